From an optimization exercise on the open Yosys and OpenROAD flow, aimed at small area; shortcuts taken in it are not production practice. At most, simulation tests tie the RTL to the original design; equivalence was not proved. Order is by start time. A run may have started before the one above it ended, and the first run may already hold edits. Not every run is shown, and edits may drop behaviour that the tests do not exercise. No functional check of the RTL was part of runs 3 and 4. In runs 7 to 20 the design's own scripts or RTL, not TritonCTS, make the clock network. The flow treats the clock pin as an ideal source. Dropping or thinning the clock tree relies on that and would not hold on a real chip. Power figures rest on the tool's default switching activity, not on a simulated workload.

==> run.sh <==
#!/bin/bash
# synth_recipe.tcl (not shown) runs the flow's synth.tcl, then flattens the netlist and writes it again
# the make line also repeats each setting of config.mk as NAME=value (left out here)
make -C /OpenROAD-flow-scripts/flow DESIGN_CONFIG=/design/flow/config.mk WORK_HOME=/design/flow/orfs CLKGATE_MAP_FILE= SYNTH_SCRIPT=/design/flow/synth_recipe.tcl finish
==> config.mk <==
export PLATFORM = sky130hd
export DESIGN_NAME = wave_wrapper
export DESIGN_NICKNAME = wave_wrapper
export VERILOG_FILES = /design/flow/design.v
export SDC_FILE = /design/flow/constraint.sdc
export NUM_CORES = 8
export LEC_CHECK = 0
export CAP_MARGIN = 20
export CORE_MARGIN = 2
export CORE_UTILIZATION = 40
export SLEW_MARGIN = 20
==> constraint.sdc <==
create_clock -name core_clock -period 10.0 [get_ports {clk}]
set_input_delay 2.0000 -clock core_clock [delete_from_list [all_inputs] [get_ports {clk}]]
set_output_delay 2.0000 -clock core_clock [all_outputs]
set_load 0.01 [all_outputs]
==> design.v <==
`timescale 1ns / 1ps
module freq_divider(
    input clk_in,   
    input rst, 
    input [1:0] sel,
    output reg clk_en
);
    reg [7:0] counter;
    reg [7:0] current_divisor;
    always @(*) begin
        case (sel)
            2'b00: current_divisor = 8'd195;  
            2'b01: current_divisor = 8'd39;  
            2'b10: current_divisor = 8'd4;  
            2'b11: current_divisor = 8'd2;   
            default: current_divisor = 8'd195;  
        endcase
    end
    always @(posedge clk_in or posedge rst) begin
        if (rst) begin
            counter <= 8'd0;
            clk_en <= 0;
        end else begin
            if (counter == (current_divisor - 1)) begin
                counter <= 8'd0;
					 clk_en <= 1;
            end else begin
                counter <= counter + 1'd1;
					 clk_en <=0;
				end 
            end
    end
endmodule
module square_wave(
    input clk,rst,
	 input [1:0] dc,
	 input clk_en,
	 output reg level,
	 output reg signed [15:0] square_out
);
	reg [7:0] counter;
   reg [7:0] dc_max;
always@(*)
  begin
    case (dc)
	  2'b00 : dc_max = 8'd32 ;   
	  2'b01 : dc_max = 8'd64 ;   
	  2'b10 : dc_max = 8'd128;   
	  2'b11 : dc_max = 8'd192;   
	endcase
end
always@(posedge clk)
  begin
    if (rst) 
	       counter <= 8'd0;
	 else if (clk_en)
          counter <= counter + 1'b1;
  end
always@(posedge clk)
  begin
    level <= (counter < dc_max);
		 if (counter < dc_max)
		    square_out <= 16'sd32767;
		 else 
		    square_out <= -16'sd32768;	  		  
		   end
endmodule
module saw_wave (
 input clk,rst,
 input dc,
 input clk_en,
 input [1:0] dc_sel,
 output reg signed [15:0] saw_out
);
 reg signed [15:0] step;
always@(*) begin
 case (dc_sel)
   2'b00: step = 16'd2048;
	2'b01: step = 16'd1024;
	2'b10: step = 16'd512;
	2'b11: step = 16'd341;
	 endcase
end
always@(posedge clk )
 begin
  if (rst) 
     saw_out <= -16'sd32768;
  else if (clk_en) begin 
   if (dc)
     saw_out <= saw_out + step;
	 else
	  saw_out <= -16'sd32768;
 end
 end
endmodule
module trig_wave(
 input clk,rst,
 input dc,
 input clk_en,
 input [1:0] dc_sel,
 output reg signed [15:0] trig_out
);
 reg signed [15:0] step_up;
 reg signed [15:0] step_down;
always@(*) begin
 case (dc_sel)
   2'b00: step_up = 16'd2048;
	2'b01: step_up = 16'd1024;
	2'b10: step_up = 16'd512;
	2'b11: step_up = 16'd341;
	 endcase
end
always@(*) begin
 case (dc_sel)
   2'b00: step_down = 16'd292;
	2'b01: step_down = 16'd341;
	2'b10: step_down = 16'd512;
	2'b11: step_down = 16'd1024;
	 endcase
end
always@(posedge clk) 
 begin
  if (rst) 
	 trig_out <= -16'sd32768;
  else if (clk_en) begin
   if (dc) begin
	 if (trig_out > 16'sd32767 - step_up)
	     trig_out <= 16'sd32767;
	 else 
	     trig_out <= trig_out + step_up;
	  end else begin
	   if (trig_out < -16'sd32768 + step_down)
		  trig_out <= -16'sd32768;
	   else
	     trig_out <= trig_out - step_down;
     end
	  end
end
endmodule
module lut_sin (
    input  wire [7:0]  address,
    input  wire        clock,
    output reg  [15:0] q
);
    reg [7:0]  addr_q;
    reg [15:0] word;
    always @(*) begin
        case (addr_q)
            8'd0: word = 16'h0000;
            8'd1: word = 16'h0324;
            8'd2: word = 16'h0648;
            8'd3: word = 16'h096A;
            8'd4: word = 16'h0C8C;
            8'd5: word = 16'h0FAB;
            8'd6: word = 16'h12C8;
            8'd7: word = 16'h15E2;
            8'd8: word = 16'h18F9;
            8'd9: word = 16'h1C0B;
            8'd10: word = 16'h1F1A;
            8'd11: word = 16'h2223;
            8'd12: word = 16'h2528;
            8'd13: word = 16'h2826;
            8'd14: word = 16'h2B1F;
            8'd15: word = 16'h2E11;
            8'd16: word = 16'h30FB;
            8'd17: word = 16'h33DF;
            8'd18: word = 16'h36BA;
            8'd19: word = 16'h398C;
            8'd20: word = 16'h3C56;
            8'd21: word = 16'h3F17;
            8'd22: word = 16'h41CE;
            8'd23: word = 16'h447A;
            8'd24: word = 16'h471C;
            8'd25: word = 16'h49B4;
            8'd26: word = 16'h4C3F;
            8'd27: word = 16'h4EBF;
            8'd28: word = 16'h5133;
            8'd29: word = 16'h539B;
            8'd30: word = 16'h55F5;
            8'd31: word = 16'h5842;
            8'd32: word = 16'h5A82;
            8'd33: word = 16'h5CB3;
            8'd34: word = 16'h5ED7;
            8'd35: word = 16'h60EB;
            8'd36: word = 16'h62F1;
            8'd37: word = 16'h64E8;
            8'd38: word = 16'h66CF;
            8'd39: word = 16'h68A6;
            8'd40: word = 16'h6A6D;
            8'd41: word = 16'h6C23;
            8'd42: word = 16'h6DC9;
            8'd43: word = 16'h6F5E;
            8'd44: word = 16'h70E2;
            8'd45: word = 16'h7254;
            8'd46: word = 16'h73B5;
            8'd47: word = 16'h7504;
            8'd48: word = 16'h7641;
            8'd49: word = 16'h776B;
            8'd50: word = 16'h7884;
            8'd51: word = 16'h7989;
            8'd52: word = 16'h7A7C;
            8'd53: word = 16'h7B5C;
            8'd54: word = 16'h7C29;
            8'd55: word = 16'h7CE3;
            8'd56: word = 16'h7D89;
            8'd57: word = 16'h7E1D;
            8'd58: word = 16'h7E9C;
            8'd59: word = 16'h7F09;
            8'd60: word = 16'h7F61;
            8'd61: word = 16'h7FA6;
            8'd62: word = 16'h7FD8;
            8'd63: word = 16'h7FF5;
            8'd64: word = 16'h7FFF;
            8'd65: word = 16'h7FF5;
            8'd66: word = 16'h7FD8;
            8'd67: word = 16'h7FA6;
            8'd68: word = 16'h7F61;
            8'd69: word = 16'h7F09;
            8'd70: word = 16'h7E9C;
            8'd71: word = 16'h7E1D;
            8'd72: word = 16'h7D89;
            8'd73: word = 16'h7CE3;
            8'd74: word = 16'h7C29;
            8'd75: word = 16'h7B5C;
            8'd76: word = 16'h7A7C;
            8'd77: word = 16'h7989;
            8'd78: word = 16'h7884;
            8'd79: word = 16'h776B;
            8'd80: word = 16'h7641;
            8'd81: word = 16'h7504;
            8'd82: word = 16'h73B5;
            8'd83: word = 16'h7254;
            8'd84: word = 16'h70E2;
            8'd85: word = 16'h6F5E;
            8'd86: word = 16'h6DC9;
            8'd87: word = 16'h6C23;
            8'd88: word = 16'h6A6D;
            8'd89: word = 16'h68A6;
            8'd90: word = 16'h66CF;
            8'd91: word = 16'h64E8;
            8'd92: word = 16'h62F1;
            8'd93: word = 16'h60EB;
            8'd94: word = 16'h5ED7;
            8'd95: word = 16'h5CB3;
            8'd96: word = 16'h5A82;
            8'd97: word = 16'h5842;
            8'd98: word = 16'h55F5;
            8'd99: word = 16'h539B;
            8'd100: word = 16'h5133;
            8'd101: word = 16'h4EBF;
            8'd102: word = 16'h4C3F;
            8'd103: word = 16'h49B4;
            8'd104: word = 16'h471C;
            8'd105: word = 16'h447A;
            8'd106: word = 16'h41CE;
            8'd107: word = 16'h3F17;
            8'd108: word = 16'h3C56;
            8'd109: word = 16'h398C;
            8'd110: word = 16'h36BA;
            8'd111: word = 16'h33DF;
            8'd112: word = 16'h30FB;
            8'd113: word = 16'h2E11;
            8'd114: word = 16'h2B1F;
            8'd115: word = 16'h2826;
            8'd116: word = 16'h2528;
            8'd117: word = 16'h2223;
            8'd118: word = 16'h1F1A;
            8'd119: word = 16'h1C0B;
            8'd120: word = 16'h18F9;
            8'd121: word = 16'h15E2;
            8'd122: word = 16'h12C8;
            8'd123: word = 16'h0FAB;
            8'd124: word = 16'h0C8C;
            8'd125: word = 16'h096A;
            8'd126: word = 16'h0648;
            8'd127: word = 16'h0324;
            8'd128: word = 16'h0000;
            8'd129: word = 16'hFCDC;
            8'd130: word = 16'hF9B8;
            8'd131: word = 16'hF696;
            8'd132: word = 16'hF374;
            8'd133: word = 16'hF055;
            8'd134: word = 16'hED38;
            8'd135: word = 16'hEA1E;
            8'd136: word = 16'hE707;
            8'd137: word = 16'hE3F5;
            8'd138: word = 16'hE0E6;
            8'd139: word = 16'hDDDD;
            8'd140: word = 16'hDAD8;
            8'd141: word = 16'hD7DA;
            8'd142: word = 16'hD4E1;
            8'd143: word = 16'hD1EF;
            8'd144: word = 16'hCF05;
            8'd145: word = 16'hCC21;
            8'd146: word = 16'hC946;
            8'd147: word = 16'hC674;
            8'd148: word = 16'hC3AA;
            8'd149: word = 16'hC0E9;
            8'd150: word = 16'hBE32;
            8'd151: word = 16'hBB86;
            8'd152: word = 16'hB8E4;
            8'd153: word = 16'hB64C;
            8'd154: word = 16'hB3C1;
            8'd155: word = 16'hB141;
            8'd156: word = 16'hAECD;
            8'd157: word = 16'hAC65;
            8'd158: word = 16'hAA0B;
            8'd159: word = 16'hA7BE;
            8'd160: word = 16'hA57E;
            8'd161: word = 16'hA34D;
            8'd162: word = 16'hA129;
            8'd163: word = 16'h9F15;
            8'd164: word = 16'h9D0F;
            8'd165: word = 16'h9B18;
            8'd166: word = 16'h9931;
            8'd167: word = 16'h975A;
            8'd168: word = 16'h9593;
            8'd169: word = 16'h93DD;
            8'd170: word = 16'h9237;
            8'd171: word = 16'h90A2;
            8'd172: word = 16'h8F1E;
            8'd173: word = 16'h8DAC;
            8'd174: word = 16'h8C4B;
            8'd175: word = 16'h8AFC;
            8'd176: word = 16'h89BF;
            8'd177: word = 16'h8895;
            8'd178: word = 16'h877C;
            8'd179: word = 16'h8677;
            8'd180: word = 16'h8584;
            8'd181: word = 16'h84A4;
            8'd182: word = 16'h83D7;
            8'd183: word = 16'h831D;
            8'd184: word = 16'h8277;
            8'd185: word = 16'h81E3;
            8'd186: word = 16'h8164;
            8'd187: word = 16'h80F7;
            8'd188: word = 16'h809F;
            8'd189: word = 16'h805A;
            8'd190: word = 16'h8028;
            8'd191: word = 16'h800B;
            8'd192: word = 16'h8001;
            8'd193: word = 16'h800B;
            8'd194: word = 16'h8028;
            8'd195: word = 16'h805A;
            8'd196: word = 16'h809F;
            8'd197: word = 16'h80F7;
            8'd198: word = 16'h8164;
            8'd199: word = 16'h81E3;
            8'd200: word = 16'h8277;
            8'd201: word = 16'h831D;
            8'd202: word = 16'h83D7;
            8'd203: word = 16'h84A4;
            8'd204: word = 16'h8584;
            8'd205: word = 16'h8677;
            8'd206: word = 16'h877C;
            8'd207: word = 16'h8895;
            8'd208: word = 16'h89BF;
            8'd209: word = 16'h8AFC;
            8'd210: word = 16'h8C4B;
            8'd211: word = 16'h8DAC;
            8'd212: word = 16'h8F1E;
            8'd213: word = 16'h90A2;
            8'd214: word = 16'h9237;
            8'd215: word = 16'h93DD;
            8'd216: word = 16'h9593;
            8'd217: word = 16'h975A;
            8'd218: word = 16'h9931;
            8'd219: word = 16'h9B18;
            8'd220: word = 16'h9D0F;
            8'd221: word = 16'h9F15;
            8'd222: word = 16'hA129;
            8'd223: word = 16'hA34D;
            8'd224: word = 16'hA57E;
            8'd225: word = 16'hA7BE;
            8'd226: word = 16'hAA0B;
            8'd227: word = 16'hAC65;
            8'd228: word = 16'hAECD;
            8'd229: word = 16'hB141;
            8'd230: word = 16'hB3C1;
            8'd231: word = 16'hB64C;
            8'd232: word = 16'hB8E4;
            8'd233: word = 16'hBB86;
            8'd234: word = 16'hBE32;
            8'd235: word = 16'hC0E9;
            8'd236: word = 16'hC3AA;
            8'd237: word = 16'hC674;
            8'd238: word = 16'hC946;
            8'd239: word = 16'hCC21;
            8'd240: word = 16'hCF05;
            8'd241: word = 16'hD1EF;
            8'd242: word = 16'hD4E1;
            8'd243: word = 16'hD7DA;
            8'd244: word = 16'hDAD8;
            8'd245: word = 16'hDDDD;
            8'd246: word = 16'hE0E6;
            8'd247: word = 16'hE3F5;
            8'd248: word = 16'hE707;
            8'd249: word = 16'hEA1E;
            8'd250: word = 16'hED38;
            8'd251: word = 16'hF055;
            8'd252: word = 16'hF374;
            8'd253: word = 16'hF696;
            8'd254: word = 16'hF9B8;
            8'd255: word = 16'hFCDC;
            default: word = 16'h0000;
        endcase
    end
    always @(posedge clock) begin
        addr_q <= address;
        q      <= word;
    end
endmodule
`timescale 1ns / 1ps
module sin_wave (
 input clk, rst,
 input clk_en,
 output signed [15:0] sin_out
);
 reg [7:0] addr;
 lut_sin u_rom(
  .address   (addr),
  .clock     (clk),
  .q         (sin_out)
);
always@(posedge clk)
 begin
  if (rst) 
   addr <= 8'h00;
 else if (clk_en)
   addr <= addr + 1'b1;
end
endmodule
module lut_ecg (
    input  wire [7:0]  address,
    input  wire        clock,
    output reg  [15:0] q
);
    reg [7:0]  addr_q;
    reg [15:0] word;
    always @(*) begin
        case (addr_q)
            8'd0: word = 16'h0000;
            8'd1: word = 16'h0000;
            8'd2: word = 16'h0000;
            8'd3: word = 16'h0000;
            8'd4: word = 16'h0000;
            8'd5: word = 16'h0000;
            8'd6: word = 16'h0000;
            8'd7: word = 16'h0000;
            8'd8: word = 16'h0000;
            8'd9: word = 16'h0000;
            8'd10: word = 16'h0000;
            8'd11: word = 16'h0000;
            8'd12: word = 16'h0000;
            8'd13: word = 16'h0000;
            8'd14: word = 16'h0000;
            8'd15: word = 16'h0000;
            8'd16: word = 16'h0000;
            8'd17: word = 16'h0000;
            8'd18: word = 16'h0000;
            8'd19: word = 16'h0000;
            8'd20: word = 16'h0000;
            8'd21: word = 16'h0000;
            8'd22: word = 16'h0000;
            8'd23: word = 16'h0000;
            8'd24: word = 16'h0000;
            8'd25: word = 16'h0000;
            8'd26: word = 16'h0000;
            8'd27: word = 16'h0000;
            8'd28: word = 16'h0000;
            8'd29: word = 16'h0001;
            8'd30: word = 16'h0002;
            8'd31: word = 16'h0004;
            8'd32: word = 16'h0007;
            8'd33: word = 16'h000E;
            8'd34: word = 16'h0019;
            8'd35: word = 16'h002C;
            8'd36: word = 16'h004A;
            8'd37: word = 16'h007A;
            8'd38: word = 16'h00C2;
            8'd39: word = 16'h0129;
            8'd40: word = 16'h01B8;
            8'd41: word = 16'h0276;
            8'd42: word = 16'h0368;
            8'd43: word = 16'h048E;
            8'd44: word = 16'h05E2;
            8'd45: word = 16'h0759;
            8'd46: word = 16'h08DE;
            8'd47: word = 16'h0A57;
            8'd48: word = 16'h0BA8;
            8'd49: word = 16'h0CB2;
            8'd50: word = 16'h0D5D;
            8'd51: word = 16'h0D98;
            8'd52: word = 16'h0D5D;
            8'd53: word = 16'h0CB2;
            8'd54: word = 16'h0BA8;
            8'd55: word = 16'h0A57;
            8'd56: word = 16'h08DE;
            8'd57: word = 16'h0759;
            8'd58: word = 16'h05E2;
            8'd59: word = 16'h048E;
            8'd60: word = 16'h0368;
            8'd61: word = 16'h0276;
            8'd62: word = 16'h01B8;
            8'd63: word = 16'h0129;
            8'd64: word = 16'h00C2;
            8'd65: word = 16'h007A;
            8'd66: word = 16'h004A;
            8'd67: word = 16'h002C;
            8'd68: word = 16'h0019;
            8'd69: word = 16'h000E;
            8'd70: word = 16'h0007;
            8'd71: word = 16'h0004;
            8'd72: word = 16'h0002;
            8'd73: word = 16'h0001;
            8'd74: word = 16'h0000;
            8'd75: word = 16'h0000;
            8'd76: word = 16'h0000;
            8'd77: word = 16'h0000;
            8'd78: word = 16'h0000;
            8'd79: word = 16'h0000;
            8'd80: word = 16'h0000;
            8'd81: word = 16'h0000;
            8'd82: word = 16'h0000;
            8'd83: word = 16'h0000;
            8'd84: word = 16'h0000;
            8'd85: word = 16'h0000;
            8'd86: word = 16'h0000;
            8'd87: word = 16'h0000;
            8'd88: word = 16'h0000;
            8'd89: word = 16'h0000;
            8'd90: word = 16'h0000;
            8'd91: word = 16'h0000;
            8'd92: word = 16'h0000;
            8'd93: word = 16'h0000;
            8'd94: word = 16'h0000;
            8'd95: word = 16'h0000;
            8'd96: word = 16'h0000;
            8'd97: word = 16'h0000;
            8'd98: word = 16'h0000;
            8'd99: word = 16'h0000;
            8'd100: word = 16'h0000;
            8'd101: word = 16'h0000;
            8'd102: word = 16'h0000;
            8'd103: word = 16'h0000;
            8'd104: word = 16'h0000;
            8'd105: word = 16'h0000;
            8'd106: word = 16'h0000;
            8'd107: word = 16'hFFFF;
            8'd108: word = 16'hFFFB;
            8'd109: word = 16'hFFE0;
            8'd110: word = 16'hFF5E;
            8'd111: word = 16'hFDA8;
            8'd112: word = 16'hF9A1;
            8'd113: word = 16'hF345;
            8'd114: word = 16'hED4D;
            8'd115: word = 16'hEBCF;
            8'd116: word = 16'hEFF8;
            8'd117: word = 16'hF6A4;
            8'd118: word = 16'hFBFC;
            8'd119: word = 16'hFEBB;
            8'd120: word = 16'hFFB5;
            8'd121: word = 16'hFFF5;
            8'd122: word = 16'h0017;
            8'd123: word = 16'h010C;
            8'd124: word = 16'h0729;
            8'd125: word = 16'h1E46;
            8'd126: word = 16'h4F28;
            8'd127: word = 16'h7FFF;
            8'd128: word = 16'h7FFF;
            8'd129: word = 16'h4F28;
            8'd130: word = 16'h1E46;
            8'd131: word = 16'h0729;
            8'd132: word = 16'h010C;
            8'd133: word = 16'h0016;
            8'd134: word = 16'hFFEC;
            8'd135: word = 16'hFF83;
            8'd136: word = 16'hFDE3;
            8'd137: word = 16'hF94E;
            8'd138: word = 16'hF067;
            8'd139: word = 16'hE547;
            8'd140: word = 16'hDE58;
            8'd141: word = 16'hE0D6;
            8'd142: word = 16'hEAC8;
            8'd143: word = 16'hF561;
            8'd144: word = 16'hFC17;
            8'd145: word = 16'hFEF1;
            8'd146: word = 16'hFFCA;
            8'd147: word = 16'hFFF8;
            8'd148: word = 16'hFFFF;
            8'd149: word = 16'h0000;
            8'd150: word = 16'h0000;
            8'd151: word = 16'h0000;
            8'd152: word = 16'h0001;
            8'd153: word = 16'h0001;
            8'd154: word = 16'h0002;
            8'd155: word = 16'h0003;
            8'd156: word = 16'h0005;
            8'd157: word = 16'h0008;
            8'd158: word = 16'h000C;
            8'd159: word = 16'h0011;
            8'd160: word = 16'h001A;
            8'd161: word = 16'h0025;
            8'd162: word = 16'h0036;
            8'd163: word = 16'h004D;
            8'd164: word = 16'h006C;
            8'd165: word = 16'h0097;
            8'd166: word = 16'h00CF;
            8'd167: word = 16'h0118;
            8'd168: word = 16'h0177;
            8'd169: word = 16'h01F1;
            8'd170: word = 16'h0289;
            8'd171: word = 16'h0346;
            8'd172: word = 16'h042C;
            8'd173: word = 16'h0541;
            8'd174: word = 16'h068A;
            8'd175: word = 16'h0809;
            8'd176: word = 16'h09C1;
            8'd177: word = 16'h0BB1;
            8'd178: word = 16'h0DD9;
            8'd179: word = 16'h1033;
            8'd180: word = 16'h12B8;
            8'd181: word = 16'h155E;
            8'd182: word = 16'h1817;
            8'd183: word = 16'h1AD4;
            8'd184: word = 16'h1D83;
            8'd185: word = 16'h2011;
            8'd186: word = 16'h226B;
            8'd187: word = 16'h247D;
            8'd188: word = 16'h2636;
            8'd189: word = 16'h2787;
            8'd190: word = 16'h2863;
            8'd191: word = 16'h28C3;
            8'd192: word = 16'h28A3;
            8'd193: word = 16'h2804;
            8'd194: word = 16'h26EC;
            8'd195: word = 16'h2566;
            8'd196: word = 16'h237E;
            8'd197: word = 16'h2146;
            8'd198: word = 16'h1ECF;
            8'd199: word = 16'h1C2E;
            8'd200: word = 16'h1976;
            8'd201: word = 16'h16B9;
            8'd202: word = 16'h1408;
            8'd203: word = 16'h1171;
            8'd204: word = 16'h0F00;
            8'd205: word = 16'h0CBF;
            8'd206: word = 16'h0AB2;
            8'd207: word = 16'h08DE;
            8'd208: word = 16'h0742;
            8'd209: word = 16'h05DF;
            8'd210: word = 16'h04B1;
            8'd211: word = 16'h03B3;
            8'd212: word = 16'h02E3;
            8'd213: word = 16'h0239;
            8'd214: word = 16'h01B0;
            8'd215: word = 16'h0145;
            8'd216: word = 16'h00F1;
            8'd217: word = 16'h00B1;
            8'd218: word = 16'h0080;
            8'd219: word = 16'h005B;
            8'd220: word = 16'h0041;
            8'd221: word = 16'h002D;
            8'd222: word = 16'h001F;
            8'd223: word = 16'h0015;
            8'd224: word = 16'h000E;
            8'd225: word = 16'h0009;
            8'd226: word = 16'h0006;
            8'd227: word = 16'h0004;
            8'd228: word = 16'h0003;
            8'd229: word = 16'h0002;
            8'd230: word = 16'h0001;
            8'd231: word = 16'h0001;
            8'd232: word = 16'h0000;
            8'd233: word = 16'h0000;
            8'd234: word = 16'h0000;
            8'd235: word = 16'h0000;
            8'd236: word = 16'h0000;
            8'd237: word = 16'h0000;
            8'd238: word = 16'h0000;
            8'd239: word = 16'h0000;
            8'd240: word = 16'h0000;
            8'd241: word = 16'h0000;
            8'd242: word = 16'h0000;
            8'd243: word = 16'h0000;
            8'd244: word = 16'h0000;
            8'd245: word = 16'h0000;
            8'd246: word = 16'h0000;
            8'd247: word = 16'h0000;
            8'd248: word = 16'h0000;
            8'd249: word = 16'h0000;
            8'd250: word = 16'h0000;
            8'd251: word = 16'h0000;
            8'd252: word = 16'h0000;
            8'd253: word = 16'h0000;
            8'd254: word = 16'h0000;
            8'd255: word = 16'h0000;
            default: word = 16'h0000;
        endcase
    end
    always @(posedge clock) begin
        addr_q <= address;
        q      <= word;
    end
endmodule
module ecg_wave(
 input clk,rst,
 input clk_en,
 output signed [15:0] ecg_out
);
 reg [7:0] addr;
 lut_ecg u_rom(addr,clk,ecg_out);
always@(posedge clk)
 begin
  if (rst)
   addr <= 8'h00;
  else if (clk_en)
   addr <= addr + 1'b1;
	 end
endmodule
module mux5to1 (
    input [2:0] sel,
    input signed [15:0] i0,
    input signed [15:0] i1, 
    input signed [15:0] i2, 
    input signed [15:0] i3, 
    input signed [15:0] i4, 
    output signed [15:0] out
);
assign out =
            (sel ==3'b000) ? i0:
            (sel ==3'b001) ? i1:
            (sel ==3'b010) ? i2:
            (sel ==3'b011) ? i3:
            (sel ==3'b100) ? i4:
                          16'sd0;
endmodule
module top_wave (
 input clk,
 input rst,
 input [1:0] dc,
 input [1:0] sel,
 input [2:0] sel_wave,
 output  signed [15:0] wave_final
);
  wire [1:0] sel_i = sel;
  wire clk_en_tb;
  wire signed [15:0] i0;
  wire signed [15:0] i1;
  wire signed [15:0] i2;
  wire signed [15:0] i3;
  wire signed [15:0] i4;
  wire level;
 freq_divider u_freq_divider (
   .clk_in (clk),
	.rst    (rst),
	.sel    (sel),
	.clk_en (clk_en_tb)
);
 square_wave u_square_wave (
   .clk  (clk),
	.rst  (rst),
	.dc   (dc),
	.clk_en (clk_en_tb),
	.level (level),
	.square_out (i0)
);
 saw_wave u_saw_wave (
   .clk (clk),
	.rst (rst),
   .clk_en (clk_en_tb),
	.dc  (level),
	.dc_sel (sel_i),
	.saw_out (i1)
);
 trig_wave u_trig_wave (
   .clk    (clk),
	.rst    (rst),
	.clk_en (clk_en_tb),
	.dc     (level),
	.dc_sel (sel_i),
	.trig_out (i2)
);
 sin_wave u_sin_wave (
   .clk (clk),
   .rst (rst),
   .clk_en (clk_en_tb),
   .sin_out (i3)
);
 ecg_wave u_ecg_wave (
   .clk     (clk),
   .rst     (rst),
   .clk_en  (clk_en_tb),
   .ecg_out (i4)
);
 mux5to1 u_mux (sel_wave,i0,i1,i2,i3,i4,wave_final);
endmodule
module amp(
 input signed [15:0] wave,
 input [2:0] amp_sel,
 output signed [23:0] wave_out
);
wire signed [23:0] wave_ext;
assign wave_ext = {{8{wave[15]}},wave};
assign wave_out =
                  (amp_sel ==3'b000) ? wave_ext:
                  (amp_sel ==3'b001) ? (wave_ext >>>1):
						(amp_sel ==3'b010) ? (wave_ext >>>2):
						(amp_sel ==3'b011) ? (wave_ext <<<1):
						(amp_sel ==3'b100) ? (wave_ext <<<2):
						        wave_ext;
endmodule 
module wave_gen(
 input clk,rst,
 input [1:0] sel_f,
 input [1:0] dc_sel,
 input [2:0] amp_sel,
 input [2:0] sel_wave,
 output signed [23:0] gen_out
);
wire signed [15:0] wave_raw;
top_wave u_top_wave (
  .clk        (clk),
  .rst        (rst),
  .dc         (dc_sel),
  .sel        (sel_f),
  .sel_wave   (sel_wave),
  .wave_final (wave_raw)
);
amp u_amp(
  .wave (wave_raw),
  .amp_sel (amp_sel),
  .wave_out (gen_out)
);
endmodule 
module noise_freq(
 input clk_i,
 input rst_i,
 input [1:0] sel_i,
 output reg en_f
);
reg [15:0] div_value; 
reg [15:0] counter;
always@(*) begin
  case(sel_i)
     2'b00: div_value = 16'd2500;  
	  2'b01: div_value = 16'd500;  
	  2'b10: div_value = 16'd250;  
	  2'b11: div_value = 16'd125;   
	  default: div_value = 16'd2500;
	    endcase
end
always@(posedge clk_i) begin
 if (rst_i) begin
     counter <= 16'd0;
	  en_f <= 0;
 end else if (counter == div_value - 1) begin
     counter <= 16'd0;
	  en_f <= 1;
 end 
  else begin
     counter <= counter + 1'b1;
	  en_f <= 0;
 end
  end
endmodule
module noise_gen(
  input clk_g,
  input rst_i,
  input en_g,
  output reg signed [15:0] gen_o
);
 wire feedback;
 assign feedback = gen_o[15] ^
                   gen_o[13] ^
			 		    gen_o[12] ^
			          gen_o[10];
always@(posedge clk_g) 
 begin
  if (rst_i)
      gen_o <= 16'b1010110100111000;
  else if (en_g)
      gen_o <= {feedback,gen_o[15:1]};
	 end
endmodule	
module noise_top(
 input clk_t,
 input rst_t,
 input [1:0] sel_n,
 input [2:0] sel_amp,
 output signed [23:0] top_o
);
 wire signed [15:0] raw_noise;
 wire en_t;
 noise_freq u_noise_freq (
     .clk_i (clk_t),
	  .rst_i (rst_t),
	  .sel_i (sel_n),
	  .en_f (en_t)
);
 noise_gen u_noise_gen (
     .clk_g (clk_t),
	  .rst_i (rst_t),
	  .en_g  (en_t),
	  .gen_o (raw_noise)  
);
  amp u_amp (
     .wave (raw_noise),
	  .amp_sel (sel_amp),
	  .wave_out (top_o)
);
endmodule
module wave_wrapper(
 input clk,
 input rst,
 input enable,
 input [2:0] wave_in_wrapper,
 input [2:0] amp_wrapper,
 input [1:0] dc_wrapper,
 input [1:0] sel_f_wrapper,
 input [1:0] noise_sel, 
 input [2:0] noise_amp,
 output reg signed [23:0] wave_out
);
 wire signed [23:0] wave_in;
 wire signed [23:0] noise_in;
 wave_gen u_wave_gen(
  .clk       (clk),
  .rst       (rst),
  .sel_f     (sel_f_wrapper),
  .dc_sel    (dc_wrapper),
  .amp_sel   (amp_wrapper),
  .sel_wave  (wave_in_wrapper),
  .gen_out   (wave_in)
);
 noise_top u_noise_top(
  .clk_t (clk),
  .rst_t (rst),
  .sel_n (noise_sel),
  .sel_amp (noise_amp),
  .top_o (noise_in)
);
always@(posedge clk)
 begin
   if(rst) 
	  wave_out <= 0;
	else if (enable)
         wave_out <= wave_in;
   else
         wave_out <= wave_in + noise_in;
		end
endmodule	
==> reports/results.ini, run 1 <==
[outcome]
status = no timing/DRC/antenna violations

[layout]
area_growth_pct = 6.26
layout.nets = 2487
final_layout_size_suffix_gt1_share_pct = 6.39
final_common_cell = nor2_1
final_util_pct = 43.1
final_cell_count_no_fill = 2948
mostFrequentLayoutCells = nor2_1 (277), nand2_1 (258), o21ai_0 (224), a21oi_1 (196), dfxtp_1 (152)

[placement]
dp_cells = 2915
dp_hpwl_um = 45800
place_congestion = 1.02
port_buffers = 41

[sta]
worstMarginPinSlew_ns = 1.07
relSlewSlack_pct = 28.5
period_share_pct = 62.6
rsz0062_at_grt = no
post-route-min-period_ns = 6.26
hold_viol_final = 0
finClkSkew_ns = 0.0167
finalSetupViolCount = 0
totalNegativeSetupSlack_ns = 0
slew_violations = 0
max_freq_mhz = 160

[hold_path]
min_to = u_wave_gen.u_top_wave.u_ecg_wave.u_rom.addr_q[7]$_DFF_P_
holdPathStages = 0
worstHoldStart = u_wave_gen.u_top_wave.u_ecg_wave.addr[7]$_SDFFE_PP0P_
hold_class = flip-flop to flip-flop

[floorplanning]
boundaryPins = 42
die_w_um = 213
die_h_um = 213
placement_rows = 76
initial_core_util_pct = 40.6
core_mm2 = 0.0431
die-area_mm2 = 0.0454

[detailed_routing]
via_per_inst = 6.58
drcViolationCount = 0
wl_per_cell_um = 22.1
vias = 19397
ant_nets = 0
drtIter0Drc = 2695
wl_um = 65200
firstDrtPassIters = 7

[worst_setup_path]
r2r-end = wave_out[22]$_SDFF_PP0_
required_ns = 10.38
worstSetupStartpointType = primary input
cp_max_fo = 16
crit_chain = clkdlybuf4s50_1 -> or4_1 -> o21ai_1 -> inv_1 -> mux4_2 -> nand2_1 -> nand2_1 -> ha_1 -> or4_4 -> a2111oi_4 -> o21ai_2 -> a311oi_2 -> o21ai_2 -> a21o_1 -> a221oi_2
crit_path_end_kind = flip-flop
path_buf_inv = 2
max_stage_delay_ns = 0.82
cp.arrival_ns = 6.64
reg2reg_from = u_wave_gen.u_top_wave.u_square_wave.square_out[14]$_DFF_P_
path_delay_family = compound AO/OA/AOI/OAI gates
cp_slowest_cell = or4_1
r2r_cells = 15
critical_path_class = primary input to flip-flop
r2r_slack_ns = 5.48

[cts]
cts-root-buf = clkbuf_16
insertion_delay_ns = 0.46
ctsHoldBuffers = 0
cts.reportedPaths.clkPinSlew_ns = 0.07
cts_inserted_buffers = 17
cts_tree = yes
post-cts-setup-buffers = 0
clockBufferDepth = 2
cts_max_level = 4
cts_resized = 0
clock_sinks = 167

[pwr]
vdd_ir_drop_max_v = 0.000131
leakagePower_nw = 6.80
power_density_mw_per_mm2 = 90.6

[logic_synthesis]
ys_seq_area_share_pct = 19.4
syn_nets = 2598
synth_area_leaders = dfxtp_1 (18%), ha_1 (8.5%), o21ai_0 (6.4%), nor2_1 (5.9%), a21oi_1 (5.6%)
async_reset_ff_share_pct = 5.39
synthFlopType = dfxtp_1
synth-seq-cells = 167
avgSynthCellArea_um2 = 7.10
netlist_area_mm2 = 0.0175
synth_edf_count = 0
yosysTopAreaCellShare_pct = 18.1
synth_cell_types = 86
syn-instance-count = 2460
yosysWarnings = 11
synth_top_area_cell = dfxtp_1

[grt]
grt_pass1_vias = 17661
antenna_found_initial = 1
grt_pass1_wl_um = 101000
grt_overflow_total = 0
grt_max_degree = 98
grt_use_total_pct = 28.3

[job]
maxCapViolCount = 0

[per-layer routing]
metal,global-route usage (%),vias to the layer above,part of all wire [%]
met4,12.4,0,4.5
met2,42.2,1293,43
met3,5.77,220,11
met1,39.3,9060,42
li1,-,8824,-
met5,0,-,0
[power breakdown]
group | internal [W] | switching, W
clock network | 0.000327 | 0.000291
registers | 0.000694 | 0.0000283
logic | 0.000146 | 0.000197
[cell usage after synthesis (16+ instances only)]
| cell type | n |
|---|---|
| nor2_1 | 277 |
| nand2_1 | 258 |
| o21ai_0 | 224 |
| a21oi_1 | 196 |
| dfxtp_1 | 158 |
| clkbuf_1 | 127 |
| ha_1 | 119 |
| nor3_1 | 76 |
| a31oi_1 | 71 |
| nand3_1 | 67 |
| inv_1 | 62 |
| nand2b_1 | 58 |
| xor2_1 | 44 |
| mux2i_1 | 41 |
| nor2b_1 | 39 |
| buf_2 | 37 |
| xnor2_1 | 34 |
| o211ai_1 | 32 |
| a211oi_1 | 31 |
| a22oi_1 | 27 |
| buf_1 | 27 |
| or3_1 | 27 |
| mux4_2 | 26 |
| o22ai_1 | 23 |
| a21o_1 | 19 |
| and3_1 | 19 |
| nand4_1 | 19 |
| o31ai_1 | 18 |
| o221ai_1 | 16 |
[cell type report]
cell class,instances,area (µm²)
inverters,68,255
multi-input cells,2024,13000
repair buffers,71,626
diodes,1,2.50
fillers,4418,24500
well taps,585,732
clock inverters,12,97.6
flip-flops and latches,167,3400
clock buffers,20,447
[per-stage QoR]
stage               setup WS, ns  power (W)  instance area [µm²]  hold slack (ns)
finish                      3.74    0.00168                18600            0.366
global route                3.51    0.00177                18600            0.382
CTS                         3.82    0.00170                18600            0.366
detailed placement          3.34    0.00107                18000            0.357
global placement            3.38    0.00107                18000            0.350
floorplan                   4.51   0.000977                17500            0.339
[state kept, by name (all words and copies together) (netlist names), 16 cells and up]
signal,cells
wave_out,19
u_noise_top.u_noise_freq.counter,16
u_noise_top.u_noise_gen.gen_o,16
u_wave_gen.u_top_wave.u_ecg_wave.u_rom.q,16
u_wave_gen.u_top_wave.u_saw_wave.saw_out,16
u_wave_gen.u_top_wave.u_sin_wave.u_rom.q,16
u_wave_gen.u_top_wave.u_trig_wave.trig_out,16
[how the worst max path moves through the flow]
stage               cells past startpoint                      end               start  slack, ns
finish                                 15  wave_out[22]$_SDFF_PP0_  wave_in_wrapper[1]       3.74
global route                           14  wave_out[22]$_SDFF_PP0_        noise_amp[0]       3.51
CTS                                    15  wave_out[22]$_SDFF_PP0_  wave_in_wrapper[1]       3.82
detailed placement                     15  wave_out[22]$_SDFF_PP0_  wave_in_wrapper[1]       3.34
global placement                       15  wave_out[22]$_SDFF_PP0_  wave_in_wrapper[1]       3.38
floorplan                              16  wave_out[22]$_SDFF_PP0_  wave_in_wrapper[0]       4.51
[worst register-to-register path: stages (launching register included)]
cell and delay [ns]:
dfxtp_1 0.30, buf_4 0.19, or4_1 0.79, o21ai_1 0.37, inv_1 0.07, mux4_2 0.47
nand2_1 0.10, nand2_1 0.08, ha_1 0.24, or4_4 0.56, a2111oi_4 0.34, o21ai_2 0.12
a311oi_2 0.33, o21ai_2 0.10, a21o_1 0.20, a221oi_2 0.20
[cells by family after synthesis]
kind of cell    share of synthesized area [%]
mux                                      6.54
simple gates                             23.8
fa+ha+maj                                8.63
flops                                    19.4
buf+inv                                  6.26
xor+xnor                                 3.91
compound gates                           31.5
==> run 2, diff against run 1 <==
==> design.v (replaced) <==
module sin_quarter (
    input  wire [5:0]  j,
    output reg  [14:0] m
);
    always @(*) begin
        case (j)
            6'd0: m = 15'h0000;
            6'd1: m = 15'h0324;
            6'd2: m = 15'h0648;
            6'd3: m = 15'h096A;
            6'd4: m = 15'h0C8C;
            6'd5: m = 15'h0FAB;
            6'd6: m = 15'h12C8;
            6'd7: m = 15'h15E2;
            6'd8: m = 15'h18F9;
            6'd9: m = 15'h1C0B;
            6'd10: m = 15'h1F1A;
            6'd11: m = 15'h2223;
            6'd12: m = 15'h2528;
            6'd13: m = 15'h2826;
            6'd14: m = 15'h2B1F;
            6'd15: m = 15'h2E11;
            6'd16: m = 15'h30FB;
            6'd17: m = 15'h33DF;
            6'd18: m = 15'h36BA;
            6'd19: m = 15'h398C;
            6'd20: m = 15'h3C56;
            6'd21: m = 15'h3F17;
            6'd22: m = 15'h41CE;
            6'd23: m = 15'h447A;
            6'd24: m = 15'h471C;
            6'd25: m = 15'h49B4;
            6'd26: m = 15'h4C3F;
            6'd27: m = 15'h4EBF;
            6'd28: m = 15'h5133;
            6'd29: m = 15'h539B;
            6'd30: m = 15'h55F5;
            6'd31: m = 15'h5842;
            6'd32: m = 15'h5A82;
            6'd33: m = 15'h5CB3;
            6'd34: m = 15'h5ED7;
            6'd35: m = 15'h60EB;
            6'd36: m = 15'h62F1;
            6'd37: m = 15'h64E8;
            6'd38: m = 15'h66CF;
            6'd39: m = 15'h68A6;
            6'd40: m = 15'h6A6D;
            6'd41: m = 15'h6C23;
            6'd42: m = 15'h6DC9;
            6'd43: m = 15'h6F5E;
            6'd44: m = 15'h70E2;
            6'd45: m = 15'h7254;
            6'd46: m = 15'h73B5;
            6'd47: m = 15'h7504;
            6'd48: m = 15'h7641;
            6'd49: m = 15'h776B;
            6'd50: m = 15'h7884;
            6'd51: m = 15'h7989;
            6'd52: m = 15'h7A7C;
            6'd53: m = 15'h7B5C;
            6'd54: m = 15'h7C29;
            6'd55: m = 15'h7CE3;
            6'd56: m = 15'h7D89;
            6'd57: m = 15'h7E1D;
            6'd58: m = 15'h7E9C;
            6'd59: m = 15'h7F09;
            6'd60: m = 15'h7F61;
            6'd61: m = 15'h7FA6;
            6'd62: m = 15'h7FD8;
            6'd63: m = 15'h7FF5;
            default: m = 15'h0000;
        endcase
    end
endmodule
module ecg_table (
    input  wire [7:0] a,
    output wire [15:0] q
);
    wire new_n25, new_n26, new_n27, new_n28, new_n29, new_n30, new_n31, new_n32;
    wire new_n33, new_n34, new_n35, new_n36, new_n37, new_n38, new_n39, new_n40;
    wire new_n41, new_n42, new_n43, new_n44, new_n45, new_n46, new_n47, new_n48;
    wire new_n49, new_n50, new_n51, new_n52, new_n53, new_n54, new_n55, new_n56;
    wire new_n57, new_n58, new_n59, new_n60, new_n61, new_n62, new_n63, new_n64;
    wire new_n65, new_n66, new_n67, new_n68, new_n69, new_n70, new_n71, new_n72;
    wire new_n73, new_n74, new_n75, new_n76, new_n77, new_n78, new_n79, new_n80;
    wire new_n81, new_n82, new_n83, new_n84, new_n85, new_n86, new_n87, new_n88;
    wire new_n89, new_n90, new_n91, new_n92, new_n93, new_n94, new_n95, new_n96;
    wire new_n97, new_n98, new_n99, new_n100, new_n101, new_n102, new_n103, new_n104;
    wire new_n105, new_n106, new_n107, new_n108, new_n109, new_n110, new_n111, new_n112;
    wire new_n113, new_n114, new_n115, new_n116, new_n117, new_n118, new_n119, new_n120;
    wire new_n121, new_n122, new_n123, new_n124, new_n125, new_n126, new_n127, new_n128;
    wire new_n129, new_n130, new_n131, new_n132, new_n134, new_n135, new_n136, new_n137;
    wire new_n138, new_n139, new_n140, new_n141, new_n142, new_n143, new_n144, new_n145;
    wire new_n146, new_n147, new_n148, new_n149, new_n150, new_n151, new_n152, new_n153;
    wire new_n154, new_n155, new_n156, new_n157, new_n158, new_n159, new_n160, new_n161;
    wire new_n162, new_n163, new_n164, new_n165, new_n166, new_n167, new_n168, new_n169;
    wire new_n170, new_n171, new_n172, new_n173, new_n174, new_n175, new_n176, new_n177;
    wire new_n178, new_n179, new_n180, new_n181, new_n182, new_n183, new_n184, new_n185;
    wire new_n186, new_n187, new_n188, new_n189, new_n190, new_n191, new_n192, new_n193;
    wire new_n194, new_n195, new_n196, new_n197, new_n198, new_n199, new_n200, new_n201;
    wire new_n202, new_n203, new_n204, new_n205, new_n207, new_n208, new_n209, new_n210;
    wire new_n211, new_n212, new_n213, new_n214, new_n215, new_n216, new_n217, new_n218;
    wire new_n219, new_n220, new_n221, new_n222, new_n223, new_n224, new_n225, new_n226;
    wire new_n227, new_n228, new_n229, new_n230, new_n231, new_n232, new_n233, new_n234;
    wire new_n235, new_n236, new_n237, new_n238, new_n239, new_n240, new_n241, new_n242;
    wire new_n243, new_n244, new_n245, new_n246, new_n247, new_n248, new_n249, new_n250;
    wire new_n251, new_n252, new_n253, new_n254, new_n255, new_n256, new_n257, new_n258;
    wire new_n259, new_n260, new_n261, new_n262, new_n263, new_n264, new_n265, new_n266;
    wire new_n267, new_n268, new_n269, new_n270, new_n271, new_n273, new_n274, new_n275;
    wire new_n276, new_n277, new_n278, new_n279, new_n280, new_n281, new_n282, new_n283;
    wire new_n284, new_n285, new_n286, new_n287, new_n288, new_n289, new_n290, new_n291;
    wire new_n292, new_n293, new_n294, new_n295, new_n296, new_n297, new_n298, new_n299;
    wire new_n300, new_n301, new_n302, new_n303, new_n304, new_n305, new_n306, new_n307;
    wire new_n308, new_n309, new_n310, new_n311, new_n312, new_n313, new_n314, new_n315;
    wire new_n316, new_n317, new_n318, new_n319, new_n320, new_n321, new_n322, new_n323;
    wire new_n324, new_n325, new_n326, new_n327, new_n328, new_n330, new_n331, new_n332;
    wire new_n333, new_n334, new_n335, new_n336, new_n337, new_n338, new_n339, new_n340;
    wire new_n341, new_n342, new_n343, new_n344, new_n345, new_n346, new_n347, new_n348;
    wire new_n349, new_n350, new_n351, new_n352, new_n353, new_n354, new_n355, new_n356;
    wire new_n357, new_n358, new_n359, new_n360, new_n361, new_n362, new_n363, new_n364;
    wire new_n365, new_n366, new_n367, new_n368, new_n369, new_n370, new_n371, new_n372;
    wire new_n374, new_n375, new_n376, new_n377, new_n378, new_n379, new_n380, new_n381;
    wire new_n382, new_n383, new_n384, new_n385, new_n386, new_n387, new_n388, new_n389;
    wire new_n390, new_n391, new_n392, new_n393, new_n394, new_n395, new_n396, new_n397;
    wire new_n398, new_n399, new_n400, new_n401, new_n402, new_n403, new_n404, new_n405;
    wire new_n406, new_n407, new_n408, new_n409, new_n410, new_n411, new_n412, new_n413;
    wire new_n414, new_n415, new_n416, new_n417, new_n418, new_n419, new_n420, new_n421;
    wire new_n422, new_n423, new_n425, new_n426, new_n427, new_n428, new_n429, new_n430;
    wire new_n431, new_n432, new_n433, new_n434, new_n435, new_n436, new_n437, new_n438;
    wire new_n439, new_n440, new_n441, new_n442, new_n443, new_n444, new_n445, new_n446;
    wire new_n447, new_n448, new_n449, new_n450, new_n451, new_n452, new_n453, new_n454;
    wire new_n455, new_n456, new_n457, new_n458, new_n459, new_n460, new_n461, new_n463;
    wire new_n464, new_n465, new_n466, new_n467, new_n468, new_n469, new_n470, new_n471;
    wire new_n472, new_n473, new_n474, new_n475, new_n476, new_n477, new_n478, new_n479;
    wire new_n480, new_n481, new_n482, new_n483, new_n484, new_n485, new_n486, new_n487;
    wire new_n488, new_n489, new_n490, new_n491, new_n492, new_n493, new_n494, new_n495;
    wire new_n496, new_n497, new_n499, new_n500, new_n501, new_n502, new_n503, new_n504;
    wire new_n505, new_n506, new_n507, new_n508, new_n509, new_n510, new_n511, new_n512;
    wire new_n513, new_n514, new_n515, new_n516, new_n517, new_n518, new_n519, new_n520;
    wire new_n521, new_n522, new_n523, new_n524, new_n525, new_n526, new_n527, new_n528;
    wire new_n529, new_n530, new_n532, new_n533, new_n534, new_n535, new_n536, new_n537;
    wire new_n538, new_n539, new_n540, new_n541, new_n542, new_n543, new_n544, new_n545;
    wire new_n546, new_n547, new_n548, new_n549, new_n550, new_n551, new_n552, new_n553;
    wire new_n554, new_n555, new_n556, new_n557, new_n558, new_n560, new_n561, new_n562;
    wire new_n563, new_n564, new_n565, new_n566, new_n567, new_n568, new_n569, new_n570;
    wire new_n571, new_n572, new_n573, new_n574, new_n575, new_n576, new_n577, new_n578;
    wire new_n579, new_n580, new_n581, new_n582, new_n583, new_n584, new_n585, new_n586;
    wire new_n587, new_n588, new_n589, new_n590, new_n592, new_n593, new_n594, new_n595;
    wire new_n596, new_n597, new_n598, new_n599, new_n600, new_n601, new_n602, new_n603;
    wire new_n604, new_n605, new_n606, new_n607, new_n608, new_n609, new_n610, new_n611;
    wire new_n612, new_n613, new_n615, new_n616, new_n617, new_n618, new_n619, new_n620;
    wire new_n621, new_n622, new_n623, new_n624, new_n625, new_n626, new_n627, new_n628;
    wire new_n629, new_n631, new_n632, new_n633, new_n634, new_n635, new_n636, new_n637;
    wire new_n638, new_n639, new_n640, new_n641, new_n643, new_n644, new_n645, new_n646;
    wire new_n647, new_n648, new_n650, new_n651;
    assign new_n25 = a[0] & a[1];
    assign new_n26 = ~a[0] & ~a[1];
    assign new_n27 = ~a[0] & ~a[2];
    assign new_n28 = a[2] & ~new_n26;
    assign new_n29 = ~new_n27 & ~new_n28;
    assign new_n30 = a[4] & ~new_n29;
    assign new_n31 = ~new_n26 & new_n30;
    assign new_n32 = ~new_n25 & new_n31;
    assign new_n33 = a[1] & ~a[3];
    assign new_n34 = new_n27 & ~new_n33;
    assign new_n35 = ~a[4] & ~new_n25;
    assign new_n36 = ~new_n34 & new_n35;
    assign new_n37 = ~a[3] & a[4];
    assign new_n38 = new_n25 & new_n37;
    assign new_n39 = ~a[5] & ~new_n38;
    assign new_n40 = ~new_n36 & new_n39;
    assign new_n41 = ~new_n32 & new_n40;
    assign new_n42 = a[0] & a[2];
    assign new_n43 = a[1] & new_n42;
    assign new_n44 = ~new_n27 & ~new_n43;
    assign new_n45 = ~a[3] & ~new_n44;
    assign new_n46 = a[2] & new_n26;
    assign new_n47 = a[1] & a[3];
    assign new_n48 = ~new_n27 & ~new_n42;
    assign new_n49 = new_n47 & new_n48;
    assign new_n50 = ~new_n46 & ~new_n49;
    assign new_n51 = ~new_n45 & new_n50;
    assign new_n52 = ~a[4] & ~new_n51;
    assign new_n53 = ~a[0] & a[2];
    assign new_n54 = a[3] & ~new_n53;
    assign new_n55 = a[4] & ~new_n54;
    assign new_n56 = ~a[0] & a[1];
    assign new_n57 = a[2] & ~new_n56;
    assign new_n58 = new_n55 & new_n57;
    assign new_n59 = a[5] & ~new_n58;
    assign new_n60 = ~new_n52 & new_n59;
    assign new_n61 = ~a[6] & ~new_n60;
    assign new_n62 = ~new_n41 & new_n61;
    assign new_n63 = a[1] & a[2];
    assign new_n64 = ~a[1] & ~a[2];
    assign new_n65 = ~new_n63 & ~new_n64;
    assign new_n66 = ~a[3] & ~new_n65;
    assign new_n67 = ~a[0] & new_n66;
    assign new_n68 = new_n27 & new_n47;
    assign new_n69 = a[4] & ~new_n68;
    assign new_n70 = a[0] & a[3];
    assign new_n71 = ~new_n63 & new_n70;
    assign new_n72 = ~new_n69 & ~new_n71;
    assign new_n73 = ~new_n67 & new_n72;
    assign new_n74 = a[1] & ~a[2];
    assign new_n75 = a[3] & new_n74;
    assign new_n76 = a[4] & ~new_n75;
    assign new_n77 = new_n67 & new_n76;
    assign new_n78 = ~a[5] & ~new_n77;
    assign new_n79 = ~new_n73 & new_n78;
    assign new_n80 = a[0] & ~new_n65;
    assign new_n81 = ~new_n53 & ~new_n80;
    assign new_n82 = ~a[3] & ~a[4];
    assign new_n83 = a[5] & new_n82;
    assign new_n84 = ~new_n81 & new_n83;
    assign new_n85 = a[6] & ~new_n84;
    assign new_n86 = ~new_n79 & new_n85;
    assign new_n87 = ~new_n62 & ~new_n86;
    assign new_n88 = a[7] & ~new_n87;
    assign new_n89 = ~a[1] & a[2];
    assign new_n90 = ~a[3] & ~new_n89;
    assign new_n91 = ~new_n53 & new_n90;
    assign new_n92 = ~new_n25 & new_n28;
    assign new_n93 = ~a[2] & ~new_n56;
    assign new_n94 = ~new_n92 & ~new_n93;
    assign new_n95 = ~new_n64 & ~new_n94;
    assign new_n96 = a[3] & ~new_n95;
    assign new_n97 = ~new_n91 & ~new_n96;
    assign new_n98 = a[4] & ~new_n97;
    assign new_n99 = ~a[2] & ~new_n25;
    assign new_n100 = a[3] & ~new_n99;
    assign new_n101 = ~a[4] & new_n100;
    assign new_n102 = ~new_n28 & new_n101;
    assign new_n103 = ~new_n98 & ~new_n102;
    assign new_n104 = a[5] & ~new_n103;
    assign new_n105 = ~a[4] & ~a[5];
    assign new_n106 = a[0] & ~a[1];
    assign new_n107 = a[2] & ~new_n106;
    assign new_n108 = ~a[3] & ~new_n107;
    assign new_n109 = a[2] & a[3];
    assign new_n110 = ~new_n47 & ~new_n109;
    assign new_n111 = new_n44 & ~new_n110;
    assign new_n112 = ~new_n108 & ~new_n111;
    assign new_n113 = new_n44 & new_n112;
    assign new_n114 = new_n105 & new_n113;
    assign new_n115 = a[6] & ~new_n114;
    assign new_n116 = ~new_n104 & new_n115;
    assign new_n117 = ~a[3] & new_n94;
    assign new_n118 = a[4] & ~new_n117;
    assign new_n119 = a[3] & new_n80;
    assign new_n120 = new_n118 & ~new_n119;
    assign new_n121 = ~a[4] & ~new_n42;
    assign new_n122 = ~new_n82 & ~new_n121;
    assign new_n123 = ~new_n45 & ~new_n122;
    assign new_n124 = a[5] & ~new_n123;
    assign new_n125 = ~new_n120 & new_n124;
    assign new_n126 = a[4] & ~a[5];
    assign new_n127 = new_n106 & new_n109;
    assign new_n128 = new_n126 & new_n127;
    assign new_n129 = ~a[6] & ~new_n128;
    assign new_n130 = ~new_n125 & new_n129;
    assign new_n131 = ~new_n116 & ~new_n130;
    assign new_n132 = ~a[7] & ~new_n131;
    assign q[0] = ~new_n88 & ~new_n132;
    assign new_n134 = ~a[2] & new_n26;
    assign new_n135 = ~new_n25 & ~new_n26;
    assign new_n136 = ~a[3] & new_n135;
    assign new_n137 = ~new_n134 & ~new_n136;
    assign new_n138 = new_n105 & ~new_n137;
    assign new_n139 = new_n31 & new_n54;
    assign new_n140 = ~new_n42 & new_n101;
    assign new_n141 = ~new_n38 & ~new_n140;
    assign new_n142 = ~new_n139 & new_n141;
    assign new_n143 = a[5] & ~new_n142;
    assign new_n144 = ~new_n138 & ~new_n143;
    assign new_n145 = a[6] & ~new_n144;
    assign new_n146 = ~a[3] & new_n42;
    assign new_n147 = ~a[1] & ~a[3];
    assign new_n148 = a[0] & new_n147;
    assign new_n149 = a[4] & ~new_n148;
    assign new_n150 = ~new_n146 & new_n149;
    assign new_n151 = a[3] & new_n81;
    assign new_n152 = new_n150 & ~new_n151;
    assign new_n153 = new_n42 & new_n47;
    assign new_n154 = ~a[4] & ~new_n153;
    assign new_n155 = a[0] & ~a[2];
    assign new_n156 = a[3] & new_n155;
    assign new_n157 = ~new_n53 & ~new_n147;
    assign new_n158 = ~new_n156 & new_n157;
    assign new_n159 = new_n154 & new_n158;
    assign new_n160 = a[5] & ~a[6];
    assign new_n161 = ~new_n159 & new_n160;
    assign new_n162 = ~new_n152 & new_n161;
    assign new_n163 = a[2] & new_n56;
    assign new_n164 = ~a[5] & ~a[6];
    assign new_n165 = a[3] & a[4];
    assign new_n166 = new_n164 & new_n165;
    assign new_n167 = new_n163 & new_n166;
    assign new_n168 = ~a[7] & ~new_n167;
    assign new_n169 = ~new_n162 & new_n168;
    assign new_n170 = ~new_n145 & new_n169;
    assign new_n171 = ~new_n31 & ~new_n165;
    assign new_n172 = ~new_n49 & ~new_n171;
    assign new_n173 = ~a[3] & new_n26;
    assign new_n174 = ~a[3] & ~new_n99;
    assign new_n175 = ~new_n173 & ~new_n174;
    assign new_n176 = ~a[2] & ~new_n26;
    assign new_n177 = ~new_n46 & ~new_n176;
    assign new_n178 = ~a[4] & ~new_n177;
    assign new_n179 = new_n175 & new_n178;
    assign new_n180 = ~a[5] & ~new_n179;
    assign new_n181 = ~new_n172 & new_n180;
    assign new_n182 = ~new_n63 & ~new_n155;
    assign new_n183 = new_n83 & new_n182;
    assign new_n184 = ~new_n181 & ~new_n183;
    assign new_n185 = a[6] & ~new_n184;
    assign new_n186 = ~a[3] & ~new_n95;
    assign new_n187 = ~new_n156 & ~new_n186;
    assign new_n188 = a[4] & ~new_n187;
    assign new_n189 = ~new_n29 & ~new_n137;
    assign new_n190 = ~a[4] & ~new_n49;
    assign new_n191 = ~new_n189 & new_n190;
    assign new_n192 = new_n160 & ~new_n191;
    assign new_n193 = ~new_n188 & new_n192;
    assign new_n194 = ~a[3] & new_n27;
    assign new_n195 = new_n76 & ~new_n194;
    assign new_n196 = ~new_n173 & new_n195;
    assign new_n197 = a[3] & ~new_n107;
    assign new_n198 = ~a[3] & ~new_n48;
    assign new_n199 = ~a[4] & ~new_n198;
    assign new_n200 = ~new_n197 & new_n199;
    assign new_n201 = new_n164 & ~new_n200;
    assign new_n202 = ~new_n196 & new_n201;
    assign new_n203 = a[7] & ~new_n202;
    assign new_n204 = ~new_n193 & new_n203;
    assign new_n205 = ~new_n185 & new_n204;
    assign q[1] = ~new_n170 & ~new_n205;
    assign new_n207 = ~a[2] & ~new_n135;
    assign new_n208 = a[3] & new_n207;
    assign new_n209 = ~new_n127 & ~new_n208;
    assign new_n210 = new_n118 & new_n209;
    assign new_n211 = ~a[3] & new_n93;
    assign new_n212 = a[3] & new_n63;
    assign new_n213 = ~a[4] & ~new_n212;
    assign new_n214 = ~new_n156 & new_n213;
    assign new_n215 = ~new_n211 & new_n214;
    assign new_n216 = a[5] & ~new_n215;
    assign new_n217 = ~new_n210 & new_n216;
    assign new_n218 = new_n126 & new_n153;
    assign new_n219 = ~a[7] & ~new_n218;
    assign new_n220 = ~new_n217 & new_n219;
    assign new_n221 = ~new_n46 & ~new_n208;
    assign new_n222 = ~a[3] & ~new_n43;
    assign new_n223 = ~new_n26 & new_n222;
    assign new_n224 = ~a[4] & ~new_n223;
    assign new_n225 = new_n221 & new_n224;
    assign new_n226 = ~a[3] & new_n28;
    assign new_n227 = a[4] & ~new_n226;
    assign new_n228 = a[3] & ~new_n63;
    assign new_n229 = ~new_n99 & new_n228;
    assign new_n230 = new_n227 & ~new_n229;
    assign new_n231 = a[5] & ~new_n230;
    assign new_n232 = ~new_n225 & new_n231;
    assign new_n233 = a[3] & new_n53;
    assign new_n234 = a[3] & new_n64;
    assign new_n235 = ~new_n233 & ~new_n234;
    assign new_n236 = ~new_n25 & ~new_n155;
    assign new_n237 = new_n235 & new_n236;
    assign new_n238 = new_n72 & ~new_n237;
    assign new_n239 = a[4] & ~new_n173;
    assign new_n240 = ~new_n233 & new_n239;
    assign new_n241 = ~a[5] & ~new_n240;
    assign new_n242 = ~new_n238 & new_n241;
    assign new_n243 = a[7] & ~new_n242;
    assign new_n244 = ~new_n232 & new_n243;
    assign new_n245 = ~a[6] & ~new_n244;
    assign new_n246 = ~new_n220 & new_n245;
    assign new_n247 = ~a[3] & new_n80;
    assign new_n248 = a[3] & new_n28;
    assign new_n249 = a[4] & ~new_n248;
    assign new_n250 = ~new_n247 & new_n249;
    assign new_n251 = a[3] & ~new_n176;
    assign new_n252 = ~new_n53 & new_n251;
    assign new_n253 = ~a[3] & ~new_n134;
    assign new_n254 = ~a[4] & ~new_n253;
    assign new_n255 = ~new_n252 & new_n254;
    assign new_n256 = ~a[5] & ~new_n255;
    assign new_n257 = ~new_n250 & new_n256;
    assign new_n258 = ~a[2] & ~new_n106;
    assign new_n259 = new_n83 & new_n258;
    assign new_n260 = a[7] & ~new_n259;
    assign new_n261 = ~new_n257 & new_n260;
    assign new_n262 = new_n55 & ~new_n223;
    assign new_n263 = a[5] & ~new_n190;
    assign new_n264 = ~new_n262 & new_n263;
    assign new_n265 = ~a[5] & new_n82;
    assign new_n266 = ~new_n46 & ~new_n99;
    assign new_n267 = new_n265 & new_n266;
    assign new_n268 = ~a[7] & ~new_n267;
    assign new_n269 = ~new_n264 & new_n268;
    assign new_n270 = a[6] & ~new_n269;
    assign new_n271 = ~new_n261 & new_n270;
    assign q[2] = new_n246 | new_n271;
    assign new_n273 = ~new_n56 & new_n197;
    assign new_n274 = ~a[4] & ~new_n273;
    assign new_n275 = ~new_n63 & new_n136;
    assign new_n276 = new_n274 & ~new_n275;
    assign new_n277 = ~new_n25 & new_n65;
    assign new_n278 = new_n37 & ~new_n277;
    assign new_n279 = new_n70 & ~new_n74;
    assign new_n280 = a[4] & ~new_n279;
    assign new_n281 = ~new_n251 & new_n280;
    assign new_n282 = ~new_n278 & new_n281;
    assign new_n283 = a[5] & ~new_n282;
    assign new_n284 = ~new_n276 & new_n283;
    assign new_n285 = ~new_n93 & ~new_n107;
    assign new_n286 = ~new_n75 & new_n121;
    assign new_n287 = ~new_n252 & new_n286;
    assign new_n288 = ~new_n285 & new_n287;
    assign new_n289 = ~a[3] & ~new_n106;
    assign new_n290 = new_n65 & new_n289;
    assign new_n291 = ~new_n92 & ~new_n290;
    assign new_n292 = new_n227 & ~new_n291;
    assign new_n293 = ~a[5] & ~new_n292;
    assign new_n294 = ~new_n288 & new_n293;
    assign new_n295 = ~new_n284 & ~new_n294;
    assign new_n296 = ~a[6] & ~new_n295;
    assign new_n297 = a[3] & new_n95;
    assign new_n298 = new_n149 & ~new_n297;
    assign new_n299 = ~new_n93 & new_n289;
    assign new_n300 = new_n54 & ~new_n207;
    assign new_n301 = ~a[4] & ~new_n300;
    assign new_n302 = ~new_n299 & new_n301;
    assign new_n303 = ~a[5] & ~new_n302;
    assign new_n304 = ~new_n298 & new_n303;
    assign new_n305 = new_n64 & new_n83;
    assign new_n306 = a[6] & ~new_n305;
    assign new_n307 = ~new_n304 & new_n306;
    assign new_n308 = ~new_n296 & ~new_n307;
    assign new_n309 = a[7] & ~new_n308;
    assign new_n310 = ~new_n46 & ~new_n80;
    assign new_n311 = a[3] & ~new_n310;
    assign new_n312 = ~new_n67 & ~new_n311;
    assign new_n313 = ~a[4] & ~new_n312;
    assign new_n314 = a[3] & new_n285;
    assign new_n315 = ~new_n146 & ~new_n314;
    assign new_n316 = ~new_n148 & new_n315;
    assign new_n317 = a[4] & ~new_n316;
    assign new_n318 = new_n160 & ~new_n317;
    assign new_n319 = ~new_n313 & new_n318;
    assign new_n320 = ~new_n63 & ~new_n134;
    assign new_n321 = new_n265 & new_n320;
    assign new_n322 = a[5] & ~new_n82;
    assign new_n323 = ~new_n106 & new_n322;
    assign new_n324 = ~new_n34 & new_n323;
    assign new_n325 = ~new_n321 & ~new_n324;
    assign new_n326 = a[6] & ~new_n325;
    assign new_n327 = ~a[7] & ~new_n326;
    assign new_n328 = ~new_n319 & new_n327;
    assign q[3] = ~new_n309 & ~new_n328;
    assign new_n330 = ~a[3] & new_n320;
    assign new_n331 = a[3] & ~new_n320;
    assign new_n332 = ~new_n330 & ~new_n331;
    assign new_n333 = ~new_n108 & ~new_n332;
    assign new_n334 = ~a[4] & ~new_n70;
    assign new_n335 = ~new_n333 & new_n334;
    assign new_n336 = new_n165 & new_n277;
    assign new_n337 = ~new_n37 & ~new_n336;
    assign new_n338 = ~new_n223 & ~new_n337;
    assign new_n339 = a[6] & ~new_n338;
    assign new_n340 = ~new_n335 & new_n339;
    assign new_n341 = ~new_n153 & ~new_n171;
    assign new_n342 = ~new_n74 & new_n198;
    assign new_n343 = ~new_n100 & ~new_n342;
    assign new_n344 = ~a[1] & ~new_n343;
    assign new_n345 = ~a[4] & ~new_n344;
    assign new_n346 = ~a[6] & ~new_n345;
    assign new_n347 = ~new_n341 & new_n346;
    assign new_n348 = ~new_n340 & ~new_n347;
    assign new_n349 = ~a[5] & ~new_n348;
    assign new_n350 = new_n30 & ~new_n253;
    assign new_n351 = new_n199 & ~new_n234;
    assign new_n352 = new_n160 & ~new_n351;
    assign new_n353 = ~new_n350 & new_n352;
    assign new_n354 = ~new_n349 & ~new_n353;
    assign new_n355 = a[7] & ~new_n354;
    assign new_n356 = ~a[4] & ~new_n111;
    assign new_n357 = a[5] & ~new_n356;
    assign new_n358 = ~new_n112 & ~new_n140;
    assign new_n359 = new_n357 & ~new_n358;
    assign new_n360 = new_n105 & new_n147;
    assign new_n361 = new_n48 & new_n360;
    assign new_n362 = ~new_n359 & ~new_n361;
    assign new_n363 = a[6] & ~new_n362;
    assign new_n364 = ~new_n67 & ~new_n153;
    assign new_n365 = a[4] & ~new_n364;
    assign new_n366 = new_n82 & ~new_n285;
    assign new_n367 = ~new_n28 & ~new_n110;
    assign new_n368 = new_n160 & ~new_n367;
    assign new_n369 = ~new_n366 & new_n368;
    assign new_n370 = ~new_n365 & new_n369;
    assign new_n371 = ~new_n363 & ~new_n370;
    assign new_n372 = ~a[7] & ~new_n371;
    assign q[4] = new_n355 | new_n372;
    assign new_n374 = ~a[4] & ~new_n56;
    assign new_n375 = ~new_n110 & new_n374;
    assign new_n376 = new_n176 & ~new_n234;
    assign new_n377 = a[4] & ~new_n127;
    assign new_n378 = ~new_n376 & new_n377;
    assign new_n379 = ~new_n375 & ~new_n378;
    assign new_n380 = a[5] & ~new_n379;
    assign new_n381 = new_n155 & new_n265;
    assign new_n382 = ~new_n380 & ~new_n381;
    assign new_n383 = a[6] & ~new_n382;
    assign new_n384 = ~new_n63 & ~new_n186;
    assign new_n385 = ~new_n297 & new_n384;
    assign new_n386 = ~a[3] & new_n43;
    assign new_n387 = ~a[4] & ~new_n386;
    assign new_n388 = ~new_n385 & new_n387;
    assign new_n389 = new_n93 & ~new_n147;
    assign new_n390 = ~new_n117 & ~new_n389;
    assign new_n391 = a[4] & ~new_n390;
    assign new_n392 = new_n160 & ~new_n391;
    assign new_n393 = ~new_n388 & new_n392;
    assign new_n394 = ~new_n383 & ~new_n393;
    assign new_n395 = ~a[7] & ~new_n394;
    assign new_n396 = ~new_n42 & ~new_n110;
    assign new_n397 = a[5] & new_n396;
    assign new_n398 = ~new_n30 & ~new_n165;
    assign new_n399 = ~new_n397 & ~new_n398;
    assign new_n400 = ~a[6] & ~new_n399;
    assign new_n401 = new_n222 & ~new_n277;
    assign new_n402 = a[3] & ~new_n44;
    assign new_n403 = new_n105 & ~new_n402;
    assign new_n404 = ~new_n401 & new_n403;
    assign new_n405 = new_n110 & new_n175;
    assign new_n406 = ~a[4] & a[5];
    assign new_n407 = ~new_n46 & new_n406;
    assign new_n408 = ~new_n405 & new_n407;
    assign new_n409 = ~new_n404 & ~new_n408;
    assign new_n410 = new_n400 & new_n409;
    assign new_n411 = ~a[5] & a[6];
    assign new_n412 = a[3] & new_n94;
    assign new_n413 = ~new_n27 & new_n136;
    assign new_n414 = ~a[4] & ~new_n413;
    assign new_n415 = ~new_n412 & new_n414;
    assign new_n416 = ~new_n53 & new_n66;
    assign new_n417 = a[4] & ~new_n47;
    assign new_n418 = ~new_n233 & new_n417;
    assign new_n419 = ~new_n416 & new_n418;
    assign new_n420 = ~new_n415 & ~new_n419;
    assign new_n421 = new_n411 & ~new_n420;
    assign new_n422 = ~new_n410 & ~new_n421;
    assign new_n423 = a[7] & ~new_n422;
    assign q[5] = new_n395 | new_n423;
    assign new_n425 = ~new_n42 & new_n253;
    assign new_n426 = new_n280 & ~new_n425;
    assign new_n427 = new_n357 & ~new_n426;
    assign new_n428 = new_n99 & new_n265;
    assign new_n429 = ~new_n427 & ~new_n428;
    assign new_n430 = a[6] & ~new_n429;
    assign new_n431 = ~new_n25 & new_n228;
    assign new_n432 = new_n118 & ~new_n431;
    assign new_n433 = ~new_n91 & ~new_n207;
    assign new_n434 = ~a[4] & ~new_n433;
    assign new_n435 = new_n160 & ~new_n434;
    assign new_n436 = ~new_n432 & new_n435;
    assign new_n437 = ~a[7] & ~new_n436;
    assign new_n438 = ~new_n430 & new_n437;
    assign new_n439 = new_n221 & ~new_n416;
    assign new_n440 = a[4] & ~new_n439;
    assign new_n441 = a[3] & ~new_n134;
    assign new_n442 = ~new_n25 & new_n441;
    assign new_n443 = ~a[4] & ~new_n416;
    assign new_n444 = ~new_n442 & new_n443;
    assign new_n445 = ~new_n440 & ~new_n444;
    assign new_n446 = new_n411 & ~new_n445;
    assign new_n447 = ~new_n198 & new_n417;
    assign new_n448 = new_n48 & new_n289;
    assign new_n449 = new_n274 & ~new_n448;
    assign new_n450 = ~new_n447 & ~new_n449;
    assign new_n451 = a[5] & ~new_n450;
    assign new_n452 = ~a[3] & ~new_n163;
    assign new_n453 = ~new_n27 & new_n452;
    assign new_n454 = ~a[4] & ~new_n453;
    assign new_n455 = new_n37 & ~new_n177;
    assign new_n456 = ~a[5] & ~new_n455;
    assign new_n457 = ~new_n454 & new_n456;
    assign new_n458 = ~a[6] & ~new_n457;
    assign new_n459 = ~new_n451 & new_n458;
    assign new_n460 = a[7] & ~new_n459;
    assign new_n461 = ~new_n446 & new_n460;
    assign q[6] = ~new_n438 & ~new_n461;
    assign new_n463 = ~new_n46 & new_n280;
    assign new_n464 = ~new_n117 & new_n463;
    assign new_n465 = new_n301 & ~new_n452;
    assign new_n466 = ~a[6] & ~new_n465;
    assign new_n467 = ~new_n464 & new_n466;
    assign new_n468 = ~new_n153 & ~new_n234;
    assign new_n469 = new_n175 & new_n468;
    assign new_n470 = a[4] & ~new_n469;
    assign new_n471 = a[6] & ~new_n375;
    assign new_n472 = ~new_n470 & new_n471;
    assign new_n473 = a[5] & ~new_n472;
    assign new_n474 = ~new_n467 & new_n473;
    assign new_n475 = ~new_n63 & new_n82;
    assign new_n476 = new_n411 & new_n475;
    assign new_n477 = ~new_n330 & new_n476;
    assign new_n478 = ~a[7] & ~new_n477;
    assign new_n479 = ~new_n474 & new_n478;
    assign new_n480 = ~new_n186 & ~new_n252;
    assign new_n481 = ~new_n26 & new_n35;
    assign new_n482 = new_n480 & new_n481;
    assign new_n483 = a[4] & ~new_n480;
    assign new_n484 = a[5] & ~new_n483;
    assign new_n485 = ~new_n482 & new_n484;
    assign new_n486 = ~new_n148 & new_n154;
    assign new_n487 = new_n177 & new_n486;
    assign new_n488 = new_n456 & ~new_n487;
    assign new_n489 = ~a[6] & ~new_n488;
    assign new_n490 = ~new_n485 & new_n489;
    assign new_n491 = ~new_n106 & new_n228;
    assign new_n492 = new_n454 & ~new_n491;
    assign new_n493 = a[4] & new_n343;
    assign new_n494 = ~new_n492 & ~new_n493;
    assign new_n495 = new_n411 & ~new_n494;
    assign new_n496 = a[7] & ~new_n495;
    assign new_n497 = ~new_n490 & new_n496;
    assign q[7] = ~new_n479 & ~new_n497;
    assign new_n499 = a[4] & new_n290;
    assign new_n500 = ~a[4] & ~new_n233;
    assign new_n501 = ~new_n285 & new_n500;
    assign new_n502 = ~new_n499 & ~new_n501;
    assign new_n503 = ~a[5] & ~new_n502;
    assign new_n504 = ~new_n25 & ~new_n396;
    assign new_n505 = ~new_n113 & new_n504;
    assign new_n506 = a[4] & ~new_n505;
    assign new_n507 = new_n274 & ~new_n386;
    assign new_n508 = a[5] & ~new_n507;
    assign new_n509 = ~new_n506 & new_n508;
    assign new_n510 = ~new_n503 & ~new_n509;
    assign new_n511 = ~a[6] & ~new_n510;
    assign new_n512 = new_n65 & new_n82;
    assign new_n513 = ~new_n56 & new_n512;
    assign new_n514 = a[3] & ~new_n135;
    assign new_n515 = new_n121 & new_n514;
    assign new_n516 = ~new_n278 & ~new_n515;
    assign new_n517 = ~new_n513 & new_n516;
    assign new_n518 = new_n411 & ~new_n517;
    assign new_n519 = ~new_n511 & ~new_n518;
    assign new_n520 = a[7] & ~new_n519;
    assign new_n521 = new_n150 & new_n209;
    assign new_n522 = new_n214 & ~new_n222;
    assign new_n523 = ~a[6] & ~new_n522;
    assign new_n524 = ~new_n521 & new_n523;
    assign new_n525 = a[6] & ~new_n101;
    assign new_n526 = a[4] & new_n315;
    assign new_n527 = new_n525 & ~new_n526;
    assign new_n528 = a[5] & ~a[7];
    assign new_n529 = ~new_n527 & new_n528;
    assign new_n530 = ~new_n524 & new_n529;
    assign q[8] = new_n520 | new_n530;
    assign new_n532 = ~new_n211 & new_n287;
    assign new_n533 = new_n37 & ~new_n56;
    assign new_n534 = ~new_n80 & new_n533;
    assign new_n535 = ~new_n532 & ~new_n534;
    assign new_n536 = new_n411 & ~new_n535;
    assign new_n537 = ~new_n90 & ~new_n233;
    assign new_n538 = ~a[4] & ~new_n537;
    assign new_n539 = ~new_n455 & ~new_n538;
    assign new_n540 = new_n164 & ~new_n539;
    assign new_n541 = new_n37 & ~new_n310;
    assign new_n542 = new_n47 & new_n121;
    assign new_n543 = ~new_n336 & ~new_n542;
    assign new_n544 = ~new_n541 & new_n543;
    assign new_n545 = new_n160 & ~new_n544;
    assign new_n546 = ~new_n540 & ~new_n545;
    assign new_n547 = ~new_n536 & new_n546;
    assign new_n548 = a[7] & ~new_n547;
    assign new_n549 = a[6] & new_n528;
    assign new_n550 = ~a[4] & new_n111;
    assign new_n551 = ~new_n195 & ~new_n550;
    assign new_n552 = new_n549 & ~new_n551;
    assign new_n553 = ~new_n47 & new_n332;
    assign new_n554 = a[4] & ~new_n553;
    assign new_n555 = ~a[6] & new_n528;
    assign new_n556 = ~new_n301 & new_n555;
    assign new_n557 = ~new_n554 & new_n556;
    assign new_n558 = ~new_n552 & ~new_n557;
    assign q[9] = new_n548 | ~new_n558;
    assign new_n560 = new_n35 & new_n109;
    assign new_n561 = ~new_n285 & ~new_n491;
    assign new_n562 = new_n69 & ~new_n561;
    assign new_n563 = ~new_n560 & ~new_n562;
    assign new_n564 = a[5] & ~new_n563;
    assign new_n565 = ~a[3] & ~new_n28;
    assign new_n566 = new_n126 & new_n565;
    assign new_n567 = ~new_n90 & ~new_n514;
    assign new_n568 = new_n105 & ~new_n567;
    assign new_n569 = ~new_n566 & ~new_n568;
    assign new_n570 = ~new_n564 & new_n569;
    assign new_n571 = ~a[6] & ~new_n570;
    assign new_n572 = ~new_n147 & ~new_n212;
    assign new_n573 = ~new_n208 & new_n572;
    assign new_n574 = ~a[4] & ~new_n573;
    assign new_n575 = ~a[3] & new_n99;
    assign new_n576 = a[4] & ~new_n575;
    assign new_n577 = new_n411 & ~new_n576;
    assign new_n578 = ~new_n574 & new_n577;
    assign new_n579 = ~new_n571 & ~new_n578;
    assign new_n580 = a[7] & ~new_n579;
    assign new_n581 = ~a[4] & ~new_n100;
    assign new_n582 = new_n549 & ~new_n581;
    assign new_n583 = ~new_n75 & ~new_n401;
    assign new_n584 = a[4] & ~new_n583;
    assign new_n585 = new_n582 & ~new_n584;
    assign new_n586 = a[4] & new_n109;
    assign new_n587 = new_n555 & ~new_n586;
    assign new_n588 = new_n320 & new_n587;
    assign new_n589 = ~new_n581 & new_n588;
    assign new_n590 = ~new_n585 & ~new_n589;
    assign q[10] = new_n580 | ~new_n590;
    assign new_n592 = ~new_n66 & ~new_n251;
    assign new_n593 = a[6] & new_n105;
    assign new_n594 = ~new_n592 & new_n593;
    assign new_n595 = ~new_n66 & ~new_n194;
    assign new_n596 = a[4] & ~new_n331;
    assign new_n597 = new_n595 & new_n596;
    assign new_n598 = a[5] & ~new_n154;
    assign new_n599 = ~new_n597 & new_n598;
    assign new_n600 = new_n235 & new_n595;
    assign new_n601 = new_n105 & ~new_n600;
    assign new_n602 = ~new_n566 & ~new_n601;
    assign new_n603 = ~new_n599 & new_n602;
    assign new_n604 = ~a[6] & ~new_n603;
    assign new_n605 = ~new_n594 & ~new_n604;
    assign new_n606 = a[7] & ~new_n605;
    assign new_n607 = new_n149 & ~new_n367;
    assign new_n608 = new_n525 & ~new_n607;
    assign new_n609 = a[4] & new_n441;
    assign new_n610 = ~new_n213 & ~new_n609;
    assign new_n611 = ~a[6] & ~new_n610;
    assign new_n612 = new_n528 & ~new_n611;
    assign new_n613 = ~new_n608 & new_n612;
    assign q[11] = new_n606 | new_n613;
    assign new_n615 = ~new_n290 & ~new_n396;
    assign new_n616 = a[4] & ~new_n615;
    assign new_n617 = new_n582 & ~new_n616;
    assign new_n618 = new_n90 & ~new_n155;
    assign new_n619 = ~new_n96 & ~new_n618;
    assign new_n620 = new_n105 & ~new_n619;
    assign new_n621 = a[5] & ~new_n441;
    assign new_n622 = new_n576 & new_n621;
    assign new_n623 = ~new_n566 & ~new_n622;
    assign new_n624 = ~new_n620 & new_n623;
    assign new_n625 = ~a[6] & ~new_n624;
    assign new_n626 = ~new_n109 & ~new_n475;
    assign new_n627 = new_n593 & new_n626;
    assign new_n628 = ~new_n625 & ~new_n627;
    assign new_n629 = a[7] & ~new_n628;
    assign q[12] = new_n617 | new_n629;
    assign new_n631 = ~new_n64 & new_n165;
    assign new_n632 = ~new_n43 & new_n631;
    assign new_n633 = new_n582 & ~new_n632;
    assign new_n634 = ~new_n54 & new_n320;
    assign new_n635 = new_n105 & ~new_n634;
    assign new_n636 = a[5] & new_n609;
    assign new_n637 = ~new_n566 & ~new_n636;
    assign new_n638 = ~new_n635 & new_n637;
    assign new_n639 = ~a[6] & ~new_n638;
    assign new_n640 = ~new_n476 & ~new_n639;
    assign new_n641 = a[7] & ~new_n640;
    assign q[13] = new_n633 | new_n641;
    assign new_n643 = a[4] & ~new_n565;
    assign new_n644 = a[7] & new_n164;
    assign new_n645 = ~new_n643 & new_n644;
    assign new_n646 = ~new_n512 & new_n645;
    assign new_n647 = ~new_n63 & new_n631;
    assign new_n648 = new_n582 & ~new_n647;
    assign q[14] = new_n646 | new_n648;
    assign new_n650 = ~new_n475 & new_n645;
    assign new_n651 = new_n582 & ~new_n631;
    assign q[15] = new_n650 | new_n651;
endmodule
module wave_wrapper(
 input clk,
 input rst,
 input enable,
 input [2:0] wave_in_wrapper,
 input [2:0] amp_wrapper,
 input [1:0] dc_wrapper,
 input [1:0] sel_f_wrapper,
 input [1:0] noise_sel,
 input [2:0] noise_amp,
 output [23:0] wave_out
);
 reg  [7:0] dcnt;
 reg        clk_en;
 reg  [7:0] dlast;
 wire [7:0] dinc;
 always @(*) begin
  case (sel_f_wrapper)
   2'b00: dlast = 8'd194;
   2'b01: dlast = 8'd38;
   2'b10: dlast = 8'd3;
   default: dlast = 8'd1;
  endcase
 end
 rca #(8) u_dinc (.a(dcnt), .b(8'd0), .ci(1'b1), .s(dinc), .co());
 wire dhit = (dcnt == dlast);
 always @(posedge clk) begin
  dcnt   <= (rst | dhit) ? 8'd0 : dinc;
  clk_en <= ~rst & dhit;
 end
 reg r1, r2, c1, c2;
 reg [7:0] aqq;
 always @(posedge clk) begin
  r1 <= rst;
  r2 <= r1;
  c1 <= clk_en;
  c2 <= c1;
 end
 wire [7:0] ainc;
 rca #(8) u_ainc (.a(aqq), .b(8'd0), .ci(c2), .s(ainc), .co());
 wire [7:0] aprev = r2 ? 8'd0 : ainc;           
 always @(posedge clk) aqq <= aprev;
 wire [2:0] anow_t;
 rca #(3) u_anow (.a(aprev[7:5]), .b(3'd0), .ci(c1 & (&aprev[4:0])), .s(anow_t), .co());
 wire [2:0] anow = r1 ? 3'd0 : anow_t;          
 reg level;
 reg below;
 always @(*) begin
  case (dc_wrapper)
   2'b00: below = (anow == 3'd0);
   2'b01: below = (anow[2:1] == 2'd0);
   2'b10: below = ~anow[2];
   default: below = ~(anow[2] & anow[1]);
  endcase
 end
 always @(posedge clk) level <= below;
 reg [11:0] step_up;
 reg [15:0] step_dn_neg;
 always @(*) begin
  case (sel_f_wrapper)
   2'b00: begin step_up = 12'd2048; step_dn_neg = 16'hFEDC; end   
   2'b01: begin step_up = 12'd1024; step_dn_neg = 16'hFEAB; end   
   2'b10: begin step_up = 12'd512;  step_dn_neg = 16'hFE00; end   
   default: begin step_up = 12'd341; step_dn_neg = 16'hFC00; end  
  endcase
 end
 reg  [15:0] saw;
 wire [15:0] saw_sum;
 rca #(16) u_saw (.a(saw), .b(clk_en ? {4'd0, step_up} : 16'd0), .ci(1'b0), .s(saw_sum), .co());
 always @(posedge clk)
  saw <= (rst | (clk_en & ~level)) ? 16'h8000 : saw_sum;
 reg  [15:0] trig;
 wire [15:0] trig_sum;
 wire [15:0] trig_step = ~clk_en ? 16'd0 : level ? {4'd0, step_up} : step_dn_neg;
 rca #(16) u_trig (.a(trig), .b(trig_step), .ci(1'b0), .s(trig_sum), .co());
 wire trig_ovf = clk_en & (level ? (~trig[15] & trig_sum[15]) : (trig[15] & ~trig_sum[15]));
 always @(posedge clk)
  trig <= rst ? 16'h8000 : trig_ovf ? {~level, {15{level}}} : trig_sum;
 wire        sgn = aqq[7];
 wire [5:0]  jneg;
 rca #(6) u_jneg (.a(~aqq[5:0]), .b(6'd0), .ci(1'b1), .s(jneg), .co());
 wire [5:0]  j = aqq[6] ? jneg : aqq[5:0];
 wire        top = aqq[6] & ~(|aqq[5:0]);
 wire [14:0] mq;
 sin_quarter u_sin (.j(j), .m(mq));
 wire [14:0] mag = mq | {15{top}};
 wire [15:0] ecg;
 ecg_table u_ecg (.a(aqq), .q(ecg));
 wire ws0 = (wave_in_wrapper == 3'd0);
 wire ws1 = (wave_in_wrapper == 3'd1);
 wire ws2 = (wave_in_wrapper == 3'd2);
 wire ws3 = (wave_in_wrapper == 3'd3);
 wire ws4 = (wave_in_wrapper == 3'd4);
 wire [15:0] wave = ({16{ws0}} & {~level, {15{level}}})
                  | ({16{ws1}} & saw)
                  | ({16{ws2}} & trig)
                  | ({16{ws3}} & ({1'b0, mag} ^ {16{sgn}}))
                  | ({16{ws4}} & ecg);
 wire wfill = ws3 & sgn;
 wire wm2 = ~rst & (amp_wrapper == 3'd2);
 wire wm1 = ~rst & (amp_wrapper == 3'd1);
 wire wp1 = ~rst & (amp_wrapper == 3'd3);
 wire wp2 = ~rst & (amp_wrapper == 3'd4);
 wire w0  = ~rst & ~(amp_wrapper == 3'd1 | amp_wrapper == 3'd2 | amp_wrapper == 3'd3 | amp_wrapper == 3'd4);
 wire noff = rst | enable;
 wire nm2 = ~noff & (noise_amp == 3'd2);
 wire nm1 = ~noff & (noise_amp == 3'd1);
 wire np1 = ~noff & (noise_amp == 3'd3);
 wire np2 = ~noff & (noise_amp == 3'd4);
 wire n0  = ~noff & ~(noise_amp == 3'd1 | noise_amp == 3'd2 | noise_amp == 3'd3 | noise_amp == 3'd4);
 wire [17:0] wsc, nsc;
 shifter u_wsh (.x(wave), .fill(wfill), .m2(wm2), .m1(wm1), .z(w0), .p1(wp1), .p2(wp2), .y(wsc));
 reg  [15:0] lfsr;
 shifter u_nsh (.x(lfsr), .fill(1'b0), .m2(nm2), .m1(nm1), .z(n0), .p1(np1), .p2(np2), .y(nsc));
 wire cin = ws3 & sgn & (w0 | wp1 | wp2 | (wm1 & ~mag[0]) | (wm2 & ~mag[0] & ~mag[1]));
 wire [9:0] lo;
 wire       c10;
 rca #(10) u_lo (.a(wsc[9:0]), .b(nsc[9:0]), .ci(cin), .s(lo), .co(c10));
 reg  [9:0] lo_r;
 reg        c10_r;
 reg  [7:0] wh_r, nh_r;
 always @(posedge clk) begin
  lo_r  <= lo;
  c10_r <= c10;
  wh_r  <= wsc[17:10];
  nh_r  <= nsc[17:10];
 end
 wire [8:0] hi;
 rca #(9) u_hi (.a({wh_r[7], wh_r}), .b({nh_r[7], nh_r}), .ci(c10_r), .s(hi), .co());
 assign wave_out = {{5{hi[8]}}, hi, lo_r};
 reg  [15:0] ncnt;
 reg         nen;
 reg  [15:0] nlast;
 wire [15:0] ninc;
 always @(*) begin
  case (noise_sel)
   2'b00: nlast = 16'd2499;
   2'b01: nlast = 16'd499;
   2'b10: nlast = 16'd249;
   default: nlast = 16'd124;
  endcase
 end
 rca #(16) u_ninc (.a(ncnt), .b(16'd0), .ci(1'b1), .s(ninc), .co());
 wire nhit = (ncnt == nlast);
 always @(posedge clk) begin
  ncnt <= (rst | nhit) ? 16'd0 : ninc;
  nen  <= ~rst & nhit;
 end
 always @(posedge clk) begin
  if (rst)
   lfsr <= 16'hAD38;
  else if (nen)
   lfsr <= {lfsr[15] ^ lfsr[13] ^ lfsr[12] ^ lfsr[10], lfsr[15:1]};
 end
endmodule
module rca #(parameter W = 8) (
 input  [W-1:0] a,
 input  [W-1:0] b,
 input          ci,
 output [W-1:0] s,
 output         co
);
 wire [W:0] c;
 assign c[0] = ci;
 genvar i;
 generate
  for (i = 0; i < W; i = i + 1) begin : bit_
   assign s[i]   = a[i] ^ b[i] ^ c[i];
   assign c[i+1] = (a[i] & b[i]) | (c[i] & (a[i] ^ b[i]));
  end
 endgenerate
 assign co = c[W];
endmodule
module shifter (
 input  [15:0] x,
 input         fill,
 input         m2, m1, z, p1, p2,
 output [17:0] y
);
 wire [21:0] e = {{4{x[15]}}, x, fill, fill};    
 genvar i;
 generate
  for (i = 0; i < 18; i = i + 1) begin : bit_
   assign y[i] = (m2 & e[i+4]) | (m1 & e[i+3]) | (z & e[i+2]) | (p1 & e[i+1]) | (p2 & e[i]);
  end
 endgenerate
endmodule
--- a/config.mk
+++ b/config.mk
@@ -5,6 +5,7 @@
 export SDC_FILE = /design/flow/constraint.sdc
 export NUM_CORES = 8
 export LEC_CHECK = 0
+export ABC_AREA = 1
 export CAP_MARGIN = 20
 export CORE_MARGIN = 2
 export CORE_UTILIZATION = 40
==> run 2 against run 1 <==
Net effect: non-clock buffer count is 8 lower; final area fell by 35%; count of clock-buffer cells in the layout decreased by 3; synthesized area decreased by 37%; register-to-register slack got worse by 3.6 ns; sequential power down 34%; first-iteration DRC count is 44% lower; clock power fell by 2%; still clean; die area decreased by 37%.
==> reports/results.ini, run 2 <==
[sta]
relSlewSlack_pct = 44.3  ; +16 points
max_freq_mhz = 111  ; -31%
post-route-min-period_ns = 9.05  ; +2.78 ns
worstMarginPinSlew_ns = 0.833  ; -0.240 ns
hold_viol_final = 0  ; unchanged
rsz0062_at_grt = no
finClkSkew_ns = 0.0194  ; +0.00269 ns
totalNegativeSetupSlack_ns = 0  ; unchanged
finalSetupViolCount = 0  ; unchanged
period_share_pct = 90.5  ; +28 points
setup_ws_ns = 0.954  ; -2.78 ns
slew_violations = 0  ; unchanged

[logic_synthesis]
syn_nets = 1889  ; -27%
netlist_area_mm2 = 0.0110  ; -37%
syn-instance-count = 1758  ; -29%
synthMuxAreaShare_pct = 0  ; -6.5 points
yosysWarnings = 2  ; -9
synthFlopType = dfxtp_1
netlist_top_cells_count = nand2_1 (533), inv_1 (232), nor2_1 (167), nand3_1 (156), dfxtp_1 (114)
synth_top_family_by_area = simple AND/OR/NAND/NOR gates
synth_edf_count = 0  ; unchanged
synthAdderAreaFrac_pct = 15.6  ; +7.0 points
avgSynthCellArea_um2 = 6.24  ; -12%
synth_compound_area_share_pct = 14.2  ; -17 points
synth_area_leaders = dfxtp_1 (21%), nand2_1 (18%), ha_1 (8.3%), inv_1 (7.9%), fa_1 (7.3%)
async_reset_ff_share_pct = 0  ; -5.4 points
synth-simple-area-share_pct = 36.4  ; +13 points
synthXorXnorAreaFrac_pct = 0.719  ; -3.2 points
synth_cell_types = 54  ; -37%
synth_most_common_cell = nand2_1
synth-seq-cells = 114  ; -32%
synth_top_area_cell = dfxtp_1
ys_seq_area_share_pct = 20.8  ; +1.4 points
yosysTopAreaCellShare_pct = 20.8  ; +2.7 points

[worst_setup_path]
required_ns = 10.35  ; -0.03 ns
max_stage_delay_ns = 0.58  ; -0.24 ns
crit_path_end_kind = flip-flop
path_common_cell = fa_1
cp_max_fo = 15  ; -1
critical_path_class = primary input to flip-flop
r2r_cells = 29  ; +14
reg2reg_from = aqq[0]$_DFF_P_
cp_slowest_cell = clkdlybuf4s50_1
worstSetupStartpointType = primary input
crit_start = sel_f_wrapper[1]
cp.arrival_ns = 9.40  ; +2.76 ns

[detailed_routing]
wl_per_cell_um = 19.4  ; -12%
wl_um = 41000  ; -37%
drtIter0Drc = 1512  ; -44%
firstDrtPassIters = 6  ; -1
via_per_inst = 5.64  ; -14%
vias = 11958  ; -38%
drcViolationCount = 0  ; unchanged
ant_nets = 0  ; unchanged

[placement]
dp_hpwl_um = 31100  ; -32%
port_buffers = 41  ; unchanged
place_congestion = 1.01  ; -0.91%
dp_slack_ns = 0.559  ; -2.78 ns
dp_cells = 2087  ; -28%

[cts]
cts.reportedPaths.clkPinSlew_ns = 0.06  ; about the same
ctsHoldBuffers = 0  ; unchanged
cts_tree = yes
clock_sinks = 114  ; -32%
cts_inserted_buffers = 17  ; unchanged
cts_resized = 0  ; unchanged
cts_max_level = 4  ; unchanged
post-cts-setup-buffers = 0  ; unchanged
insertion_delay_ns = 0.43  ; -0.03 ns
clockBufferDepth = 2  ; unchanged
cts-root-buf = clkbuf_16

[floorplanning]
placement_rows = 60  ; -21%
initial_core_util_pct = 40.7  ; +0.12 points
core_mm2 = 0.0270  ; -37%
die_w_um = 170  ; -20%
die_h_um = 170  ; -20%
boundaryPins = 42  ; unchanged
die-area_mm2 = 0.0288  ; -37%

[grt]
antenna_found_initial = 1  ; unchanged
grt_max_degree = 43  ; -56%
grt_overflow_total = 0  ; unchanged
grt_pass1_wl_um = 64200  ; -37%
grt_pass1_vias = 11340  ; -36%
grt_use_total_pct = 29.0  ; +0.67 points

[pwr]
leakagePower_nw = 5.94  ; -13%
power_density_mw_per_mm2 = 103  ; +14%
vdd_ir_drop_max_v = 0.0000811  ; -38%
power.total_w = 0.00125  ; -25%

[layout]
mostFrequentLayoutCells = nand2_1 (533), inv_1 (232), nor2_1 (167), nand3_1 (156), dfxtp_1 (114)
layout.nets = 1896  ; -24%
final_cell_count_no_fill = 2120  ; -28%
area_growth_pct = 10.7
final_layout_size_suffix_gt1_share_pct = 5.51  ; -0.88 points
final_util_pct = 45.0  ; +1.9 points
final_common_cell = nand2_1

[job]
maxCapViolCount = 0  ; unchanged

[hold_path]
hold_class = flip-flop to flip-flop
worstHoldStart = c1$_DFF_P_
holdPathStages = 0  ; unchanged

[outcome]
status = no timing/DRC/antenna violations

-- run 2: cell count changes in the layout (fill, tap and decap cells not counted), moves of 66 or more --
cell | previous run | this run
o21ai_0 | 224 | 75
nand2_1 | 258 | 533
nor2_1 | 277 | 167
nand3_1 | 67 | 156
nor3_1 | 76 | 10
a21oi_1 | 196 | 101
inv_1 | 62 | 232
-- run 2: final timing paths --
check	end	slack (ns)
min reg2reg	c2$_DFF_P_	0.37
max	trig[8]$_SDFF_PP0_	0.95
min	c2$_DFF_P_	0.37
max reg2reg	lo_r[9]$_DFF_P_	1.84
-- run 2: final cells by class --
cell class                      instances  area (µm²)
Antenna cell                            1        2.50
Clock buffer                           17         425
Clock inverter                         15         163
Fill cell                            2905       14800
Inverter                              241         907
Multi-Input combinational cell       1328        7360
Sequential cell                       114        2280
Tap cell                              341         427
Timing Repair Buffer                   63         576
-- run 2: layer usage --
layer / share of wire, % / GRT usage, %
met5: 0.032 / 0
met4: 4.1 / 12.4
met3: 9.7 / 5.92
met2: 42 / 43.5
met1: 44 / 40.2
-- run 2: critical path, delay by kind of cell --
family	cells	cell delay, ns
AOI/OAI and AO/OA	2	0.33
adders and majority gates	15	4.87
buffers and inverters	10	1.24
and+or+nand+nor	5	0.95
-- run 2: cell families after synthesis --
family                   count (synthesis)
AND/OR/NAND/NOR                        939
buffers and inverters                  316
AO/OA/AOI/OAI                          267
flip-flops                             114
adder cells (fa/ha/maj)                113
XOR/XNOR                                 9
-- run 2: through the flow --
step	hold slack, ns	area [µm²]
final	0.372	12100
after global routing	0.386	12100
after CTS	0.377	12100
after detailed placement	0.366	11500
after global placement	0.368	11500
after floorplan	0.331	11000
-- run 2: power breakdown --
part / switching (W) / internal (W) / leakage, nW
Combinational: 0.000110 / 0.0000641 / 4.73
Clock: 0.000252 / 0.000353 / 0.285
Sequential: 0.00000747 / 0.000468 / 0.925
==> run 3, diff against run 2 <==
==> design.v (replaced) <==
module sin_quarter (
    input  wire [5:0]  j,
    output reg  [14:0] m
);
    always @(*) begin
        case (j)
            6'd0: m = 15'h0000;
            6'd1: m = 15'h0324;
            6'd2: m = 15'h0648;
            6'd3: m = 15'h096A;
            6'd4: m = 15'h0C8C;
            6'd5: m = 15'h0FAB;
            6'd6: m = 15'h12C8;
            6'd7: m = 15'h15E2;
            6'd8: m = 15'h18F9;
            6'd9: m = 15'h1C0B;
            6'd10: m = 15'h1F1A;
            6'd11: m = 15'h2223;
            6'd12: m = 15'h2528;
            6'd13: m = 15'h2826;
            6'd14: m = 15'h2B1F;
            6'd15: m = 15'h2E11;
            6'd16: m = 15'h30FB;
            6'd17: m = 15'h33DF;
            6'd18: m = 15'h36BA;
            6'd19: m = 15'h398C;
            6'd20: m = 15'h3C56;
            6'd21: m = 15'h3F17;
            6'd22: m = 15'h41CE;
            6'd23: m = 15'h447A;
            6'd24: m = 15'h471C;
            6'd25: m = 15'h49B4;
            6'd26: m = 15'h4C3F;
            6'd27: m = 15'h4EBF;
            6'd28: m = 15'h5133;
            6'd29: m = 15'h539B;
            6'd30: m = 15'h55F5;
            6'd31: m = 15'h5842;
            6'd32: m = 15'h5A82;
            6'd33: m = 15'h5CB3;
            6'd34: m = 15'h5ED7;
            6'd35: m = 15'h60EB;
            6'd36: m = 15'h62F1;
            6'd37: m = 15'h64E8;
            6'd38: m = 15'h66CF;
            6'd39: m = 15'h68A6;
            6'd40: m = 15'h6A6D;
            6'd41: m = 15'h6C23;
            6'd42: m = 15'h6DC9;
            6'd43: m = 15'h6F5E;
            6'd44: m = 15'h70E2;
            6'd45: m = 15'h7254;
            6'd46: m = 15'h73B5;
            6'd47: m = 15'h7504;
            6'd48: m = 15'h7641;
            6'd49: m = 15'h776B;
            6'd50: m = 15'h7884;
            6'd51: m = 15'h7989;
            6'd52: m = 15'h7A7C;
            6'd53: m = 15'h7B5C;
            6'd54: m = 15'h7C29;
            6'd55: m = 15'h7CE3;
            6'd56: m = 15'h7D89;
            6'd57: m = 15'h7E1D;
            6'd58: m = 15'h7E9C;
            6'd59: m = 15'h7F09;
            6'd60: m = 15'h7F61;
            6'd61: m = 15'h7FA6;
            6'd62: m = 15'h7FD8;
            6'd63: m = 15'h7FF5;
            default: m = 15'h0000;
        endcase
    end
endmodule
module ecg_table (
    input  wire [7:0] a,
    output wire [15:0] q
);
    wire new_n25, new_n26, new_n27, new_n28, new_n29, new_n30, new_n31, new_n32;
    wire new_n33, new_n34, new_n35, new_n36, new_n37, new_n38, new_n39, new_n40;
    wire new_n41, new_n42, new_n43, new_n44, new_n45, new_n46, new_n47, new_n48;
    wire new_n49, new_n50, new_n51, new_n52, new_n53, new_n54, new_n55, new_n56;
    wire new_n57, new_n58, new_n59, new_n60, new_n61, new_n62, new_n63, new_n64;
    wire new_n65, new_n66, new_n67, new_n68, new_n69, new_n70, new_n71, new_n72;
    wire new_n73, new_n74, new_n75, new_n76, new_n77, new_n78, new_n79, new_n80;
    wire new_n81, new_n82, new_n83, new_n84, new_n85, new_n86, new_n87, new_n88;
    wire new_n89, new_n90, new_n91, new_n92, new_n93, new_n94, new_n95, new_n96;
    wire new_n97, new_n98, new_n99, new_n100, new_n101, new_n102, new_n103, new_n104;
    wire new_n105, new_n106, new_n107, new_n108, new_n109, new_n110, new_n111, new_n112;
    wire new_n113, new_n114, new_n115, new_n116, new_n117, new_n118, new_n119, new_n120;
    wire new_n121, new_n122, new_n123, new_n124, new_n125, new_n126, new_n127, new_n128;
    wire new_n129, new_n130, new_n131, new_n132, new_n134, new_n135, new_n136, new_n137;
    wire new_n138, new_n139, new_n140, new_n141, new_n142, new_n143, new_n144, new_n145;
    wire new_n146, new_n147, new_n148, new_n149, new_n150, new_n151, new_n152, new_n153;
    wire new_n154, new_n155, new_n156, new_n157, new_n158, new_n159, new_n160, new_n161;
    wire new_n162, new_n163, new_n164, new_n165, new_n166, new_n167, new_n168, new_n169;
    wire new_n170, new_n171, new_n172, new_n173, new_n174, new_n175, new_n176, new_n177;
    wire new_n178, new_n179, new_n180, new_n181, new_n182, new_n183, new_n184, new_n185;
    wire new_n186, new_n187, new_n188, new_n189, new_n190, new_n191, new_n192, new_n193;
    wire new_n194, new_n195, new_n196, new_n197, new_n198, new_n199, new_n200, new_n201;
    wire new_n202, new_n203, new_n204, new_n205, new_n206, new_n207, new_n208, new_n209;
    wire new_n210, new_n211, new_n213, new_n214, new_n215, new_n216, new_n217, new_n218;
    wire new_n219, new_n220, new_n221, new_n222, new_n223, new_n224, new_n225, new_n226;
    wire new_n227, new_n228, new_n229, new_n230, new_n231, new_n232, new_n233, new_n234;
    wire new_n235, new_n236, new_n237, new_n238, new_n239, new_n240, new_n241, new_n242;
    wire new_n243, new_n244, new_n245, new_n246, new_n247, new_n248, new_n249, new_n250;
    wire new_n251, new_n252, new_n253, new_n254, new_n255, new_n256, new_n257, new_n258;
    wire new_n259, new_n260, new_n261, new_n262, new_n263, new_n264, new_n265, new_n266;
    wire new_n267, new_n268, new_n269, new_n270, new_n271, new_n272, new_n273, new_n274;
    wire new_n275, new_n276, new_n278, new_n279, new_n280, new_n281, new_n282, new_n283;
    wire new_n284, new_n285, new_n286, new_n287, new_n288, new_n289, new_n290, new_n291;
    wire new_n292, new_n293, new_n294, new_n295, new_n296, new_n297, new_n298, new_n299;
    wire new_n300, new_n301, new_n302, new_n303, new_n304, new_n305, new_n306, new_n307;
    wire new_n308, new_n309, new_n310, new_n311, new_n312, new_n313, new_n314, new_n315;
    wire new_n316, new_n317, new_n318, new_n319, new_n320, new_n321, new_n322, new_n323;
    wire new_n325, new_n326, new_n327, new_n328, new_n329, new_n330, new_n331, new_n332;
    wire new_n333, new_n334, new_n335, new_n336, new_n337, new_n338, new_n339, new_n340;
    wire new_n341, new_n342, new_n343, new_n344, new_n345, new_n346, new_n347, new_n348;
    wire new_n349, new_n350, new_n351, new_n352, new_n353, new_n354, new_n355, new_n356;
    wire new_n357, new_n358, new_n359, new_n360, new_n361, new_n362, new_n363, new_n364;
    wire new_n365, new_n366, new_n368, new_n369, new_n370, new_n371, new_n372, new_n373;
    wire new_n374, new_n375, new_n376, new_n377, new_n378, new_n379, new_n380, new_n381;
    wire new_n382, new_n383, new_n384, new_n385, new_n386, new_n387, new_n388, new_n389;
    wire new_n390, new_n391, new_n392, new_n393, new_n394, new_n395, new_n396, new_n397;
    wire new_n398, new_n399, new_n400, new_n401, new_n402, new_n403, new_n404, new_n405;
    wire new_n406, new_n407, new_n408, new_n409, new_n410, new_n411, new_n412, new_n413;
    wire new_n414, new_n416, new_n417, new_n418, new_n419, new_n420, new_n421, new_n422;
    wire new_n423, new_n424, new_n425, new_n426, new_n427, new_n428, new_n429, new_n430;
    wire new_n431, new_n432, new_n433, new_n434, new_n435, new_n436, new_n437, new_n438;
    wire new_n439, new_n440, new_n441, new_n442, new_n443, new_n444, new_n445, new_n446;
    wire new_n447, new_n448, new_n449, new_n451, new_n452, new_n453, new_n454, new_n455;
    wire new_n456, new_n457, new_n458, new_n459, new_n460, new_n461, new_n462, new_n463;
    wire new_n464, new_n465, new_n466, new_n467, new_n468, new_n469, new_n470, new_n471;
    wire new_n472, new_n473, new_n474, new_n475, new_n476, new_n477, new_n478, new_n479;
    wire new_n480, new_n481, new_n482, new_n483, new_n484, new_n486, new_n487, new_n488;
    wire new_n489, new_n490, new_n491, new_n492, new_n493, new_n494, new_n495, new_n496;
    wire new_n497, new_n498, new_n499, new_n500, new_n501, new_n502, new_n503, new_n504;
    wire new_n505, new_n506, new_n507, new_n508, new_n509, new_n510, new_n511, new_n512;
    wire new_n513, new_n515, new_n516, new_n517, new_n518, new_n519, new_n520, new_n521;
    wire new_n522, new_n523, new_n524, new_n525, new_n526, new_n527, new_n528, new_n529;
    wire new_n530, new_n531, new_n532, new_n533, new_n534, new_n535, new_n536, new_n537;
    wire new_n538, new_n539, new_n540, new_n541, new_n542, new_n543, new_n545, new_n546;
    wire new_n547, new_n548, new_n549, new_n550, new_n551, new_n552, new_n553, new_n554;
    wire new_n555, new_n556, new_n557, new_n558, new_n559, new_n560, new_n561, new_n562;
    wire new_n563, new_n564, new_n565, new_n566, new_n567, new_n568, new_n569, new_n570;
    wire new_n571, new_n572, new_n573, new_n575, new_n576, new_n577, new_n578, new_n579;
    wire new_n580, new_n581, new_n582, new_n583, new_n584, new_n585, new_n586, new_n587;
    wire new_n588, new_n589, new_n590, new_n591, new_n593, new_n594, new_n595, new_n596;
    wire new_n597, new_n598, new_n599, new_n600, new_n601, new_n602, new_n603, new_n604;
    wire new_n605, new_n606, new_n608, new_n609, new_n610, new_n611, new_n612, new_n613;
    wire new_n614, new_n616, new_n617, new_n618, new_n619, new_n621, new_n622, new_n623;
    wire new_n624, new_n625, new_n626;
    assign new_n25 = ~a[0] & ~a[3];
    assign new_n26 = a[2] & new_n25;
    assign new_n27 = a[0] & ~a[1];
    assign new_n28 = ~a[0] & a[1];
    assign new_n29 = ~new_n27 & ~new_n28;
    assign new_n30 = a[2] & ~new_n29;
    assign new_n31 = ~new_n26 & ~new_n30;
    assign new_n32 = a[4] & a[5];
    assign new_n33 = a[1] & ~a[2];
    assign new_n34 = a[0] & a[3];
    assign new_n35 = new_n33 & new_n34;
    assign new_n36 = new_n32 & ~new_n35;
    assign new_n37 = new_n31 & new_n36;
    assign new_n38 = ~a[4] & ~new_n27;
    assign new_n39 = ~a[3] & ~a[4];
    assign new_n40 = ~new_n38 & ~new_n39;
    assign new_n41 = ~new_n26 & ~new_n40;
    assign new_n42 = ~a[4] & ~a[5];
    assign new_n43 = a[2] & a[3];
    assign new_n44 = new_n42 & ~new_n43;
    assign new_n45 = ~new_n41 & new_n44;
    assign new_n46 = a[1] & a[2];
    assign new_n47 = a[3] & ~new_n46;
    assign new_n48 = ~a[4] & a[5];
    assign new_n49 = ~a[0] & ~a[2];
    assign new_n50 = ~new_n27 & ~new_n49;
    assign new_n51 = new_n48 & new_n50;
    assign new_n52 = new_n47 & new_n51;
    assign new_n53 = a[6] & ~new_n52;
    assign new_n54 = ~new_n45 & new_n53;
    assign new_n55 = ~new_n37 & new_n54;
    assign new_n56 = a[0] & ~a[3];
    assign new_n57 = ~a[1] & new_n56;
    assign new_n58 = a[4] & ~new_n57;
    assign new_n59 = ~a[1] & ~a[2];
    assign new_n60 = ~new_n46 & ~new_n59;
    assign new_n61 = a[0] & ~new_n60;
    assign new_n62 = new_n25 & new_n60;
    assign new_n63 = ~new_n61 & ~new_n62;
    assign new_n64 = new_n58 & ~new_n63;
    assign new_n65 = a[0] & a[2];
    assign new_n66 = ~new_n49 & ~new_n65;
    assign new_n67 = ~a[3] & ~new_n66;
    assign new_n68 = new_n38 & new_n67;
    assign new_n69 = a[3] & ~a[4];
    assign new_n70 = new_n65 & new_n69;
    assign new_n71 = ~new_n68 & ~new_n70;
    assign new_n72 = ~new_n64 & new_n71;
    assign new_n73 = a[5] & ~new_n72;
    assign new_n74 = a[4] & ~a[5];
    assign new_n75 = new_n43 & new_n74;
    assign new_n76 = new_n27 & new_n75;
    assign new_n77 = ~a[6] & ~new_n76;
    assign new_n78 = ~new_n73 & new_n77;
    assign new_n79 = ~new_n55 & ~new_n78;
    assign new_n80 = ~a[7] & ~new_n79;
    assign new_n81 = ~a[0] & a[2];
    assign new_n82 = ~a[3] & ~new_n29;
    assign new_n83 = ~new_n81 & ~new_n82;
    assign new_n84 = new_n38 & new_n83;
    assign new_n85 = a[1] & ~a[3];
    assign new_n86 = a[4] & ~new_n85;
    assign new_n87 = ~new_n28 & new_n86;
    assign new_n88 = ~new_n30 & new_n87;
    assign new_n89 = ~a[5] & ~new_n88;
    assign new_n90 = ~new_n84 & new_n89;
    assign new_n91 = a[3] & new_n33;
    assign new_n92 = ~a[1] & ~a[3];
    assign new_n93 = a[2] & new_n92;
    assign new_n94 = ~new_n91 & ~new_n93;
    assign new_n95 = ~new_n25 & ~new_n34;
    assign new_n96 = ~new_n28 & new_n95;
    assign new_n97 = new_n94 & ~new_n96;
    assign new_n98 = a[2] & ~new_n97;
    assign new_n99 = a[4] & ~new_n98;
    assign new_n100 = a[3] & ~new_n59;
    assign new_n101 = new_n66 & new_n100;
    assign new_n102 = new_n46 & new_n56;
    assign new_n103 = ~a[4] & ~new_n102;
    assign new_n104 = new_n25 & ~new_n46;
    assign new_n105 = new_n103 & ~new_n104;
    assign new_n106 = ~new_n101 & new_n105;
    assign new_n107 = a[5] & ~new_n106;
    assign new_n108 = ~new_n99 & new_n107;
    assign new_n109 = ~new_n90 & ~new_n108;
    assign new_n110 = ~a[6] & ~new_n109;
    assign new_n111 = ~a[0] & ~a[1];
    assign new_n112 = ~a[2] & ~new_n111;
    assign new_n113 = ~new_n28 & new_n66;
    assign new_n114 = ~a[3] & ~new_n113;
    assign new_n115 = ~new_n112 & new_n114;
    assign new_n116 = ~new_n81 & new_n100;
    assign new_n117 = ~new_n115 & ~new_n116;
    assign new_n118 = ~a[0] & a[4];
    assign new_n119 = ~new_n117 & new_n118;
    assign new_n120 = a[0] & new_n47;
    assign new_n121 = new_n25 & ~new_n60;
    assign new_n122 = ~a[4] & ~new_n121;
    assign new_n123 = ~new_n120 & new_n122;
    assign new_n124 = ~a[5] & ~new_n123;
    assign new_n125 = ~new_n119 & new_n124;
    assign new_n126 = a[5] & new_n39;
    assign new_n127 = ~new_n61 & ~new_n81;
    assign new_n128 = new_n126 & ~new_n127;
    assign new_n129 = a[6] & ~new_n128;
    assign new_n130 = ~new_n125 & new_n129;
    assign new_n131 = ~new_n110 & ~new_n130;
    assign new_n132 = a[7] & ~new_n131;
    assign q[0] = ~new_n80 & ~new_n132;
    assign new_n134 = ~a[5] & a[6];
    assign new_n135 = ~a[4] & new_n43;
    assign new_n136 = new_n28 & new_n135;
    assign new_n137 = a[6] & ~new_n136;
    assign new_n138 = ~new_n134 & ~new_n137;
    assign new_n139 = ~a[1] & new_n49;
    assign new_n140 = ~new_n82 & ~new_n139;
    assign new_n141 = new_n42 & ~new_n140;
    assign new_n142 = ~new_n49 & ~new_n59;
    assign new_n143 = a[3] & new_n65;
    assign new_n144 = new_n142 & ~new_n143;
    assign new_n145 = new_n32 & ~new_n144;
    assign new_n146 = ~new_n141 & ~new_n145;
    assign new_n147 = ~new_n138 & new_n146;
    assign new_n148 = ~new_n33 & new_n56;
    assign new_n149 = a[4] & ~new_n148;
    assign new_n150 = ~new_n50 & new_n100;
    assign new_n151 = new_n149 & ~new_n150;
    assign new_n152 = a[3] & ~new_n81;
    assign new_n153 = ~new_n28 & ~new_n61;
    assign new_n154 = new_n152 & new_n153;
    assign new_n155 = new_n151 & ~new_n154;
    assign new_n156 = a[1] & a[3];
    assign new_n157 = a[2] & new_n156;
    assign new_n158 = ~a[4] & ~new_n157;
    assign new_n159 = ~a[2] & new_n34;
    assign new_n160 = new_n158 & ~new_n159;
    assign new_n161 = ~new_n81 & ~new_n92;
    assign new_n162 = new_n160 & new_n161;
    assign new_n163 = a[5] & ~new_n162;
    assign new_n164 = ~new_n155 & new_n163;
    assign new_n165 = new_n28 & new_n75;
    assign new_n166 = ~a[6] & ~new_n165;
    assign new_n167 = ~new_n164 & new_n166;
    assign new_n168 = ~new_n147 & ~new_n167;
    assign new_n169 = ~a[7] & ~new_n168;
    assign new_n170 = ~a[2] & a[4];
    assign new_n171 = ~new_n82 & ~new_n156;
    assign new_n172 = new_n170 & ~new_n171;
    assign new_n173 = ~new_n33 & new_n152;
    assign new_n174 = ~a[4] & ~new_n49;
    assign new_n175 = new_n173 & new_n174;
    assign new_n176 = ~a[3] & ~new_n46;
    assign new_n177 = ~a[4] & new_n176;
    assign new_n178 = ~new_n66 & new_n177;
    assign new_n179 = ~a[5] & ~new_n178;
    assign new_n180 = ~new_n175 & new_n179;
    assign new_n181 = ~new_n172 & new_n180;
    assign new_n182 = a[0] & ~a[2];
    assign new_n183 = ~new_n140 & ~new_n182;
    assign new_n184 = new_n66 & new_n156;
    assign new_n185 = ~new_n183 & ~new_n184;
    assign new_n186 = ~a[4] & ~new_n185;
    assign new_n187 = ~new_n56 & ~new_n176;
    assign new_n188 = ~new_n60 & ~new_n187;
    assign new_n189 = ~new_n104 & ~new_n159;
    assign new_n190 = ~new_n188 & new_n189;
    assign new_n191 = a[4] & new_n190;
    assign new_n192 = a[5] & ~new_n191;
    assign new_n193 = ~new_n186 & new_n192;
    assign new_n194 = ~new_n181 & ~new_n193;
    assign new_n195 = ~a[6] & ~new_n194;
    assign new_n196 = ~new_n112 & ~new_n113;
    assign new_n197 = ~a[4] & ~new_n29;
    assign new_n198 = ~new_n69 & ~new_n197;
    assign new_n199 = ~new_n196 & ~new_n198;
    assign new_n200 = ~a[3] & ~new_n65;
    assign new_n201 = ~new_n28 & new_n200;
    assign new_n202 = a[4] & ~new_n184;
    assign new_n203 = ~new_n201 & new_n202;
    assign new_n204 = ~a[5] & ~new_n203;
    assign new_n205 = ~new_n199 & new_n204;
    assign new_n206 = ~new_n46 & ~new_n182;
    assign new_n207 = new_n126 & new_n206;
    assign new_n208 = a[6] & ~new_n207;
    assign new_n209 = ~new_n205 & new_n208;
    assign new_n210 = ~new_n195 & ~new_n209;
    assign new_n211 = a[7] & ~new_n210;
    assign q[1] = ~new_n169 & ~new_n211;
    assign new_n213 = ~a[3] & new_n49;
    assign new_n214 = a[4] & ~new_n213;
    assign new_n215 = ~new_n201 & new_n214;
    assign new_n216 = ~new_n49 & new_n60;
    assign new_n217 = a[3] & ~new_n216;
    assign new_n218 = a[5] & ~new_n217;
    assign new_n219 = new_n215 & new_n218;
    assign new_n220 = a[3] & ~new_n29;
    assign new_n221 = new_n49 & new_n92;
    assign new_n222 = a[1] & new_n65;
    assign new_n223 = new_n48 & ~new_n222;
    assign new_n224 = ~new_n221 & new_n223;
    assign new_n225 = ~new_n220 & new_n224;
    assign new_n226 = a[2] & ~a[3];
    assign new_n227 = new_n74 & ~new_n226;
    assign new_n228 = ~new_n83 & new_n227;
    assign new_n229 = a[0] & a[1];
    assign new_n230 = new_n100 & ~new_n229;
    assign new_n231 = new_n42 & ~new_n182;
    assign new_n232 = ~new_n230 & new_n231;
    assign new_n233 = ~a[6] & ~new_n232;
    assign new_n234 = ~new_n228 & new_n233;
    assign new_n235 = ~new_n225 & new_n234;
    assign new_n236 = ~new_n219 & new_n235;
    assign new_n237 = new_n43 & ~new_n111;
    assign new_n238 = a[0] & new_n188;
    assign new_n239 = ~new_n237 & ~new_n238;
    assign new_n240 = new_n74 & ~new_n239;
    assign new_n241 = a[3] & ~new_n139;
    assign new_n242 = ~new_n65 & new_n241;
    assign new_n243 = ~a[5] & ~new_n221;
    assign new_n244 = ~a[4] & new_n243;
    assign new_n245 = ~new_n242 & new_n244;
    assign new_n246 = ~a[2] & ~new_n27;
    assign new_n247 = new_n126 & new_n246;
    assign new_n248 = a[6] & ~new_n247;
    assign new_n249 = ~new_n245 & new_n248;
    assign new_n250 = ~new_n240 & new_n249;
    assign new_n251 = ~new_n236 & ~new_n250;
    assign new_n252 = a[7] & ~new_n251;
    assign new_n253 = ~a[2] & ~new_n28;
    assign new_n254 = ~new_n30 & ~new_n253;
    assign new_n255 = ~a[3] & new_n254;
    assign new_n256 = a[4] & ~new_n255;
    assign new_n257 = ~new_n154 & new_n256;
    assign new_n258 = ~a[3] & new_n253;
    assign new_n259 = new_n160 & ~new_n258;
    assign new_n260 = a[5] & ~new_n259;
    assign new_n261 = ~new_n257 & new_n260;
    assign new_n262 = new_n65 & new_n156;
    assign new_n263 = a[4] & new_n262;
    assign new_n264 = ~a[5] & new_n263;
    assign new_n265 = ~a[6] & ~new_n264;
    assign new_n266 = ~new_n261 & new_n265;
    assign new_n267 = new_n52 & new_n117;
    assign new_n268 = new_n32 & ~new_n117;
    assign new_n269 = ~a[5] & new_n39;
    assign new_n270 = ~new_n30 & ~new_n229;
    assign new_n271 = new_n269 & ~new_n270;
    assign new_n272 = a[6] & ~new_n271;
    assign new_n273 = ~new_n268 & new_n272;
    assign new_n274 = ~new_n267 & new_n273;
    assign new_n275 = ~new_n266 & ~new_n274;
    assign new_n276 = ~a[7] & ~new_n275;
    assign q[2] = ~new_n252 & ~new_n276;
    assign new_n278 = new_n100 & ~new_n254;
    assign new_n279 = new_n58 & ~new_n278;
    assign new_n280 = a[1] & ~new_n66;
    assign new_n281 = new_n41 & ~new_n280;
    assign new_n282 = ~a[5] & ~new_n281;
    assign new_n283 = ~new_n279 & new_n282;
    assign new_n284 = new_n59 & new_n126;
    assign new_n285 = ~new_n283 & ~new_n284;
    assign new_n286 = a[6] & ~new_n285;
    assign new_n287 = ~a[5] & ~a[6];
    assign new_n288 = ~new_n201 & ~new_n230;
    assign new_n289 = a[4] & new_n254;
    assign new_n290 = ~new_n288 & ~new_n289;
    assign new_n291 = ~new_n28 & new_n38;
    assign new_n292 = ~new_n290 & ~new_n291;
    assign new_n293 = new_n287 & ~new_n292;
    assign new_n294 = a[5] & ~a[6];
    assign new_n295 = new_n25 & new_n33;
    assign new_n296 = new_n94 & ~new_n295;
    assign new_n297 = a[4] & ~new_n296;
    assign new_n298 = a[3] & new_n59;
    assign new_n299 = ~a[4] & ~new_n298;
    assign new_n300 = ~new_n295 & new_n299;
    assign new_n301 = ~new_n27 & ~new_n159;
    assign new_n302 = new_n300 & new_n301;
    assign new_n303 = ~new_n297 & ~new_n302;
    assign new_n304 = new_n294 & ~new_n303;
    assign new_n305 = a[7] & ~new_n304;
    assign new_n306 = ~new_n293 & new_n305;
    assign new_n307 = ~new_n286 & new_n306;
    assign new_n308 = a[3] & new_n81;
    assign new_n309 = ~a[1] & new_n308;
    assign new_n310 = ~new_n60 & ~new_n95;
    assign new_n311 = ~a[4] & ~new_n310;
    assign new_n312 = ~new_n309 & new_n311;
    assign new_n313 = ~new_n151 & ~new_n312;
    assign new_n314 = new_n294 & ~new_n313;
    assign new_n315 = new_n134 & new_n177;
    assign new_n316 = ~new_n139 & new_n315;
    assign new_n317 = ~new_n86 & ~new_n143;
    assign new_n318 = a[5] & a[6];
    assign new_n319 = ~new_n150 & new_n318;
    assign new_n320 = ~new_n317 & new_n319;
    assign new_n321 = ~a[7] & ~new_n320;
    assign new_n322 = ~new_n316 & new_n321;
    assign new_n323 = ~new_n314 & new_n322;
    assign q[3] = ~new_n307 & ~new_n323;
    assign new_n325 = ~new_n112 & ~new_n190;
    assign new_n326 = new_n100 & new_n206;
    assign new_n327 = ~new_n325 & ~new_n326;
    assign new_n328 = a[4] & ~new_n327;
    assign new_n329 = new_n111 & new_n226;
    assign new_n330 = ~new_n173 & ~new_n329;
    assign new_n331 = new_n160 & new_n330;
    assign new_n332 = new_n134 & ~new_n331;
    assign new_n333 = ~new_n328 & new_n332;
    assign new_n334 = ~new_n156 & new_n299;
    assign new_n335 = ~new_n115 & new_n334;
    assign new_n336 = a[4] & ~new_n262;
    assign new_n337 = ~new_n295 & new_n336;
    assign new_n338 = new_n287 & ~new_n337;
    assign new_n339 = ~new_n335 & new_n338;
    assign new_n340 = ~new_n67 & new_n299;
    assign new_n341 = ~new_n56 & new_n86;
    assign new_n342 = ~new_n113 & new_n341;
    assign new_n343 = new_n294 & ~new_n342;
    assign new_n344 = ~new_n340 & new_n343;
    assign new_n345 = a[7] & ~new_n344;
    assign new_n346 = ~new_n339 & new_n345;
    assign new_n347 = ~new_n333 & new_n346;
    assign new_n348 = new_n31 & new_n100;
    assign new_n349 = ~new_n121 & ~new_n348;
    assign new_n350 = a[4] & ~new_n349;
    assign new_n351 = new_n60 & new_n82;
    assign new_n352 = ~new_n237 & new_n299;
    assign new_n353 = ~new_n351 & new_n352;
    assign new_n354 = new_n294 & ~new_n353;
    assign new_n355 = ~new_n350 & new_n354;
    assign new_n356 = ~a[4] & ~new_n262;
    assign new_n357 = new_n318 & ~new_n356;
    assign new_n358 = ~new_n81 & new_n176;
    assign new_n359 = a[3] & new_n280;
    assign new_n360 = ~new_n358 & ~new_n359;
    assign new_n361 = new_n357 & ~new_n360;
    assign new_n362 = ~a[1] & new_n66;
    assign new_n363 = new_n315 & new_n362;
    assign new_n364 = ~a[7] & ~new_n363;
    assign new_n365 = ~new_n361 & new_n364;
    assign new_n366 = ~new_n355 & new_n365;
    assign q[4] = ~new_n347 & ~new_n366;
    assign new_n368 = ~new_n188 & ~new_n308;
    assign new_n369 = ~new_n156 & new_n368;
    assign new_n370 = a[4] & ~new_n369;
    assign new_n371 = new_n69 & new_n254;
    assign new_n372 = new_n82 & new_n174;
    assign new_n373 = new_n134 & ~new_n372;
    assign new_n374 = ~new_n371 & new_n373;
    assign new_n375 = ~new_n370 & new_n374;
    assign new_n376 = ~new_n114 & ~new_n173;
    assign new_n377 = a[4] & ~new_n376;
    assign new_n378 = new_n300 & ~new_n362;
    assign new_n379 = new_n294 & ~new_n378;
    assign new_n380 = ~new_n377 & new_n379;
    assign new_n381 = a[3] & ~new_n49;
    assign new_n382 = ~new_n222 & new_n381;
    assign new_n383 = new_n103 & ~new_n258;
    assign new_n384 = ~new_n382 & new_n383;
    assign new_n385 = ~new_n214 & new_n287;
    assign new_n386 = ~new_n384 & new_n385;
    assign new_n387 = a[7] & ~new_n386;
    assign new_n388 = ~new_n380 & new_n387;
    assign new_n389 = ~new_n375 & new_n388;
    assign new_n390 = new_n30 & new_n69;
    assign new_n391 = a[3] & new_n112;
    assign new_n392 = a[4] & ~new_n391;
    assign new_n393 = ~new_n43 & ~new_n112;
    assign new_n394 = a[3] & ~new_n50;
    assign new_n395 = ~new_n393 & ~new_n394;
    assign new_n396 = new_n392 & new_n395;
    assign new_n397 = ~new_n390 & ~new_n396;
    assign new_n398 = a[5] & ~new_n397;
    assign new_n399 = new_n182 & new_n269;
    assign new_n400 = ~new_n398 & ~new_n399;
    assign new_n401 = a[6] & ~new_n400;
    assign new_n402 = a[3] & new_n270;
    assign new_n403 = new_n56 & ~new_n59;
    assign new_n404 = ~a[4] & ~new_n403;
    assign new_n405 = ~new_n402 & new_n404;
    assign new_n406 = ~a[4] & new_n294;
    assign new_n407 = ~new_n43 & new_n229;
    assign new_n408 = new_n294 & ~new_n407;
    assign new_n409 = ~new_n62 & ~new_n298;
    assign new_n410 = new_n408 & new_n409;
    assign new_n411 = ~new_n406 & ~new_n410;
    assign new_n412 = ~new_n405 & ~new_n411;
    assign new_n413 = ~a[7] & ~new_n412;
    assign new_n414 = ~new_n401 & new_n413;
    assign q[5] = ~new_n389 & ~new_n414;
    assign new_n416 = ~new_n35 & ~new_n111;
    assign new_n417 = ~new_n188 & new_n416;
    assign new_n418 = a[4] & ~new_n417;
    assign new_n419 = ~a[4] & ~new_n220;
    assign new_n420 = new_n368 & new_n419;
    assign new_n421 = ~new_n418 & ~new_n420;
    assign new_n422 = new_n134 & ~new_n421;
    assign new_n423 = ~a[4] & ~new_n67;
    assign new_n424 = ~new_n359 & new_n423;
    assign new_n425 = new_n368 & new_n424;
    assign new_n426 = ~new_n67 & ~new_n156;
    assign new_n427 = a[4] & ~new_n426;
    assign new_n428 = a[5] & ~new_n427;
    assign new_n429 = ~new_n425 & new_n428;
    assign new_n430 = ~new_n68 & new_n243;
    assign new_n431 = ~a[6] & ~new_n430;
    assign new_n432 = ~new_n429 & new_n431;
    assign new_n433 = ~new_n422 & ~new_n432;
    assign new_n434 = a[7] & ~new_n433;
    assign new_n435 = a[4] & new_n294;
    assign new_n436 = ~a[2] & ~new_n241;
    assign new_n437 = new_n408 & ~new_n436;
    assign new_n438 = ~new_n435 & ~new_n437;
    assign new_n439 = ~new_n298 & ~new_n326;
    assign new_n440 = new_n256 & new_n439;
    assign new_n441 = ~new_n438 & ~new_n440;
    assign new_n442 = ~a[4] & new_n134;
    assign new_n443 = ~a[3] & ~new_n142;
    assign new_n444 = new_n442 & new_n443;
    assign new_n445 = ~new_n65 & ~new_n139;
    assign new_n446 = new_n357 & ~new_n445;
    assign new_n447 = ~new_n444 & ~new_n446;
    assign new_n448 = ~new_n441 & new_n447;
    assign new_n449 = ~a[7] & ~new_n448;
    assign q[6] = new_n434 | new_n449;
    assign new_n451 = ~a[3] & new_n190;
    assign new_n452 = ~new_n242 & ~new_n451;
    assign new_n453 = a[4] & new_n452;
    assign new_n454 = new_n197 & ~new_n452;
    assign new_n455 = a[5] & ~new_n454;
    assign new_n456 = ~new_n453 & new_n455;
    assign new_n457 = ~a[4] & ~new_n30;
    assign new_n458 = new_n241 & new_n457;
    assign new_n459 = new_n243 & ~new_n458;
    assign new_n460 = ~a[6] & ~new_n459;
    assign new_n461 = ~new_n456 & new_n460;
    assign new_n462 = new_n97 & new_n442;
    assign new_n463 = a[4] & ~new_n65;
    assign new_n464 = new_n134 & new_n463;
    assign new_n465 = ~new_n221 & new_n464;
    assign new_n466 = ~new_n101 & new_n465;
    assign new_n467 = a[7] & ~new_n466;
    assign new_n468 = ~new_n462 & new_n467;
    assign new_n469 = ~new_n461 & new_n468;
    assign new_n470 = a[1] & ~new_n65;
    assign new_n471 = new_n381 & ~new_n470;
    assign new_n472 = new_n256 & ~new_n471;
    assign new_n473 = ~new_n40 & ~new_n359;
    assign new_n474 = new_n187 & new_n473;
    assign new_n475 = ~a[6] & ~new_n474;
    assign new_n476 = ~new_n472 & new_n475;
    assign new_n477 = new_n82 & new_n170;
    assign new_n478 = new_n137 & ~new_n263;
    assign new_n479 = ~new_n477 & new_n478;
    assign new_n480 = a[5] & ~new_n479;
    assign new_n481 = ~new_n476 & new_n480;
    assign new_n482 = new_n221 & new_n442;
    assign new_n483 = ~a[7] & ~new_n482;
    assign new_n484 = ~new_n481 & new_n483;
    assign q[7] = ~new_n469 & ~new_n484;
    assign new_n486 = new_n149 & ~new_n154;
    assign new_n487 = ~a[3] & ~new_n222;
    assign new_n488 = new_n160 & ~new_n487;
    assign new_n489 = ~new_n486 & ~new_n488;
    assign new_n490 = new_n294 & ~new_n489;
    assign new_n491 = a[4] & new_n318;
    assign new_n492 = ~new_n200 & new_n491;
    assign new_n493 = ~new_n394 & new_n492;
    assign new_n494 = ~a[7] & ~new_n493;
    assign new_n495 = ~new_n490 & new_n494;
    assign new_n496 = ~a[3] & a[4];
    assign new_n497 = ~new_n59 & new_n206;
    assign new_n498 = new_n496 & ~new_n497;
    assign new_n499 = ~a[4] & ~new_n97;
    assign new_n500 = new_n153 & new_n499;
    assign new_n501 = ~new_n498 & ~new_n500;
    assign new_n502 = new_n134 & ~new_n501;
    assign new_n503 = new_n161 & new_n406;
    assign new_n504 = new_n360 & new_n503;
    assign new_n505 = a[4] & ~new_n59;
    assign new_n506 = new_n287 & ~new_n505;
    assign new_n507 = ~new_n288 & new_n506;
    assign new_n508 = ~new_n50 & new_n294;
    assign new_n509 = new_n392 & new_n508;
    assign new_n510 = a[7] & ~new_n509;
    assign new_n511 = ~new_n507 & new_n510;
    assign new_n512 = ~new_n504 & new_n511;
    assign new_n513 = ~new_n502 & new_n512;
    assign q[8] = ~new_n495 & ~new_n513;
    assign new_n515 = new_n153 & new_n496;
    assign new_n516 = ~new_n91 & new_n445;
    assign new_n517 = new_n383 & new_n516;
    assign new_n518 = ~new_n515 & ~new_n517;
    assign new_n519 = new_n134 & ~new_n518;
    assign new_n520 = ~new_n148 & ~new_n497;
    assign new_n521 = a[4] & ~new_n351;
    assign new_n522 = ~new_n520 & new_n521;
    assign new_n523 = new_n69 & new_n470;
    assign new_n524 = a[5] & ~new_n523;
    assign new_n525 = ~new_n522 & new_n524;
    assign new_n526 = ~a[4] & ~new_n81;
    assign new_n527 = ~new_n226 & new_n526;
    assign new_n528 = new_n243 & ~new_n527;
    assign new_n529 = ~a[6] & ~new_n528;
    assign new_n530 = ~new_n525 & new_n529;
    assign new_n531 = ~new_n519 & ~new_n530;
    assign new_n532 = a[7] & ~new_n531;
    assign new_n533 = ~new_n43 & new_n214;
    assign new_n534 = new_n357 & ~new_n533;
    assign new_n535 = ~new_n139 & new_n176;
    assign new_n536 = ~a[1] & ~new_n49;
    assign new_n537 = a[3] & ~new_n536;
    assign new_n538 = ~new_n535 & ~new_n537;
    assign new_n539 = a[4] & ~new_n538;
    assign new_n540 = new_n294 & ~new_n473;
    assign new_n541 = ~new_n539 & new_n540;
    assign new_n542 = ~new_n534 & ~new_n541;
    assign new_n543 = ~a[7] & ~new_n542;
    assign q[9] = new_n532 | new_n543;
    assign new_n545 = a[3] & new_n153;
    assign new_n546 = ~new_n351 & ~new_n545;
    assign new_n547 = new_n435 & ~new_n546;
    assign new_n548 = ~new_n40 & ~new_n85;
    assign new_n549 = ~new_n326 & new_n548;
    assign new_n550 = a[4] & ~new_n443;
    assign new_n551 = new_n134 & ~new_n550;
    assign new_n552 = ~new_n549 & new_n551;
    assign new_n553 = ~a[6] & new_n42;
    assign new_n554 = ~new_n226 & new_n553;
    assign new_n555 = a[3] & new_n29;
    assign new_n556 = new_n554 & ~new_n555;
    assign new_n557 = new_n135 & new_n294;
    assign new_n558 = ~new_n262 & new_n557;
    assign new_n559 = ~new_n556 & ~new_n558;
    assign new_n560 = ~new_n552 & new_n559;
    assign new_n561 = ~new_n547 & new_n560;
    assign new_n562 = a[7] & ~new_n561;
    assign new_n563 = a[2] & new_n187;
    assign new_n564 = ~new_n258 & ~new_n563;
    assign new_n565 = ~a[7] & new_n491;
    assign new_n566 = ~new_n564 & new_n565;
    assign new_n567 = new_n392 & ~new_n535;
    assign new_n568 = new_n60 & new_n381;
    assign new_n569 = ~a[4] & ~new_n568;
    assign new_n570 = ~a[7] & new_n294;
    assign new_n571 = ~new_n569 & new_n570;
    assign new_n572 = ~new_n567 & new_n571;
    assign new_n573 = ~new_n566 & ~new_n572;
    assign q[10] = new_n562 | ~new_n573;
    assign new_n575 = ~new_n216 & new_n392;
    assign new_n576 = ~new_n262 & ~new_n575;
    assign new_n577 = new_n294 & ~new_n576;
    assign new_n578 = ~new_n116 & ~new_n443;
    assign new_n579 = new_n553 & ~new_n578;
    assign new_n580 = ~new_n33 & ~new_n93;
    assign new_n581 = ~new_n159 & new_n442;
    assign new_n582 = new_n580 & new_n581;
    assign new_n583 = ~new_n579 & ~new_n582;
    assign new_n584 = ~new_n577 & new_n583;
    assign new_n585 = a[7] & ~new_n584;
    assign new_n586 = ~new_n57 & ~new_n237;
    assign new_n587 = new_n565 & ~new_n586;
    assign new_n588 = new_n241 & new_n435;
    assign new_n589 = ~new_n158 & new_n570;
    assign new_n590 = ~new_n588 & new_n589;
    assign new_n591 = ~new_n587 & ~new_n590;
    assign q[11] = new_n585 | ~new_n591;
    assign new_n593 = new_n60 & new_n200;
    assign new_n594 = ~new_n143 & ~new_n593;
    assign new_n595 = new_n565 & ~new_n594;
    assign new_n596 = ~new_n213 & new_n287;
    assign new_n597 = ~new_n278 & new_n596;
    assign new_n598 = ~a[6] & ~new_n241;
    assign new_n599 = new_n550 & new_n598;
    assign new_n600 = a[5] & ~new_n599;
    assign new_n601 = ~new_n43 & ~new_n176;
    assign new_n602 = a[6] & ~new_n601;
    assign new_n603 = a[7] & ~new_n74;
    assign new_n604 = ~new_n602 & new_n603;
    assign new_n605 = ~new_n600 & new_n604;
    assign new_n606 = ~new_n597 & new_n605;
    assign q[12] = new_n595 | new_n606;
    assign new_n608 = new_n111 & ~new_n152;
    assign new_n609 = new_n554 & new_n608;
    assign new_n610 = ~new_n315 & ~new_n588;
    assign new_n611 = ~new_n609 & new_n610;
    assign new_n612 = a[7] & ~new_n611;
    assign new_n613 = ~a[7] & new_n318;
    assign new_n614 = new_n263 & new_n613;
    assign q[13] = new_n612 | new_n614;
    assign new_n616 = new_n157 & new_n565;
    assign new_n617 = a[7] & new_n287;
    assign new_n618 = new_n39 & new_n59;
    assign new_n619 = new_n617 & new_n618;
    assign q[14] = new_n616 | new_n619;
    assign new_n621 = new_n100 & ~new_n174;
    assign new_n622 = ~a[4] & ~new_n100;
    assign new_n623 = new_n613 & ~new_n622;
    assign new_n624 = ~new_n621 & new_n623;
    assign new_n625 = ~new_n177 & new_n617;
    assign new_n626 = ~new_n215 & new_n625;
    assign q[15] = new_n624 | new_n626;
endmodule
module wave_wrapper(
 input clk,
 input rst,
 input enable,
 input [2:0] wave_in_wrapper,
 input [2:0] amp_wrapper,
 input [1:0] dc_wrapper,
 input [1:0] sel_f_wrapper,
 input [1:0] noise_sel,
 input [2:0] noise_amp,
 output [23:0] wave_out
);
 reg  [7:0] dcnt;
 reg        clk_en;
 reg  [7:0] dlast;
 wire [7:0] dinc;
 always @(*) begin
  case (sel_f_wrapper)
   2'b00: dlast = 8'd194;
   2'b01: dlast = 8'd38;
   2'b10: dlast = 8'd3;
   default: dlast = 8'd1;
  endcase
 end
 rca #(8) u_dinc (.a(dcnt), .b(8'd0), .ci(1'b1), .s(dinc), .co());
 wire dhit = (dcnt == dlast);
 always @(posedge clk) begin
  dcnt   <= (rst | dhit) ? 8'd0 : dinc;
  clk_en <= ~rst & dhit;
 end
 reg r1, r2, c1, c2;
 reg [7:0] aqq;
 always @(posedge clk) begin
  r1 <= rst;
  r2 <= r1;
  c1 <= clk_en;
  c2 <= c1;
 end
 wire [7:0] ainc;
 rca #(8) u_ainc (.a(aqq), .b(8'd0), .ci(c2), .s(ainc), .co());
 wire [7:0] aprev = r2 ? 8'd0 : ainc;           
 always @(posedge clk) aqq <= aprev;
 wire [2:0] anow_t;
 rca #(3) u_anow (.a(aprev[7:5]), .b(3'd0), .ci(c1 & (&aprev[4:0])), .s(anow_t), .co());
 wire [2:0] anow = r1 ? 3'd0 : anow_t;          
 reg level;
 reg below;
 always @(*) begin
  case (dc_wrapper)
   2'b00: below = (anow == 3'd0);
   2'b01: below = (anow[2:1] == 2'd0);
   2'b10: below = ~anow[2];
   default: below = ~(anow[2] & anow[1]);
  endcase
 end
 always @(posedge clk) level <= below;
 reg [11:0] step_up;
 reg [15:0] step_dn_neg;
 always @(*) begin
  case (sel_f_wrapper)
   2'b00: begin step_up = 12'd2048; step_dn_neg = 16'hFEDC; end   
   2'b01: begin step_up = 12'd1024; step_dn_neg = 16'hFEAB; end   
   2'b10: begin step_up = 12'd512;  step_dn_neg = 16'hFE00; end   
   default: begin step_up = 12'd341; step_dn_neg = 16'hFC00; end  
  endcase
 end
 reg  [15:0] saw_u;
 wire [15:0] saw_sum;
 rca #(16) u_saw (.a(saw_u), .b(clk_en ? {4'd0, step_up} : 16'd0), .ci(1'b0), .s(saw_sum), .co());
 always @(posedge clk)
  saw_u <= (rst | (clk_en & ~level)) ? 16'd0 : saw_sum;
 wire [15:0] saw = {~saw_u[15], saw_u[14:0]};
 reg  [15:0] trig_u;
 wire [15:0] trig_sum;
 wire        trig_co;
 wire [15:0] trig_step = ~clk_en ? 16'd0 : level ? {4'd0, step_up} : step_dn_neg;
 rca #(16) u_trig (.a(trig_u), .b(trig_step), .ci(1'b0), .s(trig_sum), .co(trig_co));
 wire trig_ovf = clk_en & (level ? trig_co : ~trig_co);
 always @(posedge clk)
  trig_u <= rst ? 16'd0 : trig_ovf ? {16{level}} : trig_sum;
 wire [15:0] trig = {~trig_u[15], trig_u[14:0]};
 wire        sgn = aqq[7];
 wire [5:0]  jneg;
 rca #(6) u_jneg (.a(~aqq[5:0]), .b(6'd0), .ci(1'b1), .s(jneg), .co());
 wire [5:0]  j = aqq[6] ? jneg : aqq[5:0];
 wire        top = aqq[6] & ~(|aqq[5:0]);
 wire [14:0] mq;
 sin_quarter u_sin (.j(j), .m(mq));
 wire [14:0] mag = mq | {15{top}};
 wire [15:0] ecg_sm;
 ecg_table u_ecg (.a(aqq), .q(ecg_sm));
 wire ws0 = (wave_in_wrapper == 3'd0);
 wire ws1 = (wave_in_wrapper == 3'd1);
 wire ws2 = (wave_in_wrapper == 3'd2);
 wire ws3 = (wave_in_wrapper == 3'd3);
 wire ws4 = (wave_in_wrapper == 3'd4);
 wire [15:0] vsel = ({16{ws0}} & {~level, {15{level}}})
                  | ({16{ws1}} & saw)
                  | ({16{ws2}} & trig)
                  | ({16{ws3}} & {1'b0, mag})
                  | ({16{ws4}} & {1'b0, ecg_sm[14:0]});
 wire neg = (ws3 & sgn) | (ws4 & ecg_sm[15]);
 wire [15:0] wave = vsel ^ {16{neg}};
 wire wfill = neg;
 wire wm2 = ~rst & (amp_wrapper == 3'd2);
 wire wm1 = ~rst & (amp_wrapper == 3'd1);
 wire wp1 = ~rst & (amp_wrapper == 3'd3);
 wire wp2 = ~rst & (amp_wrapper == 3'd4);
 wire w0  = ~rst & ~(amp_wrapper == 3'd1 | amp_wrapper == 3'd2 | amp_wrapper == 3'd3 | amp_wrapper == 3'd4);
 wire noff = rst | enable;
 wire nm2 = ~noff & (noise_amp == 3'd2);
 wire nm1 = ~noff & (noise_amp == 3'd1);
 wire np1 = ~noff & (noise_amp == 3'd3);
 wire np2 = ~noff & (noise_amp == 3'd4);
 wire n0  = ~noff & ~(noise_amp == 3'd1 | noise_amp == 3'd2 | noise_amp == 3'd3 | noise_amp == 3'd4);
 wire [17:0] wsc, nsc;
 shifter u_wsh (.x(wave), .fill(wfill), .m2(wm2), .m1(wm1), .z(w0), .p1(wp1), .p2(wp2), .y(wsc));
 reg  [15:0] lfsr;
 shifter u_nsh (.x(lfsr), .fill(1'b0), .m2(nm2), .m1(nm1), .z(n0), .p1(np1), .p2(np2), .y(nsc));
 wire cin = neg & (w0 | wp1 | wp2 | (wm1 & ~vsel[0]) | (wm2 & ~vsel[0] & ~vsel[1]));
 wire [9:0] lo;
 wire       c10;
 rca #(10) u_lo (.a(wsc[9:0]), .b(nsc[9:0]), .ci(cin), .s(lo), .co(c10));
 reg  [9:0] lo_r;
 reg        c10_r;
 reg  [7:0] wh_r, nh_r;
 always @(posedge clk) begin
  lo_r  <= lo;
  c10_r <= c10;
  wh_r  <= wsc[17:10];
  nh_r  <= nsc[17:10];
 end
 wire [8:0] hi;
 rca #(9) u_hi (.a({wh_r[7], wh_r}), .b({nh_r[7], nh_r}), .ci(c10_r), .s(hi), .co());
 assign wave_out = {{5{hi[8]}}, hi, lo_r};
 reg  [15:0] ncnt;
 reg         nen;
 reg  [15:0] nlast;
 wire [15:0] ninc;
 always @(*) begin
  case (noise_sel)
   2'b00: nlast = 16'd2499;
   2'b01: nlast = 16'd499;
   2'b10: nlast = 16'd249;
   default: nlast = 16'd124;
  endcase
 end
 rca #(16) u_ninc (.a(ncnt), .b(16'd0), .ci(1'b1), .s(ninc), .co());
 wire nhit = (ncnt == nlast);
 always @(posedge clk) begin
  ncnt <= (rst | nhit) ? 16'd0 : ninc;
  nen  <= ~rst & nhit;
 end
 always @(posedge clk) begin
  if (rst)
   lfsr <= 16'hAD38;
  else if (nen)
   lfsr <= {lfsr[15] ^ lfsr[13] ^ lfsr[12] ^ lfsr[10], lfsr[15:1]};
 end
endmodule
module rca #(parameter W = 8) (
 input  [W-1:0] a,
 input  [W-1:0] b,
 input          ci,
 output [W-1:0] s,
 output         co
);
 wire [W:0] c;
 assign c[0] = ci;
 genvar i;
 generate
  for (i = 0; i < W; i = i + 1) begin : bit_
   assign s[i]   = a[i] ^ b[i] ^ c[i];
   assign c[i+1] = (a[i] & b[i]) | (c[i] & (a[i] ^ b[i]));
  end
 endgenerate
 assign co = c[W];
endmodule
module shifter (
 input  [15:0] x,
 input         fill,
 input         m2, m1, z, p1, p2,
 output [17:0] y
);
 wire [21:0] e = {{4{x[15]}}, x, fill, fill};    
 genvar i;
 generate
  for (i = 0; i < 18; i = i + 1) begin : bit_
   assign y[i] = (m2 & e[i+4]) | (m1 & e[i+3]) | (z & e[i+2]) | (p1 & e[i+1]) | (p2 & e[i]);
  end
 endgenerate
endmodule
==> flow/run.sh (new file) <==
#!/bin/bash
# Layout flow: the standard ORFS flow (standard.sh), with
#  - the ABC script of the synthesis replaced by flow/abc_area.script
#    (area-oriented mapping; registers are untouched, so they are the
#    standard synthesis's), and
#  - the port buffers made with the smallest buffer cell.
set -euo pipefail
here=$(pwd)
rm -rf "$here/scripts"
cp -r "$FLOW_HOME/scripts" "$here/scripts"
cp "$here/flow/abc_area.script" "$here/scripts/abc_area.script"
bash standard.sh SCRIPTS_DIR="$here/scripts" \
  "BUFFER_PORTS_ARGS=-buffer_cell sky130_fd_sc_hd__buf_1" \
  finish > "$here/flow_make.log" 2>&1
==> flow/abc_area.script (new file) <==
strash
&get -n
&deepsyn -T 200
&put
dch
map -a
topo
stime -c
==> standard.sh (new file) <==
#!/bin/bash
# synth_recipe.tcl (not shown) runs the flow's synth.tcl, then flattens the netlist and writes it again
# the make line also repeats each setting of config.mk as NAME=value (left out here)
make -C /OpenROAD-flow-scripts/flow DESIGN_CONFIG=/design/flow/config.mk WORK_HOME=/design/flow/orfs CLKGATE_MAP_FILE= SYNTH_SCRIPT=/design/flow/synth_recipe.tcl "${@:-finish}"
removed: run.sh
==> run 3 against run 2 <==
Net effect: non-clock buffer count increased by 43; maximum frequency down 1.9%; global-route usage rose by 6.2 points; largest cell class unchanged; largest power group unchanged.
==> reports/results.ini, run 3 <==
[outcome]
status = no timing/DRC/antenna violations

[cts]
cts_resized = 0  ; unchanged
cts_max_level = 4  ; unchanged
ctsHoldBuffers = 0  ; unchanged
clockBufferDepth = 2  ; unchanged
cts.reportedPaths.clkPinSlew_ns = 0.07  ; about the same
post-cts-setup-buffers = 0  ; unchanged
clock_sinks = 114  ; unchanged
insertion_delay_ns = 0.42  ; about the same
cts-root-buf = clkbuf_16
cts_tree = yes
cts_inserted_buffers = 17  ; unchanged

[sta]
hold_viol_final = 0  ; unchanged
relSlewSlack_pct = 27.3  ; -17 points
holdWs_ns = 0.389  ; +0.0176 ns
max_freq_mhz = 108  ; -1.9%
finalSetupViolCount = 0  ; unchanged
period_share_pct = 92.2  ; +1.7 points
totalNegativeSetupSlack_ns = 0  ; unchanged
rsz0062_at_grt = no
slew_violations = 0  ; unchanged
post-route-min-period_ns = 9.22  ; +0.172 ns
finClkSkew_ns = 0.0184  ; -0.000992 ns
worstMarginPinSlew_ns = 1.08  ; +0.249 ns
setup_ws_ns = 0.782  ; -0.172 ns

[floorplanning]
core_mm2 = 0.0228  ; -15%
placement_rows = 55  ; -8.3%
initial_core_util_pct = 41.0  ; +0.31 points
die_h_um = 157  ; -7.5%
die_w_um = 157  ; -7.5%
boundaryPins = 42  ; unchanged
die-area_mm2 = 0.0246  ; -14%

[placement]
port_buffers = 41  ; unchanged
dp_slack_ns = 0.418  ; -0.141 ns
place_congestion = 1.13  ; +11%
dp_cells = 1716  ; -18%
dp_hpwl_um = 32800  ; +5.6%

[logic_synthesis]
netlist_top_cells_count = clkinv_1 (267), nor2_1 (212), dfxtp_1 (114), a21oi_1 (102), nand2_1 (82)
async_reset_ff_share_pct = 0  ; unchanged
yosysTopAreaCellShare_pct = 24.4  ; +3.6 points
synth_most_common_cell = clkinv_1
synth_area_leaders = dfxtp_1 (24%), clkinv_1 (11%), ha_1 (9.0%), fa_1 (8.8%), nor2_1 (8.5%)
syn_nets = 1428  ; -24%
synth-seq-cells = 114  ; unchanged
ys_seq_area_share_pct = 24.4  ; +3.6 points
synthFlopType = dfxtp_1
yosysWarnings = 2  ; unchanged
synth_cell_types = 42  ; -22%
syn-instance-count = 1302  ; -26%
netlist_area_mm2 = 0.00934  ; -15%
avgSynthCellArea_um2 = 7.17  ; +15%
synth_top_area_cell = dfxtp_1
synth_edf_count = 0  ; unchanged

[pwr]
p_comb_share_pct = 12.9  ; -1.0 points
p_sw_w = 0.000386  ; +4.6%
power_frac_clock_pct = 49.2  ; +1.0 points
p_seq_share_pct = 37.9  ; about the same
power.total_w = 0.00126  ; +0.32%
leakagePower_nw = 4.07  ; -31%
intPower_w = 0.000873  ; -1.4%
switching_share_pct = 30.7  ; +1.2 points
power_density_mw_per_mm2 = 115  ; +11%
vdd_ir_drop_max_v = 0.0000907  ; +12%

[layout]
mostFrequentLayoutCells = clkinv_1 (267), nor2_1 (212), dfxtp_1 (114), a21oi_1 (101), nand2_1 (82)
final_common_cell = clkinv_1
final_cell_count_no_fill = 1748  ; -18%
final_layout_size_suffix_gt1_share_pct = 7.11  ; +1.6 points
antennaDiodeCount = 0  ; -1
layout.nets = 1548  ; -18%
area_growth_pct = 17.0

[worst_setup_path]
reg2reg_from = aqq[0]$_DFF_P_
critical_path_class = primary input to flip-flop
r2r-end = lo_r[9]$_DFF_P_
required_ns = 10.34  ; about the same
cp.arrival_ns = 9.55  ; +0.15 ns
max_stage_delay_ns = 0.41  ; -0.17 ns
crit_path_end_kind = flip-flop
crit_start = sel_f_wrapper[0]
path_common_cell = fa_1
worstSetupStartpointType = primary input
r2r_cells = 32  ; +10%
cp_slowest_cell = fa_1
r2r_slack_ns = 1.14  ; -0.70 ns
cp_max_fo = 16  ; +1
endpoint = trig_u[3]$_SDFF_PP0_

[detailed_routing]
firstDrtPassIters = 6  ; unchanged
via_per_inst = 6.15  ; +9.1%
drcViolationCount = 0  ; unchanged
drtIter0Drc = 1486  ; -1.7%
wl_um = 42000  ; +2.4%
ant_nets = 0  ; unchanged
wl_per_cell_um = 24.0  ; +24%
vias = 10758  ; -10%

[job]
maxCapViolCount = 0  ; unchanged

[hold_path]
hold_class = flip-flop to flip-flop

[grt]
grt_overflow_total = 0  ; unchanged
grt_pass1_wl_um = 64300  ; about the same
grt_use_total_pct = 35.1  ; +6.2 points
grt_pass1_vias = 10358  ; -8.7%
antenna_found_initial = 1  ; unchanged
grt_max_degree = 29  ; -33%

-- run 3: cell types whose count changed after synthesis, moves of 30 or more --
cell,before,now
clkbuf_1,35,0
o22ai_1,22,52
inv_1,232,0
nand2_1,533,82
nor2_1,167,212
nand3_1,156,46
clkinv_1,2,267
-- run 3: kinds of logic (layout without fill, tap and decap cells) --
kind of cell	Yosys count	in the layout	share of synthesized area (%)
xor gates and xnor gates	20	20	1.88
buffers and inverters	272	405	11.1
adders and majority gates	108	108	17.8
and+or+nand+nor	397	397	17.7
DFF	114	114	24.4
AOI/OAI and AO/OA	391	391	27.1
-- run 3: through the flow --
stage / cell area, µm² / utilization (%)
after floorplan: 9340 / -
after global placement: 10300 / 45.4
after detailed placement: 10300 / 45.4
after CTS: 10900 / 48.0
after global routing: 10900 / 48.0
final: 10900 / 48.0
-- run 3: critical path, delay by kind of cell --
kind / cells / cell delay (ns)
and+or+nand+nor: 2 / 0.65
AOI/OAI and AO/OA: 2 / 0.55
buffers and inverters: 11 / 1.23
adders and majority gates: 16 / 5.10
-- run 3: power groups by stage --
stage | clock, W | combinational, W | sequential, W
2_1_floorplan | 0 | 0.0000936 | 0.000489
3_3_place_gp | 0 | 0.000159 | 0.000487
3_5_place_dp | 0 | 0.000157 | 0.000487
4_1_cts | 0.000630 | 0.000158 | 0.000477
5_1_grt | 0.000651 | 0.000177 | 0.000478
6_report | 0.000620 | 0.000162 | 0.000477
-- run 3: layout make-up --
cell class | count | area (µm²)
fillers | 2376 | 11900
multi-input cells | 916 | 6020
flip-flops and latches | 114 | 2280
inverters | 267 | 1000
repair buffers | 106 | 642
clock buffers | 17 | 425
well taps | 313 | 392
clock inverters | 15 | 161
-- run 3: routing by layer --
layer	wire length (µm)	track usage, %	vias up	part of all wire (%)
met5	11	0	-	0.026
met4	2690	19.3	2	6.4
met3	4740	9.53	200	11
met2	17400	51.0	771	41
met1	17200	47.0	4966	41
li1	-	-	4819	-
-- run 3: worst min path at each step --
stage,start,slack [ns],endpoint,cells after the start
2_1_floorplan,c1$_DFF_P_,0.33,c2$_DFF_P_,0
3_3_place_gp,r1$_DFF_P_,0.36,r2$_DFF_P_,0
3_5_place_dp,r1$_DFF_P_,0.37,r2$_DFF_P_,0
4_1_cts,r1$_DFF_P_,0.39,r2$_DFF_P_,0
5_1_grt,r1$_DFF_P_,0.39,r2$_DFF_P_,0
6_report,r1$_DFF_P_,0.39,r2$_DFF_P_,0
==> run 4, diff against run 3 <==
--- a/design.v
+++ b/design.v
@@ -1,76 +1,279 @@
 module sin_quarter (
-    input  wire [5:0]  j,
-    output reg  [14:0] m
+    input  wire [5:0] j,
+    output wire [14:0] m
 );
-    always @(*) begin
-        case (j)
-            6'd0: m = 15'h0000;
-            6'd1: m = 15'h0324;
-            6'd2: m = 15'h0648;
-            6'd3: m = 15'h096A;
-            6'd4: m = 15'h0C8C;
-            6'd5: m = 15'h0FAB;
-            6'd6: m = 15'h12C8;
-            6'd7: m = 15'h15E2;
-            6'd8: m = 15'h18F9;
-            6'd9: m = 15'h1C0B;
-            6'd10: m = 15'h1F1A;
-            6'd11: m = 15'h2223;
-            6'd12: m = 15'h2528;
-            6'd13: m = 15'h2826;
-            6'd14: m = 15'h2B1F;
-            6'd15: m = 15'h2E11;
-            6'd16: m = 15'h30FB;
-            6'd17: m = 15'h33DF;
-            6'd18: m = 15'h36BA;
-            6'd19: m = 15'h398C;
-            6'd20: m = 15'h3C56;
-            6'd21: m = 15'h3F17;
-            6'd22: m = 15'h41CE;
-            6'd23: m = 15'h447A;
-            6'd24: m = 15'h471C;
-            6'd25: m = 15'h49B4;
-            6'd26: m = 15'h4C3F;
-            6'd27: m = 15'h4EBF;
-            6'd28: m = 15'h5133;
-            6'd29: m = 15'h539B;
-            6'd30: m = 15'h55F5;
-            6'd31: m = 15'h5842;
-            6'd32: m = 15'h5A82;
-            6'd33: m = 15'h5CB3;
-            6'd34: m = 15'h5ED7;
-            6'd35: m = 15'h60EB;
-            6'd36: m = 15'h62F1;
-            6'd37: m = 15'h64E8;
-            6'd38: m = 15'h66CF;
-            6'd39: m = 15'h68A6;
-            6'd40: m = 15'h6A6D;
-            6'd41: m = 15'h6C23;
-            6'd42: m = 15'h6DC9;
-            6'd43: m = 15'h6F5E;
-            6'd44: m = 15'h70E2;
-            6'd45: m = 15'h7254;
-            6'd46: m = 15'h73B5;
-            6'd47: m = 15'h7504;
-            6'd48: m = 15'h7641;
-            6'd49: m = 15'h776B;
-            6'd50: m = 15'h7884;
-            6'd51: m = 15'h7989;
-            6'd52: m = 15'h7A7C;
-            6'd53: m = 15'h7B5C;
-            6'd54: m = 15'h7C29;
-            6'd55: m = 15'h7CE3;
-            6'd56: m = 15'h7D89;
-            6'd57: m = 15'h7E1D;
-            6'd58: m = 15'h7E9C;
-            6'd59: m = 15'h7F09;
-            6'd60: m = 15'h7F61;
-            6'd61: m = 15'h7FA6;
-            6'd62: m = 15'h7FD8;
-            6'd63: m = 15'h7FF5;
-            default: m = 15'h0000;
-        endcase
-    end
+    wire new_n22, new_n23, new_n24, new_n25, new_n26, new_n27, new_n28, new_n29;
+    wire new_n30, new_n31, new_n32, new_n33, new_n34, new_n35, new_n36, new_n37;
+    wire new_n38, new_n39, new_n40, new_n41, new_n42, new_n43, new_n44, new_n45;
+    wire new_n46, new_n47, new_n48, new_n49, new_n50, new_n51, new_n52, new_n53;
+    wire new_n54, new_n55, new_n56, new_n57, new_n58, new_n59, new_n60, new_n61;
+    wire new_n62, new_n63, new_n64, new_n66, new_n67, new_n68, new_n69, new_n70;
+    wire new_n71, new_n72, new_n73, new_n74, new_n75, new_n76, new_n77, new_n78;
+    wire new_n79, new_n80, new_n81, new_n82, new_n83, new_n84, new_n85, new_n86;
+    wire new_n87, new_n88, new_n89, new_n90, new_n91, new_n92, new_n93, new_n95;
+    wire new_n96, new_n97, new_n98, new_n99, new_n100, new_n101, new_n102, new_n103;
+    wire new_n104, new_n105, new_n106, new_n107, new_n108, new_n109, new_n110, new_n111;
+    wire new_n112, new_n113, new_n114, new_n115, new_n116, new_n117, new_n118, new_n119;
+    wire new_n120, new_n121, new_n122, new_n123, new_n124, new_n125, new_n127, new_n128;
+    wire new_n129, new_n130, new_n131, new_n132, new_n133, new_n134, new_n135, new_n136;
+    wire new_n137, new_n138, new_n139, new_n140, new_n141, new_n142, new_n143, new_n145;
+    wire new_n146, new_n147, new_n148, new_n149, new_n150, new_n151, new_n152, new_n153;
+    wire new_n155, new_n156, new_n157, new_n158, new_n159, new_n160, new_n161, new_n162;
+    wire new_n163, new_n164, new_n165, new_n166, new_n168, new_n169, new_n170, new_n171;
+    wire new_n172, new_n173, new_n174, new_n175, new_n176, new_n177, new_n178, new_n180;
+    wire new_n181, new_n182, new_n183, new_n184, new_n185, new_n186, new_n187, new_n188;
+    wire new_n189, new_n190, new_n191, new_n192, new_n193, new_n194, new_n195, new_n197;
+    wire new_n198, new_n199, new_n200, new_n201, new_n202, new_n203, new_n204, new_n205;
+    wire new_n206, new_n207, new_n208, new_n209, new_n210, new_n212, new_n213, new_n214;
+    wire new_n215, new_n216, new_n217, new_n218, new_n219, new_n220, new_n222, new_n223;
+    wire new_n224, new_n225, new_n226, new_n227, new_n228, new_n229, new_n230, new_n231;
+    wire new_n232, new_n233, new_n234, new_n236, new_n237, new_n238, new_n239, new_n240;
+    wire new_n241, new_n242, new_n243, new_n244, new_n245, new_n246, new_n248, new_n249;
+    wire new_n250, new_n251, new_n252, new_n253, new_n254, new_n255, new_n256, new_n257;
+    wire new_n258, new_n260, new_n261, new_n262;
+    assign new_n22 = ~j[1] & j[2];
+    assign new_n23 = ~j[0] & j[1];
+    assign new_n24 = j[0] & ~j[1];
+    assign new_n25 = ~new_n23 & ~new_n24;
+    assign new_n26 = j[2] & ~new_n25;
+    assign new_n27 = ~j[1] & ~j[2];
+    assign new_n28 = ~j[0] & ~new_n27;
+    assign new_n29 = ~new_n26 & new_n28;
+    assign new_n30 = ~new_n22 & ~new_n29;
+    assign new_n31 = ~j[3] & new_n30;
+    assign new_n32 = j[0] & ~j[3];
+    assign new_n33 = ~new_n30 & ~new_n32;
+    assign new_n34 = ~new_n31 & ~new_n33;
+    assign new_n35 = ~j[4] & ~new_n34;
+    assign new_n36 = j[1] & j[2];
+    assign new_n37 = j[0] & new_n36;
+    assign new_n38 = ~new_n27 & ~new_n37;
+    assign new_n39 = j[0] & j[2];
+    assign new_n40 = ~j[3] & ~new_n39;
+    assign new_n41 = ~new_n38 & ~new_n40;
+    assign new_n42 = ~new_n27 & new_n40;
+    assign new_n43 = ~new_n41 & ~new_n42;
+    assign new_n44 = j[4] & ~new_n43;
+    assign new_n45 = ~j[5] & ~new_n44;
+    assign new_n46 = ~new_n35 & new_n45;
+    assign new_n47 = j[4] & ~new_n31;
+    assign new_n48 = j[3] & new_n25;
+    assign new_n49 = ~j[0] & new_n27;
+    assign new_n50 = j[3] & ~new_n39;
+    assign new_n51 = ~new_n49 & new_n50;
+    assign new_n52 = ~new_n23 & new_n51;
+    assign new_n53 = ~new_n48 & ~new_n52;
+    assign new_n54 = new_n47 & new_n53;
+    assign new_n55 = j[3] & ~new_n22;
+    assign new_n56 = ~j[0] & j[2];
+    assign new_n57 = j[1] & ~new_n56;
+    assign new_n58 = new_n55 & ~new_n57;
+    assign new_n59 = ~j[4] & ~new_n58;
+    assign new_n60 = ~j[2] & ~new_n25;
+    assign new_n61 = ~new_n42 & ~new_n60;
+    assign new_n62 = new_n59 & new_n61;
+    assign new_n63 = j[5] & ~new_n62;
+    assign new_n64 = ~new_n54 & new_n63;
+    assign m[0] = new_n46 | new_n64;
+    assign new_n66 = ~j[1] & new_n40;
+    assign new_n67 = ~new_n36 & ~new_n66;
+    assign new_n68 = j[4] & ~new_n67;
+    assign new_n69 = ~new_n47 & ~new_n68;
+    assign new_n70 = ~new_n58 & ~new_n69;
+    assign new_n71 = j[3] & ~new_n60;
+    assign new_n72 = ~new_n36 & new_n71;
+    assign new_n73 = j[3] & ~new_n72;
+    assign new_n74 = ~j[2] & ~new_n24;
+    assign new_n75 = j[0] & new_n74;
+    assign new_n76 = ~new_n39 & ~new_n75;
+    assign new_n77 = ~new_n73 & new_n76;
+    assign new_n78 = j[3] & new_n37;
+    assign new_n79 = ~j[4] & ~new_n78;
+    assign new_n80 = ~new_n77 & new_n79;
+    assign new_n81 = ~j[5] & ~new_n80;
+    assign new_n82 = ~new_n70 & new_n81;
+    assign new_n83 = j[0] & ~new_n34;
+    assign new_n84 = new_n70 & new_n83;
+    assign new_n85 = j[0] & ~j[2];
+    assign new_n86 = new_n55 & ~new_n85;
+    assign new_n87 = ~j[4] & ~new_n86;
+    assign new_n88 = ~j[1] & new_n39;
+    assign new_n89 = ~j[3] & new_n22;
+    assign new_n90 = ~new_n88 & ~new_n89;
+    assign new_n91 = new_n87 & new_n90;
+    assign new_n92 = j[5] & ~new_n91;
+    assign new_n93 = ~new_n84 & new_n92;
+    assign m[1] = ~new_n82 & ~new_n93;
+    assign new_n95 = ~new_n39 & new_n71;
+    assign new_n96 = new_n47 & ~new_n95;
+    assign new_n97 = ~new_n74 & ~new_n88;
+    assign new_n98 = ~j[3] & ~new_n97;
+    assign new_n99 = ~new_n29 & ~new_n60;
+    assign new_n100 = ~new_n98 & ~new_n99;
+    assign new_n101 = new_n98 & new_n99;
+    assign new_n102 = ~j[4] & ~new_n101;
+    assign new_n103 = ~new_n100 & new_n102;
+    assign new_n104 = ~new_n96 & ~new_n103;
+    assign new_n105 = j[5] & ~new_n104;
+    assign new_n106 = ~j[3] & ~new_n25;
+    assign new_n107 = ~new_n48 & ~new_n106;
+    assign new_n108 = ~j[2] & ~new_n107;
+    assign new_n109 = j[3] & ~new_n26;
+    assign new_n110 = ~new_n108 & new_n109;
+    assign new_n111 = ~j[2] & ~new_n75;
+    assign new_n112 = j[3] & ~new_n111;
+    assign new_n113 = new_n99 & ~new_n112;
+    assign new_n114 = ~new_n110 & ~new_n113;
+    assign new_n115 = ~new_n74 & new_n114;
+    assign new_n116 = ~j[4] & ~new_n115;
+    assign new_n117 = ~new_n26 & ~new_n85;
+    assign new_n118 = ~j[3] & new_n117;
+    assign new_n119 = ~new_n56 & new_n118;
+    assign new_n120 = new_n30 & ~new_n39;
+    assign new_n121 = new_n71 & ~new_n120;
+    assign new_n122 = ~new_n119 & ~new_n121;
+    assign new_n123 = j[4] & ~new_n122;
+    assign new_n124 = ~j[5] & ~new_n123;
+    assign new_n125 = ~new_n116 & new_n124;
+    assign m[2] = new_n105 | new_n125;
+    assign new_n127 = ~new_n73 & ~new_n89;
+    assign new_n128 = ~new_n43 & new_n127;
+    assign new_n129 = j[4] & ~new_n128;
+    assign new_n130 = ~new_n74 & new_n129;
+    assign new_n131 = ~new_n84 & new_n130;
+    assign new_n132 = ~j[3] & ~new_n36;
+    assign new_n133 = ~new_n111 & new_n132;
+    assign new_n134 = ~new_n28 & new_n59;
+    assign new_n135 = ~new_n133 & new_n134;
+    assign new_n136 = ~j[5] & ~new_n135;
+    assign new_n137 = ~new_n131 & new_n136;
+    assign new_n138 = new_n113 & ~new_n117;
+    assign new_n139 = j[3] & new_n74;
+    assign new_n140 = ~j[4] & ~new_n139;
+    assign new_n141 = ~new_n138 & new_n140;
+    assign new_n142 = j[5] & ~new_n141;
+    assign new_n143 = ~new_n123 & new_n142;
+    assign m[3] = new_n137 | new_n143;
+    assign new_n145 = j[4] & ~new_n51;
+    assign new_n146 = ~new_n119 & new_n145;
+    assign new_n147 = j[1] & new_n146;
+    assign new_n148 = ~new_n87 & ~new_n147;
+    assign new_n149 = ~j[5] & ~new_n148;
+    assign new_n150 = ~j[4] & new_n114;
+    assign new_n151 = j[4] & ~new_n127;
+    assign new_n152 = j[5] & ~new_n151;
+    assign new_n153 = ~new_n150 & new_n152;
+    assign m[4] = ~new_n149 & ~new_n153;
+    assign new_n155 = ~j[4] & ~new_n32;
+    assign new_n156 = ~new_n72 & new_n155;
+    assign new_n157 = ~new_n146 & ~new_n156;
+    assign new_n158 = ~j[5] & ~new_n157;
+    assign new_n159 = ~j[3] & new_n97;
+    assign new_n160 = j[4] & ~new_n121;
+    assign new_n161 = ~new_n159 & new_n160;
+    assign new_n162 = ~j[0] & new_n22;
+    assign new_n163 = new_n155 & ~new_n162;
+    assign new_n164 = ~new_n58 & new_n163;
+    assign new_n165 = ~new_n161 & ~new_n164;
+    assign new_n166 = j[5] & ~new_n165;
+    assign m[5] = ~new_n158 & ~new_n166;
+    assign new_n168 = j[2] & ~new_n24;
+    assign new_n169 = j[3] & ~new_n168;
+    assign new_n170 = j[1] & new_n40;
+    assign new_n171 = ~new_n169 & ~new_n170;
+    assign new_n172 = j[4] & ~new_n171;
+    assign new_n173 = new_n30 & new_n141;
+    assign new_n174 = ~new_n172 & ~new_n173;
+    assign new_n175 = j[5] & ~new_n174;
+    assign new_n176 = ~j[4] & new_n128;
+    assign new_n177 = ~j[5] & ~new_n68;
+    assign new_n178 = ~new_n176 & new_n177;
+    assign m[6] = ~new_n175 & ~new_n178;
+    assign new_n180 = j[3] & new_n49;
+    assign new_n181 = j[2] & ~j[3];
+    assign new_n182 = ~j[5] & ~new_n181;
+    assign new_n183 = ~new_n180 & new_n182;
+    assign new_n184 = j[3] & j[5];
+    assign new_n185 = ~new_n28 & new_n184;
+    assign new_n186 = ~new_n183 & ~new_n185;
+    assign new_n187 = ~j[4] & ~new_n186;
+    assign new_n188 = ~new_n40 & new_n117;
+    assign new_n189 = ~j[5] & ~new_n89;
+    assign new_n190 = ~new_n188 & new_n189;
+    assign new_n191 = ~j[3] & ~new_n57;
+    assign new_n192 = j[5] & ~new_n191;
+    assign new_n193 = ~new_n52 & new_n192;
+    assign new_n194 = j[4] & ~new_n193;
+    assign new_n195 = ~new_n190 & new_n194;
+    assign m[7] = ~new_n187 & ~new_n195;
+    assign new_n197 = j[3] & new_n57;
+    assign new_n198 = ~new_n118 & ~new_n197;
+    assign new_n199 = j[4] & ~new_n198;
+    assign new_n200 = j[3] & new_n28;
+    assign new_n201 = new_n155 & ~new_n200;
+    assign new_n202 = ~new_n199 & ~new_n201;
+    assign new_n203 = ~j[5] & ~new_n202;
+    assign new_n204 = new_n32 & ~new_n36;
+    assign new_n205 = ~new_n71 & ~new_n204;
+    assign new_n206 = j[4] & ~new_n205;
+    assign new_n207 = j[3] & ~j[4];
+    assign new_n208 = j[1] & new_n207;
+    assign new_n209 = j[5] & ~new_n208;
+    assign new_n210 = ~new_n206 & new_n209;
+    assign m[8] = ~new_n203 & ~new_n210;
+    assign new_n212 = ~j[4] & ~new_n106;
+    assign new_n213 = ~new_n208 & new_n212;
+    assign new_n214 = j[4] & ~new_n88;
+    assign new_n215 = ~new_n108 & new_n214;
+    assign new_n216 = ~new_n213 & ~new_n215;
+    assign new_n217 = ~j[5] & ~new_n216;
+    assign new_n218 = ~new_n110 & new_n155;
+    assign new_n219 = j[5] & ~new_n218;
+    assign new_n220 = ~new_n129 & new_n219;
+    assign m[9] = ~new_n217 & ~new_n220;
+    assign new_n222 = ~new_n77 & new_n109;
+    assign new_n223 = new_n212 & ~new_n222;
+    assign new_n224 = j[4] & ~new_n27;
+    assign new_n225 = new_n132 & new_n224;
+    assign new_n226 = ~new_n223 & ~new_n225;
+    assign new_n227 = j[5] & ~new_n226;
+    assign new_n228 = j[3] & ~new_n24;
+    assign new_n229 = new_n160 & new_n228;
+    assign new_n230 = ~j[3] & ~new_n120;
+    assign new_n231 = ~j[4] & new_n110;
+    assign new_n232 = ~j[5] & ~new_n231;
+    assign new_n233 = ~new_n230 & new_n232;
+    assign new_n234 = ~new_n229 & new_n233;
+    assign m[10] = ~new_n227 & ~new_n234;
+    assign new_n236 = new_n31 & new_n129;
+    assign new_n237 = ~new_n27 & new_n140;
+    assign new_n238 = ~new_n119 & new_n237;
+    assign new_n239 = ~new_n236 & ~new_n238;
+    assign new_n240 = j[5] & ~new_n239;
+    assign new_n241 = j[4] & new_n222;
+    assign new_n242 = ~new_n162 & new_n207;
+    assign new_n243 = ~new_n75 & new_n242;
+    assign new_n244 = ~j[5] & ~new_n243;
+    assign new_n245 = ~new_n133 & new_n244;
+    assign new_n246 = ~new_n241 & new_n245;
+    assign m[11] = ~new_n240 & ~new_n246;
+    assign new_n248 = ~j[2] & j[3];
+    assign new_n249 = j[1] & new_n181;
+    assign new_n250 = ~new_n248 & ~new_n249;
+    assign new_n251 = ~j[4] & ~new_n112;
+    assign new_n252 = ~new_n250 & new_n251;
+    assign new_n253 = ~j[5] & ~new_n252;
+    assign new_n254 = ~new_n133 & new_n250;
+    assign new_n255 = j[5] & ~new_n254;
+    assign new_n256 = ~new_n253 & ~new_n255;
+    assign new_n257 = ~j[5] & ~new_n250;
+    assign new_n258 = j[4] & ~new_n257;
+    assign m[12] = new_n256 | new_n258;
+    assign new_n260 = new_n251 & ~new_n255;
+    assign new_n261 = j[4] & ~new_n132;
+    assign new_n262 = ~j[5] & new_n261;
+    assign m[13] = ~new_n260 & ~new_n262;
+    assign m[14] = j[5] | new_n261;
 endmodule
 module ecg_table (
     input  wire [7:0] a,
@@ -769,19 +972,18 @@
  reg  [7:0] dcnt;
  reg        clk_en;
  reg  [7:0] dlast;
- wire [7:0] dinc;
  always @(*) begin
   case (sel_f_wrapper)
-   2'b00: dlast = 8'd194;
-   2'b01: dlast = 8'd38;
-   2'b10: dlast = 8'd3;
-   default: dlast = 8'd1;
+   2'b00: dlast = 8'h32;
+   2'b01: dlast = 8'h02;
+   2'b10: dlast = 8'h2A;
+   default: dlast = 8'h0A;
   endcase
  end
- rca #(8) u_dinc (.a(dcnt), .b(8'd0), .ci(1'b1), .s(dinc), .co());
+ wire dfb = dcnt[7] ^ dcnt[4] ^ dcnt[2] ^ dcnt[1] ^ ~(|dcnt[6:0]);
  wire dhit = (dcnt == dlast);
  always @(posedge clk) begin
-  dcnt   <= (rst | dhit) ? 8'd0 : dinc;
+  dcnt   <= (rst | dhit) ? 8'h85 : {dcnt[6:0], dfb};
   clk_en <= ~rst & dhit;
  end
  reg r1, r2, c1, c2;
@@ -892,19 +1094,18 @@
  reg  [15:0] ncnt;
  reg         nen;
  reg  [15:0] nlast;
- wire [15:0] ninc;
  always @(*) begin
   case (noise_sel)
-   2'b00: nlast = 16'd2499;
-   2'b01: nlast = 16'd499;
-   2'b10: nlast = 16'd249;
-   default: nlast = 16'd124;
+   2'b00: nlast = 16'hF801;
+   2'b01: nlast = 16'hF809;
+   2'b10: nlast = 16'hD085;
+   default: nlast = 16'hD885;
   endcase
  end
- rca #(16) u_ninc (.a(ncnt), .b(16'd0), .ci(1'b1), .s(ninc), .co());
+ wire nfb = ncnt[15] ^ ncnt[11] ^ ncnt[8] ^ ncnt[6] ^ ~(|ncnt[14:0]);
  wire nhit = (ncnt == nlast);
  always @(posedge clk) begin
-  ncnt <= (rst | nhit) ? 16'd0 : ninc;
+  ncnt <= (rst | nhit) ? 16'h65C2 : {ncnt[14:0], nfb};
   nen  <= ~rst & nhit;
  end
  always @(posedge clk) begin
==> flow/run.sh (replaced) <==
#!/bin/bash
# Layout flow: the standard ORFS flow (standard.sh), with
#  - the ABC script of the synthesis replaced by flow/abc_area.script
#    (area-oriented mapping; registers are untouched, so they are the
#    standard synthesis's),
#  - the port buffers made with the smallest buffer cell,
#  - clock tree synthesis with smaller clock buffers and no dummy loads.
# make's output goes to flow_make.log; each ORFS step logs to orfs/logs/.
set -euo pipefail
here=$(pwd)
rm -rf "$here/scripts"
cp -r "$FLOW_HOME/scripts" "$here/scripts"
cp "$here/flow/abc_area.script" "$here/scripts/abc_area.script"
bash standard.sh SCRIPTS_DIR="$here/scripts" \
  "BUFFER_PORTS_ARGS=-buffer_cell sky130_fd_sc_hd__buf_1" \
  "CTS_ARGS=-sink_clustering_enable -repair_clock_nets -dont_use_dummy_load -sink_clustering_size 30 -sink_clustering_max_diameter 150 -buf_list sky130_fd_sc_hd__clkbuf_8" \
  finish > "$here/flow_make.log" 2>&1
--- a/config.mk
+++ b/config.mk
@@ -9,4 +9,5 @@
 export CAP_MARGIN = 20
 export CORE_MARGIN = 2
 export CORE_UTILIZATION = 40
+export GPL_TIMING_DRIVEN = 0
 export SLEW_MARGIN = 20
==> run 4 against run 3 <==
Net effect: synthesized cell count down 0.77%; via count down 5.9%; clock power down about 50%; maximum frequency down 4.3%; routed wire length down 12%; register-to-register slack worse by 0.77 ns; synthesized area down 3.6%; sequential cell count unchanged; combinational power down 37%; largest power group is now registers.
==> reports/results.ini, run 4 <==
[worst_setup_path]
r2r-end = lo_r[9]$_DFF_P_
critical_path_class = flip-flop to flip-flop
max_stage_delay_ns = 0.60  ; +0.19 ns
worstSetupStartpointType = flip-flop
crit_cells = 28  ; -9.7%
cp_max_fo = 20  ; +4
reg2reg_from = aqq[0]$_DFF_P_
crit_path_end_kind = flip-flop
r2r_slack_ns = 0.37  ; -0.77 ns
required_ns = 10.30  ; -0.04 ns
cp.arrival_ns = 9.93  ; +0.38 ns
cp_slowest_cell = nor4_1
endpoint = lo_r[9]$_DFF_P_
path_delay_family = adder cells
path_common_cell = fa_1
path_buf_inv = 7  ; -4
r2r_cells = 28  ; -13%
crit_start = aqq[0]$_DFF_P_

[cts]
clockBufferDepth = 2  ; unchanged
cts_inserted_buffers = 17  ; unchanged
clock_sinks = 114  ; unchanged
ctsHoldBuffers = 0  ; unchanged
cts_tree = yes
insertion_delay_ns = 0.44  ; +0.02 ns
cts_max_level = 4  ; unchanged
post-cts-setup-buffers = 0  ; unchanged
cts-root-buf = clkbuf_8
cts.reportedPaths.clkPinSlew_ns = 0.06  ; about the same

[hold_path]
hold_class = flip-flop to flip-flop
holdPathStages = 0  ; unchanged
worstHoldStart = r1$_DFF_P_

[layout]
area_growth_pct = 8.96
final_common_cell = clkinv_1
mostFrequentLayoutCells = clkinv_1 (256), nor2_1 (221), nand2_1 (116), dfxtp_1 (109), a21oi_1 (86)
final_layout_size_suffix_gt1_share_pct = 3.92  ; -3.2 points
layout.nets = 1450  ; -6.3%
final_util_pct = 44.7  ; -3.3 points

[detailed_routing]
drtIter0Drc = 1132  ; -24%
via_per_inst = 6.20  ; +0.82%
wl_um = 37100  ; -12%
ant_nets = 0  ; unchanged
drcViolationCount = 0  ; unchanged
firstDrtPassIters = 8  ; +2
vias = 10126  ; -5.9%
wl_per_cell_um = 22.7  ; -5.4%

[logic_synthesis]
ys_seq_area_share_pct = 25.3  ; +0.91 points
synth-seq-cells = 114  ; unchanged
synth_compound_area_share_pct = 26.8  ; -0.29 points
synth_top_area_cell = dfxtp_1
synthXorXnorAreaFrac_pct = 2.04  ; +0.17 points
syn-instance-count = 1292  ; -0.77%
synth_most_common_cell = clkinv_1
synth_cell_types = 40  ; -4.8%
netlist_area_mm2 = 0.00900  ; -3.6%
yosysTopAreaCellShare_pct = 25.3  ; +0.91 points
avgSynthCellArea_um2 = 6.97  ; -2.9%
synthMuxAreaShare_pct = 0  ; unchanged
syn_nets = 1389  ; -2.7%
yosysWarnings = 1  ; -1
synth-simple-area-share_pct = 20.1  ; +2.4 points
synth_area_leaders = dfxtp_1 (25%), clkinv_1 (11%), nor2_1 (9.3%), fa_1 (9.1%), ha_1 (5.3%)
netlist_top_cells_count = clkinv_1 (261), nor2_1 (224), nand2_1 (116), dfxtp_1 (114), a21oi_1 (88)
synthFlopType = dfxtp_1
synth_edf_count = 0  ; unchanged
synthAdderAreaFrac_pct = 14.4  ; -3.4 points
async_reset_ff_share_pct = 0  ; unchanged
synth_top_family_by_area = compound AO/OA/AOI/OAI gates

[floorplanning]
die-area_mm2 = 0.0237  ; -3.5%
core_mm2 = 0.0220  ; -3.6%
boundaryPins = 42  ; unchanged
initial_core_util_pct = 41.0  ; about the same
placement_rows = 54  ; -1.8%
die_h_um = 154  ; -1.8%
die_w_um = 154  ; -1.8%

[pwr]
leakagePower_nw = 3.47  ; -15%
vdd_ir_drop_max_v = 0.0000855  ; -5.7%
power.total_w = 0.000888  ; -29%
power_density_mw_per_mm2 = 90.5  ; -21%

[grt]
grt_pass1_wl_um = 57100  ; -11%
grt_overflow_total = 0  ; unchanged
grt_pass1_vias = 9598  ; -7.3%
antenna_found_initial = 1  ; unchanged
grt_use_total_pct = 31.5  ; -3.7 points
grt_max_degree = 33  ; +14%

[sta]
finalSetupViolCount = 0  ; unchanged
worstMarginPinSlew_ns = 1.06  ; -0.0206 ns
hold_viol_final = 0  ; unchanged
slew_violations = 0  ; unchanged
max_freq_mhz = 104  ; -4.3%
period_share_pct = 96.3  ; +4.2 points
post-route-min-period_ns = 9.63  ; +0.416 ns
relSlewSlack_pct = 28.5  ; +1.2 points
rsz0062_at_grt = no
finClkSkew_ns = 0.0198  ; +0.00142 ns
holdWs_ns = 0.363  ; -0.0262 ns

[placement]
dp_hpwl_um = 28700  ; -13%
place_congestion = 1.03  ; -8.3%
port_buffers = 41  ; unchanged

[job]
maxCapViolCount = 0  ; unchanged

[outcome]
status = no timing/DRC/antenna violations

-- run 4: worst min-delay path by stage --
stage               slack (ns)         end
finish                    0.36  r2$_DFF_P_
global route              0.37  r2$_DFF_P_
CTS                       0.36  r2$_DFF_P_
detailed placement        0.34  r2$_DFF_P_
global placement          0.35  r2$_DFF_P_
floorplan                 0.33  c2$_DFF_P_
-- run 4: repair_timing --
| item | 4_1_cts | 5_1_grt |
|---|---|---|
| setup endpoints to repair | 4 | 3 |
| pin swaps | 0 | 0 |
| gates resized for setup | 8 | 6 |
-- run 4: layout make-up --
cell class	instances	area, µm²
tap	280	350
clock buffer	17	234
buffer	5	37.5
fill	2305	12100
multi-input combinational	912	5740
sequential	114	2290
antenna	1	2.50
timing repair buffer	42	163
inverter	261	993
-- run 4: per-layer routing --
layer  GRT usage (%)  part of all wire (%)
met1            42.8                    42
met2            47.4                    42
met3            7.10                    10
met4            14.6                   5.3
met5               0                     0
-- run 4: cell families (layout without fill, tap and decap cells) --
family | Yosys count | after routing
AND/OR/NAND/NOR | 440 | 440
flip-flops | 114 | 114
other | 0 | 1
AO/OA/AOI/OAI | 372 | 372
adder cells (fa/ha/maj) | 79 | 79
buffers and inverters | 266 | 325
XOR/XNOR | 21 | 21
-- run 4: worst register-to-register path, delay by kind of cell (launching register included) --
family,cells,cell delay [ns]
adders and majority gates,12,4.55
xor gates and xnor gates,1,0.24
buffers and inverters,7,1.64
and+or+nand+nor,4,1.41
DFF,1,0.51
AOI/OAI and AO/OA,4,1.16
-- run 4: metrics by stage --
stage / area, µm² / instances / worst slack, ns / setup TNS, ns
2_1_floorplan: 9000 / 1292 / 1.44 / 0
3_3_place_gp: 9510 / 1613 / -1.45 / -4.87
3_5_place_dp: 9530 / 1614 / -1.04 / -2.88
4_1_cts: 9780 / 1631 / 0.156 / 0
5_1_grt: 9810 / 1631 / 0.0170 / 0
6_report: 9810 / 1632 / 0.366 / 0
-- run 4: power breakdown --
part	switching, W	internal, W	leakage, nW
clock	0.000158	0.000149	0.122
sequential	0.00000866	0.000470	0.933
combinational	0.0000690	0.0000333	2.41
==> run 5, diff against run 4 <==
--- a/design.v
+++ b/design.v
@@ -1,279 +1,76 @@
 module sin_quarter (
-    input  wire [5:0] j,
-    output wire [14:0] m
+    input  wire [5:0]  j,
+    output reg  [14:0] m
 );
-    wire new_n22, new_n23, new_n24, new_n25, new_n26, new_n27, new_n28, new_n29;
-    wire new_n30, new_n31, new_n32, new_n33, new_n34, new_n35, new_n36, new_n37;
-    wire new_n38, new_n39, new_n40, new_n41, new_n42, new_n43, new_n44, new_n45;
-    wire new_n46, new_n47, new_n48, new_n49, new_n50, new_n51, new_n52, new_n53;
-    wire new_n54, new_n55, new_n56, new_n57, new_n58, new_n59, new_n60, new_n61;
-    wire new_n62, new_n63, new_n64, new_n66, new_n67, new_n68, new_n69, new_n70;
-    wire new_n71, new_n72, new_n73, new_n74, new_n75, new_n76, new_n77, new_n78;
-    wire new_n79, new_n80, new_n81, new_n82, new_n83, new_n84, new_n85, new_n86;
-    wire new_n87, new_n88, new_n89, new_n90, new_n91, new_n92, new_n93, new_n95;
-    wire new_n96, new_n97, new_n98, new_n99, new_n100, new_n101, new_n102, new_n103;
-    wire new_n104, new_n105, new_n106, new_n107, new_n108, new_n109, new_n110, new_n111;
-    wire new_n112, new_n113, new_n114, new_n115, new_n116, new_n117, new_n118, new_n119;
-    wire new_n120, new_n121, new_n122, new_n123, new_n124, new_n125, new_n127, new_n128;
-    wire new_n129, new_n130, new_n131, new_n132, new_n133, new_n134, new_n135, new_n136;
-    wire new_n137, new_n138, new_n139, new_n140, new_n141, new_n142, new_n143, new_n145;
-    wire new_n146, new_n147, new_n148, new_n149, new_n150, new_n151, new_n152, new_n153;
-    wire new_n155, new_n156, new_n157, new_n158, new_n159, new_n160, new_n161, new_n162;
-    wire new_n163, new_n164, new_n165, new_n166, new_n168, new_n169, new_n170, new_n171;
-    wire new_n172, new_n173, new_n174, new_n175, new_n176, new_n177, new_n178, new_n180;
-    wire new_n181, new_n182, new_n183, new_n184, new_n185, new_n186, new_n187, new_n188;
-    wire new_n189, new_n190, new_n191, new_n192, new_n193, new_n194, new_n195, new_n197;
-    wire new_n198, new_n199, new_n200, new_n201, new_n202, new_n203, new_n204, new_n205;
-    wire new_n206, new_n207, new_n208, new_n209, new_n210, new_n212, new_n213, new_n214;
-    wire new_n215, new_n216, new_n217, new_n218, new_n219, new_n220, new_n222, new_n223;
-    wire new_n224, new_n225, new_n226, new_n227, new_n228, new_n229, new_n230, new_n231;
-    wire new_n232, new_n233, new_n234, new_n236, new_n237, new_n238, new_n239, new_n240;
-    wire new_n241, new_n242, new_n243, new_n244, new_n245, new_n246, new_n248, new_n249;
-    wire new_n250, new_n251, new_n252, new_n253, new_n254, new_n255, new_n256, new_n257;
-    wire new_n258, new_n260, new_n261, new_n262;
-    assign new_n22 = ~j[1] & j[2];
-    assign new_n23 = ~j[0] & j[1];
-    assign new_n24 = j[0] & ~j[1];
-    assign new_n25 = ~new_n23 & ~new_n24;
-    assign new_n26 = j[2] & ~new_n25;
-    assign new_n27 = ~j[1] & ~j[2];
-    assign new_n28 = ~j[0] & ~new_n27;
-    assign new_n29 = ~new_n26 & new_n28;
-    assign new_n30 = ~new_n22 & ~new_n29;
-    assign new_n31 = ~j[3] & new_n30;
-    assign new_n32 = j[0] & ~j[3];
-    assign new_n33 = ~new_n30 & ~new_n32;
-    assign new_n34 = ~new_n31 & ~new_n33;
-    assign new_n35 = ~j[4] & ~new_n34;
-    assign new_n36 = j[1] & j[2];
-    assign new_n37 = j[0] & new_n36;
-    assign new_n38 = ~new_n27 & ~new_n37;
-    assign new_n39 = j[0] & j[2];
-    assign new_n40 = ~j[3] & ~new_n39;
-    assign new_n41 = ~new_n38 & ~new_n40;
-    assign new_n42 = ~new_n27 & new_n40;
-    assign new_n43 = ~new_n41 & ~new_n42;
-    assign new_n44 = j[4] & ~new_n43;
-    assign new_n45 = ~j[5] & ~new_n44;
-    assign new_n46 = ~new_n35 & new_n45;
-    assign new_n47 = j[4] & ~new_n31;
-    assign new_n48 = j[3] & new_n25;
-    assign new_n49 = ~j[0] & new_n27;
-    assign new_n50 = j[3] & ~new_n39;
-    assign new_n51 = ~new_n49 & new_n50;
-    assign new_n52 = ~new_n23 & new_n51;
-    assign new_n53 = ~new_n48 & ~new_n52;
-    assign new_n54 = new_n47 & new_n53;
-    assign new_n55 = j[3] & ~new_n22;
-    assign new_n56 = ~j[0] & j[2];
-    assign new_n57 = j[1] & ~new_n56;
-    assign new_n58 = new_n55 & ~new_n57;
-    assign new_n59 = ~j[4] & ~new_n58;
-    assign new_n60 = ~j[2] & ~new_n25;
-    assign new_n61 = ~new_n42 & ~new_n60;
-    assign new_n62 = new_n59 & new_n61;
-    assign new_n63 = j[5] & ~new_n62;
-    assign new_n64 = ~new_n54 & new_n63;
-    assign m[0] = new_n46 | new_n64;
-    assign new_n66 = ~j[1] & new_n40;
-    assign new_n67 = ~new_n36 & ~new_n66;
-    assign new_n68 = j[4] & ~new_n67;
-    assign new_n69 = ~new_n47 & ~new_n68;
-    assign new_n70 = ~new_n58 & ~new_n69;
-    assign new_n71 = j[3] & ~new_n60;
-    assign new_n72 = ~new_n36 & new_n71;
-    assign new_n73 = j[3] & ~new_n72;
-    assign new_n74 = ~j[2] & ~new_n24;
-    assign new_n75 = j[0] & new_n74;
-    assign new_n76 = ~new_n39 & ~new_n75;
-    assign new_n77 = ~new_n73 & new_n76;
-    assign new_n78 = j[3] & new_n37;
-    assign new_n79 = ~j[4] & ~new_n78;
-    assign new_n80 = ~new_n77 & new_n79;
-    assign new_n81 = ~j[5] & ~new_n80;
-    assign new_n82 = ~new_n70 & new_n81;
-    assign new_n83 = j[0] & ~new_n34;
-    assign new_n84 = new_n70 & new_n83;
-    assign new_n85 = j[0] & ~j[2];
-    assign new_n86 = new_n55 & ~new_n85;
-    assign new_n87 = ~j[4] & ~new_n86;
-    assign new_n88 = ~j[1] & new_n39;
-    assign new_n89 = ~j[3] & new_n22;
-    assign new_n90 = ~new_n88 & ~new_n89;
-    assign new_n91 = new_n87 & new_n90;
-    assign new_n92 = j[5] & ~new_n91;
-    assign new_n93 = ~new_n84 & new_n92;
-    assign m[1] = ~new_n82 & ~new_n93;
-    assign new_n95 = ~new_n39 & new_n71;
-    assign new_n96 = new_n47 & ~new_n95;
-    assign new_n97 = ~new_n74 & ~new_n88;
-    assign new_n98 = ~j[3] & ~new_n97;
-    assign new_n99 = ~new_n29 & ~new_n60;
-    assign new_n100 = ~new_n98 & ~new_n99;
-    assign new_n101 = new_n98 & new_n99;
-    assign new_n102 = ~j[4] & ~new_n101;
-    assign new_n103 = ~new_n100 & new_n102;
-    assign new_n104 = ~new_n96 & ~new_n103;
-    assign new_n105 = j[5] & ~new_n104;
-    assign new_n106 = ~j[3] & ~new_n25;
-    assign new_n107 = ~new_n48 & ~new_n106;
-    assign new_n108 = ~j[2] & ~new_n107;
-    assign new_n109 = j[3] & ~new_n26;
-    assign new_n110 = ~new_n108 & new_n109;
-    assign new_n111 = ~j[2] & ~new_n75;
-    assign new_n112 = j[3] & ~new_n111;
-    assign new_n113 = new_n99 & ~new_n112;
-    assign new_n114 = ~new_n110 & ~new_n113;
-    assign new_n115 = ~new_n74 & new_n114;
-    assign new_n116 = ~j[4] & ~new_n115;
-    assign new_n117 = ~new_n26 & ~new_n85;
-    assign new_n118 = ~j[3] & new_n117;
-    assign new_n119 = ~new_n56 & new_n118;
-    assign new_n120 = new_n30 & ~new_n39;
-    assign new_n121 = new_n71 & ~new_n120;
-    assign new_n122 = ~new_n119 & ~new_n121;
-    assign new_n123 = j[4] & ~new_n122;
-    assign new_n124 = ~j[5] & ~new_n123;
-    assign new_n125 = ~new_n116 & new_n124;
-    assign m[2] = new_n105 | new_n125;
-    assign new_n127 = ~new_n73 & ~new_n89;
-    assign new_n128 = ~new_n43 & new_n127;
-    assign new_n129 = j[4] & ~new_n128;
-    assign new_n130 = ~new_n74 & new_n129;
-    assign new_n131 = ~new_n84 & new_n130;
-    assign new_n132 = ~j[3] & ~new_n36;
-    assign new_n133 = ~new_n111 & new_n132;
-    assign new_n134 = ~new_n28 & new_n59;
-    assign new_n135 = ~new_n133 & new_n134;
-    assign new_n136 = ~j[5] & ~new_n135;
-    assign new_n137 = ~new_n131 & new_n136;
-    assign new_n138 = new_n113 & ~new_n117;
-    assign new_n139 = j[3] & new_n74;
-    assign new_n140 = ~j[4] & ~new_n139;
-    assign new_n141 = ~new_n138 & new_n140;
-    assign new_n142 = j[5] & ~new_n141;
-    assign new_n143 = ~new_n123 & new_n142;
-    assign m[3] = new_n137 | new_n143;
-    assign new_n145 = j[4] & ~new_n51;
-    assign new_n146 = ~new_n119 & new_n145;
-    assign new_n147 = j[1] & new_n146;
-    assign new_n148 = ~new_n87 & ~new_n147;
-    assign new_n149 = ~j[5] & ~new_n148;
-    assign new_n150 = ~j[4] & new_n114;
-    assign new_n151 = j[4] & ~new_n127;
-    assign new_n152 = j[5] & ~new_n151;
-    assign new_n153 = ~new_n150 & new_n152;
-    assign m[4] = ~new_n149 & ~new_n153;
-    assign new_n155 = ~j[4] & ~new_n32;
-    assign new_n156 = ~new_n72 & new_n155;
-    assign new_n157 = ~new_n146 & ~new_n156;
-    assign new_n158 = ~j[5] & ~new_n157;
-    assign new_n159 = ~j[3] & new_n97;
-    assign new_n160 = j[4] & ~new_n121;
-    assign new_n161 = ~new_n159 & new_n160;
-    assign new_n162 = ~j[0] & new_n22;
-    assign new_n163 = new_n155 & ~new_n162;
-    assign new_n164 = ~new_n58 & new_n163;
-    assign new_n165 = ~new_n161 & ~new_n164;
-    assign new_n166 = j[5] & ~new_n165;
-    assign m[5] = ~new_n158 & ~new_n166;
-    assign new_n168 = j[2] & ~new_n24;
-    assign new_n169 = j[3] & ~new_n168;
-    assign new_n170 = j[1] & new_n40;
-    assign new_n171 = ~new_n169 & ~new_n170;
-    assign new_n172 = j[4] & ~new_n171;
-    assign new_n173 = new_n30 & new_n141;
-    assign new_n174 = ~new_n172 & ~new_n173;
-    assign new_n175 = j[5] & ~new_n174;
-    assign new_n176 = ~j[4] & new_n128;
-    assign new_n177 = ~j[5] & ~new_n68;
-    assign new_n178 = ~new_n176 & new_n177;
-    assign m[6] = ~new_n175 & ~new_n178;
-    assign new_n180 = j[3] & new_n49;
-    assign new_n181 = j[2] & ~j[3];
-    assign new_n182 = ~j[5] & ~new_n181;
-    assign new_n183 = ~new_n180 & new_n182;
-    assign new_n184 = j[3] & j[5];
-    assign new_n185 = ~new_n28 & new_n184;
-    assign new_n186 = ~new_n183 & ~new_n185;
-    assign new_n187 = ~j[4] & ~new_n186;
-    assign new_n188 = ~new_n40 & new_n117;
-    assign new_n189 = ~j[5] & ~new_n89;
-    assign new_n190 = ~new_n188 & new_n189;
-    assign new_n191 = ~j[3] & ~new_n57;
-    assign new_n192 = j[5] & ~new_n191;
-    assign new_n193 = ~new_n52 & new_n192;
-    assign new_n194 = j[4] & ~new_n193;
-    assign new_n195 = ~new_n190 & new_n194;
-    assign m[7] = ~new_n187 & ~new_n195;
-    assign new_n197 = j[3] & new_n57;
-    assign new_n198 = ~new_n118 & ~new_n197;
-    assign new_n199 = j[4] & ~new_n198;
-    assign new_n200 = j[3] & new_n28;
-    assign new_n201 = new_n155 & ~new_n200;
-    assign new_n202 = ~new_n199 & ~new_n201;
-    assign new_n203 = ~j[5] & ~new_n202;
-    assign new_n204 = new_n32 & ~new_n36;
-    assign new_n205 = ~new_n71 & ~new_n204;
-    assign new_n206 = j[4] & ~new_n205;
-    assign new_n207 = j[3] & ~j[4];
-    assign new_n208 = j[1] & new_n207;
-    assign new_n209 = j[5] & ~new_n208;
-    assign new_n210 = ~new_n206 & new_n209;
-    assign m[8] = ~new_n203 & ~new_n210;
-    assign new_n212 = ~j[4] & ~new_n106;
-    assign new_n213 = ~new_n208 & new_n212;
-    assign new_n214 = j[4] & ~new_n88;
-    assign new_n215 = ~new_n108 & new_n214;
-    assign new_n216 = ~new_n213 & ~new_n215;
-    assign new_n217 = ~j[5] & ~new_n216;
-    assign new_n218 = ~new_n110 & new_n155;
-    assign new_n219 = j[5] & ~new_n218;
-    assign new_n220 = ~new_n129 & new_n219;
-    assign m[9] = ~new_n217 & ~new_n220;
-    assign new_n222 = ~new_n77 & new_n109;
-    assign new_n223 = new_n212 & ~new_n222;
-    assign new_n224 = j[4] & ~new_n27;
-    assign new_n225 = new_n132 & new_n224;
-    assign new_n226 = ~new_n223 & ~new_n225;
-    assign new_n227 = j[5] & ~new_n226;
-    assign new_n228 = j[3] & ~new_n24;
-    assign new_n229 = new_n160 & new_n228;
-    assign new_n230 = ~j[3] & ~new_n120;
-    assign new_n231 = ~j[4] & new_n110;
-    assign new_n232 = ~j[5] & ~new_n231;
-    assign new_n233 = ~new_n230 & new_n232;
-    assign new_n234 = ~new_n229 & new_n233;
-    assign m[10] = ~new_n227 & ~new_n234;
-    assign new_n236 = new_n31 & new_n129;
-    assign new_n237 = ~new_n27 & new_n140;
-    assign new_n238 = ~new_n119 & new_n237;
-    assign new_n239 = ~new_n236 & ~new_n238;
-    assign new_n240 = j[5] & ~new_n239;
-    assign new_n241 = j[4] & new_n222;
-    assign new_n242 = ~new_n162 & new_n207;
-    assign new_n243 = ~new_n75 & new_n242;
-    assign new_n244 = ~j[5] & ~new_n243;
-    assign new_n245 = ~new_n133 & new_n244;
-    assign new_n246 = ~new_n241 & new_n245;
-    assign m[11] = ~new_n240 & ~new_n246;
-    assign new_n248 = ~j[2] & j[3];
-    assign new_n249 = j[1] & new_n181;
-    assign new_n250 = ~new_n248 & ~new_n249;
-    assign new_n251 = ~j[4] & ~new_n112;
-    assign new_n252 = ~new_n250 & new_n251;
-    assign new_n253 = ~j[5] & ~new_n252;
-    assign new_n254 = ~new_n133 & new_n250;
-    assign new_n255 = j[5] & ~new_n254;
-    assign new_n256 = ~new_n253 & ~new_n255;
-    assign new_n257 = ~j[5] & ~new_n250;
-    assign new_n258 = j[4] & ~new_n257;
-    assign m[12] = new_n256 | new_n258;
-    assign new_n260 = new_n251 & ~new_n255;
-    assign new_n261 = j[4] & ~new_n132;
-    assign new_n262 = ~j[5] & new_n261;
-    assign m[13] = ~new_n260 & ~new_n262;
-    assign m[14] = j[5] | new_n261;
+    always @(*) begin
+        case (j)
+            6'd0: m = 15'h0000;
+            6'd1: m = 15'h0324;
+            6'd2: m = 15'h0648;
+            6'd3: m = 15'h096A;
+            6'd4: m = 15'h0C8C;
+            6'd5: m = 15'h0FAB;
+            6'd6: m = 15'h12C8;
+            6'd7: m = 15'h15E2;
+            6'd8: m = 15'h18F9;
+            6'd9: m = 15'h1C0B;
+            6'd10: m = 15'h1F1A;
+            6'd11: m = 15'h2223;
+            6'd12: m = 15'h2528;
+            6'd13: m = 15'h2826;
+            6'd14: m = 15'h2B1F;
+            6'd15: m = 15'h2E11;
+            6'd16: m = 15'h30FB;
+            6'd17: m = 15'h33DF;
+            6'd18: m = 15'h36BA;
+            6'd19: m = 15'h398C;
+            6'd20: m = 15'h3C56;
+            6'd21: m = 15'h3F17;
+            6'd22: m = 15'h41CE;
+            6'd23: m = 15'h447A;
+            6'd24: m = 15'h471C;
+            6'd25: m = 15'h49B4;
+            6'd26: m = 15'h4C3F;
+            6'd27: m = 15'h4EBF;
+            6'd28: m = 15'h5133;
+            6'd29: m = 15'h539B;
+            6'd30: m = 15'h55F5;
+            6'd31: m = 15'h5842;
+            6'd32: m = 15'h5A82;
+            6'd33: m = 15'h5CB3;
+            6'd34: m = 15'h5ED7;
+            6'd35: m = 15'h60EB;
+            6'd36: m = 15'h62F1;
+            6'd37: m = 15'h64E8;
+            6'd38: m = 15'h66CF;
+            6'd39: m = 15'h68A6;
+            6'd40: m = 15'h6A6D;
+            6'd41: m = 15'h6C23;
+            6'd42: m = 15'h6DC9;
+            6'd43: m = 15'h6F5E;
+            6'd44: m = 15'h70E2;
+            6'd45: m = 15'h7254;
+            6'd46: m = 15'h73B5;
+            6'd47: m = 15'h7504;
+            6'd48: m = 15'h7641;
+            6'd49: m = 15'h776B;
+            6'd50: m = 15'h7884;
+            6'd51: m = 15'h7989;
+            6'd52: m = 15'h7A7C;
+            6'd53: m = 15'h7B5C;
+            6'd54: m = 15'h7C29;
+            6'd55: m = 15'h7CE3;
+            6'd56: m = 15'h7D89;
+            6'd57: m = 15'h7E1D;
+            6'd58: m = 15'h7E9C;
+            6'd59: m = 15'h7F09;
+            6'd60: m = 15'h7F61;
+            6'd61: m = 15'h7FA6;
+            6'd62: m = 15'h7FD8;
+            6'd63: m = 15'h7FF5;
+            default: m = 15'h0000;
+        endcase
+    end
 endmodule
 module ecg_table (
     input  wire [7:0] a,
--- a/flow/run.sh
+++ b/flow/run.sh
@@ -13,5 +13,5 @@
 cp "$here/flow/abc_area.script" "$here/scripts/abc_area.script"
 bash standard.sh SCRIPTS_DIR="$here/scripts" \
   "BUFFER_PORTS_ARGS=-buffer_cell sky130_fd_sc_hd__buf_1" \
-  "CTS_ARGS=-sink_clustering_enable -repair_clock_nets -dont_use_dummy_load -sink_clustering_size 30 -sink_clustering_max_diameter 150 -buf_list sky130_fd_sc_hd__clkbuf_8" \
+  "CTS_ARGS=-sink_clustering_enable -repair_clock_nets -dont_use_dummy_load -buf_list sky130_fd_sc_hd__clkbuf_8" \
   finish > "$here/flow_make.log" 2>&1
==> run 5 against run 4 <==
Net effect: first-iteration DRC count grew 0.35%; final area grew 1.1%; critical path type is now primary input to flip-flop; setup slack lost 0.094 ns; sequential power is essentially flat; hold slack lost 0.027 ns; count of clock-buffer cells in the layout is the same.
==> reports/results.ini, run 5 <==
[floorplanning]
placement_rows = 55  ; +1.9%
die_w_um = 155  ; +0.43%
die-area_mm2 = 0.0239  ; +0.87%
die_h_um = 155  ; +0.43%
initial_core_util_pct = 40.5  ; -0.51 points
core_mm2 = 0.0224  ; +2.2%
boundaryPins = 42  ; unchanged

[logic_synthesis]
netlist_top_cells_count = clkinv_1 (242), nor2_1 (194), dfxtp_1 (114), nand2_1 (114), o21ai_0 (104)
synth_compound_area_share_pct = 28.2  ; +1.4 points
synthXorXnorAreaFrac_pct = 1.64  ; -0.40 points
async_reset_ff_share_pct = 0  ; unchanged
avgSynthCellArea_um2 = 7.07  ; +1.4%
synth-seq-cells = 114  ; unchanged
synthMuxAreaShare_pct = 0  ; unchanged
synthAdderAreaFrac_pct = 15.5  ; +1.1 points
yosysWarnings = 2  ; +1
syn-instance-count = 1285  ; -0.54%
netlist_area_mm2 = 0.00908  ; +0.89%
synth_edf_count = 0  ; unchanged
ys_seq_area_share_pct = 25.1  ; -0.22 points
synthFlopType = dfxtp_1
synth_cell_types = 40  ; unchanged
synth_top_family_by_area = compound AO/OA/AOI/OAI gates
synth_top_area_cell = dfxtp_1
yosysTopAreaCellShare_pct = 25.1  ; -0.22 points
synth_area_leaders = dfxtp_1 (25%), clkinv_1 (10%), fa_1 (9.0%), nor2_1 (8.0%), ha_1 (6.5%)
synth-simple-area-share_pct = 19.2  ; -0.98 points
syn_nets = 1391  ; +0.14%
synth_most_common_cell = clkinv_1

[grt]
grt_pass1_vias = 9552  ; -0.48%
grt_use_total_pct = 32.4  ; +0.97 points
grt_overflow_total = 0  ; unchanged
antenna_found_initial = 1  ; unchanged
grt_pass1_wl_um = 58700  ; +2.9%
grt_max_degree = 27  ; -18%

[sta]
slew_violations = 0  ; unchanged
post-route-min-period_ns = 9.73  ; +0.0942 ns
worstMarginPinSlew_ns = 1.11  ; +0.0534 ns
period_share_pct = 97.3  ; +0.94 points
holdWs_ns = 0.336  ; -0.0272 ns
rsz0062_at_grt = no
totalNegativeSetupSlack_ns = 0  ; unchanged
finalSetupViolCount = 0  ; unchanged
finClkSkew_ns = 0.0245  ; +0.00467 ns
max_freq_mhz = 103  ; -0.97%
hold_viol_final = 0  ; unchanged
relSlewSlack_pct = 25.1  ; -3.4 points

[cts]
cts-root-buf = clkbuf_8
cts_max_level = 4  ; unchanged
insertion_delay_ns = 0.42  ; -0.02 ns
clockBufferDepth = 2  ; unchanged
ctsHoldBuffers = 0  ; unchanged
cts_tree = yes
cts.reportedPaths.clkPinSlew_ns = 0.07  ; about the same
cts_inserted_buffers = 17  ; unchanged
post-cts-setup-buffers = 0  ; unchanged
clock_sinks = 114  ; unchanged

[layout]
area_growth_pct = 9.20
seq_area_mm2 = 0.00229  ; +0.22%
mostFrequentLayoutCells = clkinv_1 (235), nor2_1 (191), nand2_1 (114), dfxtp_1 (109), o21ai_0 (102)
multiInputGateArea_mm2 = 0.00590  ; +2.7%
fillers = 2396  ; +3.9%
antennaDiodeCount = 0  ; -1
final_common_cell = clkinv_1
final_layout_size_suffix_gt1_share_pct = 4.83  ; +0.90 points
final_area_mm2 = 0.00992  ; +1.1%
layout.nets = 1455  ; +0.34%

[hold_path]
hold_class = flip-flop to flip-flop

[detailed_routing]
wl_um = 38800  ; +4.6%
ant_nets = 0  ; unchanged
via_per_inst = 6.21  ; about the same
drtIter0Drc = 1136  ; +0.35%
wl_per_cell_um = 23.8  ; +4.6%
drcViolationCount = 0  ; unchanged
firstDrtPassIters = 6  ; -2
vias = 10132  ; +0.059%

[placement]
place_congestion = 1.02  ; -1.5%
dp_hpwl_um = 29800  ; +3.9%
placed_cell_area_mm2 = 0.00963  ; +0.96%
port_buffers = 41  ; unchanged

[worst_setup_path]
crit_path_end_kind = flip-flop
cp_max_fo = 16  ; -20%
required_ns = 10.28  ; -0.02 ns
worstSetupStartpointType = primary input
critical_path_class = primary input to flip-flop
cp.arrival_ns = 10.01  ; +0.08 ns

[pwr]
leakagePower_nw = 3.45  ; -0.46%
vdd_ir_drop_max_v = 0.0000733  ; -14%
power_density_mw_per_mm2 = 88.3  ; -2.4%

[outcome]
status = no timing/DRC/antenna violations

[job]
maxCapViolCount = 0  ; unchanged

[run 5: cell count changes after synthesis, sizes merged, moves of 6 or more]
cell / previous run / this run
o21ai: 82 / 104
nor4: 12 / 5
a21oi: 88 / 97
a22oi: 27 / 16
o22ai: 50 / 43
o211ai: 16 / 24
ha: 38 / 47
a31oi: 12 / 18
nor2: 224 / 194
or2: 4 / 10
o2111ai: 12 / 19
clkinv: 261 / 242
[run 5: cell families after synthesis]
group | after synthesis
DFF | 114
buffers and inverters | 247
and+or+nand+nor | 416
xor gates and xnor gates | 17
AOI/OAI and AO/OA | 403
adders and majority gates | 88
[run 5: final timing paths]
path | start | to | slack, ns | cells after the start
setup / recovery | wave_in_wrapper[2] | lo_r[9]$_DFF_P_ | 0.27 | 24
hold / removal | r1$_DFF_P_ | r2$_DFF_P_ | 0.34 | 0
setup reg to reg | aqq[5]$_DFF_P_ | lo_r[9]$_DFF_P_ | 0.33 | 23
hold reg to reg | r1$_DFF_P_ | r2$_DFF_P_ | 0.34 | 0
[run 5: final cells by class]
class                      instances  share of cell area (%)
multi-input combinational        924                    59.4
sequential                       114                    23.1
inverter                         242                    9.27
tap                              285                    3.59
clock buffer                      17                    2.36
timing repair buffer              44                    1.79
buffer                             5                   0.378
timing repair inverter             1                  0.0504
[run 5: repair_timing]
action / in CTS / in global routing
endpoints found under the setup margin: 4 / 12
cloned: 0 / 1
gates resized for setup: 9 / 13
[run 5: critical path, stage by stage]
cell       delay (ns)
buf_1            0.24
clkinv_1         0.13
nor3_2           0.38
clkinv_1         0.17
nor2_1           0.47
clkinv_1         0.50
a2111oi_1        0.57
nor2_2           0.29
clkinv_1         0.27
xor2_1           0.37
a221oi_1         0.23
fa_1             0.49
fa_1             0.43
fa_1             0.46
fa_1             0.47
fa_1             0.46
fa_1             0.44
fa_1             0.43
clkinv_1         0.07
fa_1             0.17
clkinv_1         0.08
fa_1             0.42
clkinv_1         0.07
fa_1             0.37
[run 5: where the power goes]
part           switching, W  internal [W]
Combinational     0.0000654     0.0000318
Sequential       0.00000852      0.000470
Clock              0.000152      0.000149
[run 5: per-layer routing]
layer	GRT usage (%)	vias to the layer above	share of wire [%]
li1	-	4642	-
met4	14.0	2	5.1
met3	7.76	140	10
met5	0	-	0.028
met1	43.9	4685	42
met2	49.4	663	43
[run 5: through the flow]
step                      total power [W]  setup slack (ns)  cells  utilization [%]
after floorplan                  0.000550             0.751   1285                -
after global placement           0.000584             -2.99   1611             42.8
after detailed placement         0.000585            -0.918   1614             42.9
after CTS                        0.000885            0.0176   1631             44.0
after global routing             0.000919            0.0179   1632             44.2
final                            0.000876             0.272   1632             44.2
==> run 6, diff against run 5 <==
--- a/design.v
+++ b/design.v
@@ -1,76 +1,279 @@
 module sin_quarter (
-    input  wire [5:0]  j,
-    output reg  [14:0] m
+    input  wire [5:0] j,
+    output wire [14:0] m
 );
-    always @(*) begin
-        case (j)
-            6'd0: m = 15'h0000;
-            6'd1: m = 15'h0324;
-            6'd2: m = 15'h0648;
-            6'd3: m = 15'h096A;
-            6'd4: m = 15'h0C8C;
-            6'd5: m = 15'h0FAB;
-            6'd6: m = 15'h12C8;
-            6'd7: m = 15'h15E2;
-            6'd8: m = 15'h18F9;
-            6'd9: m = 15'h1C0B;
-            6'd10: m = 15'h1F1A;
-            6'd11: m = 15'h2223;
-            6'd12: m = 15'h2528;
-            6'd13: m = 15'h2826;
-            6'd14: m = 15'h2B1F;
-            6'd15: m = 15'h2E11;
-            6'd16: m = 15'h30FB;
-            6'd17: m = 15'h33DF;
-            6'd18: m = 15'h36BA;
-            6'd19: m = 15'h398C;
-            6'd20: m = 15'h3C56;
-            6'd21: m = 15'h3F17;
-            6'd22: m = 15'h41CE;
-            6'd23: m = 15'h447A;
-            6'd24: m = 15'h471C;
-            6'd25: m = 15'h49B4;
-            6'd26: m = 15'h4C3F;
-            6'd27: m = 15'h4EBF;
-            6'd28: m = 15'h5133;
-            6'd29: m = 15'h539B;
-            6'd30: m = 15'h55F5;
-            6'd31: m = 15'h5842;
-            6'd32: m = 15'h5A82;
-            6'd33: m = 15'h5CB3;
-            6'd34: m = 15'h5ED7;
-            6'd35: m = 15'h60EB;
-            6'd36: m = 15'h62F1;
-            6'd37: m = 15'h64E8;
-            6'd38: m = 15'h66CF;
-            6'd39: m = 15'h68A6;
-            6'd40: m = 15'h6A6D;
-            6'd41: m = 15'h6C23;
-            6'd42: m = 15'h6DC9;
-            6'd43: m = 15'h6F5E;
-            6'd44: m = 15'h70E2;
-            6'd45: m = 15'h7254;
-            6'd46: m = 15'h73B5;
-            6'd47: m = 15'h7504;
-            6'd48: m = 15'h7641;
-            6'd49: m = 15'h776B;
-            6'd50: m = 15'h7884;
-            6'd51: m = 15'h7989;
-            6'd52: m = 15'h7A7C;
-            6'd53: m = 15'h7B5C;
-            6'd54: m = 15'h7C29;
-            6'd55: m = 15'h7CE3;
-            6'd56: m = 15'h7D89;
-            6'd57: m = 15'h7E1D;
-            6'd58: m = 15'h7E9C;
-            6'd59: m = 15'h7F09;
-            6'd60: m = 15'h7F61;
-            6'd61: m = 15'h7FA6;
-            6'd62: m = 15'h7FD8;
-            6'd63: m = 15'h7FF5;
-            default: m = 15'h0000;
-        endcase
-    end
+    wire new_n22, new_n23, new_n24, new_n25, new_n26, new_n27, new_n28, new_n29;
+    wire new_n30, new_n31, new_n32, new_n33, new_n34, new_n35, new_n36, new_n37;
+    wire new_n38, new_n39, new_n40, new_n41, new_n42, new_n43, new_n44, new_n45;
+    wire new_n46, new_n47, new_n48, new_n49, new_n50, new_n51, new_n52, new_n53;
+    wire new_n54, new_n55, new_n56, new_n57, new_n58, new_n59, new_n60, new_n61;
+    wire new_n62, new_n63, new_n64, new_n66, new_n67, new_n68, new_n69, new_n70;
+    wire new_n71, new_n72, new_n73, new_n74, new_n75, new_n76, new_n77, new_n78;
+    wire new_n79, new_n80, new_n81, new_n82, new_n83, new_n84, new_n85, new_n86;
+    wire new_n87, new_n88, new_n89, new_n90, new_n91, new_n92, new_n93, new_n95;
+    wire new_n96, new_n97, new_n98, new_n99, new_n100, new_n101, new_n102, new_n103;
+    wire new_n104, new_n105, new_n106, new_n107, new_n108, new_n109, new_n110, new_n111;
+    wire new_n112, new_n113, new_n114, new_n115, new_n116, new_n117, new_n118, new_n119;
+    wire new_n120, new_n121, new_n122, new_n123, new_n124, new_n125, new_n127, new_n128;
+    wire new_n129, new_n130, new_n131, new_n132, new_n133, new_n134, new_n135, new_n136;
+    wire new_n137, new_n138, new_n139, new_n140, new_n141, new_n142, new_n143, new_n145;
+    wire new_n146, new_n147, new_n148, new_n149, new_n150, new_n151, new_n152, new_n153;
+    wire new_n155, new_n156, new_n157, new_n158, new_n159, new_n160, new_n161, new_n162;
+    wire new_n163, new_n164, new_n165, new_n166, new_n168, new_n169, new_n170, new_n171;
+    wire new_n172, new_n173, new_n174, new_n175, new_n176, new_n177, new_n178, new_n180;
+    wire new_n181, new_n182, new_n183, new_n184, new_n185, new_n186, new_n187, new_n188;
+    wire new_n189, new_n190, new_n191, new_n192, new_n193, new_n194, new_n195, new_n197;
+    wire new_n198, new_n199, new_n200, new_n201, new_n202, new_n203, new_n204, new_n205;
+    wire new_n206, new_n207, new_n208, new_n209, new_n210, new_n212, new_n213, new_n214;
+    wire new_n215, new_n216, new_n217, new_n218, new_n219, new_n220, new_n222, new_n223;
+    wire new_n224, new_n225, new_n226, new_n227, new_n228, new_n229, new_n230, new_n231;
+    wire new_n232, new_n233, new_n234, new_n236, new_n237, new_n238, new_n239, new_n240;
+    wire new_n241, new_n242, new_n243, new_n244, new_n245, new_n246, new_n248, new_n249;
+    wire new_n250, new_n251, new_n252, new_n253, new_n254, new_n255, new_n256, new_n257;
+    wire new_n258, new_n260, new_n261, new_n262;
+    assign new_n22 = ~j[1] & j[2];
+    assign new_n23 = ~j[0] & j[1];
+    assign new_n24 = j[0] & ~j[1];
+    assign new_n25 = ~new_n23 & ~new_n24;
+    assign new_n26 = j[2] & ~new_n25;
+    assign new_n27 = ~j[1] & ~j[2];
+    assign new_n28 = ~j[0] & ~new_n27;
+    assign new_n29 = ~new_n26 & new_n28;
+    assign new_n30 = ~new_n22 & ~new_n29;
+    assign new_n31 = ~j[3] & new_n30;
+    assign new_n32 = j[0] & ~j[3];
+    assign new_n33 = ~new_n30 & ~new_n32;
+    assign new_n34 = ~new_n31 & ~new_n33;
+    assign new_n35 = ~j[4] & ~new_n34;
+    assign new_n36 = j[1] & j[2];
+    assign new_n37 = j[0] & new_n36;
+    assign new_n38 = ~new_n27 & ~new_n37;
+    assign new_n39 = j[0] & j[2];
+    assign new_n40 = ~j[3] & ~new_n39;
+    assign new_n41 = ~new_n38 & ~new_n40;
+    assign new_n42 = ~new_n27 & new_n40;
+    assign new_n43 = ~new_n41 & ~new_n42;
+    assign new_n44 = j[4] & ~new_n43;
+    assign new_n45 = ~j[5] & ~new_n44;
+    assign new_n46 = ~new_n35 & new_n45;
+    assign new_n47 = j[4] & ~new_n31;
+    assign new_n48 = j[3] & new_n25;
+    assign new_n49 = ~j[0] & new_n27;
+    assign new_n50 = j[3] & ~new_n39;
+    assign new_n51 = ~new_n49 & new_n50;
+    assign new_n52 = ~new_n23 & new_n51;
+    assign new_n53 = ~new_n48 & ~new_n52;
+    assign new_n54 = new_n47 & new_n53;
+    assign new_n55 = j[3] & ~new_n22;
+    assign new_n56 = ~j[0] & j[2];
+    assign new_n57 = j[1] & ~new_n56;
+    assign new_n58 = new_n55 & ~new_n57;
+    assign new_n59 = ~j[4] & ~new_n58;
+    assign new_n60 = ~j[2] & ~new_n25;
+    assign new_n61 = ~new_n42 & ~new_n60;
+    assign new_n62 = new_n59 & new_n61;
+    assign new_n63 = j[5] & ~new_n62;
+    assign new_n64 = ~new_n54 & new_n63;
+    assign m[0] = new_n46 | new_n64;
+    assign new_n66 = ~j[1] & new_n40;
+    assign new_n67 = ~new_n36 & ~new_n66;
+    assign new_n68 = j[4] & ~new_n67;
+    assign new_n69 = ~new_n47 & ~new_n68;
+    assign new_n70 = ~new_n58 & ~new_n69;
+    assign new_n71 = j[3] & ~new_n60;
+    assign new_n72 = ~new_n36 & new_n71;
+    assign new_n73 = j[3] & ~new_n72;
+    assign new_n74 = ~j[2] & ~new_n24;
+    assign new_n75 = j[0] & new_n74;
+    assign new_n76 = ~new_n39 & ~new_n75;
+    assign new_n77 = ~new_n73 & new_n76;
+    assign new_n78 = j[3] & new_n37;
+    assign new_n79 = ~j[4] & ~new_n78;
+    assign new_n80 = ~new_n77 & new_n79;
+    assign new_n81 = ~j[5] & ~new_n80;
+    assign new_n82 = ~new_n70 & new_n81;
+    assign new_n83 = j[0] & ~new_n34;
+    assign new_n84 = new_n70 & new_n83;
+    assign new_n85 = j[0] & ~j[2];
+    assign new_n86 = new_n55 & ~new_n85;
+    assign new_n87 = ~j[4] & ~new_n86;
+    assign new_n88 = ~j[1] & new_n39;
+    assign new_n89 = ~j[3] & new_n22;
+    assign new_n90 = ~new_n88 & ~new_n89;
+    assign new_n91 = new_n87 & new_n90;
+    assign new_n92 = j[5] & ~new_n91;
+    assign new_n93 = ~new_n84 & new_n92;
+    assign m[1] = ~new_n82 & ~new_n93;
+    assign new_n95 = ~new_n39 & new_n71;
+    assign new_n96 = new_n47 & ~new_n95;
+    assign new_n97 = ~new_n74 & ~new_n88;
+    assign new_n98 = ~j[3] & ~new_n97;
+    assign new_n99 = ~new_n29 & ~new_n60;
+    assign new_n100 = ~new_n98 & ~new_n99;
+    assign new_n101 = new_n98 & new_n99;
+    assign new_n102 = ~j[4] & ~new_n101;
+    assign new_n103 = ~new_n100 & new_n102;
+    assign new_n104 = ~new_n96 & ~new_n103;
+    assign new_n105 = j[5] & ~new_n104;
+    assign new_n106 = ~j[3] & ~new_n25;
+    assign new_n107 = ~new_n48 & ~new_n106;
+    assign new_n108 = ~j[2] & ~new_n107;
+    assign new_n109 = j[3] & ~new_n26;
+    assign new_n110 = ~new_n108 & new_n109;
+    assign new_n111 = ~j[2] & ~new_n75;
+    assign new_n112 = j[3] & ~new_n111;
+    assign new_n113 = new_n99 & ~new_n112;
+    assign new_n114 = ~new_n110 & ~new_n113;
+    assign new_n115 = ~new_n74 & new_n114;
+    assign new_n116 = ~j[4] & ~new_n115;
+    assign new_n117 = ~new_n26 & ~new_n85;
+    assign new_n118 = ~j[3] & new_n117;
+    assign new_n119 = ~new_n56 & new_n118;
+    assign new_n120 = new_n30 & ~new_n39;
+    assign new_n121 = new_n71 & ~new_n120;
+    assign new_n122 = ~new_n119 & ~new_n121;
+    assign new_n123 = j[4] & ~new_n122;
+    assign new_n124 = ~j[5] & ~new_n123;
+    assign new_n125 = ~new_n116 & new_n124;
+    assign m[2] = new_n105 | new_n125;
+    assign new_n127 = ~new_n73 & ~new_n89;
+    assign new_n128 = ~new_n43 & new_n127;
+    assign new_n129 = j[4] & ~new_n128;
+    assign new_n130 = ~new_n74 & new_n129;
+    assign new_n131 = ~new_n84 & new_n130;
+    assign new_n132 = ~j[3] & ~new_n36;
+    assign new_n133 = ~new_n111 & new_n132;
+    assign new_n134 = ~new_n28 & new_n59;
+    assign new_n135 = ~new_n133 & new_n134;
+    assign new_n136 = ~j[5] & ~new_n135;
+    assign new_n137 = ~new_n131 & new_n136;
+    assign new_n138 = new_n113 & ~new_n117;
+    assign new_n139 = j[3] & new_n74;
+    assign new_n140 = ~j[4] & ~new_n139;
+    assign new_n141 = ~new_n138 & new_n140;
+    assign new_n142 = j[5] & ~new_n141;
+    assign new_n143 = ~new_n123 & new_n142;
+    assign m[3] = new_n137 | new_n143;
+    assign new_n145 = j[4] & ~new_n51;
+    assign new_n146 = ~new_n119 & new_n145;
+    assign new_n147 = j[1] & new_n146;
+    assign new_n148 = ~new_n87 & ~new_n147;
+    assign new_n149 = ~j[5] & ~new_n148;
+    assign new_n150 = ~j[4] & new_n114;
+    assign new_n151 = j[4] & ~new_n127;
+    assign new_n152 = j[5] & ~new_n151;
+    assign new_n153 = ~new_n150 & new_n152;
+    assign m[4] = ~new_n149 & ~new_n153;
+    assign new_n155 = ~j[4] & ~new_n32;
+    assign new_n156 = ~new_n72 & new_n155;
+    assign new_n157 = ~new_n146 & ~new_n156;
+    assign new_n158 = ~j[5] & ~new_n157;
+    assign new_n159 = ~j[3] & new_n97;
+    assign new_n160 = j[4] & ~new_n121;
+    assign new_n161 = ~new_n159 & new_n160;
+    assign new_n162 = ~j[0] & new_n22;
+    assign new_n163 = new_n155 & ~new_n162;
+    assign new_n164 = ~new_n58 & new_n163;
+    assign new_n165 = ~new_n161 & ~new_n164;
+    assign new_n166 = j[5] & ~new_n165;
+    assign m[5] = ~new_n158 & ~new_n166;
+    assign new_n168 = j[2] & ~new_n24;
+    assign new_n169 = j[3] & ~new_n168;
+    assign new_n170 = j[1] & new_n40;
+    assign new_n171 = ~new_n169 & ~new_n170;
+    assign new_n172 = j[4] & ~new_n171;
+    assign new_n173 = new_n30 & new_n141;
+    assign new_n174 = ~new_n172 & ~new_n173;
+    assign new_n175 = j[5] & ~new_n174;
+    assign new_n176 = ~j[4] & new_n128;
+    assign new_n177 = ~j[5] & ~new_n68;
+    assign new_n178 = ~new_n176 & new_n177;
+    assign m[6] = ~new_n175 & ~new_n178;
+    assign new_n180 = j[3] & new_n49;
+    assign new_n181 = j[2] & ~j[3];
+    assign new_n182 = ~j[5] & ~new_n181;
+    assign new_n183 = ~new_n180 & new_n182;
+    assign new_n184 = j[3] & j[5];
+    assign new_n185 = ~new_n28 & new_n184;
+    assign new_n186 = ~new_n183 & ~new_n185;
+    assign new_n187 = ~j[4] & ~new_n186;
+    assign new_n188 = ~new_n40 & new_n117;
+    assign new_n189 = ~j[5] & ~new_n89;
+    assign new_n190 = ~new_n188 & new_n189;
+    assign new_n191 = ~j[3] & ~new_n57;
+    assign new_n192 = j[5] & ~new_n191;
+    assign new_n193 = ~new_n52 & new_n192;
+    assign new_n194 = j[4] & ~new_n193;
+    assign new_n195 = ~new_n190 & new_n194;
+    assign m[7] = ~new_n187 & ~new_n195;
+    assign new_n197 = j[3] & new_n57;
+    assign new_n198 = ~new_n118 & ~new_n197;
+    assign new_n199 = j[4] & ~new_n198;
+    assign new_n200 = j[3] & new_n28;
+    assign new_n201 = new_n155 & ~new_n200;
+    assign new_n202 = ~new_n199 & ~new_n201;
+    assign new_n203 = ~j[5] & ~new_n202;
+    assign new_n204 = new_n32 & ~new_n36;
+    assign new_n205 = ~new_n71 & ~new_n204;
+    assign new_n206 = j[4] & ~new_n205;
+    assign new_n207 = j[3] & ~j[4];
+    assign new_n208 = j[1] & new_n207;
+    assign new_n209 = j[5] & ~new_n208;
+    assign new_n210 = ~new_n206 & new_n209;
+    assign m[8] = ~new_n203 & ~new_n210;
+    assign new_n212 = ~j[4] & ~new_n106;
+    assign new_n213 = ~new_n208 & new_n212;
+    assign new_n214 = j[4] & ~new_n88;
+    assign new_n215 = ~new_n108 & new_n214;
+    assign new_n216 = ~new_n213 & ~new_n215;
+    assign new_n217 = ~j[5] & ~new_n216;
+    assign new_n218 = ~new_n110 & new_n155;
+    assign new_n219 = j[5] & ~new_n218;
+    assign new_n220 = ~new_n129 & new_n219;
+    assign m[9] = ~new_n217 & ~new_n220;
+    assign new_n222 = ~new_n77 & new_n109;
+    assign new_n223 = new_n212 & ~new_n222;
+    assign new_n224 = j[4] & ~new_n27;
+    assign new_n225 = new_n132 & new_n224;
+    assign new_n226 = ~new_n223 & ~new_n225;
+    assign new_n227 = j[5] & ~new_n226;
+    assign new_n228 = j[3] & ~new_n24;
+    assign new_n229 = new_n160 & new_n228;
+    assign new_n230 = ~j[3] & ~new_n120;
+    assign new_n231 = ~j[4] & new_n110;
+    assign new_n232 = ~j[5] & ~new_n231;
+    assign new_n233 = ~new_n230 & new_n232;
+    assign new_n234 = ~new_n229 & new_n233;
+    assign m[10] = ~new_n227 & ~new_n234;
+    assign new_n236 = new_n31 & new_n129;
+    assign new_n237 = ~new_n27 & new_n140;
+    assign new_n238 = ~new_n119 & new_n237;
+    assign new_n239 = ~new_n236 & ~new_n238;
+    assign new_n240 = j[5] & ~new_n239;
+    assign new_n241 = j[4] & new_n222;
+    assign new_n242 = ~new_n162 & new_n207;
+    assign new_n243 = ~new_n75 & new_n242;
+    assign new_n244 = ~j[5] & ~new_n243;
+    assign new_n245 = ~new_n133 & new_n244;
+    assign new_n246 = ~new_n241 & new_n245;
+    assign m[11] = ~new_n240 & ~new_n246;
+    assign new_n248 = ~j[2] & j[3];
+    assign new_n249 = j[1] & new_n181;
+    assign new_n250 = ~new_n248 & ~new_n249;
+    assign new_n251 = ~j[4] & ~new_n112;
+    assign new_n252 = ~new_n250 & new_n251;
+    assign new_n253 = ~j[5] & ~new_n252;
+    assign new_n254 = ~new_n133 & new_n250;
+    assign new_n255 = j[5] & ~new_n254;
+    assign new_n256 = ~new_n253 & ~new_n255;
+    assign new_n257 = ~j[5] & ~new_n250;
+    assign new_n258 = j[4] & ~new_n257;
+    assign m[12] = new_n256 | new_n258;
+    assign new_n260 = new_n251 & ~new_n255;
+    assign new_n261 = j[4] & ~new_n132;
+    assign new_n262 = ~j[5] & new_n261;
+    assign m[13] = ~new_n260 & ~new_n262;
+    assign m[14] = j[5] | new_n261;
 endmodule
 module ecg_table (
     input  wire [7:0] a,
@@ -876,17 +1079,18 @@
  wire [9:0] lo;
  wire       c10;
  rca #(10) u_lo (.a(wsc[9:0]), .b(nsc[9:0]), .ci(cin), .s(lo), .co(c10));
+ wire [8:0] hp;
+ rca #(9) u_hp (.a({wsc[17], wsc[17:10]}), .b({nsc[17], nsc[17:10]}), .ci(1'b0), .s(hp), .co());
  reg  [9:0] lo_r;
  reg        c10_r;
- reg  [7:0] wh_r, nh_r;
+ reg  [8:0] hp_r;
  always @(posedge clk) begin
   lo_r  <= lo;
   c10_r <= c10;
-  wh_r  <= wsc[17:10];
-  nh_r  <= nsc[17:10];
+  hp_r  <= hp;
  end
  wire [8:0] hi;
- rca #(9) u_hi (.a({wh_r[7], wh_r}), .b({nh_r[7], nh_r}), .ci(c10_r), .s(hi), .co());
+ rca #(9) u_hi (.a(hp_r), .b(9'd0), .ci(c10_r), .s(hi), .co());
  assign wave_out = {{5{hi[8]}}, hi, lo_r};
  reg  [15:0] ncnt;
  reg         nen;
==> flow/run.sh (replaced) <==
#!/bin/bash
# Layout flow: the standard ORFS flow (standard.sh) with three changes,
# made in a copy of the ORFS scripts:
#  - synthesis uses flow/abc_area.script as its ABC script (area-oriented
#    mapping of the logic between the registers; the registers themselves
#    are the standard synthesis's, untouched);
#  - port buffers use the smallest buffer cell;
#  - the clock tree is built by flow/clock_tree.tcl (four clock buffers,
#    each driving one quarter of the flip-flops) in place of TritonCTS;
#    the rest of the CTS step (timing repair, legalisation) is ORFS's.
# make's output goes to flow_make.log; each ORFS step logs to orfs/logs/.
set -euo pipefail
here=$(pwd)
rm -rf "$here/scripts"
cp -r "$FLOW_HOME/scripts" "$here/scripts"
cp "$here/flow/abc_area.script" "$here/scripts/abc_area.script"
cp "$here/flow/clock_tree.tcl" "$here/scripts/clock_tree.tcl"
grep -q 'log_cmd clock_tree_synthesis {\*}$cts_args' "$here/scripts/cts.tcl"
sed -i 's|log_cmd clock_tree_synthesis {\*}$cts_args|source $::env(SCRIPTS_DIR)/clock_tree.tcl|' "$here/scripts/cts.tcl"
bash standard.sh SCRIPTS_DIR="$here/scripts" \
  "BUFFER_PORTS_ARGS=-buffer_cell sky130_fd_sc_hd__buf_1" \
  finish > "$here/flow_make.log" 2>&1
==> flow/clock_tree.tcl (new file) <==
# Clock tree for a small design, in place of TritonCTS: the flip-flops are
# split into four groups by position (two halves by x, each split in two by
# y), and each group is driven by one clock buffer placed at the group's
# centre; the clock port drives the four buffers.  Sourced by cts.tcl in
# place of clock_tree_synthesis.
set ctb_cell sky130_fd_sc_hd__clkbuf_4
set ctb_block [ord::get_db_block]
set ctb_clk_port [lindex [get_property [lindex [all_clocks] 0] sources] 0]
set ctb_net [$ctb_block findNet [get_name [get_nets -of_objects $ctb_clk_port]]]
set ctb_sinks {}
foreach it [$ctb_net getITerms] {
  set inst [$it getInst]
  set bb [$inst getBBox]
  lappend ctb_sinks [list [expr {([$bb xMin] + [$bb xMax]) / 2}] \
    [expr {([$bb yMin] + [$bb yMax]) / 2}] \
    "[$inst getName]/[[$it getMTerm] getName]"]
}
puts "clock_tree: [llength $ctb_sinks] sinks on [$ctb_net getName]"
set ctb_groups {}
set ctb_byx [lsort -integer -index 0 $ctb_sinks]
set ctb_n [llength $ctb_byx]
set ctb_half [expr {$ctb_n / 2}]
foreach part [list [lrange $ctb_byx 0 [expr {$ctb_half - 1}]] [lrange $ctb_byx $ctb_half end]] {
  set byy [lsort -integer -index 1 $part]
  set m [expr {[llength $byy] / 2}]
  lappend ctb_groups [lrange $byy 0 [expr {$m - 1}]] [lrange $byy $m end]
}
set ctb_i 0
foreach grp $ctb_groups {
  if {[llength $grp] == 0} { continue }
  set sx 0; set sy 0; set pins {}
  foreach s $grp {
    set sx [expr {$sx + [lindex $s 0]}]
    set sy [expr {$sy + [lindex $s 1]}]
    lappend pins [lindex $s 2]
  }
  set dbu [$ctb_block getDbUnitsPerMicron]
  set cx [expr {double($sx) / [llength $grp] / $dbu}]
  set cy [expr {double($sy) / [llength $grp] / $dbu}]
  puts "clock_tree: buffer $ctb_i drives [llength $grp] sinks at ($cx, $cy)"
  insert_buffer -buffer_cell $ctb_cell -net [$ctb_net getName] \
    -load_pins [get_pins $pins] -location [list $cx $cy] \
    -buffer_name clkbuf_leaf_$ctb_i -net_name clknet_leaf_$ctb_i
  incr ctb_i
}
foreach n [$ctb_block getNets] {
  if {[string match clknet_leaf_* [$n getName]] || [$n getName] eq [$ctb_net getName]} {
    $n setSigType CLOCK
  }
}
==> run 6 against run 5 <==
Net effect: the run now fails in clock tree synthesis; synthesized cell count increased by 0.47%; synthesized area decreased by 1.4%.
==> reports/results.ini, run 6 <==
[outcome]
status = stopped before the end
haltStage = clock tree synthesis
error_line = [ERROR STA-2204] get_property NULL is not an object.

[logic_synthesis]
synth_most_common_cell = clkinv_1
async_reset_ff_share_pct = 0  ; unchanged
synthMuxAreaShare_pct = 0  ; unchanged
synth_area_leaders = dfxtp_1 (24%), clkinv_1 (11%), nor2_1 (10%), fa_1 (8.7%), ha_1 (6.6%)
synth-simple-area-share_pct = 20.6  ; +1.4 points
syn_nets = 1395  ; +0.29%
synth_top_area_cell = dfxtp_1
synth_cell_types = 39  ; -2.5%
syn-instance-count = 1291  ; +0.47%
synth-seq-cells = 107  ; -6.1%
yosysWarnings = 1  ; -1
yosysTopAreaCellShare_pct = 23.9  ; -1.2 points
synthXorXnorAreaFrac_pct = 2.15  ; +0.51 points
synthFlopType = dfxtp_1
ys_seq_area_share_pct = 23.9  ; -1.2 points
synth_top_family_by_area = compound AO/OA/AOI/OAI gates
netlist_top_cells_count = clkinv_1 (251), nor2_1 (238), dfxtp_1 (107), a21oi_1 (100), nand2_1 (93)
netlist_area_mm2 = 0.00896  ; -1.4%
synthAdderAreaFrac_pct = 15.3  ; -0.23 points
synth_edf_count = 0  ; unchanged
synth_compound_area_share_pct = 27.1  ; -1.0 points
avgSynthCellArea_um2 = 6.94  ; -1.8%

[floorplanning]
placement_rows = 54  ; -1.8%
die_h_um = 154  ; -0.68%
die_w_um = 154  ; -0.68%
initial_core_util_pct = 40.9  ; +0.43 points
boundaryPins = 42  ; unchanged

[placement]
place_congestion = 1.07  ; +5.4%
port_buffers = 41  ; unchanged
placed_cell_area_mm2 = 0.00955  ; -0.78%
dp_hpwl_um = 28800  ; -3.4%

## run 6: cells by family after synthesis
family	after synthesis
AND/OR/NAND/NOR	441
XOR/XNOR	22
flip-flops	107
adder cells (fa/ha/maj)	86
AO/OA/AOI/OAI	379
buffers and inverters	256
## run 6: worst min path at each step
stage	end	start	cells past startpoint
3_5_place_dp	r2$_DFF_P_	r1$_DFF_P_	0
3_3_place_gp	r2$_DFF_P_	r1$_DFF_P_	0
2_1_floorplan	c2$_DFF_P_	c1$_DFF_P_	0
## run 6: power groups by stage
stage	combinational, W	sequential (W)	clock (W)
after floorplan	0.0000591	0.000461	0
after global placement	0.0000912	0.000460	0
after detailed placement	0.0000919	0.000460	0
## run 6: through the flow
stage               instances  setup WS [ns]
global placement         1612          -1.96
detailed placement       1617         -0.238
floorplan                1291           1.25
==> run 7, diff against run 6 <==
==> flow/clock_tree.tcl (replaced) <==
set ctb_leaf_cell sky130_fd_sc_hd__clkbuf_16
set ctb_root_cell sky130_fd_sc_hd__clkbuf_8
if {![info exists ctb_nx]} { set ctb_nx 2 }
if {![info exists ctb_ny]} { set ctb_ny 2 }
if {![info exists ctb_nroot]} { set ctb_nroot 2 }
set ctb_block [ord::get_db_block]
set ctb_dbu [$ctb_block getDbUnitsPerMicron]

# the clock net: the net on the flip-flops' clock pins, driven by a port
set ctb_net ""
foreach inst [$ctb_block getInsts] {
  set it [$inst findITerm CLK]
  if {$it ne "NULL" && $it ne ""} {
    set n [$it getNet]
    if {$n ne "NULL" && [llength [$n getBTerms]] > 0} { set ctb_net $n; break }
  }
}
if {$ctb_net eq ""} { error "clock_tree: no clock net found" }
set ctb_clk [$ctb_net getName]

set ctb_sinks {}
foreach it [$ctb_net getITerms] {
  set inst [$it getInst]
  set bb [$inst getBBox]
  lappend ctb_sinks [list [expr {([$bb xMin] + [$bb xMax]) / 2}] \
    [expr {([$bb yMin] + [$bb yMax]) / 2}] \
    "[$inst getName]/[[$it getMTerm] getName]"]
}
puts "clock_tree: [llength $ctb_sinks] sinks on $ctb_clk"

# split a list of {x y ...} into k parts of equal size, sorted by index idx
proc ctb_split {items k idx} {
  set s [lsort -integer -index $idx $items]
  set n [llength $s]
  set parts {}
  for {set i 0} {$i < $k} {incr i} {
    lappend parts [lrange $s [expr {$i * $n / $k}] [expr {($i + 1) * $n / $k - 1}]]
  }
  return $parts
}
proc ctb_centre {items dbu} {
  set sx 0; set sy 0
  foreach s $items { set sx [expr {$sx + [lindex $s 0]}]; set sy [expr {$sy + [lindex $s 1]}] }
  return [list [expr {double($sx) / [llength $items] / $dbu}] [expr {double($sy) / [llength $items] / $dbu}]]
}

set ctb_groups {}
foreach col [ctb_split $ctb_sinks $ctb_nx 0] {
  foreach grp [ctb_split $col $ctb_ny 1] { if {[llength $grp] > 0} { lappend ctb_groups $grp } }
}
set ctb_leaves {}
set ctb_i 0
foreach grp $ctb_groups {
  set pins {}
  foreach s $grp { lappend pins [sta::find_pin [lindex $s 2]] }
  set pins [lsearch -all -inline -not -exact $pins NULL]
  if {[llength $pins] != [llength $grp]} {
    error "clock_tree: found [llength $pins] of [llength $grp] clock pins"
  }
  set c [ctb_centre $grp $ctb_dbu]
  puts "clock_tree: leaf $ctb_i drives [llength $grp] sinks at $c"
  insert_buffer -buffer_cell $ctb_leaf_cell -net $ctb_clk -load_pins $pins \
    -location $c -buffer_name ctb_leaf_$ctb_i -net_name ctb_leafnet_$ctb_i
  set li [$ctb_block findInst ctb_leaf_$ctb_i]
  if {$li eq "NULL"} {
    foreach inst [$ctb_block getInsts] {
      if {[string match ctb_leaf_${ctb_i}* [$inst getName]]} { set li $inst }
    }
  }
  set x [expr {round([lindex $c 0] * $ctb_dbu)}]
  set y [expr {round([lindex $c 1] * $ctb_dbu)}]
  lappend ctb_leaves [list $x $y "[$li getName]/A"]
  incr ctb_i
}
if {[llength $ctb_leaves] > 4} {
  set ctb_j 0
  foreach part [ctb_split $ctb_leaves $ctb_nroot 0] {
    set pins {}
    foreach s $part { lappend pins [sta::find_pin [lindex $s 2]] }
    set c [ctb_centre $part $ctb_dbu]
    puts "clock_tree: root $ctb_j drives [llength $part] leaf buffers at $c"
    insert_buffer -buffer_cell $ctb_root_cell -net $ctb_clk -load_pins $pins \
      -location $c -buffer_name ctb_root_$ctb_j -net_name ctb_rootnet_$ctb_j
    incr ctb_j
  }
}
foreach n [$ctb_block getNets] {
  if {[string match ctb_* [$n getName]] || [$n getName] eq $ctb_clk} { $n setSigType CLOCK }
}
set ctb_left [llength [$ctb_net getITerms]]
puts "clock_tree: the clock port now drives $ctb_left cell pins"
if {$ctb_left > 4} { error "clock_tree: the clock port still drives $ctb_left pins" }
==> run 7 against run 6 <==
Net effect: synthesized area did not move; now clean on timing, DRC and antenna; synthesized cell count did not move.
==> reports/results.ini, run 7 <==
[sta]
slew_violations = 0
worstMarginPinSlew_ns = 1.20
relSlewSlack_pct = 19.8
period_share_pct = 95.8
finClkSkew_ns = 0.0124
rsz0062_at_grt = no
post-route-min-period_ns = 9.58
hold_viol_final = 0
max_freq_mhz = 104
finalSetupViolCount = 0
setup_ws_ns = 0.415

[logic_synthesis]
async_reset_ff_share_pct = 0  ; unchanged
yosysTopAreaCellShare_pct = 23.9  ; unchanged
synth_most_common_cell = clkinv_1
synthFlopType = dfxtp_1
syn_nets = 1395  ; unchanged
syn-instance-count = 1291  ; unchanged
avgSynthCellArea_um2 = 6.94  ; unchanged
synth_cell_types = 39  ; unchanged
netlist_area_mm2 = 0.00896  ; unchanged
ys_seq_area_share_pct = 23.9  ; unchanged
synth_edf_count = 0  ; unchanged
netlist_top_cells_count = clkinv_1 (251), nor2_1 (238), dfxtp_1 (107), a21oi_1 (100), nand2_1 (93)
synth_top_area_cell = dfxtp_1
synth_area_leaders = dfxtp_1 (24%), clkinv_1 (11%), nor2_1 (10%), fa_1 (8.7%), ha_1 (6.6%)
synth-seq-cells = 107  ; unchanged
yosysWarnings = 1  ; unchanged

[placement]
place_congestion = 1.07  ; unchanged
placed_cell_area_mm2 = 0.00955  ; unchanged
port_buffers = 41  ; unchanged
dp_hpwl_um = 28800  ; unchanged
dp_slack_ns = -0.238  ; unchanged

[detailed_routing]
via_per_inst = 6.21
vias = 10074
drtIter0Drc = 1051
dr_wl_met3_um = 3840
wl_met1_um = 14900
wl_met2_um = 16000
topRoutingLayerUsed = met4
wl_um = 36700
ant_nets = 0
wl_per_cell_um = 22.6
drcViolationCount = 0
firstDrtPassIters = 7

[hold_path]
min_to = r2$_DFF_P_
hold_class = flip-flop to flip-flop
holdPathStages = 0
worstHoldStart = r1$_DFF_P_

[worst_setup_path]
r2r-end = lo_r[9]$_DFF_P_
required_ns = 10.05
cp_max_fo = 23
cp.arrival_ns = 9.63
r2r_cells = 26
path_buf_inv = 7
cp_slowest_cell = dfxtp_1
critical_path_class = flip-flop to flip-flop
path_common_cell = fa_1
reg2reg_from = aqq[4]$_DFF_P_
worstSetupStartpointType = flip-flop
r2r_slack_ns = 0.42
path_delay_family = adder cells
crit_path_end_kind = flip-flop
max_stage_delay_ns = 1.13

[grt]
grt_pass1_vias = 9558
grt_pass1_wl_um = 56600
grt_overflow_total = 0
grt_use_total_pct = 30.4
grt_max_degree = 28
antenna_found_initial = 0

[cts]
cts.reportedPaths.clkPinSlew_ns = 0.10
insertion_delay_ns = 0.17
post-cts-setup-buffers = 0

[floorplanning]
die-area_mm2 = 0.0236
boundaryPins = 42  ; unchanged
initial_core_util_pct = 40.9  ; unchanged
core_mm2 = 0.0219
die_h_um = 154  ; unchanged
die_w_um = 154  ; unchanged
placement_rows = 54  ; unchanged

[pwr]
power_density_mw_per_mm2 = 74.9
vdd_ir_drop_max_v = 0.0000948
leakagePower_nw = 3.38
power.total_w = 0.000724

[layout]
layout.nets = 1448
mostFrequentLayoutCells = clkinv_1 (247), nor2_1 (238), dfxtp_1 (105), a21oi_1 (98), nand2_1 (93)
final_layout_size_suffix_gt1_share_pct = 3.06
antennaDiodeCount = 0
area_growth_pct = 7.97
final_area_mm2 = 0.00967
final_util_pct = 44.2
final_common_cell = clkinv_1

[job]
maxCapViolCount = 0

[outcome]
status = no timing/DRC/antenna violations

run 7: worst max path at each step:
| stage | from | endpoint | slack, ns | depth (start not counted) |
|---|---|---|---|---|
| detailed placement | aqq[0]$_DFF_P_ | lo_r[9]$_DFF_P_ | -0.24 | 30 |
| finish | aqq[4]$_DFF_P_ | lo_r[9]$_DFF_P_ | 0.42 | 26 |
| CTS | aqq[0]$_DFF_P_ | lo_r[9]$_DFF_P_ | 0.19 | 30 |
| global route | aqq[4]$_DFF_P_ | lo_r[9]$_DFF_P_ | 0.06 | 26 |
| global placement | aqq[0]$_DFF_P_ | lo_r[9]$_DFF_P_ | -1.96 | 29 |
| floorplan | aqq[0]$_DFF_P_ | lo_r[9]$_DFF_P_ | 1.25 | 29 |
run 7: worst reg2reg max path, delay by kind of cell, from the launching register on:
kind	cells	cell delay, ns
adders and majority gates	11	4.32
buffers and inverters	7	1.91
DFF	1	1.13
AOI/OAI and AO/OA	3	1.01
and+or+nand+nor	4	0.85
xor gates and xnor gates	1	0.26
run 7: per-layer routing:
metal	vias up	track usage [%]
met5	-	0
met4	0	11.3
met3	169	5.44
met2	653	48.5
met1	4618	41.2
li1	4634	-
run 7: logic make-up (layout without fill, tap and decap cells):
logic type	after synthesis	count (layout)	share of synthesized area (%)
AOI/OAI and AO/OA	379	379	27.1
xor gates and xnor gates	22	22	2.15
adders and majority gates	86	86	15.3
buffers and inverters	256	307	10.9
DFF	107	107	23.9
and+or+nand+nor	441	441	20.6
run 7: power by group:
| group | total [W] | leakage [nW] | switching [W] | internal [W] |
|---|---|---|---|---|
| clock network | 0.000181 | 0.0493 | 0.000107 | 0.0000739 |
| registers | 0.000450 | 0.875 | 0.00000784 | 0.000443 |
| logic | 0.0000926 | 2.45 | 0.0000622 | 0.0000305 |
| total | 0.000724 | 3.38 | 0.000177 | 0.000547 |
run 7: what timing repair did:
| action | in CTS | in global routing |
|---|---|---|
| hold buffers | 0 | 0 |
| gates resized for setup | 1 | 4 |
| cloned | 0 | 1 |
| endpoints found under the setup margin | 1 | 3 |
run 7: stage by stage:
stage	TNS, ns	hold slack (ns)	instances
floorplan	0	0.332	1291
global placement	-14.30	0.337	1612
detailed placement	-0.238	0.340	1617
CTS	0	0.340	1621
global route	0	0.369	1622
finish	0	0.362	1622
run 7: layout make-up, without the clock buffers:
cell class | count | area, µm²
repair buffers | 46 | 205
plain buffers | 5 | 37.5
inverters | 251 | 955
well taps | 280 | 350
multi-input cells | 928 | 5880
repair inverters | 1 | 5.00
flip-flops and latches | 107 | 2140
fillers | 2377 | 12200
==> run 8, diff against run 7 <==
==> flow/abc_area.script (replaced) <==
strash
&get -n
&deepsyn -T 200
&dch
&nf -p -R 1000 -F 8 -C 32
&put
topo
==> run 8 against run 7 <==
Net effect: utilization decreased by 0.22 points; sequential power about the same; sequential share of layout area increased by 0.35 points; still clean.
==> reports/results.ini, run 8 <==
[pwr]
leakagePower_nw = 3.22  ; -4.6%
power_density_mw_per_mm2 = 75.8  ; +1.2%
power.total_w = 0.000723  ; -0.22%
switching_share_pct = 24.0  ; -0.49 points
p_seq_share_pct = 62.4  ; +0.2 points
intPower_w = 0.000549  ; +0.43%
power_frac_clock_pct = 25.3  ; +0.3 points
p_sw_w = 0.000173  ; -2.2%
p_comb_share_pct = 12.3  ; -0.5 points
vdd_ir_drop_max_v = 0.0000714  ; -25%

[floorplanning]
boundaryPins = 42  ; unchanged
core_mm2 = 0.0217  ; -0.93%
die-area_mm2 = 0.0231  ; -2.1%
die_w_um = 152  ; -1.1%
placement_rows = 54  ; unchanged
initial_core_util_pct = 40.4  ; -0.51 points
die_h_um = 152  ; -1.1%

[cts]
cts_resized = 0  ; -1
post-cts-setup-buffers = 0  ; unchanged
insertion_delay_ns = 0.17  ; about the same
ctsHoldBuffers = 0  ; unchanged
cts.reportedPaths.clkPinSlew_ns = 0.11  ; about the same

[grt]
grt_pass1_wl_um = 50700  ; -10%
grt_use_total_pct = 26.6  ; -3.8 points
grt_max_degree = 42  ; +50%
antenna_found_initial = 0  ; unchanged
grt_pass1_vias = 8837  ; -7.5%
grt_overflow_total = 0  ; unchanged

[sta]
relSlewSlack_pct = 24.2  ; +4.4 points
slew_violations = 0  ; unchanged
period_share_pct = 95.9  ; about the same
finalSetupViolCount = 0  ; unchanged
setup_ws_ns = 0.414  ; -0.00135 ns
max_freq_mhz = 104  ; about the same
worstMarginPinSlew_ns = 1.14  ; -0.0644 ns
hold_viol_final = 0  ; unchanged
rsz0062_at_grt = no
post-route-min-period_ns = 9.59  ; +0.00135 ns
finClkSkew_ns = 0.0162  ; +0.00379 ns

[placement]
port_buffers = 41  ; unchanged
dp_slack_ns = 0.373  ; +0.611 ns
dp_hpwl_um = 23700  ; -18%
place_congestion = 0.978  ; -8.8%
dp_cells = 1429  ; -12%

[layout]
final_util_pct = 44.0  ; -0.22 points
mostFrequentLayoutCells = nor2_1 (118), nand2_1 (117), dfxtp_1 (103), a21oi_1 (84), clkinv_1 (70)
layout.nets = 1259  ; -13%
final_common_cell = nor2_1
fillers = 2261  ; -4.9%
antennaDiodeCount = 0  ; unchanged
final_layout_size_suffix_gt1_share_pct = 3.21  ; +0.15 points
final_cell_count_no_fill = 1433  ; -12%
area_growth_pct = 8.78

[logic_synthesis]
synthFlopType = dfxtp_1
synth_top_area_cell = dfxtp_1
synth_edf_count = 0  ; unchanged
synth_most_common_cell = nor2_1
synth_area_leaders = dfxtp_1 (24%), fa_1 (8.9%), ha_1 (6.7%), nor2_1 (5.1%), nand2_1 (5.0%)
synth-seq-cells = 107  ; unchanged
syn-instance-count = 1099  ; -15%
ys_seq_area_share_pct = 24.4  ; +0.53 points
netlist_top_cells_count = nor2_1 (118), nand2_1 (117), dfxtp_1 (107), a21oi_1 (85), clkinv_1 (71)
syn_nets = 1203  ; -14%
async_reset_ff_share_pct = 0  ; unchanged
avgSynthCellArea_um2 = 7.98  ; +15%
synth_cell_types = 62  ; +59%
yosysTopAreaCellShare_pct = 24.4  ; +0.53 points
yosysWarnings = 1  ; unchanged
netlist_area_mm2 = 0.00877  ; -2.2%

[detailed_routing]
via_per_inst = 6.69  ; +7.8%
ant_nets = 0  ; unchanged
wl_per_cell_um = 22.6  ; +0.15%
firstDrtPassIters = 8  ; +1
drtIter0Drc = 1295  ; +23%
vias = 9592  ; -4.8%
wl_um = 32400  ; -12%
drcViolationCount = 0  ; unchanged

[worst_setup_path]
crit_start = aqq[0]$_DFF_P_
required_ns = 10.06  ; about the same
cp_max_fo = 34  ; +48%
cp.arrival_ns = 9.64  ; about the same
worstSetupStartpointType = flip-flop
crit_path_end_kind = flip-flop
r2r_cells = 27  ; +3.8%
critical_path_class = flip-flop to flip-flop
reg2reg_from = aqq[0]$_DFF_P_

[job]
maxCapViolCount = 0  ; unchanged

[outcome]
status = no timing/DRC/antenna violations

[hold_path]
holdPathStages = 0  ; unchanged
hold_class = flip-flop to flip-flop
worstHoldStart = r1$_DFF_P_

[run 8: cells by family after synthesis]
kind of cell | Yosys count | share of synthesized area [%]
AOI/OAI and AO/OA | 388 | 31.1
buffers and inverters | 76 | 3.47
muxes | 2 | 0.243
xor gates and xnor gates | 26 | 2.60
and+or+nand+nor | 414 | 22.5
DFF | 107 | 24.4
adders and majority gates | 86 | 15.6
[run 8: per-stage QoR]
step,area (µm²),hold slack [ns],TNS (ns)
CTS,9520,0.354,0
global route,9540,0.375,0
floorplan,8770,0.325,0
finish,9540,0.366,0
global placement,9270,0.357,-24.53
detailed placement,9420,0.354,0
[run 8: final timing paths]
check	endpoint	slack (ns)
min	r2$_DFF_P_	0.37
min reg2reg	r2$_DFF_P_	0.37
max reg2reg	lo_r[9]$_DFF_P_	0.41
max	lo_r[9]$_DFF_P_	0.41
[run 8: area by class of cell, without the clock buffers]
cell class | instances | area (µm²) | area share (%)
Timing Repair Buffer | 50 | 248 | 2.60
Sequential cell | 107 | 2150 | 22.5
Tap cell | 280 | 350 | 3.67
Buffer | 5 | 37.5 | 0.394
Multi-Input combinational cell | 916 | 6380 | 66.9
Inverter | 71 | 270 | 2.83
[run 8: routing by layer]
| metal | part of all wire [%] | GRT usage, % | vias up |
|---|---|---|---|
| li1 | - | - | 4328 |
| met1 | 44 | 38.7 | 4559 |
| met2 | 42 | 39.9 | 594 |
| met3 | 9.7 | 4.39 | 111 |
| met4 | 3.9 | 9.08 | 0 |
| met5 | 0 | 0 | - |
[run 8: power groups by stage]
stage / logic [W] / clock network (W) / registers, W
after global routing: 0.0000996 / 0.000205 / 0.000453
after floorplan: 0.0000569 / 0 / 0.000461
final: 0.0000892 / 0.000182 / 0.000451
after global placement: 0.0000858 / 0 / 0.000461
after CTS: 0.0000890 / 0.000137 / 0.000461
after detailed placement: 0.0000886 / 0 / 0.000461
[run 8: worst max-delay path, cell delays in order (launching register included)]
cell,delay (ns)
dfxtp_2,0.86
clkinvlp_4,0.54
ha_1,0.71
nand2_1,0.14
o21a_1,0.39
nor2_1,0.49
nand2b_1,0.27
clkinv_1,0.09
ha_1,0.35
a2111oi_0,0.42
nand2_1,0.11
a221o_1,0.41
o2111ai_1,0.16
xnor2_1,0.26
a221oi_1,0.19
fa_1,0.49
fa_1,0.42
fa_1,0.41
fa_1,0.39
fa_1,0.40
fa_1,0.40
fa_1,0.38
clkinv_1,0.07
fa_1,0.16
clkinv_1,0.08
fa_1,0.42
clkinv_1,0.07
fa_1,0.37
==> run 9, diff against run 8 <==
--- a/flow/run.sh
+++ b/flow/run.sh
@@ -6,8 +6,8 @@
 #    are the standard synthesis's, untouched);
 #  - port buffers use the smallest buffer cell;
 #  - the clock tree is built by flow/clock_tree.tcl (four clock buffers,
-#    each driving one quarter of the flip-flops) in place of TritonCTS;
-#    the rest of the CTS step (timing repair, legalisation) is ORFS's.
+#    each driving one quarter of the flip-flops) in place of TritonCTS; the
+#    rest of the CTS step (timing repair, legalisation) is ORFS's.
 # make's output goes to flow_make.log; each ORFS step logs to orfs/logs/.
 set -euo pipefail
 here=$(pwd)
==> flow/abc_area.script (replaced) <==
strash
&get -n
&deepsyn -T 200
&put
dch
map -a
topo
stime -c
==> run 9 against run 8 <==
Net effect: critical endpoint unchanged; routed wire length grew 13%; hold slack lost 0.0034 ns; sequential share of layout area shrank 0.35 points; clock skew shrank 0.0038 ns.
==> reports/results.ini, run 9 <==
[pwr]
leakagePower_nw = 3.38  ; +4.8%
vdd_ir_drop_max_v = 0.0000948  ; +33%
power_density_mw_per_mm2 = 74.9  ; -1.2%

[cts]
insertion_delay_ns = 0.17  ; about the same
ctsHoldBuffers = 0  ; unchanged
cts.reportedPaths.clkPinSlew_ns = 0.10  ; about the same
post-cts-setup-buffers = 0  ; unchanged

[hold_path]
holdPathStages = 0  ; unchanged
min_to = r2$_DFF_P_
hold_class = flip-flop to flip-flop
worstHoldStart = r1$_DFF_P_

[grt]
grt_pass1_wl_um = 56600  ; +12%
antenna_found_initial = 0  ; unchanged
grt_overflow_total = 0  ; unchanged
grt_pass1_vias = 9558  ; +8.2%
use_met2_pct = 48.5  ; +8.5 points
grt-busiest-layer = met2
grt_use_total_pct = 30.4  ; +3.8 points
use_met1_pct = 41.2  ; +2.5 points
use_met3_pct = 5.44  ; +1.0 points
grt_max_degree = 28  ; -33%

[outcome]
status = no timing/DRC/antenna violations

[worst_setup_path]
r2r-end = lo_r[9]$_DFF_P_
r2r_cells = 26  ; -3.7%
critical_path_class = flip-flop to flip-flop
path_common_cell = fa_1
cp.arrival_ns = 9.63  ; about the same
crit_path_end_kind = flip-flop
max_stage_delay_ns = 1.13  ; +0.27 ns
path_delay_family = adder cells
reg2reg_from = aqq[4]$_DFF_P_
required_ns = 10.05  ; about the same
cp_slowest_cell = dfxtp_1
worstSetupStartpointType = flip-flop
r2r_slack_ns = 0.42  ; about the same
cp_max_fo = 23  ; -32%
path_buf_inv = 7  ; +2

[logic_synthesis]
netlist_area_mm2 = 0.00896  ; +2.2%
ys_seq_area_share_pct = 23.9  ; -0.53 points
yosysWarnings = 1  ; unchanged
synth_cell_types = 39  ; -37%
async_reset_ff_share_pct = 0  ; unchanged
syn_nets = 1395  ; +16%
yosysTopAreaCellShare_pct = 23.9  ; -0.53 points
synth_most_common_cell = clkinv_1
synth_edf_count = 0  ; unchanged
netlist_top_cells_count = clkinv_1 (251), nor2_1 (238), dfxtp_1 (107), a21oi_1 (100), nand2_1 (93)
synthFlopType = dfxtp_1
synth_area_leaders = dfxtp_1 (24%), clkinv_1 (11%), nor2_1 (10%), fa_1 (8.7%), ha_1 (6.6%)
syn-instance-count = 1291  ; +17%
avgSynthCellArea_um2 = 6.94  ; -13%
synth-seq-cells = 107  ; unchanged
synth_top_area_cell = dfxtp_1

[sta]
rsz0062_at_grt = no
relSlewSlack_pct = 19.8  ; -4.4 points
slew_violations = 0  ; unchanged
totalNegativeSetupSlack_ns = 0  ; unchanged
finalSetupViolCount = 0  ; unchanged
max_freq_mhz = 104  ; about the same
worstMarginPinSlew_ns = 1.20  ; +0.0644 ns
period_share_pct = 95.8  ; about the same
finClkSkew_ns = 0.0124  ; -0.00379 ns
hold_viol_final = 0  ; unchanged
post-route-min-period_ns = 9.58  ; -0.00135 ns

[layout]
layout.nets = 1448  ; +15%
area_growth_pct = 7.97
mostFrequentLayoutCells = clkinv_1 (247), nor2_1 (238), dfxtp_1 (105), a21oi_1 (98), nand2_1 (93)
final_area_mm2 = 0.00967  ; +1.4%
final_common_cell = clkinv_1
fillers = 2377  ; +5.1%
final_layout_size_suffix_gt1_share_pct = 3.06  ; -0.15 points
antennaDiodeCount = 0  ; unchanged

[floorplanning]
die_w_um = 154  ; +1.1%
initial_core_util_pct = 40.9  ; +0.51 points
boundaryPins = 42  ; unchanged
core_mm2 = 0.0219  ; +0.93%
placement_rows = 54  ; unchanged
die_h_um = 154  ; +1.1%
die-area_mm2 = 0.0236  ; +2.1%

[detailed_routing]
wl_um = 36700  ; +13%
firstDrtPassIters = 7  ; -1
ant_nets = 0  ; unchanged
drcViolationCount = 0  ; unchanged
via_per_inst = 6.21  ; -7.2%
vias = 10074  ; +5.0%
drtIter0Drc = 1051  ; -19%
wl_per_cell_um = 22.6  ; -0.15%

[placement]
placed_cell_area_mm2 = 0.00955  ; +1.4%
dp_hpwl_um = 28800  ; +21%
place_congestion = 1.07  ; +9.6%
port_buffers = 41  ; unchanged

[job]
maxCapViolCount = 0  ; unchanged

## run 9: changes by cell type after synthesis, moves of 12 or more
cell and delta:
nor2b_1 -24, and2_0 -24, a222oi_1 -26, nand3_1 +12, nor2_1 +120, a21oi_1 +15
o22ai_1 +30, nand2b_1 -12, o21ai_0 +13, nand2_1 -24, clkinv_1 +180
## run 9: how the worst max path moves through the flow
stage	cells after the start	from	slack, ns	endpoint
after floorplan	29	aqq[0]$_DFF_P_	1.25	lo_r[9]$_DFF_P_
after global placement	29	aqq[0]$_DFF_P_	-1.96	lo_r[9]$_DFF_P_
final	26	aqq[4]$_DFF_P_	0.42	lo_r[9]$_DFF_P_
after CTS	30	aqq[0]$_DFF_P_	0.19	lo_r[9]$_DFF_P_
after detailed placement	30	aqq[0]$_DFF_P_	-0.24	lo_r[9]$_DFF_P_
after global routing	26	aqq[4]$_DFF_P_	0.06	lo_r[9]$_DFF_P_
## run 9: what timing repair did
action                     4_1_cts  5_1_grt
resized for setup                1        4
setup endpoints to repair        1        3
cloned                           0        1
## run 9: power by group
part	internal, W	total [W]	switching, W
logic	0.0000305	0.0000926	0.0000622
registers	0.000443	0.000450	0.00000784
clock network	0.0000739	0.000181	0.000107
## run 9: cell type report, without the clock buffers
type                       instances  area [µm²]  share of cell area (%)
multi-input combinational        928        5880                    60.7
sequential                       107        2140                    22.2
inverter                         251         955                    9.87
tap                              280         350                    3.62
timing repair buffer              46         205                    2.12
buffer                             5        37.5                   0.388
timing repair inverter             1        5.00                  0.0517
## run 9: per-stage QoR
step           hold WS [ns]  setup slack [ns]  utilization [%]  power [W]  cells
2_1_floorplan         0.332              1.25                -   0.000520   1291
3_3_place_gp          0.337             -1.96             43.2   0.000551   1612
3_5_place_dp          0.340            -0.238             43.6   0.000552   1617
4_1_cts               0.340             0.190             44.1   0.000690   1621
5_1_grt               0.369            0.0641             44.2   0.000760   1622
6_report              0.362             0.415             44.2   0.000724   1622
## run 9: kinds of logic after synthesis
logic type	count (synthesis)	synth area share [%]
buffers and inverters	256	10.9
adders and majority gates	86	15.3
AOI/OAI and AO/OA	379	27.1
xor gates and xnor gates	22	2.15
and+or+nand+nor	441	20.6
DFF	107	23.9
## run 9: routing by layer
metal | routed length, µm | part of all wire [%] | vias up
li1 | - | - | 4634
met1 | 14900 | 41 | 4618
met2 | 16000 | 44 | 653
met3 | 3840 | 10 | 169
met4 | 1900 | 5.2 | 0
met5 | 0 | 0 | -
==> run 10, diff against run 9 <==
==> design.v (replaced) <==
module sin_quarter (
    input  wire [5:0] j,
    output wire [14:0] m
);
    wire new_n22, new_n23, new_n24, new_n25, new_n26, new_n27, new_n28, new_n29;
    wire new_n30, new_n31, new_n32, new_n33, new_n34, new_n35, new_n36, new_n37;
    wire new_n38, new_n39, new_n40, new_n41, new_n42, new_n43, new_n44, new_n45;
    wire new_n46, new_n47, new_n48, new_n49, new_n50, new_n51, new_n52, new_n53;
    wire new_n54, new_n55, new_n56, new_n57, new_n58, new_n59, new_n60, new_n61;
    wire new_n62, new_n63, new_n64, new_n66, new_n67, new_n68, new_n69, new_n70;
    wire new_n71, new_n72, new_n73, new_n74, new_n75, new_n76, new_n77, new_n78;
    wire new_n79, new_n80, new_n81, new_n82, new_n83, new_n84, new_n85, new_n86;
    wire new_n87, new_n88, new_n89, new_n90, new_n91, new_n92, new_n93, new_n95;
    wire new_n96, new_n97, new_n98, new_n99, new_n100, new_n101, new_n102, new_n103;
    wire new_n104, new_n105, new_n106, new_n107, new_n108, new_n109, new_n110, new_n111;
    wire new_n112, new_n113, new_n114, new_n115, new_n116, new_n117, new_n118, new_n119;
    wire new_n120, new_n121, new_n122, new_n123, new_n124, new_n125, new_n127, new_n128;
    wire new_n129, new_n130, new_n131, new_n132, new_n133, new_n134, new_n135, new_n136;
    wire new_n137, new_n138, new_n139, new_n140, new_n141, new_n142, new_n143, new_n145;
    wire new_n146, new_n147, new_n148, new_n149, new_n150, new_n151, new_n152, new_n153;
    wire new_n155, new_n156, new_n157, new_n158, new_n159, new_n160, new_n161, new_n162;
    wire new_n163, new_n164, new_n165, new_n166, new_n168, new_n169, new_n170, new_n171;
    wire new_n172, new_n173, new_n174, new_n175, new_n176, new_n177, new_n178, new_n180;
    wire new_n181, new_n182, new_n183, new_n184, new_n185, new_n186, new_n187, new_n188;
    wire new_n189, new_n190, new_n191, new_n192, new_n193, new_n194, new_n195, new_n197;
    wire new_n198, new_n199, new_n200, new_n201, new_n202, new_n203, new_n204, new_n205;
    wire new_n206, new_n207, new_n208, new_n209, new_n210, new_n212, new_n213, new_n214;
    wire new_n215, new_n216, new_n217, new_n218, new_n219, new_n220, new_n222, new_n223;
    wire new_n224, new_n225, new_n226, new_n227, new_n228, new_n229, new_n230, new_n231;
    wire new_n232, new_n233, new_n234, new_n236, new_n237, new_n238, new_n239, new_n240;
    wire new_n241, new_n242, new_n243, new_n244, new_n245, new_n246, new_n248, new_n249;
    wire new_n250, new_n251, new_n252, new_n253, new_n254, new_n255, new_n256, new_n257;
    wire new_n258, new_n260, new_n261, new_n262;
    assign new_n22 = ~j[1] & j[2];
    assign new_n23 = ~j[0] & j[1];
    assign new_n24 = j[0] & ~j[1];
    assign new_n25 = ~new_n23 & ~new_n24;
    assign new_n26 = j[2] & ~new_n25;
    assign new_n27 = ~j[1] & ~j[2];
    assign new_n28 = ~j[0] & ~new_n27;
    assign new_n29 = ~new_n26 & new_n28;
    assign new_n30 = ~new_n22 & ~new_n29;
    assign new_n31 = ~j[3] & new_n30;
    assign new_n32 = j[0] & ~j[3];
    assign new_n33 = ~new_n30 & ~new_n32;
    assign new_n34 = ~new_n31 & ~new_n33;
    assign new_n35 = ~j[4] & ~new_n34;
    assign new_n36 = j[1] & j[2];
    assign new_n37 = j[0] & new_n36;
    assign new_n38 = ~new_n27 & ~new_n37;
    assign new_n39 = j[0] & j[2];
    assign new_n40 = ~j[3] & ~new_n39;
    assign new_n41 = ~new_n38 & ~new_n40;
    assign new_n42 = ~new_n27 & new_n40;
    assign new_n43 = ~new_n41 & ~new_n42;
    assign new_n44 = j[4] & ~new_n43;
    assign new_n45 = ~j[5] & ~new_n44;
    assign new_n46 = ~new_n35 & new_n45;
    assign new_n47 = j[4] & ~new_n31;
    assign new_n48 = j[3] & new_n25;
    assign new_n49 = ~j[0] & new_n27;
    assign new_n50 = j[3] & ~new_n39;
    assign new_n51 = ~new_n49 & new_n50;
    assign new_n52 = ~new_n23 & new_n51;
    assign new_n53 = ~new_n48 & ~new_n52;
    assign new_n54 = new_n47 & new_n53;
    assign new_n55 = j[3] & ~new_n22;
    assign new_n56 = ~j[0] & j[2];
    assign new_n57 = j[1] & ~new_n56;
    assign new_n58 = new_n55 & ~new_n57;
    assign new_n59 = ~j[4] & ~new_n58;
    assign new_n60 = ~j[2] & ~new_n25;
    assign new_n61 = ~new_n42 & ~new_n60;
    assign new_n62 = new_n59 & new_n61;
    assign new_n63 = j[5] & ~new_n62;
    assign new_n64 = ~new_n54 & new_n63;
    assign m[0] = new_n46 | new_n64;
    assign new_n66 = ~j[1] & new_n40;
    assign new_n67 = ~new_n36 & ~new_n66;
    assign new_n68 = j[4] & ~new_n67;
    assign new_n69 = ~new_n47 & ~new_n68;
    assign new_n70 = ~new_n58 & ~new_n69;
    assign new_n71 = j[3] & ~new_n60;
    assign new_n72 = ~new_n36 & new_n71;
    assign new_n73 = j[3] & ~new_n72;
    assign new_n74 = ~j[2] & ~new_n24;
    assign new_n75 = j[0] & new_n74;
    assign new_n76 = ~new_n39 & ~new_n75;
    assign new_n77 = ~new_n73 & new_n76;
    assign new_n78 = j[3] & new_n37;
    assign new_n79 = ~j[4] & ~new_n78;
    assign new_n80 = ~new_n77 & new_n79;
    assign new_n81 = ~j[5] & ~new_n80;
    assign new_n82 = ~new_n70 & new_n81;
    assign new_n83 = j[0] & ~new_n34;
    assign new_n84 = new_n70 & new_n83;
    assign new_n85 = j[0] & ~j[2];
    assign new_n86 = new_n55 & ~new_n85;
    assign new_n87 = ~j[4] & ~new_n86;
    assign new_n88 = ~j[1] & new_n39;
    assign new_n89 = ~j[3] & new_n22;
    assign new_n90 = ~new_n88 & ~new_n89;
    assign new_n91 = new_n87 & new_n90;
    assign new_n92 = j[5] & ~new_n91;
    assign new_n93 = ~new_n84 & new_n92;
    assign m[1] = ~new_n82 & ~new_n93;
    assign new_n95 = ~new_n39 & new_n71;
    assign new_n96 = new_n47 & ~new_n95;
    assign new_n97 = ~new_n74 & ~new_n88;
    assign new_n98 = ~j[3] & ~new_n97;
    assign new_n99 = ~new_n29 & ~new_n60;
    assign new_n100 = ~new_n98 & ~new_n99;
    assign new_n101 = new_n98 & new_n99;
    assign new_n102 = ~j[4] & ~new_n101;
    assign new_n103 = ~new_n100 & new_n102;
    assign new_n104 = ~new_n96 & ~new_n103;
    assign new_n105 = j[5] & ~new_n104;
    assign new_n106 = ~j[3] & ~new_n25;
    assign new_n107 = ~new_n48 & ~new_n106;
    assign new_n108 = ~j[2] & ~new_n107;
    assign new_n109 = j[3] & ~new_n26;
    assign new_n110 = ~new_n108 & new_n109;
    assign new_n111 = ~j[2] & ~new_n75;
    assign new_n112 = j[3] & ~new_n111;
    assign new_n113 = new_n99 & ~new_n112;
    assign new_n114 = ~new_n110 & ~new_n113;
    assign new_n115 = ~new_n74 & new_n114;
    assign new_n116 = ~j[4] & ~new_n115;
    assign new_n117 = ~new_n26 & ~new_n85;
    assign new_n118 = ~j[3] & new_n117;
    assign new_n119 = ~new_n56 & new_n118;
    assign new_n120 = new_n30 & ~new_n39;
    assign new_n121 = new_n71 & ~new_n120;
    assign new_n122 = ~new_n119 & ~new_n121;
    assign new_n123 = j[4] & ~new_n122;
    assign new_n124 = ~j[5] & ~new_n123;
    assign new_n125 = ~new_n116 & new_n124;
    assign m[2] = new_n105 | new_n125;
    assign new_n127 = ~new_n73 & ~new_n89;
    assign new_n128 = ~new_n43 & new_n127;
    assign new_n129 = j[4] & ~new_n128;
    assign new_n130 = ~new_n74 & new_n129;
    assign new_n131 = ~new_n84 & new_n130;
    assign new_n132 = ~j[3] & ~new_n36;
    assign new_n133 = ~new_n111 & new_n132;
    assign new_n134 = ~new_n28 & new_n59;
    assign new_n135 = ~new_n133 & new_n134;
    assign new_n136 = ~j[5] & ~new_n135;
    assign new_n137 = ~new_n131 & new_n136;
    assign new_n138 = new_n113 & ~new_n117;
    assign new_n139 = j[3] & new_n74;
    assign new_n140 = ~j[4] & ~new_n139;
    assign new_n141 = ~new_n138 & new_n140;
    assign new_n142 = j[5] & ~new_n141;
    assign new_n143 = ~new_n123 & new_n142;
    assign m[3] = new_n137 | new_n143;
    assign new_n145 = j[4] & ~new_n51;
    assign new_n146 = ~new_n119 & new_n145;
    assign new_n147 = j[1] & new_n146;
    assign new_n148 = ~new_n87 & ~new_n147;
    assign new_n149 = ~j[5] & ~new_n148;
    assign new_n150 = ~j[4] & new_n114;
    assign new_n151 = j[4] & ~new_n127;
    assign new_n152 = j[5] & ~new_n151;
    assign new_n153 = ~new_n150 & new_n152;
    assign m[4] = ~new_n149 & ~new_n153;
    assign new_n155 = ~j[4] & ~new_n32;
    assign new_n156 = ~new_n72 & new_n155;
    assign new_n157 = ~new_n146 & ~new_n156;
    assign new_n158 = ~j[5] & ~new_n157;
    assign new_n159 = ~j[3] & new_n97;
    assign new_n160 = j[4] & ~new_n121;
    assign new_n161 = ~new_n159 & new_n160;
    assign new_n162 = ~j[0] & new_n22;
    assign new_n163 = new_n155 & ~new_n162;
    assign new_n164 = ~new_n58 & new_n163;
    assign new_n165 = ~new_n161 & ~new_n164;
    assign new_n166 = j[5] & ~new_n165;
    assign m[5] = ~new_n158 & ~new_n166;
    assign new_n168 = j[2] & ~new_n24;
    assign new_n169 = j[3] & ~new_n168;
    assign new_n170 = j[1] & new_n40;
    assign new_n171 = ~new_n169 & ~new_n170;
    assign new_n172 = j[4] & ~new_n171;
    assign new_n173 = new_n30 & new_n141;
    assign new_n174 = ~new_n172 & ~new_n173;
    assign new_n175 = j[5] & ~new_n174;
    assign new_n176 = ~j[4] & new_n128;
    assign new_n177 = ~j[5] & ~new_n68;
    assign new_n178 = ~new_n176 & new_n177;
    assign m[6] = ~new_n175 & ~new_n178;
    assign new_n180 = j[3] & new_n49;
    assign new_n181 = j[2] & ~j[3];
    assign new_n182 = ~j[5] & ~new_n181;
    assign new_n183 = ~new_n180 & new_n182;
    assign new_n184 = j[3] & j[5];
    assign new_n185 = ~new_n28 & new_n184;
    assign new_n186 = ~new_n183 & ~new_n185;
    assign new_n187 = ~j[4] & ~new_n186;
    assign new_n188 = ~new_n40 & new_n117;
    assign new_n189 = ~j[5] & ~new_n89;
    assign new_n190 = ~new_n188 & new_n189;
    assign new_n191 = ~j[3] & ~new_n57;
    assign new_n192 = j[5] & ~new_n191;
    assign new_n193 = ~new_n52 & new_n192;
    assign new_n194 = j[4] & ~new_n193;
    assign new_n195 = ~new_n190 & new_n194;
    assign m[7] = ~new_n187 & ~new_n195;
    assign new_n197 = j[3] & new_n57;
    assign new_n198 = ~new_n118 & ~new_n197;
    assign new_n199 = j[4] & ~new_n198;
    assign new_n200 = j[3] & new_n28;
    assign new_n201 = new_n155 & ~new_n200;
    assign new_n202 = ~new_n199 & ~new_n201;
    assign new_n203 = ~j[5] & ~new_n202;
    assign new_n204 = new_n32 & ~new_n36;
    assign new_n205 = ~new_n71 & ~new_n204;
    assign new_n206 = j[4] & ~new_n205;
    assign new_n207 = j[3] & ~j[4];
    assign new_n208 = j[1] & new_n207;
    assign new_n209 = j[5] & ~new_n208;
    assign new_n210 = ~new_n206 & new_n209;
    assign m[8] = ~new_n203 & ~new_n210;
    assign new_n212 = ~j[4] & ~new_n106;
    assign new_n213 = ~new_n208 & new_n212;
    assign new_n214 = j[4] & ~new_n88;
    assign new_n215 = ~new_n108 & new_n214;
    assign new_n216 = ~new_n213 & ~new_n215;
    assign new_n217 = ~j[5] & ~new_n216;
    assign new_n218 = ~new_n110 & new_n155;
    assign new_n219 = j[5] & ~new_n218;
    assign new_n220 = ~new_n129 & new_n219;
    assign m[9] = ~new_n217 & ~new_n220;
    assign new_n222 = ~new_n77 & new_n109;
    assign new_n223 = new_n212 & ~new_n222;
    assign new_n224 = j[4] & ~new_n27;
    assign new_n225 = new_n132 & new_n224;
    assign new_n226 = ~new_n223 & ~new_n225;
    assign new_n227 = j[5] & ~new_n226;
    assign new_n228 = j[3] & ~new_n24;
    assign new_n229 = new_n160 & new_n228;
    assign new_n230 = ~j[3] & ~new_n120;
    assign new_n231 = ~j[4] & new_n110;
    assign new_n232 = ~j[5] & ~new_n231;
    assign new_n233 = ~new_n230 & new_n232;
    assign new_n234 = ~new_n229 & new_n233;
    assign m[10] = ~new_n227 & ~new_n234;
    assign new_n236 = new_n31 & new_n129;
    assign new_n237 = ~new_n27 & new_n140;
    assign new_n238 = ~new_n119 & new_n237;
    assign new_n239 = ~new_n236 & ~new_n238;
    assign new_n240 = j[5] & ~new_n239;
    assign new_n241 = j[4] & new_n222;
    assign new_n242 = ~new_n162 & new_n207;
    assign new_n243 = ~new_n75 & new_n242;
    assign new_n244 = ~j[5] & ~new_n243;
    assign new_n245 = ~new_n133 & new_n244;
    assign new_n246 = ~new_n241 & new_n245;
    assign m[11] = ~new_n240 & ~new_n246;
    assign new_n248 = ~j[2] & j[3];
    assign new_n249 = j[1] & new_n181;
    assign new_n250 = ~new_n248 & ~new_n249;
    assign new_n251 = ~j[4] & ~new_n112;
    assign new_n252 = ~new_n250 & new_n251;
    assign new_n253 = ~j[5] & ~new_n252;
    assign new_n254 = ~new_n133 & new_n250;
    assign new_n255 = j[5] & ~new_n254;
    assign new_n256 = ~new_n253 & ~new_n255;
    assign new_n257 = ~j[5] & ~new_n250;
    assign new_n258 = j[4] & ~new_n257;
    assign m[12] = new_n256 | new_n258;
    assign new_n260 = new_n251 & ~new_n255;
    assign new_n261 = j[4] & ~new_n132;
    assign new_n262 = ~j[5] & new_n261;
    assign m[13] = ~new_n260 & ~new_n262;
    assign m[14] = j[5] | new_n261;
endmodule
module ecg_table (
    input  wire [7:0] a,
    output wire [15:0] q
);
    wire new_n25, new_n26, new_n27, new_n28, new_n29, new_n30, new_n31, new_n32;
    wire new_n33, new_n34, new_n35, new_n36, new_n37, new_n38, new_n39, new_n40;
    wire new_n41, new_n42, new_n43, new_n44, new_n45, new_n46, new_n47, new_n48;
    wire new_n49, new_n50, new_n51, new_n52, new_n53, new_n54, new_n55, new_n56;
    wire new_n57, new_n58, new_n59, new_n60, new_n61, new_n62, new_n63, new_n64;
    wire new_n65, new_n66, new_n67, new_n68, new_n69, new_n70, new_n71, new_n72;
    wire new_n73, new_n74, new_n75, new_n76, new_n77, new_n78, new_n79, new_n80;
    wire new_n81, new_n82, new_n83, new_n84, new_n85, new_n86, new_n87, new_n88;
    wire new_n89, new_n90, new_n91, new_n92, new_n93, new_n94, new_n95, new_n96;
    wire new_n97, new_n98, new_n99, new_n100, new_n101, new_n102, new_n103, new_n104;
    wire new_n105, new_n106, new_n107, new_n108, new_n109, new_n110, new_n111, new_n112;
    wire new_n113, new_n114, new_n115, new_n116, new_n117, new_n118, new_n119, new_n120;
    wire new_n121, new_n122, new_n123, new_n124, new_n125, new_n126, new_n127, new_n128;
    wire new_n129, new_n130, new_n131, new_n132, new_n133, new_n134, new_n135, new_n136;
    wire new_n137, new_n138, new_n139, new_n140, new_n141, new_n142, new_n143, new_n144;
    wire new_n145, new_n146, new_n147, new_n148, new_n150, new_n151, new_n152, new_n153;
    wire new_n154, new_n155, new_n156, new_n157, new_n158, new_n159, new_n160, new_n161;
    wire new_n162, new_n163, new_n164, new_n165, new_n166, new_n167, new_n168, new_n169;
    wire new_n170, new_n171, new_n172, new_n173, new_n174, new_n175, new_n176, new_n177;
    wire new_n178, new_n179, new_n180, new_n181, new_n182, new_n183, new_n184, new_n185;
    wire new_n186, new_n187, new_n188, new_n189, new_n190, new_n191, new_n192, new_n193;
    wire new_n194, new_n195, new_n196, new_n197, new_n198, new_n199, new_n200, new_n201;
    wire new_n202, new_n203, new_n204, new_n205, new_n206, new_n207, new_n208, new_n209;
    wire new_n210, new_n211, new_n212, new_n213, new_n214, new_n215, new_n216, new_n217;
    wire new_n218, new_n219, new_n220, new_n221, new_n223, new_n224, new_n225, new_n226;
    wire new_n227, new_n228, new_n229, new_n230, new_n231, new_n232, new_n233, new_n234;
    wire new_n235, new_n236, new_n237, new_n238, new_n239, new_n240, new_n241, new_n242;
    wire new_n243, new_n244, new_n245, new_n246, new_n247, new_n248, new_n249, new_n250;
    wire new_n251, new_n252, new_n253, new_n254, new_n255, new_n256, new_n257, new_n258;
    wire new_n259, new_n260, new_n261, new_n262, new_n263, new_n264, new_n265, new_n266;
    wire new_n267, new_n268, new_n269, new_n270, new_n271, new_n272, new_n273, new_n274;
    wire new_n275, new_n276, new_n277, new_n278, new_n279, new_n280, new_n281, new_n282;
    wire new_n283, new_n284, new_n286, new_n287, new_n288, new_n289, new_n290, new_n291;
    wire new_n292, new_n293, new_n294, new_n295, new_n296, new_n297, new_n298, new_n299;
    wire new_n300, new_n301, new_n302, new_n303, new_n304, new_n305, new_n306, new_n307;
    wire new_n308, new_n309, new_n310, new_n311, new_n312, new_n313, new_n314, new_n315;
    wire new_n316, new_n317, new_n318, new_n319, new_n320, new_n321, new_n322, new_n323;
    wire new_n324, new_n325, new_n326, new_n327, new_n328, new_n329, new_n330, new_n331;
    wire new_n332, new_n333, new_n334, new_n335, new_n337, new_n338, new_n339, new_n340;
    wire new_n341, new_n342, new_n343, new_n344, new_n345, new_n346, new_n347, new_n348;
    wire new_n349, new_n350, new_n351, new_n352, new_n353, new_n354, new_n355, new_n356;
    wire new_n357, new_n358, new_n359, new_n360, new_n361, new_n362, new_n363, new_n364;
    wire new_n365, new_n366, new_n367, new_n368, new_n369, new_n370, new_n371, new_n372;
    wire new_n373, new_n375, new_n376, new_n377, new_n378, new_n379, new_n380, new_n381;
    wire new_n382, new_n383, new_n384, new_n385, new_n386, new_n387, new_n388, new_n389;
    wire new_n390, new_n391, new_n392, new_n393, new_n394, new_n395, new_n396, new_n397;
    wire new_n398, new_n399, new_n400, new_n401, new_n402, new_n403, new_n404, new_n405;
    wire new_n406, new_n407, new_n408, new_n409, new_n410, new_n411, new_n412, new_n413;
    wire new_n414, new_n415, new_n416, new_n417, new_n418, new_n419, new_n420, new_n421;
    wire new_n422, new_n423, new_n425, new_n426, new_n427, new_n428, new_n429, new_n430;
    wire new_n431, new_n432, new_n433, new_n434, new_n435, new_n436, new_n437, new_n438;
    wire new_n439, new_n440, new_n441, new_n442, new_n443, new_n444, new_n445, new_n446;
    wire new_n447, new_n448, new_n449, new_n450, new_n451, new_n452, new_n453, new_n454;
    wire new_n455, new_n456, new_n457, new_n458, new_n459, new_n460, new_n461, new_n462;
    wire new_n464, new_n465, new_n466, new_n467, new_n468, new_n469, new_n470, new_n471;
    wire new_n472, new_n473, new_n474, new_n475, new_n476, new_n477, new_n478, new_n479;
    wire new_n480, new_n481, new_n482, new_n483, new_n484, new_n485, new_n486, new_n487;
    wire new_n488, new_n489, new_n490, new_n491, new_n492, new_n493, new_n494, new_n495;
    wire new_n496, new_n497, new_n498, new_n500, new_n501, new_n502, new_n503, new_n504;
    wire new_n505, new_n506, new_n507, new_n508, new_n509, new_n510, new_n511, new_n512;
    wire new_n513, new_n514, new_n515, new_n516, new_n517, new_n518, new_n519, new_n520;
    wire new_n521, new_n522, new_n523, new_n524, new_n525, new_n526, new_n527, new_n528;
    wire new_n529, new_n530, new_n531, new_n532, new_n534, new_n535, new_n536, new_n537;
    wire new_n538, new_n539, new_n540, new_n541, new_n542, new_n543, new_n544, new_n545;
    wire new_n546, new_n547, new_n548, new_n549, new_n550, new_n551, new_n552, new_n553;
    wire new_n554, new_n555, new_n556, new_n557, new_n558, new_n559, new_n560, new_n562;
    wire new_n563, new_n564, new_n565, new_n566, new_n567, new_n568, new_n569, new_n570;
    wire new_n571, new_n572, new_n573, new_n574, new_n575, new_n576, new_n577, new_n578;
    wire new_n579, new_n580, new_n581, new_n582, new_n583, new_n584, new_n585, new_n586;
    wire new_n588, new_n589, new_n590, new_n591, new_n592, new_n593, new_n594, new_n595;
    wire new_n596, new_n597, new_n598, new_n599, new_n600, new_n601, new_n602, new_n603;
    wire new_n604, new_n605, new_n606, new_n607, new_n608, new_n609, new_n610, new_n612;
    wire new_n613, new_n614, new_n615, new_n616, new_n617, new_n618, new_n619, new_n620;
    wire new_n621, new_n622, new_n623, new_n624, new_n625, new_n627, new_n628, new_n629;
    wire new_n630, new_n631, new_n632, new_n633, new_n635, new_n637, new_n638, new_n639;
    wire new_n640, new_n641, new_n642, new_n643, new_n644, new_n645, new_n646;
    assign new_n25 = ~a[3] & ~a[4];
    assign new_n26 = ~a[2] & ~a[4];
    assign new_n27 = ~a[3] & new_n26;
    assign new_n28 = a[3] & a[4];
    assign new_n29 = a[0] & new_n28;
    assign new_n30 = ~a[2] & new_n29;
    assign new_n31 = ~a[1] & new_n30;
    assign new_n32 = a[0] & a[1];
    assign new_n33 = a[2] & new_n32;
    assign new_n34 = ~a[2] & ~a[3];
    assign new_n35 = ~a[0] & a[1];
    assign new_n36 = new_n34 & new_n35;
    assign new_n37 = ~new_n33 & ~new_n36;
    assign new_n38 = a[0] & a[2];
    assign new_n39 = a[3] & new_n38;
    assign new_n40 = ~a[4] & new_n39;
    assign new_n41 = new_n37 & ~new_n40;
    assign new_n42 = a[5] & ~a[6];
    assign new_n43 = ~a[1] & ~a[2];
    assign new_n44 = new_n25 & new_n43;
    assign new_n45 = new_n42 & ~new_n44;
    assign new_n46 = ~a[3] & a[4];
    assign new_n47 = ~a[0] & ~a[1];
    assign new_n48 = a[2] & new_n47;
    assign new_n49 = new_n46 & new_n48;
    assign new_n50 = new_n45 & ~new_n49;
    assign new_n51 = new_n41 & new_n50;
    assign new_n52 = ~new_n31 & new_n51;
    assign new_n53 = a[2] & ~a[3];
    assign new_n54 = ~a[4] & new_n53;
    assign new_n55 = ~a[0] & new_n54;
    assign new_n56 = ~a[5] & a[6];
    assign new_n57 = a[0] & ~a[1];
    assign new_n58 = new_n26 & new_n57;
    assign new_n59 = new_n56 & ~new_n58;
    assign new_n60 = ~new_n55 & new_n59;
    assign new_n61 = ~a[5] & ~a[6];
    assign new_n62 = a[0] & new_n27;
    assign new_n63 = ~new_n61 & ~new_n62;
    assign new_n64 = ~a[1] & a[4];
    assign new_n65 = new_n39 & new_n64;
    assign new_n66 = ~new_n63 & ~new_n65;
    assign new_n67 = ~new_n60 & ~new_n66;
    assign new_n68 = ~new_n52 & new_n67;
    assign new_n69 = new_n27 & new_n68;
    assign new_n70 = ~a[0] & ~a[2];
    assign new_n71 = ~a[1] & new_n70;
    assign new_n72 = ~a[1] & new_n34;
    assign new_n73 = ~new_n39 & ~new_n72;
    assign new_n74 = ~new_n71 & ~new_n73;
    assign new_n75 = ~a[2] & a[3];
    assign new_n76 = ~a[4] & new_n47;
    assign new_n77 = new_n75 & new_n76;
    assign new_n78 = a[2] & a[3];
    assign new_n79 = a[1] & a[4];
    assign new_n80 = ~a[0] & ~new_n79;
    assign new_n81 = new_n78 & ~new_n80;
    assign new_n82 = ~new_n33 & ~new_n54;
    assign new_n83 = ~new_n81 & new_n82;
    assign new_n84 = ~new_n77 & new_n83;
    assign new_n85 = ~new_n74 & new_n84;
    assign new_n86 = ~a[5] & ~new_n85;
    assign new_n87 = a[1] & ~a[3];
    assign new_n88 = new_n26 & new_n87;
    assign new_n89 = a[6] & ~new_n88;
    assign new_n90 = ~new_n86 & new_n89;
    assign new_n91 = ~new_n69 & new_n90;
    assign new_n92 = new_n25 & new_n91;
    assign new_n93 = ~new_n64 & ~new_n71;
    assign new_n94 = a[1] & a[3];
    assign new_n95 = new_n26 & new_n94;
    assign new_n96 = ~a[4] & new_n32;
    assign new_n97 = ~new_n29 & ~new_n96;
    assign new_n98 = ~new_n95 & new_n97;
    assign new_n99 = new_n93 & new_n98;
    assign new_n100 = new_n61 & ~new_n99;
    assign new_n101 = ~new_n92 & ~new_n100;
    assign new_n102 = a[2] & new_n57;
    assign new_n103 = ~new_n101 & ~new_n102;
    assign new_n104 = ~a[4] & new_n78;
    assign new_n105 = ~new_n27 & ~new_n104;
    assign new_n106 = a[4] & new_n53;
    assign new_n107 = ~new_n75 & ~new_n106;
    assign new_n108 = ~a[0] & ~new_n107;
    assign new_n109 = new_n105 & ~new_n108;
    assign new_n110 = a[1] & ~new_n109;
    assign new_n111 = ~a[1] & new_n54;
    assign new_n112 = a[6] & ~new_n111;
    assign new_n113 = ~a[2] & a[4];
    assign new_n114 = ~a[3] & new_n113;
    assign new_n115 = new_n47 & new_n114;
    assign new_n116 = a[3] & ~a[4];
    assign new_n117 = ~a[0] & new_n116;
    assign new_n118 = ~a[5] & ~new_n117;
    assign new_n119 = a[0] & new_n25;
    assign new_n120 = new_n118 & ~new_n119;
    assign new_n121 = ~new_n115 & new_n120;
    assign new_n122 = new_n112 & new_n121;
    assign new_n123 = ~new_n110 & new_n122;
    assign new_n124 = new_n32 & new_n75;
    assign new_n125 = ~a[4] & new_n124;
    assign new_n126 = new_n42 & ~new_n125;
    assign new_n127 = ~a[0] & ~new_n105;
    assign new_n128 = new_n25 & new_n33;
    assign new_n129 = new_n38 & new_n46;
    assign new_n130 = ~new_n48 & ~new_n129;
    assign new_n131 = ~new_n128 & new_n130;
    assign new_n132 = ~new_n127 & new_n131;
    assign new_n133 = new_n126 & new_n132;
    assign new_n134 = ~new_n123 & ~new_n133;
    assign new_n135 = ~new_n103 & new_n134;
    assign new_n136 = a[7] & ~new_n135;
    assign new_n137 = new_n47 & new_n78;
    assign new_n138 = a[4] & new_n38;
    assign new_n139 = a[1] & new_n138;
    assign new_n140 = ~new_n137 & ~new_n139;
    assign new_n141 = a[5] & a[6];
    assign new_n142 = ~new_n32 & new_n113;
    assign new_n143 = new_n141 & ~new_n142;
    assign new_n144 = ~new_n114 & ~new_n125;
    assign new_n145 = new_n143 & new_n144;
    assign new_n146 = new_n140 & new_n145;
    assign new_n147 = ~a[7] & ~new_n146;
    assign new_n148 = new_n68 & new_n147;
    assign q[0] = new_n136 | new_n148;
    assign new_n150 = ~a[0] & new_n78;
    assign new_n151 = new_n118 & new_n150;
    assign new_n152 = ~a[6] & ~new_n151;
    assign new_n153 = ~new_n48 & ~new_n152;
    assign new_n154 = new_n107 & ~new_n116;
    assign new_n155 = new_n32 & new_n154;
    assign new_n156 = a[1] & new_n34;
    assign new_n157 = a[5] & ~new_n156;
    assign new_n158 = ~new_n31 & new_n157;
    assign new_n159 = ~a[2] & new_n116;
    assign new_n160 = a[4] & ~new_n75;
    assign new_n161 = ~new_n159 & ~new_n160;
    assign new_n162 = ~a[0] & ~new_n161;
    assign new_n163 = ~a[1] & new_n40;
    assign new_n164 = ~new_n162 & ~new_n163;
    assign new_n165 = new_n158 & new_n164;
    assign new_n166 = ~new_n155 & new_n165;
    assign new_n167 = ~new_n153 & ~new_n166;
    assign new_n168 = a[1] & a[2];
    assign new_n169 = a[3] & new_n168;
    assign new_n170 = ~a[4] & new_n169;
    assign new_n171 = ~a[0] & new_n170;
    assign new_n172 = new_n28 & new_n38;
    assign new_n173 = new_n143 & ~new_n172;
    assign new_n174 = ~new_n171 & new_n173;
    assign new_n175 = new_n25 & ~new_n32;
    assign new_n176 = new_n56 & ~new_n76;
    assign new_n177 = ~new_n175 & new_n176;
    assign new_n178 = ~a[7] & ~new_n177;
    assign new_n179 = ~new_n174 & new_n178;
    assign new_n180 = ~new_n167 & new_n179;
    assign new_n181 = new_n26 & new_n47;
    assign new_n182 = ~a[1] & ~new_n46;
    assign new_n183 = ~new_n181 & new_n182;
    assign new_n184 = new_n46 & new_n168;
    assign new_n185 = a[0] & new_n116;
    assign new_n186 = ~a[2] & new_n35;
    assign new_n187 = ~new_n185 & ~new_n186;
    assign new_n188 = ~new_n184 & new_n187;
    assign new_n189 = ~new_n183 & new_n188;
    assign new_n190 = ~new_n38 & ~new_n189;
    assign new_n191 = ~a[5] & ~new_n138;
    assign new_n192 = ~new_n190 & new_n191;
    assign new_n193 = new_n112 & ~new_n192;
    assign new_n194 = ~new_n69 & new_n193;
    assign new_n195 = new_n25 & new_n70;
    assign new_n196 = new_n53 & new_n57;
    assign new_n197 = a[2] & new_n35;
    assign new_n198 = ~new_n196 & ~new_n197;
    assign new_n199 = ~new_n181 & new_n198;
    assign new_n200 = new_n32 & new_n114;
    assign new_n201 = a[0] & new_n113;
    assign new_n202 = new_n28 & ~new_n201;
    assign new_n203 = ~new_n200 & ~new_n202;
    assign new_n204 = new_n199 & new_n203;
    assign new_n205 = new_n126 & new_n204;
    assign new_n206 = a[3] & new_n57;
    assign new_n207 = ~new_n40 & ~new_n206;
    assign new_n208 = ~new_n102 & new_n207;
    assign new_n209 = ~a[4] & ~new_n208;
    assign new_n210 = new_n46 & new_n57;
    assign new_n211 = ~a[2] & new_n210;
    assign new_n212 = new_n75 & new_n79;
    assign new_n213 = new_n35 & new_n113;
    assign new_n214 = new_n61 & ~new_n213;
    assign new_n215 = ~new_n212 & new_n214;
    assign new_n216 = ~new_n211 & new_n215;
    assign new_n217 = ~new_n209 & new_n216;
    assign new_n218 = ~new_n205 & ~new_n217;
    assign new_n219 = ~new_n195 & ~new_n218;
    assign new_n220 = a[7] & ~new_n219;
    assign new_n221 = ~new_n194 & new_n220;
    assign q[1] = new_n180 | new_n221;
    assign new_n223 = a[5] & new_n62;
    assign new_n224 = ~a[4] & ~a[5];
    assign new_n225 = new_n33 & new_n224;
    assign new_n226 = ~new_n77 & ~new_n111;
    assign new_n227 = ~new_n225 & new_n226;
    assign new_n228 = ~new_n223 & new_n227;
    assign new_n229 = ~new_n35 & ~new_n57;
    assign new_n230 = new_n114 & ~new_n229;
    assign new_n231 = ~new_n181 & ~new_n230;
    assign new_n232 = ~a[5] & ~new_n231;
    assign new_n233 = new_n152 & ~new_n232;
    assign new_n234 = new_n228 & new_n233;
    assign new_n235 = new_n25 & new_n35;
    assign new_n236 = a[4] & new_n78;
    assign new_n237 = ~a[1] & new_n236;
    assign new_n238 = ~new_n184 & ~new_n237;
    assign new_n239 = ~new_n124 & ~new_n196;
    assign new_n240 = ~new_n137 & new_n239;
    assign new_n241 = new_n238 & new_n240;
    assign new_n242 = a[5] & ~new_n241;
    assign new_n243 = ~new_n235 & ~new_n242;
    assign new_n244 = new_n234 & new_n243;
    assign new_n245 = ~new_n91 & ~new_n244;
    assign new_n246 = a[7] & ~new_n245;
    assign new_n247 = a[3] & new_n47;
    assign new_n248 = new_n113 & new_n247;
    assign new_n249 = a[0] & new_n26;
    assign new_n250 = ~new_n170 & ~new_n249;
    assign new_n251 = ~new_n248 & new_n250;
    assign new_n252 = new_n32 & ~new_n107;
    assign new_n253 = ~a[3] & new_n213;
    assign new_n254 = new_n45 & ~new_n253;
    assign new_n255 = ~new_n49 & ~new_n65;
    assign new_n256 = new_n254 & new_n255;
    assign new_n257 = ~new_n252 & new_n256;
    assign new_n258 = new_n251 & new_n257;
    assign new_n259 = ~new_n104 & ~new_n114;
    assign new_n260 = new_n47 & ~new_n259;
    assign new_n261 = new_n141 & ~new_n212;
    assign new_n262 = ~new_n184 & new_n261;
    assign new_n263 = ~new_n260 & new_n262;
    assign new_n264 = ~new_n61 & ~new_n263;
    assign new_n265 = ~new_n138 & ~new_n264;
    assign new_n266 = new_n78 & ~new_n229;
    assign new_n267 = ~a[6] & ~new_n266;
    assign new_n268 = new_n53 & new_n64;
    assign new_n269 = ~new_n170 & ~new_n268;
    assign new_n270 = ~new_n36 & ~new_n102;
    assign new_n271 = a[0] & new_n46;
    assign new_n272 = ~a[1] & new_n75;
    assign new_n273 = ~new_n271 & ~new_n272;
    assign new_n274 = new_n270 & new_n273;
    assign new_n275 = new_n269 & new_n274;
    assign new_n276 = new_n267 & new_n275;
    assign new_n277 = ~a[1] & ~new_n38;
    assign new_n278 = new_n25 & ~new_n70;
    assign new_n279 = ~new_n277 & new_n278;
    assign new_n280 = ~a[5] & ~new_n279;
    assign new_n281 = ~new_n276 & new_n280;
    assign new_n282 = ~new_n265 & ~new_n281;
    assign new_n283 = ~new_n258 & new_n282;
    assign new_n284 = ~a[7] & ~new_n283;
    assign q[2] = ~new_n246 & ~new_n284;
    assign new_n286 = ~new_n57 & ~new_n160;
    assign new_n287 = ~new_n159 & new_n286;
    assign new_n288 = new_n109 & new_n287;
    assign new_n289 = ~new_n29 & new_n81;
    assign new_n290 = new_n57 & ~new_n161;
    assign new_n291 = ~a[4] & new_n186;
    assign new_n292 = new_n56 & ~new_n291;
    assign new_n293 = ~new_n290 & new_n292;
    assign new_n294 = ~new_n289 & new_n293;
    assign new_n295 = ~new_n288 & new_n294;
    assign new_n296 = new_n34 & ~new_n35;
    assign new_n297 = ~new_n266 & ~new_n296;
    assign new_n298 = ~a[4] & ~new_n57;
    assign new_n299 = ~new_n235 & new_n298;
    assign new_n300 = new_n61 & ~new_n299;
    assign new_n301 = ~a[0] & new_n75;
    assign new_n302 = new_n26 & new_n42;
    assign new_n303 = ~new_n301 & new_n302;
    assign new_n304 = ~new_n300 & ~new_n303;
    assign new_n305 = new_n297 & ~new_n304;
    assign new_n306 = ~new_n44 & new_n141;
    assign new_n307 = new_n273 & new_n286;
    assign new_n308 = new_n42 & ~new_n186;
    assign new_n309 = ~new_n268 & new_n308;
    assign new_n310 = ~new_n307 & new_n309;
    assign new_n311 = ~new_n306 & ~new_n310;
    assign new_n312 = ~new_n305 & new_n311;
    assign new_n313 = ~new_n295 & new_n312;
    assign new_n314 = a[7] & ~new_n313;
    assign new_n315 = new_n78 & new_n141;
    assign new_n316 = new_n32 & new_n315;
    assign new_n317 = ~a[7] & ~new_n316;
    assign new_n318 = ~new_n39 & ~new_n87;
    assign new_n319 = new_n166 & ~new_n318;
    assign new_n320 = a[4] & new_n141;
    assign new_n321 = new_n25 & new_n56;
    assign new_n322 = ~new_n71 & new_n321;
    assign new_n323 = ~new_n320 & ~new_n322;
    assign new_n324 = ~new_n26 & new_n87;
    assign new_n325 = ~new_n323 & ~new_n324;
    assign new_n326 = new_n47 & ~new_n105;
    assign new_n327 = new_n42 & ~new_n210;
    assign new_n328 = new_n26 & new_n206;
    assign new_n329 = new_n327 & ~new_n328;
    assign new_n330 = ~new_n326 & new_n329;
    assign new_n331 = ~new_n325 & ~new_n330;
    assign new_n332 = ~a[0] & new_n212;
    assign new_n333 = ~new_n331 & ~new_n332;
    assign new_n334 = ~new_n319 & new_n333;
    assign new_n335 = new_n317 & ~new_n334;
    assign q[3] = ~new_n314 & ~new_n335;
    assign new_n337 = a[6] & ~new_n114;
    assign new_n338 = new_n38 & new_n94;
    assign new_n339 = ~new_n210 & ~new_n213;
    assign new_n340 = ~new_n338 & new_n339;
    assign new_n341 = new_n337 & new_n340;
    assign new_n342 = a[5] & ~new_n341;
    assign new_n343 = ~new_n276 & new_n342;
    assign new_n344 = new_n277 & new_n322;
    assign new_n345 = ~a[7] & ~new_n344;
    assign new_n346 = ~new_n343 & new_n345;
    assign new_n347 = a[4] & new_n48;
    assign new_n348 = a[5] & ~new_n106;
    assign new_n349 = ~new_n195 & ~new_n201;
    assign new_n350 = new_n348 & new_n349;
    assign new_n351 = ~new_n347 & new_n350;
    assign new_n352 = new_n61 & ~new_n159;
    assign new_n353 = ~a[4] & new_n168;
    assign new_n354 = ~new_n338 & ~new_n353;
    assign new_n355 = new_n352 & new_n354;
    assign new_n356 = ~new_n351 & ~new_n355;
    assign new_n357 = a[2] & new_n119;
    assign new_n358 = new_n43 & new_n116;
    assign new_n359 = ~new_n181 & ~new_n358;
    assign new_n360 = ~new_n253 & new_n359;
    assign new_n361 = ~new_n357 & new_n360;
    assign new_n362 = ~new_n356 & new_n361;
    assign new_n363 = ~new_n185 & ~new_n201;
    assign new_n364 = ~new_n272 & new_n363;
    assign new_n365 = new_n46 & ~new_n229;
    assign new_n366 = new_n53 & new_n76;
    assign new_n367 = a[6] & ~new_n169;
    assign new_n368 = ~new_n366 & new_n367;
    assign new_n369 = ~new_n365 & new_n368;
    assign new_n370 = new_n364 & new_n369;
    assign new_n371 = ~new_n141 & ~new_n370;
    assign new_n372 = ~new_n362 & new_n371;
    assign new_n373 = a[7] & ~new_n372;
    assign q[4] = ~new_n346 & ~new_n373;
    assign new_n375 = a[5] & ~new_n319;
    assign new_n376 = ~new_n62 & ~new_n375;
    assign new_n377 = a[6] & ~new_n376;
    assign new_n378 = new_n32 & new_n46;
    assign new_n379 = new_n47 & new_n53;
    assign new_n380 = ~new_n235 & ~new_n379;
    assign new_n381 = ~new_n378 & new_n380;
    assign new_n382 = new_n254 & new_n381;
    assign new_n383 = ~new_n377 & ~new_n382;
    assign new_n384 = ~new_n32 & ~new_n64;
    assign new_n385 = ~new_n38 & new_n384;
    assign new_n386 = a[3] & ~new_n385;
    assign new_n387 = ~new_n141 & ~new_n170;
    assign new_n388 = ~new_n386 & new_n387;
    assign new_n389 = ~new_n114 & ~new_n315;
    assign new_n390 = ~new_n47 & ~new_n389;
    assign new_n391 = ~new_n236 & ~new_n390;
    assign new_n392 = ~new_n388 & new_n391;
    assign new_n393 = ~a[7] & ~new_n392;
    assign new_n394 = ~new_n383 & new_n393;
    assign new_n395 = a[4] & ~new_n70;
    assign new_n396 = ~new_n29 & ~new_n53;
    assign new_n397 = new_n395 & new_n396;
    assign new_n398 = ~new_n48 & ~new_n58;
    assign new_n399 = ~new_n212 & new_n398;
    assign new_n400 = a[5] & ~new_n358;
    assign new_n401 = ~a[2] & new_n235;
    assign new_n402 = new_n400 & ~new_n401;
    assign new_n403 = new_n399 & new_n402;
    assign new_n404 = ~new_n397 & new_n403;
    assign new_n405 = ~new_n235 & ~new_n301;
    assign new_n406 = ~new_n338 & ~new_n395;
    assign new_n407 = ~new_n111 & new_n406;
    assign new_n408 = new_n405 & new_n407;
    assign new_n409 = ~a[5] & ~new_n408;
    assign new_n410 = ~a[6] & ~new_n409;
    assign new_n411 = ~new_n404 & new_n410;
    assign new_n412 = a[4] & new_n94;
    assign new_n413 = new_n25 & new_n57;
    assign new_n414 = new_n56 & ~new_n413;
    assign new_n415 = ~new_n412 & new_n414;
    assign new_n416 = new_n140 & new_n415;
    assign new_n417 = ~new_n73 & ~new_n182;
    assign new_n418 = new_n70 & ~new_n94;
    assign new_n419 = ~new_n405 & ~new_n418;
    assign new_n420 = ~new_n417 & ~new_n419;
    assign new_n421 = new_n416 & new_n420;
    assign new_n422 = ~new_n411 & ~new_n421;
    assign new_n423 = a[7] & ~new_n422;
    assign q[5] = new_n394 | new_n423;
    assign new_n425 = ~new_n96 & ~new_n185;
    assign new_n426 = ~new_n168 & ~new_n425;
    assign new_n427 = ~a[0] & new_n114;
    assign new_n428 = ~new_n129 & ~new_n412;
    assign new_n429 = new_n400 & new_n428;
    assign new_n430 = ~new_n427 & new_n429;
    assign new_n431 = ~new_n426 & new_n430;
    assign new_n432 = new_n32 & ~new_n154;
    assign new_n433 = ~new_n160 & ~new_n301;
    assign new_n434 = new_n277 & ~new_n433;
    assign new_n435 = ~new_n88 & new_n112;
    assign new_n436 = ~new_n434 & new_n435;
    assign new_n437 = ~new_n432 & new_n436;
    assign new_n438 = ~new_n431 & ~new_n437;
    assign new_n439 = ~new_n55 & ~new_n438;
    assign new_n440 = ~new_n141 & ~new_n439;
    assign new_n441 = a[7] & ~new_n440;
    assign new_n442 = ~a[4] & ~new_n229;
    assign new_n443 = ~new_n38 & ~new_n47;
    assign new_n444 = ~a[2] & ~new_n32;
    assign new_n445 = new_n443 & ~new_n444;
    assign new_n446 = ~new_n442 & new_n445;
    assign new_n447 = new_n34 & ~new_n79;
    assign new_n448 = ~new_n181 & ~new_n447;
    assign new_n449 = new_n327 & new_n448;
    assign new_n450 = ~new_n446 & new_n449;
    assign new_n451 = ~new_n155 & new_n450;
    assign new_n452 = new_n320 & ~new_n443;
    assign new_n453 = new_n398 & new_n452;
    assign new_n454 = new_n321 & new_n444;
    assign new_n455 = new_n317 & ~new_n454;
    assign new_n456 = ~new_n453 & new_n455;
    assign new_n457 = ~new_n451 & new_n456;
    assign new_n458 = new_n34 & new_n80;
    assign new_n459 = a[7] & new_n61;
    assign new_n460 = ~new_n128 & new_n459;
    assign new_n461 = ~new_n458 & new_n460;
    assign new_n462 = ~new_n457 & ~new_n461;
    assign q[6] = ~new_n441 & new_n462;
    assign new_n464 = new_n32 & new_n236;
    assign new_n465 = ~new_n230 & ~new_n464;
    assign new_n466 = ~new_n171 & new_n465;
    assign new_n467 = new_n141 & ~new_n466;
    assign new_n468 = new_n71 & new_n321;
    assign new_n469 = new_n25 & ~new_n168;
    assign new_n470 = new_n42 & ~new_n206;
    assign new_n471 = ~new_n469 & new_n470;
    assign new_n472 = new_n37 & ~new_n291;
    assign new_n473 = new_n471 & new_n472;
    assign new_n474 = ~new_n468 & ~new_n473;
    assign new_n475 = ~new_n467 & new_n474;
    assign new_n476 = ~new_n347 & ~new_n475;
    assign new_n477 = ~a[7] & ~new_n476;
    assign new_n478 = ~new_n47 & new_n104;
    assign new_n479 = new_n116 & ~new_n478;
    assign new_n480 = new_n234 & ~new_n479;
    assign new_n481 = ~new_n234 & ~new_n478;
    assign new_n482 = ~a[5] & ~new_n481;
    assign new_n483 = ~new_n480 & new_n482;
    assign new_n484 = ~new_n150 & new_n239;
    assign new_n485 = ~new_n38 & new_n122;
    assign new_n486 = a[4] & new_n42;
    assign new_n487 = ~new_n32 & new_n34;
    assign new_n488 = new_n443 & ~new_n487;
    assign new_n489 = new_n486 & ~new_n488;
    assign new_n490 = ~new_n485 & ~new_n489;
    assign new_n491 = new_n484 & ~new_n490;
    assign new_n492 = new_n52 & new_n442;
    assign new_n493 = ~a[3] & new_n61;
    assign new_n494 = new_n71 & new_n493;
    assign new_n495 = a[7] & ~new_n494;
    assign new_n496 = ~new_n492 & new_n495;
    assign new_n497 = ~new_n491 & new_n496;
    assign new_n498 = ~new_n483 & new_n497;
    assign q[7] = ~new_n477 & ~new_n498;
    assign new_n500 = ~new_n197 & ~new_n378;
    assign new_n501 = ~new_n469 & new_n500;
    assign new_n502 = a[3] & new_n35;
    assign new_n503 = ~new_n48 & ~new_n502;
    assign new_n504 = new_n42 & ~new_n169;
    assign new_n505 = new_n503 & new_n504;
    assign new_n506 = new_n501 & new_n505;
    assign new_n507 = ~new_n28 & ~new_n44;
    assign new_n508 = ~new_n268 & new_n507;
    assign new_n509 = new_n56 & ~new_n353;
    assign new_n510 = ~new_n186 & ~new_n206;
    assign new_n511 = new_n509 & new_n510;
    assign new_n512 = new_n508 & new_n511;
    assign new_n513 = ~new_n506 & ~new_n512;
    assign new_n514 = a[7] & ~new_n30;
    assign new_n515 = ~new_n513 & new_n514;
    assign new_n516 = new_n57 & new_n154;
    assign new_n517 = ~new_n124 & ~new_n129;
    assign new_n518 = ~a[7] & new_n42;
    assign new_n519 = ~new_n175 & new_n518;
    assign new_n520 = new_n517 & new_n519;
    assign new_n521 = new_n251 & new_n520;
    assign new_n522 = ~new_n516 & new_n521;
    assign new_n523 = ~new_n33 & new_n484;
    assign new_n524 = ~a[7] & new_n141;
    assign new_n525 = a[4] & new_n524;
    assign new_n526 = ~new_n523 & new_n525;
    assign new_n527 = new_n297 & new_n503;
    assign new_n528 = a[4] & ~new_n43;
    assign new_n529 = new_n459 & ~new_n528;
    assign new_n530 = ~new_n527 & new_n529;
    assign new_n531 = ~new_n526 & ~new_n530;
    assign new_n532 = ~new_n522 & new_n531;
    assign q[8] = new_n515 | ~new_n532;
    assign new_n534 = ~new_n238 & ~new_n384;
    assign new_n535 = ~new_n38 & new_n94;
    assign new_n536 = ~new_n395 & new_n535;
    assign new_n537 = ~new_n211 & ~new_n347;
    assign new_n538 = ~new_n536 & new_n537;
    assign new_n539 = ~new_n534 & new_n538;
    assign new_n540 = new_n42 & ~new_n539;
    assign new_n541 = ~new_n75 & new_n80;
    assign new_n542 = new_n507 & new_n541;
    assign new_n543 = ~new_n200 & ~new_n268;
    assign new_n544 = ~new_n328 & new_n543;
    assign new_n545 = ~new_n542 & new_n544;
    assign new_n546 = new_n56 & ~new_n545;
    assign new_n547 = ~new_n26 & ~new_n185;
    assign new_n548 = new_n61 & ~new_n547;
    assign new_n549 = new_n495 & ~new_n548;
    assign new_n550 = ~new_n546 & new_n549;
    assign new_n551 = ~new_n540 & new_n550;
    assign new_n552 = ~a[0] & new_n95;
    assign new_n553 = ~new_n115 & ~new_n552;
    assign new_n554 = new_n207 & new_n553;
    assign new_n555 = new_n238 & new_n554;
    assign new_n556 = new_n42 & ~new_n555;
    assign new_n557 = ~new_n236 & ~new_n427;
    assign new_n558 = new_n141 & ~new_n557;
    assign new_n559 = new_n317 & ~new_n558;
    assign new_n560 = ~new_n556 & new_n559;
    assign q[9] = ~new_n551 & ~new_n560;
    assign new_n562 = ~a[6] & ~new_n297;
    assign new_n563 = new_n510 & ~new_n562;
    assign new_n564 = new_n224 & ~new_n563;
    assign new_n565 = new_n42 & new_n104;
    assign new_n566 = ~new_n509 & ~new_n565;
    assign new_n567 = ~new_n32 & ~new_n259;
    assign new_n568 = ~new_n566 & new_n567;
    assign new_n569 = a[1] & new_n321;
    assign new_n570 = ~new_n124 & ~new_n247;
    assign new_n571 = new_n270 & new_n570;
    assign new_n572 = new_n486 & ~new_n571;
    assign new_n573 = ~new_n569 & ~new_n572;
    assign new_n574 = ~new_n568 & new_n573;
    assign new_n575 = ~new_n564 & new_n574;
    assign new_n576 = a[7] & ~new_n575;
    assign new_n577 = ~new_n104 & ~new_n106;
    assign new_n578 = ~a[1] & ~new_n577;
    assign new_n579 = ~new_n47 & new_n113;
    assign new_n580 = ~new_n124 & ~new_n579;
    assign new_n581 = ~new_n578 & new_n580;
    assign new_n582 = new_n518 & ~new_n581;
    assign new_n583 = ~new_n78 & ~new_n197;
    assign new_n584 = ~new_n296 & new_n583;
    assign new_n585 = new_n525 & ~new_n584;
    assign new_n586 = ~new_n582 & ~new_n585;
    assign q[10] = new_n576 | ~new_n586;
    assign new_n588 = a[2] & new_n79;
    assign new_n589 = ~new_n417 & ~new_n588;
    assign new_n590 = new_n42 & ~new_n589;
    assign new_n591 = ~new_n168 & ~new_n247;
    assign new_n592 = a[6] & ~new_n591;
    assign new_n593 = new_n73 & ~new_n592;
    assign new_n594 = new_n224 & ~new_n593;
    assign new_n595 = ~new_n590 & ~new_n594;
    assign new_n596 = a[7] & ~new_n595;
    assign new_n597 = ~new_n46 & ~new_n170;
    assign new_n598 = new_n518 & ~new_n597;
    assign new_n599 = new_n95 & new_n459;
    assign new_n600 = new_n418 & new_n486;
    assign new_n601 = new_n210 & new_n524;
    assign new_n602 = ~new_n600 & ~new_n601;
    assign new_n603 = ~new_n599 & new_n602;
    assign new_n604 = new_n169 & new_n525;
    assign new_n605 = new_n195 & new_n459;
    assign new_n606 = new_n172 & new_n524;
    assign new_n607 = ~new_n605 & ~new_n606;
    assign new_n608 = ~new_n604 & new_n607;
    assign new_n609 = new_n603 & new_n608;
    assign new_n610 = ~new_n598 & new_n609;
    assign q[11] = new_n596 | ~new_n610;
    assign new_n612 = a[1] & new_n53;
    assign new_n613 = a[6] & ~new_n75;
    assign new_n614 = ~new_n612 & new_n613;
    assign new_n615 = ~new_n267 & ~new_n614;
    assign new_n616 = ~new_n124 & ~new_n615;
    assign new_n617 = new_n224 & ~new_n616;
    assign new_n618 = a[3] & ~new_n71;
    assign new_n619 = new_n486 & ~new_n487;
    assign new_n620 = ~new_n618 & new_n619;
    assign new_n621 = ~new_n617 & ~new_n620;
    assign new_n622 = a[7] & ~new_n621;
    assign new_n623 = ~new_n156 & ~new_n379;
    assign new_n624 = new_n525 & ~new_n623;
    assign new_n625 = new_n607 & ~new_n624;
    assign q[12] = new_n622 | ~new_n625;
    assign new_n627 = new_n486 & new_n618;
    assign new_n628 = new_n56 & new_n469;
    assign new_n629 = ~new_n627 & ~new_n628;
    assign new_n630 = a[7] & ~new_n629;
    assign new_n631 = new_n338 & new_n525;
    assign new_n632 = new_n326 & new_n459;
    assign new_n633 = ~new_n631 & ~new_n632;
    assign q[13] = new_n630 | ~new_n633;
    assign new_n635 = new_n44 & new_n459;
    assign q[14] = new_n604 | new_n635;
    assign new_n637 = a[3] & ~new_n43;
    assign new_n638 = new_n525 & ~new_n637;
    assign new_n639 = a[3] & ~new_n444;
    assign new_n640 = new_n524 & new_n639;
    assign new_n641 = ~new_n459 & ~new_n640;
    assign new_n642 = ~new_n114 & ~new_n116;
    assign new_n643 = new_n46 & new_n47;
    assign new_n644 = ~new_n353 & ~new_n643;
    assign new_n645 = new_n642 & new_n644;
    assign new_n646 = ~new_n641 & ~new_n645;
    assign q[15] = new_n638 | new_n646;
endmodule
module wave_wrapper(
 input clk,
 input rst,
 input enable,
 input [2:0] wave_in_wrapper,
 input [2:0] amp_wrapper,
 input [1:0] dc_wrapper,
 input [1:0] sel_f_wrapper,
 input [1:0] noise_sel,
 input [2:0] noise_amp,
 output [23:0] wave_out
);
 reg  [7:0] dcnt;
 reg        clk_en;
 reg  [7:0] dlast;
 always @(*) begin
  case (sel_f_wrapper)
   2'b00: dlast = 8'h32;
   2'b01: dlast = 8'h02;
   2'b10: dlast = 8'h2A;
   default: dlast = 8'h0A;
  endcase
 end
 wire dfb = dcnt[7] ^ dcnt[4] ^ dcnt[2] ^ dcnt[1] ^ ~(|dcnt[6:0]);
 wire dhit = (dcnt == dlast);
 always @(posedge clk) begin
  dcnt   <= (rst | dhit) ? 8'h85 : {dcnt[6:0], dfb};
  clk_en <= ~rst & dhit;
 end
 reg r1, r2, c1, c2;
 reg [7:0] aqq;
 always @(posedge clk) begin
  r1 <= rst;
  r2 <= r1;
  c1 <= clk_en;
  c2 <= c1;
 end
 wire [7:0] ainc;
 rca #(8) u_ainc (.a(aqq), .b(8'd0), .ci(c2), .s(ainc), .co());
 wire [7:0] aprev = r2 ? 8'd0 : ainc;           
 always @(posedge clk) aqq <= aprev;
 wire [2:0] anow_t;
 rca #(3) u_anow (.a(aprev[7:5]), .b(3'd0), .ci(c1 & (&aprev[4:0])), .s(anow_t), .co());
 wire [2:0] anow = r1 ? 3'd0 : anow_t;          
 reg level;
 reg below;
 always @(*) begin
  case (dc_wrapper)
   2'b00: below = (anow == 3'd0);
   2'b01: below = (anow[2:1] == 2'd0);
   2'b10: below = ~anow[2];
   default: below = ~(anow[2] & anow[1]);
  endcase
 end
 always @(posedge clk) level <= below;
 reg [11:0] step_up;
 reg [15:0] step_dn_neg;
 always @(*) begin
  case (sel_f_wrapper)
   2'b00: begin step_up = 12'd2048; step_dn_neg = 16'hFEDC; end   
   2'b01: begin step_up = 12'd1024; step_dn_neg = 16'hFEAB; end   
   2'b10: begin step_up = 12'd512;  step_dn_neg = 16'hFE00; end   
   default: begin step_up = 12'd341; step_dn_neg = 16'hFC00; end  
  endcase
 end
 reg  [15:0] saw_u;
 wire [15:0] saw_sum;
 rca #(16) u_saw (.a(saw_u), .b(clk_en ? {4'd0, step_up} : 16'd0), .ci(1'b0), .s(saw_sum), .co());
 always @(posedge clk)
  saw_u <= (rst | (clk_en & ~level)) ? 16'd0 : saw_sum;
 wire [15:0] saw = {~saw_u[15], saw_u[14:0]};
 reg  [15:0] trig_u;
 wire [15:0] trig_sum;
 wire        trig_co;
 wire [15:0] trig_step = ~clk_en ? 16'd0 : level ? {4'd0, step_up} : step_dn_neg;
 rca #(16) u_trig (.a(trig_u), .b(trig_step), .ci(1'b0), .s(trig_sum), .co(trig_co));
 wire trig_ovf = clk_en & (level ? trig_co : ~trig_co);
 always @(posedge clk)
  trig_u <= rst ? 16'd0 : trig_ovf ? {16{level}} : trig_sum;
 wire [15:0] trig = {~trig_u[15], trig_u[14:0]};
 wire        sgn = aqq[7];
 wire [5:0]  jneg;
 rca #(6) u_jneg (.a(~aqq[5:0]), .b(6'd0), .ci(1'b1), .s(jneg), .co());
 wire [5:0]  j = aqq[6] ? jneg : aqq[5:0];
 wire        top = aqq[6] & ~(|aqq[5:0]);
 wire [14:0] mq;
 sin_quarter u_sin (.j(j), .m(mq));
 wire [14:0] mag = mq | {15{top}};
 wire [15:0] ecg_sm;
 ecg_table u_ecg (.a(aqq), .q(ecg_sm));
 wire ws0 = (wave_in_wrapper == 3'd0);
 wire ws1 = (wave_in_wrapper == 3'd1);
 wire ws2 = (wave_in_wrapper == 3'd2);
 wire ws3 = (wave_in_wrapper == 3'd3);
 wire ws4 = (wave_in_wrapper == 3'd4);
 wire [15:0] vsel = ({16{ws0}} & {~level, {15{level}}})
                  | ({16{ws1}} & saw)
                  | ({16{ws2}} & trig)
                  | ({16{ws3}} & {1'b0, mag})
                  | ({16{ws4}} & {1'b0, ecg_sm[14:0]});
 wire neg = (ws3 & sgn) | (ws4 & ecg_sm[15]);
 wire [15:0] wave = vsel ^ {16{neg}};
 wire wfill = neg;
 wire wm2 = ~rst & (amp_wrapper == 3'd2);
 wire wm1 = ~rst & (amp_wrapper == 3'd1);
 wire wp1 = ~rst & (amp_wrapper == 3'd3);
 wire wp2 = ~rst & (amp_wrapper == 3'd4);
 wire w0  = ~rst & ~(amp_wrapper == 3'd1 | amp_wrapper == 3'd2 | amp_wrapper == 3'd3 | amp_wrapper == 3'd4);
 wire noff = rst | enable;
 wire nm2 = ~noff & (noise_amp == 3'd2);
 wire nm1 = ~noff & (noise_amp == 3'd1);
 wire np1 = ~noff & (noise_amp == 3'd3);
 wire np2 = ~noff & (noise_amp == 3'd4);
 wire n0  = ~noff & ~(noise_amp == 3'd1 | noise_amp == 3'd2 | noise_amp == 3'd3 | noise_amp == 3'd4);
 wire [17:0] wsc, nsc;
 shifter u_wsh (.x(wave), .fill(wfill), .m2(wm2), .m1(wm1), .z(w0), .p1(wp1), .p2(wp2), .y(wsc));
 reg  [15:0] lfsr;
 shifter u_nsh (.x(lfsr), .fill(1'b0), .m2(nm2), .m1(nm1), .z(n0), .p1(np1), .p2(np2), .y(nsc));
 wire cin = neg & (w0 | wp1 | wp2 | (wm1 & ~vsel[0]) | (wm2 & ~vsel[0] & ~vsel[1]));
 wire [8:0] lo;
 wire       c9;
 rca #(9) u_lo (.a(wsc[8:0]), .b(nsc[8:0]), .ci(cin), .s(lo), .co(c9));
 wire [9:0] hp;
 rca #(10) u_hp (.a({wsc[17], wsc[17:9]}), .b({nsc[17], nsc[17:9]}), .ci(1'b0), .s(hp), .co());
 reg  [8:0] lo_r;
 reg        c9_r;
 reg  [9:0] hp_r;
 always @(posedge clk) begin
  lo_r <= lo;
  c9_r <= c9;
  hp_r <= hp;
 end
 wire [9:0] hi;
 rca #(10) u_hi (.a(hp_r), .b(10'd0), .ci(c9_r), .s(hi), .co());
 assign wave_out = {{5{hi[9]}}, hi, lo_r};
 reg  [15:0] ncnt;
 reg         nen;
 reg  [15:0] nlast;
 always @(*) begin
  case (noise_sel)
   2'b00: nlast = 16'hF801;
   2'b01: nlast = 16'hF809;
   2'b10: nlast = 16'hD085;
   default: nlast = 16'hD885;
  endcase
 end
 wire nfb = ncnt[15] ^ ncnt[11] ^ ncnt[8] ^ ncnt[6] ^ ~(|ncnt[14:0]);
 wire nhit = (ncnt == nlast);
 always @(posedge clk) begin
  ncnt <= (rst | nhit) ? 16'h65C2 : {ncnt[14:0], nfb};
  nen  <= ~rst & nhit;
 end
 always @(posedge clk) begin
  if (rst)
   lfsr <= 16'hAD38;
  else if (nen)
   lfsr <= {lfsr[15] ^ lfsr[13] ^ lfsr[12] ^ lfsr[10], lfsr[15:1]};
 end
endmodule
module rca #(parameter W = 8) (
 input  [W-1:0] a,
 input  [W-1:0] b,
 input          ci,
 output [W-1:0] s,
 output         co
);
 wire [W:0] c;
 assign c[0] = ci;
 genvar i;
 generate
  for (i = 0; i < W; i = i + 1) begin : bit_
   assign s[i]   = a[i] ^ b[i] ^ c[i];
   assign c[i+1] = (a[i] & b[i]) | (c[i] & (a[i] ^ b[i]));
  end
 endgenerate
 assign co = c[W];
endmodule
module shifter (
 input  [15:0] x,
 input         fill,
 input         m2, m1, z, p1, p2,
 output [17:0] y
);
 wire [21:0] e = {{4{x[15]}}, x, fill, fill};    
 genvar i;
 generate
  for (i = 0; i < 18; i = i + 1) begin : bit_
   assign y[i] = (m2 & e[i+4]) | (m1 & e[i+3]) | (z & e[i+2]) | (p1 & e[i+1]) | (p2 & e[i]);
  end
 endgenerate
endmodule
==> flow/abc_area.script (replaced) <==
strash
&get -n
&deepsyn -T 200
&dch
&nf -p -R 1000 -F 8 -C 32
&put
topo
==> run 10 against run 9 <==
Net effect: synthesized cell count decreased by 12%; global-route usage decreased by 2.4 points; critical endpoint is now lo_r[8]$_DFF_P_; maximum frequency decreased by 0.14%; sequential share of layout area increased by 0.27 points; register-to-register slack about the same; sequential power about the same; critical path type unchanged; synthesized area decreased by 1.9%; sequential cell count unchanged; clock skew decreased by 0.0012 ns; highest routed layer unchanged; critical path depth increased by 4; still clean on timing, DRC and antenna; utilization decreased by 0.054 points; clock power about the same.
==> reports/results.ini, run 10 <==
[outcome]
status = no timing/DRC/antenna violations

[grt]
grt-busiest-layer = met2
grt_overflow_total = 0  ; unchanged
grt_use_total_pct = 28.0  ; -2.4 points
use_met3_pct = 4.52  ; -0.92 points
grt_max_degree = 40  ; +43%
grt_pass1_vias = 9305  ; -2.6%
grt_pass1_wl_um = 53400  ; -5.8%
use_met2_pct = 41.9  ; -6.5 points
antenna_found_initial = 0  ; unchanged
use_met1_pct = 40.7  ; -0.48 points

[sta]
post-route-min-period_ns = 9.60  ; +0.0131 ns
worstMarginPinSlew_ns = 1.19  ; -0.0114 ns
relSlewSlack_pct = 18.6  ; -1.2 points
slew_violations = 0  ; unchanged
finalSetupViolCount = 0  ; unchanged
setup_ws_ns = 0.402  ; -0.0131 ns
max_freq_mhz = 104  ; -0.14%
rsz0062_at_grt = no
finClkSkew_ns = 0.0113  ; -0.00119 ns
totalNegativeSetupSlack_ns = 0  ; unchanged
hold_viol_final = 0  ; unchanged
period_share_pct = 96.0  ; +0.13 points

[logic_synthesis]
async_reset_ff_share_pct = 0  ; unchanged
synth_cell_types = 58  ; +49%
syn_nets = 1225  ; -12%
avgSynthCellArea_um2 = 7.77  ; +12%
synth_most_common_cell = nand2_1
synth-seq-cells = 107  ; unchanged
syn-instance-count = 1130  ; -12%
yosysWarnings = 1  ; unchanged
synth_edf_count = 0  ; unchanged
synth_top_area_cell = dfxtp_1
yosysTopAreaCellShare_pct = 24.4  ; +0.47 points
synth_area_leaders = dfxtp_1 (24%), fa_1 (8.9%), nand2_1 (6.0%), nor2_1 (5.8%), ha_1 (5.4%)
synthFlopType = dfxtp_1
ys_seq_area_share_pct = 24.4  ; +0.47 points
netlist_top_cells_count = nand2_1 (140), nor2_1 (136), dfxtp_1 (107), a21oi_1 (85), o21ai_0 (82)
netlist_area_mm2 = 0.00878  ; -1.9%

[cts]
ctsHoldBuffers = 0  ; unchanged
insertion_delay_ns = 0.17  ; about the same
cts.reportedPaths.clkPinSlew_ns = 0.11  ; about the same

[worst_setup_path]
crit_path_end_kind = flip-flop
worstSetupStartpointType = flip-flop
cp_max_fo = 28  ; +22%
path_common_cell = fa_1
cp_slowest_cell = o41ai_1
required_ns = 10.06  ; about the same
critical_path_class = flip-flop to flip-flop
max_stage_delay_ns = 0.59  ; -0.54 ns
path_buf_inv = 7  ; unchanged
path_delay_family = adder cells
cp.arrival_ns = 9.66  ; +0.03 ns

[floorplanning]
die_h_um = 152  ; -0.95%
initial_core_util_pct = 40.5  ; -0.42 points
core_mm2 = 0.0217  ; -0.93%
boundaryPins = 42  ; unchanged
placement_rows = 54  ; unchanged
die-area_mm2 = 0.0232  ; -1.9%
die_w_um = 152  ; -0.95%

[layout]
antennaDiodeCount = 0  ; unchanged
layout.nets = 1282  ; -11%
final_common_cell = nand2_1
final_util_pct = 44.1  ; -0.054 points
final_cell_count_no_fill = 1465  ; -9.7%
fillers = 2235  ; -6.0%
final_layout_size_suffix_gt1_share_pct = 3.12  ; +0.067 points
mostFrequentLayoutCells = nand2_1 (140), nor2_1 (136), dfxtp_1 (102), a21oi_1 (84), o21ai_0 (77)
final_area_mm2 = 0.00957  ; -1.0%
area_growth_pct = 8.96

[detailed_routing]
drcViolationCount = 0  ; unchanged
wl_um = 33600  ; -8.3%
via_per_inst = 6.70  ; +7.8%
vias = 9810  ; -2.6%
wl_per_cell_um = 22.9  ; +1.5%
firstDrtPassIters = 8  ; +1
drtIter0Drc = 1458  ; +39%
ant_nets = 0  ; unchanged

[placement]
place_congestion = 1.03  ; -3.8%
dp_cells = 1458  ; -9.8%
dp_hpwl_um = 24800  ; -14%
port_buffers = 41  ; unchanged
placed_cell_area_mm2 = 0.00944  ; -1.2%
dp_slack_ns = -0.0989  ; +0.139 ns

[pwr]
vdd_ir_drop_max_v = 0.0000838  ; -12%
power_density_mw_per_mm2 = 75.7  ; +1.2%
leakagePower_nw = 3.44  ; +1.7%

[hold_path]
hold_class = flip-flop to flip-flop

[job]
maxCapViolCount = 0  ; unchanged

==> run 10: cell types whose count changed in the layout (fill, tap and decap cells not counted), sizes merged, moves of 21 or more <==
cell,previous run,this run
nand2,93,140
and2,0,22
clkinv,248,62
nor2b,0,21
a222oi,0,29
nor2,238,136
o22ai,45,7
==> run 10: report_power, final <==
group / switching [W] / internal, W
Sequential: 0.00000872 / 0.000442
Combinational: 0.0000578 / 0.0000330
Clock: 0.000109 / 0.0000740
Total: 0.000176 / 0.000549
==> run 10: timing repair <==
| action | CTS | global route |
|---|---|---|
| resized for setup | 1 | 3 |
| setup endpoints to repair | 1 | 5 |
| setup buffers | 0 | 3 |
==> run 10: cells by family after synthesis <==
logic type | share of synthesized area (%)
DFF | 24.4
xor gates and xnor gates | 2.89
and+or+nand+nor | 24.0
buffers and inverters | 3.12
AOI/OAI and AO/OA | 31.2
muxes | 0.114
adders and majority gates | 14.3
==> run 10: per-layer routing <==
metal | part of all wire [%] | routed length (µm)
met3 | 10 | 3420
met4 | 4.4 | 1490
met1 | 43 | 14400
met5 | 0 | 0
met2 | 42 | 14200
==> run 10: metrics by stage <==
| stage | hold WS (ns) | power [W] |
|---|---|---|
| 6_report | 0.369 | 0.000725 |
| 5_1_grt | 0.387 | 0.000760 |
| 4_1_cts | 0.364 | 0.000689 |
| 3_5_place_dp | 0.363 | 0.000551 |
| 3_3_place_gp | 0.364 | 0.000547 |
| 2_1_floorplan | 0.325 | 0.000517 |
==> run 10: layout make-up, without the clock buffers <==
type | instances | area (µm²) | share of cell area (%)
inverters | 63 | 240 | 2.51
well taps | 280 | 350 | 3.66
flip-flops and latches | 107 | 2150 | 22.4
plain buffers | 5 | 37.5 | 0.392
multi-input cells | 955 | 6420 | 67.1
repair buffers | 51 | 274 | 2.86
==> run 10: final timing paths <==
| path | to | slack [ns] | depth (start not counted) | from |
|---|---|---|---|---|
| setup reg to reg | lo_r[8]$_DFF_P_ | 0.40 | 30 | aqq[0]$_DFF_P_ |
| hold reg to reg | r2$_DFF_P_ | 0.37 | 0 | r1$_DFF_P_ |
| hold / removal | r2$_DFF_P_ | 0.37 | 0 | r1$_DFF_P_ |
| setup / recovery | lo_r[8]$_DFF_P_ | 0.40 | 30 | aqq[0]$_DFF_P_ |
==> run 10: worst reg2reg max path: cells and delay by family, from the launching register on <==
family / cells / cell delay, ns
flip-flops: 1 / 0.57
AND/OR/NAND/NOR: 2 / 0.27
AO/OA/AOI/OAI: 9 / 2.80
buffers and inverters: 7 / 1.38
XOR/XNOR: 1 / 0.22
adder cells (fa/ha/maj): 11 / 4.24
==> run 11, diff against run 10 <==
==> flow/abc_area.script (replaced) <==
strash
&get -n
&deepsyn -T 200
&dc2
&dch
&nf -p -R 1000 -F 8 -C 32
&put
topo
==> run 11 against run 10 <==
Net effect: utilization rose by 0.081 points; final area up 0.18%; clock power is essentially flat; critical path depth is the same; via count is 0.38% higher; final cell count is 0.89% higher; critical path type unchanged; combinational power decreased by 0.8%; still clean; sequential cell count is the same; maximum frequency grew 1.4%; power fell by 0.64%; register-to-register slack gained 0.13 ns; clock skew shrank 0.0029 ns.
==> reports/results.ini, run 11 <==
[layout]
final_area_mm2 = 0.00959  ; +0.18%
final_cell_count_no_fill = 1478  ; +0.89%
antennaDiodeCount = 0  ; unchanged
fillers = 2266  ; +1.4%
final_common_cell = nand2_1
final_util_pct = 44.2  ; +0.081 points
mostFrequentLayoutCells = nand2_1 (161), nor2_1 (128), dfxtp_1 (101), a21oi_1 (91), o21ai_0 (74)
area_growth_pct = 9.11
final_layout_size_suffix_gt1_share_pct = 3.17  ; +0.050 points
layout.nets = 1295  ; +1.0%

[logic_synthesis]
synth_edf_count = 0  ; unchanged
syn-instance-count = 1144  ; +1.2%
synth_cell_types = 60  ; +3.4%
avgSynthCellArea_um2 = 7.68  ; -1.2%
yosysTopAreaCellShare_pct = 24.4  ; about the same
synth_compound_area_share_pct = 30.2  ; -1.0 points
syn_nets = 1239  ; +1.1%
synth_area_leaders = dfxtp_1 (24%), fa_1 (8.9%), nand2_1 (6.9%), nor2_1 (5.5%), ha_1 (5.4%)
yosysWarnings = 1  ; unchanged
netlist_area_mm2 = 0.00879  ; about the same
ys_seq_area_share_pct = 24.4  ; about the same
synthFlopType = dfxtp_1
synthMuxAreaShare_pct = 0  ; -0.11 points
synthXorXnorAreaFrac_pct = 2.89  ; about the same
synth-seq-cells = 107  ; unchanged
netlist_top_cells_count = nand2_1 (161), nor2_1 (128), dfxtp_1 (107), a21oi_1 (92), o21ai_0 (78)
synth-simple-area-share_pct = 25.1  ; +1.1 points
synth_most_common_cell = nand2_1
async_reset_ff_share_pct = 0  ; unchanged
synthAdderAreaFrac_pct = 14.3  ; about the same
synth_top_family_by_area = compound AO/OA/AOI/OAI gates
synth_top_area_cell = dfxtp_1

[detailed_routing]
drtIter0Drc = 1503  ; +3.1%
ant_nets = 0  ; unchanged
vias = 9847  ; +0.38%
drcViolationCount = 0  ; unchanged
via_per_inst = 6.66  ; -0.51%
firstDrtPassIters = 8  ; unchanged
wl_um = 33400  ; -0.72%
wl_per_cell_um = 22.6  ; -1.6%

[worst_setup_path]
required_ns = 10.05  ; about the same
path_buf_inv = 6  ; -1
cp_max_fo = 31  ; +11%
max_stage_delay_ns = 0.62  ; +0.03 ns
path_delay_family = adder cells
path_common_cell = fa_1
crit_path_end_kind = flip-flop
cp.arrival_ns = 9.51  ; -0.15 ns
crit_cells = 30  ; unchanged
worstSetupStartpointType = flip-flop
r2r_cells = 30  ; unchanged
critical_path_class = flip-flop to flip-flop
cp_slowest_cell = dfxtp_4

[grt]
grt_pass1_wl_um = 52500  ; -1.6%
grt_max_degree = 39  ; -2.5%
antenna_found_initial = 0  ; unchanged
grt_overflow_total = 0  ; unchanged
grt_use_total_pct = 27.7  ; -0.27 points
grt_pass1_vias = 9007  ; -3.2%

[cts]
insertion_delay_ns = 0.16  ; about the same
cts.reportedPaths.clkPinSlew_ns = 0.10  ; about the same

[sta]
max_freq_mhz = 106  ; +1.4%
rsz0062_at_grt = no
finalSetupViolCount = 0  ; unchanged
finClkSkew_ns = 0.00834  ; -0.00292 ns
period_share_pct = 94.6  ; -1.3 points
slew_violations = 0  ; unchanged
post-route-min-period_ns = 9.46  ; -0.135 ns
hold_viol_final = 0  ; unchanged
relSlewSlack_pct = 25.2  ; +6.6 points
worstMarginPinSlew_ns = 1.09  ; -0.0966 ns

[floorplanning]
placement_rows = 54  ; unchanged
core_mm2 = 0.0217  ; unchanged
die_w_um = 152  ; about the same
initial_core_util_pct = 40.5  ; about the same
die-area_mm2 = 0.0232  ; about the same
boundaryPins = 42  ; unchanged
die_h_um = 152  ; about the same

[hold_path]
hold_class = flip-flop to flip-flop
holdPathStages = 0  ; unchanged

[pwr]
leakagePower_nw = 3.37  ; -1.8%
power.total_w = 0.000720  ; -0.64%
power_density_mw_per_mm2 = 75.1  ; -0.82%
vdd_ir_drop_max_v = 0.0000812  ; -3.2%

[outcome]
status = no timing/DRC/antenna violations

[placement]
port_buffers = 41  ; unchanged
dp_hpwl_um = 24900  ; +0.46%
place_congestion = 1.05  ; +2.0%
dp_cells = 1474  ; +1.1%
placed_cell_area_mm2 = 0.00948  ; +0.44%

[job]
maxCapViolCount = 0  ; unchanged

[run 11: cell types whose count changed in the layout (fill, tap and decap cells not counted), moves of 5 or more]
cell	before	now
a21oi_1	84	91
a311oi_1	10	4
and2_0	22	28
and3_1	16	4
nand2_1	140	161
nand3_1	23	39
nor2_1	136	128
nor4_1	11	6
o32ai_1	6	1
or3_1	4	12
[run 11: report_power, final]
group / internal [W] / switching [W]
Combinational: 0.0000324 / 0.0000576
Sequential: 0.000442 / 0.00000826
Clock: 0.0000739 / 0.000106
[run 11: through the flow]
stage                     setup slack (ns)  setup TNS, ns  hold WS (ns)
final                                0.537              0         0.356
after global routing                 0.167              0         0.366
after CTS                            0.239              0         0.340
after detailed placement             0.267              0         0.338
after global placement               -2.15         -16.69         0.337
after floorplan                       1.16              0         0.325
[run 11: worst paths after layout]
path / start / end / slack (ns)
min reg2reg: r1$_DFF_P_ / r2$_DFF_P_ / 0.36
min: r1$_DFF_P_ / r2$_DFF_P_ / 0.36
max: aqq[0]$_DFF_P_ / lo_r[8]$_DFF_P_ / 0.54
max reg2reg: aqq[0]$_DFF_P_ / lo_r[8]$_DFF_P_ / 0.54
[run 11: layout make-up, without the clock buffers]
| type | count | area [µm²] | share of cell area (%) |
|---|---|---|---|
| repair buffers | 50 | 267 | 2.78 |
| inverters | 63 | 236 | 2.47 |
| plain buffers | 5 | 37.5 | 0.391 |
| multi-input cells | 969 | 6450 | 67.2 |
| well taps | 280 | 350 | 3.65 |
| flip-flops and latches | 107 | 2150 | 22.4 |
[run 11: logic make-up (layout without fill, tap and decap cells)]
logic type,count (synthesis),count (layout)
buffers and inverters,68,122
AO/OA/AOI/OAI,385,385
adder cells (fa/ha/maj),77,77
XOR/XNOR,29,29
AND/OR/NAND/NOR,478,478
flip-flops,107,107
[run 11: worst register-to-register path: cells and delay by family, from the launching register on]
| kind | cells | cell delay, ns |
|---|---|---|
| adders and majority gates | 11 | 4.23 |
| AOI/OAI and AO/OA | 5 | 1.38 |
| and+or+nand+nor | 7 | 1.26 |
| DFF | 1 | 0.62 |
| xor gates and xnor gates | 1 | 0.42 |
| buffers and inverters | 6 | 1.42 |
[run 11: metal layers]
layer | part of all wire [%] | track usage [%] | wire length [µm]
met3 | 10 | 4.41 | 3450
met4 | 4.5 | 9.84 | 1500
met5 | 0 | 0 | 0
met2 | 43 | 42.2 | 14400
met1 | 42 | 39.8 | 14000
[run 11: timing repair]
item                       CTS  global route
setup endpoints to repair    0             3
hold buffers                 0             0
resized for setup            0             3
hold endpoints to repair     0             0
buffers inserted             0             0
==> run 12, diff against run 11 <==
==> flow/abc_area.script (replaced) <==
strash
&get -n
&deepsyn -T 200
&dch
&nf -p -R 1000 -F 8 -C 32
&put
topo
--- a/config.mk
+++ b/config.mk
@@ -6,8 +6,8 @@
 export NUM_CORES = 8
 export LEC_CHECK = 0
 export ABC_AREA = 1
-export CAP_MARGIN = 20
+export CAP_MARGIN = 0
 export CORE_MARGIN = 2
 export CORE_UTILIZATION = 40
 export GPL_TIMING_DRIVEN = 0
-export SLEW_MARGIN = 20
+export SLEW_MARGIN = 0
==> run 12 against run 11 <==
Net effect: clock power up 3%; maximum frequency down 2.7%; synthesized cell count decreased by 1.2%; clock skew rose by 0.0045 ns; global-route usage up 0.085 points.
==> reports/results.ini, run 12 <==
[worst_setup_path]
cp.arrival_ns = 9.79  ; +0.28 ns
worstSetupStartpointType = flip-flop
path_common_cell = fa_1
r2r_slack_ns = 0.27  ; -0.26 ns
cp_slowest_cell = xor2_1
max_stage_delay_ns = 1.09  ; +0.47 ns
required_ns = 10.06  ; about the same
cp_max_fo = 24  ; -23%
crit_path_end_kind = flip-flop
critical_path_class = flip-flop to flip-flop

[sta]
finalSetupViolCount = 0  ; unchanged
rsz0062_at_grt = no
finClkSkew_ns = 0.0128  ; +0.00448 ns
post-route-min-period_ns = 9.73  ; +0.264 ns
hold_viol_final = 0  ; unchanged
worstMarginPinSlew_ns = 1.37  ; +0.278 ns
relSlewSlack_pct = 6.23  ; -19 points
slew_violations = 0  ; unchanged
period_share_pct = 97.3  ; +2.6 points
totalNegativeSetupSlack_ns = 0  ; unchanged
max_freq_mhz = 103  ; -2.7%

[logic_synthesis]
synth_most_common_cell = nand2_1
syn_nets = 1225  ; -1.1%
netlist_area_mm2 = 0.00878  ; about the same
synthFlopType = dfxtp_1
ys_seq_area_share_pct = 24.4  ; about the same
yosysWarnings = 1  ; unchanged
netlist_top_cells_count = nand2_1 (140), nor2_1 (136), dfxtp_1 (107), a21oi_1 (85), o21ai_0 (82)
synth-seq-cells = 107  ; unchanged
synth_edf_count = 0  ; unchanged
synth_area_leaders = dfxtp_1 (24%), fa_1 (8.9%), nand2_1 (6.0%), nor2_1 (5.8%), ha_1 (5.4%)
yosysTopAreaCellShare_pct = 24.4  ; about the same
synth_top_area_cell = dfxtp_1
synth_cell_types = 58  ; -3.3%
syn-instance-count = 1130  ; -1.2%
async_reset_ff_share_pct = 0  ; unchanged
avgSynthCellArea_um2 = 7.77  ; +1.2%

[detailed_routing]
wl_um = 33500  ; +0.28%
firstDrtPassIters = 12  ; +4
drcViolationCount = 0  ; unchanged
ant_nets = 0  ; unchanged
via_per_inst = 6.72  ; +0.86%
drtIter0Drc = 1471  ; -2.1%
vias = 9804  ; -0.44%
wl_per_cell_um = 22.9  ; +1.6%

[pwr]
power_density_mw_per_mm2 = 76.4  ; +1.8%
leakagePower_nw = 3.39  ; +0.57%
power.total_w = 0.000725  ; +0.60%
vdd_ir_drop_max_v = 0.0000849  ; +4.6%

[floorplanning]
core_mm2 = 0.0217  ; unchanged
die-area_mm2 = 0.0232  ; about the same
die_w_um = 152  ; about the same
placement_rows = 54  ; unchanged
boundaryPins = 42  ; unchanged
die_h_um = 152  ; about the same
initial_core_util_pct = 40.5  ; about the same

[cts]
cts_resized = 1  ; +1
ctsHoldBuffers = 0  ; unchanged
post-cts-setup-buffers = 0  ; unchanged
cts.reportedPaths.clkPinSlew_ns = 0.11  ; about the same
insertion_delay_ns = 0.17  ; about the same

[layout]
mostFrequentLayoutCells = nand2_1 (140), nor2_1 (136), dfxtp_1 (102), a21oi_1 (85), o21ai_0 (80)
area_growth_pct = 7.90
antennaDiodeCount = 0  ; unchanged
layout.nets = 1276  ; -1.5%
final_layout_size_suffix_gt1_share_pct = 2.21  ; -0.97 points
final_common_cell = nand2_1

[job]
maxCapViolCount = 0  ; unchanged

[grt]
grt_pass1_wl_um = 52800  ; +0.57%
grt_overflow_total = 0  ; unchanged
grt_use_total_pct = 27.8  ; +0.085 points
grt_pass1_vias = 9103  ; +1.1%
grt_max_degree = 42  ; +7.7%
antenna_found_initial = 0  ; unchanged

[placement]
port_buffers = 41  ; unchanged
place_congestion = 1.03  ; -1.9%
dp_hpwl_um = 24500  ; -2.0%

[outcome]
status = no timing/DRC/antenna violations

[hold_path]
hold_class = flip-flop to flip-flop

## run 12: cell types whose count changed in the layout (fill, tap and decap cells not counted), moves of 4 or more
cell / delta
and2_0: -6
a221oi_1: -4
o32ai_1: +5
nor4_1: +5
nor2_1: +8
a21oi_1: -6
and3_1: +12
nand2_1: -21
buf_4: -4
nand3_1: -16
or3_1: -8
o21ai_0: +6
a311oi_1: +6
## run 12: per-layer routing
metal | wire, µm | track usage, %
met5 | 0 | 0
met4 | 1300 | 8.54
met3 | 3700 | 4.92
met2 | 14200 | 41.5
met1 | 14200 | 40.8
## run 12: layout make-up, without the clock buffers
class                      count  area (µm²)
fill                        2214       12200
multi-input combinational    955        6390
timing repair buffer          45         208
tap                          280         350
sequential                   107        2150
buffer                         5        37.5
inverter                      63         240
## run 12: critical path, delay by kind of cell, from the launching register on
family | cells | cell delay (ns)
adder cells (fa/ha/maj) | 10 | 3.86
AND/OR/NAND/NOR | 6 | 1.51
flip-flops | 1 | 0.72
XOR/XNOR | 2 | 1.34
AO/OA/AOI/OAI | 6 | 1.43
buffers and inverters | 4 | 0.72
## run 12: power breakdown
group | switching (W) | internal [W]
Combinational | 0.0000570 | 0.0000320
Sequential | 0.00000852 | 0.000442
Clock | 0.000111 | 0.0000741
## run 12: final timing paths
path | start | to | cells past startpoint
hold reg to reg | r1$_DFF_P_ | r2$_DFF_P_ | 0
setup reg to reg | aqq[1]$_DFF_P_ | lo_r[8]$_DFF_P_ | 28
hold / removal | r1$_DFF_P_ | r2$_DFF_P_ | 0
setup / recovery | aqq[1]$_DFF_P_ | lo_r[8]$_DFF_P_ | 28
## run 12: metrics by stage
step                cell area (µm²)  std cells  worst slack [ns]  hold WS [ns]  util (%)
finish                         9480       1459             0.273         0.368      43.7
global route                   9480       1459           0.00724         0.386      43.7
CTS                            9470       1459            0.0701         0.361      43.6
detailed placement             9360       1455            -0.360         0.360      43.2
global placement               9290       1451             -2.04         0.364      42.8
floorplan                      8780       1130              1.38         0.325         -
## run 12: cells by family (layout without fill, tap and decap cells)
family | count (synthesis) | count (layout) | synth area share, %
fa+ha+maj | 77 | 77 | 14.3
mux | 1 | 1 | 0.114
compound gates | 394 | 394 | 31.2
xor+xnor | 29 | 29 | 2.89
flops | 107 | 107 | 24.4
simple gates | 454 | 454 | 24.0
buf+inv | 68 | 117 | 3.12
==> run 13, diff against run 12 <==
--- a/config.mk
+++ b/config.mk
@@ -8,6 +8,6 @@
 export ABC_AREA = 1
 export CAP_MARGIN = 0
 export CORE_MARGIN = 2
-export CORE_UTILIZATION = 40
+export CORE_UTILIZATION = 60
 export GPL_TIMING_DRIVEN = 0
 export SLEW_MARGIN = 0
==> run 13 against run 12 <==
Net effect: the layout now fails its checks (max-capacitance violations, max-slew violations); synthesized area unchanged; via count grew 3.8%; sequential power about the same; largest cell class unchanged.
==> reports/results.ini, run 13 <==
[detailed_routing]
wl_per_cell_um = 23.2  ; +1.4%
ant_nets = 0  ; unchanged
vias = 10177  ; +3.8%
via_per_inst = 7.48  ; +11%
drtIter0Drc = 2630  ; +79%
wl_um = 31600  ; -5.4%
drcViolationCount = 0  ; unchanged
firstDrtPassIters = 12  ; unchanged

[pwr]
p_sw_w = 0.000172  ; -2.6%
leakagePower_nw = 3.39  ; -0.20%
power_frac_clock_pct = 24.8  ; -0.7 points
switching_share_pct = 23.9  ; -0.45 points
intPower_w = 0.000547  ; -0.14%
p_seq_share_pct = 62.7  ; +0.5 points
p_comb_share_pct = 12.5  ; +0.2 points
vdd_ir_drop_max_v = 0.000120  ; +41%
power_density_mw_per_mm2 = 77.1  ; +0.81%

[logic_synthesis]
netlist_top_cells_count = nand2_1 (140), nor2_1 (136), dfxtp_1 (107), a21oi_1 (85), o21ai_0 (82)
synthFlopType = dfxtp_1
async_reset_ff_share_pct = 0  ; unchanged
yosysWarnings = 1  ; unchanged
synth_edf_count = 0  ; unchanged
ys_seq_area_share_pct = 24.4  ; unchanged
yosysTopAreaCellShare_pct = 24.4  ; unchanged
synth_top_area_cell = dfxtp_1
avgSynthCellArea_um2 = 7.77  ; unchanged
synth_area_leaders = dfxtp_1 (24%), fa_1 (8.9%), nand2_1 (6.0%), nor2_1 (5.8%), ha_1 (5.4%)
syn-instance-count = 1130  ; unchanged
synth-seq-cells = 107  ; unchanged
synth_cell_types = 58  ; unchanged
syn_nets = 1225  ; unchanged
synth_most_common_cell = nand2_1
netlist_area_mm2 = 0.00878  ; unchanged

[placement]
port_buffers = 41  ; unchanged
dp_hpwl_um = 22800  ; -6.9%
place_congestion = 1.10  ; +7.0%

[cts]
cts.reportedPaths.clkPinSlew_ns = 0.11  ; about the same
insertion_delay_ns = 0.17  ; about the same
post-cts-setup-buffers = 0  ; unchanged
ctsHoldBuffers = 0  ; unchanged
cts_resized = 2  ; +1

[grt]
antenna_found_initial = 0  ; unchanged
grt_use_total_pct = 39.0  ; +11 points
grt_overflow_total = 0  ; unchanged
grt_pass1_vias = 9501  ; +4.4%
grt_pass1_wl_um = 50500  ; -4.4%
grt_max_degree = 43  ; +2.4%

[worst_setup_path]
path_buf_inv = 4  ; unchanged
path_common_cell = fa_1
cp.arrival_ns = 9.57  ; -0.22 ns
crit_path_end_kind = flip-flop
worstSetupStartpointType = flip-flop
required_ns = 10.06  ; about the same
cp_slowest_cell = dfxtp_1
path_delay_family = adder cells
critical_path_class = flip-flop to flip-flop
max_stage_delay_ns = 1.34  ; +0.25 ns
cp_max_fo = 38  ; +58%

[outcome]
status = failed layout checks
violations = max-capacitance violations, max-slew violations

[floorplanning]
placement_rows = 44  ; -19%
die-area_mm2 = 0.0156  ; -33%
initial_core_util_pct = 60.9  ; +20 points
die_w_um = 125  ; -18%
core_mm2 = 0.0144  ; -33%
die_h_um = 125  ; -18%
boundaryPins = 42  ; unchanged

[sta]
rsz0062_at_grt = no
finClkSkew_ns = 0.0165  ; +0.00370 ns
holdWs_ns = 0.356  ; -0.0122 ns
totalNegativeSetupSlack_ns = 0  ; unchanged
period_share_pct = 95.1  ; -2.2 points
slew_violations = 39  ; +39
finalSetupViolCount = 0  ; unchanged
worstMarginPinSlew_ns = 1.50  ; +0.133 ns
relSlewSlack_pct = -0.401  ; -6.6 points
post-route-min-period_ns = 9.51  ; -0.216 ns
max_freq_mhz = 105  ; +2.3%
hold_viol_final = 0  ; unchanged

[layout]
area_growth_pct = 6.25
final_layout_size_suffix_gt1_share_pct = 1.87  ; -0.34 points
mostFrequentLayoutCells = nand2_1 (140), nor2_1 (136), dfxtp_1 (103), a21oi_1 (85), o21ai_0 (79)
final_common_cell = nand2_1
antennaDiodeCount = 0  ; unchanged
final_util_pct = 64.7  ; +21 points
layout.nets = 1274  ; -0.16%

[job]
maxCapViolCount = 1  ; +1

[hold_path]
hold_class = flip-flop to flip-flop

-- run 13: kinds of logic after synthesis --
kind of cell    Yosys count  synth area share, %
simple gates            454                 24.0
compound gates          394                 31.2
flops                   107                 24.4
fa+ha+maj                77                 14.3
buf+inv                  68                 3.12
xor+xnor                 29                 2.89
mux                       1                0.114
-- run 13: path summary, 6_finish.rpt --
path	start	end	slack [ns]	cells past startpoint
worst max register to register	aqq[4]$_DFF_P_	lo_r[8]$_DFF_P_	0.49	29
worst max-delay path	aqq[4]$_DFF_P_	lo_r[8]$_DFF_P_	0.49	29
worst min register to register	r1$_DFF_P_	r2$_DFF_P_	0.36	0
worst min-delay path	r1$_DFF_P_	r2$_DFF_P_	0.36	0
-- run 13: power groups by stage --
stage | clock [W] | sequential, W | combinational (W)
after global placement | 0 | 0.000460 | 0.0000841
after detailed placement | 0 | 0.000461 | 0.0000877
after global routing | 0.000196 | 0.000453 | 0.0000997
after floorplan | 0 | 0.000460 | 0.0000569
after CTS | 0.000137 | 0.000461 | 0.0000885
final | 0.000179 | 0.000451 | 0.0000898
-- run 13: final cells by class, without the clock buffers --
type                    count  area [µm²]
repair buffers             43         173
flip-flops and latches    107        2150
well taps                 184         230
multi-input cells         955        6390
plain buffers               5        37.5
inverters                  63         251
fillers                  1255        5090
-- run 13: worst register-to-register path: cells and delay by family (launching register included) --
| kind | cells | cell delay, ns |
|---|---|---|
| AND/OR/NAND/NOR | 8 | 1.46 |
| XOR/XNOR | 1 | 0.29 |
| adder cells (fa/ha/maj) | 10 | 3.91 |
| buffers and inverters | 4 | 1.13 |
| AO/OA/AOI/OAI | 6 | 1.27 |
| flip-flops | 1 | 1.34 |
-- run 13: metrics by stage --
step | setup WS [ns] | instance area, µm² | power (W) | std cells
after floorplan | 1.38 | 8780 | 0.000517 | 1130
after global placement | -1.73 | 9170 | 0.000544 | 1355
after detailed placement | -0.417 | 9200 | 0.000548 | 1356
after CTS | 0.0671 | 9300 | 0.000687 | 1360
after global routing | 0.107 | 9330 | 0.000748 | 1361
final | 0.489 | 9330 | 0.000719 | 1361
-- run 13: layer usage --
layer / up-vias / share of wire [%] / wire length, µm / track usage (%)
met4: 0 / 7.5 / 2380 / 17.7
met1: 4551 / 38 / 11900 / 52.7
met2: 933 / 41 / 12900 / 59.3
met3: 275 / 14 / 4410 / 9.54
met5: - / 0 / 0 / 0
li1: 4418 / - / - / -
==> run 14, diff against run 13 <==
==> flow/run.sh (replaced) <==
#!/bin/bash
# Layout flow: the standard ORFS flow (standard.sh) with these changes,
# made in copies of the ORFS scripts:
#  - synthesis uses flow/abc_area.script as its ABC script (ABC's &deepsyn
#    and area-oriented mapping of the logic between the registers; the
#    registers are the standard synthesis's, untouched).  &deepsyn is
#    randomised: synthesis runs once per seed (NSYN seeds, in parallel, each
#    in its own work folder syn_<seed>/) and the smallest netlist is kept;
#  - port buffers use the smallest buffer cell;
#  - the clock tree is built by flow/clock_tree.tcl (four clock buffers,
#    each driving one quarter of the flip-flops) in place of TritonCTS; the
#    rest of the CTS step (timing repair, legalisation) is ORFS's.
# Each make's output goes to a log in this folder (synth_<seed>.log,
# flow_make.log); each ORFS step logs to <work folder>/logs/.
set -euo pipefail
here=$(pwd)
NSYN=4
prep_scripts() {
  rm -rf "$1"
  cp -r "$FLOW_HOME/scripts" "$1"
  sed "s/@SEED@/$2/" "$here/flow/abc_area.script" > "$1/abc_area.script"
  cp "$here/flow/clock_tree.tcl" "$1/clock_tree.tcl"
  grep -q 'log_cmd clock_tree_synthesis {\*}$cts_args' "$1/cts.tcl"
  sed -i 's|log_cmd clock_tree_synthesis {\*}$cts_args|source $::env(SCRIPTS_DIR)/clock_tree.tcl|' "$1/cts.tcl"
}
pids=()
for s in $(seq 1 $NSYN); do
  prep_scripts "$here/scripts_$s" "$s"
  bash standard.sh WORK_HOME="$here/syn_$s" SCRIPTS_DIR="$here/scripts_$s" synth \
    > "$here/synth_$s.log" 2>&1 &
  pids+=($!)
done
for p in "${pids[@]}"; do wait "$p" || true; done
best=""; best_area=""
for s in $(seq 1 $NSYN); do
  rpt="$here/syn_$s/reports/$FLOW_PLATFORM/wave_wrapper/base/synth_stat.txt"
  [[ -f "$here/syn_$s/results/$FLOW_PLATFORM/wave_wrapper/base/1_synth.odb" && -f "$rpt" ]] || continue
  a=$(sed -n "s/.*Chip area for module.*: \([0-9.]*\).*/\1/p" "$rpt" | tail -1)
  echo "seed $s: synthesis area $a" | tee -a "$here/synth_choice.log"
  if [[ -z "$best" ]] || awk -v a="$a" -v b="$best_area" 'BEGIN{exit !(a < b)}'; then
    best=$s; best_area=$a
  fi
done
[[ -n "$best" ]]
echo "kept seed $best ($best_area)" | tee -a "$here/synth_choice.log"
mkdir -p "$here/orfs"
cp -a "$here/syn_$best/." "$here/orfs/"
bash standard.sh SCRIPTS_DIR="$here/scripts_$best" \
  "BUFFER_PORTS_ARGS=-buffer_cell sky130_fd_sc_hd__buf_1" \
  finish > "$here/flow_make.log" 2>&1
==> flow/abc_area.script (replaced) <==
strash
&get -n
&deepsyn -T 200 -S @SEED@
&dch
&nf -p -R 1000 -F 8 -C 32
&put
topo
--- a/config.mk
+++ b/config.mk
@@ -6,8 +6,8 @@
 export NUM_CORES = 8
 export LEC_CHECK = 0
 export ABC_AREA = 1
-export CAP_MARGIN = 0
+export CAP_MARGIN = 20
 export CORE_MARGIN = 2
 export CORE_UTILIZATION = 60
 export GPL_TIMING_DRIVEN = 0
-export SLEW_MARGIN = 0
+export SLEW_MARGIN = 20
==> run 14 against run 13 <==
Net effect: the run now finishes clean; via count fell by 1.2%; clock skew decreased by 0.0050 ns; die area decreased by 1.3%; power up 0.44%; synthesized area decreased by 1.4%; critical endpoint is now hp_r[8]$_DFF_P_; hold slack improved by 0.0045 ns; maximum frequency increased by 1.2%; critical path depth decreased by 2; register-to-register slack improved by 0.12 ns; clock power barely moved; critical path type unchanged; global-route usage up 0.88 points; synthesized cell count down 2.7%.
==> reports/results.ini, run 14 <==
[outcome]
status = no timing/DRC/antenna violations

[layout]
layout.nets = 1252  ; -1.7%
final_area_mm2 = 0.00929  ; -0.46%
final_common_cell = nand2_1
area_growth_pct = 7.27
final_layout_size_suffix_gt1_share_pct = 3.03  ; +1.2 points
mostFrequentLayoutCells = nand2_1 (149), dfxtp_1 (102), nor2_1 (97), o21ai_0 (85), a21oi_1 (81)

[logic_synthesis]
synth_top_area_cell = dfxtp_1
netlist_area_mm2 = 0.00866  ; -1.4%
synthFlopType = dfxtp_1
synth_most_common_cell = nand2_1
synth-seq-cells = 107  ; unchanged
yosysWarnings = 1  ; unchanged
netlist_top_cells_count = nand2_1 (149), dfxtp_1 (107), nor2_1 (99), o21ai_0 (87), a21oi_1 (81)
syn_nets = 1195  ; -2.4%
yosysTopAreaCellShare_pct = 24.7  ; +0.35 points
syn-instance-count = 1100  ; -2.7%
ys_seq_area_share_pct = 24.7  ; +0.35 points
synth_cell_types = 63  ; +8.6%
async_reset_ff_share_pct = 0  ; unchanged
avgSynthCellArea_um2 = 7.87  ; +1.3%
synth_edf_count = 0  ; unchanged
synth_area_leaders = dfxtp_1 (25%), fa_1 (9.0%), nand2_1 (6.5%), ha_1 (5.5%), o21ai_0 (5.0%)

[placement]
port_buffers = 41  ; unchanged
placed_cell_area_mm2 = 0.00916  ; -0.49%
dp_hpwl_um = 22500  ; -0.98%
dp_slack_ns = -0.341  ; +0.0753 ns
place_congestion = 1.10  ; -0.52%

[worst_setup_path]
crit_path_end_kind = flip-flop
critical_path_class = flip-flop to flip-flop
r2r_cells = 27  ; -6.9%
cp_slowest_cell = dfxtp_2
crit_cells = 27  ; -6.9%
worstSetupStartpointType = flip-flop
cp_max_fo = 28  ; -26%
path_common_cell = fa_1
required_ns = 10.05  ; about the same
path_buf_inv = 3  ; -1
cp.arrival_ns = 9.44  ; -0.13 ns
max_stage_delay_ns = 0.77  ; -0.57 ns
path_delay_family = adder cells

[floorplanning]
die_w_um = 124  ; -0.68%
placement_rows = 43  ; -2.3%
boundaryPins = 42  ; unchanged
die-area_mm2 = 0.0154  ; -1.3%
initial_core_util_pct = 61.9  ; +1.0 points
die_h_um = 124  ; -0.68%
core_mm2 = 0.0140  ; -3.0%

[sta]
setup_ws_ns = 0.604  ; +0.115 ns
finalSetupViolCount = 0  ; unchanged
max_freq_mhz = 106  ; +1.2%
post-route-min-period_ns = 9.40  ; -0.115 ns
slew_violations = 0  ; -100%
rsz0062_at_grt = no
worstMarginPinSlew_ns = 1.21  ; -0.297 ns
finClkSkew_ns = 0.0115  ; -0.00499 ns
period_share_pct = 94.0  ; -1.2 points
hold_viol_final = 0  ; unchanged
relSlewSlack_pct = 19.4  ; +20 points

[hold_path]
holdPathStages = 0  ; unchanged
hold_class = flip-flop to flip-flop

[pwr]
power_density_mw_per_mm2 = 77.8  ; +0.90%
power.total_w = 0.000722  ; +0.44%
vdd_ir_drop_max_v = 0.000138  ; +15%
leakagePower_nw = 3.33  ; -1.8%

[detailed_routing]
ant_nets = 0  ; unchanged
firstDrtPassIters = 11  ; -1
topRoutingLayerUsed = met4
dr_wl_met3_um = 4200  ; -4.8%
wl_per_cell_um = 23.5  ; +1.0%
via_per_inst = 7.52  ; +0.61%
wl_met2_um = 13300  ; +2.9%
wl_um = 31400  ; -0.81%
vias = 10051  ; -1.2%
drtIter0Drc = 2490  ; -5.3%
wl_met1_um = 11700  ; -1.7%
drcViolationCount = 0  ; unchanged

[cts]
cts.reportedPaths.clkPinSlew_ns = 0.10  ; about the same
ctsHoldBuffers = 0  ; unchanged
insertion_delay_ns = 0.17  ; about the same

[grt]
antenna_found_initial = 1  ; +1
grt_max_degree = 40  ; -7.0%
grt_overflow_total = 0  ; unchanged
grt_use_total_pct = 39.9  ; +0.88 points
grt_pass1_wl_um = 48500  ; -3.8%
grt_pass1_vias = 9211  ; -3.1%

[job]
maxCapViolCount = 0  ; -1

==> run 14: cell count changes after synthesis, moves of 5 or more <==
| cell | change |
|---|---|
| o22ai_1 | +5 |
| and3_1 | -13 |
| nor2_1 | -37 |
| o21ai_0 | +5 |
| a311oi_1 | -8 |
| or2_0 | -9 |
| xnor2_1 | +5 |
| a41oi_1 | +6 |
| a31oi_1 | -8 |
| a222oi_1 | -10 |
| nand2b_1 | +10 |
| nand2_1 | +9 |
| xor2_1 | -6 |
==> run 14: logic make-up (layout without fill, tap and decap cells) <==
group / count (synthesis) / in the layout / share of synthesized area, %
compound gates: 395 / 395 / 31.6
xor+xnor: 28 / 28 / 2.83
fa+ha+maj: 77 / 77 / 14.5
buf+inv: 68 / 123 / 3.16
flops: 107 / 107 / 24.7
other cells: 0 / 1 / 0
simple gates: 425 / 425 / 23.1
==> run 14: repair_timing <==
item / 4_1_cts / 5_1_grt
resized for setup: 1 / 2
endpoints found under the setup margin: 5 / 6
setup buffers: 0 / 3
==> run 14: through the flow <==
step,cells,setup TNS [ns],utilization (%),hold slack (ns)
after floorplan,1100,0,-,0.325
after global routing,1335,0,66.4,0.364
after detailed placement,1328,-0.869,65.4,0.346
final,1336,0,66.4,0.360
after CTS,1332,0,66.2,0.344
after global placement,1321,-3.16,64.6,0.338
==> run 14: worst paths after layout <==
| check | from | endpoint | slack [ns] |
|---|---|---|---|
| max reg2reg | aqq[1]$_DFF_P_ | hp_r[8]$_DFF_P_ | 0.60 |
| max | aqq[1]$_DFF_P_ | hp_r[8]$_DFF_P_ | 0.60 |
| min reg2reg | r1$_DFF_P_ | r2$_DFF_P_ | 0.36 |
| min | r1$_DFF_P_ | r2$_DFF_P_ | 0.36 |
==> run 14: final cells by class, without the clock buffers <==
cell class	instances	area, µm²
Buffer	5	37.5
Multi-Input combinational cell	925	6280
Timing Repair Buffer	51	250
Sequential cell	107	2150
Fill cell	1218	4700
Antenna cell	1	2.50
Inverter	63	241
Tap cell	180	225
==> run 14: per-layer routing <==
metal	track usage (%)	vias up
met2	60.7	906
li1	-	4317
met5	0	-
met4	16.9	0
met1	52.3	4566
met3	12.3	262
==> run 14: worst register-to-register path, delay by kind of cell, from the launching register on <==
| family | cells | cell delay [ns] |
|---|---|---|
| flops | 1 | 0.77 |
| simple gates | 5 | 0.91 |
| fa+ha+maj | 11 | 4.39 |
| buf+inv | 3 | 0.98 |
| compound gates | 7 | 1.74 |
| xor+xnor | 1 | 0.49 |
==> run 14: power breakdown <==
part / leakage, nW / switching (W) / internal [W] / total (W)
registers: 0.877 / 0.00000944 / 0.000442 / 0.000452
logic: 2.40 / 0.0000593 / 0.0000330 / 0.0000923
clock network: 0.0493 / 0.000105 / 0.0000738 / 0.000179
total: 3.33 / 0.000174 / 0.000549 / 0.000722
==> run 15, diff against run 14 <==
--- a/config.mk
+++ b/config.mk
@@ -8,6 +8,6 @@
 export ABC_AREA = 1
 export CAP_MARGIN = 20
 export CORE_MARGIN = 2
-export CORE_UTILIZATION = 60
+export CORE_UTILIZATION = 50
 export GPL_TIMING_DRIVEN = 0
-export SLEW_MARGIN = 20
+export SLEW_MARGIN = 10
==> run 15 against run 14 <==
Net effect: still clean; register-to-register slack got worse by 0.33 ns; utilization decreased by 11 points; final cell count rose by 3.7%; global-route usage decreased by 6.4 points; sequential share of layout area down 0.40 points; synthesized area unchanged; final area up 1.6%; hold slack better by 0.0041 ns; power is 0.10% lower; synthesized cell count unchanged; sequential power hardly changed.
==> reports/results.ini, run 15 <==
[floorplanning]
placement_rows = 48  ; +12%
die-area_mm2 = 0.0184  ; +19%
boundaryPins = 42  ; unchanged
die_w_um = 136  ; +9.2%
initial_core_util_pct = 50.6  ; -11 points
core_mm2 = 0.0171  ; +22%
die_h_um = 136  ; +9.2%

[logic_synthesis]
syn_nets = 1195  ; unchanged
synth-seq-cells = 107  ; unchanged
yosysWarnings = 1  ; unchanged
synth_cell_types = 63  ; unchanged
syn-instance-count = 1100  ; unchanged
netlist_top_cells_count = nand2_1 (149), dfxtp_1 (107), nor2_1 (99), o21ai_0 (87), a21oi_1 (81)
synth_area_leaders = dfxtp_1 (25%), fa_1 (9.0%), nand2_1 (6.5%), ha_1 (5.5%), o21ai_0 (5.0%)
synth_edf_count = 0  ; unchanged
ys_seq_area_share_pct = 24.7  ; unchanged
synthFlopType = dfxtp_1
async_reset_ff_share_pct = 0  ; unchanged
yosysTopAreaCellShare_pct = 24.7  ; unchanged
avgSynthCellArea_um2 = 7.87  ; unchanged
netlist_area_mm2 = 0.00866  ; unchanged
synth_top_area_cell = dfxtp_1
synth_most_common_cell = nand2_1

[outcome]
status = no timing/DRC/antenna violations

[detailed_routing]
wl_met1_um = 12900  ; +11%
wl_per_cell_um = 22.9  ; -2.5%
ant_nets = 0  ; unchanged
drtIter0Drc = 1599  ; -36%
topRoutingLayerUsed = met4
vias = 9734  ; -3.2%
drcViolationCount = 0  ; unchanged
wl_um = 31700  ; +1.1%
via_per_inst = 7.02  ; -6.6%
firstDrtPassIters = 10  ; -1
dr_wl_met3_um = 3840  ; -8.4%
wl_met2_um = 13600  ; +1.9%

[placement]
port_buffers = 41  ; unchanged
dp_hpwl_um = 23400  ; +3.8%
place_congestion = 1.05  ; -4.4%

[hold_path]
hold_class = flip-flop to flip-flop
min_to = r2$_DFF_P_
holdPathStages = 0  ; unchanged
worstHoldStart = r1$_DFF_P_

[cts]
ctsHoldBuffers = 0  ; unchanged
insertion_delay_ns = 0.17  ; about the same
cts.reportedPaths.clkPinSlew_ns = 0.10  ; about the same

[sta]
worstMarginPinSlew_ns = 1.21  ; +0.000893 ns
post-route-min-period_ns = 9.72  ; +0.326 ns
max_freq_mhz = 103  ; -3.4%
slew_violations = 0  ; unchanged
period_share_pct = 97.2  ; +3.3 points
finClkSkew_ns = 0.0119  ; +0.000408 ns
finalSetupViolCount = 0  ; unchanged
rsz0062_at_grt = no
relSlewSlack_pct = 19.4  ; -0.060 points
hold_viol_final = 0  ; unchanged
holdWs_ns = 0.364  ; +0.00410 ns

[pwr]
leakagePower_nw = 3.37  ; +1.3%
power.total_w = 0.000722  ; -0.10%
power_density_mw_per_mm2 = 76.5  ; -1.7%
vdd_ir_drop_max_v = 0.000104  ; -25%

[worst_setup_path]
reg2reg_from = aqq[1]$_DFF_P_
r2r-end = hp_r[8]$_DFF_P_
worstSetupStartpointType = flip-flop
path_common_cell = fa_1
critical_path_class = flip-flop to flip-flop
crit_start = aqq[1]$_DFF_P_
crit_path_end_kind = flip-flop
cp_slowest_cell = ha_1
cp.arrival_ns = 9.77  ; +0.33 ns
r2r_slack_ns = 0.28  ; -0.33 ns
cp_max_fo = 17  ; -39%
required_ns = 10.05  ; about the same
r2r_cells = 28  ; +3.7%
max_stage_delay_ns = 0.71  ; -0.06 ns

[layout]
layout.nets = 1258  ; +0.48%
area_growth_pct = 8.96
final_layout_size_suffix_gt1_share_pct = 2.93  ; -0.10 points
antennaDiodeCount = 0  ; -1
mostFrequentLayoutCells = nand2_1 (149), dfxtp_1 (105), nor2_1 (99), o21ai_0 (85), a21oi_1 (81)
final_common_cell = nand2_1

[grt]
grt_use_total_pct = 33.5  ; -6.4 points
grt_max_degree = 39  ; -2.5%
grt_overflow_total = 0  ; unchanged
antenna_found_initial = 0  ; -1
grt_pass1_vias = 8653  ; -6.1%
grt_pass1_wl_um = 49100  ; +1.1%

[job]
maxCapViolCount = 0  ; unchanged

-- run 15: timing repair --
action                                  CTS  global route
setup buffers                             0             3
endpoints found under the setup margin    0             6
gates resized for setup                   0             2
-- run 15: per-layer routing --
layer,GRT usage [%],vias up
li1,-,4340
met5,0,-
met3,7.52,150
met4,10.1,0
met2,50.8,749
met1,47.5,4495
-- run 15: stage by stage --
| stage | cells | worst slack (ns) | setup TNS, ns | instance area (µm²) | utilization, % |
|---|---|---|---|---|---|
| after floorplan | 1100 | 1.51 | 0 | 8660 | - |
| final | 1386 | 0.278 | 0 | 9440 | 55.1 |
| after CTS | 1382 | 0.0634 | 0 | 9380 | 54.8 |
| after global routing | 1386 | 0.00968 | 0 | 9440 | 55.1 |
| after global placement | 1366 | -1.16 | -6.95 | 9100 | 53.2 |
| after detailed placement | 1378 | 0.0782 | 0 | 9280 | 54.2 |
-- run 15: layout make-up, without the clock buffers --
type	count	area (µm²)
tap	225	282
fill	1672	7680
inverter	63	240
buffer	5	37.5
multi-input combinational	925	6280
timing repair buffer	57	353
sequential	107	2150
-- run 15: power by group --
group	leakage [nW]	total (W)	switching (W)	internal [W]
logic	2.45	0.0000900	0.0000567	0.0000333
clock network	0.0493	0.000181	0.000107	0.0000739
registers	0.875	0.000451	0.00000895	0.000442
total	3.37	0.000722	0.000172	0.000549
-- run 15: kinds of logic after synthesis --
logic type               share of synthesized area [%]
buffers and inverters                             3.16
AND/OR/NAND/NOR                                   23.1
flip-flops                                        24.7
XOR/XNOR                                          2.83
adder cells (fa/ha/maj)                           14.5
AO/OA/AOI/OAI                                     31.6
-- run 15: how the worst max path moves through the flow --
stage	slack (ns)	end	cells after the start
floorplan	1.51	lo_r[8]$_DFF_P_	27
global placement	-1.16	hp_r[8]$_DFF_P_	26
detailed placement	0.08	hp_r[8]$_DFF_P_	27
CTS	0.06	hp_r[8]$_DFF_P_	27
global route	0.01	lo_r[8]$_DFF_P_	31
finish	0.28	hp_r[8]$_DFF_P_	28
-- run 15: critical path: cells and delay by family (launching register included) --
family / cells / cell delay [ns]
AO/OA/AOI/OAI: 7 / 1.88
adder cells (fa/ha/maj): 11 / 4.42
flip-flops: 1 / 0.69
AND/OR/NAND/NOR: 5 / 0.89
XOR/XNOR: 1 / 0.47
buffers and inverters: 4 / 1.22
==> run 16, diff against run 15 <==
--- a/flow/run.sh
+++ b/flow/run.sh
@@ -7,6 +7,9 @@
 #    randomised: synthesis runs once per seed (NSYN seeds, in parallel, each
 #    in its own work folder syn_<seed>/) and the smallest netlist is kept;
 #  - port buffers use the smallest buffer cell;
+#  - the repairs of max slew and capacitance aim at the limits themselves
+#    (no margin) up to clock tree synthesis, and 15% below them after
+#    global routing, whose parasitics are closer to the final ones;
 #  - the clock tree is built by flow/clock_tree.tcl (four clock buffers,
 #    each driving one quarter of the flip-flops) in place of TritonCTS; the
 #    rest of the CTS step (timing repair, legalisation) is ORFS's.
@@ -47,4 +50,7 @@
 cp -a "$here/syn_$best/." "$here/orfs/"
 bash standard.sh SCRIPTS_DIR="$here/scripts_$best" \
   "BUFFER_PORTS_ARGS=-buffer_cell sky130_fd_sc_hd__buf_1" \
-  finish > "$here/flow_make.log" 2>&1
+  CAP_MARGIN=0 SLEW_MARGIN=0 cts > "$here/flow_make.log" 2>&1
+bash standard.sh SCRIPTS_DIR="$here/scripts_$best" \
+  "BUFFER_PORTS_ARGS=-buffer_cell sky130_fd_sc_hd__buf_1" \
+  CAP_MARGIN=15 SLEW_MARGIN=15 finish >> "$here/flow_make.log" 2>&1
--- a/config.mk
+++ b/config.mk
@@ -8,6 +8,6 @@
 export ABC_AREA = 1
 export CAP_MARGIN = 20
 export CORE_MARGIN = 2
-export CORE_UTILIZATION = 50
+export CORE_UTILIZATION = 40
 export GPL_TIMING_DRIVEN = 0
-export SLEW_MARGIN = 10
+export SLEW_MARGIN = 20
==> run 16 against run 15 <==
Net effect: still clean; register-to-register slack better by 0.11 ns; synthesized area stayed put; setup slack better by 0.11 ns; combinational power hardly changed; hold slack worse by 0.0083 ns; critical path type unchanged; critical endpoint is now lo_r[8]$_DFF_P_; largest cell class unchanged.
==> reports/results.ini, run 16 <==
[logic_synthesis]
netlist_area_mm2 = 0.00866  ; unchanged
syn_nets = 1195  ; unchanged
ys_seq_area_share_pct = 24.7  ; unchanged
synth_cell_types = 63  ; unchanged
synth-seq-cells = 107  ; unchanged
yosysTopAreaCellShare_pct = 24.7  ; unchanged
synth_top_area_cell = dfxtp_1
async_reset_ff_share_pct = 0  ; unchanged
yosysWarnings = 1  ; unchanged
synth_edf_count = 0  ; unchanged
synthFlopType = dfxtp_1
avgSynthCellArea_um2 = 7.87  ; unchanged
syn-instance-count = 1100  ; unchanged
synth_area_leaders = dfxtp_1 (25%), fa_1 (9.0%), nand2_1 (6.5%), ha_1 (5.5%), o21ai_0 (5.0%)
netlist_top_cells_count = nand2_1 (149), dfxtp_1 (107), nor2_1 (99), o21ai_0 (87), a21oi_1 (81)
synth_most_common_cell = nand2_1

[worst_setup_path]
path_common_cell = fa_1
cp_slowest_cell = dfxtp_1
critical_path_class = flip-flop to flip-flop
worstSetupStartpointType = flip-flop
required_ns = 10.06  ; about the same
cp_max_fo = 29  ; +12
cp.arrival_ns = 9.67  ; -0.10 ns
crit_path_end_kind = flip-flop
max_stage_delay_ns = 1.19  ; +0.48 ns
path_buf_inv = 4  ; unchanged
path_delay_family = adder cells

[grt]
antenna_found_initial = 0  ; unchanged
grt_pass1_wl_um = 50900  ; +3.7%
grt_overflow_total = 0  ; unchanged
grt_pass1_vias = 8610  ; -0.50%
grt_max_degree = 47  ; +21%
grt_use_total_pct = 28.4  ; -5.1 points

[hold_path]
hold_class = flip-flop to flip-flop

[sta]
finalSetupViolCount = 0  ; unchanged
rsz0062_at_grt = no
holdWs_ns = 0.356  ; -0.00832 ns
hold_viol_final = 0  ; unchanged
relSlewSlack_pct = 13.5  ; -5.8 points
post-route-min-period_ns = 9.61  ; -0.114 ns
slew_violations = 0  ; unchanged
period_share_pct = 96.1  ; -1.1 points
worstMarginPinSlew_ns = 1.29  ; +0.0873 ns
finClkSkew_ns = 0.0186  ; +0.00672 ns
totalNegativeSetupSlack_ns = 0  ; unchanged
max_freq_mhz = 104  ; +1.2%

[floorplanning]
placement_rows = 53  ; +10%
initial_core_util_pct = 40.9  ; -9.7 points
die-area_mm2 = 0.0228  ; +24%
boundaryPins = 42  ; unchanged
core_mm2 = 0.0212  ; +24%
die_h_um = 151  ; +11%
die_w_um = 151  ; +11%

[layout]
final_cell_count_no_fill = 1426  ; +2.9%
antennaDiodeCount = 0  ; unchanged
final_area_mm2 = 0.00938  ; -0.64%
final_layout_size_suffix_gt1_share_pct = 2.69  ; -0.24 points
area_growth_pct = 8.26
final_util_pct = 44.3  ; -11 points
layout.nets = 1248  ; -0.79%
final_common_cell = nand2_1
mostFrequentLayoutCells = nand2_1 (149), dfxtp_1 (102), nor2_1 (98), o21ai_0 (85), a21oi_1 (81)

[placement]
port_buffers = 41  ; unchanged
place_congestion = 1.01  ; -4.1%
dp_hpwl_um = 24200  ; +3.3%
dp_cells = 1421  ; +3.1%
placed_cell_area_mm2 = 0.00925  ; -0.34%

[job]
maxCapViolCount = 0  ; unchanged

[detailed_routing]
wl_um = 33100  ; +4.2%
vias = 9590  ; -1.5%
drcViolationCount = 0  ; unchanged
wl_per_cell_um = 23.2  ; +1.3%
via_per_inst = 6.73  ; -4.2%
ant_nets = 0  ; unchanged
drtIter0Drc = 1703  ; +6.5%
firstDrtPassIters = 9  ; -1

[pwr]
leakagePower_nw = 3.31  ; -1.8%
vdd_ir_drop_max_v = 0.000136  ; +31%
power_density_mw_per_mm2 = 77.4  ; +1.2%

[cts]
cts.reportedPaths.clkPinSlew_ns = 0.11  ; about the same
ctsHoldBuffers = 0  ; unchanged
insertion_delay_ns = 0.17  ; about the same

[outcome]
status = no timing/DRC/antenna violations

==> run 16: cell count changes in the layout (fill, tap and decap cells not counted) <==
cell,delta
buf_4,-6
dfxtp_2,+4
dfxtp_1,-3
buf_16,-2
buf_8,-2
clkinv_1,-2
clkinv_2,+2
buf_1,-1
clkbuf_2,+1
dfxtp_4,-1
nor2_1,-1
nor2_2,+1
==> run 16: layout make-up, without the clock buffers <==
class                           count  area (µm²)
Buffer                              5        37.5
Fill cell                        2203       11800
Inverter                           63         243
Multi-Input combinational cell    925        6280
Sequential cell                   107        2150
Tap cell                          275         344
Timing Repair Buffer               47         224
==> run 16: timing repair <==
| action | in CTS | in global routing |
|---|---|---|
| buffers inserted | 0 | 0 |
| resized for setup | 3 | 1 |
| gates cloned | 0 | 0 |
| setup endpoints to repair | 9 | 1 |
==> run 16: worst paths after layout <==
check	slack (ns)	cells after the start	from	to
worst min-delay path	0.36	0	r1$_DFF_P_	r2$_DFF_P_
worst max register to register	0.39	25	aqq[2]$_DFF_P_	lo_r[8]$_DFF_P_
worst max-delay path	0.39	25	aqq[2]$_DFF_P_	lo_r[8]$_DFF_P_
worst min register to register	0.36	0	r1$_DFF_P_	r2$_DFF_P_
==> run 16: logic make-up after synthesis <==
logic type	synth area share, %
xor gates and xnor gates	2.83
DFF	24.7
buffers and inverters	3.16
and+or+nand+nor	23.1
AOI/OAI and AO/OA	31.6
adders and majority gates	14.5
==> run 16: report_power, final <==
part           internal [W]  leakage [nW]  switching (W)   total, W
logic             0.0000329          2.38      0.0000570  0.0000899
clock network     0.0000741        0.0493       0.000110   0.000184
registers          0.000442         0.876     0.00000876   0.000451
==> run 16: worst reg2reg max path, stage by stage (launching register included) <==
cell	delay (ns)
dfxtp_1	1.19
clkinv_1	0.86
nor2_1	1.14
nand2_1	0.39
o21ai_0	0.32
a221oi_1	0.15
a21oi_1	0.19
nor3_1	0.12
a22o_1	0.26
a221oi_1	0.31
a211oi_1	0.18
nor3_1	0.43
xnor2_1	0.22
a21oi_1	0.15
fa_1	0.48
fa_1	0.39
fa_1	0.40
fa_1	0.39
fa_1	0.41
fa_1	0.39
clkinv_1	0.07
fa_1	0.17
clkinv_1	0.08
fa_1	0.37
clkinv_1	0.07
fa_1	0.37
==> run 16: through the flow <==
step	power (W)	setup slack, ns
global route	0.000761	0.111
CTS	0.000688	0.00665
finish	0.000725	0.393
detailed placement	0.000550	-0.973
floorplan	0.000518	1.51
global placement	0.000548	-1.54
==> run 16: layer usage <==
metal	up-vias	track usage, %	part of all wire, %
li1	4321	-	-
met1	4493	43.4	45
met2	651	41.2	40
met3	125	4.88	11
met4	0	6.92	3.9
met5	-	0	0
==> run 17, diff against run 16 <==
--- a/config.mk
+++ b/config.mk
@@ -8,6 +8,6 @@
 export ABC_AREA = 1
 export CAP_MARGIN = 20
 export CORE_MARGIN = 2
-export CORE_UTILIZATION = 40
+export CORE_UTILIZATION = 60
 export GPL_TIMING_DRIVEN = 0
 export SLEW_MARGIN = 20
==> run 17 against run 16 <==
Net effect: die area fell by 33%; setup slack improved by 0.17 ns; clock skew fell by 0.010 ns; highest routed layer unchanged.
==> reports/results.ini, run 17 <==
[hold_path]
hold_class = flip-flop to flip-flop
holdPathStages = 0  ; unchanged

[worst_setup_path]
cp_slowest_cell = dfxtp_2
worstSetupStartpointType = flip-flop
path_common_cell = fa_1
path_delay_family = adder cells
max_stage_delay_ns = 0.76  ; -0.43 ns
required_ns = 10.05  ; about the same
crit_cells = 26  ; +4.0%
crit_path_end_kind = flip-flop
path_buf_inv = 2  ; -2
r2r_cells = 26  ; +4.0%
cp_max_fo = 28  ; -3.4%
critical_path_class = flip-flop to flip-flop
cp.arrival_ns = 9.49  ; -0.18 ns

[sta]
totalNegativeSetupSlack_ns = 0  ; unchanged
relSlewSlack_pct = 14.9  ; +1.3 points
post-route-min-period_ns = 9.44  ; -0.170 ns
hold_viol_final = 0  ; unchanged
holdWs_ns = 0.356  ; -0.000352 ns
worstMarginPinSlew_ns = 1.27  ; -0.0200 ns
period_share_pct = 94.4  ; -1.7 points
max_freq_mhz = 106  ; +1.8%
slew_violations = 0  ; unchanged
finClkSkew_ns = 0.00869  ; -0.00996 ns
finalSetupViolCount = 0  ; unchanged
rsz0062_at_grt = no

[logic_synthesis]
synth_cell_types = 63  ; unchanged
synth_edf_count = 0  ; unchanged
synth_top_area_cell = dfxtp_1
yosysTopAreaCellShare_pct = 24.7  ; unchanged
synth-seq-cells = 107  ; unchanged
syn-instance-count = 1100  ; unchanged
netlist_area_mm2 = 0.00866  ; unchanged
synth_area_leaders = dfxtp_1 (25%), fa_1 (9.0%), nand2_1 (6.5%), ha_1 (5.5%), o21ai_0 (5.0%)
avgSynthCellArea_um2 = 7.87  ; unchanged
async_reset_ff_share_pct = 0  ; unchanged
synthFlopType = dfxtp_1
yosysWarnings = 1  ; unchanged
netlist_top_cells_count = nand2_1 (149), dfxtp_1 (107), nor2_1 (99), o21ai_0 (87), a21oi_1 (81)
syn_nets = 1195  ; unchanged
ys_seq_area_share_pct = 24.7  ; unchanged
synth_most_common_cell = nand2_1

[cts]
insertion_delay_ns = 0.17  ; about the same
cts.reportedPaths.clkPinSlew_ns = 0.10  ; about the same
post-cts-setup-buffers = 0  ; unchanged

[layout]
mostFrequentLayoutCells = nand2_1 (149), dfxtp_1 (103), nor2_1 (98), o21ai_0 (85), a21oi_1 (81)
area_growth_pct = 6.27
layout.nets = 1243  ; -0.40%
final_layout_size_suffix_gt1_share_pct = 2.09  ; -0.60 points
final_common_cell = nand2_1

[job]
maxCapViolCount = 0  ; unchanged

[placement]
port_buffers = 41  ; unchanged
dp_hpwl_um = 22300  ; -7.9%
place_congestion = 1.10  ; +9.0%

[pwr]
power_density_mw_per_mm2 = 78.4  ; +1.3%
vdd_ir_drop_max_v = 0.000107  ; -22%
leakagePower_nw = 3.28  ; -0.92%

[floorplanning]
boundaryPins = 42  ; unchanged
initial_core_util_pct = 61.9  ; +21 points
die_h_um = 124  ; -18%
die-area_mm2 = 0.0154  ; -33%
placement_rows = 43  ; -19%
die_w_um = 124  ; -18%
core_mm2 = 0.0140  ; -34%

[grt]
grt_overflow_total = 0  ; unchanged
grt_pass1_wl_um = 48500  ; -4.7%
grt_use_total_pct = 39.9  ; +12 points
antenna_found_initial = 1  ; +1
grt_max_degree = 48  ; +2.1%
grt_pass1_vias = 9111  ; +5.8%

[detailed_routing]
via_per_inst = 7.50  ; +11%
firstDrtPassIters = 14  ; +5
wl_per_cell_um = 23.3  ; +0.55%
drcViolationCount = 0  ; unchanged
drtIter0Drc = 2362  ; +39%
ant_nets = 0  ; unchanged
vias = 9946  ; +3.7%
wl_um = 31000  ; -6.4%

[outcome]
status = no timing/DRC/antenna violations

-- run 17: changes by cell type in the layout (fill, tap and decap cells not counted), sizes merged --
cell / before / now
clkinvlp: 1 / 0
diode: 0 / 1
buf: 51 / 46
clkinv: 62 / 63
-- run 17: cell families (layout without fill, tap and decap cells) --
logic type      after synthesis  after routing  share of synthesized area (%)
fa+ha+maj                    77             77                           14.5
buf+inv                      68            114                           3.16
simple gates                425            425                           23.1
xor+xnor                     28             28                           2.83
flops                       107            107                           24.7
other cells                   0              1                              0
compound gates              395            395                           31.6
-- run 17: power breakdown --
part / internal [W] / switching, W / total (W)
clock: 0.0000739 / 0.000106 / 0.000180
combinational: 0.0000321 / 0.0000585 / 0.0000906
sequential: 0.000442 / 0.00000910 / 0.000451
total: 0.000548 / 0.000174 / 0.000722
-- run 17: timing repair --
action                     in CTS  in global routing
gates cloned                    0                  0
setup endpoints to repair       6                  6
resized for setup               3                  2
hold buffers                    0                  0
-- run 17: final cells by class, without the clock buffers --
type                    instances  area [µm²]
diodes                          1        2.50
plain buffers                   5        37.5
fillers                      1199        4780
inverters                      63         239
multi-input cells             925        6280
flip-flops and latches        107        2150
well taps                     180         225
repair buffers                 42         170
-- run 17: per-stage QoR --
| stage | total power [W] | setup slack, ns | instance area, µm² | instances | utilization [%] |
|---|---|---|---|---|---|
| after floorplan | 0.000518 | 1.51 | 8660 | 1100 | - |
| after global placement | 0.000544 | -0.716 | 9040 | 1321 | 64.6 |
| after detailed placement | 0.000549 | -0.517 | 9080 | 1322 | 64.9 |
| after CTS | 0.000687 | 0.182 | 9190 | 1326 | 65.7 |
| after global routing | 0.000751 | 0.156 | 9200 | 1326 | 65.8 |
| final | 0.000722 | 0.562 | 9210 | 1327 | 65.8 |
-- run 17: final timing paths --
check | from | endpoint | slack (ns)
max | aqq[1]$_DFF_P_ | hp_r[8]$_DFF_P_ | 0.56
min | r1$_DFF_P_ | r2$_DFF_P_ | 0.36
max reg2reg | aqq[1]$_DFF_P_ | hp_r[8]$_DFF_P_ | 0.56
min reg2reg | r1$_DFF_P_ | r2$_DFF_P_ | 0.36
-- run 17: worst register-to-register path, delay by kind of cell, from the launching register on --
kind	cells	cell delay, ns
buffers and inverters	2	0.98
flip-flops	1	0.76
adder cells (fa/ha/maj)	11	4.42
AND/OR/NAND/NOR	5	1.04
XOR/XNOR	1	0.46
AO/OA/AOI/OAI	7	1.68
-- run 17: per-layer routing --
layer / up-vias / wire length (µm) / global-route usage (%)
met3: 224 / 4210 / 10.6
met5: - / 0 / 0
met1: 4520 / 11500 / 53.2
li1: 4293 / - / -
met4: 0 / 1950 / 17.2
met2: 909 / 13300 / 61.0
==> run 18, diff against run 17 <==
--- a/config.mk
+++ b/config.mk
@@ -8,6 +8,6 @@
 export ABC_AREA = 1
 export CAP_MARGIN = 20
 export CORE_MARGIN = 2
-export CORE_UTILIZATION = 60
+export CORE_UTILIZATION = 55
 export GPL_TIMING_DRIVEN = 0
 export SLEW_MARGIN = 20
==> run 18 against run 17 <==
Net effect: still clean on timing, DRC and antenna; maximum frequency decreased by 0.17%; synthesized cell count did not move; sequential share of layout area decreased by 0.25 points; via count is 1.8% lower; critical path depth down 1; utilization fell by 5.1 points; setup slack worse by 0.016 ns; hold slack got worse by 0.0012 ns.
==> reports/results.ini, run 18 <==
[grt]
grt_use_total_pct = 35.3  ; -4.6 points
grt_pass1_vias = 8661  ; -4.9%
grt_pass1_wl_um = 47300  ; -2.5%
grt_max_degree = 48  ; unchanged
antenna_found_initial = 0  ; -1
grt_overflow_total = 0  ; unchanged

[sta]
worstMarginPinSlew_ns = 1.26  ; -0.0160 ns
finalSetupViolCount = 0  ; unchanged
holdWs_ns = 0.355  ; -0.00116 ns
relSlewSlack_pct = 15.8  ; +0.87 points
totalNegativeSetupSlack_ns = 0  ; unchanged
finClkSkew_ns = 0.00979  ; +0.00110 ns
hold_viol_final = 0  ; unchanged
max_freq_mhz = 106  ; -0.17%
slew_violations = 0  ; unchanged
post-route-min-period_ns = 9.45  ; +0.0162 ns
period_share_pct = 94.5  ; +0.16 points
rsz0062_at_grt = no

[floorplanning]
die_w_um = 129  ; +4.3%
placement_rows = 45  ; +4.7%
boundaryPins = 42  ; unchanged
initial_core_util_pct = 56.6  ; -5.4 points
core_mm2 = 0.0153  ; +9.5%
die_h_um = 129  ; +4.3%
die-area_mm2 = 0.0168  ; +8.8%

[outcome]
status = no timing/DRC/antenna violations

[pwr]
vdd_ir_drop_max_v = 0.000100  ; -6.0%
power_density_mw_per_mm2 = 77.2  ; -1.5%
leakagePower_nw = 3.31  ; +0.85%

[logic_synthesis]
yosysWarnings = 1  ; unchanged
synth-seq-cells = 107  ; unchanged
ys_seq_area_share_pct = 24.7  ; unchanged
synth_cell_types = 63  ; unchanged
netlist_area_mm2 = 0.00866  ; unchanged
synth_area_leaders = dfxtp_1 (25%), fa_1 (9.0%), nand2_1 (6.5%), ha_1 (5.5%), o21ai_0 (5.0%)
syn_nets = 1195  ; unchanged
synth_top_area_cell = dfxtp_1
synthFlopType = dfxtp_1
syn-instance-count = 1100  ; unchanged
netlist_top_cells_count = nand2_1 (149), dfxtp_1 (107), nor2_1 (99), o21ai_0 (87), a21oi_1 (81)
yosysTopAreaCellShare_pct = 24.7  ; unchanged
synth_edf_count = 0  ; unchanged
avgSynthCellArea_um2 = 7.87  ; unchanged
async_reset_ff_share_pct = 0  ; unchanged
synth_most_common_cell = nand2_1

[detailed_routing]
firstDrtPassIters = 11  ; -3
via_per_inst = 7.18  ; -4.3%
drtIter0Drc = 2077  ; -12%
drcViolationCount = 0  ; unchanged
wl_per_cell_um = 22.1  ; -5.3%
ant_nets = 0  ; unchanged
vias = 9767  ; -1.8%
wl_um = 30100  ; -2.8%

[worst_setup_path]
cp.arrival_ns = 9.51  ; +0.02 ns
crit_path_end_kind = flip-flop
r2r_cells = 25  ; -3.8%
critical_path_class = flip-flop to flip-flop
cp_max_fo = 29  ; +3.6%
required_ns = 10.05  ; about the same
worstSetupStartpointType = flip-flop

[layout]
final_area_mm2 = 0.00930  ; +0.98%
area_growth_pct = 7.31
antennaDiodeCount = 0  ; -1
mostFrequentLayoutCells = nand2_1 (149), dfxtp_1 (103), nor2_1 (99), o21ai_0 (85), a21oi_1 (81)
final_common_cell = nand2_1
final_layout_size_suffix_gt1_share_pct = 2.52  ; +0.43 points
layout.nets = 1247  ; +0.32%
final_util_pct = 60.7  ; -5.1 points

[placement]
dp_hpwl_um = 21700  ; -2.4%
port_buffers = 41  ; unchanged
placed_cell_area_mm2 = 0.00917  ; +0.90%
place_congestion = 1.09  ; -1.0%

[job]
maxCapViolCount = 0  ; unchanged

[cts]
post-cts-setup-buffers = 0  ; unchanged
cts.reportedPaths.clkPinSlew_ns = 0.10  ; about the same
insertion_delay_ns = 0.16  ; about the same

[hold_path]
holdPathStages = 0  ; unchanged
hold_class = flip-flop to flip-flop

run 18: cell count changes in the layout (fill, tap and decap cells not counted):
| cell | delta |
|---|---|
| buf_4 | +2 |
| buf_6 | +2 |
| buf_16 | +1 |
| buf_8 | -1 |
| dfxtp_2 | +1 |
| dfxtp_4 | -1 |
| diode_2 | -1 |
| nor2_1 | +1 |
| nor2_2 | -1 |
| o21ai_1 | -1 |
| o21ai_2 | +1 |
| o31ai_1 | -1 |
| o31ai_2 | +1 |
run 18: stage by stage:
step / std cells / worst slack [ns] / power [W]
2_1_floorplan: 1100 / 1.51 / 0.000518
5_1_grt: 1361 / 0.212 / 0.000749
4_1_cts: 1360 / 0.0646 / 0.000687
3_5_place_dp: 1356 / -0.640 / 0.000549
3_3_place_gp: 1352 / -1.09 / 0.000546
6_report: 1361 / 0.546 / 0.000718
run 18: what timing repair did:
| item | in CTS | in global routing |
|---|---|---|
| setup endpoints to repair | 7 | 6 |
| hold buffers | 0 | 0 |
| gates resized for setup | 2 | 3 |
| pin swaps | 0 | 0 |
run 18: area by class of cell, without the clock buffers:
| type | instances | area (µm²) |
|---|---|---|
| multi-input combinational | 925 | 6290 |
| fill | 1431 | 6020 |
| sequential | 107 | 2150 |
| tap | 211 | 264 |
| inverter | 63 | 239 |
| timing repair buffer | 46 | 220 |
| buffer | 5 | 37.5 |
run 18: path summary, 6_finish.rpt:
check / start / end / slack (ns)
worst max-delay path: aqq[2]$_DFF_P_ / lo_r[8]$_DFF_P_ / 0.55
worst min-delay path: r1$_DFF_P_ / r2$_DFF_P_ / 0.35
worst max register to register: aqq[2]$_DFF_P_ / lo_r[8]$_DFF_P_ / 0.55
worst min register to register: r1$_DFF_P_ / r2$_DFF_P_ / 0.35
run 18: worst max-delay path: stages (launching register included):
cell      delay, ns
dfxtp_1        1.17
clkinv_1       0.77
nor2_1         1.15
nand2_1        0.41
o21ai_0        0.27
a221oi_1       0.13
a21oi_1        0.18
nor3_1         0.14
a22o_1         0.28
a221oi_1       0.28
a211oi_1       0.21
nor3_1         0.43
xnor2_1        0.22
a21oi_1        0.14
fa_1           0.48
fa_1           0.40
fa_1           0.40
fa_1           0.41
fa_1           0.39
fa_1           0.38
clkinv_1       0.07
fa_1           0.16
clkinv_1       0.07
fa_1           0.37
clkinv_1       0.07
fa_1           0.37
run 18: metal layers:
layer	track usage, %	up-vias	share of wire [%]	routed length [µm]
met2	53.9	838	41	12200
met1	50.0	4403	40	12100
li1	-	4309	-	-
met3	7.51	217	13	4020
met5	0	-	0	0
met4	11.3	0	5.8	1750
run 18: where the power goes:
part | switching [W] | internal [W] | total, W
clock | 0.000104 | 0.0000738 | 0.000177
combinational | 0.0000567 | 0.0000324 | 0.0000891
sequential | 0.00000864 | 0.000442 | 0.000451
total | 0.000169 | 0.000548 | 0.000718
run 18: logic make-up (layout without fill, tap and decap cells):
| logic type | count (synthesis) | in the layout | synth area share (%) |
|---|---|---|---|
| adders and majority gates | 77 | 77 | 14.5 |
| DFF | 107 | 107 | 24.7 |
| AOI/OAI and AO/OA | 395 | 395 | 31.6 |
| and+or+nand+nor | 425 | 425 | 23.1 |
| buffers and inverters | 68 | 118 | 3.16 |
| xor gates and xnor gates | 28 | 28 | 2.83 |
==> run 19, diff against run 18 <==
--- a/config.mk
+++ b/config.mk
@@ -8,6 +8,6 @@
 export ABC_AREA = 1
 export CAP_MARGIN = 20
 export CORE_MARGIN = 2
-export CORE_UTILIZATION = 55
+export CORE_UTILIZATION = 65
 export GPL_TIMING_DRIVEN = 0
 export SLEW_MARGIN = 20
==> run 19 against run 18 <==
Net effect: sequential power about the same; still clean; setup slack lost 0.15 ns; routed wire length up 9.0%; combinational power increased by 6.1%; largest power group unchanged; die area fell by 15%; via count up 5.2%; maximum frequency is 1.6% lower; highest routed layer unchanged; critical path depth up 2; largest cell class unchanged; register-to-register slack got worse by 0.15 ns; first-iteration DRC count grew 22%; final cell count shrank 2.5%.
==> reports/results.ini, run 19 <==
[layout]
final_common_cell = nand2_1
area_growth_pct = 6.51
final_area_mm2 = 0.00923  ; -0.74%
layout.nets = 1248  ; +0.080%
final_layout_size_suffix_gt1_share_pct = 2.35  ; -0.18 points
antennaDiodeCount = 0  ; unchanged
mostFrequentLayoutCells = nand2_1 (149), dfxtp_1 (103), nor2_1 (99), o21ai_0 (85), a21oi_1 (81)

[worst_setup_path]
cp_max_fo = 38  ; +31%
critical_path_class = flip-flop to flip-flop
cp.arrival_ns = 9.65  ; +0.14 ns
worstSetupStartpointType = flip-flop
r2r_cells = 27  ; +8.0%
crit_path_end_kind = flip-flop
required_ns = 10.04  ; about the same

[placement]
port_buffers = 41  ; unchanged
placed_cell_area_mm2 = 0.00908  ; -0.90%
dp_hpwl_um = 22900  ; +5.2%
place_congestion = 1.11  ; +2.5%
dp_slack_ns = -0.690  ; -0.0498 ns

[sta]
finClkSkew_ns = 0.00919  ; -0.000599 ns
setup_ws_ns = 0.395  ; -0.151 ns
rsz0062_at_grt = no
max_freq_mhz = 104  ; -1.6%
worstMarginPinSlew_ns = 1.27  ; +0.0141 ns
period_share_pct = 96.0  ; +1.5 points
relSlewSlack_pct = 15.0  ; -0.75 points
finalSetupViolCount = 0  ; unchanged
holdWs_ns = 0.366  ; +0.0115 ns
hold_viol_final = 0  ; unchanged
totalNegativeSetupSlack_ns = 0  ; unchanged
post-route-min-period_ns = 9.60  ; +0.151 ns
slew_violations = 0  ; unchanged

[logic_synthesis]
yosysTopAreaCellShare_pct = 24.7  ; unchanged
syn_nets = 1195  ; unchanged
netlist_area_mm2 = 0.00866  ; unchanged
avgSynthCellArea_um2 = 7.87  ; unchanged
synth-seq-cells = 107  ; unchanged
synth_cell_types = 63  ; unchanged
yosysWarnings = 1  ; unchanged
synthFlopType = dfxtp_1
ys_seq_area_share_pct = 24.7  ; unchanged
netlist_top_cells_count = nand2_1 (149), dfxtp_1 (107), nor2_1 (99), o21ai_0 (87), a21oi_1 (81)
synth_most_common_cell = nand2_1
async_reset_ff_share_pct = 0  ; unchanged
synth_edf_count = 0  ; unchanged
syn-instance-count = 1100  ; unchanged
synth_top_area_cell = dfxtp_1
synth_area_leaders = dfxtp_1 (25%), fa_1 (9.0%), nand2_1 (6.5%), ha_1 (5.5%), o21ai_0 (5.0%)

[detailed_routing]
wl_per_cell_um = 24.7  ; +12%
wl_met2_um = 14000  ; +15%
drcViolationCount = 0  ; unchanged
ant_nets = 0  ; unchanged
topRoutingLayerUsed = met4
wl_um = 32800  ; +9.0%
firstDrtPassIters = 12  ; +1
dr_wl_met3_um = 4610  ; +15%
vias = 10279  ; +5.2%
via_per_inst = 7.75  ; +7.9%
drtIter0Drc = 2544  ; +22%
wl_met1_um = 11800  ; -2.6%

[hold_path]
hold_class = flip-flop to flip-flop
holdPathStages = 0  ; unchanged

[cts]
ctsHoldBuffers = 0  ; unchanged
cts.reportedPaths.clkPinSlew_ns = 0.10  ; about the same
insertion_delay_ns = 0.16  ; about the same

[pwr]
power.total_w = 0.000727  ; +1.4%
switching_share_pct = 24.5  ; +0.92 points
power_density_mw_per_mm2 = 78.8  ; +2.1%
p_sw_w = 0.000178  ; +5.3%
p_seq_share_pct = 62.3  ; -0.6 points
intPower_w = 0.000549  ; +0.14%
leakagePower_nw = 3.30  ; -0.16%
vdd_ir_drop_max_v = 0.0000993  ; -0.87%
p_comb_share_pct = 13.0  ; +0.6 points
power_frac_clock_pct = 24.7  ; about the same

[floorplanning]
initial_core_util_pct = 65.9  ; +9.4 points
die-area_mm2 = 0.0143  ; -15%
boundaryPins = 42  ; unchanged
die_h_um = 119  ; -7.8%
die_w_um = 119  ; -7.8%
core_mm2 = 0.0131  ; -14%
placement_rows = 42  ; -6.7%

[grt]
antenna_found_initial = 0  ; unchanged
grt_pass1_wl_um = 51100  ; +8.1%
grt_overflow_total = 0  ; unchanged
grt_use_total_pct = 44.2  ; +9.0 points
grt_pass1_vias = 9601  ; +11%
grt_max_degree = 48  ; unchanged

[outcome]
status = no timing/DRC/antenna violations

[job]
maxCapViolCount = 0  ; unchanged

run 19: worst paths after layout:
| check | startpoint | to | slack, ns |
|---|---|---|---|
| setup / recovery | aqq[0]$_DFF_P_ | hp_r[8]$_DFF_P_ | 0.40 |
| hold reg to reg | r1$_DFF_P_ | r2$_DFF_P_ | 0.37 |
| hold / removal | r1$_DFF_P_ | r2$_DFF_P_ | 0.37 |
| setup reg to reg | aqq[0]$_DFF_P_ | hp_r[8]$_DFF_P_ | 0.40 |
run 19: cell families (layout without fill, tap and decap cells):
group,Yosys count,after routing,synth area share (%)
fa+ha+maj,77,77,14.5
buf+inv,68,119,3.16
simple gates,425,425,23.1
flops,107,107,24.7
xor+xnor,28,28,2.83
compound gates,395,395,31.6
run 19: timing repair:
| item | 4_1_cts | 5_1_grt |
|---|---|---|
| gates resized for setup | 2 | 1 |
| buffers inserted | 0 | 0 |
| setup endpoints to repair | 7 | 1 |
| pin swaps | 0 | 0 |
run 19: worst max-delay path, stage by stage, from the launching register on:
cell      delay [ns]
dfxtp_2         0.90
clkinv_1        0.61
ha_1            0.61
nor2b_1         0.33
ha_1            0.41
nand2_1         0.05
o21ai_1         0.18
buf_4           0.24
clkinv_2        0.23
nor2_1          0.34
nand2_1         0.16
o21a_1          0.15
nor2_1          0.16
a211o_1         0.14
a21oi_1         0.07
o21ai_0         0.31
o311ai_0        0.23
xnor2_1         0.51
o221ai_1        0.29
ha_1            0.27
fa_1            0.38
fa_1            0.41
fa_1            0.42
fa_1            0.40
fa_1            0.39
fa_1            0.39
fa_1            0.40
fa_1            0.45
run 19: per-layer routing:
metal,vias up,GRT usage (%)
li1,4296,-
met1,4671,56.1
met2,1003,69.5
met3,309,13.2
met4,0,20.0
met5,-,0
run 19: cell type report, without the clock buffers:
cell class,instances,area (µm²)
Buffer,5,37.5
Fill cell,1043,3910
Inverter,63,239
Multi-Input combinational cell,925,6270
Sequential cell,107,2150
Tap cell,176,220
Timing Repair Buffer,47,208
run 19: through the flow:
step | cells | utilization (%)
global route | 1327 | 70.2
global placement | 1317 | 68.8
detailed placement | 1319 | 69.1
CTS | 1323 | 69.9
finish | 1327 | 70.2
floorplan | 1100 | -
run 19: power groups by stage:
stage	sequential [W]	clock, W	combinational [W]
2_1_floorplan	0.000461	0	0.0000574
3_3_place_gp	0.000460	0	0.0000834
3_5_place_dp	0.000462	0	0.0000896
4_1_cts	0.000462	0.000137	0.0000910
5_1_grt	0.000454	0.000193	0.000103
6_report	0.000453	0.000180	0.0000945
==> run 20, diff against run 19 <==
--- a/design.v
+++ b/design.v
@@ -994,7 +994,7 @@
  reg  [7:0] dcnt;
  reg        clk_en;
  reg  [7:0] dlast;
- always @(*) begin
+ always_comb begin
   case (sel_f_wrapper)
    2'b00: dlast = 8'h32;
    2'b01: dlast = 8'h02;
@@ -1025,7 +1025,7 @@
  wire [2:0] anow = r1 ? 3'd0 : anow_t;          
  reg level;
  reg below;
- always @(*) begin
+ always_comb begin
   case (dc_wrapper)
    2'b00: below = (anow == 3'd0);
    2'b01: below = (anow[2:1] == 2'd0);
@@ -1036,7 +1036,7 @@
  always @(posedge clk) level <= below;
  reg [11:0] step_up;
  reg [15:0] step_dn_neg;
- always @(*) begin
+ always_comb begin
   case (sel_f_wrapper)
    2'b00: begin step_up = 12'd2048; step_dn_neg = 16'hFEDC; end   
    2'b01: begin step_up = 12'd1024; step_dn_neg = 16'hFEAB; end   
@@ -1117,7 +1117,7 @@
  reg  [15:0] ncnt;
  reg         nen;
  reg  [15:0] nlast;
- always @(*) begin
+ always_comb begin
   case (noise_sel)
    2'b00: nlast = 16'hF801;
    2'b01: nlast = 16'hF809;
--- a/config.mk
+++ b/config.mk
@@ -8,6 +8,6 @@
 export ABC_AREA = 1
 export CAP_MARGIN = 20
 export CORE_MARGIN = 2
-export CORE_UTILIZATION = 65
+export CORE_UTILIZATION = 60
 export GPL_TIMING_DRIVEN = 0
 export SLEW_MARGIN = 20
==> run 20 against run 19 <==
Net effect: still clean; via count down 3.2%; synthesized cell count unchanged; sequential share of layout area up 0.081 points; critical endpoint unchanged; largest power group unchanged; highest routed layer unchanged.
==> reports/results.ini, run 20 <==
[floorplanning]
initial_core_util_pct = 61.9  ; -4.0 points
placement_rows = 43  ; +2.4%
die_h_um = 124  ; +3.9%
die_w_um = 124  ; +3.9%
core_mm2 = 0.0140  ; +6.5%
boundaryPins = 42  ; unchanged
die-area_mm2 = 0.0154  ; +8.1%

[detailed_routing]
drcViolationCount = 0  ; unchanged
wl_per_cell_um = 23.3  ; -5.6%
vias = 9946  ; -3.2%
ant_nets = 0  ; unchanged
drtIter0Drc = 2362  ; -7.2%
firstDrtPassIters = 14  ; +2
via_per_inst = 7.50  ; -3.2%
wl_um = 31000  ; -5.6%

[sta]
rsz0062_at_grt = no
relSlewSlack_pct = 14.9  ; -0.12 points
finClkSkew_ns = 0.00869  ; -0.000504 ns
period_share_pct = 94.4  ; -1.7 points
max_freq_mhz = 106  ; +1.8%
hold_viol_final = 0  ; unchanged
post-route-min-period_ns = 9.44  ; -0.167 ns
slew_violations = 0  ; unchanged
finalSetupViolCount = 0  ; unchanged
holdWs_ns = 0.356  ; -0.0103 ns
setup_ws_ns = 0.562  ; +0.167 ns
worstMarginPinSlew_ns = 1.27  ; +0.00187 ns

[grt]
grt-busiest-layer = met2
use_met1_pct = 53.2  ; -3.0 points
use_met2_pct = 61.0  ; -8.5 points
grt_overflow_total = 0  ; unchanged
antenna_found_initial = 1  ; +1
grt_pass1_vias = 9111  ; -5.1%
grt_pass1_wl_um = 48500  ; -5.1%
use_met3_pct = 10.6  ; -2.6 points
grt_use_total_pct = 39.9  ; -4.3 points
grt_max_degree = 48  ; unchanged

[logic_synthesis]
synth-simple-area-share_pct = 23.1  ; unchanged
synth_top_family_by_area = compound AO/OA/AOI/OAI gates
syn_nets = 1195  ; unchanged
synthAdderAreaFrac_pct = 14.5  ; unchanged
synthXorXnorAreaFrac_pct = 2.83  ; unchanged
synth_cell_types = 63  ; unchanged
synth-seq-cells = 107  ; unchanged
synth_area_leaders = dfxtp_1 (25%), fa_1 (9.0%), nand2_1 (6.5%), ha_1 (5.5%), o21ai_0 (5.0%)
synth_edf_count = 0  ; unchanged
netlist_top_cells_count = nand2_1 (149), dfxtp_1 (107), nor2_1 (99), o21ai_0 (87), a21oi_1 (81)
synth_compound_area_share_pct = 31.6  ; unchanged
synth_most_common_cell = nand2_1
yosysWarnings = 1  ; unchanged
netlist_area_mm2 = 0.00866  ; unchanged
ys_seq_area_share_pct = 24.7  ; unchanged
synthMuxAreaShare_pct = 0  ; unchanged
yosysTopAreaCellShare_pct = 24.7  ; unchanged
syn-instance-count = 1100  ; unchanged
async_reset_ff_share_pct = 0  ; unchanged
synth_top_area_cell = dfxtp_1
avgSynthCellArea_um2 = 7.87  ; unchanged
synthFlopType = dfxtp_1

[worst_setup_path]
cp.arrival_ns = 9.49  ; -0.16 ns
crit_cells = 26  ; -3.7%
path_delay_family = adder cells
critical_path_class = flip-flop to flip-flop
worstSetupStartpointType = flip-flop
max_stage_delay_ns = 0.76  ; -0.14 ns
path_buf_inv = 2  ; -1
path_common_cell = fa_1
required_ns = 10.05  ; about the same
cp_slowest_cell = dfxtp_2
crit_path_end_kind = flip-flop
r2r_cells = 26  ; -3.7%
cp_max_fo = 28  ; -26%

[pwr]
leakagePower_nw = 3.28  ; -0.69%
power_density_mw_per_mm2 = 78.4  ; -0.54%
power.total_w = 0.000722  ; -0.77%
vdd_ir_drop_max_v = 0.000107  ; +7.3%

[layout]
layout.nets = 1243  ; -0.40%
fillers = 1199  ; +15%
final_layout_size_suffix_gt1_share_pct = 2.09  ; -0.25 points
final_common_cell = nand2_1
final_util_pct = 65.8  ; -4.4 points
final_cell_count_no_fill = 1327  ; unchanged
area_growth_pct = 6.27
mostFrequentLayoutCells = nand2_1 (149), dfxtp_1 (103), nor2_1 (98), o21ai_0 (85), a21oi_1 (81)

[placement]
dp_cells = 1322  ; +0.23%
dp_slack_ns = -0.517  ; +0.173 ns
place_congestion = 1.10  ; -1.5%
port_buffers = 41  ; unchanged
dp_hpwl_um = 22300  ; -2.6%

[hold_path]
hold_class = flip-flop to flip-flop
holdPathStages = 0  ; unchanged

[cts]
ctsHoldBuffers = 0  ; unchanged
insertion_delay_ns = 0.17  ; about the same
cts.reportedPaths.clkPinSlew_ns = 0.10  ; about the same

[outcome]
status = no timing/DRC/antenna violations

[job]
maxCapViolCount = 0  ; unchanged

==> run 20: layout make-up, without the clock buffers <==
type,instances,area [µm²],area share [%]
antenna,1,2.50,0.0272
buffer,5,37.5,0.408
inverter,63,239,2.60
multi-input combinational,925,6280,68.2
sequential,107,2150,23.4
tap,180,225,2.45
timing repair buffer,42,170,1.85
==> run 20: cells by family after synthesis <==
family,count (synthesis)
and+or+nand+nor,425
AOI/OAI and AO/OA,395
DFF,107
adders and majority gates,77
buffers and inverters,68
xor gates and xnor gates,28
==> run 20: path summary, 6_finish.rpt <==
kind	start	end	slack [ns]
max reg2reg	aqq[1]$_DFF_P_	hp_r[8]$_DFF_P_	0.56
max	aqq[1]$_DFF_P_	hp_r[8]$_DFF_P_	0.56
min reg2reg	r1$_DFF_P_	r2$_DFF_P_	0.36
min	r1$_DFF_P_	r2$_DFF_P_	0.36
==> run 20: stage by stage <==
step | area [µm²] | setup TNS [ns]
3_3_place_gp | 9040 | -3.16
4_1_cts | 9190 | 0
3_5_place_dp | 9080 | -1.92
6_report | 9210 | 0
5_1_grt | 9200 | 0
2_1_floorplan | 8660 | 0
==> run 20: timing repair <==
action / in CTS / in global routing
gates cloned: 0 / 0
pin swaps: 0 / 0
resized for setup: 3 / 2
buffers inserted: 0 / 0
setup endpoints to repair: 6 / 6
==> run 20: report_power, final <==
| group | switching [W] | internal [W] | total [W] |
|---|---|---|---|
| clock | 0.000106 | 0.0000739 | 0.000180 |
| combinational | 0.0000585 | 0.0000321 | 0.0000906 |
| sequential | 0.00000910 | 0.000442 | 0.000451 |
| total | 0.000174 | 0.000548 | 0.000722 |
==> run 20: per-layer routing <==
layer | vias to the layer above | wire length [µm]
li1 | 4293 | -
met1 | 4520 | 11500
met2 | 909 | 13300
met3 | 224 | 4210
met4 | 0 | 1950
met5 | - | 0

-- port drivers added, routing unchanged --
No port has a modelled driver above. Below, the same layouts with a new extraction and two added sets of constraints. Step 1 assumes that a clkbuf_16 drives the clock port and a buf_2 every other input. Step 2 also shifts input and output timing later by t, the mid clock arrival at the registers, as if the neighbouring blocks saw the same clock. Three values: no drivers, after step 1, after step 2; two values: the first two.
run | t, ns | setup slack, ns | clock arrival spread, ns
run 1 | 0.502 | 3.739 / 3.751 / 3.249 | 0.018 / 0.018
run 2 | 0.468 | 0.954 / 0.975 / 0.508 | 0.021 / 0.021
run 3 | 0.460 | 0.782 / 0.801 / 0.341 | 0.018 / 0.019
run 4 | 0.464 | 0.366 / 0.366 / 0.314 | 0.031 / 0.031
run 5 | 0.452 | 0.272 / 0.274 / -0.178 | 0.035 / 0.035
run 7 | 0.243 | 0.415 / 0.415 / 0.389 | 0.013 / 0.012
run 8 | 0.242 | 0.414 / 0.414 / 0.414 | 0.017 / 0.017
run 9 | 0.243 | 0.415 / 0.415 / 0.389 | 0.013 / 0.012
run 10 | 0.244 | 0.402 / 0.402 / 0.402 | 0.012 / 0.012
run 11 | 0.240 | 0.537 / 0.537 / 0.537 | 0.008 / 0.008
run 12 | 0.246 | 0.273 / 0.273 / 0.273 | 0.013 / 0.013
run 13 | 0.243 | 0.489 / 0.489 / 0.489 | 0.018 / 0.017
run 14 | 0.238 | 0.604 / 0.604 / 0.604 | 0.011 / 0.011
run 15 | 0.239 | 0.278 / 0.278 / 0.278 | 0.012 / 0.012
run 16 | 0.247 | 0.393 / 0.393 / 0.393 | 0.018 / 0.019
run 17 | 0.239 | 0.562 / 0.562 / 0.562 | 0.009 / 0.009
run 18 | 0.235 | 0.546 / 0.546 / 0.546 | 0.010 / 0.010
run 19 | 0.240 | 0.395 / 0.395 / 0.395 | 0.009 / 0.009
run 20 | 0.239 | 0.562 / 0.562 / 0.562 | 0.009 / 0.009
Met with ideal ports but missed after step 2: setup timing in run 5. For run 1, which loses most, drivers alone change the setup slack by +0.012 ns; drivers and shift together by -0.490 ns.
